From an optimization exercise on the open Yosys and OpenROAD flow, aimed at small area, a short achievable clock period and few clock cycles per item; shortcuts taken in it are not production practice.
At most, simulation tests tie the RTL to the original design; equivalence was not proved.
Order is by start time. A run may have started before the one above it ended, and the first run may already hold edits.
Some runs may be left out. An edit can pass the tests and still lose a function that they never use.
For runs 3 to 13, 20 to 23 and 27, only the layout was checked, not whether the RTL still works.

File: config.mk
export PLATFORM = sky130hd
export DESIGN_NAME = filter
export DESIGN_NICKNAME = filter
export VERILOG_FILES = /design/flow/design.v
export SDC_FILE = /design/flow/constraint.sdc
export NUM_CORES = 4
export LEC_CHECK = 0
export CAP_MARGIN = 20
export CORE_MARGIN = 2
export CORE_UTILIZATION = 40
export SLEW_MARGIN = 20
export SYNTH_MEMORY_MAX_BITS = 16384
File: constraint.sdc
create_clock -name core_clock -period 10.0 [get_ports {clk}]
set_input_delay 2.0000 -clock core_clock [delete_from_list [all_inputs] [get_ports {clk}]]
set_output_delay 2.0000 -clock core_clock [all_outputs]
set_load 0.01 [all_outputs]
File: design.v
`timescale 1ns / 1ps
module filter
 #(parameter DWIDTH = 16,
   parameter DDWIDTH = 2*DWIDTH,
	parameter L = 160,
	parameter L_LOG = 8,
	parameter M = 147,
	parameter M_LOG = 8,
	parameter CWIDTH = 4*L,
	parameter J = 4,
	parameter J_LOG = 2)
  (input clk,
   input rst,
	output req_in,
	input ack_in,
	input signed [0:DWIDTH-1] data_in,
	output req_out,
	input ack_out,
	output signed [0:DWIDTH-1] data_out);
	reg req_out_buf;
	assign req_out = req_out_buf;
	reg req_in_buf;
	assign req_in = req_in_buf;
	reg signed [0:DWIDTH-1] sum;
	assign data_out = sum;
	reg signed [0:DWIDTH-1] input_buf [0:J - 1];
	reg signed [0:DDWIDTH-1] calc_buf;
	reg signed [0:DDWIDTH-1] last_calc;
	integer i;
	reg [0:J_LOG] count;
	reg signed [0:DWIDTH-1] h_in_reg [0:CWIDTH - 1];
	reg [0:L_LOG - 1] cur_mod;
	reg f;
	initial begin 
		$readmemh ("coef.hex", h_in_reg);
	end
	always @(posedge clk) begin
		if (rst) begin
			req_in_buf <= 1;
			req_out_buf <= 0;
			sum <= 0;
			count <= 0;
			cur_mod <= 0;
			f <= 0;
			for (i = 0; i < J; i = i + 1) begin
				input_buf[i] <= 0;
			end
		end
		else begin
			if (req_in && ack_in) begin
				req_in_buf <= 0;
				calc_buf <= 0;
				count <= 0;
				f <= 0;
				for(i = 0; i < J - 1; i = i + 1) begin
					input_buf[i + 1] <= input_buf[i]; 
				end
				input_buf[0] <= data_in;
			end
			if (req_out && ack_out) begin
				req_out_buf <= 0;
			end
			else if (!req_in && !req_out && !ack_in && !ack_out) begin		
				if (count == J + 1) begin
					req_in_buf <= cur_mod < M;
					calc_buf <= 0;
					count <= 0;
				end
				else if (count == J) begin
					sum <= calc_buf[1:DWIDTH];
					if (cur_mod >= L - M) begin
						cur_mod <= cur_mod - (L - M);
					end
					else begin
						cur_mod <= cur_mod + M;
					end
					req_out_buf <= 1;
					count <= count + 1;
				end
				else begin
					if(f) begin
						f <= 0;
						calc_buf <= last_calc + calc_buf;
						count <= count + 1;
					end
					else begin
						f <= 1;
						last_calc <= input_buf[count] * h_in_reg[count * L + cur_mod];
					end
				end
			end
		end
	end
endmodule
File: coef.hex
0000
0000
ffff
fffd
fffb
fff8
fff4
fff0
ffeb
ffe5
ffdf
ffd7
ffcf
ffc7
ffbd
ffb3
ffa8
ff9c
ff90
ff82
ff74
ff66
ff56
ff46
ff34
ff22
ff10
fefc
fee8
fed3
febd
fea7
fe8f
fe77
fe5f
fe45
fe2b
fe10
fdf4
fdd8
fdbb
fd9d
fd7f
fd60
fd40
fd20
fd00
fcde
fcbc
fc9a
fc77
fc53
fc30
fc0b
fbe6
fbc1
fb9c
fb76
fb4f
fb29
fb02
fadb
fab3
fa8c
fa64
fa3c
fa14
f9ec
f9c4
f99c
f974
f94c
f924
f8fd
f8d5
f8ae
f887
f860
f839
f813
f7ed
f7c8
f7a3
f77f
f75b
f738
f716
f6f4
f6d3
f6b3
f693
f675
f657
f63b
f61f
f604
f5eb
f5d2
f5bb
f5a5
f590
f57d
f56b
f55a
f54b
f53d
f531
f527
f51e
f516
f511
f50d
f50b
f50b
f50d
f511
f517
f51f
f528
f535
f543
f553
f566
f57b
f592
f5ac
f5c8
f5e6
f607
f62b
f651
f67a
f6a5
f6d3
f704
f737
f76d
f7a6
f7e2
f820
f862
f8a6
f8ee
f938
f985
f9d6
fa29
fa7f
fad9
fb35
fb95
fbf8
fc5e
fcc7
fd33
fda3
fe15
fe8b
ff04
ff81
0000
0083
0109
0192
021e
02ae
0341
03d7
0470
050d
05ad
064f
06f6
079f
084b
08fb
09ae
0a64
0b1c
0bd8
0c98
0d5a
0e1f
0ee7
0fb2
1080
1150
1224
12fa
13d4
14b0
158e
1670
1754
183a
1923
1a0f
1afd
1bed
1ce0
1dd5
1ecc
1fc6
20c1
21bf
22bf
23c0
24c4
25c9
26d1
27da
28e4
29f0
2afe
2c0d
2d1e
2e30
2f43
3057
316d
3283
339b
34b3
35cc
36e6
3800
391c
3a37
3b53
3c70
3d8c
3ea9
3fc6
40e3
4200
431c
4439
4555
4671
478c
48a7
49c1
4ada
4bf2
4d0a
4e21
4f36
504a
515d
526f
537f
548e
559b
56a7
57b0
58b8
59be
5ac2
5bc4
5cc4
5dc1
5ebc
5fb4
60ab
619e
628f
637d
6468
6550
6636
6718
67f7
68d3
69ab
6a81
6b52
6c21
6ceb
6db3
6e76
6f36
6ff1
70a9
715d
720d
72b9
7360
7404
74a3
753e
75d5
7667
76f4
777d
7802
7882
78fd
7974
79e6
7a53
7abb
7b1e
7b7d
7bd6
7c2b
7c7b
7cc5
7d0b
7d4c
7d87
7dbd
7def
7e1b
7e42
7e64
7e80
7e98
7eaa
7eb7
7ebf
7ec1
7ebf
7eb7
7eaa
7e98
7e80
7e64
7e42
7e1b
7def
7dbd
7d87
7d4c
7d0b
7cc5
7c7b
7c2b
7bd6
7b7d
7b1e
7abb
7a53
79e6
7974
78fd
7882
7802
777d
76f4
7667
75d5
753e
74a3
7404
7360
72b9
720d
715d
70a9
6ff1
6f36
6e76
6db3
6ceb
6c21
6b52
6a81
69ab
68d3
67f7
6718
6636
6550
6468
637d
628f
619e
60ab
5fb4
5ebc
5dc1
5cc4
5bc4
5ac2
59be
58b8
57b0
56a7
559b
548e
537f
526f
515d
504a
4f36
4e21
4d0a
4bf2
4ada
49c1
48a7
478c
4671
4555
4439
431c
4200
40e3
3fc6
3ea9
3d8c
3c70
3b53
3a37
391c
3800
36e6
35cc
34b3
339b
3283
316d
3057
2f43
2e30
2d1e
2c0d
2afe
29f0
28e4
27da
26d1
25c9
24c4
23c0
22bf
21bf
20c1
1fc6
1ecc
1dd5
1ce0
1bed
1afd
1a0f
1923
183a
1754
1670
158e
14b0
13d4
12fa
1224
1150
1080
0fb2
0ee7
0e1f
0d5a
0c98
0bd8
0b1c
0a64
09ae
08fb
084b
079f
06f6
064f
05ad
050d
0470
03d7
0341
02ae
021e
0192
0109
0083
0000
ff81
ff04
fe8b
fe15
fda3
fd33
fcc7
fc5e
fbf8
fb95
fb35
fad9
fa7f
fa29
f9d6
f985
f938
f8ee
f8a6
f862
f820
f7e2
f7a6
f76d
f737
f704
f6d3
f6a5
f67a
f651
f62b
f607
f5e6
f5c8
f5ac
f592
f57b
f566
f553
f543
f535
f528
f51f
f517
f511
f50d
f50b
f50b
f50d
f511
f516
f51e
f527
f531
f53d
f54b
f55a
f56b
f57d
f590
f5a5
f5bb
f5d2
f5eb
f604
f61f
f63b
f657
f675
f693
f6b3
f6d3
f6f4
f716
f738
f75b
f77f
f7a3
f7c8
f7ed
f813
f839
f860
f887
f8ae
f8d5
f8fd
f924
f94c
f974
f99c
f9c4
f9ec
fa14
fa3c
fa64
fa8c
fab3
fadb
fb02
fb29
fb4f
fb76
fb9c
fbc1
fbe6
fc0b
fc30
fc53
fc77
fc9a
fcbc
fcde
fd00
fd20
fd40
fd60
fd7f
fd9d
fdbb
fdd8
fdf4
fe10
fe2b
fe45
fe5f
fe77
fe8f
fea7
febd
fed3
fee8
fefc
ff10
ff22
ff34
ff46
ff56
ff66
ff74
ff82
ff90
ff9c
ffa8
ffb3
ffbd
ffc7
ffcf
ffd7
ffdf
ffe5
ffeb
fff0
fff4
fff8
fffb
fffd
ffff
0000
File: run.sh
#!/bin/bash
# synth_recipe.tcl (not shown) runs the flow's synth.tcl, then flattens the netlist and writes it again
# the make line also repeats each setting of config.mk as NAME=value (left out here)
make -C /OpenROAD-flow-scripts/flow DESIGN_CONFIG=/design/flow/config.mk WORK_HOME=/design/flow/orfs CLKGATE_MAP_FILE= SYNTH_SCRIPT=/design/flow/synth_recipe.tcl finish
==> results of run 1 <==
-- cell type report --
cell class | count | area, sq um
fillers | 6667 | 35500
multi-input cells | 2668 | 20100
inverters | 319 | 1200
clock buffers | 17 | 425
repair buffers | 393 | 3250
clock inverters | 15 | 188
well taps | 864 | 1080
flip-flops and latches | 156 | 3760
diodes | 5 | 12.5
-- flip-flops by register name, indices dropped and copies added, names as in the netlist --
| signal | cells |
|---|---|
| f | 1 |
| req_out_buf | 1 |
| sum | 16 |
| last_calc | 31 |
| req_in_buf | 1 |
| cur_mod | 8 |
| input_buf | 64 |
| calc_buf | 31 |
| count | 3 |
-- synth_stat cells (13+ instances only) --
cell type  number
nor2_1        273
buf_4          38
a2111oi_0      16
and2_1         29
nand3_1        68
a211oi_1       61
inv_1         313
xor2_1         35
buf_1          13
nor3_1         80
o31ai_1        14
o211ai_1       42
ha_1          141
a31oi_1        60
edfxtp_1       62
a221oi_1       19
nand2b_1       68
dfxtp_1        94
o21ai_0       209
o221ai_1       18
clkbuf_1      109
xnor2_1        46
nand2_1       453
nor2b_1        37
a21oi_1       299
a311oi_1       33
fa_1          258
and3_1         18
o311ai_0       31
mux2i_1        21
buf_2          96
a21o_1         37
a22oi_1        25
o22ai_1        23
-- critical path, delay by kind of cell, from the launching register on --
kind                       cells  cell delay (ns)
adders and majority gates      8             3.52
buffers and inverters          8             1.39
AOI/OAI and AO/OA              7             1.79
DFF                            1             0.35
and+or+nand+nor                8             1.97
xor gates and xnor gates       1             0.13
-- kinds of logic after synthesis --
group | count (synthesis) | synth area share
AOI/OAI and AO/OA | 1028 | 0.255
xor gates and xnor gates | 82 | 0.0276
adders and majority gates | 400 | 0.264
buffers and inverters | 588 | 0.0973
DFF | 156 | 0.142
muxes | 48 | 0.0238
and+or+nand+nor | 1110 | 0.190
-- routing by layer --
layer | track usage | wire [um] | vias up
met2 | 0.548 | 53500 | 2084
met5 | 0.00926 | 135 | -
li1 | - | - | 12200
met3 | 0.166 | 19400 | 440
met4 | 0.183 | 7120 | 8
met1 | 0.561 | 57800 | 14200
-- path summary, 6_finish.rpt --
check / slack, ns / cells past startpoint / startpoint / to
worst max-delay path: 0.54 / 32 / cur_mod[7]$_SDFFE_PP0P_ / last_calc[1]$_DFFE_PP_
worst min-delay path: 0.45 / 2 / sum[15]$_SDFFE_PP0P_ / sum[15]$_SDFFE_PP0P_
worst max register to register: 0.54 / 32 / cur_mod[7]$_SDFFE_PP0P_ / last_calc[1]$_DFFE_PP_
worst min register to register: 0.45 / 2 / sum[15]$_SDFFE_PP0P_ / sum[15]$_SDFFE_PP0P_
-- per-stage QoR --
step | hold slack, ns | setup slack [ns] | util | cells | cell area, sq um
2_1_floorplan | 0.436 | 1.32 | - | 3412 | 26300
3_3_place_gp | 0.443 | 0.746 | 0.448 | 4400 | 29400
3_5_place_dp | 0.447 | 0.780 | 0.448 | 4400 | 29400
4_1_cts | 0.457 | 0.736 | 0.458 | 4432 | 30000
5_1_grt | 0.474 | 0.154 | 0.458 | 4432 | 30000
6_report | 0.454 | 0.536 | 0.458 | 4437 | 30000
==> flow_summary.json, run 1 <==
{
  "grt_overflow": 0,
  "post-dp-hpwl_um": 106000,
  "area_delta_synth_final_pct": 14.0,
  "synth.cell_area_sq_um": 26300,
  "coreArea_sq_um": 65500,
  "synth_area_leaders": "fa_1 (20%), dfxtp_1 (7.1%), edfxtp_1 (7.1%)",
  "postCtsSetupBuffers": 0,
  "die_h_um": 261,
  "drt_pass1_iterations": 10,
  "rsz0062_at_grt": "false",
  "slowest_delay_ns": 0.62,
  "grt_antenna_before_repair": 8,
  "slowest_stage": "o311ai_2",
  "syn_nets": 3831,
  "criticalPathCategory": "reg -> reg",
  "fin_crit_sh": 0.946,
  "setup_viol": 0,
  "clock_sinks": 156,
  "synth-main-ff-cell": "dfxtp_1",
  "clockBufferDepth": 2,
  "synth_seq_cells": 156,
  "cts_max_level": 4,
  "path_common_cell": "fa_1",
  "final_common_cell": "nand2_1",
  "die_width_um": 261,
  "crit_required_ns": 10.24,
  "ant_nets": 0,
  "grt_pass1_wl_um": 199000,
  "status": "complete, no violations",
  "critPathCaptureType": "register",
  "clk_pin_slew_ns": 0.09,
  "fin_tns_setup_ns": 0,
  "totalWireLength_um": 138000,
  "initial_core_util": 0.402,
  "synthCells": 3412,
  "maxSlewViolCount": 0,
  "min_period_ns": 9.46,
  "synthArstFlopShare": 0,
  "relSlewSlack": 0.201,
  "cts_hold_buf": 0,
  "cp_max_fo": 47,
  "start_kind": "register",
  "max_cap_viol_count": 0,
  "synth_area_per_cell_sq_um": 7.72,
  "fmax_mhz": 106,
  "die_area_sq_um": 67900,
  "cts_buffers": 17,
  "core.rowCount": 94,
  "drc": 0,
  "synth_top_area_share": 0.196,
  "place_congestion": 1.09,
  "track_usage": 0.407,
  "finalHoldViolations": 0,
  "synth.distinct_cells": 103,
  "drive_above_1_share": 0.136,
  "post_drt_via_cell_ratio": 6.54,
  "first_iter_violations": 4709,
  "cts_resized": 0,
  "clock_skew_ns": 0.0193,
  "min_path_type": "reg -> reg",
  "ys_seq_area_frac": 0.142,
  "arrival_ns": 9.71,
  "synth_edf_count": 62,
  "cts_tree": "done",
  "first_global_vias": 27500,
  "clockRootBuffer": "clkbuf_16",
  "drt-wirelength-per-cell_um": 31.1,
  "worst_pin_slew_ns": 1.17,
  "vias": 29000,
  "port_buffers": 37,
  "clock_latency_ns": 0.49,
  "synth-warning-count": 2,
  "nNetsFinal": 3974,
  "ios": 38,
  "layout_common_cells": "nand2_1 (452), buf_4 (340), inv_1 (311)",
  "grt_max_degree": 130,
  "yosys.area.top_type": "fa_1"
}
Testbench counts, summed over its fixed seeds: cycles 61,016, items 5,120.
Power of run 1 is not shown: the default activity estimate is doubtful for this run.
--- run 2: outline of the changes from run 1 ---
design.v: 94 -> 962 lines; modules unchanged: 0
  filter: edited, 93 -> 961 lines, shown in part
==> module filter as of run 2, first 46 of 961 lines <==
module filter
 #(parameter DWIDTH = 16,
   parameter DDWIDTH = 2*DWIDTH,
	parameter L = 160,
	parameter L_LOG = 8,
	parameter M = 147,
	parameter M_LOG = 8,
	parameter CWIDTH = 4*L,
	parameter J = 4,
	parameter J_LOG = 2)
  (input clk,
   input rst,
	output req_in,
	input ack_in,
	input signed [0:DWIDTH-1] data_in,
	output req_out,
	input ack_out,
	output signed [0:DWIDTH-1] data_out);
  reg req_in_r, req_out_r;
  reg [15:0] dout;
  assign req_in = req_in_r;
  assign req_out = req_out_r;
  assign data_out = dout;
  wire [15:0] din = data_in;
  reg [15:0] xb, x0, x1, x2, x3;    
  reg xbv;                          
  reg v0, v1, v2, v3;               
  reg [7:0] p;                      
  reg [7:0] a;                      
  reg a_is_p;                       
  reg sh_done;                      
  reg run_a, a_conf, run_b;         
  reg sa0, sa1, sb2, sb3, fb_en;    
  reg pc_full;                      
  reg pend;                         
  reg [30:0] ps, pc;
  reg [28:0] rom;
  always @(*) begin
    case (a)
      8'd0: rom = {13'h0000, 16'h0000};
      8'd1: rom = {13'h0000, 16'h0083};
      8'd2: rom = {13'h1fff, 16'h0109};
      8'd3: rom = {13'h1ffd, 16'h0192};
      8'd4: rom = {13'h1ffb, 16'h021e};
      8'd5: rom = {13'h1ff8, 16'h02ae};
      8'd6: rom = {13'h1ff4, 16'h0341};
removed: coef.hex
==> flow_summary.json, run 2 <==
{
  "status": "complete, no violations",
  "crit_required_ns": 10.49,
  "fmax_mhz": 167,
  "worst_pin_slew_ns": 1.19,
  "critPathCaptureType": "register",
  "final_common_cell": "fa_1",
  "coreArea_sq_um": 60600,
  "core.rowCount": 90,
  "cp-startpoint": "p[0]$_SDFFE_PP0P_",
  "netlist_top_cells_count": "fa_1 (266), inv_1 (260), a22oi_1 (211)",
  "cp_cell_sequence": "ha_1 > o31ai_2 > o211ai_2 > o21ai_1 > nand3_1 > inv_2 > ha_1 > a21oi_1 > buf_4 > nor2_1 > a211oi_1 > a2111oi_0 > a211oi_1 > nand3_1",
  "start_kind": "register",
  "syn_nets": 3000,
  "clockRootBuffer": "clkbuf_16",
  "synth_top_area_share": 0.217,
  "grt_antenna_before_repair": 4,
  "relSlewSlack": 0.205,
  "synth_seq_cells": 263,
  "fin_tns_setup_ns": 0,
  "grt_max_degree": 105,
  "yosys.cell_count.top_type": "fa_1",
  "min_path_type": "reg -> reg",
  "slowest_delay_ns": 0.81,
  "finalHoldViolations": 0,
  "clk_pin_slew_ns": 0.06,
  "rsz0062_at_grt": "false",
  "clock_latency_ns": 0.59,
  "cts_buffers": 34,
  "cts_max_level": 2,
  "cp_max_fo": 16,
  "drc": 0,
  "cp.depth": 14,
  "drive_above_1_share": 0.0661,
  "synth_area_per_cell_sq_um": 9.26,
  "cts_tree": "done",
  "worst-path-buf-inv": 2,
  "grt_overflow": 0,
  "clock_skew_ns": 0.0309,
  "track_usage": 0.312,
  "fin_crit_sh": 0.599,
  "clock_sinks": 263,
  "maxSlewViolCount": 0,
  "die_width_um": 252,
  "postCtsSetupBuffers": 0,
  "setup_viol": 0,
  "layout_common_cells": "fa_1 (266), inv_1 (259), a22oi_1 (211)",
  "synth.distinct_cells": 88,
  "min_period_ns": 5.99,
  "synth.cell_area_sq_um": 24600,
  "yosys.area.top_type": "fa_1",
  "crit_end": "rom[1]$_DFF_P_",
  "synthArstFlopShare": 0,
  "criticalPathCategory": "reg -> reg",
  "cts_resized": 0,
  "synth_area_leaders": "fa_1 (22%), dfxtp_1 (14%), edfxtp_1 (12%)",
  "synthCells": 2653,
  "initial_core_util": 0.406,
  "area_delta_synth_final_pct": 8.40,
  "rrSetupSlack_ns": 4.01,
  "path_delay_family": "compound AO/OA/AOI/OAI gates",
  "ios": 38,
  "rr_worst_depth": 14,
  "synth-warning-count": 1,
  "place_congestion": 1.03,
  "die_h_um": 252,
  "synth_edf_count": 96,
  "totalWireLength_um": 99100,
  "first_global_vias": 21800,
  "die_area_sq_um": 63400,
  "grt_pass1_wl_um": 147000,
  "max_cap_viol_count": 0,
  "cts_hold_buf": 0,
  "first_iter_violations": 2859,
  "arrival_ns": 6.48,
  "ys_seq_area_frac": 0.253,
  "r2r_end": "rom[1]$_DFF_P_",
  "clockBufferDepth": 3,
  "port_buffers": 37,
  "rr_startpoint": "p[0]$_SDFFE_PP0P_",
  "nNetsFinal": 2892,
  "vias": 21600,
  "drt_pass1_iterations": 6,
  "post_drt_via_cell_ratio": 6.43,
  "drt-wirelength-per-cell_um": 29.6,
  "synth-main-ff-cell": "dfxtp_1",
  "ant_nets": 0,
  "diodes": 0,
  "post-dp-hpwl_um": 69800,
  "slowest_stage": "ha_1"
}
## run 2: area by class of cell
cell class,count,area (sq um)
clock buffers,42,911
clock inverters,20,250
well taps,782,978
fillers,5958,33900
flip-flops and latches,263,6230
inverters,267,1000
repair buffers,101,858
multi-input cells,1878,16400
## run 2: cells by family (layout without fill, tap and decap cells)
family                     Yosys count  count (layout)  share of synthesized area
AOI/OAI and AO/OA                  793             793                      0.226
adders and majority gates          327             327                      0.248
buffers and inverters              512             430                     0.0811
xor gates and xnor gates           270             270                     0.0962
and+or+nand+nor                    476             476                     0.0902
DFF                                263             263                      0.253
muxes                               12              12                    0.00555
## run 2: through the flow
stage | worst slack (ns) | cell area, sq um | hold slack, ns | util | std cells
final | 4.01 | 26600 | 0.364 | 0.440 | 3353
after global routing | 4.02 | 26600 | 0.372 | 0.440 | 3353
after CTS | 4.33 | 26600 | 0.367 | 0.440 | 3353
after global placement | 3.70 | 25500 | 0.353 | 0.420 | 3290
after floorplan | 2.86 | 24600 | 0.331 | - | 2653
after detailed placement | 3.77 | 25500 | 0.359 | 0.421 | 3291
## run 2: worst min-delay path by stage
stage,start,to,slack (ns),cells after the start
floorplan,rom[16]$_DFF_P_,on0[0]$_DFF_P_,0.33,0
global placement,rom[28]$_DFF_P_,ng0[6]$_DFF_P_,0.35,0
detailed placement,rom[28]$_DFF_P_,ng0[6]$_DFF_P_,0.36,0
CTS,rom[28]$_DFF_P_,ng0[6]$_DFF_P_,0.37,0
global route,rom[28]$_DFF_P_,ng0[6]$_DFF_P_,0.37,0
finish,rom[28]$_DFF_P_,ng0[6]$_DFF_P_,0.36,0
## run 2: layer usage
metal | vias up | routed length [um] | track usage
met5 | - | 23 | 0
met4 | 4 | 5250 | 0.148
met3 | 329 | 12000 | 0.102
met2 | 1485 | 41100 | 0.448
met1 | 10700 | 40700 | 0.424
li1 | 9035 | - | -
Testbench counts for the RTL of run 2, summed over its fixed seeds: cycles 10,272, items 5,120.
Power of run 2 is left out: the tool's default activity adds up to more than one toggle a clock period on the data nets, which glitch-free logic cannot reach.
==> run 3, diff against run 2 <==
--- a/design.v
+++ b/design.v
@@ -26,182 +26,682 @@
   reg [15:0] xb, x0, x1, x2, x3;    
   reg xbv;                          
   reg v0, v1, v2, v3;               
-  reg [7:0] p;                      
+  reg [7:0] p, q;                   
   reg [7:0] a;                      
   reg a_is_p;                       
   reg sh_done;                      
   reg run_a, a_conf, run_b;         
-  reg sa0, sa1, sb2, sb3, fb_en;    
+  reg fb_en;                        
   reg pc_full;                      
   reg pend;                         
+  reg [15:0] xm0, xm1;              
   reg [30:0] ps, pc;
-  reg [28:0] rom;
-  always @(*) begin
-    case (a)
-      8'd0: rom = {13'h0000, 16'h0000};
-      8'd1: rom = {13'h0000, 16'h0083};
-      8'd2: rom = {13'h1fff, 16'h0109};
-      8'd3: rom = {13'h1ffd, 16'h0192};
-      8'd4: rom = {13'h1ffb, 16'h021e};
-      8'd5: rom = {13'h1ff8, 16'h02ae};
-      8'd6: rom = {13'h1ff4, 16'h0341};
-      8'd7: rom = {13'h1ff0, 16'h03d7};
-      8'd8: rom = {13'h1feb, 16'h0470};
-      8'd9: rom = {13'h1fe5, 16'h050d};
-      8'd10: rom = {13'h1fdf, 16'h05ad};
-      8'd11: rom = {13'h1fd7, 16'h064f};
-      8'd12: rom = {13'h1fcf, 16'h06f6};
-      8'd13: rom = {13'h1fc7, 16'h079f};
-      8'd14: rom = {13'h1fbd, 16'h084b};
-      8'd15: rom = {13'h1fb3, 16'h08fb};
-      8'd16: rom = {13'h1fa8, 16'h09ae};
-      8'd17: rom = {13'h1f9c, 16'h0a64};
-      8'd18: rom = {13'h1f90, 16'h0b1c};
-      8'd19: rom = {13'h1f82, 16'h0bd8};
-      8'd20: rom = {13'h1f74, 16'h0c98};
-      8'd21: rom = {13'h1f66, 16'h0d5a};
-      8'd22: rom = {13'h1f56, 16'h0e1f};
-      8'd23: rom = {13'h1f46, 16'h0ee7};
-      8'd24: rom = {13'h1f34, 16'h0fb2};
-      8'd25: rom = {13'h1f22, 16'h1080};
-      8'd26: rom = {13'h1f10, 16'h1150};
-      8'd27: rom = {13'h1efc, 16'h1224};
-      8'd28: rom = {13'h1ee8, 16'h12fa};
-      8'd29: rom = {13'h1ed3, 16'h13d4};
-      8'd30: rom = {13'h1ebd, 16'h14b0};
-      8'd31: rom = {13'h1ea7, 16'h158e};
-      8'd32: rom = {13'h1e8f, 16'h1670};
-      8'd33: rom = {13'h1e77, 16'h1754};
-      8'd34: rom = {13'h1e5f, 16'h183a};
-      8'd35: rom = {13'h1e45, 16'h1923};
-      8'd36: rom = {13'h1e2b, 16'h1a0f};
-      8'd37: rom = {13'h1e10, 16'h1afd};
-      8'd38: rom = {13'h1df4, 16'h1bed};
-      8'd39: rom = {13'h1dd8, 16'h1ce0};
-      8'd40: rom = {13'h1dbb, 16'h1dd5};
-      8'd41: rom = {13'h1d9d, 16'h1ecc};
-      8'd42: rom = {13'h1d7f, 16'h1fc6};
-      8'd43: rom = {13'h1d60, 16'h20c1};
-      8'd44: rom = {13'h1d40, 16'h21bf};
-      8'd45: rom = {13'h1d20, 16'h22bf};
-      8'd46: rom = {13'h1d00, 16'h23c0};
-      8'd47: rom = {13'h1cde, 16'h24c4};
-      8'd48: rom = {13'h1cbc, 16'h25c9};
-      8'd49: rom = {13'h1c9a, 16'h26d1};
-      8'd50: rom = {13'h1c77, 16'h27da};
-      8'd51: rom = {13'h1c53, 16'h28e4};
-      8'd52: rom = {13'h1c30, 16'h29f0};
-      8'd53: rom = {13'h1c0b, 16'h2afe};
-      8'd54: rom = {13'h1be6, 16'h2c0d};
-      8'd55: rom = {13'h1bc1, 16'h2d1e};
-      8'd56: rom = {13'h1b9c, 16'h2e30};
-      8'd57: rom = {13'h1b76, 16'h2f43};
-      8'd58: rom = {13'h1b4f, 16'h3057};
-      8'd59: rom = {13'h1b29, 16'h316d};
-      8'd60: rom = {13'h1b02, 16'h3283};
-      8'd61: rom = {13'h1adb, 16'h339b};
-      8'd62: rom = {13'h1ab3, 16'h34b3};
-      8'd63: rom = {13'h1a8c, 16'h35cc};
-      8'd64: rom = {13'h1a64, 16'h36e6};
-      8'd65: rom = {13'h1a3c, 16'h3800};
-      8'd66: rom = {13'h1a14, 16'h391c};
-      8'd67: rom = {13'h19ec, 16'h3a37};
-      8'd68: rom = {13'h19c4, 16'h3b53};
-      8'd69: rom = {13'h199c, 16'h3c70};
-      8'd70: rom = {13'h1974, 16'h3d8c};
-      8'd71: rom = {13'h194c, 16'h3ea9};
-      8'd72: rom = {13'h1924, 16'h3fc6};
-      8'd73: rom = {13'h18fd, 16'h40e3};
-      8'd74: rom = {13'h18d5, 16'h4200};
-      8'd75: rom = {13'h18ae, 16'h431c};
-      8'd76: rom = {13'h1887, 16'h4439};
-      8'd77: rom = {13'h1860, 16'h4555};
-      8'd78: rom = {13'h1839, 16'h4671};
-      8'd79: rom = {13'h1813, 16'h478c};
-      8'd80: rom = {13'h17ed, 16'h48a7};
-      8'd81: rom = {13'h17c8, 16'h49c1};
-      8'd82: rom = {13'h17a3, 16'h4ada};
-      8'd83: rom = {13'h177f, 16'h4bf2};
-      8'd84: rom = {13'h175b, 16'h4d0a};
-      8'd85: rom = {13'h1738, 16'h4e21};
-      8'd86: rom = {13'h1716, 16'h4f36};
-      8'd87: rom = {13'h16f4, 16'h504a};
-      8'd88: rom = {13'h16d3, 16'h515d};
-      8'd89: rom = {13'h16b3, 16'h526f};
-      8'd90: rom = {13'h1693, 16'h537f};
-      8'd91: rom = {13'h1675, 16'h548e};
-      8'd92: rom = {13'h1657, 16'h559b};
-      8'd93: rom = {13'h163b, 16'h56a7};
-      8'd94: rom = {13'h161f, 16'h57b0};
-      8'd95: rom = {13'h1604, 16'h58b8};
-      8'd96: rom = {13'h15eb, 16'h59be};
-      8'd97: rom = {13'h15d2, 16'h5ac2};
-      8'd98: rom = {13'h15bb, 16'h5bc4};
-      8'd99: rom = {13'h15a5, 16'h5cc4};
-      8'd100: rom = {13'h1590, 16'h5dc1};
-      8'd101: rom = {13'h157d, 16'h5ebc};
-      8'd102: rom = {13'h156b, 16'h5fb4};
-      8'd103: rom = {13'h155a, 16'h60ab};
-      8'd104: rom = {13'h154b, 16'h619e};
-      8'd105: rom = {13'h153d, 16'h628f};
-      8'd106: rom = {13'h1531, 16'h637d};
-      8'd107: rom = {13'h1527, 16'h6468};
-      8'd108: rom = {13'h151e, 16'h6550};
-      8'd109: rom = {13'h1516, 16'h6636};
-      8'd110: rom = {13'h1511, 16'h6718};
-      8'd111: rom = {13'h150d, 16'h67f7};
-      8'd112: rom = {13'h150b, 16'h68d3};
-      8'd113: rom = {13'h150b, 16'h69ab};
-      8'd114: rom = {13'h150d, 16'h6a81};
-      8'd115: rom = {13'h1511, 16'h6b52};
-      8'd116: rom = {13'h1517, 16'h6c21};
-      8'd117: rom = {13'h151f, 16'h6ceb};
-      8'd118: rom = {13'h1528, 16'h6db3};
-      8'd119: rom = {13'h1535, 16'h6e76};
-      8'd120: rom = {13'h1543, 16'h6f36};
-      8'd121: rom = {13'h1553, 16'h6ff1};
-      8'd122: rom = {13'h1566, 16'h70a9};
-      8'd123: rom = {13'h157b, 16'h715d};
-      8'd124: rom = {13'h1592, 16'h720d};
-      8'd125: rom = {13'h15ac, 16'h72b9};
-      8'd126: rom = {13'h15c8, 16'h7360};
-      8'd127: rom = {13'h15e6, 16'h7404};
-      8'd128: rom = {13'h1607, 16'h74a3};
-      8'd129: rom = {13'h162b, 16'h753e};
-      8'd130: rom = {13'h1651, 16'h75d5};
-      8'd131: rom = {13'h167a, 16'h7667};
-      8'd132: rom = {13'h16a5, 16'h76f4};
-      8'd133: rom = {13'h16d3, 16'h777d};
-      8'd134: rom = {13'h1704, 16'h7802};
-      8'd135: rom = {13'h1737, 16'h7882};
-      8'd136: rom = {13'h176d, 16'h78fd};
-      8'd137: rom = {13'h17a6, 16'h7974};
-      8'd138: rom = {13'h17e2, 16'h79e6};
-      8'd139: rom = {13'h1820, 16'h7a53};
-      8'd140: rom = {13'h1862, 16'h7abb};
-      8'd141: rom = {13'h18a6, 16'h7b1e};
-      8'd142: rom = {13'h18ee, 16'h7b7d};
-      8'd143: rom = {13'h1938, 16'h7bd6};
-      8'd144: rom = {13'h1985, 16'h7c2b};
-      8'd145: rom = {13'h19d6, 16'h7c7b};
-      8'd146: rom = {13'h1a29, 16'h7cc5};
-      8'd147: rom = {13'h1a7f, 16'h7d0b};
-      8'd148: rom = {13'h1ad9, 16'h7d4c};
-      8'd149: rom = {13'h1b35, 16'h7d87};
-      8'd150: rom = {13'h1b95, 16'h7dbd};
-      8'd151: rom = {13'h1bf8, 16'h7def};
-      8'd152: rom = {13'h1c5e, 16'h7e1b};
-      8'd153: rom = {13'h1cc7, 16'h7e42};
-      8'd154: rom = {13'h1d33, 16'h7e64};
-      8'd155: rom = {13'h1da3, 16'h7e80};
-      8'd156: rom = {13'h1e15, 16'h7e98};
-      8'd157: rom = {13'h1e8b, 16'h7eaa};
-      8'd158: rom = {13'h1f04, 16'h7eb7};
-      8'd159: rom = {13'h1f81, 16'h7ebf};
-      8'd160: rom = {13'h0000, 16'h7ec1};
-      default: rom = 29'd0;
-    endcase
-  end
+  wire [28:0] rom;
+  wire rm0 = a[0] ? 1'b1 : 1'b0;
+  wire rm1 = a[0] ? 1'b0 : 1'b1;
+  wire rm2 = a[1] ? rm1 : rm0;
+  wire rm3 = a[1] ? 1'b1 : 1'b0;
+  wire rm4 = a[2] ? rm3 : rm2;
+  wire rm5 = a[1] ? 1'b1 : rm0;
+  wire rm6 = a[3] ? rm5 : rm4;
+  wire rm7 = a[2] ? rm3 : 1'b0;
+  wire rm8 = a[3] ? 1'b0 : rm7;
+  wire rm9 = a[4] ? rm8 : rm6;
+  wire rm10 = a[1] ? rm0 : 1'b0;
+  wire rm11 = a[1] ? rm1 : 1'b1;
+  wire rm12 = a[2] ? rm11 : rm10;
+  wire rm13 = a[1] ? rm0 : rm1;
+  wire rm14 = a[1] ? 1'b0 : 1'b1;
+  wire rm15 = a[2] ? rm14 : rm13;
+  wire rm16 = a[3] ? rm15 : rm12;
+  wire rm17 = a[1] ? rm1 : 1'b0;
+  wire rm18 = a[2] ? rm17 : rm14;
+  wire rm19 = a[2] ? rm11 : rm5;
+  wire rm20 = a[3] ? rm19 : rm18;
+  wire rm21 = a[4] ? rm20 : rm16;
+  wire rm22 = a[5] ? rm21 : rm9;
+  wire rm23 = a[2] ? rm13 : rm10;
+  wire rm24 = a[1] ? 1'b0 : rm0;
+  wire rm25 = a[2] ? rm11 : rm24;
+  wire rm26 = a[3] ? rm25 : rm23;
+  wire rm27 = a[2] ? rm24 : rm14;
+  wire rm28 = a[2] ? rm14 : rm11;
+  wire rm29 = a[3] ? rm28 : rm27;
+  wire rm30 = a[4] ? rm29 : rm26;
+  wire rm31 = a[2] ? rm13 : 1'b0;
+  wire rm32 = a[2] ? rm10 : rm2;
+  wire rm33 = a[3] ? rm32 : rm31;
+  wire rm34 = a[2] ? rm14 : rm5;
+  wire rm35 = a[3] ? rm34 : rm11;
+  wire rm36 = a[4] ? rm35 : rm33;
+  wire rm37 = a[5] ? rm36 : rm30;
+  wire rm38 = a[6] ? rm37 : rm22;
+  wire rm39 = a[1] ? 1'b1 : rm1;
+  wire rm40 = a[2] ? rm24 : rm39;
+  wire rm41 = a[2] ? rm1 : rm13;
+  wire rm42 = a[3] ? rm41 : rm40;
+  wire rm43 = a[2] ? rm5 : 1'b1;
+  wire rm44 = a[1] ? 1'b0 : rm1;
+  wire rm45 = a[2] ? rm3 : rm44;
+  wire rm46 = a[3] ? rm45 : rm43;
+  wire rm47 = a[4] ? rm46 : rm42;
+  wire rm48 = a[5] ? 1'b1 : rm47;
+  wire rm49 = a[7] ? rm48 : rm38;
+  assign rom[0] = rm49;
+  wire rm50 = a[1] ? rm0 : 1'b1;
+  wire rm51 = a[2] ? rm50 : rm0;
+  wire rm52 = a[2] ? 1'b1 : rm10;
+  wire rm53 = a[3] ? rm52 : rm51;
+  wire rm54 = a[2] ? rm5 : rm44;
+  wire rm55 = a[2] ? rm13 : rm44;
+  wire rm56 = a[3] ? rm55 : rm54;
+  wire rm57 = a[4] ? rm56 : rm53;
+  wire rm58 = a[2] ? rm44 : rm3;
+  wire rm59 = a[2] ? rm14 : rm17;
+  wire rm60 = a[3] ? rm59 : rm58;
+  wire rm61 = a[2] ? rm0 : rm17;
+  wire rm62 = a[2] ? rm11 : rm2;
+  wire rm63 = a[3] ? rm62 : rm61;
+  wire rm64 = a[4] ? rm63 : rm60;
+  wire rm65 = a[5] ? rm64 : rm57;
+  wire rm66 = a[2] ? rm44 : rm13;
+  wire rm67 = a[2] ? 1'b0 : rm14;
+  wire rm68 = a[3] ? rm67 : rm66;
+  wire rm69 = a[3] ? rm34 : rm39;
+  wire rm70 = a[4] ? rm69 : rm68;
+  wire rm71 = a[2] ? rm10 : rm14;
+  wire rm72 = a[2] ? rm0 : rm14;
+  wire rm73 = a[3] ? rm72 : rm71;
+  wire rm74 = a[2] ? rm5 : rm50;
+  wire rm75 = a[2] ? 1'b0 : rm44;
+  wire rm76 = a[3] ? rm75 : rm74;
+  wire rm77 = a[4] ? rm76 : rm73;
+  wire rm78 = a[5] ? rm77 : rm70;
+  wire rm79 = a[6] ? rm78 : rm65;
+  wire rm80 = a[2] ? rm3 : rm50;
+  wire rm81 = a[2] ? rm50 : rm3;
+  wire rm82 = a[3] ? rm81 : rm80;
+  wire rm83 = a[2] ? rm0 : rm50;
+  wire rm84 = a[2] ? rm5 : rm14;
+  wire rm85 = a[3] ? rm84 : rm83;
+  wire rm86 = a[4] ? rm85 : rm82;
+  wire rm87 = a[5] ? 1'b0 : rm86;
+  wire rm88 = a[7] ? rm87 : rm79;
+  assign rom[1] = rm88;
+  wire rm89 = a[2] ? rm50 : 1'b0;
+  wire rm90 = a[3] ? rm34 : rm89;
+  wire rm91 = a[2] ? rm3 : rm11;
+  wire rm92 = a[2] ? rm0 : rm10;
+  wire rm93 = a[3] ? rm92 : rm91;
+  wire rm94 = a[4] ? rm93 : rm90;
+  wire rm95 = a[2] ? rm50 : rm11;
+  wire rm96 = a[3] ? rm95 : rm25;
+  wire rm97 = a[2] ? rm5 : rm10;
+  wire rm98 = a[2] ? rm10 : rm3;
+  wire rm99 = a[3] ? rm98 : rm97;
+  wire rm100 = a[4] ? rm99 : rm96;
+  wire rm101 = a[5] ? rm100 : rm94;
+  wire rm102 = a[2] ? rm17 : rm39;
+  wire rm103 = a[2] ? rm0 : rm13;
+  wire rm104 = a[3] ? rm103 : rm102;
+  wire rm105 = a[2] ? rm17 : rm44;
+  wire rm106 = a[2] ? rm24 : 1'b1;
+  wire rm107 = a[3] ? rm106 : rm105;
+  wire rm108 = a[4] ? rm107 : rm104;
+  wire rm109 = a[2] ? rm2 : rm39;
+  wire rm110 = a[2] ? rm0 : rm11;
+  wire rm111 = a[3] ? rm110 : rm109;
+  wire rm112 = a[2] ? rm10 : 1'b0;
+  wire rm113 = a[3] ? rm13 : rm112;
+  wire rm114 = a[4] ? rm113 : rm111;
+  wire rm115 = a[5] ? rm114 : rm108;
+  wire rm116 = a[6] ? rm115 : rm101;
+  wire rm117 = a[2] ? rm5 : rm11;
+  wire rm118 = a[3] ? rm117 : rm34;
+  wire rm119 = a[2] ? 1'b1 : rm17;
+  wire rm120 = a[2] ? rm3 : rm17;
+  wire rm121 = a[3] ? rm120 : rm119;
+  wire rm122 = a[4] ? rm121 : rm118;
+  wire rm123 = a[5] ? 1'b0 : rm122;
+  wire rm124 = a[7] ? rm123 : rm116;
+  assign rom[2] = rm124;
+  wire rm125 = a[3] ? rm5 : rm59;
+  wire rm126 = a[2] ? rm11 : rm39;
+  wire rm127 = a[3] ? rm31 : rm126;
+  wire rm128 = a[4] ? rm127 : rm125;
+  wire rm129 = a[2] ? rm11 : rm17;
+  wire rm130 = a[2] ? rm14 : rm24;
+  wire rm131 = a[3] ? rm130 : rm129;
+  wire rm132 = a[2] ? rm5 : rm1;
+  wire rm133 = a[3] ? rm92 : rm132;
+  wire rm134 = a[4] ? rm133 : rm131;
+  wire rm135 = a[5] ? rm134 : rm128;
+  wire rm136 = a[3] ? rm23 : rm120;
+  wire rm137 = a[2] ? rm13 : rm17;
+  wire rm138 = a[2] ? rm13 : 1'b1;
+  wire rm139 = a[3] ? rm138 : rm137;
+  wire rm140 = a[4] ? rm139 : rm136;
+  wire rm141 = a[2] ? rm0 : rm44;
+  wire rm142 = a[2] ? rm17 : 1'b1;
+  wire rm143 = a[3] ? rm142 : rm141;
+  wire rm144 = a[2] ? rm14 : rm3;
+  wire rm145 = a[3] ? rm144 : rm24;
+  wire rm146 = a[4] ? rm145 : rm143;
+  wire rm147 = a[5] ? rm146 : rm140;
+  wire rm148 = a[6] ? rm147 : rm135;
+  wire rm149 = a[2] ? rm11 : rm44;
+  wire rm150 = a[3] ? rm149 : rm24;
+  wire rm151 = a[2] ? rm39 : rm50;
+  wire rm152 = a[2] ? rm50 : rm44;
+  wire rm153 = a[3] ? rm152 : rm151;
+  wire rm154 = a[4] ? rm153 : rm150;
+  wire rm155 = a[5] ? 1'b0 : rm154;
+  wire rm156 = a[7] ? rm155 : rm148;
+  assign rom[3] = rm156;
+  wire rm157 = a[3] ? rm152 : rm23;
+  wire rm158 = a[2] ? rm11 : rm3;
+  wire rm159 = a[2] ? rm11 : rm1;
+  wire rm160 = a[3] ? rm159 : rm158;
+  wire rm161 = a[4] ? rm160 : rm157;
+  wire rm162 = a[2] ? rm24 : rm11;
+  wire rm163 = a[2] ? rm14 : rm44;
+  wire rm164 = a[3] ? rm163 : rm162;
+  wire rm165 = a[2] ? rm50 : rm2;
+  wire rm166 = a[2] ? rm2 : rm1;
+  wire rm167 = a[3] ? rm166 : rm165;
+  wire rm168 = a[4] ? rm167 : rm164;
+  wire rm169 = a[5] ? rm168 : rm161;
+  wire rm170 = a[3] ? rm12 : rm144;
+  wire rm171 = a[2] ? rm17 : rm3;
+  wire rm172 = a[2] ? rm39 : rm1;
+  wire rm173 = a[3] ? rm172 : rm171;
+  wire rm174 = a[4] ? rm173 : rm170;
+  wire rm175 = a[2] ? rm2 : rm44;
+  wire rm176 = a[2] ? 1'b1 : rm1;
+  wire rm177 = a[3] ? rm176 : rm175;
+  wire rm178 = a[2] ? rm3 : rm13;
+  wire rm179 = a[2] ? rm24 : rm50;
+  wire rm180 = a[3] ? rm179 : rm178;
+  wire rm181 = a[4] ? rm180 : rm177;
+  wire rm182 = a[5] ? rm181 : rm174;
+  wire rm183 = a[6] ? rm182 : rm169;
+  wire rm184 = a[2] ? rm14 : rm2;
+  wire rm185 = a[2] ? 1'b1 : rm50;
+  wire rm186 = a[3] ? rm185 : rm184;
+  wire rm187 = a[2] ? rm17 : rm24;
+  wire rm188 = a[2] ? rm39 : rm44;
+  wire rm189 = a[3] ? rm188 : rm187;
+  wire rm190 = a[4] ? rm189 : rm186;
+  wire rm191 = a[5] ? 1'b0 : rm190;
+  wire rm192 = a[7] ? rm191 : rm183;
+  assign rom[4] = rm192;
+  wire rm193 = a[2] ? rm24 : 1'b0;
+  wire rm194 = a[2] ? rm13 : rm1;
+  wire rm195 = a[3] ? rm194 : rm193;
+  wire rm196 = a[3] ? rm41 : rm71;
+  wire rm197 = a[4] ? rm196 : rm195;
+  wire rm198 = a[2] ? rm5 : rm39;
+  wire rm199 = a[2] ? rm14 : 1'b0;
+  wire rm200 = a[3] ? rm199 : rm198;
+  wire rm201 = a[2] ? rm14 : rm10;
+  wire rm202 = a[2] ? rm17 : rm13;
+  wire rm203 = a[3] ? rm202 : rm201;
+  wire rm204 = a[4] ? rm203 : rm200;
+  wire rm205 = a[5] ? rm204 : rm197;
+  wire rm206 = a[2] ? rm1 : rm24;
+  wire rm207 = a[3] ? rm206 : rm103;
+  wire rm208 = a[2] ? rm2 : rm13;
+  wire rm209 = a[2] ? rm5 : rm2;
+  wire rm210 = a[3] ? rm209 : rm208;
+  wire rm211 = a[4] ? rm210 : rm207;
+  wire rm212 = a[2] ? rm0 : rm3;
+  wire rm213 = a[3] ? rm212 : rm54;
+  wire rm214 = a[2] ? 1'b1 : rm24;
+  wire rm215 = a[2] ? rm2 : rm11;
+  wire rm216 = a[3] ? rm215 : rm214;
+  wire rm217 = a[4] ? rm216 : rm213;
+  wire rm218 = a[5] ? rm217 : rm211;
+  wire rm219 = a[6] ? rm218 : rm205;
+  wire rm220 = a[2] ? rm14 : rm50;
+  wire rm221 = a[2] ? rm1 : rm11;
+  wire rm222 = a[3] ? rm221 : rm220;
+  wire rm223 = a[2] ? rm3 : rm14;
+  wire rm224 = a[2] ? rm5 : rm17;
+  wire rm225 = a[3] ? rm224 : rm223;
+  wire rm226 = a[4] ? rm225 : rm222;
+  wire rm227 = a[5] ? 1'b0 : rm226;
+  wire rm228 = a[7] ? rm227 : rm219;
+  assign rom[5] = rm228;
+  wire rm229 = a[2] ? rm39 : rm13;
+  wire rm230 = a[3] ? rm229 : rm7;
+  wire rm231 = a[3] ? rm59 : rm0;
+  wire rm232 = a[4] ? rm231 : rm230;
+  wire rm233 = a[2] ? rm3 : 1'b1;
+  wire rm234 = a[3] ? rm233 : rm84;
+  wire rm235 = a[2] ? rm14 : 1'b1;
+  wire rm236 = a[2] ? rm10 : rm5;
+  wire rm237 = a[3] ? rm236 : rm235;
+  wire rm238 = a[4] ? rm237 : rm234;
+  wire rm239 = a[5] ? rm238 : rm232;
+  wire rm240 = a[2] ? rm2 : rm14;
+  wire rm241 = a[3] ? rm240 : rm163;
+  wire rm242 = a[2] ? 1'b0 : rm11;
+  wire rm243 = a[3] ? rm242 : rm236;
+  wire rm244 = a[4] ? rm243 : rm241;
+  wire rm245 = a[2] ? rm44 : rm5;
+  wire rm246 = a[2] ? rm13 : rm3;
+  wire rm247 = a[3] ? rm246 : rm245;
+  wire rm248 = a[2] ? rm17 : rm0;
+  wire rm249 = a[3] ? rm248 : rm103;
+  wire rm250 = a[4] ? rm249 : rm247;
+  wire rm251 = a[5] ? rm250 : rm244;
+  wire rm252 = a[6] ? rm251 : rm239;
+  wire rm253 = a[3] ? rm233 : rm144;
+  wire rm254 = a[2] ? rm13 : rm2;
+  wire rm255 = a[2] ? 1'b0 : rm2;
+  wire rm256 = a[3] ? rm255 : rm254;
+  wire rm257 = a[4] ? rm256 : rm253;
+  wire rm258 = a[5] ? 1'b1 : rm257;
+  wire rm259 = a[7] ? rm258 : rm252;
+  assign rom[6] = rm259;
+  wire rm260 = a[2] ? rm50 : rm17;
+  wire rm261 = a[3] ? rm260 : rm0;
+  wire rm262 = a[2] ? 1'b1 : rm14;
+  wire rm263 = a[3] ? rm262 : rm13;
+  wire rm264 = a[4] ? rm263 : rm261;
+  wire rm265 = a[2] ? rm5 : 1'b0;
+  wire rm266 = a[3] ? 1'b1 : rm265;
+  wire rm267 = a[2] ? 1'b1 : 1'b0;
+  wire rm268 = a[3] ? rm267 : rm235;
+  wire rm269 = a[4] ? rm268 : rm266;
+  wire rm270 = a[5] ? rm269 : rm264;
+  wire rm271 = a[3] ? rm71 : rm45;
+  wire rm272 = a[2] ? 1'b0 : 1'b1;
+  wire rm273 = a[3] ? rm52 : rm272;
+  wire rm274 = a[4] ? rm273 : rm271;
+  wire rm275 = a[3] ? rm71 : 1'b1;
+  wire rm276 = a[2] ? rm24 : rm2;
+  wire rm277 = a[3] ? rm276 : rm215;
+  wire rm278 = a[4] ? rm277 : rm275;
+  wire rm279 = a[5] ? rm278 : rm274;
+  wire rm280 = a[6] ? rm279 : rm270;
+  wire rm281 = a[3] ? rm52 : rm224;
+  wire rm282 = a[4] ? rm281 : rm194;
+  wire rm283 = a[5] ? 1'b1 : rm282;
+  wire rm284 = a[7] ? rm283 : rm280;
+  assign rom[7] = rm284;
+  wire rm285 = a[3] ? rm276 : rm3;
+  wire rm286 = a[2] ? rm0 : rm1;
+  wire rm287 = a[3] ? rm286 : rm40;
+  wire rm288 = a[4] ? rm287 : rm285;
+  wire rm289 = a[3] ? rm1 : rm248;
+  wire rm290 = a[3] ? rm0 : rm194;
+  wire rm291 = a[4] ? rm290 : rm289;
+  wire rm292 = a[5] ? rm291 : rm288;
+  wire rm293 = a[2] ? rm1 : rm17;
+  wire rm294 = a[3] ? rm103 : rm293;
+  wire rm295 = a[2] ? rm1 : rm0;
+  wire rm296 = a[3] ? rm1 : rm295;
+  wire rm297 = a[4] ? rm296 : rm294;
+  wire rm298 = a[3] ? rm172 : rm1;
+  wire rm299 = a[2] ? rm17 : rm50;
+  wire rm300 = a[3] ? rm299 : rm248;
+  wire rm301 = a[4] ? rm300 : rm298;
+  wire rm302 = a[5] ? rm301 : rm297;
+  wire rm303 = a[6] ? rm302 : rm292;
+  wire rm304 = a[3] ? rm209 : rm276;
+  wire rm305 = a[3] ? 1'b0 : rm52;
+  wire rm306 = a[4] ? rm305 : rm304;
+  wire rm307 = a[5] ? 1'b0 : rm306;
+  wire rm308 = a[7] ? rm307 : rm303;
+  assign rom[8] = rm308;
+  wire rm309 = a[3] ? rm201 : rm267;
+  wire rm310 = a[2] ? rm3 : rm5;
+  wire rm311 = a[3] ? rm15 : rm310;
+  wire rm312 = a[4] ? rm311 : rm309;
+  wire rm313 = a[2] ? rm11 : rm14;
+  wire rm314 = a[3] ? rm2 : rm313;
+  wire rm315 = a[3] ? rm14 : rm276;
+  wire rm316 = a[4] ? rm315 : rm314;
+  wire rm317 = a[5] ? rm316 : rm312;
+  wire rm318 = a[2] ? rm3 : rm39;
+  wire rm319 = a[3] ? rm318 : rm13;
+  wire rm320 = a[2] ? rm2 : rm3;
+  wire rm321 = a[3] ? rm2 : rm320;
+  wire rm322 = a[4] ? rm321 : rm319;
+  wire rm323 = a[3] ? rm209 : rm2;
+  wire rm324 = a[3] ? rm313 : rm98;
+  wire rm325 = a[4] ? rm324 : rm323;
+  wire rm326 = a[5] ? rm325 : rm322;
+  wire rm327 = a[6] ? rm326 : rm317;
+  wire rm328 = a[3] ? rm52 : rm201;
+  wire rm329 = a[3] ? 1'b1 : 1'b0;
+  wire rm330 = a[4] ? rm329 : rm328;
+  wire rm331 = a[5] ? 1'b1 : rm330;
+  wire rm332 = a[7] ? rm331 : rm327;
+  assign rom[9] = rm332;
+  wire rm333 = a[3] ? rm235 : 1'b0;
+  wire rm334 = a[3] ? rm45 : rm267;
+  wire rm335 = a[4] ? rm334 : rm333;
+  wire rm336 = a[2] ? rm10 : rm11;
+  wire rm337 = a[3] ? rm336 : rm71;
+  wire rm338 = a[3] ? rm223 : rm91;
+  wire rm339 = a[4] ? rm338 : rm337;
+  wire rm340 = a[5] ? rm339 : rm335;
+  wire rm341 = a[2] ? 1'b1 : rm44;
+  wire rm342 = a[3] ? rm341 : rm54;
+  wire rm343 = a[2] ? rm11 : 1'b0;
+  wire rm344 = a[3] ? rm12 : rm343;
+  wire rm345 = a[4] ? rm344 : rm342;
+  wire rm346 = a[3] ? rm52 : rm12;
+  wire rm347 = a[3] ? rm71 : rm267;
+  wire rm348 = a[4] ? rm347 : rm346;
+  wire rm349 = a[5] ? rm348 : rm345;
+  wire rm350 = a[6] ? rm349 : rm340;
+  wire rm351 = a[3] ? 1'b0 : rm235;
+  wire rm352 = a[4] ? 1'b1 : rm351;
+  wire rm353 = a[5] ? 1'b1 : rm352;
+  wire rm354 = a[7] ? rm353 : rm350;
+  assign rom[10] = rm354;
+  wire rm355 = a[3] ? rm7 : 1'b0;
+  wire rm356 = a[3] ? rm75 : 1'b1;
+  wire rm357 = a[4] ? rm356 : rm355;
+  wire rm358 = a[2] ? 1'b1 : rm3;
+  wire rm359 = a[3] ? rm242 : rm358;
+  wire rm360 = a[3] ? rm67 : rm52;
+  wire rm361 = a[4] ? rm360 : rm359;
+  wire rm362 = a[5] ? rm361 : rm357;
+  wire rm363 = a[2] ? 1'b1 : rm5;
+  wire rm364 = a[3] ? rm75 : rm363;
+  wire rm365 = a[2] ? rm11 : 1'b1;
+  wire rm366 = a[3] ? rm112 : rm365;
+  wire rm367 = a[4] ? rm366 : rm364;
+  wire rm368 = a[3] ? 1'b0 : rm365;
+  wire rm369 = a[3] ? rm67 : 1'b1;
+  wire rm370 = a[4] ? rm369 : rm368;
+  wire rm371 = a[5] ? rm370 : rm367;
+  wire rm372 = a[6] ? rm371 : rm362;
+  wire rm373 = a[3] ? 1'b1 : rm7;
+  wire rm374 = a[4] ? 1'b1 : rm373;
+  wire rm375 = a[5] ? 1'b1 : rm374;
+  wire rm376 = a[7] ? rm375 : rm372;
+  assign rom[11] = rm376;
+  wire rm377 = a[3] ? rm363 : 1'b0;
+  wire rm378 = a[4] ? rm377 : 1'b0;
+  wire rm379 = a[3] ? rm242 : 1'b1;
+  wire rm380 = a[3] ? rm358 : 1'b0;
+  wire rm381 = a[4] ? rm380 : rm379;
+  wire rm382 = a[5] ? rm381 : rm378;
+  wire rm383 = a[3] ? 1'b1 : rm112;
+  wire rm384 = a[4] ? rm383 : rm356;
+  wire rm385 = a[4] ? rm380 : rm368;
+  wire rm386 = a[5] ? rm385 : rm384;
+  wire rm387 = a[6] ? rm386 : rm382;
+  wire rm388 = a[7] ? 1'b1 : rm387;
+  assign rom[12] = rm388;
+  wire rm389 = a[3] ? rm52 : 1'b0;
+  wire rm390 = a[4] ? 1'b1 : rm389;
+  wire rm391 = a[5] ? rm390 : 1'b0;
+  wire rm392 = a[4] ? 1'b0 : rm356;
+  wire rm393 = a[4] ? 1'b1 : rm383;
+  wire rm394 = a[5] ? rm393 : rm392;
+  wire rm395 = a[6] ? rm394 : rm391;
+  wire rm396 = a[7] ? 1'b1 : rm395;
+  assign rom[13] = rm396;
+  wire rm397 = a[4] ? 1'b1 : rm377;
+  wire rm398 = a[5] ? 1'b1 : rm397;
+  wire rm399 = a[6] ? rm398 : 1'b0;
+  wire rm400 = a[7] ? 1'b1 : rm399;
+  assign rom[14] = rm400;
+  assign rom[15] = 1'b0;
+  wire rm401 = a[3] ? 1'b1 : rm58;
+  wire rm402 = a[3] ? rm265 : 1'b0;
+  wire rm403 = a[4] ? rm402 : rm401;
+  wire rm404 = a[2] ? rm44 : 1'b1;
+  wire rm405 = a[3] ? rm242 : rm404;
+  wire rm406 = a[3] ? rm320 : rm212;
+  wire rm407 = a[4] ? rm406 : rm405;
+  wire rm408 = a[5] ? rm407 : rm403;
+  wire rm409 = a[2] ? rm39 : rm2;
+  wire rm410 = a[3] ? rm409 : 1'b0;
+  wire rm411 = a[2] ? rm44 : rm39;
+  wire rm412 = a[3] ? rm365 : rm411;
+  wire rm413 = a[4] ? rm412 : rm410;
+  wire rm414 = a[3] ? rm233 : rm109;
+  wire rm415 = a[2] ? rm50 : 1'b1;
+  wire rm416 = a[2] ? 1'b0 : rm50;
+  wire rm417 = a[3] ? rm416 : rm415;
+  wire rm418 = a[4] ? rm417 : rm414;
+  wire rm419 = a[5] ? rm418 : rm413;
+  wire rm420 = a[6] ? rm419 : rm408;
+  wire rm421 = a[3] ? rm75 : rm95;
+  wire rm422 = a[2] ? rm50 : rm5;
+  wire rm423 = a[3] ? rm422 : rm126;
+  wire rm424 = a[4] ? rm423 : rm421;
+  wire rm425 = a[5] ? 1'b0 : rm424;
+  wire rm426 = a[7] ? rm425 : rm420;
+  assign rom[16] = rm426;
+  wire rm427 = a[2] ? rm44 : rm17;
+  wire rm428 = a[2] ? rm50 : rm39;
+  wire rm429 = a[3] ? rm428 : rm427;
+  wire rm430 = a[2] ? rm0 : rm24;
+  wire rm431 = a[3] ? rm430 : rm97;
+  wire rm432 = a[4] ? rm431 : rm429;
+  wire rm433 = a[2] ? rm44 : rm11;
+  wire rm434 = a[2] ? rm10 : rm1;
+  wire rm435 = a[3] ? rm434 : rm433;
+  wire rm436 = a[2] ? rm2 : rm5;
+  wire rm437 = a[3] ? rm62 : rm436;
+  wire rm438 = a[4] ? rm437 : rm435;
+  wire rm439 = a[5] ? rm438 : rm432;
+  wire rm440 = a[3] ? rm23 : 1'b0;
+  wire rm441 = a[2] ? rm1 : rm3;
+  wire rm442 = a[3] ? rm11 : rm441;
+  wire rm443 = a[4] ? rm442 : rm440;
+  wire rm444 = a[3] ? rm15 : rm91;
+  wire rm445 = a[3] ? rm138 : rm14;
+  wire rm446 = a[4] ? rm445 : rm444;
+  wire rm447 = a[5] ? rm446 : rm443;
+  wire rm448 = a[6] ? rm447 : rm439;
+  wire rm449 = a[3] ? rm62 : rm83;
+  wire rm450 = a[2] ? 1'b0 : rm0;
+  wire rm451 = a[3] ? rm106 : rm450;
+  wire rm452 = a[4] ? rm451 : rm449;
+  wire rm453 = a[5] ? 1'b0 : rm452;
+  wire rm454 = a[7] ? rm453 : rm448;
+  assign rom[17] = rm454;
+  wire rm455 = a[3] ? rm19 : rm171;
+  wire rm456 = a[3] ? rm178 : rm214;
+  wire rm457 = a[4] ? rm456 : rm455;
+  wire rm458 = a[3] ? rm32 : rm142;
+  wire rm459 = a[2] ? rm17 : rm1;
+  wire rm460 = a[3] ? rm336 : rm459;
+  wire rm461 = a[4] ? rm460 : rm458;
+  wire rm462 = a[5] ? rm461 : rm457;
+  wire rm463 = a[3] ? rm404 : 1'b1;
+  wire rm464 = a[2] ? rm39 : rm10;
+  wire rm465 = a[3] ? rm464 : rm178;
+  wire rm466 = a[4] ? rm465 : rm463;
+  wire rm467 = a[2] ? rm24 : rm10;
+  wire rm468 = a[3] ? rm51 : rm467;
+  wire rm469 = a[3] ? rm61 : rm260;
+  wire rm470 = a[4] ? rm469 : rm468;
+  wire rm471 = a[5] ? rm470 : rm466;
+  wire rm472 = a[6] ? rm471 : rm462;
+  wire rm473 = a[3] ? rm240 : rm188;
+  wire rm474 = a[2] ? rm2 : rm50;
+  wire rm475 = a[2] ? rm1 : rm14;
+  wire rm476 = a[3] ? rm475 : rm474;
+  wire rm477 = a[4] ? rm476 : rm473;
+  wire rm478 = a[5] ? 1'b0 : rm477;
+  wire rm479 = a[7] ? rm478 : rm472;
+  assign rom[18] = rm479;
+  wire rm480 = a[3] ? rm1 : rm144;
+  wire rm481 = a[2] ? rm1 : rm10;
+  wire rm482 = a[3] ? rm481 : rm67;
+  wire rm483 = a[4] ? rm482 : rm480;
+  wire rm484 = a[3] ? rm336 : rm194;
+  wire rm485 = a[2] ? rm0 : rm39;
+  wire rm486 = a[3] ? rm485 : rm27;
+  wire rm487 = a[4] ? rm486 : rm484;
+  wire rm488 = a[5] ? rm487 : rm483;
+  wire rm489 = a[3] ? rm248 : rm0;
+  wire rm490 = a[2] ? rm2 : 1'b0;
+  wire rm491 = a[3] ? rm490 : rm220;
+  wire rm492 = a[4] ? rm491 : rm489;
+  wire rm493 = a[2] ? rm13 : rm14;
+  wire rm494 = a[3] ? rm493 : rm132;
+  wire rm495 = a[2] ? rm2 : rm10;
+  wire rm496 = a[3] ? rm495 : rm215;
+  wire rm497 = a[4] ? rm496 : rm494;
+  wire rm498 = a[5] ? rm497 : rm492;
+  wire rm499 = a[6] ? rm498 : rm488;
+  wire rm500 = a[3] ? rm45 : rm450;
+  wire rm501 = a[2] ? rm24 : rm44;
+  wire rm502 = a[3] ? rm501 : rm246;
+  wire rm503 = a[4] ? rm502 : rm500;
+  wire rm504 = a[5] ? 1'b0 : rm503;
+  wire rm505 = a[7] ? rm504 : rm499;
+  assign rom[19] = rm505;
+  wire rm506 = a[3] ? rm3 : rm358;
+  wire rm507 = a[2] ? rm1 : rm2;
+  wire rm508 = a[3] ? rm109 : rm507;
+  wire rm509 = a[4] ? rm508 : rm506;
+  wire rm510 = a[3] ? rm336 : rm209;
+  wire rm511 = a[3] ? rm240 : rm404;
+  wire rm512 = a[4] ? rm511 : rm510;
+  wire rm513 = a[5] ? rm512 : rm509;
+  wire rm514 = a[3] ? rm4 : rm2;
+  wire rm515 = a[3] ? rm365 : rm52;
+  wire rm516 = a[4] ? rm515 : rm514;
+  wire rm517 = a[3] ? rm62 : rm165;
+  wire rm518 = a[2] ? rm50 : rm10;
+  wire rm519 = a[2] ? rm44 : rm0;
+  wire rm520 = a[3] ? rm519 : rm518;
+  wire rm521 = a[4] ? rm520 : rm517;
+  wire rm522 = a[5] ? rm521 : rm516;
+  wire rm523 = a[6] ? rm522 : rm513;
+  wire rm524 = a[3] ? rm112 : rm212;
+  wire rm525 = a[2] ? 1'b1 : rm0;
+  wire rm526 = a[2] ? rm44 : rm1;
+  wire rm527 = a[3] ? rm526 : rm525;
+  wire rm528 = a[4] ? rm527 : rm524;
+  wire rm529 = a[5] ? 1'b0 : rm528;
+  wire rm530 = a[7] ? rm529 : rm523;
+  assign rom[20] = rm530;
+  wire rm531 = a[3] ? rm223 : rm358;
+  wire rm532 = a[3] ? rm151 : rm163;
+  wire rm533 = a[4] ? rm532 : rm531;
+  wire rm534 = a[3] ? rm40 : rm206;
+  wire rm535 = a[3] ? rm248 : rm1;
+  wire rm536 = a[4] ? rm535 : rm534;
+  wire rm537 = a[5] ? rm536 : rm533;
+  wire rm538 = a[3] ? rm474 : rm299;
+  wire rm539 = a[2] ? rm24 : rm0;
+  wire rm540 = a[3] ? rm539 : rm485;
+  wire rm541 = a[4] ? rm540 : rm538;
+  wire rm542 = a[2] ? 1'b0 : rm5;
+  wire rm543 = a[3] ? rm542 : rm109;
+  wire rm544 = a[3] ? rm212 : rm7;
+  wire rm545 = a[4] ? rm544 : rm543;
+  wire rm546 = a[5] ? rm545 : rm541;
+  wire rm547 = a[6] ? rm546 : rm537;
+  wire rm548 = a[2] ? rm13 : rm0;
+  wire rm549 = a[3] ? 1'b1 : rm548;
+  wire rm550 = a[2] ? 1'b0 : rm3;
+  wire rm551 = a[3] ? rm550 : rm212;
+  wire rm552 = a[4] ? rm551 : rm549;
+  wire rm553 = a[5] ? 1'b0 : rm552;
+  wire rm554 = a[7] ? rm553 : rm547;
+  assign rom[21] = rm554;
+  wire rm555 = a[3] ? rm235 : rm358;
+  wire rm556 = a[4] ? rm309 : rm555;
+  wire rm557 = a[3] ? rm246 : rm310;
+  wire rm558 = a[4] ? rm285 : rm557;
+  wire rm559 = a[5] ? rm558 : rm556;
+  wire rm560 = a[3] ? rm276 : rm229;
+  wire rm561 = a[2] ? rm13 : rm50;
+  wire rm562 = a[3] ? rm66 : rm561;
+  wire rm563 = a[4] ? rm562 : rm560;
+  wire rm564 = a[3] ? rm75 : rm84;
+  wire rm565 = a[3] ? rm233 : 1'b0;
+  wire rm566 = a[4] ? rm565 : rm564;
+  wire rm567 = a[5] ? rm566 : rm563;
+  wire rm568 = a[6] ? rm567 : rm559;
+  wire rm569 = a[2] ? rm24 : rm3;
+  wire rm570 = a[3] ? rm1 : rm569;
+  wire rm571 = a[3] ? rm67 : rm548;
+  wire rm572 = a[4] ? rm571 : rm570;
+  wire rm573 = a[5] ? 1'b0 : rm572;
+  wire rm574 = a[7] ? rm573 : rm568;
+  assign rom[22] = rm574;
+  wire rm575 = a[3] ? 1'b1 : rm358;
+  wire rm576 = a[4] ? rm273 : rm575;
+  wire rm577 = a[3] ? rm54 : rm223;
+  wire rm578 = a[4] ? rm577 : rm271;
+  wire rm579 = a[5] ? rm578 : rm576;
+  wire rm580 = a[3] ? rm245 : rm201;
+  wire rm581 = a[3] ? rm242 : rm336;
+  wire rm582 = a[4] ? rm581 : rm580;
+  wire rm583 = a[3] ? 1'b0 : rm404;
+  wire rm584 = a[3] ? rm267 : 1'b0;
+  wire rm585 = a[4] ? rm584 : rm583;
+  wire rm586 = a[5] ? rm585 : rm582;
+  wire rm587 = a[6] ? rm586 : rm579;
+  wire rm588 = a[3] ? rm2 : rm199;
+  wire rm589 = a[2] ? rm39 : rm14;
+  wire rm590 = a[3] ? rm0 : rm589;
+  wire rm591 = a[4] ? rm590 : rm588;
+  wire rm592 = a[5] ? 1'b0 : rm591;
+  wire rm593 = a[7] ? rm592 : rm587;
+  assign rom[23] = rm593;
+  wire rm594 = a[4] ? rm379 : rm575;
+  wire rm595 = a[3] ? rm365 : rm7;
+  wire rm596 = a[3] ? rm404 : rm7;
+  wire rm597 = a[4] ? rm596 : rm595;
+  wire rm598 = a[5] ? rm597 : rm594;
+  wire rm599 = a[3] ? rm75 : rm52;
+  wire rm600 = a[4] ? rm368 : rm599;
+  wire rm601 = a[5] ? 1'b1 : rm600;
+  wire rm602 = a[6] ? rm601 : rm598;
+  wire rm603 = a[3] ? rm336 : rm7;
+  wire rm604 = a[3] ? rm3 : rm84;
+  wire rm605 = a[4] ? rm604 : rm603;
+  wire rm606 = a[5] ? 1'b0 : rm605;
+  wire rm607 = a[7] ? rm606 : rm602;
+  assign rom[24] = rm607;
+  wire rm608 = a[4] ? 1'b1 : rm575;
+  wire rm609 = a[4] ? rm373 : rm351;
+  wire rm610 = a[5] ? rm609 : rm608;
+  wire rm611 = a[3] ? 1'b0 : rm242;
+  wire rm612 = a[4] ? 1'b1 : rm611;
+  wire rm613 = a[5] ? 1'b0 : rm612;
+  wire rm614 = a[6] ? rm613 : rm610;
+  wire rm615 = a[3] ? rm267 : rm358;
+  wire rm616 = a[4] ? rm615 : rm379;
+  wire rm617 = a[5] ? 1'b0 : rm616;
+  wire rm618 = a[7] ? rm617 : rm614;
+  assign rom[25] = rm618;
+  wire rm619 = a[4] ? rm351 : 1'b1;
+  wire rm620 = a[5] ? rm619 : rm608;
+  wire rm621 = a[4] ? 1'b1 : 1'b0;
+  wire rm622 = a[5] ? 1'b1 : rm621;
+  wire rm623 = a[6] ? rm622 : rm620;
+  wire rm624 = a[4] ? rm329 : rm379;
+  wire rm625 = a[5] ? 1'b0 : rm624;
+  wire rm626 = a[7] ? rm625 : rm623;
+  assign rom[26] = rm626;
+  wire rm627 = a[5] ? 1'b1 : rm608;
+  wire rm628 = a[4] ? 1'b0 : 1'b1;
+  wire rm629 = a[5] ? 1'b0 : rm628;
+  wire rm630 = a[6] ? rm629 : rm627;
+  wire rm631 = a[5] ? 1'b0 : rm390;
+  wire rm632 = a[7] ? rm631 : rm630;
+  assign rom[27] = rm632;
+  wire rm633 = a[6] ? 1'b1 : rm627;
+  wire rm634 = a[5] ? 1'b0 : 1'b1;
+  wire rm635 = a[7] ? rm634 : rm633;
+  assign rom[28] = rm635;
   wire [12:0] c0 = rom[28:16];
   wire [15:0] c1 = rom[15:0];
   wire [6:0] bo0, bt0, bn0;
@@ -257,8 +757,6 @@
     on0 <= bo0; tw0 <= bt0; ng0 <= bn0;
     on1 <= bo1; tw1 <= bt1; ng1 <= bn1;
   end
-  wire [15:0] xm0 = (x0 & {16{sa0}}) | (x3 & {16{sb3}});
-  wire [15:0] xm1 = (x1 & {16{sa1}}) | (x2 & {16{sb2}});
   wire [30:0] ts, tc;
   wire t1 = (ps[0] & fb_en) ^ (pc[0] & fb_en) ^ ng0[0];
   wire t2 = ((ps[0] & fb_en) & (pc[0] & fb_en)) | ((ps[0] & fb_en) & ng0[0]) | ((pc[0] & fb_en) & ng0[0]);
@@ -895,27 +1393,36 @@
   wire start = a_is_p & (!ns | sh_done | xbv);
   wire shift = start & ns & !sh_done;
   wire abort = run_a & !a_conf;
-  wire [7:0] pnext = (p < 8'd13) ? p + 8'd147 : p - 8'd13;
+  wire wrap = (p < 8'd13);
+  wire [7:0] pnext = wrap ? p + 8'd147 : p - 8'd13;
+  wire [7:0] qnext = wrap ? q - 8'd147 : q + 8'd13;
   wire pc_full_n = run_b | (pc_full & !load);
   wire ofree_n = req_out_r ? ack_out : !(load | pend);
   wire conf_n = start & !(pc_full_n & !ofree_n);
   wire v1_n = shift ? v0 : v1;
+  wire [15:0] xa0 = shift ? xb : x0;
+  wire [15:0] xa1 = (shift ? x0 : x1) & {16{v1_n}};
+  wire [15:0] xb3 = x3 & {16{a_conf & v3}};
+  wire [15:0] xb2 = x2 & {16{a_conf & v2}};
   always @(posedge clk) begin
     if (req_in_r) xb <= din;
     if (shift) begin
       x0 <= xb; x1 <= x0; x2 <= x1; x3 <= x2;
     end
     if (load) dout <= sum[30:15];
+    xm0 <= conf_n ? xa0 : xb3;
+    xm1 <= conf_n ? xa1 : xb2;
     if (rst) begin
       req_in_r <= 1'b1;
       xbv <= 1'b0;
       v0 <= 1'b0; v1 <= 1'b0; v2 <= 1'b0; v3 <= 1'b0;
       p <= 8'd0;
+      q <= 8'd160;
       a <= 8'd0;
       a_is_p <= 1'b1;
       sh_done <= 1'b0;
       run_a <= 1'b0; a_conf <= 1'b0; run_b <= 1'b0;
-      sa0 <= 1'b0; sa1 <= 1'b0; sb2 <= 1'b0; sb3 <= 1'b0; fb_en <= 1'b1;
+      fb_en <= 1'b1;
       pc_full <= 1'b0;
       pend <= 1'b0;
       req_out_r <= 1'b0;
@@ -931,11 +1438,12 @@
       a_conf <= conf_n;
       run_b <= a_conf;
       if (start) begin
-        a <= 8'd160 - p;
+        a <= q;
         a_is_p <= 1'b0;
         if (shift) sh_done <= 1'b1;
       end else if (a_conf) begin
         p <= pnext;
+        q <= qnext;
         a <= pnext;
         a_is_p <= 1'b1;
         sh_done <= 1'b0;
@@ -943,10 +1451,6 @@
         a <= p;
         a_is_p <= 1'b1;
       end
-      sa0 <= conf_n;
-      sa1 <= conf_n & v1_n;
-      sb2 <= a_conf & v2;
-      sb3 <= a_conf & v3;
       fb_en <= !conf_n;
       pc_full <= pc_full_n;
       if (req_out_r) begin
--- a/config.mk
+++ b/config.mk
@@ -5,8 +5,10 @@
 export SDC_FILE = /design/flow/constraint.sdc
 export NUM_CORES = 4
 export LEC_CHECK = 0
+export ABC_CLOCK_PERIOD_IN_PS = 3000
 export CAP_MARGIN = 20
 export CORE_MARGIN = 2
 export CORE_UTILIZATION = 40
+export SETUP_SLACK_MARGIN = 5
 export SLEW_MARGIN = 20
 export SYNTH_MEMORY_MAX_BITS = 16384
==> flow_summary.json, run 3 <==
{
  "arrival_ns": 5.28,
  "synth.cell_area_sq_um": 25600,
  "min_path_type": "reg -> reg",
  "ios": 38,
  "vias": 21000,
  "finalHoldViolations": 0,
  "coreArea_sq_um": 63200,
  "die_area_sq_um": 66100,
  "cp.depth": 12,
  "drt_pass1_iterations": 9,
  "netlist_top_cells_count": "fa_1 (268), inv_1 (256), a22oi_1 (210)",
  "ys_seq_area_frac": 0.238,
  "fmax_mhz": 209,
  "diodes": 0,
  "path_common_cell": "fa_1",
  "cp_max_fo": 13,
  "clock_skew_ns": 0.0481,
  "multi_input_area_sq_um": 17300,
  "postCtsSetupBuffers": 0,
  "synthArstFlopShare": 0,
  "clockBufferDepth": 3,
  "cp_cell_sequence": "clkinv_1 > xnor2_1 > fa_1 > fa_1 > fa_1 > fa_1 > inv_1 > fa_1 > inv_1 > fa_1 > inv_1 > ha_1",
  "setup_viol": 0,
  "final_util": 0.430,
  "nNetsFinal": 2971,
  "grt_max_degree": 86,
  "yosys.area.top_type": "fa_1",
  "rsz0062_at_grt": "false",
  "r2r_end": "pc[18]$_DFF_P_",
  "worst-path-buf-inv": 4,
  "die_width_um": 257,
  "crit_required_ns": 10.49,
  "clock_sinks": 272,
  "grt_antenna_before_repair": 0,
  "crit_end": "pc[18]$_DFF_P_",
  "port_buffers": 37,
  "layout_common_cells": "fa_1 (268), inv_1 (256), a22oi_1 (210)",
  "rrSetupSlack_ns": 5.21,
  "rr_startpoint": "ng0[3]$_DFF_P_",
  "post-dp-hpwl_um": 60300,
  "cts_tree": "done",
  "synth-warning-count": 1,
  "clock_latency_ns": 0.61,
  "syn_nets": 3109,
  "grt_pass1_wl_um": 131000,
  "synthCells": 2746,
  "fin_crit_sh": 0.479,
  "rr_worst_depth": 12,
  "synth_seq_cells": 272,
  "critPathCaptureType": "register",
  "clockRootBuffer": "clkbuf_16",
  "synth_area_per_cell_sq_um": 9.33,
  "slowest_delay_ns": 0.70,
  "ant_nets": 0,
  "status": "complete, no violations",
  "fin_tns_setup_ns": 0,
  "post_drt_via_cell_ratio": 6.04,
  "cts_max_level": 1,
  "synth-main-ff-cell": "dfxtp_1",
  "slowest_stage": "clkinv_1",
  "worst_pin_slew_ns": 1.10,
  "cts_resized": 0,
  "initial_core_util": 0.405,
  "path_delay_family": "adder cells",
  "seq_area_sq_um": 6100,
  "yosys.cell_count.top_type": "fa_1",
  "synth_top_area_share": 0.209,
  "cts_buffers": 29,
  "drt-wirelength-per-cell_um": 24.5,
  "synth.distinct_cells": 94,
  "first_global_vias": 21100,
  "core.rowCount": 92,
  "grt_overflow": 0,
  "place_congestion": 0.992,
  "cp-startpoint": "ng0[3]$_DFF_P_",
  "relSlewSlack": 0.262,
  "synth_area_leaders": "fa_1 (21%), dfxtp_1 (16%), edfxtp_1 (7.5%)",
  "criticalPathCategory": "reg -> reg",
  "die_h_um": 257,
  "area_delta_synth_final_pct": 6.20,
  "drive_above_1_share": 0.0696,
  "num-fill-cells": 6071,
  "totalWireLength_um": 85000,
  "clk_pin_slew_ns": 0.06,
  "max_cap_viol_count": 0,
  "cts_hold_buf": 0,
  "maxSlewViolCount": 0,
  "track_usage": 0.255,
  "final_common_cell": "fa_1",
  "drc": 0,
  "start_kind": "register",
  "synth_edf_count": 64,
  "min_period_ns": 4.79,
  "first_iter_violations": 2661
}
## run 3: cells by family (layout without fill, tap and decap cells)
kind of cell | count (synthesis) | in the layout | synth area share
AOI/OAI and AO/OA | 689 | 689 | 0.191
xor gates and xnor gates | 278 | 278 | 0.0951
DFF | 272 | 272 | 0.238
and+or+nand+nor | 576 | 576 | 0.109
adders and majority gates | 343 | 343 | 0.246
muxes | 69 | 69 | 0.0350
buffers and inverters | 519 | 403 | 0.0860
## run 3: how the worst min path moves through the flow
stage          slack, ns           start  depth (start not counted)          endpoint
2_1_floorplan       0.40   x1[0]$_DFF_P_                          0   x2[0]$_DFFE_PP_
3_3_place_gp        0.41  x1[15]$_DFF_P_                          0  x2[15]$_DFFE_PP_
3_5_place_dp        0.42  x1[10]$_DFF_P_                          0  x2[10]$_DFFE_PP_
4_1_cts             0.43  x1[11]$_DFF_P_                          0  x2[11]$_DFFE_PP_
5_1_grt             0.44  x1[12]$_DFF_P_                          0  x2[12]$_DFFE_PP_
6_report            0.43  x1[10]$_DFF_P_                          0  x2[10]$_DFFE_PP_
## run 3: area by class of cell
type                       count  share of cell area
multi-input combinational   1955               0.637
sequential                   272               0.224
tap                          846              0.0389
inverter                     264              0.0364
clock buffer                  41              0.0302
timing repair buffer          86              0.0271
clock inverter                12             0.00566
## run 3: through the flow
step | cells | area (sq um) | hold WS (ns) | setup WS [ns]
2_1_floorplan | 2746 | 25600 | 0.404 | 5.66
3_3_place_gp | 3423 | 26200 | 0.409 | 5.35
3_5_place_dp | 3423 | 26200 | 0.415 | 5.24
4_1_cts | 3476 | 27200 | 0.430 | 5.23
5_1_grt | 3476 | 27200 | 0.443 | 5.01
6_report | 3476 | 27200 | 0.428 | 5.21
## run 3: metal layers
metal / part of all wire / vias up / global-route usage
met4: 0.046 / 0 / 0.105
met2: 0.44 / 1256 / 0.391
met3: 0.095 / 260 / 0.0454
met1: 0.42 / 10300 / 0.354
li1: - / 9137 / -
met5: 0 / - / 0
Power of run 3 is left out for the same reason.
==> run 4, diff against run 3 <==
--- a/config.mk
+++ b/config.mk
@@ -5,7 +5,6 @@
 export SDC_FILE = /design/flow/constraint.sdc
 export NUM_CORES = 4
 export LEC_CHECK = 0
-export ABC_CLOCK_PERIOD_IN_PS = 3000
 export CAP_MARGIN = 20
 export CORE_MARGIN = 2
 export CORE_UTILIZATION = 40
==> flow_summary.json, run 4 <==
{
  "status": "complete, no violations",
  "first_global_vias": 21100,
  "relSlewSlack": 0.262,
  "clockBufferDepth": 3,
  "synth.distinct_cells": 94,
  "maxSlewViolCount": 0,
  "design_area_sq_um": 27200,
  "r2r_end": "pc[18]$_DFF_P_",
  "hold_start": "x1[10]$_DFF_P_",
  "synth.cell_area_sq_um": 25600,
  "die_width_um": 257,
  "core.rowCount": 92,
  "die_h_um": 257,
  "synth-warning-count": 1,
  "clockRootBuffer": "clkbuf_16",
  "initial_core_util": 0.405,
  "synthArstFlopShare": 0,
  "whs_path_depth": 0,
  "clock_skew_ns": 0.0481,
  "crit_required_ns": 10.49,
  "highest_layer": "met4",
  "rsz0062_at_grt": "false",
  "cts_hold_buf": 0,
  "ant_nets": 0,
  "grt_max_degree": 86,
  "cts_buffers": 29,
  "synth_top_area_share": 0.209,
  "fin_crit_sh": 0.479,
  "post-dp-hpwl_um": 60300,
  "synthCells": 2746,
  "synth_area_leaders": "fa_1 (21%), dfxtp_1 (16%), edfxtp_1 (7.5%)",
  "area_delta_synth_final_pct": 6.20,
  "ys_seq_area_frac": 0.238,
  "synth_area_per_cell_sq_um": 9.33,
  "min_path_type": "reg -> reg",
  "rrSetupSlack_ns": 5.21,
  "clk_pin_slew_ns": 0.06,
  "nNetsFinal": 2971,
  "netlist_top_cells_count": "fa_1 (268), inv_1 (256), a22oi_1 (210)",
  "placed_area_sq_um": 26200,
  "clock_latency_ns": 0.61,
  "num-fill-cells": 6071,
  "setup_viol": 0,
  "postCtsSetupBuffers": 0,
  "min_period_ns": 4.79,
  "rr_worst_depth": 12,
  "fmax_mhz": 209,
  "syn_nets": 3109,
  "drt-wirelength-per-cell_um": 24.5,
  "drc": 0,
  "grt_overflow": 0,
  "vias": 21000,
  "synth_seq_cells": 272,
  "synth_edf_count": 64,
  "cts_resized": 0,
  "yosys.area.top_type": "fa_1",
  "cp_max_fo": 13,
  "place_congestion": 0.992,
  "grt_pass1_wl_um": 131000,
  "track_usage": 0.255,
  "finalHoldViolations": 0,
  "arrival_ns": 5.28,
  "port_buffers": 37,
  "final_common_cell": "fa_1",
  "fin_tns_setup_ns": 0,
  "whs_endpoint": "x2[10]$_DFFE_PP_",
  "coreArea_sq_um": 63200,
  "max_cap_viol_count": 0,
  "critPathCaptureType": "register",
  "cts_max_level": 1,
  "wl_met3_um": 8100,
  "rr_startpoint": "ng0[3]$_DFF_P_",
  "worst_pin_slew_ns": 1.10,
  "yosys.cell_count.top_type": "fa_1",
  "clock_sinks": 272,
  "synth-main-ff-cell": "dfxtp_1",
  "diodes": 0,
  "start_kind": "register",
  "die_area_sq_um": 66100,
  "layout_common_cells": "fa_1 (268), inv_1 (256), a22oi_1 (210)",
  "dr_wl_met2_um": 37200,
  "grt_antenna_before_repair": 0,
  "ios": 38,
  "criticalPathCategory": "reg -> reg",
  "cts_tree": "done",
  "totalWireLength_um": 85000,
  "post_drt_via_cell_ratio": 6.04,
  "met1_length_um": 35800,
  "first_iter_violations": 2661,
  "drive_above_1_share": 0.0696,
  "drt_pass1_iterations": 9
}
==> run 4: layer usage <==
layer | up-vias | global-route usage
met5 | - | 0
met4 | 0 | 0.105
li1 | 9137 | -
met1 | 10300 | 0.354
met2 | 1256 | 0.391
met3 | 260 | 0.0454
==> run 4: worst max-delay path, stage by stage (launching register included) <==
cell      delay [ns]
dfxtp_1         0.50
clkinv_1        0.70
xnor2_1         0.48
fa_1            0.47
fa_1            0.43
fa_1            0.43
fa_1            0.38
inv_1           0.08
fa_1            0.40
inv_1           0.08
fa_1            0.42
inv_1           0.08
ha_1            0.22
==> run 4: how the worst max path moves through the flow <==
stage,start,to,slack [ns],cells past startpoint
after CTS,ng0[3]$_DFF_P_,pc[18]$_DFF_P_,5.23,12
after global placement,ng0[3]$_DFF_P_,pc[18]$_DFF_P_,5.35,12
final,ng0[3]$_DFF_P_,pc[18]$_DFF_P_,5.21,12
after detailed placement,ng0[3]$_DFF_P_,pc[18]$_DFF_P_,5.24,12
after global routing,ng0[3]$_DFF_P_,pc[18]$_DFF_P_,5.01,12
after floorplan,ng0[4]$_DFF_P_,pc[18]$_DFF_P_,5.66,13
==> run 4: metrics by stage <==
step	util	worst slack (ns)	hold slack (ns)	std cells
after global placement	0.415	5.35	0.409	3423
after global routing	0.430	5.01	0.443	3476
after CTS	0.430	5.23	0.430	3476
after floorplan	-	5.66	0.404	2746
after detailed placement	0.415	5.24	0.415	3423
final	0.430	5.21	0.428	3476
==> run 4: layout make-up <==
type                    instances  area [sq um]  area share
clock buffers                  41           821      0.0302
clock inverters                12           154     0.00566
inverters                     264           991      0.0364
multi-input cells            1955         17300       0.637
flip-flops and latches        272          6100       0.224
well taps                     846          1060      0.0389
repair buffers                 86           738      0.0271
==> run 4: kinds of logic after synthesis <==
| family | synth area share |
|---|---|
| compound gates | 0.191 |
| simple gates | 0.109 |
| buf+inv | 0.0860 |
| fa+ha+maj | 0.246 |
| xor+xnor | 0.0951 |
| flops | 0.238 |
| mux | 0.0350 |
Power of run 4 is left out for the same reason.
==> run 5, diff against run 4 <==
==> flow/run.sh (new file) <==
#!/bin/bash
# Standard layout, with timing repair aiming below the clock period.
set -euo pipefail
bash standard.sh SETUP_SLACK_MARGIN=6.5 finish > standard_make.log 2>&1
==> standard.sh (new file) <==
#!/bin/bash
# synth_recipe.tcl (not shown) runs the flow's synth.tcl, then flattens the netlist and writes it again
# the make line also repeats each setting of config.mk as NAME=value (left out here)
make -C /OpenROAD-flow-scripts/flow DESIGN_CONFIG=/design/flow/config.mk WORK_HOME=/design/flow/orfs CLKGATE_MAP_FILE= SYNTH_SCRIPT=/design/flow/synth_recipe.tcl "${@:-finish}"
--- a/config.mk
+++ b/config.mk
@@ -8,6 +8,5 @@
 export CAP_MARGIN = 20
 export CORE_MARGIN = 2
 export CORE_UTILIZATION = 40
-export SETUP_SLACK_MARGIN = 5
 export SLEW_MARGIN = 20
 export SYNTH_MEMORY_MAX_BITS = 16384
removed: run.sh
==> flow_summary.json, run 5 <==
{
  "min_period_ns": 4.11,
  "synth-main-ff-cell": "dfxtp_1",
  "clockRootBuffer": "clkbuf_16",
  "post-dp-hpwl_um": 60300,
  "placed_cells": 3414,
  "start_kind": "register",
  "relSlewSlack": 0.284,
  "criticalPathCategory": "reg -> reg",
  "synth.area.mux_share": 0.0350,
  "ant_nets": 0,
  "first_iter_violations": 2583,
  "crit_required_ns": 10.49,
  "min_path_type": "reg -> reg",
  "yosys.cell_count.top_type": "fa_1",
  "totalWireLength_um": 86300,
  "clock_sinks": 272,
  "cts_tree": "done",
  "ios": 38,
  "synth_area_per_cell_sq_um": 9.33,
  "max_cap_viol_count": 0,
  "clk_pin_slew_ns": 0.07,
  "nNetsFinal": 3015,
  "synthCells": 2746,
  "synth.cell_area_sq_um": 25600,
  "rr_worst_depth": 10,
  "status": "complete, no violations",
  "synth_seq_cells": 272,
  "worst_pin_slew_ns": 1.07,
  "setup_viol": 0,
  "coreArea_sq_um": 63200,
  "die_width_um": 257,
  "clock_skew_ns": 0.0481,
  "grt_antenna_before_repair": 0,
  "yosys.area.top_type": "fa_1",
  "track_usage": 0.257,
  "r2r_end": "pc[19]$_DFF_P_",
  "netlist_top_cells_count": "fa_1 (268), inv_1 (256), a22oi_1 (210)",
  "drive_above_1_share": 0.195,
  "vias": 21100,
  "place_congestion": 0.995,
  "first_global_vias": 21200,
  "synth-xor-area-share": 0.0951,
  "design_area_sq_um": 28900,
  "critPathCaptureType": "register",
  "synth-compound-area-share": 0.191,
  "synth_area_leaders": "fa_1 (21%), dfxtp_1 (16%), edfxtp_1 (7.5%)",
  "grt_pass1_wl_um": 132000,
  "synth_edf_count": 64,
  "crit_end": "pc[19]$_DFF_P_",
  "placed_area_sq_um": 26400,
  "synth-warning-count": 1,
  "cts_max_level": 1,
  "diodes": 0,
  "synth.distinct_cells": 94,
  "grt_max_degree": 84,
  "clockBufferDepth": 3,
  "post_drt_via_cell_ratio": 5.99,
  "cp-startpoint": "on1[7]$_DFF_P_",
  "cts_hold_buf": 0,
  "final_cells": 3520,
  "cp_max_fo": 17,
  "cts_buffers": 29,
  "arrival_ns": 4.59,
  "clock_latency_ns": 0.61,
  "core.rowCount": 92,
  "final_common_cell": "inv_1",
  "rr_startpoint": "on1[7]$_DFF_P_",
  "synth_fa_ha_area_frac": 0.246,
  "syn_nets": 3109,
  "die_area_sq_um": 66100,
  "drt_pass1_iterations": 7,
  "holdWs_ns": 0.424,
  "synth_top_area_share": 0.209,
  "die_h_um": 257,
  "rsz0062_at_grt": "true",
  "fin_tns_setup_ns": 0,
  "rrSetupSlack_ns": 5.89,
  "synth_top_family_by_area": "adder cells",
  "ys_seq_area_frac": 0.238,
  "drc": 0,
  "synthSimpleGateAreaFrac": 0.109,
  "port_buffers": 37,
  "fmax_mhz": 244,
  "maxSlewViolCount": 0,
  "area_delta_synth_final_pct": 12.8,
  "initial_core_util": 0.405,
  "synthArstFlopShare": 0,
  "grt_overflow": 0,
  "drt-wirelength-per-cell_um": 24.5,
  "fin_crit_sh": 0.411,
  "finalHoldViolations": 0,
  "layout_common_cells": "inv_1 (202), a22oi_1 (198), fa_1 (178)"
}
run 5: cell counts after synthesis:
Identical to the previous run, type by type.
run 5: kinds of logic after synthesis:
group,Yosys count
buf+inv,519
mux,69
simple gates,576
fa+ha+maj,343
xor+xnor,278
flops,272
compound gates,689
run 5: critical path, stage by stage (launching register included):
cell	delay, ns
dfxtp_1	0.86
a22oi_1	0.27
fa_1	0.54
inv_1	0.05
fa_1	0.36
inv_1	0.08
fa_1	0.41
inv_1	0.08
fa_1	0.42
fa_1	0.52
fa_1	0.42
run 5: how the worst min path moves through the flow:
stage / from / to / slack (ns) / cells past startpoint
floorplan: x1[0]$_DFF_P_ / x2[0]$_DFFE_PP_ / 0.40 / 0
global placement: x1[15]$_DFF_P_ / x2[15]$_DFFE_PP_ / 0.41 / 0
detailed placement: x1[4]$_DFF_P_ / x2[4]$_DFFE_PP_ / 0.41 / 0
CTS: x1[4]$_DFF_P_ / x2[4]$_DFFE_PP_ / 0.43 / 0
global route: x1[2]$_DFF_P_ / x2[2]$_DFFE_PP_ / 0.44 / 0
finish: x1[4]$_DFF_P_ / x2[4]$_DFFE_PP_ / 0.42 / 0
run 5: area by class of cell:
class,instances,area (sq um)
fill,5899,34300
multi-input combinational,1956,18100
sequential,272,6300
timing repair buffer,129,1400
tap,846,1060
inverter,264,1030
clock buffer,35,758
clock inverter,18,231
run 5: what timing repair did:
| action | CTS | global route |
|---|---|---|
| gates cloned | 6 | 1 |
| pin swaps | 35 | 35 |
| endpoints found under the setup margin | 97 | 78 |
| buffers inserted | 24 | 22 |
| resized for setup | 232 | 136 |
run 5: per-layer routing:
metal,track usage,part of all wire
met1,0.355,0.42
met2,0.406,0.44
met3,0.0463,0.094
met4,0.0888,0.043
met5,0,0
run 5: metrics by stage:
stage / util / setup WS (ns)
finish: 0.457 / 5.89
global route: 0.457 / 5.84
CTS: 0.448 / 5.95
detailed placement: 0.417 / 5.33
global placement: 0.417 / 5.46
floorplan: - / 6.03
Power of run 5 is left out for the same reason.
==> run 6, diff against run 5 <==
==> flow/run.sh (replaced) <==
#!/bin/bash
# Standard layout, with timing repair aiming below the clock period.
set -euo pipefail
bash standard.sh SETUP_SLACK_MARGIN=6.0 finish > standard_make.log 2>&1
==> flow_summary.json, run 6 <==
{
  "relSlewSlack": 0.246,
  "synthArstFlopShare": 0,
  "ys_seq_area_frac": 0.238,
  "clock_skew_ns": 0.0177,
  "yosys.cell_count.top_type": "fa_1",
  "cp_max_fo": 8,
  "synth_top_area_share": 0.209,
  "final_cells": 3503,
  "maxSlewViolCount": 0,
  "whs_path_depth": 0,
  "status": "complete, no violations",
  "cts_buffers": 30,
  "ios": 38,
  "track_usage": 0.253,
  "arrival_ns": 4.49,
  "synth_seq_cells": 272,
  "synth.distinct_cells": 94,
  "drt_pass1_iterations": 7,
  "post_drt_via_cell_ratio": 6.07,
  "die_h_um": 257,
  "layout_common_cells": "inv_1 (251), fa_1 (250), a22oi_1 (207)",
  "max_cap_viol_count": 0,
  "cts_tree": "done",
  "grt_antenna_before_repair": 1,
  "fin_tns_setup_ns": 0,
  "synth_edf_count": 64,
  "worst_pin_slew_ns": 1.13,
  "start_kind": "register",
  "criticalPathCategory": "reg -> reg",
  "setup_viol": 0,
  "netlist_top_cells_count": "fa_1 (268), inv_1 (256), a22oi_1 (210)",
  "clock_latency_ns": 0.59,
  "port_buffers": 37,
  "area_delta_synth_final_pct": 8.47,
  "drc": 0,
  "clk_pin_slew_ns": 0.06,
  "syn_nets": 3109,
  "clockRootBuffer": "clkbuf_16",
  "grt_overflow": 0,
  "totalWireLength_um": 85500,
  "synth.cell_area_sq_um": 25600,
  "nNetsFinal": 2996,
  "min_path_type": "reg -> reg",
  "finalHoldViolations": 0,
  "core.rowCount": 92,
  "die_width_um": 257,
  "diodes": 0,
  "critPathCaptureType": "register",
  "place_congestion": 0.976,
  "fmax_mhz": 249,
  "die_area_sq_um": 66100,
  "synth-main-ff-cell": "dfxtp_1",
  "synthCells": 2746,
  "drt-wirelength-per-cell_um": 24.4,
  "clock_sinks": 272,
  "vias": 21300,
  "final_common_cell": "inv_1",
  "num-fill-cells": 6032,
  "drive_above_1_share": 0.112,
  "coreArea_sq_um": 63200,
  "post-dp-hpwl_um": 59100,
  "cts_max_level": 1,
  "first_iter_violations": 2837,
  "grt_pass1_wl_um": 130000,
  "synth_area_per_cell_sq_um": 9.33,
  "synth-warning-count": 1,
  "rsz0062_at_grt": "true",
  "initial_core_util": 0.405,
  "crit_required_ns": 10.47,
  "fin_crit_sh": 0.401,
  "cts_hold_buf": 0,
  "synth_area_leaders": "fa_1 (21%), dfxtp_1 (16%), edfxtp_1 (7.5%)",
  "ant_nets": 0,
  "min_period_ns": 4.01,
  "first_global_vias": 21400,
  "placed_cells": 3429,
  "clockBufferDepth": 3,
  "rr_worst_depth": 12,
  "yosys.area.top_type": "fa_1",
  "grt_max_degree": 88
}
[run 6: cell types whose count changed in the layout (fill, tap and decap cells not counted), moves of 10 or more]
| cell | previous run | this run |
|---|---|---|
| dfxtp_4 | 54 | 42 |
| fa_2 | 90 | 18 |
| and2_1 | 28 | 38 |
| and2_4 | 11 | 1 |
| ha_1 | 59 | 70 |
| fa_1 | 178 | 250 |
| inv_2 | 53 | 7 |
| inv_1 | 202 | 251 |
| clkdlybuf4s50_1 | 27 | 37 |
| nand2_4 | 10 | 0 |
| dfxtp_1 | 144 | 155 |
| nand2_1 | 177 | 192 |
[run 6: per-layer routing]
| metal | GRT usage | vias up | wire (um) |
|---|---|---|---|
| met4 | 0.114 | 0 | 4290 |
| met3 | 0.0543 | 297 | 8950 |
| li1 | - | 9185 | - |
| met5 | 0 | - | 0 |
| met1 | 0.345 | 10400 | 34800 |
| met2 | 0.384 | 1355 | 37500 |
[run 6: final cells by class]
| type | count | area (sq um) | share of cell area |
|---|---|---|---|
| Clock buffer | 43 | 840 | 0.0302 |
| Clock inverter | 13 | 120 | 0.00432 |
| Inverter | 264 | 1010 | 0.0363 |
| Multi-Input combinational cell | 1955 | 17500 | 0.629 |
| Sequential cell | 272 | 6260 | 0.225 |
| Tap cell | 846 | 1060 | 0.0381 |
| Timing Repair Buffer | 110 | 1010 | 0.0364 |
[run 6: per-stage QoR]
step                setup WS, ns  hold slack (ns)   util  instance area (sq um)
finish                      5.99            0.423  0.440                  27800
global route                5.87            0.437  0.440                  27800
CTS                         5.95            0.424  0.435                  27500
detailed placement          5.21            0.413  0.416                  26300
global placement            5.34            0.408  0.416                  26300
floorplan                   5.95            0.404      -                  25700
[run 6: kinds of logic (layout without fill, tap and decap cells)]
group,count (synthesis),in the layout,share of synthesized area
fa+ha+maj,343,343,0.246
xor+xnor,278,278,0.0951
compound gates,689,689,0.191
flops,272,272,0.238
mux,69,69,0.0350
simple gates,576,576,0.109
buf+inv,519,430,0.0860
[run 6: worst paths after layout]
path | slack [ns] | end | from
hold / removal | 0.42 | x2[7]$_DFFE_PP_ | x1[7]$_DFF_P_
hold reg to reg | 0.42 | x2[7]$_DFFE_PP_ | x1[7]$_DFF_P_
setup / recovery | 5.99 | pc[21]$_DFF_P_ | fb_en$_SDFF_PP1_
setup reg to reg | 5.99 | pc[21]$_DFF_P_ | fb_en$_SDFF_PP1_
[run 6: worst max-delay path, stage by stage (launching register included)]
cell	delay (ns)
dfxtp_4	0.43
buf_8	0.16
nand2_2	0.07
fa_1	0.57
fa_1	0.43
fa_1	0.49
inv_1	0.05
fa_2	0.33
fa_1	0.49
inv_1	0.05
fa_1	0.35
inv_1	0.07
fa_1	0.39
[run 6: timing repair]
action / in CTS / in global routing
gates resized for setup: 76 / 75
setup buffers: 12 / 6
pin swaps: 1 / 9
endpoints found under the setup margin: 68 / 33
Power of run 6 is left out for the same reason.
--- run 7: outline of the changes from run 6 ---
design.v: 1466 -> 1551 lines; modules unchanged: 0
  filter: edited, 1465 -> 1550 lines, shown in part
==> module filter, changes in run 7, first 35 of 1580 lines <==
@@ -27,14 +27,16 @@
   reg v0, v1, v2, v3;               
   reg [7:0] p, q;                   
   reg [7:0] a;                      
-  reg a_is_p;                       
-  reg sh_done;                      
-  reg run_a, a_conf, run_b;         
+  reg opb;                          
+  reg a1, a2;                       
+  reg b1, b2;                       
   reg fb_en;                        
-  reg pc_full;                      
+  reg [1:0] nfl;                    
+  reg full;                         
+  reg spv;                          
   reg pend;                         
-  reg [15:0] xm0, xm1;              
-  reg [30:0] ps, pc;
+  reg [15:0] sp;
+  reg [30:0] acc;
   wire [28:0] rom;
   wire rm0 = a[0] ? 1'b1 : 1'b0;
   wire rm1 = a[0] ? 1'b0 : 1'b1;
@@ -701,716 +703,800 @@
   wire rm634 = a[5] ? 1'b0 : 1'b1;
   wire rm635 = a[7] ? rm634 : rm633;
   assign rom[28] = rm635;
-  wire [12:0] c0 = rom[28:16];
-  wire [15:0] c1 = rom[15:0];
-  wire [6:0] bo0, bt0, bn0;
+  reg [28:0] cr;
+  always @(posedge clk) cr <= rom;
+  wire [12:0] c0 = cr[28:16];
+  wire [15:0] c1 = cr[15:0];
+  wire ns = (p < 8'd147);                  
==> flow/run.sh (replaced) <==
#!/bin/bash
# Standard layout, with timing repair aiming below the clock period.
set -euo pipefail
bash standard.sh SETUP_SLACK_MARGIN=6.5 finish > standard_make.log 2>&1
==> flow_summary.json, run 7 <==
{
  "status": "complete, no violations",
  "yosys.cell_count.top_type": "inv_1",
  "synth.cell_area_sq_um": 27200,
  "finalHoldViolations": 0,
  "netlist_top_cells_count": "inv_1 (314), dfxtp_1 (293), xnor2_1 (251)",
  "regMostFlops": "r1",
  "drive_above_1_share": 0.113,
  "ios": 38,
  "path_delay_family": "adder cells",
  "core.rowCount": 95,
  "worst_pin_slew_ns": 0.946,
  "seq_area_sq_um": 8320,
  "grt_overflow": 0,
  "min_path_type": "reg -> reg",
  "synth_top_area_share": 0.216,
  "rr_startpoint": "r1[14]$_DFF_P_",
  "fmax_mhz": 253,
  "grt_antenna_before_repair": 0,
  "coreArea_sq_um": 67300,
  "synthArstFlopShare": 0,
  "ys_seq_area_frac": 0.304,
  "cts_buffers": 42,
  "slowest_stage": "or4_4",
  "final_common_cell": "inv_1",
  "initial_core_util": 0.404,
  "track_usage": 0.245,
  "fin_tns_setup_ns": 0,
  "whs_path_depth": 0,
  "r2r_end": "acc[27]$_DFF_P_",
  "critPathCaptureType": "register",
  "start_kind": "register",
  "slowest_delay_ns": 0.50,
  "min_period_ns": 3.95,
  "worst-path-buf-inv": 2,
  "num-fill-cells": 6416,
  "area_delta_synth_final_pct": 11.4,
  "grt_pass1_wl_um": 133000,
  "cts_hold_buf": 0,
  "diodes": 0,
  "synth.distinct_cells": 79,
  "hold_start": "x1[6]$_DFF_P_",
  "totalWireLength_um": 87300,
  "crit_required_ns": 10.46,
  "maxSlewViolCount": 0,
  "place_congestion": 0.988,
  "cp_cell_sequence": "inv_1 > fa_2 > fa_1 > inv_1 > fa_1 > ha_4 > nor3_1 > or4_4 > o21ai_4 > nor3b_4 > a2111oi_4 > o311ai_1 > a21oi_1 > xnor2_1",
  "yosys.area.top_type": "dfxtp_1",
  "criticalPathCategory": "reg -> reg",
  "first_global_vias": 21600,
  "first_iter_violations": 2271,
  "synthCells": 2893,
  "die_h_um": 265,
  "cts_tree": "done",
  "drt_pass1_iterations": 6,
  "synth_edf_count": 80,
  "largest_reg_flops": 114,
  "cp_max_fo": 3,
  "drc": 0,
  "synth-main-ff-cell": "dfxtp_1",
  "ant_nets": 0,
  "arrival_ns": 4.41,
  "setup_viol": 0,
  "synth_area_per_cell_sq_um": 9.40,
  "synth_seq_cells": 373,
  "cts_max_level": 2,
  "nNetsFinal": 3169,
  "layout_common_cells": "inv_1 (299), dfxtp_1 (263), xnor2_1 (251)",
  "vias": 21600,
  "rr_worst_depth": 14,
  "rsz0062_at_grt": "true",
  "clk_pin_slew_ns": 0.06,
  "die_width_um": 265,
  "multi_input_area_sq_um": 17200,
  "relSlewSlack": 0.368,
  "port_buffers": 37,
  "max_cap_viol_count": 0,
  "syn_nets": 3246,
  "synth-warning-count": 1,
  "clockBufferDepth": 3,
  "clockRootBuffer": "clkbuf_16",
  "rrSetupSlack_ns": 6.05,
  "post_drt_via_cell_ratio": 5.79,
  "grt_max_degree": 67,
  "drt-wirelength-per-cell_um": 23.5,
  "clock_latency_ns": 0.58,
  "post-dp-hpwl_um": 61700,
  "clock_sinks": 373,
  "clock_skew_ns": 0.0172,
  "synth_area_leaders": "dfxtp_1 (22%), fa_1 (17%), edfxtp_1 (8.8%)",
  "whs_endpoint": "x2[6]$_DFFE_PP_",
  "fin_crit_sh": 0.395,
  "die_area_sq_um": 70100
}
[run 7: logic make-up (layout without fill, tap and decap cells)]
family / count (synthesis) / in the layout / share of synthesized area
compound gates: 742 / 742 / 0.185
buf+inv: 555 / 509 / 0.0781
simple gates: 515 / 516 / 0.0859
flops: 373 / 373 / 0.304
fa+ha+maj: 333 / 333 / 0.218
xor+xnor: 304 / 304 / 0.0979
mux: 71 / 71 / 0.0308
[run 7: cell type report]
| cell class | instances | share of cell area |
|---|---|---|
| flip-flops and latches | 373 | 0.275 |
| clock inverters | 19 | 0.00793 |
| multi-input cells | 1966 | 0.568 |
| clock buffers | 57 | 0.0406 |
| inverters | 325 | 0.0409 |
| well taps | 873 | 0.0361 |
| repair buffers | 108 | 0.0323 |
[run 7: routing by layer]
layer,vias up,routed length (um),GRT usage
li1,9682,-,-
met1,10600,38400,0.339
met3,234,7270,0.0514
met4,0,3700,0.100
met5,-,0,0
met2,1070,37900,0.374
[run 7: per-stage QoR]
stage	util	setup slack [ns]	instances	area [sq um]	hold slack [ns]
2_1_floorplan	-	6.31	2893	27300	0.329
3_3_place_gp	0.418	5.29	3604	28100	0.407
3_5_place_dp	0.418	5.23	3604	28100	0.418
4_1_cts	0.445	6.04	3702	29900	0.433
5_1_grt	0.450	5.92	3721	30300	0.440
6_report	0.450	6.05	3721	30300	0.433
[run 7: timing repair]
| action | CTS | global route |
|---|---|---|
| setup endpoints to repair | 58 | 34 |
| gates resized for setup | 46 | 66 |
| cloned | 0 | 1 |
| pin swaps | 30 | 32 |
| setup buffers | 22 | 18 |
[run 7: worst max-delay path by stage]
stage                           startpoint         endpoint  depth (start not counted)
after floorplan             r1[80]$_DFF_P_  acc[28]$_DFF_P_                         16
after global placement    fb_en$_SDFF_PP1_  acc[27]$_DFF_P_                         14
after detailed placement  fb_en$_SDFF_PP1_  acc[27]$_DFF_P_                         14
after CTS                   r1[24]$_DFF_P_  acc[27]$_DFF_P_                         14
after global routing        r1[26]$_DFF_P_  acc[27]$_DFF_P_                         14
final                       r1[14]$_DFF_P_  acc[27]$_DFF_P_                         14
Power of run 7 is not shown: the default activity estimate is doubtful for this run.
==> run 8, diff against run 7 <==
==> flow/run.sh (replaced) <==
#!/bin/bash
# Standard layout, with timing repair aiming below the clock period.
set -euo pipefail
bash standard.sh SETUP_SLACK_MARGIN=7.0 finish > standard_make.log 2>&1
==> flow_summary.json, run 8 <==
{
  "synth.cell_area_sq_um": 27200,
  "fin_tns_setup_ns": 0,
  "synth_area_leaders": "dfxtp_1 (22%), fa_1 (17%), edfxtp_1 (8.8%)",
  "worst_pin_slew_ns": 0.892,
  "largest_reg_flops": 114,
  "maxSlewViolCount": 0,
  "syn_nets": 3246,
  "fin_crit_sh": 0.391,
  "track_usage": 0.245,
  "criticalPathCategory": "reg -> reg",
  "setup_slack_ns": 6.09,
  "initial_core_util": 0.404,
  "rsz0062_at_grt": "true",
  "first_iter_violations": 2369,
  "clock_sinks": 373,
  "ant_nets": 0,
  "post_drt_via_cell_ratio": 5.82,
  "drt_pass1_iterations": 5,
  "final_cells": 3767,
  "relSlewSlack": 0.403,
  "cts_buffers": 42,
  "first_global_vias": 22100,
  "synthArstFlopShare": 0,
  "synth_area_per_cell_sq_um": 9.40,
  "vias": 21900,
  "grt_overflow": 0,
  "final_common_cell": "inv_1",
  "clockRootBuffer": "clkbuf_16",
  "core.rowCount": 95,
  "synth_top_area_share": 0.216,
  "finalHoldViolations": 0,
  "setup_viol": 0,
  "die_h_um": 265,
  "ys_seq_area_frac": 0.304,
  "grt_max_degree": 82,
  "drive_above_1_share": 0.172,
  "post-dp-hpwl_um": 60700,
  "ios": 38,
  "synth.distinct_cells": 79,
  "grt_antenna_before_repair": 3,
  "drt-wirelength-per-cell_um": 23.1,
  "layout_common_cells": "inv_1 (293), xnor2_1 (246), fa_1 (219)",
  "synthCells": 2893,
  "cp_max_fo": 4,
  "min_period_ns": 3.91,
  "crit_required_ns": 10.45,
  "synth_seq_cells": 373,
  "totalWireLength_um": 86900,
  "holdWs_ns": 0.426,
  "synth_edf_count": 80,
  "min_path_type": "reg -> reg",
  "arrival_ns": 4.36,
  "synth-main-ff-cell": "dfxtp_1",
  "port_buffers": 37,
  "critPathCaptureType": "register",
  "status": "complete, no violations",
  "regMostFlops": "r1",
  "place_congestion": 0.979,
  "coreArea_sq_um": 67300,
  "drc": 0,
  "clockBufferDepth": 3,
  "synth-warning-count": 1,
  "place_ws_ns": 5.28,
  "nNetsFinal": 3212,
  "cts_max_level": 2,
  "max_cap_viol_count": 0,
  "start_kind": "register",
  "grt_pass1_wl_um": 133000,
  "die_area_sq_um": 70100,
  "fmax_mhz": 256,
  "die_width_um": 265,
  "yosys.area.top_type": "dfxtp_1",
  "cts_tree": "done",
  "yosys.cell_count.top_type": "inv_1",
  "clk_pin_slew_ns": 0.06,
  "netlist_top_cells_count": "inv_1 (314), dfxtp_1 (293), xnor2_1 (251)",
  "placed_cells": 3601,
  "cts_hold_buf": 0,
  "clock_skew_ns": 0.0155,
  "clock_latency_ns": 0.56,
  "area_delta_synth_final_pct": 15.6
}
[run 8: cell counts after synthesis]
Identical to the previous run, type by type.
[run 8: final cells by class]
cell class | instances | area (sq um)
Antenna cell | 1 | 2.50
Clock buffer | 63 | 1340
Clock inverter | 15 | 193
Fill cell | 6305 | 35800
Inverter | 325 | 1280
Multi-Input combinational cell | 1965 | 17600
Sequential cell | 373 | 8560
Tap cell | 873 | 1090
Timing Repair Buffer | 152 | 1360
[run 8: metrics by stage]
stage,utilization,instance area [sq um]
detailed placement,0.419,28200
global route,0.467,31400
CTS,0.457,30700
global placement,0.419,28200
finish,0.467,31400
floorplan,-,27500
[run 8: cell families after synthesis]
| kind of cell | Yosys count | synth area share |
|---|---|---|
| compound gates | 742 | 0.185 |
| buf+inv | 555 | 0.0781 |
| simple gates | 515 | 0.0859 |
| flops | 373 | 0.304 |
| fa+ha+maj | 333 | 0.218 |
| xor+xnor | 304 | 0.0979 |
| mux | 71 | 0.0308 |
[run 8: metal layers]
layer	share of wire	GRT usage	wire length [um]
met1	0.43	0.339	37300
met2	0.43	0.369	37600
met3	0.095	0.0526	8250
met4	0.044	0.104	3790
met5	0	0	0
[run 8: worst max-delay path, cell delays in order, from the launching register on]
cell	delay, ns
dfxtp_2	0.32
fa_2	0.39
inv_2	0.06
fa_1	0.42
fa_1	0.51
inv_2	0.05
ha_4	0.28
nand3_2	0.08
or4_4	0.54
o21ai_4	0.17
nor3b_4	0.31
a2111oi_4	0.13
o311ai_1	0.29
a21oi_1	0.12
xnor2_1	0.14
[run 8: path summary, 6_finish.rpt]
path / from / to / slack [ns] / cells after the start
worst max-delay path: r1[34]$_DFF_P_ / acc[27]$_DFF_P_ / 6.09 / 14
worst min-delay path: x1[6]$_DFF_P_ / x2[6]$_DFFE_PP_ / 0.43 / 0
worst max register to register: r1[34]$_DFF_P_ / acc[27]$_DFF_P_ / 6.09 / 14
worst min register to register: x1[6]$_DFF_P_ / x2[6]$_DFFE_PP_ / 0.43 / 0
[run 8: repair_timing]
item                                    CTS  global route
buffers inserted                         41            45
endpoints found under the hold margin     0             0
endpoints found under the setup margin  153            88
resized for setup                       309            98
cloned                                    0             1
pin swaps                                33            30
Power of run 8 is not shown: the default activity estimate is doubtful for this run.
==> run 9: too many edits to list; what changed since run 8 <==
design.v: 1551 -> 1575 lines; modules unchanged: 0
  filter: edited, 1550 -> 1574 lines, not shown
==> flow_summary.json, run 9 <==
{
  "ys_seq_area_frac": 0.303,
  "clockRootBuffer": "clkbuf_16",
  "crit_required_ns": 10.47,
  "worst_pin_slew_ns": 0.908,
  "criticalPathCategory": "reg -> reg",
  "rr_worst_depth": 15,
  "nNetsFinal": 3199,
  "clock_skew_ns": 0.0373,
  "track_usage": 0.247,
  "cts_hold_buf": 0,
  "synth.distinct_cells": 84,
  "diodes": 0,
  "syn_nets": 3281,
  "cts_tree": "done",
  "die_area_sq_um": 71000,
  "grt_pass1_wl_um": 135000,
  "clock_latency_ns": 0.59,
  "die_width_um": 267,
  "synthCells": 2908,
  "totalWireLength_um": 88200,
  "layout_common_cells": "inv_1 (309), nand2_1 (236), fa_1 (233)",
  "rsz0062_at_grt": "true",
  "rrSetupSlack_ns": 6.62,
  "first_iter_violations": 2092,
  "start_kind": "register",
  "regMostFlops": "r1",
  "ant_nets": 0,
  "cts_buffers": 43,
  "synth_area_per_cell_sq_um": 9.48,
  "coreArea_sq_um": 68500,
  "drc": 0,
  "synthArstFlopShare": 0,
  "cp_max_fo": 13,
  "whs_endpoint": "x2[14]$_DFFE_PP_",
  "initial_core_util": 0.403,
  "synth_area_leaders": "dfxtp_1 (22%), fa_1 (18%), edfxtp_1 (8.7%)",
  "synth_seq_cells": 377,
  "grt_antenna_before_repair": 2,
  "synth-main-ff-cell": "dfxtp_1",
  "ios": 38,
  "first_global_vias": 21800,
  "clk_pin_slew_ns": 0.06,
  "critPathCaptureType": "register",
  "die_h_um": 267,
  "synth_top_area_share": 0.216,
  "rr_startpoint": "fb_en$_SDFF_PP1_",
  "synth_edf_count": 80,
  "drive_above_1_share": 0.138,
  "yosys.area.top_type": "dfxtp_1",
  "status": "complete, no violations",
  "synth-warning-count": 1,
  "maxSlewViolCount": 0,
  "hold_start": "x1[14]$_DFF_P_",
  "relSlewSlack": 0.392,
  "synth.cell_area_sq_um": 27600,
  "grt_max_degree": 75,
  "fin_tns_setup_ns": 0,
  "netlist_top_cells_count": "inv_1 (322), dfxtp_1 (297), fa_1 (244)",
  "drt_pass1_iterations": 6,
  "cts_max_level": 2,
  "core.rowCount": 96,
  "grt_overflow": 0,
  "setup_viol": 0,
  "clock_sinks": 377,
  "final_common_cell": "inv_1",
  "min_path_type": "reg -> reg",
  "whs_path_depth": 0,
  "yosys.cell_count.top_type": "inv_1",
  "fmax_mhz": 296,
  "min_period_ns": 3.38,
  "fin_crit_sh": 0.338,
  "max_cap_viol_count": 0,
  "clockBufferDepth": 3,
  "area_delta_synth_final_pct": 11.1,
  "drt-wirelength-per-cell_um": 23.6,
  "r2r_end": "ac[3]$_DFF_P_",
  "vias": 21600,
  "post-dp-hpwl_um": 63100,
  "place_congestion": 1.00,
  "largest_reg_flops": 114,
  "arrival_ns": 3.85,
  "post_drt_via_cell_ratio": 5.77,
  "finalHoldViolations": 0,
  "port_buffers": 37
}
==> run 9: layout make-up <==
type / count / area, sq um
Clock buffer: 56 / 1190
Clock inverter: 23 / 190
Timing Repair Buffer: 109 / 933
Sequential cell: 377 / 8580
Tap cell: 882 / 1100
Inverter: 334 / 1270
Multi-Input combinational cell: 1960 / 17400
Fill cell: 6503 / 37800
Timing Repair inverter: 1 / 5.00
==> run 9: worst max-delay path by stage <==
stage	startpoint	to	slack, ns	depth (start not counted)
after global routing	fb_en$_SDFF_PP1_	ac[3]$_DFF_P_	6.47	15
after floorplan	fb_en$_SDFF_PP1_	ac[3]$_DFF_P_	6.60	16
final	fb_en$_SDFF_PP1_	ac[3]$_DFF_P_	6.62	15
after CTS	fb_en$_SDFF_PP1_	ac[2]$_DFF_P_	6.59	16
after detailed placement	fb_en$_SDFF_PP1_	ac[2]$_DFF_P_	6.32	16
after global placement	fb_en$_SDFF_PP1_	ac[2]$_DFF_P_	6.31	16
==> run 9: kinds of logic after synthesis <==
logic type	after synthesis	share of synthesized area
AOI/OAI and AO/OA	694	0.177
xor gates and xnor gates	305	0.0969
adders and majority gates	353	0.227
buffers and inverters	573	0.0799
DFF	377	0.303
muxes	59	0.0259
and+or+nand+nor	547	0.0913
==> run 9: timing repair <==
item,in CTS,in global routing
endpoints found under the setup margin,122,69
buffers inserted,23,15
pin swaps,17,16
cloned,4,0
resized for setup,177,99
==> run 9: layer usage <==
| layer | track usage | share of wire | up-vias |
|---|---|---|---|
| li1 | - | - | 9616 |
| met1 | 0.330 | 0.42 | 10600 |
| met2 | 0.385 | 0.45 | 1074 |
| met3 | 0.0538 | 0.092 | 256 |
| met4 | 0.109 | 0.045 | 0 |
| met5 | 0 | 0 | - |
==> run 9: critical path, cell delays in order, from the launching register on <==
cell and delay [ns]:
dfxtp_4 0.35, buf_12 0.14, and2_4 0.14, fa_1 0.50, inv_1 0.05, fa_1 0.46, fa_1 0.49, inv_1 0.04
ha_2 0.18, fa_2 0.36, a21oi_2 0.14, nor2_1 0.04, nor2_1 0.12, nor2b_1 0.07, o21ai_1 0.12, nand2b_1 0.06
==> run 9: metrics by stage <==
step,worst slack (ns),util,area [sq um],hold slack [ns],instances
global route,6.47,0.447,30600,0.438,3742
floorplan,6.60,-,27700,0.329,2908
CTS,6.59,0.441,30200,0.432,3727
finish,6.62,0.447,30600,0.433,3742
detailed placement,6.32,0.416,28400,0.415,3621
global placement,6.31,0.415,28400,0.408,3621
Power of run 9 is not shown: the default activity estimate is doubtful for this run.
==> run 10, diff against run 9 <==
--- a/config.mk
+++ b/config.mk
@@ -7,6 +7,6 @@
 export LEC_CHECK = 0
 export CAP_MARGIN = 20
 export CORE_MARGIN = 2
-export CORE_UTILIZATION = 40
+export CORE_UTILIZATION = 60
 export SLEW_MARGIN = 20
 export SYNTH_MEMORY_MAX_BITS = 16384
==> flow_summary.json, run 10 <==
{
  "status": "complete, no violations",
  "cts_max_level": 2,
  "core.rowCount": 78,
  "place_congestion": 1.01,
  "syn_nets": 3281,
  "met2_usage": 0.559,
  "die_area_sq_um": 47700,
  "port_buffers": 37,
  "regMostFlops": "r1",
  "post-dp-hpwl_um": 58900,
  "clockBufferDepth": 3,
  "synthCells": 2908,
  "worst_pin_slew_ns": 0.983,
  "met1_usage": 0.459,
  "synth_area_leaders": "dfxtp_1 (22%), fa_1 (18%), edfxtp_1 (8.7%)",
  "initial_core_util": 0.608,
  "criticalPathCategory": "reg -> reg",
  "die_h_um": 218,
  "drt_pass1_iterations": 8,
  "synth_top_area_share": 0.216,
  "ant_nets": 0,
  "min_period_ns": 3.49,
  "slowest_stage": "fa_1",
  "clock_latency_ns": 0.59,
  "area_delta_synth_final_pct": 11.8,
  "nNetsFinal": 3228,
  "rsz0062_at_grt": "true",
  "finalHoldViolations": 0,
  "clock_sinks": 377,
  "drc": 0,
  "slowest_delay_ns": 0.51,
  "synth_area_per_cell_sq_um": 9.48,
  "clk_pin_slew_ns": 0.06,
  "synth-warning-count": 1,
  "min_path_type": "reg -> reg",
  "synth-main-ff-cell": "dfxtp_1",
  "relSlewSlack": 0.342,
  "synth.distinct_cells": 84,
  "setup_slack_ns": 6.51,
  "ios": 38,
  "vias": 22300,
  "diodes": 0,
  "grt_max_degree": 87,
  "fmax_mhz": 287,
  "use_met3": 0.0743,
  "netlist_top_cells_count": "inv_1 (322), dfxtp_1 (297), fa_1 (244)",
  "synthArstFlopShare": 0,
  "start_kind": "register",
  "path_common_cell": "fa_1",
  "first_iter_violations": 2622,
  "coreArea_sq_um": 45400,
  "drive_above_1_share": 0.153,
  "fin_crit_sh": 0.349,
  "yosys.area.top_type": "dfxtp_1",
  "arrival_ns": 3.95,
  "grt_overflow": 0,
  "max_cap_viol_count": 0,
  "synth_seq_cells": 377,
  "track_usage": 0.355,
  "synth.cell_area_sq_um": 27600,
  "clockRootBuffer": "clkbuf_16",
  "num-fill-cells": 3403,
  "maxSlewViolCount": 0,
  "cp_cell_sequence": "buf_12 > and2_4 > fa_1 > inv_1 > fa_1 > fa_1 > inv_1 > ha_2 > fa_2 > a21oi_2 > nor2_1 > nor2_2 > nor2b_1 > o21ai_1 > nand2b_1",
  "yosys.cell_count.top_type": "inv_1",
  "crit_required_ns": 10.46,
  "grt_antenna_before_repair": 0,
  "final_common_cell": "inv_1",
  "die_width_um": 218,
  "cp_max_fo": 6,
  "synth_edf_count": 80,
  "setup_viol": 0,
  "fin_tns_setup_ns": 0,
  "clock_skew_ns": 0.0267,
  "grt_pass1_wl_um": 130000,
  "cts_tree": "done",
  "cts_buffers": 42,
  "drt-wirelength-per-cell_um": 24.6,
  "place_ws_ns": 6.30,
  "post_drt_via_cell_ratio": 6.39,
  "ys_seq_area_frac": 0.303,
  "layout_common_cells": "inv_1 (307), fa_1 (236), nand2_1 (234)",
  "busiest_layer": "met2",
  "largest_reg_flops": 114,
  "critPathCaptureType": "register",
  "first_global_vias": 22200,
  "totalWireLength_um": 85700
}
==> run 10: kinds of logic after synthesis <==
logic type | Yosys count | synth area share
compound gates | 694 | 0.177
buf+inv | 573 | 0.0799
simple gates | 547 | 0.0913
flops | 377 | 0.303
fa+ha+maj | 353 | 0.227
xor+xnor | 305 | 0.0969
mux | 59 | 0.0259
==> run 10: critical path, delay by kind of cell (launching register included) <==
kind / cells / cell delay (ns)
fa+ha+maj: 5 / 1.98
simple gates: 5 / 0.46
flops: 1 / 0.38
compound gates: 2 / 0.27
buf+inv: 3 / 0.24
==> run 10: final cells by class <==
cell class | instances | area, sq um | area share
clock buffers | 60 | 1220 | 0.0396
inverters | 334 | 1270 | 0.0413
multi-input cells | 1959 | 17500 | 0.567
clock inverters | 18 | 300 | 0.00974
well taps | 600 | 751 | 0.0244
repair buffers | 141 | 1220 | 0.0397
flip-flops and latches | 377 | 8580 | 0.278
==> run 10: timing repair <==
item                                    4_1_cts  5_1_grt
buffers inserted                             29       39
gates resized for setup                     188      130
cloned                                        1        2
endpoints found under the hold margin         0        0
hold buffers                                  0        0
pin swaps                                    14       35
endpoints found under the setup margin      128      106
==> run 10: final timing paths <==
| kind | from | to | slack (ns) | cells after the start |
|---|---|---|---|---|
| hold / removal | x1[5]$_DFF_P_ | x2[5]$_DFFE_PP_ | 0.42 | 0 |
| hold reg to reg | x1[5]$_DFF_P_ | x2[5]$_DFFE_PP_ | 0.42 | 0 |
| setup / recovery | fb_en$_SDFF_PP1_ | ac[3]$_DFF_P_ | 6.51 | 15 |
| setup reg to reg | fb_en$_SDFF_PP1_ | ac[3]$_DFF_P_ | 6.51 | 15 |
==> run 10: metrics by stage <==
stage / util / hold slack, ns / cells / instance area [sq um]
final: 0.679 / 0.421 / 3489 / 30800
after global placement: 0.619 / 0.407 / 3340 / 28100
after global routing: 0.679 / 0.443 / 3489 / 30800
after floorplan: - / 0.329 / 2908 / 27700
after detailed placement: 0.619 / 0.413 / 3340 / 28100
after CTS: 0.662 / 0.424 / 3448 / 30100
==> run 10: routing by layer <==
| metal | part of all wire | vias to the layer above |
|---|---|---|
| met5 | 0 | - |
| met1 | 0.38 | 10800 |
| met4 | 0.062 | 0 |
| met3 | 0.10 | 368 |
| met2 | 0.45 | 1466 |
| li1 | - | 9688 |
Power of run 10 is not shown: the default activity estimate is doubtful for this run.
--- run 11: outline of the changes from run 10 ---
design.v: 1575 -> 1571 lines; modules unchanged: 0
  filter: edited, 1574 -> 1570 lines, shown in part
==> module filter as of run 11, first 31 of 1570 lines <==
module filter
 #(parameter DWIDTH = 16,
   parameter DDWIDTH = 2*DWIDTH,
	parameter L = 160,
	parameter L_LOG = 8,
	parameter M = 147,
	parameter M_LOG = 8,
	parameter CWIDTH = 4*L,
	parameter J = 4,
	parameter J_LOG = 2)
  (input clk,
   input rst,
	output req_in,
	input ack_in,
	input signed [0:DWIDTH-1] data_in,
	output req_out,
	input ack_out,
	output signed [0:DWIDTH-1] data_out);
  reg req_in_r, req_out_r;
  reg [15:0] dout;
  assign req_in = req_in_r;
  assign req_out = req_out_r;
  assign data_out = dout;
  wire [15:0] din = data_in;
  reg [15:0] xb, x0, x1, x2, x3;    
  reg xbv;                          
  reg v0, v1, v2, v3;               
  reg [7:0] p;                      
  reg [7:0] a;                      
  reg opb;                          
  reg a1, a2;                       
==> flow/run.sh (replaced) <==
#!/bin/bash
# The standard layout (standard.sh), with these changes:
#  - synthesis skips the quick ABC pass inside Yosys's synth, so the adder
#    trees reach the full-adder extraction as written (same registers);
#  - timing repair aims below the clock period (larger setup margin).
set -euo pipefail
bash standard.sh SYNTH_ARGS=-noabc SETUP_SLACK_MARGIN=7.0 finish > standard_make.log 2>&1
--- a/config.mk
+++ b/config.mk
@@ -7,6 +7,6 @@
 export LEC_CHECK = 0
 export CAP_MARGIN = 20
 export CORE_MARGIN = 2
-export CORE_UTILIZATION = 60
+export CORE_UTILIZATION = 40
 export SLEW_MARGIN = 20
 export SYNTH_MEMORY_MAX_BITS = 16384
==> flow_summary.json, run 11 <==
{
  "status": "complete, no violations",
  "synth.cell_area_sq_um": 25900,
  "synth_area_per_cell_sq_um": 9.73,
  "nNetsFinal": 2899,
  "synthCells": 2659,
  "regMostFlops": "r1",
  "finalHoldViolations": 0,
  "clock_latency_ns": 0.58,
  "layout_common_cells": "dfxtp_1 (212), nand2_1 (211), fa_1 (211)",
  "r2r_end": "ac[3]$_DFF_P_",
  "drc": 0,
  "syn_nets": 2996,
  "maxSlewViolCount": 0,
  "clock_skew_ns": 0.0408,
  "rsz0062_at_grt": "true",
  "final_util": 0.452,
  "grt_overflow": 0,
  "clk_pin_slew_ns": 0.06,
  "ant_nets": 0,
  "cts_tree": "done",
  "post_drt_via_cell_ratio": 6.05,
  "drive_above_1_share": 0.147,
  "placed_area_sq_um": 26800,
  "rr_worst_depth": 12,
  "synth-warning-count": 1,
  "met1_length_um": 38400,
  "cts_max_level": 2,
  "die_area_sq_um": 66700,
  "synthSimpleGateAreaFrac": 0.0997,
  "fmax_mhz": 305,
  "synth_seq_cells": 366,
  "start_kind": "register",
  "first_iter_violations": 2320,
  "first_global_vias": 21300,
  "drt_pass1_iterations": 6,
  "rrSetupSlack_ns": 6.72,
  "critPathCaptureType": "register",
  "yosys.area.top_type": "dfxtp_1",
  "clockRootBuffer": "clkbuf_16",
  "ys_seq_area_frac": 0.314,
  "vias": 20900,
  "synth_edf_count": 80,
  "core.rowCount": 93,
  "area_delta_synth_final_pct": 12.2,
  "synth_top_family_by_area": "adder cells",
  "clock_sinks": 366,
  "cts_buffers": 42,
  "synth-compound-area-share": 0.192,
  "yosys.cell_count.top_type": "dfxtp_1",
  "synth.area.mux_share": 0.0200,
  "synth-main-ff-cell": "dfxtp_1",
  "crit_required_ns": 10.45,
  "synthArstFlopShare": 0,
  "whs_path_depth": 0,
  "highest_layer": "met4",
  "criticalPathCategory": "reg -> reg",
  "setup_viol": 0,
  "holdWs_ns": 0.404,
  "cp_max_fo": 2,
  "drt-wirelength-per-cell_um": 26.3,
  "clockBufferDepth": 3,
  "coreArea_sq_um": 64200,
  "cts_hold_buf": 0,
  "fin_tns_setup_ns": 0,
  "ios": 38,
  "whs_endpoint": "x2[14]$_DFFE_PP_",
  "largest_reg_flops": 111,
  "dr_wl_met2_um": 40200,
  "die_width_um": 258,
  "fin_crit_sh": 0.328,
  "grt_antenna_before_repair": 6,
  "initial_core_util": 0.403,
  "hold_start": "x1[14]$_DFF_P_",
  "max_cap_viol_count": 0,
  "design_area_sq_um": 29000,
  "totalWireLength_um": 90600,
  "worst_pin_slew_ns": 1.06,
  "track_usage": 0.269,
  "die_h_um": 258,
  "relSlewSlack": 0.291,
  "synth_area_leaders": "dfxtp_1 (22%), fa_1 (19%), edfxtp_1 (9.3%)",
  "netlist_top_cells_count": "dfxtp_1 (286), fa_1 (240), nand2_1 (213)",
  "grt_max_degree": 79,
  "arrival_ns": 3.73,
  "place_congestion": 0.954,
  "synth-xor-area-share": 0.101,
  "synth.distinct_cells": 78,
  "rr_startpoint": "r1[61]$_DFF_P_",
  "synth_top_area_share": 0.221,
  "synth_fa_ha_area_frac": 0.223,
  "wl_met3_um": 7980,
  "grt_pass1_wl_um": 137000,
  "port_buffers": 37,
  "min_path_type": "reg -> reg",
  "post-dp-hpwl_um": 63200,
  "num-fill-cells": 6099,
  "min_period_ns": 3.28,
  "final_common_cell": "dfxtp_1"
}
==> run 11: cell count changes in the layout (fill, tap and decap cells not counted), moves of 21 or more <==
| cell | previous run | this run |
|---|---|---|
| and2_1 | 17 | 38 |
| a21oi_1 | 124 | 150 |
| o21ai_0 | 69 | 135 |
| fa_2 | 8 | 29 |
| inv_1 | 307 | 63 |
| ha_1 | 90 | 65 |
| nand2_1 | 234 | 211 |
| buf_4 | 86 | 62 |
| fa_1 | 236 | 211 |
==> run 11: layout make-up <==
class,count,area (sq um),area share
well taps,855,1070,0.0368
clock buffers,63,1230,0.0424
diodes,4,10.0,0.000345
inverters,69,263,0.00905
multi-input cells,1963,16900,0.581
clock inverters,13,156,0.00539
repair buffers,120,1090,0.0375
flip-flops and latches,366,8340,0.287
==> run 11: worst max-delay path: stages (launching register included) <==
cell and delay [ns]:
dfxtp_1 0.32, fa_2 0.39, fa_2 0.34, fa_1 0.48, fa_2 0.50, ha_4 0.19
fa_2 0.37, a21oi_2 0.14, nor2_1 0.06, nor2_2 0.14, nor2b_1 0.06, o21ai_1 0.11
nand2b_1 0.07
==> run 11: metal layers <==
| layer | up-vias | track usage |
|---|---|---|
| li1 | 9109 | - |
| met2 | 1078 | 0.419 |
| met1 | 10500 | 0.360 |
| met4 | 0 | 0.117 |
| met3 | 229 | 0.0611 |
| met5 | - | 0 |
==> run 11: cells by family (layout without fill, tap and decap cells) <==
logic type / Yosys count / count (layout)
other cells: 0 / 4
flops: 366 / 366
buf+inv: 330 / 265
xor+xnor: 298 / 298
simple gates: 551 / 551
compound gates: 749 / 749
mux: 48 / 48
fa+ha+maj: 317 / 317
==> run 11: worst max-delay path by stage <==
stage / from / endpoint / slack [ns]
detailed placement: req_in_r$_SDFFE_PP1P_ / req_in / 6.37
global route: fb_en$_SDFF_PP1_ / ac[2]$_DFF_P_ / 6.57
floorplan: r1[37]$_DFF_P_ / ac[2]$_DFF_P_ / 6.84
CTS: fb_en$_SDFF_PP1_ / ac[2]$_DFF_P_ / 6.68
finish: r1[61]$_DFF_P_ / ac[3]$_DFF_P_ / 6.72
global placement: fb_en$_SDFF_PP1_ / ac[3]$_DFF_P_ / 6.39
==> run 11: through the flow <==
step / worst slack [ns] / instances
4_1_cts: 6.68 / 3436
3_3_place_gp: 6.39 / 3340
5_1_grt: 6.57 / 3453
2_1_floorplan: 6.84 / 2659
3_5_place_dp: 6.37 / 3340
6_report: 6.72 / 3453
==> run 11: what timing repair did <==
action                                  4_1_cts  5_1_grt
pin swaps                                    24       38
resized for setup                           189       98
buffers inserted                             18       13
cloned                                        2        0
endpoints found under the setup margin       95       69
Power of run 11 is not shown: the default activity estimate is doubtful for this run.
==> run 12, diff against run 11 <==
--- a/config.mk
+++ b/config.mk
@@ -8,5 +8,6 @@
 export CAP_MARGIN = 20
 export CORE_MARGIN = 2
 export CORE_UTILIZATION = 40
+export CTS_BUF_LIST = sky130_fd_sc_hd__clkbuf_8
 export SLEW_MARGIN = 20
 export SYNTH_MEMORY_MAX_BITS = 16384
==> flow_summary.json, run 12 <==
{
  "worst-path-buf-inv": 0,
  "grt_antenna_before_repair": 8,
  "cts_max_level": 3,
  "synth_seq_cells": 366,
  "place_congestion": 0.954,
  "hold_start": "x1[13]$_DFF_P_",
  "regMostFlops": "r1",
  "arrival_ns": 3.81,
  "crit_required_ns": 10.53,
  "critPathCaptureType": "register",
  "vias": 21000,
  "slowest_delay_ns": 0.54,
  "ios": 38,
  "relSlewSlack": 0.283,
  "drive_above_1_share": 0.160,
  "coreArea_sq_um": 64200,
  "synth-warning-count": 1,
  "status": "complete, no violations",
  "drc": 0,
  "final_common_cell": "dfxtp_1",
  "synth.cell_area_sq_um": 25900,
  "synth_area_leaders": "dfxtp_1 (22%), fa_1 (19%), edfxtp_1 (9.3%)",
  "die_area_sq_um": 66700,
  "clockBufferDepth": 3,
  "clock_skew_ns": 0.0325,
  "track_usage": 0.272,
  "setup_viol": 0,
  "core.rowCount": 93,
  "clk_pin_slew_ns": 0.06,
  "clockRootBuffer": "clkbuf_8",
  "whs_path_depth": 0,
  "synth_top_area_share": 0.221,
  "cp-startpoint": "r1[61]$_DFF_P_",
  "grt_pass1_wl_um": 137000,
  "clock_latency_ns": 0.64,
  "nNetsFinal": 2927,
  "criticalPathCategory": "reg -> reg",
  "yosys.area.top_type": "dfxtp_1",
  "fmax_mhz": 304,
  "post_drt_via_cell_ratio": 6.02,
  "ys_seq_area_frac": 0.314,
  "cts_buffers": 68,
  "yosys.cell_count.top_type": "dfxtp_1",
  "finalHoldViolations": 0,
  "die_h_um": 258,
  "ant_nets": 0,
  "rsz0062_at_grt": "true",
  "die_width_um": 258,
  "start_kind": "register",
  "synthArstFlopShare": 0,
  "fin_crit_sh": 0.329,
  "synth-main-ff-cell": "dfxtp_1",
  "synth_edf_count": 80,
  "post-dp-hpwl_um": 63200,
  "totalWireLength_um": 91100,
  "area_delta_synth_final_pct": 12.2,
  "cts_tree": "done",
  "whs_endpoint": "x2[13]$_DFFE_PP_",
  "path_delay_family": "adder cells",
  "first_global_vias": 21600,
  "final_util": 0.452,
  "drt-wirelength-per-cell_um": 26.1,
  "synth.distinct_cells": 78,
  "layout_common_cells": "dfxtp_1 (212), nand2_1 (211), fa_1 (208)",
  "maxSlewViolCount": 0,
  "slowest_stage": "fa_1",
  "max_cap_viol_count": 0,
  "initial_core_util": 0.403,
  "grt_overflow": 0,
  "min_period_ns": 3.29,
  "grt_max_degree": 79,
  "largest_reg_flops": 111,
  "min_path_type": "reg -> reg",
  "clock_sinks": 366,
  "num-fill-cells": 6125,
  "worst_pin_slew_ns": 1.08,
  "fin_tns_setup_ns": 0,
  "synthCells": 2659,
  "drt_pass1_iterations": 6,
  "cp_cell_sequence": "fa_2 > fa_2 > fa_1 > fa_2 > ha_4 > fa_2 > a21oi_2 > nor2_2 > nor2_2 > nor2b_1 > o21ai_1 > nand2b_1",
  "syn_nets": 2996,
  "synth_area_per_cell_sq_um": 9.73,
  "netlist_top_cells_count": "dfxtp_1 (286), fa_1 (240), nand2_1 (213)",
  "rrSetupSlack_ns": 6.71,
  "cp_max_fo": 2,
  "port_buffers": 37,
  "rr_worst_depth": 12,
  "first_iter_violations": 2199,
  "path_common_cell": "fa_2",
  "r2r_end": "ac[3]$_DFF_P_",
  "holdWs_ns": 0.413,
  "rr_startpoint": "r1[61]$_DFF_P_"
}
==> run 12: worst max path at each step <==
| stage | endpoint | slack [ns] | cells after the start |
|---|---|---|---|
| 6_report | ac[3]$_DFF_P_ | 6.71 | 12 |
| 5_1_grt | ac[3]$_DFF_P_ | 6.58 | 12 |
| 4_1_cts | ac[2]$_DFF_P_ | 6.70 | 12 |
| 3_5_place_dp | req_in | 6.37 | 1 |
| 3_3_place_gp | ac[3]$_DFF_P_ | 6.39 | 13 |
| 2_1_floorplan | ac[2]$_DFF_P_ | 6.84 | 12 |
==> run 12: kinds of logic after synthesis <==
| kind of cell | after synthesis | share of synthesized area |
|---|---|---|
| adders and majority gates | 317 | 0.223 |
| muxes | 48 | 0.0200 |
| AOI/OAI and AO/OA | 749 | 0.192 |
| and+or+nand+nor | 551 | 0.0997 |
| xor gates and xnor gates | 298 | 0.101 |
| buffers and inverters | 330 | 0.0500 |
| DFF | 366 | 0.314 |
==> run 12: through the flow <==
stage	cells	setup WS, ns	instance area (sq um)
after CTS	3480	6.70	28700
after global routing	3495	6.58	29000
after floorplan	2659	6.84	26000
after global placement	3340	6.39	26800
final	3495	6.71	29000
after detailed placement	3340	6.37	26800
==> run 12: area by class of cell <==
type                    instances  area, sq um  area share
diodes                          4         10.0    0.000345
clock buffers                  77         1060      0.0365
clock inverters                39          254     0.00875
inverters                      69          263     0.00905
multi-input cells            1963        16900       0.582
flip-flops and latches        366         8330       0.287
well taps                     855         1070      0.0368
repair buffers                122         1130      0.0390
==> run 12: metal layers <==
layer  share of wire  up-vias  track usage
li1                -     9164            -
met1            0.41    10500        0.355
met2            0.44     1146        0.422
met3           0.093      255       0.0709
met4           0.047        2        0.124
met5         0.00014        -            0
==> run 12: repair_timing <==
action                                  CTS  global route
pin swaps                                52            40
hold buffers                              0             0
setup buffers                            22            11
endpoints found under the setup margin   89            74
gates cloned                              2             0
gates resized for setup                 208            90
Power of run 12 is not shown: the default activity estimate is doubtful for this run.
--- run 13: outline of the changes from run 12 ---
design.v: 1571 -> 1577 lines; modules unchanged: 0
  filter: edited, 1570 -> 1576 lines, shown in part
==> module filter as of run 13, first 40 of 1576 lines <==
module filter
 #(parameter DWIDTH = 16,
   parameter DDWIDTH = 2*DWIDTH,
	parameter L = 160,
	parameter L_LOG = 8,
	parameter M = 147,
	parameter M_LOG = 8,
	parameter CWIDTH = 4*L,
	parameter J = 4,
	parameter J_LOG = 2)
  (input clk,
   input rst,
	output req_in,
	input ack_in,
	input signed [0:DWIDTH-1] data_in,
	output req_out,
	input ack_out,
	output signed [0:DWIDTH-1] data_out);
  reg req_in_r, req_out_r;
  reg [15:0] dout;
  assign req_in = req_in_r;
  assign req_out = req_out_r;
  assign data_out = dout;
  wire [15:0] din = data_in;
  reg [15:0] xb, x0, x1, x2, x3;    
  reg xbv;                          
  reg v0, v1, v2, v3;               
  reg [7:0] p;                      
  reg [7:0] a;                      
  reg opb;                          
  reg a1, a2;                       
  reg b1, b2;                       
  reg fb_en;                        
  reg [1:0] nfl;                    
  reg full;                         
  reg spv;                          
  reg pend;                         
  reg [15:0] sp;
  reg [30:0] acc;
  reg [4:0] ac;
--- a/config.mk
+++ b/config.mk
@@ -8,6 +8,5 @@
 export CAP_MARGIN = 20
 export CORE_MARGIN = 2
 export CORE_UTILIZATION = 40
-export CTS_BUF_LIST = sky130_fd_sc_hd__clkbuf_8
 export SLEW_MARGIN = 20
 export SYNTH_MEMORY_MAX_BITS = 16384
==> flow_summary.json, run 13 <==
{
  "synth_area_per_cell_sq_um": 10.1,
  "ios": 38,
  "ys_seq_area_frac": 0.316,
  "coreArea_sq_um": 64200,
  "place_ws_ns": 6.14,
  "slowest_delay_ns": 0.57,
  "vias": 20300,
  "slowest_stage": "fa_1",
  "first_iter_violations": 2330,
  "rrSetupSlack_ns": 6.88,
  "whs_endpoint": "r1[107]$_DFF_P_",
  "rr_startpoint": "r1[72]$_DFF_P_",
  "netlist_top_cells_count": "dfxtp_1 (289), fa_1 (240), xnor2_1 (221)",
  "grt_overflow": 0,
  "status": "complete, no violations",
  "multi_input_area_sq_um": 16600,
  "finalHoldViolations": 0,
  "synth.cell_area_sq_um": 25900,
  "rsz0062_at_grt": "true",
  "totalWireLength_um": 83000,
  "track_usage": 0.245,
  "maxSlewViolCount": 0,
  "die_width_um": 259,
  "synth_area_leaders": "dfxtp_1 (22%), fa_1 (19%), edfxtp_1 (9.3%)",
  "port_buffers": 37,
  "layout_common_cells": "fa_1 (230), dfxtp_1 (229), xnor2_1 (216)",
  "worst-path-buf-inv": 0,
  "yosys.area.top_type": "dfxtp_1",
  "fin_tns_setup_ns": 0,
  "worst_pin_slew_ns": 1.03,
  "hold_start": "ng0[7]$_DFF_P_",
  "min_path_type": "reg -> reg",
  "post_drt_via_cell_ratio": 6.04,
  "nNetsFinal": 2807,
  "critPathCaptureType": "register",
  "clk_pin_slew_ns": 0.06,
  "r2r_end": "ac[3]$_DFF_P_",
  "yosys.cell_count.top_type": "dfxtp_1",
  "synth_seq_cells": 369,
  "grt_pass1_wl_um": 127000,
  "drive_above_1_share": 0.141,
  "setup_slack_ns": 6.88,
  "clock_skew_ns": 0.0463,
  "synth-warning-count": 1,
  "path_delay_family": "adder cells",
  "syn_nets": 2906,
  "crit_required_ns": 10.45,
  "largest_reg_flops": 114,
  "relSlewSlack": 0.310,
  "die_h_um": 259,
  "drt-wirelength-per-cell_um": 24.7,
  "drc": 0,
  "initial_core_util": 0.404,
  "cp_max_fo": 2,
  "clockRootBuffer": "clkbuf_16",
  "core.rowCount": 93,
  "area_delta_synth_final_pct": 10.5,
  "die_area_sq_um": 66900,
  "ant_nets": 0,
  "place_congestion": 1.02,
  "seq_area_sq_um": 8360,
  "rr_worst_depth": 10,
  "cp_cell_sequence": "fa_1 > fa_1 > fa_1 > ha_2 > fa_2 > a21o_1 > a21oi_2 > nor2b_1 > o21ai_1 > nand2b_1",
  "fmax_mhz": 321,
  "cts_max_level": 2,
  "cp.depth": 10,
  "whs_path_depth": 0,
  "synth_edf_count": 80,
  "setup_viol": 0,
  "grt_max_degree": 74,
  "min_period_ns": 3.12,
  "synth-main-ff-cell": "dfxtp_1",
  "synthCells": 2569,
  "first_global_vias": 20600,
  "synthArstFlopShare": 0,
  "clock_sinks": 369,
  "path_common_cell": "fa_1",
  "drt_pass1_iterations": 8,
  "fin_crit_sh": 0.312,
  "final_cells": 3360,
  "regMostFlops": "r1",
  "criticalPathCategory": "reg -> reg",
  "clockBufferDepth": 3,
  "num-fill-cells": 6058,
  "clock_latency_ns": 0.59,
  "max_cap_viol_count": 0,
  "grt_antenna_before_repair": 3,
  "cts_buffers": 42,
  "placed_cells": 3242,
  "final_common_cell": "fa_1",
  "synth.distinct_cells": 83,
  "start_kind": "register",
  "cts_tree": "done",
  "arrival_ns": 3.57,
  "synth_top_area_share": 0.223,
  "post-dp-hpwl_um": 55500
}
==> run 13: cell count changes in the layout (fill, tap and decap cells not counted), sizes merged, moves of 14 or more <==
cell / change
nand2: -74
inv: -27
o21ai: -22
a22o: +18
a21oi: -17
clkbuf: -17
mux2: +15
mux2i: -15
xnor2: +14
==> run 13: routing by layer <==
metal | share of wire | track usage | wire length, um
met1 | 0.41 | 0.331 | 34200
met2 | 0.44 | 0.375 | 36500
met3 | 0.10 | 0.0516 | 8300
met4 | 0.048 | 0.113 | 4020
met5 | 0.00013 | 0 | 11
==> run 13: cell families after synthesis <==
family,after synthesis,share of synthesized area
flops,369,0.316
xor+xnor,303,0.102
buf+inv,317,0.0519
simple gates,468,0.0879
compound gates,747,0.198
mux,48,0.0217
fa+ha+maj,317,0.222
==> run 13: worst max path at each step <==
| stage | start | endpoint | slack, ns |
|---|---|---|---|
| after detailed placement | rst | a[3]$_SDFFE_PP0P_ | 6.14 |
| after global routing | fb_en$_SDFF_PP1_ | ac[3]$_DFF_P_ | 6.82 |
| after floorplan | ng1[1]$_DFF_P_ | r1[65]$_DFF_P_ | 6.98 |
| final | r1[72]$_DFF_P_ | ac[3]$_DFF_P_ | 6.88 |
| after global placement | fb_en$_SDFF_PP1_ | ac[2]$_DFF_P_ | 6.20 |
| after CTS | fb_en$_SDFF_PP1_ | ac[2]$_DFF_P_ | 6.86 |
==> run 13: stage by stage <==
| step | hold slack [ns] | area (sq um) | util |
|---|---|---|---|
| global route | 0.436 | 28700 | 0.446 |
| global placement | 0.408 | 26600 | 0.414 |
| detailed placement | 0.416 | 26600 | 0.414 |
| floorplan | 0.374 | 26000 | - |
| CTS | 0.431 | 28300 | 0.440 |
| finish | 0.431 | 28700 | 0.446 |
==> run 13: layout make-up <==
class | count | area share
flip-flops and latches | 369 | 0.291
well taps | 855 | 0.0373
inverters | 61 | 0.00877
diodes | 1 | 0.0000873
repair buffers | 113 | 0.0338
multi-input cells | 1883 | 0.581
clock inverters | 17 | 0.00563
clock buffers | 61 | 0.0421
==> run 13: repair_timing <==
item | 4_1_cts | 5_1_grt
buffers inserted | 24 | 15
pin swaps | 21 | 25
hold buffers | 0 | 0
setup endpoints to repair | 116 | 85
gates cloned | 0 | 0
resized for setup | 168 | 76
endpoints found under the hold margin | 0 | 0
Power of run 13 is not shown: the default activity estimate is doubtful for this run.
==> run 14, diff against run 13 <==
--- a/design.v
+++ b/design.v
@@ -38,7 +38,7 @@
   reg pend;                         
   reg [15:0] sp;
   reg [30:0] acc;
-  reg [4:0] ac;
+  reg [6:0] ac;
   wire [26:0] rom;
   wire rm0 = a[0] ? 1'b1 : 1'b0;
   wire rm1 = a[0] ? 1'b0 : 1'b1;
@@ -1225,295 +1225,302 @@
   wire t332 = (r1[10] & r1[11]) | (r1[10] & r1[12]) | (r1[11] & r1[12]);
   wire t333 = r1[14] ^ r1[15] ^ r1[16];
   wire t334 = (r1[14] & r1[15]) | (r1[14] & r1[16]) | (r1[15] & r1[16]);
-  wire t335 = r1[18] ^ r1[19] ^ r1[20];
-  wire t336 = (r1[18] & r1[19]) | (r1[18] & r1[20]) | (r1[19] & r1[20]);
-  wire t337 = r1[22] ^ r1[23] ^ r1[24];
-  wire t338 = (r1[22] & r1[23]) | (r1[22] & r1[24]) | (r1[23] & r1[24]);
-  wire t339 = r1[25] ^ (acc[6] & fb_en);
-  wire t340 = r1[25] & (acc[6] & fb_en);
-  wire t341 = r1[26] ^ r1[27] ^ r1[28];
-  wire t342 = (r1[26] & r1[27]) | (r1[26] & r1[28]) | (r1[27] & r1[28]);
-  wire t343 = r1[29] ^ (acc[7] & fb_en);
-  wire t344 = r1[29] & (acc[7] & fb_en);
-  wire t345 = r1[30] ^ r1[31] ^ r1[32];
-  wire t346 = (r1[30] & r1[31]) | (r1[30] & r1[32]) | (r1[31] & r1[32]);
-  wire t347 = r1[33] ^ (acc[8] & fb_en);
-  wire t348 = r1[33] & (acc[8] & fb_en);
-  wire t349 = r1[34] ^ r1[35] ^ r1[36];
-  wire t350 = (r1[34] & r1[35]) | (r1[34] & r1[36]) | (r1[35] & r1[36]);
-  wire t351 = r1[37] ^ (acc[9] & fb_en);
-  wire t352 = r1[37] & (acc[9] & fb_en);
-  wire t353 = r1[38] ^ r1[39] ^ r1[40];
-  wire t354 = (r1[38] & r1[39]) | (r1[38] & r1[40]) | (r1[39] & r1[40]);
-  wire t355 = r1[41] ^ (acc[10] & fb_en);
-  wire t356 = r1[41] & (acc[10] & fb_en);
-  wire t357 = r1[42] ^ r1[43] ^ r1[44];
-  wire t358 = (r1[42] & r1[43]) | (r1[42] & r1[44]) | (r1[43] & r1[44]);
-  wire t359 = r1[45] ^ (acc[11] & fb_en);
-  wire t360 = r1[45] & (acc[11] & fb_en);
-  wire t361 = r1[46] ^ r1[47] ^ r1[48];
-  wire t362 = (r1[46] & r1[47]) | (r1[46] & r1[48]) | (r1[47] & r1[48]);
-  wire t363 = r1[49] ^ (acc[12] & fb_en) ^ (ac[1] & fb_en);
-  wire t364 = (r1[49] & (acc[12] & fb_en)) | (r1[49] & (ac[1] & fb_en)) | ((acc[12] & fb_en) & (ac[1] & fb_en));
-  wire t365 = r1[50] ^ r1[51] ^ r1[52];
-  wire t366 = (r1[50] & r1[51]) | (r1[50] & r1[52]) | (r1[51] & r1[52]);
-  wire t367 = r1[53] ^ (acc[13] & fb_en);
-  wire t368 = r1[53] & (acc[13] & fb_en);
-  wire t369 = r1[54] ^ r1[55] ^ r1[56];
-  wire t370 = (r1[54] & r1[55]) | (r1[54] & r1[56]) | (r1[55] & r1[56]);
-  wire t371 = r1[57] ^ (acc[14] & fb_en);
-  wire t372 = r1[57] & (acc[14] & fb_en);
-  wire t373 = r1[58] ^ r1[59] ^ r1[60];
-  wire t374 = (r1[58] & r1[59]) | (r1[58] & r1[60]) | (r1[59] & r1[60]);
-  wire t375 = r1[61] ^ (acc[15] & fb_en);
-  wire t376 = r1[61] & (acc[15] & fb_en);
-  wire t377 = r1[62] ^ r1[63] ^ r1[64];
-  wire t378 = (r1[62] & r1[63]) | (r1[62] & r1[64]) | (r1[63] & r1[64]);
-  wire t379 = r1[65] ^ (acc[16] & fb_en);
-  wire t380 = r1[65] & (acc[16] & fb_en);
-  wire t381 = r1[66] ^ r1[67] ^ r1[68];
-  wire t382 = (r1[66] & r1[67]) | (r1[66] & r1[68]) | (r1[67] & r1[68]);
-  wire t383 = r1[69] ^ (acc[17] & fb_en);
-  wire t384 = r1[69] & (acc[17] & fb_en);
-  wire t385 = r1[70] ^ r1[71] ^ r1[72];
-  wire t386 = (r1[70] & r1[71]) | (r1[70] & r1[72]) | (r1[71] & r1[72]);
-  wire t387 = r1[73] ^ (acc[18] & fb_en) ^ (ac[2] & fb_en);
-  wire t388 = (r1[73] & (acc[18] & fb_en)) | (r1[73] & (ac[2] & fb_en)) | ((acc[18] & fb_en) & (ac[2] & fb_en));
-  wire t389 = r1[74] ^ r1[75] ^ r1[76];
-  wire t390 = (r1[74] & r1[75]) | (r1[74] & r1[76]) | (r1[75] & r1[76]);
-  wire t391 = r1[77] ^ (acc[19] & fb_en);
-  wire t392 = r1[77] & (acc[19] & fb_en);
-  wire t393 = r1[78] ^ r1[79] ^ r1[80];
-  wire t394 = (r1[78] & r1[79]) | (r1[78] & r1[80]) | (r1[79] & r1[80]);
-  wire t395 = r1[81] ^ (acc[20] & fb_en);
-  wire t396 = r1[81] & (acc[20] & fb_en);
-  wire t397 = r1[82] ^ r1[83] ^ r1[84];
-  wire t398 = (r1[82] & r1[83]) | (r1[82] & r1[84]) | (r1[83] & r1[84]);
-  wire t399 = r1[85] ^ (acc[21] & fb_en);
-  wire t400 = r1[85] & (acc[21] & fb_en);
-  wire t401 = r1[86] ^ r1[87] ^ r1[88];
-  wire t402 = (r1[86] & r1[87]) | (r1[86] & r1[88]) | (r1[87] & r1[88]);
-  wire t403 = r1[89] ^ (acc[22] & fb_en);
-  wire t404 = r1[89] & (acc[22] & fb_en);
-  wire t405 = r1[90] ^ r1[91] ^ r1[92];
-  wire t406 = (r1[90] & r1[91]) | (r1[90] & r1[92]) | (r1[91] & r1[92]);
-  wire t407 = r1[93] ^ (acc[23] & fb_en);
-  wire t408 = r1[93] & (acc[23] & fb_en);
-  wire t409 = r1[94] ^ r1[95] ^ r1[96];
-  wire t410 = (r1[94] & r1[95]) | (r1[94] & r1[96]) | (r1[95] & r1[96]);
-  wire t411 = r1[97] ^ (acc[24] & fb_en) ^ (ac[3] & fb_en);
-  wire t412 = (r1[97] & (acc[24] & fb_en)) | (r1[97] & (ac[3] & fb_en)) | ((acc[24] & fb_en) & (ac[3] & fb_en));
-  wire t413 = r1[98] ^ r1[99] ^ r1[100];
-  wire t414 = (r1[98] & r1[99]) | (r1[98] & r1[100]) | (r1[99] & r1[100]);
-  wire t415 = r1[101] ^ (acc[25] & fb_en);
-  wire t416 = r1[101] & (acc[25] & fb_en);
-  wire t417 = r1[102] ^ r1[103] ^ r1[104];
-  wire t418 = (r1[102] & r1[103]) | (r1[102] & r1[104]) | (r1[103] & r1[104]);
-  wire t419 = r1[105] ^ (acc[26] & fb_en);
-  wire t420 = r1[105] & (acc[26] & fb_en);
-  wire t421 = r1[106] ^ r1[107] ^ r1[108];
-  wire t422 = (r1[106] & r1[107]) | (r1[106] & r1[108]) | (r1[107] & r1[108]);
-  wire t423 = r1[109] ^ (acc[27] & fb_en);
-  wire t424 = r1[109] & (acc[27] & fb_en);
-  wire t425 = r1[110] ^ r1[111];
-  wire t426 = r1[110] & r1[111];
-  wire t427 = r1[2] ^ r1[3];
-  wire t428 = r1[2] & r1[3];
-  wire t429 = r1[4] ^ r1[5] ^ t328;
-  wire t430 = (r1[4] & r1[5]) | (r1[4] & t328) | (r1[5] & t328);
-  wire t431 = r1[8] ^ r1[9] ^ t329;
-  wire t432 = (r1[8] & r1[9]) | (r1[8] & t329) | (r1[9] & t329);
-  wire t433 = r1[13] ^ t330 ^ (acc[3] & fb_en);
-  wire t434 = (r1[13] & t330) | (r1[13] & (acc[3] & fb_en)) | (t330 & (acc[3] & fb_en));
-  wire t435 = r1[17] ^ (acc[4] & fb_en) ^ t332;
-  wire t436 = (r1[17] & (acc[4] & fb_en)) | (r1[17] & t332) | ((acc[4] & fb_en) & t332);
-  wire t437 = r1[21] ^ (acc[5] & fb_en) ^ t334;
-  wire t438 = (r1[21] & (acc[5] & fb_en)) | (r1[21] & t334) | ((acc[5] & fb_en) & t334);
-  wire t439 = (ac[0] & fb_en) ^ t336 ^ t337;
-  wire t440 = ((ac[0] & fb_en) & t336) | ((ac[0] & fb_en) & t337) | (t336 & t337);
-  wire t441 = t338 ^ t341 ^ t340;
-  wire t442 = (t338 & t341) | (t338 & t340) | (t341 & t340);
-  wire t443 = t342 ^ t345 ^ t344;
-  wire t444 = (t342 & t345) | (t342 & t344) | (t345 & t344);
-  wire t445 = t346 ^ t349 ^ t348;
-  wire t446 = (t346 & t349) | (t346 & t348) | (t349 & t348);
-  wire t447 = t350 ^ t353 ^ t352;
-  wire t448 = (t350 & t353) | (t350 & t352) | (t353 & t352);
-  wire t449 = t354 ^ t357 ^ t356;
-  wire t450 = (t354 & t357) | (t354 & t356) | (t357 & t356);
-  wire t451 = t358 ^ t361 ^ t360;
-  wire t452 = (t358 & t361) | (t358 & t360) | (t361 & t360);
-  wire t453 = t362 ^ t365 ^ t367;
-  wire t454 = (t362 & t365) | (t362 & t367) | (t365 & t367);
-  wire t455 = t366 ^ t369 ^ t368;
-  wire t456 = (t366 & t369) | (t366 & t368) | (t369 & t368);
-  wire t457 = t370 ^ t373 ^ t372;
-  wire t458 = (t370 & t373) | (t370 & t372) | (t373 & t372);
-  wire t459 = t374 ^ t377 ^ t376;
-  wire t460 = (t374 & t377) | (t374 & t376) | (t377 & t376);
-  wire t461 = t378 ^ t381 ^ t380;
-  wire t462 = (t378 & t381) | (t378 & t380) | (t381 & t380);
-  wire t463 = t382 ^ t385 ^ t384;
-  wire t464 = (t382 & t385) | (t382 & t384) | (t385 & t384);
-  wire t465 = t386 ^ t389 ^ t391;
-  wire t466 = (t386 & t389) | (t386 & t391) | (t389 & t391);
-  wire t467 = t390 ^ t393 ^ t392;
-  wire t468 = (t390 & t393) | (t390 & t392) | (t393 & t392);
-  wire t469 = t394 ^ t397 ^ t396;
-  wire t470 = (t394 & t397) | (t394 & t396) | (t397 & t396);
-  wire t471 = t398 ^ t401 ^ t400;
-  wire t472 = (t398 & t401) | (t398 & t400) | (t401 & t400);
-  wire t473 = t402 ^ t405 ^ t404;
-  wire t474 = (t402 & t405) | (t402 & t404) | (t405 & t404);
-  wire t475 = t406 ^ t409 ^ t408;
-  wire t476 = (t406 & t409) | (t406 & t408) | (t409 & t408);
-  wire t477 = t410 ^ t413 ^ t415;
-  wire t478 = (t410 & t413) | (t410 & t415) | (t413 & t415);
-  wire t479 = t414 ^ t417 ^ t416;
-  wire t480 = (t414 & t417) | (t414 & t416) | (t417 & t416);
-  wire t481 = t418 ^ t421 ^ t420;
-  wire t482 = (t418 & t421) | (t418 & t420) | (t421 & t420);
-  wire t483 = t425 ^ (acc[28] & fb_en) ^ t422;
-  wire t484 = (t425 & (acc[28] & fb_en)) | (t425 & t422) | ((acc[28] & fb_en) & t422);
-  wire t485 = r1[112] ^ r1[113] ^ t426;
-  wire t486 = (r1[112] & r1[113]) | (r1[112] & t426) | (r1[113] & t426);
-  wire t487 = r1[114] ^ (acc[30] & fb_en) ^ (ac[4] & fb_en);
-  wire t488 = t427 ^ t327;
-  wire t489 = t427 & t327;
-  wire t490 = t428 ^ (acc[1] & fb_en) ^ t429;
-  wire t491 = (t428 & (acc[1] & fb_en)) | (t428 & t429) | ((acc[1] & fb_en) & t429);
-  wire t492 = (acc[2] & fb_en) ^ t430 ^ t431;
-  wire t493 = ((acc[2] & fb_en) & t430) | ((acc[2] & fb_en) & t431) | (t430 & t431);
-  wire t494 = t331 ^ t432 ^ t433;
-  wire t495 = (t331 & t432) | (t331 & t433) | (t432 & t433);
-  wire t496 = t333 ^ t434 ^ t435;
-  wire t497 = (t333 & t434) | (t333 & t435) | (t434 & t435);
-  wire t498 = t335 ^ t436 ^ t437;
-  wire t499 = (t335 & t436) | (t335 & t437) | (t436 & t437);
-  wire t500 = t339 ^ t438 ^ t439;
-  wire t501 = (t339 & t438) | (t339 & t439) | (t438 & t439);
-  wire t502 = t343 ^ t440 ^ t441;
-  wire t503 = (t343 & t440) | (t343 & t441) | (t440 & t441);
-  wire t504 = t347 ^ t442 ^ t443;
-  wire t505 = (t347 & t442) | (t347 & t443) | (t442 & t443);
-  wire t506 = t351 ^ t444 ^ t445;
-  wire t507 = (t351 & t444) | (t351 & t445) | (t444 & t445);
-  wire t508 = t355 ^ t446 ^ t447;
-  wire t509 = (t355 & t446) | (t355 & t447) | (t446 & t447);
-  wire t510 = t359 ^ t448 ^ t449;
-  wire t511 = (t359 & t448) | (t359 & t449) | (t448 & t449);
-  wire t512 = t363 ^ t450 ^ t451;
-  wire t513 = (t363 & t450) | (t363 & t451) | (t450 & t451);
-  wire t514 = t364 ^ t452 ^ t453;
-  wire t515 = (t364 & t452) | (t364 & t453) | (t452 & t453);
-  wire t516 = t371 ^ t454 ^ t455;
-  wire t517 = (t371 & t454) | (t371 & t455) | (t454 & t455);
-  wire t518 = t375 ^ t456 ^ t457;
-  wire t519 = (t375 & t456) | (t375 & t457) | (t456 & t457);
-  wire t520 = t379 ^ t458 ^ t459;
-  wire t521 = (t379 & t458) | (t379 & t459) | (t458 & t459);
-  wire t522 = t383 ^ t460 ^ t461;
-  wire t523 = (t383 & t460) | (t383 & t461) | (t460 & t461);
-  wire t524 = t387 ^ t462 ^ t463;
-  wire t525 = (t387 & t462) | (t387 & t463) | (t462 & t463);
-  wire t526 = t388 ^ t464 ^ t465;
-  wire t527 = (t388 & t464) | (t388 & t465) | (t464 & t465);
-  wire t528 = t395 ^ t466 ^ t467;
-  wire t529 = (t395 & t466) | (t395 & t467) | (t466 & t467);
-  wire t530 = t399 ^ t468 ^ t469;
-  wire t531 = (t399 & t468) | (t399 & t469) | (t468 & t469);
-  wire t532 = t403 ^ t470 ^ t471;
-  wire t533 = (t403 & t470) | (t403 & t471) | (t470 & t471);
-  wire t534 = t407 ^ t472 ^ t473;
-  wire t535 = (t407 & t472) | (t407 & t473) | (t472 & t473);
-  wire t536 = t411 ^ t474 ^ t475;
-  wire t537 = (t411 & t474) | (t411 & t475) | (t474 & t475);
-  wire t538 = t412 ^ t476 ^ t477;
-  wire t539 = (t412 & t476) | (t412 & t477) | (t476 & t477);
-  wire t540 = t419 ^ t478 ^ t479;
-  wire t541 = (t419 & t478) | (t419 & t479) | (t478 & t479);
-  wire t542 = t423 ^ t480 ^ t481;
-  wire t543 = (t423 & t480) | (t423 & t481) | (t480 & t481);
-  wire t544 = t424 ^ t483 ^ t482;
-  wire t545 = (t424 & t483) | (t424 & t482) | (t483 & t482);
-  wire t546 = (acc[29] & fb_en) ^ t485 ^ t484;
-  wire t547 = ((acc[29] & fb_en) & t485) | ((acc[29] & fb_en) & t484) | (t485 & t484);
-  wire t548 = t486 ^ t487;
-  assign ts[0] = t488;
+  wire t335 = r1[17] ^ (acc[4] & fb_en);
+  wire t336 = r1[17] & (acc[4] & fb_en);
+  wire t337 = r1[18] ^ r1[19] ^ r1[20];
+  wire t338 = (r1[18] & r1[19]) | (r1[18] & r1[20]) | (r1[19] & r1[20]);
+  wire t339 = r1[21] ^ (acc[5] & fb_en);
+  wire t340 = r1[21] & (acc[5] & fb_en);
+  wire t341 = r1[22] ^ r1[23] ^ r1[24];
+  wire t342 = (r1[22] & r1[23]) | (r1[22] & r1[24]) | (r1[23] & r1[24]);
+  wire t343 = r1[25] ^ (acc[6] & fb_en);
+  wire t344 = r1[25] & (acc[6] & fb_en);
+  wire t345 = r1[26] ^ r1[27] ^ r1[28];
+  wire t346 = (r1[26] & r1[27]) | (r1[26] & r1[28]) | (r1[27] & r1[28]);
+  wire t347 = r1[29] ^ (acc[7] & fb_en);
+  wire t348 = r1[29] & (acc[7] & fb_en);
+  wire t349 = r1[30] ^ r1[31] ^ r1[32];
+  wire t350 = (r1[30] & r1[31]) | (r1[30] & r1[32]) | (r1[31] & r1[32]);
+  wire t351 = r1[33] ^ (acc[8] & fb_en) ^ (ac[1] & fb_en);
+  wire t352 = (r1[33] & (acc[8] & fb_en)) | (r1[33] & (ac[1] & fb_en)) | ((acc[8] & fb_en) & (ac[1] & fb_en));
+  wire t353 = r1[34] ^ r1[35] ^ r1[36];
+  wire t354 = (r1[34] & r1[35]) | (r1[34] & r1[36]) | (r1[35] & r1[36]);
+  wire t355 = r1[37] ^ (acc[9] & fb_en);
+  wire t356 = r1[37] & (acc[9] & fb_en);
+  wire t357 = r1[38] ^ r1[39] ^ r1[40];
+  wire t358 = (r1[38] & r1[39]) | (r1[38] & r1[40]) | (r1[39] & r1[40]);
+  wire t359 = r1[41] ^ (acc[10] & fb_en);
+  wire t360 = r1[41] & (acc[10] & fb_en);
+  wire t361 = r1[42] ^ r1[43] ^ r1[44];
+  wire t362 = (r1[42] & r1[43]) | (r1[42] & r1[44]) | (r1[43] & r1[44]);
+  wire t363 = r1[45] ^ (acc[11] & fb_en);
+  wire t364 = r1[45] & (acc[11] & fb_en);
+  wire t365 = r1[46] ^ r1[47] ^ r1[48];
+  wire t366 = (r1[46] & r1[47]) | (r1[46] & r1[48]) | (r1[47] & r1[48]);
+  wire t367 = r1[49] ^ (acc[12] & fb_en) ^ (ac[2] & fb_en);
+  wire t368 = (r1[49] & (acc[12] & fb_en)) | (r1[49] & (ac[2] & fb_en)) | ((acc[12] & fb_en) & (ac[2] & fb_en));
+  wire t369 = r1[50] ^ r1[51] ^ r1[52];
+  wire t370 = (r1[50] & r1[51]) | (r1[50] & r1[52]) | (r1[51] & r1[52]);
+  wire t371 = r1[53] ^ (acc[13] & fb_en);
+  wire t372 = r1[53] & (acc[13] & fb_en);
+  wire t373 = r1[54] ^ r1[55] ^ r1[56];
+  wire t374 = (r1[54] & r1[55]) | (r1[54] & r1[56]) | (r1[55] & r1[56]);
+  wire t375 = r1[57] ^ (acc[14] & fb_en);
+  wire t376 = r1[57] & (acc[14] & fb_en);
+  wire t377 = r1[58] ^ r1[59] ^ r1[60];
+  wire t378 = (r1[58] & r1[59]) | (r1[58] & r1[60]) | (r1[59] & r1[60]);
+  wire t379 = r1[61] ^ (acc[15] & fb_en);
+  wire t380 = r1[61] & (acc[15] & fb_en);
+  wire t381 = r1[62] ^ r1[63] ^ r1[64];
+  wire t382 = (r1[62] & r1[63]) | (r1[62] & r1[64]) | (r1[63] & r1[64]);
+  wire t383 = r1[65] ^ (acc[16] & fb_en) ^ (ac[3] & fb_en);
+  wire t384 = (r1[65] & (acc[16] & fb_en)) | (r1[65] & (ac[3] & fb_en)) | ((acc[16] & fb_en) & (ac[3] & fb_en));
+  wire t385 = r1[66] ^ r1[67] ^ r1[68];
+  wire t386 = (r1[66] & r1[67]) | (r1[66] & r1[68]) | (r1[67] & r1[68]);
+  wire t387 = r1[69] ^ (acc[17] & fb_en);
+  wire t388 = r1[69] & (acc[17] & fb_en);
+  wire t389 = r1[70] ^ r1[71] ^ r1[72];
+  wire t390 = (r1[70] & r1[71]) | (r1[70] & r1[72]) | (r1[71] & r1[72]);
+  wire t391 = r1[73] ^ (acc[18] & fb_en);
+  wire t392 = r1[73] & (acc[18] & fb_en);
+  wire t393 = r1[74] ^ r1[75] ^ r1[76];
+  wire t394 = (r1[74] & r1[75]) | (r1[74] & r1[76]) | (r1[75] & r1[76]);
+  wire t395 = r1[77] ^ (acc[19] & fb_en);
+  wire t396 = r1[77] & (acc[19] & fb_en);
+  wire t397 = r1[78] ^ r1[79] ^ r1[80];
+  wire t398 = (r1[78] & r1[79]) | (r1[78] & r1[80]) | (r1[79] & r1[80]);
+  wire t399 = r1[81] ^ (acc[20] & fb_en) ^ (ac[4] & fb_en);
+  wire t400 = (r1[81] & (acc[20] & fb_en)) | (r1[81] & (ac[4] & fb_en)) | ((acc[20] & fb_en) & (ac[4] & fb_en));
+  wire t401 = r1[82] ^ r1[83] ^ r1[84];
+  wire t402 = (r1[82] & r1[83]) | (r1[82] & r1[84]) | (r1[83] & r1[84]);
+  wire t403 = r1[85] ^ (acc[21] & fb_en);
+  wire t404 = r1[85] & (acc[21] & fb_en);
+  wire t405 = r1[86] ^ r1[87] ^ r1[88];
+  wire t406 = (r1[86] & r1[87]) | (r1[86] & r1[88]) | (r1[87] & r1[88]);
+  wire t407 = r1[89] ^ (acc[22] & fb_en);
+  wire t408 = r1[89] & (acc[22] & fb_en);
+  wire t409 = r1[90] ^ r1[91] ^ r1[92];
+  wire t410 = (r1[90] & r1[91]) | (r1[90] & r1[92]) | (r1[91] & r1[92]);
+  wire t411 = r1[93] ^ (acc[23] & fb_en);
+  wire t412 = r1[93] & (acc[23] & fb_en);
+  wire t413 = r1[94] ^ r1[95] ^ r1[96];
+  wire t414 = (r1[94] & r1[95]) | (r1[94] & r1[96]) | (r1[95] & r1[96]);
+  wire t415 = r1[97] ^ (acc[24] & fb_en) ^ (ac[5] & fb_en);
+  wire t416 = (r1[97] & (acc[24] & fb_en)) | (r1[97] & (ac[5] & fb_en)) | ((acc[24] & fb_en) & (ac[5] & fb_en));
+  wire t417 = r1[98] ^ r1[99] ^ r1[100];
+  wire t418 = (r1[98] & r1[99]) | (r1[98] & r1[100]) | (r1[99] & r1[100]);
+  wire t419 = r1[101] ^ (acc[25] & fb_en);
+  wire t420 = r1[101] & (acc[25] & fb_en);
+  wire t421 = r1[102] ^ r1[103] ^ r1[104];
+  wire t422 = (r1[102] & r1[103]) | (r1[102] & r1[104]) | (r1[103] & r1[104]);
+  wire t423 = r1[105] ^ (acc[26] & fb_en);
+  wire t424 = r1[105] & (acc[26] & fb_en);
+  wire t425 = r1[106] ^ r1[107] ^ r1[108];
+  wire t426 = (r1[106] & r1[107]) | (r1[106] & r1[108]) | (r1[107] & r1[108]);
+  wire t427 = r1[109] ^ (acc[27] & fb_en);
+  wire t428 = r1[109] & (acc[27] & fb_en);
+  wire t429 = r1[110] ^ r1[111] ^ (acc[28] & fb_en);
+  wire t430 = (r1[110] & r1[111]) | (r1[110] & (acc[28] & fb_en)) | (r1[111] & (acc[28] & fb_en));
+  wire t431 = r1[2] ^ r1[3];
+  wire t432 = r1[2] & r1[3];
+  wire t433 = r1[4] ^ r1[5] ^ t328;
+  wire t434 = (r1[4] & r1[5]) | (r1[4] & t328) | (r1[5] & t328);
+  wire t435 = r1[8] ^ r1[9] ^ t329;
+  wire t436 = (r1[8] & r1[9]) | (r1[8] & t329) | (r1[9] & t329);
+  wire t437 = r1[13] ^ t330 ^ (acc[3] & fb_en);
+  wire t438 = (r1[13] & t330) | (r1[13] & (acc[3] & fb_en)) | (t330 & (acc[3] & fb_en));
+  wire t439 = (ac[0] & fb_en) ^ t332 ^ t333;
+  wire t440 = ((ac[0] & fb_en) & t332) | ((ac[0] & fb_en) & t333) | (t332 & t333);
+  wire t441 = t334 ^ t337 ^ t336;
+  wire t442 = (t334 & t337) | (t334 & t336) | (t337 & t336);
+  wire t443 = t338 ^ t341 ^ t340;
+  wire t444 = (t338 & t341) | (t338 & t340) | (t341 & t340);
+  wire t445 = t342 ^ t345 ^ t344;
+  wire t446 = (t342 & t345) | (t342 & t344) | (t345 & t344);
+  wire t447 = t346 ^ t349 ^ t348;
+  wire t448 = (t346 & t349) | (t346 & t348) | (t349 & t348);
+  wire t449 = t350 ^ t353 ^ t355;
+  wire t450 = (t350 & t353) | (t350 & t355) | (t353 & t355);
+  wire t451 = t354 ^ t357 ^ t356;
+  wire t452 = (t354 & t357) | (t354 & t356) | (t357 & t356);
+  wire t453 = t358 ^ t361 ^ t360;
+  wire t454 = (t358 & t361) | (t358 & t360) | (t361 & t360);
+  wire t455 = t362 ^ t365 ^ t364;
+  wire t456 = (t362 & t365) | (t362 & t364) | (t365 & t364);
+  wire t457 = t366 ^ t369 ^ t371;
+  wire t458 = (t366 & t369) | (t366 & t371) | (t369 & t371);
+  wire t459 = t370 ^ t373 ^ t372;
+  wire t460 = (t370 & t373) | (t370 & t372) | (t373 & t372);
+  wire t461 = t374 ^ t377 ^ t376;
+  wire t462 = (t374 & t377) | (t374 & t376) | (t377 & t376);
+  wire t463 = t378 ^ t381 ^ t380;
+  wire t464 = (t378 & t381) | (t378 & t380) | (t381 & t380);
+  wire t465 = t382 ^ t385 ^ t387;
+  wire t466 = (t382 & t385) | (t382 & t387) | (t385 & t387);
+  wire t467 = t386 ^ t389 ^ t388;
+  wire t468 = (t386 & t389) | (t386 & t388) | (t389 & t388);
+  wire t469 = t390 ^ t393 ^ t392;
+  wire t470 = (t390 & t393) | (t390 & t392) | (t393 & t392);
+  wire t471 = t394 ^ t397 ^ t396;
+  wire t472 = (t394 & t397) | (t394 & t396) | (t397 & t396);
+  wire t473 = t398 ^ t401 ^ t403;
+  wire t474 = (t398 & t401) | (t398 & t403) | (t401 & t403);
+  wire t475 = t402 ^ t405 ^ t404;
+  wire t476 = (t402 & t405) | (t402 & t404) | (t405 & t404);
+  wire t477 = t406 ^ t409 ^ t408;
+  wire t478 = (t406 & t409) | (t406 & t408) | (t409 & t408);
+  wire t479 = t410 ^ t413 ^ t412;
+  wire t480 = (t410 & t413) | (t410 & t412) | (t413 & t412);
+  wire t481 = t414 ^ t417 ^ t419;
+  wire t482 = (t414 & t417) | (t414 & t419) | (t417 & t419);
+  wire t483 = t418 ^ t421 ^ t420;
+  wire t484 = (t418 & t421) | (t418 & t420) | (t421 & t420);
+  wire t485 = t422 ^ t425 ^ t424;
+  wire t486 = (t422 & t425) | (t422 & t424) | (t425 & t424);
+  wire t487 = (ac[6] & fb_en) ^ t426 ^ t428;
+  wire t488 = ((ac[6] & fb_en) & t426) | ((ac[6] & fb_en) & t428) | (t426 & t428);
+  wire t489 = r1[112] ^ r1[113] ^ (acc[29] & fb_en);
+  wire t490 = (r1[112] & r1[113]) | (r1[112] & (acc[29] & fb_en)) | (r1[113] & (acc[29] & fb_en));
+  wire t491 = t431 ^ t327;
+  wire t492 = t431 & t327;
+  wire t493 = t432 ^ (acc[1] & fb_en) ^ t433;
+  wire t494 = (t432 & (acc[1] & fb_en)) | (t432 & t433) | ((acc[1] & fb_en) & t433);
+  wire t495 = (acc[2] & fb_en) ^ t434 ^ t435;
+  wire t496 = ((acc[2] & fb_en) & t434) | ((acc[2] & fb_en) & t435) | (t434 & t435);
+  wire t497 = t331 ^ t436 ^ t437;
+  wire t498 = (t331 & t436) | (t331 & t437) | (t436 & t437);
+  wire t499 = t335 ^ t438 ^ t439;
+  wire t500 = (t335 & t438) | (t335 & t439) | (t438 & t439);
+  wire t501 = t339 ^ t440 ^ t441;
+  wire t502 = (t339 & t440) | (t339 & t441) | (t440 & t441);
+  wire t503 = t343 ^ t442 ^ t443;
+  wire t504 = (t343 & t442) | (t343 & t443) | (t442 & t443);
+  wire t505 = t347 ^ t444 ^ t445;
+  wire t506 = (t347 & t444) | (t347 & t445) | (t444 & t445);
+  wire t507 = t351 ^ t446 ^ t447;
+  wire t508 = (t351 & t446) | (t351 & t447) | (t446 & t447);
+  wire t509 = t352 ^ t448 ^ t449;
+  wire t510 = (t352 & t448) | (t352 & t449) | (t448 & t449);
+  wire t511 = t359 ^ t450 ^ t451;
+  wire t512 = (t359 & t450) | (t359 & t451) | (t450 & t451);
+  wire t513 = t363 ^ t452 ^ t453;
+  wire t514 = (t363 & t452) | (t363 & t453) | (t452 & t453);
+  wire t515 = t367 ^ t454 ^ t455;
+  wire t516 = (t367 & t454) | (t367 & t455) | (t454 & t455);
+  wire t517 = t368 ^ t456 ^ t457;
+  wire t518 = (t368 & t456) | (t368 & t457) | (t456 & t457);
+  wire t519 = t375 ^ t458 ^ t459;
+  wire t520 = (t375 & t458) | (t375 & t459) | (t458 & t459);
+  wire t521 = t379 ^ t460 ^ t461;
+  wire t522 = (t379 & t460) | (t379 & t461) | (t460 & t461);
+  wire t523 = t383 ^ t462 ^ t463;
+  wire t524 = (t383 & t462) | (t383 & t463) | (t462 & t463);
+  wire t525 = t384 ^ t464 ^ t465;
+  wire t526 = (t384 & t464) | (t384 & t465) | (t464 & t465);
+  wire t527 = t391 ^ t466 ^ t467;
+  wire t528 = (t391 & t466) | (t391 & t467) | (t466 & t467);
+  wire t529 = t395 ^ t468 ^ t469;
+  wire t530 = (t395 & t468) | (t395 & t469) | (t468 & t469);
+  wire t531 = t399 ^ t470 ^ t471;
+  wire t532 = (t399 & t470) | (t399 & t471) | (t470 & t471);
+  wire t533 = t400 ^ t472 ^ t473;
+  wire t534 = (t400 & t472) | (t400 & t473) | (t472 & t473);
+  wire t535 = t407 ^ t474 ^ t475;
+  wire t536 = (t407 & t474) | (t407 & t475) | (t474 & t475);
+  wire t537 = t411 ^ t476 ^ t477;
+  wire t538 = (t411 & t476) | (t411 & t477) | (t476 & t477);
+  wire t539 = t415 ^ t478 ^ t479;
+  wire t540 = (t415 & t478) | (t415 & t479) | (t478 & t479);
+  wire t541 = t416 ^ t480 ^ t481;
+  wire t542 = (t416 & t480) | (t416 & t481) | (t480 & t481);
+  wire t543 = t423 ^ t482 ^ t483;
+  wire t544 = (t423 & t482) | (t423 & t483) | (t482 & t483);
+  wire t545 = t427 ^ t484 ^ t485;
+  wire t546 = (t427 & t484) | (t427 & t485) | (t484 & t485);
+  wire t547 = t429 ^ t486 ^ t487;
+  wire t548 = (t429 & t486) | (t429 & t487) | (t486 & t487);
+  wire t549 = t430 ^ t489 ^ t488;
+  wire t550 = (t430 & t489) | (t430 & t488) | (t489 & t488);
+  wire t551 = r1[114] ^ (acc[30] & fb_en) ^ t490;
+  assign ts[0] = t491;
   assign tc[0] = (acc[0] & fb_en);
-  assign ts[1] = t489;
-  assign tc[1] = t490;
-  assign ts[2] = t491;
-  assign tc[2] = t492;
-  assign ts[3] = t493;
-  assign tc[3] = t494;
-  assign ts[4] = t495;
-  assign tc[4] = t496;
-  assign ts[5] = t497;
-  assign tc[5] = t498;
-  assign ts[6] = t499;
-  assign tc[6] = t500;
-  assign ts[7] = t501;
-  assign tc[7] = t502;
-  assign ts[8] = t503;
-  assign tc[8] = t504;
-  assign ts[9] = t505;
-  assign tc[9] = t506;
-  assign ts[10] = t507;
-  assign tc[10] = t508;
-  assign ts[11] = t509;
-  assign tc[11] = t510;
-  assign ts[12] = t511;
-  assign tc[12] = t512;
-  assign ts[13] = t513;
-  assign tc[13] = t514;
-  assign ts[14] = t515;
-  assign tc[14] = t516;
-  assign ts[15] = t517;
-  assign tc[15] = t518;
-  assign ts[16] = t519;
-  assign tc[16] = t520;
-  assign ts[17] = t521;
-  assign tc[17] = t522;
-  assign ts[18] = t523;
-  assign tc[18] = t524;
-  assign ts[19] = t525;
-  assign tc[19] = t526;
-  assign ts[20] = t527;
-  assign tc[20] = t528;
-  assign ts[21] = t529;
-  assign tc[21] = t530;
-  assign ts[22] = t531;
-  assign tc[22] = t532;
-  assign ts[23] = t533;
-  assign tc[23] = t534;
-  assign ts[24] = t535;
-  assign tc[24] = t536;
-  assign ts[25] = t537;
-  assign tc[25] = t538;
-  assign ts[26] = t539;
-  assign tc[26] = t540;
-  assign ts[27] = t541;
-  assign tc[27] = t542;
-  assign ts[28] = t543;
-  assign tc[28] = t544;
-  assign ts[29] = t545;
-  assign tc[29] = t546;
-  assign ts[30] = t547;
-  assign tc[30] = t548;
-  wire [6:0] cs0 = {1'b0, ts[5:0]} + {1'b0, tc[5:0]};
-  always @(posedge clk) begin acc[5:0] <= cs0[5:0]; ac[0] <= cs0[6]; end
-  wire [6:0] cs1 = {1'b0, ts[11:6]} + {1'b0, tc[11:6]};
-  always @(posedge clk) begin acc[11:6] <= cs1[5:0]; ac[1] <= cs1[6]; end
-  wire [6:0] cs2 = {1'b0, ts[17:12]} + {1'b0, tc[17:12]};
-  always @(posedge clk) begin acc[17:12] <= cs2[5:0]; ac[2] <= cs2[6]; end
-  wire [6:0] cs3 = {1'b0, ts[23:18]} + {1'b0, tc[23:18]};
-  always @(posedge clk) begin acc[23:18] <= cs3[5:0]; ac[3] <= cs3[6]; end
-  wire [6:0] cs4 = {1'b0, ts[29:24]} + {1'b0, tc[29:24]};
-  always @(posedge clk) begin acc[29:24] <= cs4[5:0]; ac[4] <= cs4[6]; end
-  wire [0:0] cs5 = ts[30:30] + tc[30:30];
-  always @(posedge clk) acc[30:30] <= cs5;
-  wire [30:0] acv = (31'd1 << 6) & {31{ac[0]}} | (31'd1 << 12) & {31{ac[1]}} | (31'd1 << 18) & {31{ac[2]}} | (31'd1 << 24) & {31{ac[3]}} | (31'd1 << 30) & {31{ac[4]}};
+  assign ts[1] = t492;
+  assign tc[1] = t493;
+  assign ts[2] = t494;
+  assign tc[2] = t495;
+  assign ts[3] = t496;
+  assign tc[3] = t497;
+  assign ts[4] = t498;
+  assign tc[4] = t499;
+  assign ts[5] = t500;
+  assign tc[5] = t501;
+  assign ts[6] = t502;
+  assign tc[6] = t503;
+  assign ts[7] = t504;
+  assign tc[7] = t505;
+  assign ts[8] = t506;
+  assign tc[8] = t507;
+  assign ts[9] = t508;
+  assign tc[9] = t509;
+  assign ts[10] = t510;
+  assign tc[10] = t511;
+  assign ts[11] = t512;
+  assign tc[11] = t513;
+  assign ts[12] = t514;
+  assign tc[12] = t515;
+  assign ts[13] = t516;
+  assign tc[13] = t517;
+  assign ts[14] = t518;
+  assign tc[14] = t519;
+  assign ts[15] = t520;
+  assign tc[15] = t521;
+  assign ts[16] = t522;
+  assign tc[16] = t523;
+  assign ts[17] = t524;
+  assign tc[17] = t525;
+  assign ts[18] = t526;
+  assign tc[18] = t527;
+  assign ts[19] = t528;
+  assign tc[19] = t529;
+  assign ts[20] = t530;
+  assign tc[20] = t531;
+  assign ts[21] = t532;
+  assign tc[21] = t533;
+  assign ts[22] = t534;
+  assign tc[22] = t535;
+  assign ts[23] = t536;
+  assign tc[23] = t537;
+  assign ts[24] = t538;
+  assign tc[24] = t539;
+  assign ts[25] = t540;
+  assign tc[25] = t541;
+  assign ts[26] = t542;
+  assign tc[26] = t543;
+  assign ts[27] = t544;
+  assign tc[27] = t545;
+  assign ts[28] = t546;
+  assign tc[28] = t547;
+  assign ts[29] = t548;
+  assign tc[29] = t549;
+  assign ts[30] = t550;
+  assign tc[30] = t551;
+  wire [4:0] cs0 = {1'b0, ts[3:0]} + {1'b0, tc[3:0]};
+  always @(posedge clk) begin acc[3:0] <= cs0[3:0]; ac[0] <= cs0[4]; end
+  wire [4:0] cs1 = {1'b0, ts[7:4]} + {1'b0, tc[7:4]};
+  always @(posedge clk) begin acc[7:4] <= cs1[3:0]; ac[1] <= cs1[4]; end
+  wire [4:0] cs2 = {1'b0, ts[11:8]} + {1'b0, tc[11:8]};
+  always @(posedge clk) begin acc[11:8] <= cs2[3:0]; ac[2] <= cs2[4]; end
+  wire [4:0] cs3 = {1'b0, ts[15:12]} + {1'b0, tc[15:12]};
+  always @(posedge clk) begin acc[15:12] <= cs3[3:0]; ac[3] <= cs3[4]; end
+  wire [4:0] cs4 = {1'b0, ts[19:16]} + {1'b0, tc[19:16]};
+  always @(posedge clk) begin acc[19:16] <= cs4[3:0]; ac[4] <= cs4[4]; end
+  wire [4:0] cs5 = {1'b0, ts[23:20]} + {1'b0, tc[23:20]};
+  always @(posedge clk) begin acc[23:20] <= cs5[3:0]; ac[5] <= cs5[4]; end
+  wire [4:0] cs6 = {1'b0, ts[27:24]} + {1'b0, tc[27:24]};
+  always @(posedge clk) begin acc[27:24] <= cs6[3:0]; ac[6] <= cs6[4]; end
+  wire [2:0] cs7 = ts[30:28] + tc[30:28];
+  always @(posedge clk) acc[30:28] <= cs7;
+  wire [30:0] acv = (31'd1 << 4) & {31{ac[0]}} | (31'd1 << 8) & {31{ac[1]}} | (31'd1 << 12) & {31{ac[2]}} | (31'd1 << 16) & {31{ac[3]}} | (31'd1 << 20) & {31{ac[4]}} | (31'd1 << 24) & {31{ac[5]}} | (31'd1 << 28) & {31{ac[6]}};
   wire [30:0] res = acc + acv;             
   wire dfree = !pend & !req_out_r;         
   wire take = req_out_r & ack_out;         
--- a/config.mk
+++ b/config.mk
@@ -8,5 +8,7 @@
 export CAP_MARGIN = 20
 export CORE_MARGIN = 2
 export CORE_UTILIZATION = 40
+export CTS_CLUSTER_DIAMETER = 100
+export CTS_CLUSTER_SIZE = 25
 export SLEW_MARGIN = 20
 export SYNTH_MEMORY_MAX_BITS = 16384
==> flow_summary.json, run 14 <==
{
  "max_cap_viol_count": 0,
  "die_area_sq_um": 67200,
  "maxSlewViolCount": 0,
  "netlist_top_cells_count": "dfxtp_1 (291), fa_1 (246), nand2_1 (227)",
  "fin_tns_setup_ns": 0,
  "grt_max_degree": 80,
  "synth-warning-count": 1,
  "relSlewSlack": 0.301,
  "worst_pin_slew_ns": 1.05,
  "synth.distinct_cells": 82,
  "ant_nets": 0,
  "synth_area_leaders": "dfxtp_1 (22%), fa_1 (19%), edfxtp_1 (9.2%)",
  "drt-wirelength-per-cell_um": 24.3,
  "critPathCaptureType": "primary output",
  "synthArstFlopShare": 0,
  "layout_common_cells": "fa_1 (231), dfxtp_1 (229), nand2_1 (225)",
  "ios": 38,
  "worst-path-buf-inv": 1,
  "synth_area_per_cell_sq_um": 9.90,
  "path_delay_family": "flip-flops",
  "diodes": 0,
  "slowest_delay_ns": 0.39,
  "synth_top_area_share": 0.224,
  "fin_crit_sh": 0.311,
  "largest_reg_flops": 114,
  "cts_max_level": 1,
  "place_congestion": 0.967,
  "totalWireLength_um": 82300,
  "rrSetupSlack_ns": 6.99,
  "grt_antenna_before_repair": 0,
  "clk_pin_slew_ns": 0.09,
  "slowest_stage": "edfxtp_1",
  "rr_worst_depth": 6,
  "regMostFlops": "r1",
  "coreArea_sq_um": 64500,
  "drc": 0,
  "crit_required_ns": 8.00,
  "arrival_ns": 1.11,
  "drt_pass1_iterations": 6,
  "cts_buffers": 23,
  "cts_hold_buf": 0,
  "cp_max_fo": 1,
  "status": "complete, no violations",
  "die_h_um": 259,
  "fmax_mhz": 321,
  "first_global_vias": 20600,
  "synth_edf_count": 80,
  "grt_pass1_wl_um": 126000,
  "design_area_sq_um": 28300,
  "vias": 20400,
  "clock_skew_ns": 0.0282,
  "area_delta_synth_final_pct": 8.62,
  "synth_seq_cells": 371,
  "core.rowCount": 93,
  "synth-main-ff-cell": "dfxtp_1",
  "syn_nets": 2973,
  "cts_tree": "done",
  "grt_overflow": 0,
  "finalHoldViolations": 0,
  "post-dp-hpwl_um": 57000,
  "yosys.cell_count.top_type": "dfxtp_1",
  "die_width_um": 259,
  "ys_seq_area_frac": 0.316,
  "port_buffers": 37,
  "initial_core_util": 0.404,
  "post_drt_via_cell_ratio": 6.02,
  "start_kind": "register",
  "min_path_type": "reg -> reg",
  "clock_latency_ns": 0.59,
  "criticalPathCategory": "reg -> out",
  "clock_sinks": 371,
  "cp.depth": 1,
  "final_common_cell": "fa_1",
  "cp_cell_sequence": "buf_2",
  "whs_path_depth": 0,
  "synthCells": 2629,
  "first_iter_violations": 2277,
  "yosys.area.top_type": "dfxtp_1",
  "nNetsFinal": 2857,
  "min_period_ns": 3.11,
  "synth.cell_area_sq_um": 26000,
  "drive_above_1_share": 0.126,
  "rsz0062_at_grt": "true",
  "placed_area_sq_um": 26700,
  "clockRootBuffer": "clkbuf_16",
  "setup_viol": 0,
  "clockBufferDepth": 3,
  "track_usage": 0.241
}
run 14: what timing repair did:
item | 4_1_cts | 5_1_grt
resized for setup | 162 | 82
pin swaps | 2 | 11
endpoints found under the setup margin | 154 | 66
cloned | 0 | 2
setup buffers | 17 | 26
run 14: worst paths after layout:
check                    end                from
max              data_out[0]  dout[15]$_DFFE_PP_
min          x2[1]$_DFFE_PP_       x1[1]$_DFF_P_
max reg2reg   r1[61]$_DFF_P_      tw0[6]$_DFF_P_
min reg2reg  x2[1]$_DFFE_PP_       x1[1]$_DFF_P_
run 14: layout make-up:
cell class                 instances  area (sq um)
timing repair buffer             118          1050
inverter                          54           225
tap                              855          1070
multi-input combinational       1945         16700
clock buffer                      31           616
clock inverter                    10           171
sequential                       371          8410
fill                            6082         36200
run 14: layer usage:
layer | global-route usage | share of wire
met2 | 0.371 | 0.44
met1 | 0.330 | 0.42
met4 | 0.109 | 0.048
met3 | 0.0436 | 0.087
met5 | 0 | 0
run 14: stage by stage:
| step | std cells | hold slack, ns | setup WS, ns | util |
|---|---|---|---|---|
| 5_1_grt | 3384 | 0.456 | 6.85 | 0.439 |
| 4_1_cts | 3356 | 0.442 | 6.87 | 0.431 |
| 3_5_place_dp | 3298 | 0.414 | 5.96 | 0.415 |
| 3_3_place_gp | 3298 | 0.410 | 6.14 | 0.415 |
| 6_report | 3384 | 0.440 | 6.89 | 0.439 |
| 2_1_floorplan | 2629 | 0.374 | 6.99 | - |
run 14: cell families (layout without fill, tap and decap cells):
family / after synthesis / in the layout / synth area share
simple gates: 550 / 551 / 0.0982
compound gates: 734 / 734 / 0.194
fa+ha+maj: 326 / 326 / 0.227
buf+inv: 314 / 213 / 0.0483
flops: 371 / 371 / 0.316
mux: 43 / 43 / 0.0180
xor+xnor: 291 / 291 / 0.0979
Testbench counts for the RTL of run 14, summed over its fixed seeds: cycles 10,280, items 5,120.
Power of run 14 is not shown: the default activity estimate is doubtful for this run.
==> run 15, diff against run 14 <==
==> flow/run.sh (replaced) <==
#!/bin/bash
# The standard layout (standard.sh), with these changes:
#  - synthesis skips the quick ABC pass inside Yosys's synth, so the adder
#    trees reach the full-adder extraction as written (same registers);
#  - timing repair aims below the clock period (larger setup margin).
set -euo pipefail
bash standard.sh SYNTH_ARGS=-noabc SETUP_SLACK_MARGIN=6.9 finish > standard_make.log 2>&1
==> flow_summary.json, run 15 <==
{
  "critPathCaptureType": "primary output",
  "synthCells": 2629,
  "fmax_mhz": 325,
  "synth_top_area_share": 0.224,
  "crit_required_ns": 8.00,
  "coreArea_sq_um": 64500,
  "diodes": 0,
  "rsz0062_at_grt": "true",
  "worst-path-buf-inv": 1,
  "synth.distinct_cells": 82,
  "die_area_sq_um": 67200,
  "first_global_vias": 20300,
  "regMostFlops": "r1",
  "min_period_ns": 3.08,
  "fin_crit_sh": 0.308,
  "die_width_um": 259,
  "clk_pin_slew_ns": 0.10,
  "synth_top_family_by_area": "adder cells",
  "slowest_delay_ns": 0.37,
  "clockRootBuffer": "clkbuf_16",
  "clockBufferDepth": 3,
  "post-dp-hpwl_um": 56700,
  "clock_skew_ns": 0.0247,
  "whs_path_depth": 0,
  "r2r_end": "cr[10]$_DFF_P_",
  "cp_cell_sequence": "buf_2",
  "totalWireLength_um": 81200,
  "start_kind": "register",
  "netlist_top_cells_count": "dfxtp_1 (291), fa_1 (246), nand2_1 (227)",
  "clock_latency_ns": 0.57,
  "area_delta_synth_final_pct": 6.17,
  "ys_seq_area_frac": 0.316,
  "port_buffers": 37,
  "drt-wirelength-per-cell_um": 24.3,
  "cts_buffers": 21,
  "synth.area.mux_share": 0.0180,
  "drc": 0,
  "min_path_type": "reg -> reg",
  "post_drt_via_cell_ratio": 6.03,
  "ios": 38,
  "initial_core_util": 0.404,
  "path_delay_family": "flip-flops",
  "rrSetupSlack_ns": 6.94,
  "cts_tree": "done",
  "core.rowCount": 93,
  "synth_edf_count": 80,
  "largest_reg_flops": 114,
  "arrival_ns": 1.08,
  "synth.cell_area_sq_um": 26000,
  "ant_nets": 0,
  "hold_start": "x1[5]$_DFF_P_",
  "drive_above_1_share": 0.0971,
  "synth-compound-area-share": 0.194,
  "criticalPathCategory": "reg -> out",
  "synth-warning-count": 1,
  "synthSimpleGateAreaFrac": 0.0982,
  "syn_nets": 2973,
  "drt_pass1_iterations": 6,
  "place_congestion": 0.976,
  "grt_antenna_before_repair": 0,
  "slowest_stage": "edfxtp_1",
  "first_iter_violations": 2384,
  "final_common_cell": "fa_1",
  "max_cap_viol_count": 0,
  "cp_max_fo": 1,
  "synth-xor-area-share": 0.0979,
  "synth-main-ff-cell": "dfxtp_1",
  "layout_common_cells": "fa_1 (246), dfxtp_1 (237), nand2_1 (226)",
  "rr_startpoint": "a[5]$_SDFFE_PP0P_",
  "synthArstFlopShare": 0,
  "grt_overflow": 0,
  "die_h_um": 259,
  "yosys.area.top_type": "dfxtp_1",
  "maxSlewViolCount": 0,
  "rr_worst_depth": 8,
  "grt_max_degree": 65,
  "track_usage": 0.239,
  "cts_max_level": 1,
  "grt_pass1_wl_um": 125000,
  "nNetsFinal": 2823,
  "relSlewSlack": 0.373,
  "worst_pin_slew_ns": 0.938,
  "whs_endpoint": "x2[5]$_DFFE_PP_",
  "synth_fa_ha_area_frac": 0.227,
  "synth_area_per_cell_sq_um": 9.90,
  "finalHoldViolations": 0,
  "synth_area_leaders": "dfxtp_1 (22%), fa_1 (19%), edfxtp_1 (9.2%)",
  "setup_viol": 0,
  "vias": 20200,
  "fin_tns_setup_ns": 0,
  "yosys.cell_count.top_type": "dfxtp_1",
  "clock_sinks": 371,
  "status": "complete, no violations",
  "synth_seq_cells": 371,
  "holdWs_ns": 0.435
}
run 15: cell counts after synthesis:
Identical to the previous run, type by type.
run 15: what timing repair did:
action,4_1_cts,5_1_grt
gates cloned,0,1
endpoints found under the setup margin,114,52
gates resized for setup,124,46
hold buffers,0,0
pin swaps,2,0
buffers inserted,9,1
run 15: kinds of logic (layout without fill, tap and decap cells):
| logic type | count (synthesis) | after routing |
|---|---|---|
| xor+xnor | 291 | 291 |
| simple gates | 550 | 551 |
| fa+ha+maj | 326 | 326 |
| flops | 371 | 371 |
| mux | 43 | 43 |
| compound gates | 734 | 734 |
| buf+inv | 314 | 176 |
run 15: worst max-delay path by stage:
stage                                     start           endpoint  slack, ns  cells after the start
after floorplan                         ack_out  nfl[1]$_SDFF_PP0_       6.94                      7
after global placement        p[0]$_SDFFE_PP0P_     tw1[4]$_DFF_P_       6.13                      9
after detailed placement      p[0]$_SDFFE_PP0P_     tw1[2]$_DFF_P_       6.00                      9
after CTS                 req_in_r$_SDFFE_PP1P_             req_in       6.77                      1
after global routing          a[2]$_SDFFE_PP0P_     cr[17]$_DFF_P_       6.83                      7
final                         dout[3]$_DFFE_PP_       data_out[12]       6.92                      1
run 15: layout make-up:
class | count | area (sq um)
clock buffer | 30 | 569
clock inverter | 6 | 103
fill | 6245 | 36800
inverter | 54 | 223
multi-input combinational | 1945 | 16600
sequential | 371 | 8350
tap | 855 | 1070
timing repair buffer | 86 | 704
run 15: layer usage:
layer | global-route usage | part of all wire | vias up
met5 | 0 | 0 | -
met2 | 0.368 | 0.44 | 1124
met3 | 0.0509 | 0.091 | 247
li1 | - | - | 8914
met4 | 0.101 | 0.047 | 0
met1 | 0.325 | 0.43 | 9889
run 15: through the flow:
| step | utilization | instance area, sq um | setup slack, ns | cells |
|---|---|---|---|---|
| floorplan | - | 26000 | 6.94 | 2629 |
| global placement | 0.415 | 26700 | 6.13 | 3300 |
| detailed placement | 0.415 | 26700 | 6.00 | 3300 |
| CTS | 0.427 | 27500 | 6.77 | 3345 |
| global route | 0.429 | 27600 | 6.83 | 3347 |
| finish | 0.429 | 27600 | 6.92 | 3347 |
Power of run 15 is not shown: the default activity estimate is doubtful for this run.
==> run 16, diff against run 15 <==
--- a/config.mk
+++ b/config.mk
@@ -5,6 +5,7 @@
 export SDC_FILE = /design/flow/constraint.sdc
 export NUM_CORES = 4
 export LEC_CHECK = 0
+export ABC_AREA = 1
 export CAP_MARGIN = 20
 export CORE_MARGIN = 2
 export CORE_UTILIZATION = 40
==> flow_summary.json, run 16 <==
{
  "largest_reg_flops": 114,
  "synth_area_per_cell_sq_um": 8.79,
  "min_period_ns": 3.17,
  "criticalPathCategory": "reg -> out",
  "synth_edf_count": 80,
  "cts_hold_buf": 0,
  "fmax_mhz": 315,
  "grt_overflow": 0,
  "die_area_sq_um": 66100,
  "die_h_um": 257,
  "rsz0062_at_grt": "true",
  "vias": 21600,
  "drive_above_1_share": 0.102,
  "clock_sinks": 371,
  "clockBufferDepth": 3,
  "syn_nets": 3259,
  "regMostFlops": "r1",
  "fin_tns_setup_ns": 0,
  "place_ws_ns": 6.08,
  "drt_pass1_iterations": 6,
  "drt-wirelength-per-cell_um": 24.7,
  "synthCells": 2915,
  "min_path_type": "reg -> reg",
  "cts_buffers": 20,
  "worst-path-buf-inv": 2,
  "place_congestion": 0.971,
  "synth-main-ff-cell": "dfxtp_1",
  "grt_antenna_before_repair": 4,
  "setup_viol": 0,
  "yosys.cell_count.top_type": "nand2_1",
  "arrival_ns": 1.17,
  "ys_seq_area_frac": 0.321,
  "cp_cell_sequence": "buf_12 > clkbuf_2",
  "initial_core_util": 0.405,
  "ant_nets": 0,
  "final_common_cell": "nand2_1",
  "design_area_sq_um": 28200,
  "netlist_top_cells_count": "nand2_1 (572), inv_1 (328), dfxtp_1 (291)",
  "max_cap_viol_count": 0,
  "grt_pass1_wl_um": 139000,
  "synth.distinct_cells": 59,
  "clock_skew_ns": 0.0258,
  "critPathCaptureType": "primary output",
  "finalHoldViolations": 0,
  "coreArea_sq_um": 63200,
  "cp_max_fo": 11,
  "port_buffers": 37,
  "totalWireLength_um": 94100,
  "status": "complete, no violations",
  "first_iter_violations": 2201,
  "nNetsFinal": 3292,
  "post_drt_via_cell_ratio": 5.66,
  "setup_slack_ns": 6.83,
  "first_global_vias": 21300,
  "clockRootBuffer": "clkbuf_16",
  "synth.cell_area_sq_um": 25600,
  "post-dp-hpwl_um": 70700,
  "start_kind": "register",
  "placed_area_sq_um": 26600,
  "die_width_um": 257,
  "maxSlewViolCount": 0,
  "area_delta_synth_final_pct": 10.1,
  "drc": 0,
  "synth-warning-count": 1,
  "track_usage": 0.278,
  "yosys.area.top_type": "dfxtp_1",
  "worst_pin_slew_ns": 1.07,
  "clock_latency_ns": 0.57,
  "grt_max_degree": 83,
  "crit_required_ns": 8.00,
  "relSlewSlack": 0.281,
  "fin_crit_sh": 0.317,
  "cts_max_level": 1,
  "final_cells": 3807,
  "layout_common_cells": "nand2_1 (570), inv_1 (295), xor2_1 (269)",
  "ios": 38,
  "synth_area_leaders": "dfxtp_1 (23%), fa_1 (19%), edfxtp_1 (9.4%)",
  "slowest_stage": "dfxtp_2",
  "synth_top_area_share": 0.227,
  "cts_tree": "done",
  "clk_pin_slew_ns": 0.10,
  "slowest_delay_ns": 0.36,
  "core.rowCount": 92,
  "path_delay_family": "flip-flops",
  "num-fill-cells": 6214,
  "placed_cells": 3676,
  "synthArstFlopShare": 0,
  "synth_seq_cells": 371
}
run 16: cell count changes in the layout (fill, tap and decap cells not counted), sizes merged, moves of 44 or more:
cell	delta
a21oi	-55
a22oi	-215
and2	-44
buf	+77
inv	+255
nand2	+349
nand3	+115
o22ai	+193
xnor2	-215
xor2	+198
run 16: path summary, 6_finish.rpt:
check | depth (start not counted) | to | slack [ns] | from
worst max-delay path | 2 | req_in | 6.83 | req_in_r$_SDFFE_PP1P_
worst min-delay path | 0 | x2[3]$_DFFE_PP_ | 0.44 | x1[3]$_DFF_P_
worst max register to register | 9 | cr[17]$_DFF_P_ | 6.94 | a[2]$_SDFFE_PP0P_
worst min register to register | 0 | x2[3]$_DFFE_PP_ | 0.44 | x1[3]$_DFF_P_
run 16: through the flow:
step                      hold slack, ns  utilization
after detailed placement           0.415        0.422
after global routing               0.449        0.446
final                              0.438        0.446
after global placement             0.411        0.422
after CTS                          0.440        0.436
after floorplan                    0.374            -
run 16: final cells by class:
| class | count | area [sq um] | share of cell area |
|---|---|---|---|
| Clock buffer | 30 | 559 | 0.0198 |
| Clock inverter | 4 | 61.3 | 0.00217 |
| Multi-Input combinational cell | 2050 | 15600 | 0.552 |
| Sequential cell | 371 | 8280 | 0.293 |
| Antenna cell | 1 | 2.50 | 0.0000887 |
| Timing Repair Buffer | 164 | 1280 | 0.0452 |
| Inverter | 340 | 1390 | 0.0494 |
| Tap cell | 846 | 1060 | 0.0375 |
| Timing Repair inverter | 1 | 5.00 | 0.000177 |
run 16: kinds of logic after synthesis:
logic type / after synthesis / share of synthesized area
xor+xnor: 274 / 0.0937
fa+ha+maj: 324 / 0.230
flops: 371 / 0.321
buf+inv: 494 / 0.0757
simple gates: 901 / 0.145
compound gates: 551 / 0.134
run 16: layer usage:
metal	track usage	wire [um]	vias up
li1	-	-	9635
met1	0.407	42300	10600
met2	0.406	39200	1125
met3	0.0763	9950	183
met4	0.0631	2560	4
met5	0	17	-
run 16: repair_timing:
action | in CTS | in global routing
pin swaps | 0 | 4
setup buffers | 32 | 62
setup endpoints to repair | 90 | 56
gates resized for setup | 104 | 60
cloned | 0 | 2
Power of run 16 is not shown: the default activity estimate is doubtful for this run.
==> run 17, diff against run 16 <==
==> flow/run.sh (replaced) <==
#!/bin/bash
# The standard layout (standard.sh), with these changes:
#  - synthesis skips the quick ABC pass inside Yosys's synth, so the adder
#    trees reach the full-adder extraction as written (same registers);
#  - timing repair aims below the clock period (larger setup margin).
set -euo pipefail
bash standard.sh SYNTH_ARGS=-noabc SETUP_SLACK_MARGIN=6.95 finish > standard_make.log 2>&1
--- a/config.mk
+++ b/config.mk
@@ -5,7 +5,6 @@
 export SDC_FILE = /design/flow/constraint.sdc
 export NUM_CORES = 4
 export LEC_CHECK = 0
-export ABC_AREA = 1
 export CAP_MARGIN = 20
 export CORE_MARGIN = 2
 export CORE_UTILIZATION = 40
==> flow_summary.json, run 17 <==
{
  "core.rowCount": 93,
  "vias": 20200,
  "clockBufferDepth": 3,
  "track_usage": 0.241,
  "first_global_vias": 20400,
  "slowest_stage": "edfxtp_1",
  "place_congestion": 0.989,
  "coreArea_sq_um": 64500,
  "ios": 38,
  "clockRootBuffer": "clkbuf_16",
  "grt_overflow": 0,
  "min_path_type": "reg -> reg",
  "final_common_cell": "fa_1",
  "die_width_um": 259,
  "drive_above_1_share": 0.0997,
  "cts_hold_buf": 0,
  "regMostFlops": "r1",
  "clock_latency_ns": 0.57,
  "worst_pin_slew_ns": 1.07,
  "yosys.area.top_type": "dfxtp_1",
  "maxSlewViolCount": 0,
  "cp_cell_sequence": "buf_2",
  "rr_startpoint": "cr[19]$_DFF_P_",
  "max_cap_viol_count": 0,
  "start_kind": "register",
  "whs_endpoint": "x2[6]$_DFFE_PP_",
  "synthArstFlopShare": 0,
  "die_area_sq_um": 67200,
  "path_delay_family": "flip-flops",
  "first_iter_violations": 2476,
  "synth_area_leaders": "dfxtp_1 (22%), fa_1 (19%), edfxtp_1 (9.2%)",
  "netlist_top_cells_count": "dfxtp_1 (291), fa_1 (246), nand2_1 (227)",
  "hold_start": "x1[6]$_DFF_P_",
  "synth_seq_cells": 371,
  "whs_path_depth": 0,
  "synth.distinct_cells": 82,
  "grt_pass1_wl_um": 126000,
  "rr_worst_depth": 6,
  "synth_top_area_share": 0.224,
  "synthCells": 2629,
  "drc": 0,
  "drt_pass1_iterations": 8,
  "cts_buffers": 22,
  "fin_crit_sh": 0.309,
  "syn_nets": 2973,
  "nNetsFinal": 2828,
  "post-dp-hpwl_um": 57200,
  "holdWs_ns": 0.437,
  "r2r_end": "r1[61]$_DFF_P_",
  "totalWireLength_um": 82400,
  "layout_common_cells": "fa_1 (246), dfxtp_1 (233), nand2_1 (225)",
  "clock_skew_ns": 0.0278,
  "largest_reg_flops": 114,
  "clock_sinks": 371,
  "synth-warning-count": 1,
  "min_period_ns": 3.09,
  "critPathCaptureType": "primary output",
  "cts_tree": "done",
  "port_buffers": 37,
  "synth_area_per_cell_sq_um": 9.90,
  "grt_antenna_before_repair": 2,
  "rrSetupSlack_ns": 6.92,
  "post_drt_via_cell_ratio": 6.04,
  "worst-path-buf-inv": 1,
  "slowest_delay_ns": 0.38,
  "criticalPathCategory": "reg -> out",
  "area_delta_synth_final_pct": 6.41,
  "setup_viol": 0,
  "yosys.cell_count.top_type": "dfxtp_1",
  "initial_core_util": 0.404,
  "relSlewSlack": 0.285,
  "cts_max_level": 1,
  "drt-wirelength-per-cell_um": 24.6,
  "rsz0062_at_grt": "true",
  "grt_max_degree": 82,
  "ys_seq_area_frac": 0.316,
  "synth_edf_count": 80,
  "status": "complete, no violations",
  "finalHoldViolations": 0,
  "crit_required_ns": 8.00,
  "synth.cell_area_sq_um": 26000,
  "die_h_um": 259,
  "final_util": 0.430,
  "clk_pin_slew_ns": 0.10,
  "fin_tns_setup_ns": 0,
  "cp_max_fo": 1,
  "arrival_ns": 1.09,
  "synth-main-ff-cell": "dfxtp_1",
  "diodes": 0,
  "ant_nets": 0,
  "fmax_mhz": 324
}
run 17: cells by family (layout without fill, tap and decap cells):
logic type,after synthesis,after routing,share of synthesized area
AOI/OAI and AO/OA,734,734,0.194
xor gates and xnor gates,291,291,0.0979
adders and majority gates,326,326,0.227
buffers and inverters,314,181,0.0483
DFF,371,371,0.316
muxes,43,43,0.0180
and+or+nand+nor,550,551,0.0982
run 17: cell type report:
class,count,area (sq um)
clock inverters,7,123
clock buffers,30,602
fillers,6235,36800
inverters,54,221
well taps,855,1070
repair buffers,90,744
flip-flops and latches,371,8340
multi-input cells,1945,16600
run 17: how the worst max path moves through the flow:
stage	start	to	slack, ns	cells after the start
detailed placement	p[0]$_SDFFE_PP0P_	tw1[3]$_DFF_P_	6.01	9
global route	dout[13]$_DFFE_PP_	data_out[2]	6.85	1
global placement	p[0]$_SDFFE_PP0P_	tw1[5]$_DFF_P_	6.18	9
CTS	req_in_r$_SDFFE_PP1P_	req_in	6.81	1
finish	dout[11]$_DFFE_PP_	data_out[4]	6.91	1
floorplan	cr[24]$_DFF_P_	r1[65]$_DFF_P_	6.95	8
run 17: timing repair:
item	CTS	global route
setup endpoints to repair	133	74
gates cloned	0	1
gates resized for setup	130	40
pin swaps	2	0
buffers inserted	11	4
run 17: routing by layer:
layer  GRT usage  part of all wire  vias up
met5           0                 0        -
met4       0.102             0.045        0
met3      0.0425             0.085      232
met2       0.372              0.44     1051
met1       0.333              0.43    10100
li1            -                 -     8904
run 17: metrics by stage:
step                setup slack, ns  cell area, sq um  std cells
finish                         6.91             27700       3352
global route                   6.85             27700       3352
CTS                            6.81             27600       3347
detailed placement             6.01             26700       3299
global placement               6.18             26700       3299
floorplan                      6.95             26100       2629
Power of run 17 is not shown: the default activity estimate is doubtful for this run.
==> run 18, diff against run 17 <==
==> flow/run.sh (replaced) <==
#!/bin/bash
# The standard layout (standard.sh), with these changes:
#  - synthesis skips the quick ABC pass inside Yosys's synth, so the adder
#    trees reach the full-adder extraction as written (same registers);
#  - timing repair aims below the clock period (larger setup margin).
set -euo pipefail
bash standard.sh SYNTH_ARGS=-noabc SETUP_SLACK_MARGIN=6.8 finish > standard_make.log 2>&1
==> flow_summary.json, run 18 <==
{
  "status": "complete, no violations",
  "synth-main-ff-cell": "dfxtp_1",
  "ys_seq_area_frac": 0.316,
  "start_kind": "register",
  "area_delta_synth_final_pct": 6.19,
  "vias": 20100,
  "synthArstFlopShare": 0,
  "die_h_um": 259,
  "worst-path-buf-inv": 0,
  "cp_cell_sequence": "a22oi_1 > xor2_1 > fa_1 > fa_1 > fa_1 > fa_1",
  "synth.cell_area_sq_um": 26000,
  "critPathCaptureType": "register",
  "synth_area_per_cell_sq_um": 9.90,
  "criticalPathCategory": "reg -> reg",
  "finalHoldViolations": 0,
  "synth.distinct_cells": 82,
  "min_path_type": "reg -> reg",
  "clockBufferDepth": 3,
  "post_drt_via_cell_ratio": 6.01,
  "slowest_stage": "dfxtp_1",
  "busiest_layer": "met2",
  "drt-wirelength-per-cell_um": 24.1,
  "synth_top_area_share": 0.224,
  "grt_pass1_wl_um": 124000,
  "synth-warning-count": 1,
  "cts_tree": "done",
  "totalWireLength_um": 80700,
  "first_global_vias": 20100,
  "arrival_ns": 3.64,
  "setup_viol": 0,
  "largest_reg_flops": 114,
  "clock_sinks": 371,
  "ant_nets": 0,
  "netlist_top_cells_count": "dfxtp_1 (291), fa_1 (246), nand2_1 (227)",
  "rsz0062_at_grt": "false",
  "grt_overflow": 0,
  "placed_cells": 3297,
  "yosys.area.top_type": "dfxtp_1",
  "syn_nets": 2973,
  "clock_latency_ns": 0.60,
  "fin_crit_sh": 0.321,
  "met2_usage": 0.365,
  "max_cap_viol_count": 0,
  "yosys.cell_count.top_type": "dfxtp_1",
  "initial_core_util": 0.404,
  "slowest_delay_ns": 0.70,
  "post-dp-hpwl_um": 56400,
  "num-fill-cells": 6136,
  "final_common_cell": "dfxtp_1",
  "drc": 0,
  "synth_edf_count": 80,
  "relSlewSlack": 0.309,
  "die_width_um": 259,
  "path_delay_family": "adder cells",
  "cts_buffers": 23,
  "port_buffers": 37,
  "cts_hold_buf": 0,
  "place_congestion": 0.993,
  "synth_area_leaders": "dfxtp_1 (22%), fa_1 (19%), edfxtp_1 (9.2%)",
  "drive_above_1_share": 0.0911,
  "met1_usage": 0.326,
  "die_area_sq_um": 67200,
  "grt_max_degree": 75,
  "core.rowCount": 93,
  "maxSlewViolCount": 0,
  "use_met3": 0.0441,
  "worst_pin_slew_ns": 1.04,
  "clock_skew_ns": 0.0385,
  "cts_max_level": 1,
  "crit_required_ns": 10.43,
  "drt_pass1_iterations": 9,
  "final_cells": 3348,
  "fmax_mhz": 311,
  "min_period_ns": 3.21,
  "cp_max_fo": 12,
  "synth_seq_cells": 371,
  "regMostFlops": "r1",
  "nNetsFinal": 2821,
  "grt_antenna_before_repair": 2,
  "path_common_cell": "fa_1",
  "track_usage": 0.238,
  "clk_pin_slew_ns": 0.10,
  "synthCells": 2629,
  "clockRootBuffer": "clkbuf_16",
  "ios": 38,
  "fin_tns_setup_ns": 0,
  "layout_common_cells": "dfxtp_1 (247), fa_1 (246), nand2_1 (227)",
  "coreArea_sq_um": 64500,
  "first_iter_violations": 2360
}
==> run 18: changes by cell type in the layout (fill, tap and decap cells not counted), moves of 3 or more <==
cell      change
buf_4         -5
clkbuf_2      +6
dfxtp_2       -9
buf_6         -4
clkbuf_1      -3
nand2b_1      +3
dfxtp_4       -5
buf_2         -5
dfxtp_1      +14
nand2b_2      -3
==> run 18: layout make-up <==
cell class	instances	area [sq um]	area share
inverters	54	214	0.00774
repair buffers	83	683	0.0247
diodes	1	2.50	0.0000905
clock buffers	28	616	0.0223
multi-input cells	1944	16600	0.600
well taps	855	1070	0.0387
flip-flops and latches	371	8310	0.300
clock inverters	12	174	0.00629
==> run 18: worst paths after layout <==
path	from	slack (ns)	end	cells after the start
worst min-delay path	x1[8]$_DFF_P_	0.43	x2[8]$_DFFE_PP_	0
worst max-delay path	tw0[6]$_DFF_P_	6.79	r1[61]$_DFF_P_	6
worst max register to register	tw0[6]$_DFF_P_	6.79	r1[61]$_DFF_P_	6
worst min register to register	x1[8]$_DFF_P_	0.43	x2[8]$_DFFE_PP_	0
==> run 18: kinds of logic after synthesis <==
kind of cell | count (synthesis) | synth area share
fa+ha+maj | 326 | 0.227
xor+xnor | 291 | 0.0979
buf+inv | 314 | 0.0483
compound gates | 734 | 0.194
simple gates | 550 | 0.0982
flops | 371 | 0.316
mux | 43 | 0.0180
==> run 18: layer usage <==
| layer | vias to the layer above | share of wire |
|---|---|---|
| met3 | 273 | 0.088 |
| met5 | - | 0 |
| met4 | 0 | 0.051 |
| met1 | 9851 | 0.42 |
| met2 | 1098 | 0.44 |
| li1 | 8910 | - |
==> run 18: what timing repair did <==
action / 4_1_cts / 5_1_grt
gates resized for setup: 95 / 37
setup endpoints to repair: 67 / 49
pin swaps: 0 / 2
buffers inserted: 8 / 2
==> run 18: metrics by stage <==
stage / setup slack (ns) / area (sq um) / hold slack (ns) / util
finish: 6.79 / 27700 / 0.435 / 0.429
global placement: 6.31 / 26700 / 0.410 / 0.414
detailed placement: 6.30 / 26700 / 0.412 / 0.414
global route: 6.80 / 27600 / 0.441 / 0.429
CTS: 6.74 / 27600 / 0.437 / 0.429
floorplan: 6.80 / 26000 / 0.374 / -
Power of run 18 is not shown: the default activity estimate is doubtful for this run.
==> run 19, diff against run 18 <==
==> flow/run.sh (replaced) <==
#!/bin/bash
# The standard layout (standard.sh), with these changes:
#  - synthesis skips the quick ABC pass inside Yosys's synth, so the adder
#    trees reach the full-adder extraction as written (same registers);
#  - timing repair aims below the clock period (larger setup margin).
set -euo pipefail
bash standard.sh SYNTH_ARGS=-noabc SETUP_SLACK_MARGIN=6.9 MATCH_CELL_FOOTPRINT=0 finish > standard_make.log 2>&1
==> flow_summary.json, run 19 <==
{
  "status": "complete, no violations",
  "clk_pin_slew_ns": 0.10,
  "synth_area_leaders": "dfxtp_1 (22%), fa_1 (19%), edfxtp_1 (9.2%)",
  "die_area_sq_um": 67200,
  "crit_required_ns": 10.46,
  "initial_core_util": 0.404,
  "slowest_stage": "o21ai_0",
  "yosys.cell_count.top_type": "dfxtp_1",
  "grt_antenna_before_repair": 2,
  "num-fill-cells": 6211,
  "synth-main-ff-cell": "dfxtp_1",
  "multi_input_area_sq_um": 16600,
  "ant_nets": 0,
  "met2_usage": 0.364,
  "fin_crit_sh": 0.312,
  "drc": 0,
  "met1_usage": 0.328,
  "finalHoldViolations": 0,
  "busiest_layer": "met2",
  "yosys.area.top_type": "dfxtp_1",
  "slowest_delay_ns": 0.61,
  "place_congestion": 0.997,
  "first_iter_violations": 2342,
  "core.rowCount": 93,
  "synth_edf_count": 80,
  "die_width_um": 259,
  "start_kind": "register",
  "coreArea_sq_um": 64500,
  "grt_max_degree": 70,
  "syn_nets": 2973,
  "area_delta_synth_final_pct": 6.32,
  "synthCells": 2629,
  "relSlewSlack": 0.300,
  "die_h_um": 259,
  "fmax_mhz": 321,
  "use_met3": 0.0438,
  "critPathCaptureType": "register",
  "synth.distinct_cells": 82,
  "arrival_ns": 3.58,
  "grt_pass1_wl_um": 125000,
  "synth_seq_cells": 371,
  "synth_top_area_share": 0.224,
  "max_cap_viol_count": 0,
  "design_area_sq_um": 27700,
  "clockBufferDepth": 3,
  "ys_seq_area_frac": 0.316,
  "setup_viol": 0,
  "synth_area_per_cell_sq_um": 9.90,
  "cp_cell_sequence": "buf_4 > buf_8 > nand3_1 > o21ai_0 > mux2_2 > o21ai_0 > a221o_1 > nand2_1",
  "largest_reg_flops": 114,
  "clock_latency_ns": 0.56,
  "drive_above_1_share": 0.0950,
  "fin_tns_setup_ns": 0,
  "seq_area_sq_um": 8320,
  "min_period_ns": 3.12,
  "port_buffers": 37,
  "nNetsFinal": 2826,
  "cp-startpoint": "a[0]$_SDFFE_PP0P_",
  "totalWireLength_um": 80600,
  "grt_overflow": 0,
  "min_path_type": "reg -> reg",
  "clockRootBuffer": "clkbuf_16",
  "synthArstFlopShare": 0,
  "worst-path-buf-inv": 2,
  "hold_start": "ng0[7]$_DFF_P_",
  "drt-wirelength-per-cell_um": 24.1,
  "track_usage": 0.238,
  "path_delay_family": "compound AO/OA/AOI/OAI gates",
  "netlist_top_cells_count": "dfxtp_1 (291), fa_1 (246), nand2_1 (227)",
  "layout_common_cells": "fa_1 (246), dfxtp_1 (242), nand2_1 (226)",
  "rsz0062_at_grt": "true",
  "cts_buffers": 22,
  "drt_pass1_iterations": 8,
  "cp_max_fo": 54,
  "maxSlewViolCount": 0,
  "post_drt_via_cell_ratio": 5.95,
  "final_common_cell": "fa_1",
  "placed_area_sq_um": 26700,
  "regMostFlops": "r1",
  "path_common_cell": "o21ai_0",
  "rrSetupSlack_ns": 6.88,
  "cts_max_level": 1,
  "vias": 19900,
  "worst_pin_slew_ns": 1.05,
  "ios": 38,
  "clock_skew_ns": 0.0234,
  "synth-warning-count": 1,
  "criticalPathCategory": "reg -> reg",
  "clock_sinks": 371,
  "synth.cell_area_sq_um": 26000,
  "rr_startpoint": "a[0]$_SDFFE_PP0P_",
  "post-dp-hpwl_um": 56400,
  "cts_tree": "done",
  "cts_hold_buf": 0,
  "first_global_vias": 20200
}
[run 19: changes by cell type in the layout (fill, tap and decap cells not counted), moves of 2 or more]
cell / delta
inv_12: -2
dfxtp_4: +4
clkbuf_2: +10
buf_2: -10
dfxtp_1: -5
buf_4: +6
clkinv_8: +2
clkbuf_1: +2
[run 19: area by class of cell]
class | instances | share of cell area
tap | 855 | 0.0386
timing repair buffer | 89 | 0.0269
antenna | 1 | 0.0000904
multi-input combinational | 1944 | 0.600
inverter | 54 | 0.00773
clock inverter | 9 | 0.00484
clock buffer | 29 | 0.0216
sequential | 371 | 0.301
[run 19: worst reg2reg max path, stage by stage, from the launching register on]
cell and delay (ns):
dfxtp_2 0.32, buf_4 0.47, buf_8 0.41, nand3_1 0.34
o21ai_0 0.19, mux2_2 0.35, o21ai_0 0.61, a221o_1 0.26
nand2_1 0.06
[run 19: what timing repair did]
action | in CTS | in global routing
setup endpoints to repair | 86 | 69
pin swaps | 1 | 0
resized for setup | 82 | 34
gates cloned | 0 | 0
setup buffers | 11 | 2
[run 19: kinds of logic after synthesis]
group           synth area share
xor+xnor                  0.0979
fa+ha+maj                  0.227
mux                       0.0180
compound gates             0.194
buf+inv                   0.0483
simple gates              0.0982
flops                      0.316
[run 19: metal layers]
metal | wire (um) | vias up
met5 | 9 | -
met4 | 3690 | 2
met3 | 6990 | 234
met2 | 35700 | 1038
met1 | 34300 | 9770
li1 | - | 8898
[run 19: final timing paths]
| path | endpoint | depth (start not counted) |
|---|---|---|
| hold reg to reg | r1[107]$_DFF_P_ | 0 |
| setup / recovery | cr[10]$_DFF_P_ | 8 |
| setup reg to reg | cr[10]$_DFF_P_ | 8 |
| hold / removal | r1[107]$_DFF_P_ | 0 |
[run 19: metrics by stage]
step	cells	setup WS [ns]	hold slack, ns	util
floorplan	2629	6.94	0.374	-
finish	3352	6.88	0.426	0.429
CTS	3348	6.88	0.434	0.427
global placement	3299	6.35	0.409	0.415
detailed placement	3299	6.28	0.414	0.415
global route	3351	6.77	0.443	0.429
Power of run 19 is not shown: the default activity estimate is doubtful for this run.
==> run 20, diff against run 19 <==
--- a/design.v
+++ b/design.v
@@ -1098,412 +1098,401 @@
   wire t324 = ((((on1[6] & m1[13]) | (tw1[6] & m1[12])) ^ ng1[6]) & (((on1[7] & m1[11]) | (tw1[7] & m1[10])) ^ ng1[7])) | ((((on1[6] & m1[13]) | (tw1[6] & m1[12])) ^ ng1[6]) & t232) | ((((on1[7] & m1[11]) | (tw1[7] & m1[10])) ^ ng1[7]) & t232);
   wire t325 = ~ng1[5] ^ (((tw0[7] & m0[11])) ^ ~ng0[7]) ^ (((on1[6] & m1[14]) | (tw1[6] & m1[13])) ^ ng1[6]);
   wire t326 = (~ng1[5] & (((tw0[7] & m0[11])) ^ ~ng0[7])) | (~ng1[5] & (((on1[6] & m1[14]) | (tw1[6] & m1[13])) ^ ng1[6])) | ((((tw0[7] & m0[11])) ^ ~ng0[7]) & (((on1[6] & m1[14]) | (tw1[6] & m1[13])) ^ ng1[6]));
-  reg [114:0] r1;
+  wire t327 = ng0[7] ^ (((tw1[6] & m1[14])) ^ ng1[6]) ^ (((on1[7] & m1[13]) | (tw1[7] & m1[12])) ^ ng1[7]);
+  wire t328 = (ng0[7] & (((tw1[6] & m1[14])) ^ ng1[6])) | (ng0[7] & (((on1[7] & m1[13]) | (tw1[7] & m1[12])) ^ ng1[7])) | ((((tw1[6] & m1[14])) ^ ng1[6]) & (((on1[7] & m1[13]) | (tw1[7] & m1[12])) ^ ng1[7]));
+  wire t329 = (((on1[7] & m1[12]) | (tw1[7] & m1[11])) ^ ng1[7]) ^ t322 ^ t325;
+  wire t330 = ((((on1[7] & m1[12]) | (tw1[7] & m1[11])) ^ ng1[7]) & t322) | ((((on1[7] & m1[12]) | (tw1[7] & m1[11])) ^ ng1[7]) & t325) | (t322 & t325);
+  wire t331 = t318 ^ t321 ^ t320;
+  wire t332 = (t318 & t321) | (t318 & t320) | (t321 & t320);
+  wire t333 = t317 ^ t314 ^ t319;
+  wire t334 = (t317 & t314) | (t317 & t319) | (t314 & t319);
+  wire t335 = t310 ^ t313 ^ t312;
+  wire t336 = (t310 & t313) | (t310 & t312) | (t313 & t312);
+  wire t337 = t306 ^ t309 ^ t308;
+  wire t338 = (t306 & t309) | (t306 & t308) | (t309 & t308);
+  wire t339 = t305 ^ t302 ^ t304;
+  wire t340 = (t305 & t302) | (t305 & t304) | (t302 & t304);
+  wire t341 = t298 ^ t301 ^ t303;
+  wire t342 = (t298 & t301) | (t298 & t303) | (t301 & t303);
+  wire t343 = ~ng0[0] ^ ng1[0] ^ (((on0[0] & m0[0])) ^ ~ng0[0]);
+  wire t344 = (~ng0[0] & ng1[0]) | (~ng0[0] & (((on0[0] & m0[0])) ^ ~ng0[0])) | (ng1[0] & (((on0[0] & m0[0])) ^ ~ng0[0]));
+  reg [105:0] r1;
   always @(posedge clk) begin
-    r1[0] <= ~ng0[0];
-    r1[1] <= ng1[0];
-    r1[2] <= (((on0[0] & m0[0])) ^ ~ng0[0]);
-    r1[3] <= (((on1[0] & m1[0])) ^ ng1[0]);
-    r1[4] <= (((on0[0] & m0[1]) | (tw0[0] & m0[0])) ^ ~ng0[0]);
-    r1[5] <= (((on1[0] & m1[1]) | (tw1[0] & m1[0])) ^ ng1[0]);
-    r1[6] <= t233;
-    r1[7] <= (((on0[1] & m0[0])) ^ ~ng0[1]);
-    r1[8] <= (((on1[0] & m1[2]) | (tw1[0] & m1[1])) ^ ng1[0]);
-    r1[9] <= (((on1[1] & m1[0])) ^ ng1[1]);
-    r1[10] <= t234;
+    r1[0] <= (((on1[0] & m1[0])) ^ ng1[0]);
+    r1[1] <= t343;
+    r1[2] <= (((on0[0] & m0[1]) | (tw0[0] & m0[0])) ^ ~ng0[0]);
+    r1[3] <= (((on1[0] & m1[1]) | (tw1[0] & m1[0])) ^ ng1[0]);
+    r1[4] <= t344;
+    r1[5] <= (((on0[1] & m0[0])) ^ ~ng0[1]);
+    r1[6] <= (((on1[0] & m1[2]) | (tw1[0] & m1[1])) ^ ng1[0]);
+    r1[7] <= (((on1[1] & m1[0])) ^ ng1[1]);
+    r1[8] <= t233;
+    r1[9] <= (((on1[0] & m1[3]) | (tw1[0] & m1[2])) ^ ng1[0]);
+    r1[10] <= (((on1[1] & m1[1]) | (tw1[1] & m1[0])) ^ ng1[1]);
     r1[11] <= t235;
-    r1[12] <= (((on1[0] & m1[3]) | (tw1[0] & m1[2])) ^ ng1[0]);
-    r1[13] <= (((on1[1] & m1[1]) | (tw1[1] & m1[0])) ^ ng1[1]);
-    r1[14] <= t236;
+    r1[12] <= t234;
+    r1[13] <= t236;
+    r1[14] <= t239;
     r1[15] <= t237;
-    r1[16] <= t239;
-    r1[17] <= t123;
+    r1[16] <= t123;
+    r1[17] <= t240;
     r1[18] <= t238;
-    r1[19] <= t240;
-    r1[20] <= t241;
-    r1[21] <= t243;
-    r1[22] <= t242;
+    r1[19] <= t241;
+    r1[20] <= t243;
+    r1[21] <= t242;
+    r1[22] <= t245;
     r1[23] <= t244;
-    r1[24] <= t245;
-    r1[25] <= t247;
-    r1[26] <= t246;
-    r1[27] <= t248;
-    r1[28] <= t249;
-    r1[29] <= t251;
-    r1[30] <= t250;
-    r1[31] <= t252;
-    r1[32] <= t253;
-    r1[33] <= t255;
-    r1[34] <= t254;
+    r1[24] <= t247;
+    r1[25] <= t246;
+    r1[26] <= t248;
+    r1[27] <= t249;
+    r1[28] <= t251;
+    r1[29] <= t250;
+    r1[30] <= t252;
+    r1[31] <= t253;
+    r1[32] <= t255;
+    r1[33] <= t254;
+    r1[34] <= t257;
     r1[35] <= t256;
-    r1[36] <= t257;
-    r1[37] <= t259;
-    r1[38] <= t258;
+    r1[36] <= t259;
+    r1[37] <= t258;
+    r1[38] <= t261;
     r1[39] <= t260;
-    r1[40] <= t261;
-    r1[41] <= t263;
-    r1[42] <= t262;
+    r1[40] <= t263;
+    r1[41] <= t262;
+    r1[42] <= t265;
     r1[43] <= t264;
-    r1[44] <= t265;
-    r1[45] <= t267;
-    r1[46] <= t266;
-    r1[47] <= t268;
-    r1[48] <= t269;
-    r1[49] <= t271;
-    r1[50] <= t270;
+    r1[44] <= t267;
+    r1[45] <= t266;
+    r1[46] <= t268;
+    r1[47] <= t269;
+    r1[48] <= t271;
+    r1[49] <= t270;
+    r1[50] <= t273;
     r1[51] <= t272;
-    r1[52] <= t273;
-    r1[53] <= t275;
-    r1[54] <= t274;
+    r1[52] <= t275;
+    r1[53] <= t274;
+    r1[54] <= t277;
     r1[55] <= t276;
-    r1[56] <= t277;
-    r1[57] <= t279;
-    r1[58] <= t278;
+    r1[56] <= t279;
+    r1[57] <= t278;
+    r1[58] <= t281;
     r1[59] <= t280;
-    r1[60] <= t281;
-    r1[61] <= t283;
-    r1[62] <= t282;
+    r1[60] <= t283;
+    r1[61] <= t282;
+    r1[62] <= t285;
     r1[63] <= t284;
-    r1[64] <= t285;
-    r1[65] <= t287;
+    r1[64] <= t287;
+    r1[65] <= t289;
     r1[66] <= t286;
     r1[67] <= t288;
-    r1[68] <= t289;
-    r1[69] <= t291;
-    r1[70] <= t290;
+    r1[68] <= t291;
+    r1[69] <= t290;
+    r1[70] <= t293;
     r1[71] <= t292;
-    r1[72] <= t293;
-    r1[73] <= t295;
-    r1[74] <= t294;
+    r1[72] <= t295;
+    r1[73] <= t294;
+    r1[74] <= t297;
     r1[75] <= t296;
-    r1[76] <= t297;
-    r1[77] <= t299;
-    r1[78] <= t298;
-    r1[79] <= t300;
-    r1[80] <= t301;
-    r1[81] <= t303;
-    r1[82] <= t302;
-    r1[83] <= t304;
-    r1[84] <= t305;
-    r1[85] <= t307;
-    r1[86] <= t306;
-    r1[87] <= t308;
-    r1[88] <= t309;
-    r1[89] <= t311;
-    r1[90] <= t310;
-    r1[91] <= t312;
-    r1[92] <= t313;
-    r1[93] <= t315;
-    r1[94] <= t314;
-    r1[95] <= t316;
-    r1[96] <= t317;
-    r1[97] <= t319;
-    r1[98] <= t318;
-    r1[99] <= t320;
-    r1[100] <= t321;
-    r1[101] <= t323;
-    r1[102] <= t322;
-    r1[103] <= t324;
-    r1[104] <= t325;
-    r1[105] <= (((on1[7] & m1[12]) | (tw1[7] & m1[11])) ^ ng1[7]);
-    r1[106] <= t326;
-    r1[107] <= ng0[7];
-    r1[108] <= (((tw1[6] & m1[14])) ^ ng1[6]);
-    r1[109] <= (((on1[7] & m1[13]) | (tw1[7] & m1[12])) ^ ng1[7]);
-    r1[110] <= ~ng1[6];
-    r1[111] <= (((on1[7] & m1[14]) | (tw1[7] & m1[13])) ^ ng1[7]);
-    r1[112] <= 1'b1;
-    r1[113] <= (((tw1[7] & m1[14])) ^ ng1[7]);
-    r1[114] <= ~ng1[7];
+    r1[76] <= t299;
+    r1[77] <= t300;
+    r1[78] <= t341;
+    r1[79] <= t307;
+    r1[80] <= t339;
+    r1[81] <= t342;
+    r1[82] <= t311;
+    r1[83] <= t337;
+    r1[84] <= t340;
+    r1[85] <= t315;
+    r1[86] <= t335;
+    r1[87] <= t338;
+    r1[88] <= t316;
+    r1[89] <= t333;
+    r1[90] <= t336;
+    r1[91] <= t323;
+    r1[92] <= t331;
+    r1[93] <= t334;
+    r1[94] <= t324;
+    r1[95] <= t329;
+    r1[96] <= t332;
+    r1[97] <= t326;
+    r1[98] <= t327;
+    r1[99] <= t330;
+    r1[100] <= ~ng1[6];
+    r1[101] <= (((on1[7] & m1[14]) | (tw1[7] & m1[13])) ^ ng1[7]);
+    r1[102] <= t328;
+    r1[103] <= 1'b1;
+    r1[104] <= (((tw1[7] & m1[14])) ^ ng1[7]);
+    r1[105] <= ~ng1[7];
   end
   wire [30:0] ts, tc;
-  wire t327 = r1[0] ^ r1[1];
-  wire t328 = r1[0] & r1[1];
-  wire t329 = r1[6] ^ r1[7];
-  wire t330 = r1[6] & r1[7];
-  wire t331 = r1[10] ^ r1[11] ^ r1[12];
-  wire t332 = (r1[10] & r1[11]) | (r1[10] & r1[12]) | (r1[11] & r1[12]);
-  wire t333 = r1[14] ^ r1[15] ^ r1[16];
-  wire t334 = (r1[14] & r1[15]) | (r1[14] & r1[16]) | (r1[15] & r1[16]);
-  wire t335 = r1[17] ^ (acc[4] & fb_en);
-  wire t336 = r1[17] & (acc[4] & fb_en);
-  wire t337 = r1[18] ^ r1[19] ^ r1[20];
-  wire t338 = (r1[18] & r1[19]) | (r1[18] & r1[20]) | (r1[19] & r1[20]);
-  wire t339 = r1[21] ^ (acc[5] & fb_en);
-  wire t340 = r1[21] & (acc[5] & fb_en);
-  wire t341 = r1[22] ^ r1[23] ^ r1[24];
-  wire t342 = (r1[22] & r1[23]) | (r1[22] & r1[24]) | (r1[23] & r1[24]);
-  wire t343 = r1[25] ^ (acc[6] & fb_en);
-  wire t344 = r1[25] & (acc[6] & fb_en);
-  wire t345 = r1[26] ^ r1[27] ^ r1[28];
-  wire t346 = (r1[26] & r1[27]) | (r1[26] & r1[28]) | (r1[27] & r1[28]);
-  wire t347 = r1[29] ^ (acc[7] & fb_en);
-  wire t348 = r1[29] & (acc[7] & fb_en);
-  wire t349 = r1[30] ^ r1[31] ^ r1[32];
-  wire t350 = (r1[30] & r1[31]) | (r1[30] & r1[32]) | (r1[31] & r1[32]);
-  wire t351 = r1[33] ^ (acc[8] & fb_en) ^ (ac[1] & fb_en);
-  wire t352 = (r1[33] & (acc[8] & fb_en)) | (r1[33] & (ac[1] & fb_en)) | ((acc[8] & fb_en) & (ac[1] & fb_en));
-  wire t353 = r1[34] ^ r1[35] ^ r1[36];
-  wire t354 = (r1[34] & r1[35]) | (r1[34] & r1[36]) | (r1[35] & r1[36]);
-  wire t355 = r1[37] ^ (acc[9] & fb_en);
-  wire t356 = r1[37] & (acc[9] & fb_en);
-  wire t357 = r1[38] ^ r1[39] ^ r1[40];
-  wire t358 = (r1[38] & r1[39]) | (r1[38] & r1[40]) | (r1[39] & r1[40]);
-  wire t359 = r1[41] ^ (acc[10] & fb_en);
-  wire t360 = r1[41] & (acc[10] & fb_en);
-  wire t361 = r1[42] ^ r1[43] ^ r1[44];
-  wire t362 = (r1[42] & r1[43]) | (r1[42] & r1[44]) | (r1[43] & r1[44]);
-  wire t363 = r1[45] ^ (acc[11] & fb_en);
-  wire t364 = r1[45] & (acc[11] & fb_en);
-  wire t365 = r1[46] ^ r1[47] ^ r1[48];
-  wire t366 = (r1[46] & r1[47]) | (r1[46] & r1[48]) | (r1[47] & r1[48]);
-  wire t367 = r1[49] ^ (acc[12] & fb_en) ^ (ac[2] & fb_en);
-  wire t368 = (r1[49] & (acc[12] & fb_en)) | (r1[49] & (ac[2] & fb_en)) | ((acc[12] & fb_en) & (ac[2] & fb_en));
-  wire t369 = r1[50] ^ r1[51] ^ r1[52];
-  wire t370 = (r1[50] & r1[51]) | (r1[50] & r1[52]) | (r1[51] & r1[52]);
-  wire t371 = r1[53] ^ (acc[13] & fb_en);
-  wire t372 = r1[53] & (acc[13] & fb_en);
-  wire t373 = r1[54] ^ r1[55] ^ r1[56];
-  wire t374 = (r1[54] & r1[55]) | (r1[54] & r1[56]) | (r1[55] & r1[56]);
-  wire t375 = r1[57] ^ (acc[14] & fb_en);
-  wire t376 = r1[57] & (acc[14] & fb_en);
-  wire t377 = r1[58] ^ r1[59] ^ r1[60];
-  wire t378 = (r1[58] & r1[59]) | (r1[58] & r1[60]) | (r1[59] & r1[60]);
-  wire t379 = r1[61] ^ (acc[15] & fb_en);
-  wire t380 = r1[61] & (acc[15] & fb_en);
-  wire t381 = r1[62] ^ r1[63] ^ r1[64];
-  wire t382 = (r1[62] & r1[63]) | (r1[62] & r1[64]) | (r1[63] & r1[64]);
-  wire t383 = r1[65] ^ (acc[16] & fb_en) ^ (ac[3] & fb_en);
-  wire t384 = (r1[65] & (acc[16] & fb_en)) | (r1[65] & (ac[3] & fb_en)) | ((acc[16] & fb_en) & (ac[3] & fb_en));
-  wire t385 = r1[66] ^ r1[67] ^ r1[68];
-  wire t386 = (r1[66] & r1[67]) | (r1[66] & r1[68]) | (r1[67] & r1[68]);
-  wire t387 = r1[69] ^ (acc[17] & fb_en);
-  wire t388 = r1[69] & (acc[17] & fb_en);
-  wire t389 = r1[70] ^ r1[71] ^ r1[72];
-  wire t390 = (r1[70] & r1[71]) | (r1[70] & r1[72]) | (r1[71] & r1[72]);
-  wire t391 = r1[73] ^ (acc[18] & fb_en);
-  wire t392 = r1[73] & (acc[18] & fb_en);
-  wire t393 = r1[74] ^ r1[75] ^ r1[76];
-  wire t394 = (r1[74] & r1[75]) | (r1[74] & r1[76]) | (r1[75] & r1[76]);
-  wire t395 = r1[77] ^ (acc[19] & fb_en);
-  wire t396 = r1[77] & (acc[19] & fb_en);
-  wire t397 = r1[78] ^ r1[79] ^ r1[80];
-  wire t398 = (r1[78] & r1[79]) | (r1[78] & r1[80]) | (r1[79] & r1[80]);
-  wire t399 = r1[81] ^ (acc[20] & fb_en) ^ (ac[4] & fb_en);
-  wire t400 = (r1[81] & (acc[20] & fb_en)) | (r1[81] & (ac[4] & fb_en)) | ((acc[20] & fb_en) & (ac[4] & fb_en));
-  wire t401 = r1[82] ^ r1[83] ^ r1[84];
-  wire t402 = (r1[82] & r1[83]) | (r1[82] & r1[84]) | (r1[83] & r1[84]);
-  wire t403 = r1[85] ^ (acc[21] & fb_en);
-  wire t404 = r1[85] & (acc[21] & fb_en);
-  wire t405 = r1[86] ^ r1[87] ^ r1[88];
-  wire t406 = (r1[86] & r1[87]) | (r1[86] & r1[88]) | (r1[87] & r1[88]);
-  wire t407 = r1[89] ^ (acc[22] & fb_en);
-  wire t408 = r1[89] & (acc[22] & fb_en);
-  wire t409 = r1[90] ^ r1[91] ^ r1[92];
-  wire t410 = (r1[90] & r1[91]) | (r1[90] & r1[92]) | (r1[91] & r1[92]);
-  wire t411 = r1[93] ^ (acc[23] & fb_en);
-  wire t412 = r1[93] & (acc[23] & fb_en);
-  wire t413 = r1[94] ^ r1[95] ^ r1[96];
-  wire t414 = (r1[94] & r1[95]) | (r1[94] & r1[96]) | (r1[95] & r1[96]);
-  wire t415 = r1[97] ^ (acc[24] & fb_en) ^ (ac[5] & fb_en);
-  wire t416 = (r1[97] & (acc[24] & fb_en)) | (r1[97] & (ac[5] & fb_en)) | ((acc[24] & fb_en) & (ac[5] & fb_en));
-  wire t417 = r1[98] ^ r1[99] ^ r1[100];
-  wire t418 = (r1[98] & r1[99]) | (r1[98] & r1[100]) | (r1[99] & r1[100]);
-  wire t419 = r1[101] ^ (acc[25] & fb_en);
-  wire t420 = r1[101] & (acc[25] & fb_en);
-  wire t421 = r1[102] ^ r1[103] ^ r1[104];
-  wire t422 = (r1[102] & r1[103]) | (r1[102] & r1[104]) | (r1[103] & r1[104]);
-  wire t423 = r1[105] ^ (acc[26] & fb_en);
-  wire t424 = r1[105] & (acc[26] & fb_en);
-  wire t425 = r1[106] ^ r1[107] ^ r1[108];
-  wire t426 = (r1[106] & r1[107]) | (r1[106] & r1[108]) | (r1[107] & r1[108]);
-  wire t427 = r1[109] ^ (acc[27] & fb_en);
-  wire t428 = r1[109] & (acc[27] & fb_en);
-  wire t429 = r1[110] ^ r1[111] ^ (acc[28] & fb_en);
-  wire t430 = (r1[110] & r1[111]) | (r1[110] & (acc[28] & fb_en)) | (r1[111] & (acc[28] & fb_en));
+  wire t345 = r1[5] ^ r1[6];
+  wire t346 = r1[5] & r1[6];
+  wire t347 = r1[9] ^ r1[10] ^ r1[11];
+  wire t348 = (r1[9] & r1[10]) | (r1[9] & r1[11]) | (r1[10] & r1[11]);
+  wire t349 = r1[13] ^ r1[14] ^ r1[15];
+  wire t350 = (r1[13] & r1[14]) | (r1[13] & r1[15]) | (r1[14] & r1[15]);
+  wire t351 = r1[16] ^ (acc[4] & fb_en);
+  wire t352 = r1[16] & (acc[4] & fb_en);
+  wire t353 = r1[17] ^ r1[18] ^ r1[19];
+  wire t354 = (r1[17] & r1[18]) | (r1[17] & r1[19]) | (r1[18] & r1[19]);
+  wire t355 = r1[20] ^ (acc[5] & fb_en);
+  wire t356 = r1[20] & (acc[5] & fb_en);
+  wire t357 = r1[21] ^ r1[22] ^ r1[23];
+  wire t358 = (r1[21] & r1[22]) | (r1[21] & r1[23]) | (r1[22] & r1[23]);
+  wire t359 = r1[24] ^ (acc[6] & fb_en);
+  wire t360 = r1[24] & (acc[6] & fb_en);
+  wire t361 = r1[25] ^ r1[26] ^ r1[27];
+  wire t362 = (r1[25] & r1[26]) | (r1[25] & r1[27]) | (r1[26] & r1[27]);
+  wire t363 = r1[28] ^ (acc[7] & fb_en);
+  wire t364 = r1[28] & (acc[7] & fb_en);
+  wire t365 = r1[29] ^ r1[30] ^ r1[31];
+  wire t366 = (r1[29] & r1[30]) | (r1[29] & r1[31]) | (r1[30] & r1[31]);
+  wire t367 = r1[32] ^ (acc[8] & fb_en) ^ (ac[1] & fb_en);
+  wire t368 = (r1[32] & (acc[8] & fb_en)) | (r1[32] & (ac[1] & fb_en)) | ((acc[8] & fb_en) & (ac[1] & fb_en));
+  wire t369 = r1[33] ^ r1[34] ^ r1[35];
+  wire t370 = (r1[33] & r1[34]) | (r1[33] & r1[35]) | (r1[34] & r1[35]);
+  wire t371 = r1[36] ^ (acc[9] & fb_en);
+  wire t372 = r1[36] & (acc[9] & fb_en);
+  wire t373 = r1[37] ^ r1[38] ^ r1[39];
+  wire t374 = (r1[37] & r1[38]) | (r1[37] & r1[39]) | (r1[38] & r1[39]);
+  wire t375 = r1[40] ^ (acc[10] & fb_en);
+  wire t376 = r1[40] & (acc[10] & fb_en);
+  wire t377 = r1[41] ^ r1[42] ^ r1[43];
+  wire t378 = (r1[41] & r1[42]) | (r1[41] & r1[43]) | (r1[42] & r1[43]);
+  wire t379 = r1[44] ^ (acc[11] & fb_en);
+  wire t380 = r1[44] & (acc[11] & fb_en);
+  wire t381 = r1[45] ^ r1[46] ^ r1[47];
+  wire t382 = (r1[45] & r1[46]) | (r1[45] & r1[47]) | (r1[46] & r1[47]);
+  wire t383 = r1[48] ^ (acc[12] & fb_en) ^ (ac[2] & fb_en);
+  wire t384 = (r1[48] & (acc[12] & fb_en)) | (r1[48] & (ac[2] & fb_en)) | ((acc[12] & fb_en) & (ac[2] & fb_en));
+  wire t385 = r1[49] ^ r1[50] ^ r1[51];
+  wire t386 = (r1[49] & r1[50]) | (r1[49] & r1[51]) | (r1[50] & r1[51]);
+  wire t387 = r1[52] ^ (acc[13] & fb_en);
+  wire t388 = r1[52] & (acc[13] & fb_en);
+  wire t389 = r1[53] ^ r1[54] ^ r1[55];
+  wire t390 = (r1[53] & r1[54]) | (r1[53] & r1[55]) | (r1[54] & r1[55]);
+  wire t391 = r1[56] ^ (acc[14] & fb_en);
+  wire t392 = r1[56] & (acc[14] & fb_en);
+  wire t393 = r1[57] ^ r1[58] ^ r1[59];
+  wire t394 = (r1[57] & r1[58]) | (r1[57] & r1[59]) | (r1[58] & r1[59]);
+  wire t395 = r1[60] ^ (acc[15] & fb_en);
+  wire t396 = r1[60] & (acc[15] & fb_en);
+  wire t397 = r1[61] ^ r1[62] ^ r1[63];
+  wire t398 = (r1[61] & r1[62]) | (r1[61] & r1[63]) | (r1[62] & r1[63]);
+  wire t399 = r1[64] ^ (acc[16] & fb_en) ^ (ac[3] & fb_en);
+  wire t400 = (r1[64] & (acc[16] & fb_en)) | (r1[64] & (ac[3] & fb_en)) | ((acc[16] & fb_en) & (ac[3] & fb_en));
+  wire t401 = r1[65] ^ r1[66] ^ r1[67];
+  wire t402 = (r1[65] & r1[66]) | (r1[65] & r1[67]) | (r1[66] & r1[67]);
+  wire t403 = r1[68] ^ (acc[17] & fb_en);
+  wire t404 = r1[68] & (acc[17] & fb_en);
+  wire t405 = r1[69] ^ r1[70] ^ r1[71];
+  wire t406 = (r1[69] & r1[70]) | (r1[69] & r1[71]) | (r1[70] & r1[71]);
+  wire t407 = r1[72] ^ (acc[18] & fb_en);
+  wire t408 = r1[72] & (acc[18] & fb_en);
+  wire t409 = r1[73] ^ r1[74] ^ r1[75];
+  wire t410 = (r1[73] & r1[74]) | (r1[73] & r1[75]) | (r1[74] & r1[75]);
+  wire t411 = r1[76] ^ (acc[19] & fb_en);
+  wire t412 = r1[76] & (acc[19] & fb_en);
+  wire t413 = r1[77] ^ r1[78] ^ (acc[20] & fb_en);
+  wire t414 = (r1[77] & r1[78]) | (r1[77] & (acc[20] & fb_en)) | (r1[78] & (acc[20] & fb_en));
+  wire t415 = r1[79] ^ r1[80];
+  wire t416 = r1[79] & r1[80];
+  wire t417 = r1[82] ^ r1[83];
+  wire t418 = r1[82] & r1[83];
+  wire t419 = r1[85] ^ r1[86];
+  wire t420 = r1[85] & r1[86];
+  wire t421 = r1[88] ^ r1[89] ^ r1[90];
+  wire t422 = (r1[88] & r1[89]) | (r1[88] & r1[90]) | (r1[89] & r1[90]);
+  wire t423 = r1[91] ^ r1[92];
+  wire t424 = r1[91] & r1[92];
+  wire t425 = r1[94] ^ r1[95];
+  wire t426 = r1[94] & r1[95];
+  wire t427 = r1[97] ^ r1[98];
+  wire t428 = r1[97] & r1[98];
+  wire t429 = r1[100] ^ r1[101] ^ r1[102];
+  wire t430 = (r1[100] & r1[101]) | (r1[100] & r1[102]) | (r1[101] & r1[102]);
   wire t431 = r1[2] ^ r1[3];
   wire t432 = r1[2] & r1[3];
-  wire t433 = r1[4] ^ r1[5] ^ t328;
-  wire t434 = (r1[4] & r1[5]) | (r1[4] & t328) | (r1[5] & t328);
-  wire t435 = r1[8] ^ r1[9] ^ t329;
-  wire t436 = (r1[8] & r1[9]) | (r1[8] & t329) | (r1[9] & t329);
-  wire t437 = r1[13] ^ t330 ^ (acc[3] & fb_en);
-  wire t438 = (r1[13] & t330) | (r1[13] & (acc[3] & fb_en)) | (t330 & (acc[3] & fb_en));
-  wire t439 = (ac[0] & fb_en) ^ t332 ^ t333;
-  wire t440 = ((ac[0] & fb_en) & t332) | ((ac[0] & fb_en) & t333) | (t332 & t333);
-  wire t441 = t334 ^ t337 ^ t336;
-  wire t442 = (t334 & t337) | (t334 & t336) | (t337 & t336);
-  wire t443 = t338 ^ t341 ^ t340;
-  wire t444 = (t338 & t341) | (t338 & t340) | (t341 & t340);
-  wire t445 = t342 ^ t345 ^ t344;
-  wire t446 = (t342 & t345) | (t342 & t344) | (t345 & t344);
-  wire t447 = t346 ^ t349 ^ t348;
-  wire t448 = (t346 & t349) | (t346 & t348) | (t349 & t348);
-  wire t449 = t350 ^ t353 ^ t355;
-  wire t450 = (t350 & t353) | (t350 & t355) | (t353 & t355);
-  wire t451 = t354 ^ t357 ^ t356;
-  wire t452 = (t354 & t357) | (t354 & t356) | (t357 & t356);
-  wire t453 = t358 ^ t361 ^ t360;
-  wire t454 = (t358 & t361) | (t358 & t360) | (t361 & t360);
-  wire t455 = t362 ^ t365 ^ t364;
-  wire t456 = (t362 & t365) | (t362 & t364) | (t365 & t364);
-  wire t457 = t366 ^ t369 ^ t371;
-  wire t458 = (t366 & t369) | (t366 & t371) | (t369 & t371);
-  wire t459 = t370 ^ t373 ^ t372;
-  wire t460 = (t370 & t373) | (t370 & t372) | (t373 & t372);
-  wire t461 = t374 ^ t377 ^ t376;
-  wire t462 = (t374 & t377) | (t374 & t376) | (t377 & t376);
-  wire t463 = t378 ^ t381 ^ t380;
-  wire t464 = (t378 & t381) | (t378 & t380) | (t381 & t380);
-  wire t465 = t382 ^ t385 ^ t387;
-  wire t466 = (t382 & t385) | (t382 & t387) | (t385 & t387);
-  wire t467 = t386 ^ t389 ^ t388;
-  wire t468 = (t386 & t389) | (t386 & t388) | (t389 & t388);
-  wire t469 = t390 ^ t393 ^ t392;
-  wire t470 = (t390 & t393) | (t390 & t392) | (t393 & t392);
-  wire t471 = t394 ^ t397 ^ t396;
-  wire t472 = (t394 & t397) | (t394 & t396) | (t397 & t396);
-  wire t473 = t398 ^ t401 ^ t403;
-  wire t474 = (t398 & t401) | (t398 & t403) | (t401 & t403);
-  wire t475 = t402 ^ t405 ^ t404;
-  wire t476 = (t402 & t405) | (t402 & t404) | (t405 & t404);
-  wire t477 = t406 ^ t409 ^ t408;
-  wire t478 = (t406 & t409) | (t406 & t408) | (t409 & t408);
-  wire t479 = t410 ^ t413 ^ t412;
-  wire t480 = (t410 & t413) | (t410 & t412) | (t413 & t412);
-  wire t481 = t414 ^ t417 ^ t419;
-  wire t482 = (t414 & t417) | (t414 & t419) | (t417 & t419);
-  wire t483 = t418 ^ t421 ^ t420;
-  wire t484 = (t418 & t421) | (t418 & t420) | (t421 & t420);
-  wire t485 = t422 ^ t425 ^ t424;
-  wire t486 = (t422 & t425) | (t422 & t424) | (t425 & t424);
-  wire t487 = (ac[6] & fb_en) ^ t426 ^ t428;
-  wire t488 = ((ac[6] & fb_en) & t426) | ((ac[6] & fb_en) & t428) | (t426 & t428);
-  wire t489 = r1[112] ^ r1[113] ^ (acc[29] & fb_en);
-  wire t490 = (r1[112] & r1[113]) | (r1[112] & (acc[29] & fb_en)) | (r1[113] & (acc[29] & fb_en));
-  wire t491 = t431 ^ t327;
-  wire t492 = t431 & t327;
-  wire t493 = t432 ^ (acc[1] & fb_en) ^ t433;
-  wire t494 = (t432 & (acc[1] & fb_en)) | (t432 & t433) | ((acc[1] & fb_en) & t433);
-  wire t495 = (acc[2] & fb_en) ^ t434 ^ t435;
-  wire t496 = ((acc[2] & fb_en) & t434) | ((acc[2] & fb_en) & t435) | (t434 & t435);
-  wire t497 = t331 ^ t436 ^ t437;
-  wire t498 = (t331 & t436) | (t331 & t437) | (t436 & t437);
-  wire t499 = t335 ^ t438 ^ t439;
-  wire t500 = (t335 & t438) | (t335 & t439) | (t438 & t439);
-  wire t501 = t339 ^ t440 ^ t441;
-  wire t502 = (t339 & t440) | (t339 & t441) | (t440 & t441);
-  wire t503 = t343 ^ t442 ^ t443;
-  wire t504 = (t343 & t442) | (t343 & t443) | (t442 & t443);
-  wire t505 = t347 ^ t444 ^ t445;
-  wire t506 = (t347 & t444) | (t347 & t445) | (t444 & t445);
-  wire t507 = t351 ^ t446 ^ t447;
-  wire t508 = (t351 & t446) | (t351 & t447) | (t446 & t447);
-  wire t509 = t352 ^ t448 ^ t449;
-  wire t510 = (t352 & t448) | (t352 & t449) | (t448 & t449);
-  wire t511 = t359 ^ t450 ^ t451;
-  wire t512 = (t359 & t450) | (t359 & t451) | (t450 & t451);
-  wire t513 = t363 ^ t452 ^ t453;
-  wire t514 = (t363 & t452) | (t363 & t453) | (t452 & t453);
-  wire t515 = t367 ^ t454 ^ t455;
-  wire t516 = (t367 & t454) | (t367 & t455) | (t454 & t455);
-  wire t517 = t368 ^ t456 ^ t457;
-  wire t518 = (t368 & t456) | (t368 & t457) | (t456 & t457);
-  wire t519 = t375 ^ t458 ^ t459;
-  wire t520 = (t375 & t458) | (t375 & t459) | (t458 & t459);
-  wire t521 = t379 ^ t460 ^ t461;
-  wire t522 = (t379 & t460) | (t379 & t461) | (t460 & t461);
-  wire t523 = t383 ^ t462 ^ t463;
-  wire t524 = (t383 & t462) | (t383 & t463) | (t462 & t463);
-  wire t525 = t384 ^ t464 ^ t465;
-  wire t526 = (t384 & t464) | (t384 & t465) | (t464 & t465);
-  wire t527 = t391 ^ t466 ^ t467;
-  wire t528 = (t391 & t466) | (t391 & t467) | (t466 & t467);
-  wire t529 = t395 ^ t468 ^ t469;
-  wire t530 = (t395 & t468) | (t395 & t469) | (t468 & t469);
-  wire t531 = t399 ^ t470 ^ t471;
-  wire t532 = (t399 & t470) | (t399 & t471) | (t470 & t471);
-  wire t533 = t400 ^ t472 ^ t473;
-  wire t534 = (t400 & t472) | (t400 & t473) | (t472 & t473);
-  wire t535 = t407 ^ t474 ^ t475;
-  wire t536 = (t407 & t474) | (t407 & t475) | (t474 & t475);
-  wire t537 = t411 ^ t476 ^ t477;
-  wire t538 = (t411 & t476) | (t411 & t477) | (t476 & t477);
-  wire t539 = t415 ^ t478 ^ t479;
-  wire t540 = (t415 & t478) | (t415 & t479) | (t478 & t479);
-  wire t541 = t416 ^ t480 ^ t481;
-  wire t542 = (t416 & t480) | (t416 & t481) | (t480 & t481);
-  wire t543 = t423 ^ t482 ^ t483;
-  wire t544 = (t423 & t482) | (t423 & t483) | (t482 & t483);
-  wire t545 = t427 ^ t484 ^ t485;
-  wire t546 = (t427 & t484) | (t427 & t485) | (t484 & t485);
-  wire t547 = t429 ^ t486 ^ t487;
-  wire t548 = (t429 & t486) | (t429 & t487) | (t486 & t487);
-  wire t549 = t430 ^ t489 ^ t488;
-  wire t550 = (t430 & t489) | (t430 & t488) | (t489 & t488);
-  wire t551 = r1[114] ^ (acc[30] & fb_en) ^ t490;
-  assign ts[0] = t491;
+  wire t433 = r1[7] ^ r1[8] ^ t345;
+  wire t434 = (r1[7] & r1[8]) | (r1[7] & t345) | (r1[8] & t345);
+  wire t435 = r1[12] ^ t346 ^ (acc[3] & fb_en);
+  wire t436 = (r1[12] & t346) | (r1[12] & (acc[3] & fb_en)) | (t346 & (acc[3] & fb_en));
+  wire t437 = (ac[0] & fb_en) ^ t348 ^ t349;
+  wire t438 = ((ac[0] & fb_en) & t348) | ((ac[0] & fb_en) & t349) | (t348 & t349);
+  wire t439 = t350 ^ t353 ^ t352;
+  wire t440 = (t350 & t353) | (t350 & t352) | (t353 & t352);
+  wire t441 = t354 ^ t357 ^ t356;
+  wire t442 = (t354 & t357) | (t354 & t356) | (t357 & t356);
+  wire t443 = t358 ^ t361 ^ t360;
+  wire t444 = (t358 & t361) | (t358 & t360) | (t361 & t360);
+  wire t445 = t362 ^ t365 ^ t364;
+  wire t446 = (t362 & t365) | (t362 & t364) | (t365 & t364);
+  wire t447 = t366 ^ t369 ^ t371;
+  wire t448 = (t366 & t369) | (t366 & t371) | (t369 & t371);
+  wire t449 = t370 ^ t373 ^ t372;
+  wire t450 = (t370 & t373) | (t370 & t372) | (t373 & t372);
+  wire t451 = t374 ^ t377 ^ t376;
+  wire t452 = (t374 & t377) | (t374 & t376) | (t377 & t376);
+  wire t453 = t378 ^ t381 ^ t380;
+  wire t454 = (t378 & t381) | (t378 & t380) | (t381 & t380);
+  wire t455 = t382 ^ t385 ^ t387;
+  wire t456 = (t382 & t385) | (t382 & t387) | (t385 & t387);
+  wire t457 = t386 ^ t389 ^ t388;
+  wire t458 = (t386 & t389) | (t386 & t388) | (t389 & t388);
+  wire t459 = t390 ^ t393 ^ t392;
+  wire t460 = (t390 & t393) | (t390 & t392) | (t393 & t392);
+  wire t461 = t394 ^ t397 ^ t396;
+  wire t462 = (t394 & t397) | (t394 & t396) | (t397 & t396);
+  wire t463 = t398 ^ t401 ^ t403;
+  wire t464 = (t398 & t401) | (t398 & t403) | (t401 & t403);
+  wire t465 = t402 ^ t405 ^ t404;
+  wire t466 = (t402 & t405) | (t402 & t404) | (t405 & t404);
+  wire t467 = t406 ^ t409 ^ t408;
+  wire t468 = (t406 & t409) | (t406 & t408) | (t409 & t408);
+  wire t469 = (ac[4] & fb_en) ^ t410 ^ t412;
+  wire t470 = ((ac[4] & fb_en) & t410) | ((ac[4] & fb_en) & t412) | (t410 & t412);
+  wire t471 = r1[81] ^ t415 ^ (acc[21] & fb_en);
+  wire t472 = (r1[81] & t415) | (r1[81] & (acc[21] & fb_en)) | (t415 & (acc[21] & fb_en));
+  wire t473 = r1[84] ^ t416 ^ t417;
+  wire t474 = (r1[84] & t416) | (r1[84] & t417) | (t416 & t417);
+  wire t475 = r1[87] ^ t418 ^ t419;
+  wire t476 = (r1[87] & t418) | (r1[87] & t419) | (t418 & t419);
+  wire t477 = t420 ^ (acc[24] & fb_en) ^ (ac[5] & fb_en);
+  wire t478 = (t420 & (acc[24] & fb_en)) | (t420 & (ac[5] & fb_en)) | ((acc[24] & fb_en) & (ac[5] & fb_en));
+  wire t479 = r1[93] ^ t423 ^ (acc[25] & fb_en);
+  wire t480 = (r1[93] & t423) | (r1[93] & (acc[25] & fb_en)) | (t423 & (acc[25] & fb_en));
+  wire t481 = r1[96] ^ t424 ^ t425;
+  wire t482 = (r1[96] & t424) | (r1[96] & t425) | (t424 & t425);
+  wire t483 = r1[99] ^ t426 ^ t427;
+  wire t484 = (r1[99] & t426) | (r1[99] & t427) | (t426 & t427);
+  wire t485 = t428 ^ (acc[28] & fb_en) ^ (ac[6] & fb_en);
+  wire t486 = (t428 & (acc[28] & fb_en)) | (t428 & (ac[6] & fb_en)) | ((acc[28] & fb_en) & (ac[6] & fb_en));
+  wire t487 = r1[103] ^ r1[104] ^ (acc[29] & fb_en);
+  wire t488 = (r1[103] & r1[104]) | (r1[103] & (acc[29] & fb_en)) | (r1[104] & (acc[29] & fb_en));
+  wire t489 = r1[0] ^ r1[1];
+  wire t490 = r1[0] & r1[1];
+  wire t491 = r1[4] ^ t431 ^ (acc[1] & fb_en);
+  wire t492 = (r1[4] & t431) | (r1[4] & (acc[1] & fb_en)) | (t431 & (acc[1] & fb_en));
+  wire t493 = t432 ^ (acc[2] & fb_en) ^ t433;
+  wire t494 = (t432 & (acc[2] & fb_en)) | (t432 & t433) | ((acc[2] & fb_en) & t433);
+  wire t495 = t347 ^ t434 ^ t435;
+  wire t496 = (t347 & t434) | (t347 & t435) | (t434 & t435);
+  wire t497 = t351 ^ t436 ^ t437;
+  wire t498 = (t351 & t436) | (t351 & t437) | (t436 & t437);
+  wire t499 = t355 ^ t438 ^ t439;
+  wire t500 = (t355 & t438) | (t355 & t439) | (t438 & t439);
+  wire t501 = t359 ^ t440 ^ t441;
+  wire t502 = (t359 & t440) | (t359 & t441) | (t440 & t441);
+  wire t503 = t363 ^ t442 ^ t443;
+  wire t504 = (t363 & t442) | (t363 & t443) | (t442 & t443);
+  wire t505 = t367 ^ t444 ^ t445;
+  wire t506 = (t367 & t444) | (t367 & t445) | (t444 & t445);
+  wire t507 = t368 ^ t446 ^ t447;
+  wire t508 = (t368 & t446) | (t368 & t447) | (t446 & t447);
+  wire t509 = t375 ^ t448 ^ t449;
+  wire t510 = (t375 & t448) | (t375 & t449) | (t448 & t449);
+  wire t511 = t379 ^ t450 ^ t451;
+  wire t512 = (t379 & t450) | (t379 & t451) | (t450 & t451);
+  wire t513 = t383 ^ t452 ^ t453;
+  wire t514 = (t383 & t452) | (t383 & t453) | (t452 & t453);
+  wire t515 = t384 ^ t454 ^ t455;
+  wire t516 = (t384 & t454) | (t384 & t455) | (t454 & t455);
+  wire t517 = t391 ^ t456 ^ t457;
+  wire t518 = (t391 & t456) | (t391 & t457) | (t456 & t457);
+  wire t519 = t395 ^ t458 ^ t459;
+  wire t520 = (t395 & t458) | (t395 & t459) | (t458 & t459);
+  wire t521 = t399 ^ t460 ^ t461;
+  wire t522 = (t399 & t460) | (t399 & t461) | (t460 & t461);
+  wire t523 = t400 ^ t462 ^ t463;
+  wire t524 = (t400 & t462) | (t400 & t463) | (t462 & t463);
+  wire t525 = t407 ^ t464 ^ t465;
+  wire t526 = (t407 & t464) | (t407 & t465) | (t464 & t465);
+  wire t527 = t411 ^ t466 ^ t467;
+  wire t528 = (t411 & t466) | (t411 & t467) | (t466 & t467);
+  wire t529 = t413 ^ t468 ^ t469;
+  wire t530 = (t413 & t468) | (t413 & t469) | (t468 & t469);
+  wire t531 = t414 ^ t471 ^ t470;
+  wire t532 = (t414 & t471) | (t414 & t470) | (t471 & t470);
+  wire t533 = (acc[22] & fb_en) ^ t473 ^ t472;
+  wire t534 = ((acc[22] & fb_en) & t473) | ((acc[22] & fb_en) & t472) | (t473 & t472);
+  wire t535 = (acc[23] & fb_en) ^ t474 ^ t475;
+  wire t536 = ((acc[23] & fb_en) & t474) | ((acc[23] & fb_en) & t475) | (t474 & t475);
+  wire t537 = t421 ^ t476 ^ t477;
+  wire t538 = (t421 & t476) | (t421 & t477) | (t476 & t477);
+  wire t539 = t422 ^ t478 ^ t479;
+  wire t540 = (t422 & t478) | (t422 & t479) | (t478 & t479);
+  wire t541 = (acc[26] & fb_en) ^ t481 ^ t480;
+  wire t542 = ((acc[26] & fb_en) & t481) | ((acc[26] & fb_en) & t480) | (t481 & t480);
+  wire t543 = (acc[27] & fb_en) ^ t482 ^ t483;
+  wire t544 = ((acc[27] & fb_en) & t482) | ((acc[27] & fb_en) & t483) | (t482 & t483);
+  wire t545 = t429 ^ t484 ^ t485;
+  wire t546 = (t429 & t484) | (t429 & t485) | (t484 & t485);
+  wire t547 = t430 ^ t486 ^ t487;
+  wire t548 = (t430 & t486) | (t430 & t487) | (t486 & t487);
+  wire t549 = r1[105] ^ (acc[30] & fb_en) ^ t488;
+  assign ts[0] = t489;
   assign tc[0] = (acc[0] & fb_en);
-  assign ts[1] = t492;
-  assign tc[1] = t493;
-  assign ts[2] = t494;
-  assign tc[2] = t495;
-  assign ts[3] = t496;
-  assign tc[3] = t497;
-  assign ts[4] = t498;
-  assign tc[4] = t499;
-  assign ts[5] = t500;
-  assign tc[5] = t501;
-  assign ts[6] = t502;
-  assign tc[6] = t503;
-  assign ts[7] = t504;
-  assign tc[7] = t505;
-  assign ts[8] = t506;
-  assign tc[8] = t507;
-  assign ts[9] = t508;
-  assign tc[9] = t509;
-  assign ts[10] = t510;
-  assign tc[10] = t511;
-  assign ts[11] = t512;
-  assign tc[11] = t513;
-  assign ts[12] = t514;
-  assign tc[12] = t515;
-  assign ts[13] = t516;
-  assign tc[13] = t517;
-  assign ts[14] = t518;
-  assign tc[14] = t519;
-  assign ts[15] = t520;
-  assign tc[15] = t521;
-  assign ts[16] = t522;
-  assign tc[16] = t523;
-  assign ts[17] = t524;
-  assign tc[17] = t525;
-  assign ts[18] = t526;
-  assign tc[18] = t527;
-  assign ts[19] = t528;
-  assign tc[19] = t529;
-  assign ts[20] = t530;
-  assign tc[20] = t531;
-  assign ts[21] = t532;
-  assign tc[21] = t533;
-  assign ts[22] = t534;
-  assign tc[22] = t535;
-  assign ts[23] = t536;
-  assign tc[23] = t537;
-  assign ts[24] = t538;
-  assign tc[24] = t539;
-  assign ts[25] = t540;
-  assign tc[25] = t541;
-  assign ts[26] = t542;
-  assign tc[26] = t543;
-  assign ts[27] = t544;
-  assign tc[27] = t545;
-  assign ts[28] = t546;
-  assign tc[28] = t547;
-  assign ts[29] = t548;
-  assign tc[29] = t549;
-  assign ts[30] = t550;
-  assign tc[30] = t551;
+  assign ts[1] = t490;
+  assign tc[1] = t491;
+  assign ts[2] = t492;
+  assign tc[2] = t493;
+  assign ts[3] = t494;
+  assign tc[3] = t495;
+  assign ts[4] = t496;
+  assign tc[4] = t497;
+  assign ts[5] = t498;
+  assign tc[5] = t499;
+  assign ts[6] = t500;
+  assign tc[6] = t501;
+  assign ts[7] = t502;
+  assign tc[7] = t503;
+  assign ts[8] = t504;
+  assign tc[8] = t505;
+  assign ts[9] = t506;
+  assign tc[9] = t507;
+  assign ts[10] = t508;
+  assign tc[10] = t509;
+  assign ts[11] = t510;
+  assign tc[11] = t511;
+  assign ts[12] = t512;
+  assign tc[12] = t513;
+  assign ts[13] = t514;
+  assign tc[13] = t515;
+  assign ts[14] = t516;
+  assign tc[14] = t517;
+  assign ts[15] = t518;
+  assign tc[15] = t519;
+  assign ts[16] = t520;
+  assign tc[16] = t521;
+  assign ts[17] = t522;
+  assign tc[17] = t523;
+  assign ts[18] = t524;
+  assign tc[18] = t525;
+  assign ts[19] = t526;
+  assign tc[19] = t527;
+  assign ts[20] = t528;
+  assign tc[20] = t529;
+  assign ts[21] = t530;
+  assign tc[21] = t531;
+  assign ts[22] = t532;
+  assign tc[22] = t533;
+  assign ts[23] = t534;
+  assign tc[23] = t535;
+  assign ts[24] = t536;
+  assign tc[24] = t537;
+  assign ts[25] = t538;
+  assign tc[25] = t539;
+  assign ts[26] = t540;
+  assign tc[26] = t541;
+  assign ts[27] = t542;
+  assign tc[27] = t543;
+  assign ts[28] = t544;
+  assign tc[28] = t545;
+  assign ts[29] = t546;
+  assign tc[29] = t547;
+  assign ts[30] = t548;
+  assign tc[30] = t549;
   wire [4:0] cs0 = {1'b0, ts[3:0]} + {1'b0, tc[3:0]};
   always @(posedge clk) begin acc[3:0] <= cs0[3:0]; ac[0] <= cs0[4]; end
   wire [4:0] cs1 = {1'b0, ts[7:4]} + {1'b0, tc[7:4]};
==> flow/run.sh (replaced) <==
#!/bin/bash
# The standard layout (standard.sh), with these changes:
#  - synthesis skips the quick ABC pass inside Yosys's synth, so the adder
#    trees reach the full-adder extraction as written (same registers);
#  - timing repair aims below the clock period (larger setup margin).
set -euo pipefail
bash standard.sh SYNTH_ARGS=-noabc SETUP_SLACK_MARGIN=6.9 finish > standard_make.log 2>&1
==> flow_summary.json, run 20 <==
{
  "first_global_vias": 20900,
  "synth_top_family_by_area": "adder cells",
  "synth_area_leaders": "dfxtp_1 (22%), fa_1 (19%), edfxtp_1 (9.3%)",
  "crit_end": "cr[18]$_DFF_P_",
  "totalWireLength_um": 87700,
  "cp-startpoint": "a[1]$_SDFFE_PP0P_",
  "port_buffers": 37,
  "final_util": 0.432,
  "drc": 0,
  "nNetsFinal": 2841,
  "status": "complete, no violations",
  "min_period_ns": 3.17,
  "start_kind": "register",
  "finalHoldViolations": 0,
  "synthArstFlopShare": 0,
  "rr_startpoint": "a[1]$_SDFFE_PP0P_",
  "initial_core_util": 0.403,
  "synth_top_area_share": 0.219,
  "yosys.cell_count.top_type": "dfxtp_1",
  "post_drt_via_cell_ratio": 6.05,
  "clock_latency_ns": 0.60,
  "highest_layer": "met4",
  "worst_pin_slew_ns": 1.20,
  "coreArea_sq_um": 64100,
  "place_congestion": 1.00,
  "ys_seq_area_frac": 0.312,
  "ant_nets": 0,
  "fin_crit_sh": 0.317,
  "criticalPathCategory": "reg -> reg",
  "synth-xor-area-share": 0.0981,
  "clock_skew_ns": 0.0500,
  "clock_sinks": 362,
  "syn_nets": 2964,
  "synth.distinct_cells": 79,
  "arrival_ns": 3.69,
  "max_cap_viol_count": 0,
  "largest_reg_flops": 105,
  "layout_common_cells": "fa_1 (246), nand2_1 (232), dfxtp_1 (225)",
  "fmax_mhz": 316,
  "grt_overflow": 0,
  "cts_max_level": 1,
  "synthCells": 2620,
  "final_common_cell": "fa_1",
  "drt_pass1_iterations": 7,
  "die_width_um": 258,
  "setup_slack_ns": 6.83,
  "core.rowCount": 93,
  "netlist_top_cells_count": "dfxtp_1 (282), fa_1 (246), nand2_1 (233)",
  "vias": 20400,
  "synth.area.mux_share": 0.0183,
  "min_path_type": "reg -> reg",
  "yosys.area.top_type": "dfxtp_1",
  "critPathCaptureType": "register",
  "synth-compound-area-share": 0.191,
  "drt-wirelength-per-cell_um": 26.0,
  "setup_viol": 0,
  "wl_met3_um": 7230,
  "cp_max_fo": 44,
  "synth.cell_area_sq_um": 25800,
  "crit_required_ns": 10.52,
  "rsz0062_at_grt": "true",
  "regMostFlops": "r1",
  "place_ws_ns": 6.32,
  "fin_tns_setup_ns": 0,
  "synthSimpleGateAreaFrac": 0.104,
  "first_iter_violations": 2241,
  "relSlewSlack": 0.196,
  "synth_seq_cells": 362,
  "die_area_sq_um": 66600,
  "grt_pass1_wl_um": 133000,
  "synth-warning-count": 1,
  "maxSlewViolCount": 0,
  "met1_length_um": 36900,
  "area_delta_synth_final_pct": 7.21,
  "grt_max_degree": 68,
  "diodes": 0,
  "synth-main-ff-cell": "dfxtp_1",
  "cts_tree": "done",
  "die_h_um": 258,
  "clockBufferDepth": 3,
  "rrSetupSlack_ns": 6.83,
  "r2r_end": "cr[18]$_DFF_P_",
  "synth_edf_count": 80,
  "synth_fa_ha_area_frac": 0.229,
  "rr_worst_depth": 7,
  "clockRootBuffer": "clkbuf_16",
  "track_usage": 0.262,
  "post-dp-hpwl_um": 62500,
  "drive_above_1_share": 0.100,
  "clk_pin_slew_ns": 0.10,
  "grt_antenna_before_repair": 0,
  "ios": 38,
  "cts_buffers": 23,
  "dr_wl_met2_um": 39600,
  "synth_area_per_cell_sq_um": 9.85
}
-- run 20: worst min path at each step --
stage	from	endpoint	slack, ns	cells past startpoint
floorplan	x1[0]$_DFF_P_	x2[0]$_DFFE_PP_	0.41	0
global placement	x1[6]$_DFF_P_	x2[6]$_DFFE_PP_	0.41	0
detailed placement	x1[6]$_DFF_P_	x2[6]$_DFFE_PP_	0.41	0
CTS	x1[4]$_DFF_P_	x2[4]$_DFFE_PP_	0.43	0
global route	x1[4]$_DFF_P_	x2[4]$_DFFE_PP_	0.44	0
finish	x1[4]$_DFF_P_	x2[4]$_DFFE_PP_	0.42	0
-- run 20: layout make-up --
class / count / area (sq um)
Fill cell: 6226 / 36400
Multi-Input combinational cell: 1943 / 16600
Sequential cell: 362 / 8170
Tap cell: 855 / 1070
Timing Repair Buffer: 98 / 791
Clock buffer: 30 / 616
Inverter: 69 / 270
Clock inverter: 9 / 171
-- run 20: per-stage QoR --
step,hold WS [ns],cells,instance area (sq um)
global route,0.438,3366,27700
CTS,0.432,3364,27500
detailed placement,0.415,3315,26700
floorplan,0.408,2620,25800
global placement,0.413,3315,26700
finish,0.424,3366,27700
-- run 20: worst max-delay path, cell delays in order, from the launching register on --
cell and delay (ns):
dfxtp_2 0.72, buf_6 0.40, nor2b_1 0.95, o21ai_0 0.20
o221ai_1 0.15, mux2i_2 0.19, a21oi_1 0.31, or3_1 0.16
-- run 20: kinds of logic after synthesis --
logic type | Yosys count
buffers and inverters | 316
adders and majority gates | 324
DFF | 362
and+or+nand+nor | 569
xor gates and xnor gates | 289
AOI/OAI and AO/OA | 715
muxes | 45
-- run 20: repair_timing --
action,CTS,global route
gates resized for setup,129,47
setup endpoints to repair,81,69
buffers inserted,10,1
cloned,0,1
hold buffers,0,0
pin swaps,0,1
-- run 20: per-layer routing --
layer | up-vias | GRT usage
li1 | 8911 | -
met1 | 10200 | 0.357
met2 | 1062 | 0.414
met3 | 215 | 0.0400
met4 | 0 | 0.111
met5 | - | 0
Power of run 20 is not shown: the default activity estimate is doubtful for this run.
==> run 21, diff against run 20 <==
--- a/design.v
+++ b/design.v
@@ -29,7 +29,7 @@
   reg [7:0] p;                      
   reg [7:0] a;                      
   reg opb;                          
-  reg a1, a2;                       
+  reg a1;                           
   reg b1, b2;                       
   reg fb_en;                        
   reg [1:0] nfl;                    
@@ -1520,16 +1520,16 @@
     if (shift) begin
       x0 <= xb; x1 <= x0; x2 <= x1; x3 <= x2;
     end
-    if (ld_d) dout <= spv ? sp : res[30:15];
     if (ld_s) sp <= res[30:15];
     if (rst) begin
+      dout <= 16'd0;
       req_in_r <= 1'b1;
       xbv <= 1'b0;
       v0 <= 1'b0; v1 <= 1'b0; v2 <= 1'b0; v3 <= 1'b0;
       p <= 8'd0;
       a <= 8'd0;
       opb <= 1'b0;
-      a1 <= 1'b0; a2 <= 1'b0; b1 <= 1'b0; b2 <= 1'b0;
+      a1 <= 1'b0; b1 <= 1'b0; b2 <= 1'b0;
       fb_en <= 1'b1;
       nfl <= 2'd0;
       full <= 1'b0;
@@ -1537,6 +1537,7 @@
       pend <= 1'b0;
       req_out_r <= 1'b0;
     end else begin
+      if (ld_d) dout <= spv ? sp : res[30:15];
       if (req_in_r & ack_in) req_in_r <= 1'b0;
       else if (!req_in_r & !ack_in & (!xbv | shift)) req_in_r <= 1'b1;
       if (req_in_r & ack_in) xbv <= 1'b1;
@@ -1554,7 +1555,6 @@
       end
       a1 <= start;
       b1 <= opb;
-      a2 <= a1;
       b2 <= b1;
       fb_en <= !a1;
       nfl <= nfl + {1'b0, start} - {1'b0, take};
==> flow/run.sh (replaced) <==
#!/bin/bash
# The standard layout (standard.sh), with these changes:
#  - synthesis skips the quick ABC pass inside Yosys's synth, so the adder
#    trees reach the full-adder extraction as written (same registers);
#  - timing repair aims below the clock period (larger setup margin).
set -euo pipefail
bash standard.sh SYNTH_ARGS=-noabc SETUP_SLACK_MARGIN=6.95 finish > standard_make.log 2>&1
==> flow_summary.json, run 21 <==
{
  "synth_top_area_share": 0.231,
  "clock_skew_ns": 0.0215,
  "post_drt_via_cell_ratio": 6.12,
  "arrival_ns": 1.13,
  "finalHoldViolations": 0,
  "grt_overflow": 0,
  "num-fill-cells": 6105,
  "drive_above_1_share": 0.107,
  "ant_nets": 0,
  "critPathCaptureType": "primary output",
  "first_global_vias": 20900,
  "cts_max_level": 1,
  "drc": 0,
  "cp_cell_sequence": "buf_12 > buf_6",
  "synth_edf_count": 64,
  "synth_area_per_cell_sq_um": 9.60,
  "layout_common_cells": "nand2_1 (258), fa_1 (242), xnor2_1 (227)",
  "synth.cell_area_sq_um": 25800,
  "worst-path-buf-inv": 2,
  "yosys.area.top_type": "dfxtp_1",
  "busiest_layer": "met2",
  "drt_pass1_iterations": 6,
  "nNetsFinal": 2910,
  "clockRootBuffer": "clkbuf_16",
  "first_iter_violations": 2340,
  "drt-wirelength-per-cell_um": 24.9,
  "regMostFlops": "r1",
  "largest_reg_flops": 105,
  "cts_hold_buf": 0,
  "cts_tree": "done",
  "worst_pin_slew_ns": 1.11,
  "netlist_top_cells_count": "dfxtp_1 (298), nand2_1 (259), fa_1 (246)",
  "path_delay_family": "flip-flops",
  "diodes": 0,
  "synthCells": 2685,
  "cp_max_fo": 2,
  "synth_top_family_by_area": "adder cells",
  "met2_usage": 0.381,
  "coreArea_sq_um": 64100,
  "clock_latency_ns": 0.56,
  "seq_area_sq_um": 8060,
  "synth_area_leaders": "dfxtp_1 (23%), fa_1 (19%), xnor2_1 (7.7%)",
  "design_area_sq_um": 28000,
  "cts_buffers": 20,
  "vias": 21000,
  "status": "complete, no violations",
  "core.rowCount": 93,
  "grt_max_degree": 75,
  "port_buffers": 37,
  "clockBufferDepth": 3,
  "relSlewSlack": 0.262,
  "crit_required_ns": 8.00,
  "clk_pin_slew_ns": 0.08,
  "synth.distinct_cells": 75,
  "synthArstFlopShare": 0,
  "initial_core_util": 0.402,
  "final_common_cell": "nand2_1",
  "criticalPathCategory": "reg -> out",
  "place_congestion": 0.990,
  "yosys.cell_count.top_type": "dfxtp_1",
  "ys_seq_area_frac": 0.306,
  "slowest_stage": "dfxtp_2",
  "die_width_um": 258,
  "synth-warning-count": 1,
  "post-dp-hpwl_um": 59200,
  "synth-compound-area-share": 0.204,
  "fmax_mhz": 320,
  "synth-xor-area-share": 0.0989,
  "start_kind": "register",
  "multi_input_area_sq_um": 16700,
  "max_cap_viol_count": 0,
  "placed_area_sq_um": 26600,
  "synth.area.mux_share": 0.0113,
  "synth-main-ff-cell": "dfxtp_1",
  "min_path_type": "reg -> reg",
  "rsz0062_at_grt": "true",
  "ios": 38,
  "place_ws_ns": 5.93,
  "min_period_ns": 3.13,
  "track_usage": 0.250,
  "setup_viol": 0,
  "maxSlewViolCount": 0,
  "met1_usage": 0.352,
  "fin_crit_sh": 0.313,
  "clock_sinks": 362,
  "grt_pass1_wl_um": 130000,
  "synth_fa_ha_area_frac": 0.229,
  "die_area_sq_um": 66500,
  "setup_slack_ns": 6.87,
  "synthSimpleGateAreaFrac": 0.100,
  "die_h_um": 258,
  "fin_tns_setup_ns": 0,
  "totalWireLength_um": 85600,
  "grt_antenna_before_repair": 2,
  "use_met3": 0.0547,
  "synth_seq_cells": 362,
  "area_delta_synth_final_pct": 8.44,
  "slowest_delay_ns": 0.34,
  "syn_nets": 3029
}
==> run 21: cell count changes after synthesis, sizes merged, moves of 8 or more <==
cell / change
a2111oi: +9
a21oi: +17
a22o: +16
clkbuf: +20
dfxtp: +16
edfxtp: -16
inv: +14
mux2: -10
nand2: +26
nand2b: -13
nor2: -14
o22ai: +8
==> run 21: worst register-to-register path: stages (launching register included) <==
cell	delay (ns)
dfxtp_4	0.64
buf_6	0.44
nand2b_1	0.17
buf_4	0.32
o21ai_0	0.14
o21ai_0	0.16
a31oi_1	0.23
a2111oi_1	0.61
o32ai_1	0.20
==> run 21: final timing paths <==
kind                         startpoint         endpoint  slack (ns)  cells after the start
setup / recovery  req_in_r$_SDFFE_PP1P_           req_in        6.87                      2
hold / removal            x1[6]$_DFF_P_  x2[6]$_DFFE_PP_        0.44                      0
setup reg to reg      a[2]$_SDFFE_PP0P_   cr[17]$_DFF_P_        6.92                      8
hold reg to reg           x1[6]$_DFF_P_  x2[6]$_DFFE_PP_        0.44                      0
==> run 21: area by class of cell <==
type,count,share of cell area
multi-input cells,1979,0.597
flip-flops and latches,362,0.288
repair buffers,122,0.0422
well taps,855,0.0383
clock buffers,29,0.0195
inverters,81,0.0116
clock inverters,6,0.00304
==> run 21: metrics by stage <==
step,hold slack [ns],cells,utilization
finish,0.438,3434,0.436
global route,0.455,3434,0.436
CTS,0.436,3414,0.429
detailed placement,0.415,3360,0.414
global placement,0.411,3360,0.414
floorplan,0.402,2685,-
==> run 21: kinds of logic (layout without fill, tap and decap cells) <==
logic type / after synthesis / count (layout)
AO/OA/AOI/OAI: 775 / 775
XOR/XNOR: 291 / 291
multiplexers: 28 / 28
buffers and inverters: 344 / 238
AND/OR/NAND/NOR: 561 / 561
adder cells (fa/ha/maj): 324 / 324
flip-flops: 362 / 362
==> run 21: timing repair <==
item,4_1_cts,5_1_grt
pin swaps,1,1
cloned,1,2
gates resized for setup,179,74
setup endpoints to repair,107,69
setup buffers,18,18
==> run 21: per-layer routing <==
layer  up-vias  share of wire
li1       9141              -
met1     10500           0.43
met2      1195           0.44
met3       210           0.10
met4         4          0.037
met5         -        0.00034
Power of run 21 is not shown: the default activity estimate is doubtful for this run.
==> run 22, diff against run 21 <==
--- a/design.v
+++ b/design.v
@@ -1516,7 +1516,7 @@
   wire ld_d = dfree & (spv | full);
   wire ld_s = full & (dfree ? spv : !spv);
   always @(posedge clk) begin
-    if (req_in_r) xb <= din;
+    if (!xbv) xb <= din;                   
     if (shift) begin
       x0 <= xb; x1 <= x0; x2 <= x1; x3 <= x2;
     end
==> flow_summary.json, run 22 <==
{
  "status": "complete, no violations",
  "yosys.area.top_type": "dfxtp_1",
  "synthArstFlopShare": 0,
  "hold_start": "x1[8]$_DFF_P_",
  "critPathCaptureType": "primary output",
  "worst-path-buf-inv": 1,
  "layout_common_cells": "fa_1 (246), nand2_1 (234), xnor2_1 (219), dfxtp_1 (219), a22oi_1 (211)",
  "clock_latency_ns": 0.56,
  "cts_max_level": 1,
  "clock_skew_ns": 0.0274,
  "initial_core_util": 0.405,
  "synth_edf_count": 64,
  "rsz0062_at_grt": "true",
  "path_delay_family": "flip-flops",
  "netlist_top_cells_count": "dfxtp_1 (298), fa_1 (246), nand2_1 (234)",
  "relSlewSlack": 0.228,
  "drt_pass1_iterations": 6,
  "grt_antenna_before_repair": 0,
  "first_global_vias": 21100,
  "synth.cell_area_sq_um": 26100,
  "synth_top_area_share": 0.228,
  "cts_hold_buf": 0,
  "die_width_um": 259,
  "start_kind": "register",
  "post-dp-hpwl_um": 58400,
  "fin_tns_setup_ns": 0,
  "first_iter_violations": 2311,
  "rrSetupSlack_ns": 6.93,
  "rr_worst_depth": 6,
  "clockRootBuffer": "clkbuf_16",
  "clk_pin_slew_ns": 0.10,
  "cts_buffers": 20,
  "slowest_delay_ns": 0.41,
  "ant_nets": 0,
  "setup_viol": 0,
  "die_area_sq_um": 67300,
  "finalHoldViolations": 0,
  "cts_tree": "done",
  "totalWireLength_um": 83900,
  "synth-main-ff-cell": "dfxtp_1",
  "whs_endpoint": "x2[8]$_DFFE_PP_",
  "track_usage": 0.244,
  "drt-wirelength-per-cell_um": 24.3,
  "crit_required_ns": 8.00,
  "clockBufferDepth": 3,
  "place_congestion": 0.970,
  "synth_area_per_cell_sq_um": 9.61,
  "diodes": 0,
  "nNetsFinal": 2922,
  "synth_area_leaders": "dfxtp_1 (23%), fa_1 (19%), xnor2_1 (7.4%)",
  "maxSlewViolCount": 0,
  "clock_sinks": 362,
  "grt_max_degree": 66,
  "grt_overflow": 0,
  "core.rowCount": 93,
  "r2r_end": "r1[78]$_DFF_P_",
  "cp_cell_sequence": "buf_6",
  "ys_seq_area_frac": 0.302,
  "max_cap_viol_count": 0,
  "die_h_um": 259,
  "ios": 38,
  "min_path_type": "reg -> reg",
  "criticalPathCategory": "reg -> out",
  "fmax_mhz": 324,
  "synth-warning-count": 1,
  "final_common_cell": "fa_1",
  "slowest_stage": "dfxtp_4",
  "area_delta_synth_final_pct": 7.26,
  "post_drt_via_cell_ratio": 6.08,
  "cp_max_fo": 3,
  "grt_pass1_wl_um": 128000,
  "port_buffers": 37,
  "syn_nets": 3060,
  "coreArea_sq_um": 64500,
  "arrival_ns": 1.08,
  "synthCells": 2716,
  "synth.distinct_cells": 74,
  "whs_path_depth": 0,
  "drc": 0,
  "synth_seq_cells": 362,
  "regMostFlops": "r1",
  "min_period_ns": 3.08,
  "worst_pin_slew_ns": 1.16,
  "drive_above_1_share": 0.0969,
  "rr_startpoint": "on1[5]$_DFF_P_",
  "yosys.cell_count.top_type": "dfxtp_1",
  "largest_reg_flops": 105,
  "num-fill-cells": 6235,
  "vias": 20900,
  "fin_crit_sh": 0.308
}
[run 22: changes by cell type in the layout (fill, tap and decap cells not counted), sizes merged, moves of 7 or more]
cell | before | now
o21ai | 139 | 147
nand2 | 259 | 234
and2 | 48 | 57
o31ai | 4 | 12
nand2b | 24 | 39
nor2 | 90 | 100
xnor2 | 227 | 220
a32o | 2 | 9
inv | 80 | 60
buf | 100 | 90
mux2i | 20 | 32
xor2 | 64 | 72
a22o | 18 | 11
nor2b | 21 | 32
[run 22: cell families after synthesis]
kind of cell    count (synthesis)  synth area share
compound gates                773             0.199
xor+xnor                      292            0.0980
fa+ha+maj                     325             0.226
buf+inv                       332            0.0498
flops                         362             0.302
mux                            42            0.0166
simple gates                  590             0.108
[run 22: worst register-to-register path, stage by stage, from the launching register on]
cell	delay (ns)
dfxtp_2	0.61
a22oi_1	0.20
xnor2_1	0.24
fa_1	0.47
fa_1	0.42
fa_1	0.58
fa_1	0.43
[run 22: metrics by stage]
stage                     area [sq um]  setup slack (ns)  utilization  cells  hold WS [ns]
after floorplan                  26100              6.93            -   2716         0.401
after global placement           26900              6.14        0.417   3386         0.415
after detailed placement         26900              6.09        0.417   3386         0.412
after CTS                        27800              6.90        0.431   3436         0.437
after global routing             28000              6.86        0.434   3446         0.450
final                            28000              6.92        0.434   3446         0.439
[run 22: what timing repair did]
action                     4_1_cts  5_1_grt
cloned                           1        0
buffers inserted                14       10
gates resized for setup        176       41
setup endpoints to repair      140       51
pin swaps                        0        0
[run 22: final cells by class]
type	count	area (sq um)	share of cell area
clock buffer	29	556	0.0198
clock inverter	6	103	0.00366
inverter	62	264	0.00943
multi-input combinational	2023	17000	0.606
sequential	362	8050	0.288
tap	855	1070	0.0382
timing repair buffer	109	977	0.0349
[run 22: worst max path at each step]
stage | from | end | slack, ns | depth (start not counted)
5_1_grt | cr[26]$_DFF_P_ | r1[78]$_DFF_P_ | 6.86 | 6
4_1_cts | req_in_r$_SDFFE_PP1P_ | req_in | 6.90 | 1
6_report | req_in_r$_SDFFE_PP1P_ | req_in | 6.92 | 1
3_3_place_gp | rst | dout[11]$_SDFFE_PP0P_ | 6.14 | 5
3_5_place_dp | rst | dout[11]$_SDFFE_PP0P_ | 6.09 | 5
2_1_floorplan | ng0[7]$_DFF_P_ | r1[78]$_DFF_P_ | 6.93 | 7
[run 22: metal layers]
layer,global-route usage,part of all wire,vias up
met1,0.331,0.42,10200
met3,0.0461,0.085,305
met4,0.111,0.053,0
li1,-,-,9229
met2,0.377,0.44,1173
met5,0,0,-
Power of run 22 is not shown: the default activity estimate is doubtful for this run.
==> run 23, diff against run 22 <==
==> flow/run.sh (replaced) <==
#!/bin/bash
# The standard layout (standard.sh), with these changes:
#  - synthesis skips the quick ABC pass inside Yosys's synth, so the adder
#    trees reach the full-adder extraction as written (same registers);
#  - timing repair aims below the clock period (larger setup margin).
set -euo pipefail
bash standard.sh SYNTH_ARGS=-noabc SETUP_SLACK_MARGIN=7.0 finish > standard_make.log 2>&1
==> flow_summary.json, run 23 <==
{
  "status": "complete, no violations",
  "fin_tns_setup_ns": 0,
  "clk_pin_slew_ns": 0.10,
  "min_period_ns": 3.06,
  "drc": 0,
  "post-dp-hpwl_um": 56700,
  "drive_above_1_share": 0.115,
  "totalWireLength_um": 84000,
  "ios": 38,
  "critPathCaptureType": "primary output",
  "arrival_ns": 1.06,
  "track_usage": 0.241,
  "port_buffers": 37,
  "clockRootBuffer": "clkbuf_16",
  "crit_required_ns": 8.00,
  "cp-startpoint": "req_in_r$_SDFFE_PP1P_",
  "slowest_delay_ns": 0.40,
  "synthCells": 2716,
  "synth_area_per_cell_sq_um": 9.61,
  "synth_top_area_share": 0.228,
  "final_common_cell": "fa_1",
  "drt-wirelength-per-cell_um": 24.3,
  "synth_edf_count": 64,
  "setup_slack_ns": 6.94,
  "rrSetupSlack_ns": 7.00,
  "post_drt_via_cell_ratio": 6.09,
  "fin_crit_sh": 0.306,
  "worst-path-buf-inv": 1,
  "synth-warning-count": 1,
  "synth-main-ff-cell": "dfxtp_1",
  "fmax_mhz": 327,
  "relSlewSlack": 0.185,
  "start_kind": "register",
  "grt_pass1_wl_um": 128000,
  "rr_startpoint": "a[3]$_SDFFE_PP0P_",
  "ys_seq_area_frac": 0.302,
  "final_util": 0.441,
  "synthArstFlopShare": 0,
  "die_width_um": 259,
  "setup_viol": 0,
  "place_congestion": 0.976,
  "cp_cell_sequence": "buf_6",
  "met1_usage": 0.325,
  "synth_seq_cells": 362,
  "layout_common_cells": "fa_1 (239), nand2_1 (233), xnor2_1 (217)",
  "cp_max_fo": 2,
  "criticalPathCategory": "reg -> out",
  "core.rowCount": 93,
  "max_cap_viol_count": 0,
  "yosys.cell_count.top_type": "dfxtp_1",
  "regMostFlops": "r1",
  "maxSlewViolCount": 0,
  "worst_pin_slew_ns": 1.22,
  "busiest_layer": "met2",
  "clock_sinks": 362,
  "clockBufferDepth": 3,
  "cts_buffers": 21,
  "yosys.area.top_type": "dfxtp_1",
  "clock_skew_ns": 0.0295,
  "largest_reg_flops": 105,
  "drt_pass1_iterations": 7,
  "met2_usage": 0.374,
  "nNetsFinal": 2940,
  "holdWs_ns": 0.437,
  "synth_area_leaders": "dfxtp_1 (23%), fa_1 (19%), xnor2_1 (7.4%)",
  "netlist_top_cells_count": "dfxtp_1 (298), fa_1 (246), nand2_1 (234)",
  "grt_max_degree": 75,
  "grt_overflow": 0,
  "slowest_stage": "dfxtp_4",
  "hold_start": "x1[8]$_DFF_P_",
  "place_ws_ns": 6.09,
  "die_h_um": 259,
  "area_delta_synth_final_pct": 8.77,
  "coreArea_sq_um": 64500,
  "clock_latency_ns": 0.55,
  "ant_nets": 0,
  "path_delay_family": "flip-flops",
  "vias": 21100,
  "first_global_vias": 21300,
  "diodes": 0,
  "min_path_type": "reg -> reg",
  "grt_antenna_before_repair": 1,
  "synth.cell_area_sq_um": 26100,
  "cts_tree": "done",
  "cts_max_level": 1,
  "use_met3": 0.0461,
  "syn_nets": 3060,
  "die_area_sq_um": 67300,
  "first_iter_violations": 2140,
  "rsz0062_at_grt": "true",
  "finalHoldViolations": 0,
  "initial_core_util": 0.405,
  "synth.distinct_cells": 74
}
run 23: cell counts after synthesis:
Identical to the previous run, type by type.
run 23: layer usage:
metal	up-vias	part of all wire
li1	9256	-
met1	10400	0.41
met2	1153	0.45
met3	290	0.090
met4	2	0.051
met5	-	0.00015
run 23: kinds of logic (layout without fill, tap and decap cells):
logic type	count (synthesis)	count (layout)	share of synthesized area
and+or+nand+nor	590	591	0.108
AOI/OAI and AO/OA	773	773	0.199
buffers and inverters	332	222	0.0498
muxes	42	42	0.0166
adders and majority gates	325	325	0.226
xor gates and xnor gates	292	292	0.0980
DFF	362	362	0.302
run 23: path summary, 6_finish.rpt:
| check | cells after the start | to |
|---|---|---|
| setup / recovery | 1 | req_in |
| hold / removal | 0 | x2[8]$_DFFE_PP_ |
| setup reg to reg | 7 | cr[22]$_DFF_P_ |
| hold reg to reg | 0 | x2[8]$_DFFE_PP_ |
run 23: what timing repair did:
item	in CTS	in global routing
hold buffers	0	0
hold endpoints to repair	0	0
buffers inserted	14	26
gates resized for setup	204	83
gates cloned	2	1
setup endpoints to repair	156	77
pin swaps	0	4
run 23: stage by stage:
| stage | cell area (sq um) | cells |
|---|---|---|
| after global routing | 28400 | 3462 |
| after global placement | 26800 | 3385 |
| after detailed placement | 26800 | 3385 |
| after CTS | 27900 | 3435 |
| after floorplan | 26100 | 2716 |
| final | 28400 | 3462 |
run 23: cell type report:
cell class / instances / area, sq um
Clock inverter: 7 / 128
Timing Repair inverter: 1 / 6.26
Sequential cell: 362 / 8110
Fill cell: 6193 / 36100
Timing Repair Buffer: 125 / 1180
Tap cell: 855 / 1070
Inverter: 62 / 259
Multi-Input combinational cell: 2023 / 17100
Clock buffer: 27 / 548
Power of run 23 is not shown: the default activity estimate is doubtful for this run.
==> run 24, diff against run 23 <==
--- a/design.v
+++ b/design.v
@@ -27,7 +27,7 @@
   reg xbv;                          
   reg v0, v1, v2, v3;               
   reg [7:0] p;                      
-  reg [7:0] a;                      
+  reg [3:0] o0, o1, o2, o3;         
   reg opb;                          
   reg a1;                           
   reg b1, b2;                       
@@ -40,666 +40,357 @@
   reg [30:0] acc;
   reg [6:0] ac;
   wire [26:0] rom;
-  wire rm0 = a[0] ? 1'b1 : 1'b0;
-  wire rm1 = a[0] ? 1'b0 : 1'b1;
-  wire rm2 = a[1] ? rm1 : rm0;
-  wire rm3 = a[1] ? 1'b1 : 1'b0;
-  wire rm4 = a[2] ? rm3 : rm2;
-  wire rm5 = a[1] ? 1'b1 : rm0;
-  wire rm6 = a[3] ? rm5 : rm4;
-  wire rm7 = a[2] ? rm3 : 1'b0;
-  wire rm8 = a[3] ? 1'b0 : rm7;
-  wire rm9 = a[4] ? rm8 : rm6;
-  wire rm10 = a[1] ? rm0 : 1'b0;
-  wire rm11 = a[1] ? rm1 : 1'b1;
-  wire rm12 = a[2] ? rm11 : rm10;
-  wire rm13 = a[1] ? rm0 : rm1;
-  wire rm14 = a[1] ? 1'b0 : 1'b1;
-  wire rm15 = a[2] ? rm14 : rm13;
-  wire rm16 = a[3] ? rm15 : rm12;
-  wire rm17 = a[1] ? rm1 : 1'b0;
-  wire rm18 = a[2] ? rm17 : rm14;
-  wire rm19 = a[2] ? rm11 : rm5;
-  wire rm20 = a[3] ? rm19 : rm18;
-  wire rm21 = a[4] ? rm20 : rm16;
-  wire rm22 = a[5] ? rm21 : rm9;
-  wire rm23 = a[2] ? rm13 : rm10;
-  wire rm24 = a[1] ? 1'b0 : rm0;
-  wire rm25 = a[2] ? rm11 : rm24;
-  wire rm26 = a[3] ? rm25 : rm23;
-  wire rm27 = a[2] ? rm24 : rm14;
-  wire rm28 = a[2] ? rm14 : rm11;
-  wire rm29 = a[3] ? rm28 : rm27;
-  wire rm30 = a[4] ? rm29 : rm26;
-  wire rm31 = a[2] ? rm13 : 1'b0;
-  wire rm32 = a[2] ? rm10 : rm2;
-  wire rm33 = a[3] ? rm32 : rm31;
-  wire rm34 = a[2] ? rm14 : rm5;
-  wire rm35 = a[3] ? rm34 : rm11;
-  wire rm36 = a[4] ? rm35 : rm33;
-  wire rm37 = a[5] ? rm36 : rm30;
-  wire rm38 = a[6] ? rm37 : rm22;
-  wire rm39 = a[1] ? 1'b1 : rm1;
-  wire rm40 = a[2] ? rm24 : rm39;
-  wire rm41 = a[2] ? rm1 : rm13;
-  wire rm42 = a[3] ? rm41 : rm40;
-  wire rm43 = a[2] ? rm5 : 1'b1;
-  wire rm44 = a[1] ? 1'b0 : rm1;
-  wire rm45 = a[2] ? rm3 : rm44;
-  wire rm46 = a[3] ? rm45 : rm43;
-  wire rm47 = a[4] ? rm46 : rm42;
-  wire rm48 = a[5] ? 1'b1 : rm47;
-  wire rm49 = a[7] ? rm48 : rm38;
-  assign rom[0] = rm49;
-  wire rm50 = a[1] ? rm0 : 1'b1;
-  wire rm51 = a[2] ? rm50 : rm0;
-  wire rm52 = a[2] ? 1'b1 : rm10;
-  wire rm53 = a[3] ? rm52 : rm51;
-  wire rm54 = a[2] ? rm5 : rm44;
-  wire rm55 = a[2] ? rm13 : rm44;
-  wire rm56 = a[3] ? rm55 : rm54;
-  wire rm57 = a[4] ? rm56 : rm53;
-  wire rm58 = a[2] ? rm44 : rm3;
-  wire rm59 = a[2] ? rm14 : rm17;
-  wire rm60 = a[3] ? rm59 : rm58;
-  wire rm61 = a[2] ? rm0 : rm17;
-  wire rm62 = a[2] ? rm11 : rm2;
-  wire rm63 = a[3] ? rm62 : rm61;
-  wire rm64 = a[4] ? rm63 : rm60;
-  wire rm65 = a[5] ? rm64 : rm57;
-  wire rm66 = a[2] ? rm44 : rm13;
-  wire rm67 = a[2] ? 1'b0 : rm14;
-  wire rm68 = a[3] ? rm67 : rm66;
-  wire rm69 = a[3] ? rm34 : rm39;
-  wire rm70 = a[4] ? rm69 : rm68;
-  wire rm71 = a[2] ? rm10 : rm14;
-  wire rm72 = a[2] ? rm0 : rm14;
-  wire rm73 = a[3] ? rm72 : rm71;
-  wire rm74 = a[2] ? rm5 : rm50;
-  wire rm75 = a[2] ? 1'b0 : rm44;
-  wire rm76 = a[3] ? rm75 : rm74;
-  wire rm77 = a[4] ? rm76 : rm73;
-  wire rm78 = a[5] ? rm77 : rm70;
-  wire rm79 = a[6] ? rm78 : rm65;
-  wire rm80 = a[2] ? rm3 : rm50;
-  wire rm81 = a[2] ? rm50 : rm3;
-  wire rm82 = a[3] ? rm81 : rm80;
-  wire rm83 = a[2] ? rm0 : rm50;
-  wire rm84 = a[2] ? rm5 : rm14;
-  wire rm85 = a[3] ? rm84 : rm83;
-  wire rm86 = a[4] ? rm85 : rm82;
-  wire rm87 = a[5] ? 1'b0 : rm86;
-  wire rm88 = a[7] ? rm87 : rm79;
-  assign rom[1] = rm88;
-  wire rm89 = a[2] ? rm50 : 1'b0;
-  wire rm90 = a[3] ? rm34 : rm89;
-  wire rm91 = a[2] ? rm3 : rm11;
-  wire rm92 = a[2] ? rm0 : rm10;
-  wire rm93 = a[3] ? rm92 : rm91;
-  wire rm94 = a[4] ? rm93 : rm90;
-  wire rm95 = a[2] ? rm50 : rm11;
-  wire rm96 = a[3] ? rm95 : rm25;
-  wire rm97 = a[2] ? rm5 : rm10;
-  wire rm98 = a[2] ? rm10 : rm3;
-  wire rm99 = a[3] ? rm98 : rm97;
-  wire rm100 = a[4] ? rm99 : rm96;
-  wire rm101 = a[5] ? rm100 : rm94;
-  wire rm102 = a[2] ? rm17 : rm39;
-  wire rm103 = a[2] ? rm0 : rm13;
-  wire rm104 = a[3] ? rm103 : rm102;
-  wire rm105 = a[2] ? rm17 : rm44;
-  wire rm106 = a[2] ? rm24 : 1'b1;
-  wire rm107 = a[3] ? rm106 : rm105;
-  wire rm108 = a[4] ? rm107 : rm104;
-  wire rm109 = a[2] ? rm2 : rm39;
-  wire rm110 = a[2] ? rm0 : rm11;
-  wire rm111 = a[3] ? rm110 : rm109;
-  wire rm112 = a[2] ? rm10 : 1'b0;
-  wire rm113 = a[3] ? rm13 : rm112;
-  wire rm114 = a[4] ? rm113 : rm111;
-  wire rm115 = a[5] ? rm114 : rm108;
-  wire rm116 = a[6] ? rm115 : rm101;
-  wire rm117 = a[2] ? rm5 : rm11;
-  wire rm118 = a[3] ? rm117 : rm34;
-  wire rm119 = a[2] ? 1'b1 : rm17;
-  wire rm120 = a[2] ? rm3 : rm17;
-  wire rm121 = a[3] ? rm120 : rm119;
-  wire rm122 = a[4] ? rm121 : rm118;
-  wire rm123 = a[5] ? 1'b0 : rm122;
-  wire rm124 = a[7] ? rm123 : rm116;
-  assign rom[2] = rm124;
-  wire rm125 = a[3] ? rm5 : rm59;
-  wire rm126 = a[2] ? rm11 : rm39;
-  wire rm127 = a[3] ? rm31 : rm126;
-  wire rm128 = a[4] ? rm127 : rm125;
-  wire rm129 = a[2] ? rm11 : rm17;
-  wire rm130 = a[2] ? rm14 : rm24;
-  wire rm131 = a[3] ? rm130 : rm129;
-  wire rm132 = a[2] ? rm5 : rm1;
-  wire rm133 = a[3] ? rm92 : rm132;
-  wire rm134 = a[4] ? rm133 : rm131;
-  wire rm135 = a[5] ? rm134 : rm128;
-  wire rm136 = a[3] ? rm23 : rm120;
-  wire rm137 = a[2] ? rm13 : rm17;
-  wire rm138 = a[2] ? rm13 : 1'b1;
-  wire rm139 = a[3] ? rm138 : rm137;
-  wire rm140 = a[4] ? rm139 : rm136;
-  wire rm141 = a[2] ? rm0 : rm44;
-  wire rm142 = a[2] ? rm17 : 1'b1;
-  wire rm143 = a[3] ? rm142 : rm141;
-  wire rm144 = a[2] ? rm14 : rm3;
-  wire rm145 = a[3] ? rm144 : rm24;
-  wire rm146 = a[4] ? rm145 : rm143;
-  wire rm147 = a[5] ? rm146 : rm140;
-  wire rm148 = a[6] ? rm147 : rm135;
-  wire rm149 = a[2] ? rm11 : rm44;
-  wire rm150 = a[3] ? rm149 : rm24;
-  wire rm151 = a[2] ? rm39 : rm50;
-  wire rm152 = a[2] ? rm50 : rm44;
-  wire rm153 = a[3] ? rm152 : rm151;
-  wire rm154 = a[4] ? rm153 : rm150;
-  wire rm155 = a[5] ? 1'b0 : rm154;
-  wire rm156 = a[7] ? rm155 : rm148;
-  assign rom[3] = rm156;
-  wire rm157 = a[3] ? rm152 : rm23;
-  wire rm158 = a[2] ? rm11 : rm3;
-  wire rm159 = a[2] ? rm11 : rm1;
-  wire rm160 = a[3] ? rm159 : rm158;
-  wire rm161 = a[4] ? rm160 : rm157;
-  wire rm162 = a[2] ? rm24 : rm11;
-  wire rm163 = a[2] ? rm14 : rm44;
-  wire rm164 = a[3] ? rm163 : rm162;
-  wire rm165 = a[2] ? rm50 : rm2;
-  wire rm166 = a[2] ? rm2 : rm1;
-  wire rm167 = a[3] ? rm166 : rm165;
-  wire rm168 = a[4] ? rm167 : rm164;
-  wire rm169 = a[5] ? rm168 : rm161;
-  wire rm170 = a[3] ? rm12 : rm144;
-  wire rm171 = a[2] ? rm17 : rm3;
-  wire rm172 = a[2] ? rm39 : rm1;
-  wire rm173 = a[3] ? rm172 : rm171;
-  wire rm174 = a[4] ? rm173 : rm170;
-  wire rm175 = a[2] ? rm2 : rm44;
-  wire rm176 = a[2] ? 1'b1 : rm1;
-  wire rm177 = a[3] ? rm176 : rm175;
-  wire rm178 = a[2] ? rm3 : rm13;
-  wire rm179 = a[2] ? rm24 : rm50;
-  wire rm180 = a[3] ? rm179 : rm178;
-  wire rm181 = a[4] ? rm180 : rm177;
-  wire rm182 = a[5] ? rm181 : rm174;
-  wire rm183 = a[6] ? rm182 : rm169;
-  wire rm184 = a[2] ? rm14 : rm2;
-  wire rm185 = a[2] ? 1'b1 : rm50;
-  wire rm186 = a[3] ? rm185 : rm184;
-  wire rm187 = a[2] ? rm17 : rm24;
-  wire rm188 = a[2] ? rm39 : rm44;
-  wire rm189 = a[3] ? rm188 : rm187;
-  wire rm190 = a[4] ? rm189 : rm186;
-  wire rm191 = a[5] ? 1'b0 : rm190;
-  wire rm192 = a[7] ? rm191 : rm183;
-  assign rom[4] = rm192;
-  wire rm193 = a[2] ? rm24 : 1'b0;
-  wire rm194 = a[2] ? rm13 : rm1;
-  wire rm195 = a[3] ? rm194 : rm193;
-  wire rm196 = a[3] ? rm41 : rm71;
-  wire rm197 = a[4] ? rm196 : rm195;
-  wire rm198 = a[2] ? rm5 : rm39;
-  wire rm199 = a[2] ? rm14 : 1'b0;
-  wire rm200 = a[3] ? rm199 : rm198;
-  wire rm201 = a[2] ? rm14 : rm10;
-  wire rm202 = a[2] ? rm17 : rm13;
-  wire rm203 = a[3] ? rm202 : rm201;
-  wire rm204 = a[4] ? rm203 : rm200;
-  wire rm205 = a[5] ? rm204 : rm197;
-  wire rm206 = a[2] ? rm1 : rm24;
-  wire rm207 = a[3] ? rm206 : rm103;
-  wire rm208 = a[2] ? rm2 : rm13;
-  wire rm209 = a[2] ? rm5 : rm2;
-  wire rm210 = a[3] ? rm209 : rm208;
-  wire rm211 = a[4] ? rm210 : rm207;
-  wire rm212 = a[2] ? rm0 : rm3;
-  wire rm213 = a[3] ? rm212 : rm54;
-  wire rm214 = a[2] ? 1'b1 : rm24;
-  wire rm215 = a[2] ? rm2 : rm11;
-  wire rm216 = a[3] ? rm215 : rm214;
-  wire rm217 = a[4] ? rm216 : rm213;
-  wire rm218 = a[5] ? rm217 : rm211;
-  wire rm219 = a[6] ? rm218 : rm205;
-  wire rm220 = a[2] ? rm14 : rm50;
-  wire rm221 = a[2] ? rm1 : rm11;
-  wire rm222 = a[3] ? rm221 : rm220;
-  wire rm223 = a[2] ? rm3 : rm14;
-  wire rm224 = a[2] ? rm5 : rm17;
-  wire rm225 = a[3] ? rm224 : rm223;
-  wire rm226 = a[4] ? rm225 : rm222;
-  wire rm227 = a[5] ? 1'b0 : rm226;
-  wire rm228 = a[7] ? rm227 : rm219;
-  assign rom[5] = rm228;
-  wire rm229 = a[2] ? rm39 : rm13;
-  wire rm230 = a[3] ? rm229 : rm7;
-  wire rm231 = a[3] ? rm59 : rm0;
-  wire rm232 = a[4] ? rm231 : rm230;
-  wire rm233 = a[2] ? rm3 : 1'b1;
-  wire rm234 = a[3] ? rm233 : rm84;
-  wire rm235 = a[2] ? rm14 : 1'b1;
-  wire rm236 = a[2] ? rm10 : rm5;
-  wire rm237 = a[3] ? rm236 : rm235;
-  wire rm238 = a[4] ? rm237 : rm234;
-  wire rm239 = a[5] ? rm238 : rm232;
-  wire rm240 = a[2] ? rm2 : rm14;
-  wire rm241 = a[3] ? rm240 : rm163;
-  wire rm242 = a[2] ? 1'b0 : rm11;
-  wire rm243 = a[3] ? rm242 : rm236;
-  wire rm244 = a[4] ? rm243 : rm241;
-  wire rm245 = a[2] ? rm44 : rm5;
-  wire rm246 = a[2] ? rm13 : rm3;
-  wire rm247 = a[3] ? rm246 : rm245;
-  wire rm248 = a[2] ? rm17 : rm0;
-  wire rm249 = a[3] ? rm248 : rm103;
-  wire rm250 = a[4] ? rm249 : rm247;
-  wire rm251 = a[5] ? rm250 : rm244;
-  wire rm252 = a[6] ? rm251 : rm239;
-  wire rm253 = a[3] ? rm233 : rm144;
-  wire rm254 = a[2] ? rm13 : rm2;
-  wire rm255 = a[2] ? 1'b0 : rm2;
-  wire rm256 = a[3] ? rm255 : rm254;
-  wire rm257 = a[4] ? rm256 : rm253;
-  wire rm258 = a[5] ? 1'b1 : rm257;
-  wire rm259 = a[7] ? rm258 : rm252;
-  assign rom[6] = rm259;
-  wire rm260 = a[2] ? rm50 : rm17;
-  wire rm261 = a[3] ? rm260 : rm0;
-  wire rm262 = a[2] ? 1'b1 : rm14;
-  wire rm263 = a[3] ? rm262 : rm13;
-  wire rm264 = a[4] ? rm263 : rm261;
-  wire rm265 = a[2] ? rm5 : 1'b0;
-  wire rm266 = a[3] ? 1'b1 : rm265;
-  wire rm267 = a[2] ? 1'b1 : 1'b0;
-  wire rm268 = a[3] ? rm267 : rm235;
-  wire rm269 = a[4] ? rm268 : rm266;
-  wire rm270 = a[5] ? rm269 : rm264;
-  wire rm271 = a[3] ? rm71 : rm45;
-  wire rm272 = a[2] ? 1'b0 : 1'b1;
-  wire rm273 = a[3] ? rm52 : rm272;
-  wire rm274 = a[4] ? rm273 : rm271;
-  wire rm275 = a[3] ? rm71 : 1'b1;
-  wire rm276 = a[2] ? rm24 : rm2;
-  wire rm277 = a[3] ? rm276 : rm215;
-  wire rm278 = a[4] ? rm277 : rm275;
-  wire rm279 = a[5] ? rm278 : rm274;
-  wire rm280 = a[6] ? rm279 : rm270;
-  wire rm281 = a[3] ? rm52 : rm224;
-  wire rm282 = a[4] ? rm281 : rm194;
-  wire rm283 = a[5] ? 1'b1 : rm282;
-  wire rm284 = a[7] ? rm283 : rm280;
-  assign rom[7] = rm284;
-  wire rm285 = a[3] ? rm276 : rm3;
-  wire rm286 = a[2] ? rm0 : rm1;
-  wire rm287 = a[3] ? rm286 : rm40;
-  wire rm288 = a[4] ? rm287 : rm285;
-  wire rm289 = a[3] ? rm1 : rm248;
-  wire rm290 = a[3] ? rm0 : rm194;
-  wire rm291 = a[4] ? rm290 : rm289;
-  wire rm292 = a[5] ? rm291 : rm288;
-  wire rm293 = a[2] ? rm1 : rm17;
-  wire rm294 = a[3] ? rm103 : rm293;
-  wire rm295 = a[2] ? rm1 : rm0;
-  wire rm296 = a[3] ? rm1 : rm295;
-  wire rm297 = a[4] ? rm296 : rm294;
-  wire rm298 = a[3] ? rm172 : rm1;
-  wire rm299 = a[2] ? rm17 : rm50;
-  wire rm300 = a[3] ? rm299 : rm248;
-  wire rm301 = a[4] ? rm300 : rm298;
-  wire rm302 = a[5] ? rm301 : rm297;
-  wire rm303 = a[6] ? rm302 : rm292;
-  wire rm304 = a[3] ? rm209 : rm276;
-  wire rm305 = a[3] ? 1'b0 : rm52;
-  wire rm306 = a[4] ? rm305 : rm304;
-  wire rm307 = a[5] ? 1'b0 : rm306;
-  wire rm308 = a[7] ? rm307 : rm303;
-  assign rom[8] = rm308;
-  wire rm309 = a[3] ? rm201 : rm267;
-  wire rm310 = a[2] ? rm3 : rm5;
-  wire rm311 = a[3] ? rm15 : rm310;
-  wire rm312 = a[4] ? rm311 : rm309;
-  wire rm313 = a[2] ? rm11 : rm14;
-  wire rm314 = a[3] ? rm2 : rm313;
-  wire rm315 = a[3] ? rm14 : rm276;
-  wire rm316 = a[4] ? rm315 : rm314;
-  wire rm317 = a[5] ? rm316 : rm312;
-  wire rm318 = a[2] ? rm3 : rm39;
-  wire rm319 = a[3] ? rm318 : rm13;
-  wire rm320 = a[2] ? rm2 : rm3;
-  wire rm321 = a[3] ? rm2 : rm320;
-  wire rm322 = a[4] ? rm321 : rm319;
-  wire rm323 = a[3] ? rm209 : rm2;
-  wire rm324 = a[3] ? rm313 : rm98;
-  wire rm325 = a[4] ? rm324 : rm323;
-  wire rm326 = a[5] ? rm325 : rm322;
-  wire rm327 = a[6] ? rm326 : rm317;
-  wire rm328 = a[3] ? rm52 : rm201;
-  wire rm329 = a[3] ? 1'b1 : 1'b0;
-  wire rm330 = a[4] ? rm329 : rm328;
-  wire rm331 = a[5] ? 1'b1 : rm330;
-  wire rm332 = a[7] ? rm331 : rm327;
-  assign rom[9] = rm332;
-  wire rm333 = a[3] ? rm235 : 1'b0;
-  wire rm334 = a[3] ? rm45 : rm267;
-  wire rm335 = a[4] ? rm334 : rm333;
-  wire rm336 = a[2] ? rm10 : rm11;
-  wire rm337 = a[3] ? rm336 : rm71;
-  wire rm338 = a[3] ? rm223 : rm91;
-  wire rm339 = a[4] ? rm338 : rm337;
-  wire rm340 = a[5] ? rm339 : rm335;
-  wire rm341 = a[2] ? 1'b1 : rm44;
-  wire rm342 = a[3] ? rm341 : rm54;
-  wire rm343 = a[2] ? rm11 : 1'b0;
-  wire rm344 = a[3] ? rm12 : rm343;
-  wire rm345 = a[4] ? rm344 : rm342;
-  wire rm346 = a[3] ? rm52 : rm12;
-  wire rm347 = a[3] ? rm71 : rm267;
-  wire rm348 = a[4] ? rm347 : rm346;
-  wire rm349 = a[5] ? rm348 : rm345;
-  wire rm350 = a[6] ? rm349 : rm340;
-  wire rm351 = a[3] ? 1'b0 : rm235;
-  wire rm352 = a[4] ? 1'b1 : rm351;
-  wire rm353 = a[5] ? 1'b1 : rm352;
-  wire rm354 = a[7] ? rm353 : rm350;
-  assign rom[10] = rm354;
-  wire rm355 = a[3] ? rm7 : 1'b0;
-  wire rm356 = a[3] ? rm75 : 1'b1;
-  wire rm357 = a[4] ? rm356 : rm355;
-  wire rm358 = a[2] ? 1'b1 : rm3;
-  wire rm359 = a[3] ? rm242 : rm358;
-  wire rm360 = a[3] ? rm67 : rm52;
-  wire rm361 = a[4] ? rm360 : rm359;
-  wire rm362 = a[5] ? rm361 : rm357;
-  wire rm363 = a[2] ? 1'b1 : rm5;
-  wire rm364 = a[3] ? rm75 : rm363;
-  wire rm365 = a[2] ? rm11 : 1'b1;
-  wire rm366 = a[3] ? rm112 : rm365;
-  wire rm367 = a[4] ? rm366 : rm364;
-  wire rm368 = a[3] ? 1'b0 : rm365;
-  wire rm369 = a[3] ? rm67 : 1'b1;
-  wire rm370 = a[4] ? rm369 : rm368;
-  wire rm371 = a[5] ? rm370 : rm367;
-  wire rm372 = a[6] ? rm371 : rm362;
-  wire rm373 = a[3] ? 1'b1 : rm7;
-  wire rm374 = a[4] ? 1'b1 : rm373;
-  wire rm375 = a[5] ? 1'b1 : rm374;
-  wire rm376 = a[7] ? rm375 : rm372;
-  assign rom[11] = rm376;
-  wire rm377 = a[3] ? rm363 : 1'b0;
-  wire rm378 = a[4] ? rm377 : 1'b0;
-  wire rm379 = a[3] ? rm242 : 1'b1;
-  wire rm380 = a[3] ? rm358 : 1'b0;
-  wire rm381 = a[4] ? rm380 : rm379;
-  wire rm382 = a[5] ? rm381 : rm378;
-  wire rm383 = a[3] ? 1'b1 : rm112;
-  wire rm384 = a[4] ? rm383 : rm356;
-  wire rm385 = a[4] ? rm380 : rm368;
-  wire rm386 = a[5] ? rm385 : rm384;
-  wire rm387 = a[6] ? rm386 : rm382;
-  wire rm388 = a[7] ? 1'b1 : rm387;
-  assign rom[12] = rm388;
-  wire rm389 = a[3] ? rm52 : 1'b0;
-  wire rm390 = a[4] ? 1'b1 : rm389;
-  wire rm391 = a[5] ? rm390 : 1'b0;
-  wire rm392 = a[4] ? 1'b0 : rm356;
-  wire rm393 = a[4] ? 1'b1 : rm383;
-  wire rm394 = a[5] ? rm393 : rm392;
-  wire rm395 = a[6] ? rm394 : rm391;
-  wire rm396 = a[7] ? 1'b1 : rm395;
-  assign rom[13] = rm396;
-  wire rm397 = a[4] ? 1'b1 : rm377;
-  wire rm398 = a[5] ? 1'b1 : rm397;
-  wire rm399 = a[6] ? rm398 : 1'b0;
-  wire rm400 = a[7] ? 1'b1 : rm399;
-  assign rom[14] = rm400;
-  wire rm401 = a[3] ? 1'b1 : rm58;
-  wire rm402 = a[3] ? rm265 : 1'b0;
-  wire rm403 = a[4] ? rm402 : rm401;
-  wire rm404 = a[2] ? rm44 : 1'b1;
-  wire rm405 = a[3] ? rm242 : rm404;
-  wire rm406 = a[3] ? rm320 : rm212;
-  wire rm407 = a[4] ? rm406 : rm405;
-  wire rm408 = a[5] ? rm407 : rm403;
-  wire rm409 = a[2] ? rm39 : rm2;
-  wire rm410 = a[3] ? rm409 : 1'b0;
-  wire rm411 = a[2] ? rm44 : rm39;
-  wire rm412 = a[3] ? rm365 : rm411;
-  wire rm413 = a[4] ? rm412 : rm410;
-  wire rm414 = a[3] ? rm233 : rm109;
-  wire rm415 = a[2] ? rm50 : 1'b1;
-  wire rm416 = a[2] ? 1'b0 : rm50;
-  wire rm417 = a[3] ? rm416 : rm415;
-  wire rm418 = a[4] ? rm417 : rm414;
-  wire rm419 = a[5] ? rm418 : rm413;
-  wire rm420 = a[6] ? rm419 : rm408;
-  wire rm421 = a[3] ? rm75 : rm95;
-  wire rm422 = a[2] ? rm50 : rm5;
-  wire rm423 = a[3] ? rm422 : rm126;
-  wire rm424 = a[4] ? rm423 : rm421;
-  wire rm425 = a[5] ? 1'b0 : rm424;
-  wire rm426 = a[7] ? rm425 : rm420;
-  assign rom[15] = rm426;
-  wire rm427 = a[2] ? 1'b0 : rm10;
-  wire rm428 = a[3] ? rm187 : rm427;
-  wire rm429 = a[3] ? rm187 : rm97;
-  wire rm430 = a[4] ? rm429 : rm428;
-  wire rm431 = a[2] ? rm10 : rm24;
-  wire rm432 = a[3] ? rm431 : rm427;
-  wire rm433 = a[2] ? rm3 : rm24;
-  wire rm434 = a[2] ? rm44 : rm0;
-  wire rm435 = a[3] ? rm434 : rm433;
-  wire rm436 = a[4] ? rm435 : rm432;
-  wire rm437 = a[5] ? rm436 : rm430;
-  wire rm438 = a[2] ? rm17 : rm5;
-  wire rm439 = a[3] ? rm438 : 1'b0;
-  wire rm440 = a[3] ? rm427 : rm105;
-  wire rm441 = a[4] ? rm440 : rm439;
-  wire rm442 = a[2] ? 1'b1 : rm2;
-  wire rm443 = a[3] ? rm442 : rm0;
-  wire rm444 = a[3] ? rm137 : rm98;
-  wire rm445 = a[4] ? rm444 : rm443;
-  wire rm446 = a[5] ? rm445 : rm441;
-  wire rm447 = a[6] ? rm446 : rm437;
-  wire rm448 = a[3] ? rm11 : rm58;
-  wire rm449 = a[3] ? rm55 : rm11;
-  wire rm450 = a[4] ? rm449 : rm448;
-  wire rm451 = a[5] ? 1'b0 : rm450;
-  wire rm452 = a[7] ? rm451 : rm447;
-  assign rom[16] = rm452;
-  wire rm453 = a[2] ? rm1 : 1'b0;
-  wire rm454 = a[2] ? rm10 : rm44;
-  wire rm455 = a[3] ? rm454 : rm453;
-  wire rm456 = a[3] ? rm179 : rm434;
-  wire rm457 = a[4] ? rm456 : rm455;
-  wire rm458 = a[3] ? rm75 : rm453;
-  wire rm459 = a[2] ? 1'b1 : rm13;
-  wire rm460 = a[3] ? rm459 : rm83;
-  wire rm461 = a[4] ? rm460 : rm458;
-  wire rm462 = a[5] ? rm461 : rm457;
-  wire rm463 = a[3] ? rm45 : 1'b1;
-  wire rm464 = a[3] ? rm110 : rm137;
-  wire rm465 = a[4] ? rm464 : rm463;
-  wire rm466 = a[2] ? rm17 : rm1;
-  wire rm467 = a[3] ? rm466 : rm91;
-  wire rm468 = a[3] ? rm220 : rm416;
-  wire rm469 = a[4] ? rm468 : rm467;
-  wire rm470 = a[5] ? rm469 : rm465;
-  wire rm471 = a[6] ? rm470 : rm462;
-  wire rm472 = a[2] ? rm2 : rm5;
-  wire rm473 = a[2] ? rm44 : rm17;
-  wire rm474 = a[3] ? rm473 : rm472;
-  wire rm475 = a[2] ? rm5 : rm3;
-  wire rm476 = a[3] ? rm475 : rm473;
-  wire rm477 = a[4] ? rm476 : rm474;
-  wire rm478 = a[5] ? 1'b0 : rm477;
-  wire rm479 = a[7] ? rm478 : rm471;
-  assign rom[17] = rm479;
-  wire rm480 = a[2] ? rm2 : 1'b0;
-  wire rm481 = a[3] ? rm0 : rm480;
-  wire rm482 = a[2] ? rm50 : rm14;
-  wire rm483 = a[3] ? rm482 : rm459;
-  wire rm484 = a[4] ? rm483 : rm481;
-  wire rm485 = a[2] ? rm3 : rm0;
-  wire rm486 = a[3] ? 1'b0 : rm485;
-  wire rm487 = a[3] ? rm206 : rm3;
-  wire rm488 = a[4] ? rm487 : rm486;
-  wire rm489 = a[5] ? rm488 : rm484;
-  wire rm490 = a[3] ? rm194 : rm1;
-  wire rm491 = a[3] ? rm138 : rm209;
-  wire rm492 = a[4] ? rm491 : rm490;
-  wire rm493 = a[2] ? 1'b0 : rm0;
-  wire rm494 = a[3] ? rm320 : rm493;
-  wire rm495 = a[2] ? rm39 : rm10;
-  wire rm496 = a[2] ? rm39 : rm11;
-  wire rm497 = a[3] ? rm496 : rm495;
-  wire rm498 = a[4] ? rm497 : rm494;
-  wire rm499 = a[5] ? rm498 : rm492;
-  wire rm500 = a[6] ? rm499 : rm489;
-  wire rm501 = a[3] ? rm165 : rm176;
-  wire rm502 = a[2] ? rm39 : rm5;
-  wire rm503 = a[3] ? rm502 : rm84;
-  wire rm504 = a[4] ? rm503 : rm501;
-  wire rm505 = a[5] ? 1'b0 : rm504;
-  wire rm506 = a[7] ? rm505 : rm500;
-  assign rom[18] = rm506;
-  wire rm507 = a[3] ? rm14 : rm112;
-  wire rm508 = a[2] ? rm0 : rm39;
-  wire rm509 = a[3] ? rm254 : rm508;
-  wire rm510 = a[4] ? rm509 : rm507;
-  wire rm511 = a[3] ? 1'b0 : rm15;
-  wire rm512 = a[3] ? rm246 : rm267;
-  wire rm513 = a[4] ? rm512 : rm511;
-  wire rm514 = a[5] ? rm513 : rm510;
-  wire rm515 = a[3] ? rm66 : rm13;
-  wire rm516 = a[3] ? rm112 : rm242;
-  wire rm517 = a[4] ? rm516 : rm515;
-  wire rm518 = a[2] ? rm10 : rm13;
-  wire rm519 = a[3] ? rm518 : rm41;
-  wire rm520 = a[2] ? rm17 : rm11;
-  wire rm521 = a[3] ? rm132 : rm520;
-  wire rm522 = a[4] ? rm521 : rm519;
-  wire rm523 = a[5] ? rm522 : rm517;
-  wire rm524 = a[6] ? rm523 : rm514;
-  wire rm525 = a[2] ? rm1 : rm14;
-  wire rm526 = a[3] ? rm11 : rm525;
-  wire rm527 = a[2] ? 1'b0 : rm1;
-  wire rm528 = a[2] ? rm5 : rm0;
-  wire rm529 = a[3] ? rm528 : rm527;
-  wire rm530 = a[4] ? rm529 : rm526;
-  wire rm531 = a[5] ? 1'b0 : rm530;
-  wire rm532 = a[7] ? rm531 : rm524;
-  assign rom[19] = rm532;
-  wire rm533 = a[3] ? rm144 : 1'b0;
-  wire rm534 = a[2] ? rm24 : rm17;
-  wire rm535 = a[3] ? rm534 : rm310;
-  wire rm536 = a[4] ? rm535 : rm533;
-  wire rm537 = a[3] ? rm0 : rm508;
-  wire rm538 = a[2] ? rm50 : rm1;
-  wire rm539 = a[3] ? rm538 : rm0;
-  wire rm540 = a[4] ? rm539 : rm537;
-  wire rm541 = a[5] ? rm540 : rm536;
-  wire rm542 = a[3] ? rm172 : rm206;
-  wire rm543 = a[4] ? rm542 : rm260;
-  wire rm544 = a[2] ? rm13 : rm24;
-  wire rm545 = a[3] ? rm341 : rm544;
-  wire rm546 = a[3] ? rm525 : rm235;
-  wire rm547 = a[4] ? rm546 : rm545;
-  wire rm548 = a[5] ? rm547 : rm543;
-  wire rm549 = a[6] ? rm548 : rm541;
-  wire rm550 = a[3] ? rm427 : rm166;
-  wire rm551 = a[3] ? rm262 : rm525;
-  wire rm552 = a[4] ? rm551 : rm550;
-  wire rm553 = a[5] ? 1'b0 : rm552;
-  wire rm554 = a[7] ? rm553 : rm549;
-  assign rom[20] = rm554;
-  wire rm555 = a[3] ? rm91 : rm272;
-  wire rm556 = a[4] ? rm555 : rm355;
-  wire rm557 = a[3] ? rm14 : rm163;
-  wire rm558 = a[3] ? rm229 : rm14;
-  wire rm559 = a[4] ? rm558 : rm557;
-  wire rm560 = a[5] ? rm559 : rm556;
-  wire rm561 = a[3] ? rm229 : rm276;
-  wire rm562 = a[2] ? rm2 : rm17;
-  wire rm563 = a[3] ? rm209 : rm562;
-  wire rm564 = a[4] ? rm563 : rm561;
-  wire rm565 = a[3] ? rm363 : rm58;
-  wire rm566 = a[3] ? rm199 : 1'b1;
-  wire rm567 = a[4] ? rm566 : rm565;
-  wire rm568 = a[5] ? rm567 : rm564;
-  wire rm569 = a[6] ? rm568 : rm560;
-  wire rm570 = a[2] ? rm39 : rm14;
-  wire rm571 = a[3] ? rm0 : rm570;
-  wire rm572 = a[3] ? rm358 : rm166;
-  wire rm573 = a[4] ? rm572 : rm571;
-  wire rm574 = a[5] ? 1'b0 : rm573;
-  wire rm575 = a[7] ? rm574 : rm569;
-  assign rom[21] = rm575;
-  wire rm576 = a[3] ? rm242 : rm267;
-  wire rm577 = a[4] ? rm576 : 1'b0;
-  wire rm578 = a[3] ? rm144 : rm34;
-  wire rm579 = a[3] ? rm245 : rm144;
-  wire rm580 = a[4] ? rm579 : rm578;
-  wire rm581 = a[5] ? rm580 : rm577;
-  wire rm582 = a[3] ? rm54 : rm91;
-  wire rm583 = a[4] ? rm346 : rm582;
-  wire rm584 = a[3] ? rm272 : 1'b1;
-  wire rm585 = a[4] ? rm584 : rm266;
-  wire rm586 = a[5] ? rm585 : rm583;
-  wire rm587 = a[6] ? rm586 : rm581;
-  wire rm588 = a[3] ? rm13 : rm233;
-  wire rm589 = a[2] ? rm24 : rm3;
-  wire rm590 = a[3] ? rm1 : rm589;
-  wire rm591 = a[4] ? rm590 : rm588;
-  wire rm592 = a[5] ? 1'b0 : rm591;
-  wire rm593 = a[7] ? rm592 : rm587;
-  assign rom[22] = rm593;
-  wire rm594 = a[4] ? rm389 : 1'b0;
-  wire rm595 = a[3] ? rm7 : rm235;
-  wire rm596 = a[3] ? rm265 : rm235;
-  wire rm597 = a[4] ? rm596 : rm595;
-  wire rm598 = a[5] ? rm597 : rm594;
-  wire rm599 = a[3] ? rm363 : rm242;
-  wire rm600 = a[4] ? rm383 : rm599;
-  wire rm601 = a[5] ? 1'b0 : rm600;
-  wire rm602 = a[6] ? rm601 : rm598;
-  wire rm603 = a[3] ? rm12 : rm235;
-  wire rm604 = a[3] ? rm14 : rm58;
-  wire rm605 = a[4] ? rm604 : rm603;
-  wire rm606 = a[5] ? 1'b0 : rm605;
-  wire rm607 = a[7] ? rm606 : rm602;
-  assign rom[23] = rm607;
-  wire rm608 = a[4] ? rm351 : rm373;
-  wire rm609 = a[5] ? rm608 : 1'b0;
-  wire rm610 = a[3] ? 1'b1 : rm52;
-  wire rm611 = a[4] ? 1'b0 : rm610;
-  wire rm612 = a[5] ? 1'b1 : rm611;
-  wire rm613 = a[6] ? rm612 : rm609;
-  wire rm614 = a[3] ? rm272 : rm67;
-  wire rm615 = a[4] ? rm614 : rm389;
-  wire rm616 = a[5] ? 1'b0 : rm615;
-  wire rm617 = a[7] ? rm616 : rm613;
-  assign rom[24] = rm617;
-  wire rm618 = a[4] ? rm373 : 1'b0;
-  wire rm619 = a[5] ? rm618 : 1'b0;
-  wire rm620 = a[4] ? 1'b0 : 1'b1;
-  wire rm621 = a[5] ? 1'b0 : rm620;
-  wire rm622 = a[6] ? rm621 : rm619;
-  wire rm623 = a[3] ? 1'b0 : 1'b1;
-  wire rm624 = a[4] ? rm623 : rm389;
-  wire rm625 = a[5] ? 1'b0 : rm624;
-  wire rm626 = a[7] ? rm625 : rm622;
-  assign rom[25] = rm626;
-  wire rm627 = a[4] ? 1'b1 : 1'b0;
-  wire rm628 = a[5] ? 1'b1 : rm627;
-  wire rm629 = a[6] ? rm628 : 1'b0;
-  wire rm630 = a[4] ? 1'b0 : rm379;
-  wire rm631 = a[5] ? 1'b0 : rm630;
-  wire rm632 = a[7] ? rm631 : rm629;
-  assign rom[26] = rm632;
+  wire rm0 = o0[1] | o0[2];
+  wire rm1 = o0[2] | o0[3];
+  wire rm2 = o0[1] | o0[2] | o0[3];
+  wire rm3 = (o1[0] & rm0) | (o1[1] & rm1) | (o1[2] & rm2) | (o1[3] & rm2);
+  wire rm4 = (o1[1] & rm1);
+  wire rm5 = o0[3];
+  wire rm6 = o0[0] | o0[1] | o0[2];
+  wire rm7 = o0[0] | o0[3];
+  wire rm8 = o0[0] | o0[1];
+  wire rm9 = (o1[0] & rm5) | (o1[1] & rm6) | (o1[2] & rm7) | (o1[3] & rm8);
+  wire rm10 = o0[2];
+  wire rm11 = (o1[0] & rm8) | (o1[1] & rm10) | (o1[2] & rm2) | (o1[3] & rm6);
+  wire rm12 = (o2[0] & rm3) | (o2[1] & rm4) | (o2[2] & rm9) | (o2[3] & rm11);
+  wire rm13 = o0[1];
+  wire rm14 = (o1[0] & rm5) | (o1[1] & rm7) | (o1[2] & rm13) | (o1[3] & rm6);
+  wire rm15 = (o1[0] & rm8) | (o1[1] & rm13) | (o1[2] & rm6) | (o1[3] & rm8);
+  wire rm16 = (o1[1] & rm7) | (o1[2] & rm0) | (o1[3] & rm5);
+  wire rm17 = (o1[0] & rm6) | (o1[1] & rm6) | (o1[2] & rm2) | (o1[3] & rm8);
+  wire rm18 = (o2[0] & rm14) | (o2[1] & rm15) | (o2[2] & rm16) | (o2[3] & rm17);
+  wire rm19 = o0[0] | o0[2] | o0[3];
+  wire rm20 = o0[0] | o0[2];
+  wire rm21 = (o1[0] & rm19) | (o1[1] & rm13) | (o1[2] & rm7) | (o1[3] & rm20);
+  wire rm22 = o0[0];
+  wire rm23 = o1[0] | (o1[1] & rm2) | (o1[2] & rm22) | (o1[3] & rm1);
+  wire rm24 = (o2[0] & rm21) | (o2[1] & rm23) | o2[2] | (o2[3] & rm21);
+  wire rm25 = (o3[0] & rm12) | (o3[1] & rm18) | (o3[2] & rm24) | (o3[3] & rm12);
+  assign rom[0] = rm25;
+  wire rm26 = o0[1] | o0[3];
+  wire rm27 = o0[0] | o0[1] | o0[3];
+  wire rm28 = (o1[0] & rm26) | (o1[1] & rm27) | (o1[2] & rm5) | o1[3];
+  wire rm29 = (o1[0] & rm22) | (o1[1] & rm2) | (o1[2] & rm22) | (o1[3] & rm7);
+  wire rm30 = (o1[0] & rm1) | (o1[1] & rm22) | (o1[2] & rm10) | (o1[3] & rm8);
+  wire rm31 = (o1[0] & rm10) | (o1[1] & rm26) | (o1[2] & rm0) | (o1[3] & rm6);
+  wire rm32 = (o2[0] & rm28) | (o2[1] & rm29) | (o2[2] & rm30) | (o2[3] & rm31);
+  wire rm33 = (o1[0] & rm7) | (o1[1] & rm22) | (o1[2] & rm8);
+  wire rm34 = (o1[0] & rm19) | (o1[1] & rm19) | (o1[2] & rm2) | (o1[3] & rm8);
+  wire rm35 = (o1[0] & rm8) | (o1[1] & rm5) | (o1[2] & rm8) | (o1[3] & rm26);
+  wire rm36 = (o1[0] & rm27) | (o1[1] & rm2) | (o1[2] & rm22);
+  wire rm37 = (o2[0] & rm33) | (o2[1] & rm34) | (o2[2] & rm35) | (o2[3] & rm36);
+  wire rm38 = (o1[0] & rm27) | (o1[1] & rm1) | (o1[2] & rm1) | (o1[3] & rm27);
+  wire rm39 = (o1[0] & rm27) | (o1[1] & rm26) | (o1[2] & rm8) | (o1[3] & rm2);
+  wire rm40 = (o2[0] & rm38) | (o2[1] & rm39) | (o2[3] & rm38);
+  wire rm41 = (o3[0] & rm32) | (o3[1] & rm37) | (o3[2] & rm40) | (o3[3] & rm32);
+  assign rom[1] = rm41;
+  wire rm42 = (o1[1] & rm27) | (o1[2] & rm2) | (o1[3] & rm8);
+  wire rm43 = (o1[0] & rm6) | (o1[1] & rm1) | (o1[2] & rm5) | (o1[3] & rm26);
+  wire rm44 = (o1[0] & rm13) | (o1[1] & rm6) | (o1[2] & rm6) | (o1[3] & rm27);
+  wire rm45 = (o1[0] & rm5) | (o1[1] & rm2) | (o1[2] & rm1) | (o1[3] & rm5);
+  wire rm46 = (o2[0] & rm42) | (o2[1] & rm43) | (o2[2] & rm44) | (o2[3] & rm45);
+  wire rm47 = (o1[0] & rm19) | (o1[1] & rm10) | (o1[2] & rm7) | (o1[3] & rm26);
+  wire rm48 = (o1[0] & rm22) | (o1[1] & rm10) | o1[2] | (o1[3] & rm13);
+  wire rm49 = (o1[0] & rm19) | (o1[1] & rm0) | (o1[2] & rm6) | (o1[3] & rm26);
+  wire rm50 = (o1[1] & rm5) | (o1[2] & rm7) | (o1[3] & rm7);
+  wire rm51 = (o2[0] & rm47) | (o2[1] & rm48) | (o2[2] & rm49) | (o2[3] & rm50);
+  wire rm52 = (o1[0] & rm2) | (o1[1] & rm8) | (o1[2] & rm6) | (o1[3] & rm2);
+  wire rm53 = (o1[0] & rm10) | o1[1] | (o1[2] & rm10) | (o1[3] & rm1);
+  wire rm54 = (o2[0] & rm52) | (o2[1] & rm53) | (o2[3] & rm52);
+  wire rm55 = (o3[0] & rm46) | (o3[1] & rm51) | (o3[2] & rm54) | (o3[3] & rm46);
+  assign rom[2] = rm55;
+  wire rm56 = (o1[0] & rm10) | (o1[1] & rm8) | (o1[2] & rm2) | (o1[3] & rm2);
+  wire rm57 = (o1[0] & rm19) | (o1[1] & rm6) | (o1[3] & rm7);
+  wire rm58 = (o1[0] & rm10) | (o1[1] & rm6) | (o1[2] & rm13) | (o1[3] & rm8);
+  wire rm59 = (o1[0] & rm20) | (o1[1] & rm2) | (o1[2] & rm5) | (o1[3] & rm26);
+  wire rm60 = (o2[0] & rm56) | (o2[1] & rm57) | (o2[2] & rm58) | (o2[3] & rm59);
+  wire rm61 = (o1[0] & rm10) | (o1[1] & rm1) | (o1[2] & rm5) | (o1[3] & rm7);
+  wire rm62 = (o1[0] & rm10) | (o1[1] & rm7) | o1[2] | (o1[3] & rm7);
+  wire rm63 = (o1[0] & rm22) | (o1[1] & rm26) | o1[2] | (o1[3] & rm10);
+  wire rm64 = (o1[0] & rm13) | (o1[1] & rm13) | (o1[2] & rm1) | (o1[3] & rm8);
+  wire rm65 = (o2[0] & rm61) | (o2[1] & rm62) | (o2[2] & rm63) | (o2[3] & rm64);
+  wire rm66 = (o1[0] & rm13) | (o1[1] & rm13) | (o1[2] & rm22) | (o1[3] & rm6);
+  wire rm67 = (o1[0] & rm27) | (o1[1] & rm19) | (o1[2] & rm22) | (o1[3] & rm27);
+  wire rm68 = (o2[0] & rm66) | (o2[1] & rm67) | (o2[3] & rm66);
+  wire rm69 = (o3[0] & rm60) | (o3[1] & rm65) | (o3[2] & rm68) | (o3[3] & rm60);
+  assign rom[3] = rm69;
+  wire rm70 = (o1[0] & rm5) | (o1[1] & rm7) | (o1[2] & rm22) | (o1[3] & rm27);
+  wire rm71 = (o1[0] & rm1) | (o1[1] & rm6) | (o1[2] & rm20) | (o1[3] & rm6);
+  wire rm72 = (o1[0] & rm6) | (o1[1] & rm13) | (o1[2] & rm22) | (o1[3] & rm8);
+  wire rm73 = (o1[0] & rm0) | (o1[1] & rm27) | (o1[2] & rm20) | (o1[3] & rm0);
+  wire rm74 = (o2[0] & rm70) | (o2[1] & rm71) | (o2[2] & rm72) | (o2[3] & rm73);
+  wire rm75 = (o1[0] & rm1) | (o1[1] & rm8) | (o1[2] & rm5) | (o1[3] & rm6);
+  wire rm76 = (o1[0] & rm1) | (o1[1] & rm10) | (o1[2] & rm20) | (o1[3] & rm19);
+  wire rm77 = (o1[0] & rm22) | (o1[1] & rm0) | (o1[2] & rm20) | o1[3];
+  wire rm78 = (o1[0] & rm7) | (o1[1] & rm1) | (o1[2] & rm27) | (o1[3] & rm13);
+  wire rm79 = (o2[0] & rm75) | (o2[1] & rm76) | (o2[2] & rm77) | (o2[3] & rm78);
+  wire rm80 = (o1[0] & rm0) | (o1[1] & rm8) | (o1[2] & rm27) | o1[3];
+  wire rm81 = (o1[0] & rm13) | (o1[1] & rm10) | (o1[2] & rm22) | (o1[3] & rm19);
+  wire rm82 = (o2[0] & rm80) | (o2[1] & rm81) | (o2[3] & rm80);
+  wire rm83 = (o3[0] & rm74) | (o3[1] & rm79) | (o3[2] & rm82) | (o3[3] & rm74);
+  assign rom[4] = rm83;
+  wire rm84 = (o1[1] & rm13) | (o1[2] & rm20) | (o1[3] & rm7);
+  wire rm85 = (o1[0] & rm8) | (o1[1] & rm5) | (o1[2] & rm7) | (o1[3] & rm20);
+  wire rm86 = (o1[0] & rm19) | (o1[1] & rm2) | (o1[3] & rm8);
+  wire rm87 = (o1[0] & rm5) | (o1[1] & rm8) | (o1[2] & rm7) | (o1[3] & rm10);
+  wire rm88 = (o2[0] & rm84) | (o2[1] & rm85) | (o2[2] & rm86) | (o2[3] & rm87);
+  wire rm89 = (o1[0] & rm7) | (o1[1] & rm26) | (o1[2] & rm13) | (o1[3] & rm20);
+  wire rm90 = (o1[0] & rm7) | (o1[1] & rm0) | (o1[2] & rm0) | (o1[3] & rm2);
+  wire rm91 = (o1[0] & rm22) | (o1[1] & rm2) | (o1[2] & rm1) | (o1[3] & rm26);
+  wire rm92 = (o1[0] & rm13) | o1[1] | (o1[2] & rm6) | (o1[3] & rm0);
+  wire rm93 = (o2[0] & rm89) | (o2[1] & rm90) | (o2[2] & rm91) | (o2[3] & rm92);
+  wire rm94 = (o1[0] & rm27) | (o1[1] & rm8) | (o1[2] & rm6) | (o1[3] & rm20);
+  wire rm95 = (o1[0] & rm8) | (o1[1] & rm1) | (o1[2] & rm10) | (o1[3] & rm2);
+  wire rm96 = (o2[0] & rm94) | (o2[1] & rm95) | (o2[3] & rm94);
+  wire rm97 = (o3[0] & rm88) | (o3[1] & rm93) | (o3[2] & rm96) | (o3[3] & rm88);
+  assign rom[5] = rm97;
+  wire rm98 = (o1[1] & rm1) | (o1[2] & rm7) | (o1[3] & rm19);
+  wire rm99 = (o1[0] & rm26) | (o1[1] & rm26) | (o1[2] & rm10) | (o1[3] & rm8);
+  wire rm100 = (o1[0] & rm8) | (o1[1] & rm2) | o1[2] | (o1[3] & rm1);
+  wire rm101 = o1[0] | (o1[1] & rm8) | (o1[2] & rm2) | (o1[3] & rm5);
+  wire rm102 = (o2[0] & rm98) | (o2[1] & rm99) | (o2[2] & rm100) | (o2[3] & rm101);
+  wire rm103 = (o1[0] & rm22) | (o1[1] & rm8) | (o1[2] & rm8) | (o1[3] & rm0);
+  wire rm104 = (o1[0] & rm2) | (o1[1] & rm5) | (o1[2] & rm6);
+  wire rm105 = (o1[0] & rm2) | (o1[1] & rm22) | (o1[2] & rm1) | (o1[3] & rm7);
+  wire rm106 = (o1[0] & rm7) | (o1[1] & rm26) | (o1[2] & rm26) | (o1[3] & rm10);
+  wire rm107 = (o2[0] & rm103) | (o2[1] & rm104) | (o2[2] & rm105) | (o2[3] & rm106);
+  wire rm108 = (o1[0] & rm1) | (o1[1] & rm8) | o1[2] | (o1[3] & rm1);
+  wire rm109 = (o1[0] & rm0) | (o1[1] & rm7) | (o1[2] & rm0);
+  wire rm110 = (o2[0] & rm108) | (o2[1] & rm109) | o2[2] | (o2[3] & rm108);
+  wire rm111 = (o3[0] & rm102) | (o3[1] & rm107) | (o3[2] & rm110) | (o3[3] & rm102);
+  assign rom[6] = rm111;
+  wire rm112 = (o1[0] & rm26) | (o1[1] & rm26) | (o1[2] & rm10) | (o1[3] & rm27);
+  wire rm113 = (o1[0] & rm7) | (o1[1] & rm7) | (o1[2] & rm8) | o1[3];
+  wire rm114 = (o1[1] & rm2) | o1[2] | o1[3];
+  wire rm115 = o1[0] | (o1[1] & rm8) | o1[3];
+  wire rm116 = (o2[0] & rm112) | (o2[1] & rm113) | (o2[2] & rm114) | (o2[3] & rm115);
+  wire rm117 = (o1[0] & rm22) | (o1[1] & rm1) | (o1[2] & rm8) | (o1[3] & rm5);
+  wire rm118 = o1[0] | (o1[2] & rm5) | o1[3];
+  wire rm119 = o1[0] | o1[1] | (o1[2] & rm8) | (o1[3] & rm5);
+  wire rm120 = (o1[0] & rm6) | (o1[1] & rm0) | (o1[2] & rm0) | (o1[3] & rm13);
+  wire rm121 = (o2[0] & rm117) | (o2[1] & rm118) | (o2[2] & rm119) | (o2[3] & rm120);
+  wire rm122 = (o1[0] & rm20) | (o1[1] & rm7) | (o1[2] & rm20) | (o1[3] & rm7);
+  wire rm123 = (o1[0] & rm10) | (o1[1] & rm2) | (o1[2] & rm5) | o1[3];
+  wire rm124 = (o2[0] & rm122) | (o2[1] & rm123) | o2[2] | (o2[3] & rm122);
+  wire rm125 = (o3[0] & rm116) | (o3[1] & rm121) | (o3[2] & rm124) | (o3[3] & rm116);
+  assign rom[7] = rm125;
+  wire rm126 = (o1[0] & rm1) | (o1[1] & rm1) | (o1[2] & rm0) | (o1[3] & rm13);
+  wire rm127 = (o1[0] & rm19) | (o1[1] & rm13) | (o1[2] & rm20) | (o1[3] & rm26);
+  wire rm128 = (o1[0] & rm26) | (o1[1] & rm10) | (o1[2] & rm20) | (o1[3] & rm20);
+  wire rm129 = (o1[0] & rm20) | (o1[1] & rm7) | (o1[2] & rm26) | (o1[3] & rm26);
+  wire rm130 = (o2[0] & rm126) | (o2[1] & rm127) | (o2[2] & rm128) | (o2[3] & rm129);
+  wire rm131 = (o1[0] & rm10) | (o1[1] & rm20) | (o1[2] & rm7) | (o1[3] & rm26);
+  wire rm132 = (o1[0] & rm26) | (o1[1] & rm20) | (o1[2] & rm20) | (o1[3] & rm20);
+  wire rm133 = (o1[0] & rm20) | (o1[1] & rm20) | (o1[2] & rm20) | (o1[3] & rm19);
+  wire rm134 = (o1[0] & rm26) | (o1[1] & rm10) | (o1[2] & rm27) | (o1[3] & rm10);
+  wire rm135 = (o2[0] & rm131) | (o2[1] & rm132) | (o2[2] & rm133) | (o2[3] & rm134);
+  wire rm136 = (o1[0] & rm0) | (o1[1] & rm13) | (o1[2] & rm0) | (o1[3] & rm2);
+  wire rm137 = (o1[0] & rm5) | o1[1];
+  wire rm138 = (o2[0] & rm136) | (o2[1] & rm137) | (o2[3] & rm136);
+  wire rm139 = (o3[0] & rm130) | (o3[1] & rm135) | (o3[2] & rm138) | (o3[3] & rm130);
+  assign rom[8] = rm139;
+  wire rm140 = o1[1] | (o1[2] & rm5) | (o1[3] & rm8);
+  wire rm141 = (o1[0] & rm2) | (o1[1] & rm1) | (o1[2] & rm7) | (o1[3] & rm8);
+  wire rm142 = (o1[0] & rm8) | (o1[1] & rm6) | (o1[2] & rm0) | (o1[3] & rm0);
+  wire rm143 = (o1[0] & rm0) | (o1[1] & rm13) | (o1[2] & rm8) | (o1[3] & rm8);
+  wire rm144 = (o2[0] & rm140) | (o2[1] & rm141) | (o2[2] & rm142) | (o2[3] & rm143);
+  wire rm145 = (o1[0] & rm7) | (o1[1] & rm7) | (o1[2] & rm19) | (o1[3] & rm1);
+  wire rm146 = (o1[0] & rm1) | (o1[1] & rm0) | (o1[2] & rm0) | (o1[3] & rm0);
+  wire rm147 = (o1[0] & rm0) | (o1[1] & rm0) | (o1[2] & rm0) | (o1[3] & rm2);
+  wire rm148 = (o1[0] & rm1) | (o1[1] & rm5) | (o1[2] & rm8) | (o1[3] & rm6);
+  wire rm149 = (o2[0] & rm145) | (o2[1] & rm146) | (o2[2] & rm147) | (o2[3] & rm148);
+  wire rm150 = (o1[0] & rm5) | (o1[1] & rm8) | (o1[2] & rm5) | o1[3];
+  wire rm151 = o1[2] | o1[3];
+  wire rm152 = (o2[0] & rm150) | (o2[1] & rm151) | o2[2] | (o2[3] & rm150);
+  wire rm153 = (o3[0] & rm144) | (o3[1] & rm149) | (o3[2] & rm152) | (o3[3] & rm144);
+  assign rom[9] = rm153;
+  wire rm154 = o1[2] | (o1[3] & rm8);
+  wire rm155 = o1[1] | (o1[2] & rm22) | (o1[3] & rm1);
+  wire rm156 = (o1[0] & rm8) | (o1[1] & rm5) | (o1[2] & rm6) | (o1[3] & rm5);
+  wire rm157 = (o1[0] & rm6) | (o1[1] & rm1) | (o1[2] & rm8) | (o1[3] & rm1);
+  wire rm158 = (o2[0] & rm154) | (o2[1] & rm155) | (o2[2] & rm156) | (o2[3] & rm157);
+  wire rm159 = (o1[0] & rm22) | (o1[1] & rm2) | (o1[2] & rm22) | o1[3];
+  wire rm160 = (o1[1] & rm6) | (o1[2] & rm5) | (o1[3] & rm6);
+  wire rm161 = (o1[0] & rm5) | (o1[1] & rm6) | (o1[2] & rm5) | o1[3];
+  wire rm162 = o1[1] | (o1[2] & rm8) | (o1[3] & rm5);
+  wire rm163 = (o2[0] & rm159) | (o2[1] & rm160) | (o2[2] & rm161) | (o2[3] & rm162);
+  wire rm164 = o1[0] | (o1[1] & rm8);
+  wire rm165 = (o2[0] & rm164) | o2[1] | o2[2] | (o2[3] & rm164);
+  wire rm166 = (o3[0] & rm158) | (o3[1] & rm163) | (o3[2] & rm165) | (o3[3] & rm158);
+  assign rom[10] = rm166;
+  wire rm167 = (o1[3] & rm1);
+  wire rm168 = o1[0] | o1[1] | (o1[2] & rm22);
+  wire rm169 = (o1[0] & rm1) | o1[1] | (o1[2] & rm6);
+  wire rm170 = (o1[0] & rm5) | o1[1] | (o1[2] & rm8);
+  wire rm171 = (o2[0] & rm167) | (o2[1] & rm168) | (o2[2] & rm169) | (o2[3] & rm170);
+  wire rm172 = (o1[0] & rm2) | o1[1] | (o1[2] & rm22);
+  wire rm173 = o1[0] | (o1[1] & rm6) | (o1[3] & rm5);
+  wire rm174 = o1[0] | (o1[1] & rm6);
+  wire rm175 = o1[0] | o1[1] | (o1[2] & rm8);
+  wire rm176 = (o2[0] & rm172) | (o2[1] & rm173) | (o2[2] & rm174) | (o2[3] & rm175);
+  wire rm177 = (o1[1] & rm1) | o1[2] | o1[3];
+  wire rm178 = (o2[0] & rm177) | o2[1] | o2[2] | (o2[3] & rm177);
+  wire rm179 = (o3[0] & rm171) | (o3[1] & rm176) | (o3[2] & rm178) | (o3[3] & rm171);
+  assign rom[11] = rm179;
+  wire rm180 = (o1[2] & rm2) | o1[3];
+  wire rm181 = o1[0] | o1[1] | (o1[2] & rm6);
+  wire rm182 = (o1[2] & rm1) | o1[3];
+  wire rm183 = (o2[1] & rm180) | (o2[2] & rm181) | (o2[3] & rm182);
+  wire rm184 = (o1[1] & rm5) | o1[2] | o1[3];
+  wire rm185 = (o2[0] & rm168) | (o2[1] & rm184) | (o2[2] & rm174) | (o2[3] & rm182);
+  wire rm186 = (o3[0] & rm183) | (o3[1] & rm185) | o3[2] | (o3[3] & rm183);
+  assign rom[12] = rm186;
+  wire rm187 = (o1[2] & rm5) | o1[3];
+  wire rm188 = (o2[2] & rm187) | o2[3];
+  wire rm189 = (o2[0] & rm168) | (o2[2] & rm184) | o2[3];
+  wire rm190 = (o3[0] & rm188) | (o3[1] & rm189) | o3[2] | (o3[3] & rm188);
+  assign rom[13] = rm190;
+  wire rm191 = (o2[0] & rm180) | o2[1] | o2[2] | o2[3];
+  wire rm192 = (o3[1] & rm191) | o3[2];
+  assign rom[14] = rm192;
+  wire rm193 = (o1[0] & rm1) | (o1[1] & rm22) | o1[2] | o1[3];
+  wire rm194 = (o1[3] & rm2);
+  wire rm195 = o1[0] | (o1[1] & rm22) | (o1[2] & rm6);
+  wire rm196 = (o1[0] & rm1) | (o1[1] & rm26) | (o1[2] & rm1) | (o1[3] & rm0);
+  wire rm197 = (o2[0] & rm193) | (o2[1] & rm194) | (o2[2] & rm195) | (o2[3] & rm196);
+  wire rm198 = (o1[2] & rm0) | (o1[3] & rm19);
+  wire rm199 = (o1[0] & rm19) | (o1[1] & rm22) | o1[2] | (o1[3] & rm6);
+  wire rm200 = (o1[0] & rm19) | (o1[1] & rm0) | o1[2] | (o1[3] & rm1);
+  wire rm201 = o1[0] | (o1[1] & rm27) | (o1[2] & rm27);
+  wire rm202 = (o2[0] & rm198) | (o2[1] & rm199) | (o2[2] & rm200) | (o2[3] & rm201);
+  wire rm203 = (o1[0] & rm6) | (o1[1] & rm27) | (o1[2] & rm22);
+  wire rm204 = (o1[0] & rm19) | (o1[1] & rm6) | (o1[2] & rm2) | (o1[3] & rm27);
+  wire rm205 = (o2[0] & rm203) | (o2[1] & rm204) | (o2[3] & rm203);
+  wire rm206 = (o3[0] & rm197) | (o3[1] & rm202) | (o3[2] & rm205) | (o3[3] & rm197);
+  assign rom[15] = rm206;
+  wire rm207 = (o1[0] & rm5) | (o1[2] & rm13) | (o1[3] & rm10);
+  wire rm208 = (o1[0] & rm5) | (o1[1] & rm2) | (o1[2] & rm13) | (o1[3] & rm10);
+  wire rm209 = (o1[0] & rm5) | (o1[2] & rm13) | (o1[3] & rm5);
+  wire rm210 = (o1[0] & rm13) | (o1[1] & rm1) | (o1[2] & rm26) | (o1[3] & rm22);
+  wire rm211 = (o2[0] & rm207) | (o2[1] & rm208) | (o2[2] & rm209) | (o2[3] & rm210);
+  wire rm212 = (o1[2] & rm2) | (o1[3] & rm10);
+  wire rm213 = (o1[0] & rm22) | (o1[1] & rm10) | (o1[2] & rm5);
+  wire rm214 = (o1[0] & rm26) | (o1[1] & rm26) | (o1[2] & rm0) | o1[3];
+  wire rm215 = (o1[0] & rm1) | (o1[1] & rm5) | (o1[2] & rm10) | (o1[3] & rm7);
+  wire rm216 = (o2[0] & rm212) | (o2[1] & rm213) | (o2[2] & rm214) | (o2[3] & rm215);
+  wire rm217 = (o1[0] & rm1) | (o1[1] & rm22) | (o1[2] & rm6) | (o1[3] & rm6);
+  wire rm218 = (o1[0] & rm6) | (o1[1] & rm6) | (o1[2] & rm22) | (o1[3] & rm7);
+  wire rm219 = (o2[0] & rm217) | (o2[1] & rm218) | (o2[3] & rm217);
+  wire rm220 = (o3[0] & rm211) | (o3[1] & rm216) | (o3[2] & rm219) | (o3[3] & rm211);
+  assign rom[16] = rm220;
+  wire rm221 = (o1[1] & rm20) | (o1[2] & rm22) | (o1[3] & rm5);
+  wire rm222 = (o1[0] & rm26) | (o1[1] & rm22) | (o1[2] & rm27) | (o1[3] & rm13);
+  wire rm223 = (o1[1] & rm20) | (o1[2] & rm22);
+  wire rm224 = (o1[0] & rm27) | (o1[1] & rm26) | (o1[2] & rm7) | o1[3];
+  wire rm225 = (o2[0] & rm221) | (o2[1] & rm222) | (o2[2] & rm223) | (o2[3] & rm224);
+  wire rm226 = o1[0] | o1[1] | (o1[2] & rm22) | (o1[3] & rm1);
+  wire rm227 = (o1[0] & rm10) | (o1[1] & rm7) | (o1[2] & rm6) | (o1[3] & rm26);
+  wire rm228 = (o1[0] & rm6) | (o1[1] & rm1) | (o1[2] & rm20) | (o1[3] & rm10);
+  wire rm229 = (o1[0] & rm27) | (o1[2] & rm27) | (o1[3] & rm8);
+  wire rm230 = (o2[0] & rm226) | (o2[1] & rm227) | (o2[2] & rm228) | (o2[3] & rm229);
+  wire rm231 = (o1[0] & rm2) | (o1[1] & rm0) | (o1[2] & rm10) | (o1[3] & rm22);
+  wire rm232 = (o1[0] & rm10) | (o1[1] & rm22) | (o1[2] & rm1) | (o1[3] & rm2);
+  wire rm233 = (o2[0] & rm231) | (o2[1] & rm232) | (o2[3] & rm231);
+  wire rm234 = (o3[0] & rm225) | (o3[1] & rm230) | (o3[2] & rm233) | (o3[3] & rm225);
+  assign rom[17] = rm234;
+  wire rm235 = (o1[1] & rm0) | (o1[2] & rm26) | (o1[3] & rm26);
+  wire rm236 = (o1[0] & rm7) | o1[1] | (o1[2] & rm8) | (o1[3] & rm27);
+  wire rm237 = (o1[0] & rm26) | (o1[1] & rm1);
+  wire rm238 = (o1[0] & rm1) | (o1[1] & rm1) | (o1[2] & rm13) | (o1[3] & rm20);
+  wire rm239 = (o2[0] & rm235) | (o2[1] & rm236) | (o2[2] & rm237) | (o2[3] & rm238);
+  wire rm240 = (o1[0] & rm20) | (o1[1] & rm20) | (o1[2] & rm20) | (o1[3] & rm7);
+  wire rm241 = (o1[0] & rm0) | (o1[1] & rm2) | o1[2] | (o1[3] & rm7);
+  wire rm242 = (o1[0] & rm26) | (o1[2] & rm1) | (o1[3] & rm0);
+  wire rm243 = (o1[0] & rm5) | (o1[1] & rm19) | (o1[2] & rm6) | (o1[3] & rm19);
+  wire rm244 = (o2[0] & rm240) | (o2[1] & rm241) | (o2[2] & rm242) | (o2[3] & rm243);
+  wire rm245 = (o1[0] & rm20) | o1[1] | (o1[2] & rm0) | (o1[3] & rm27);
+  wire rm246 = (o1[0] & rm8) | (o1[1] & rm2) | (o1[2] & rm2) | (o1[3] & rm19);
+  wire rm247 = (o2[0] & rm245) | (o2[1] & rm246) | (o2[3] & rm245);
+  wire rm248 = (o3[0] & rm239) | (o3[1] & rm244) | (o3[2] & rm247) | (o3[3] & rm239);
+  assign rom[18] = rm248;
+  wire rm249 = (o1[1] & rm5) | (o1[2] & rm8) | (o1[3] & rm8);
+  wire rm250 = (o1[0] & rm19) | (o1[1] & rm26) | (o1[2] & rm0) | (o1[3] & rm7);
+  wire rm251 = (o1[0] & rm7) | (o1[1] & rm8);
+  wire rm252 = o1[1] | (o1[2] & rm1) | (o1[3] & rm7);
+  wire rm253 = (o2[0] & rm249) | (o2[1] & rm250) | (o2[2] & rm251) | (o2[3] & rm252);
+  wire rm254 = (o1[0] & rm7) | (o1[1] & rm7) | (o1[2] & rm7) | (o1[3] & rm22);
+  wire rm255 = (o1[0] & rm6) | (o1[3] & rm5);
+  wire rm256 = (o1[0] & rm7) | (o1[1] & rm20) | (o1[2] & rm7) | (o1[3] & rm5);
+  wire rm257 = (o1[0] & rm6) | (o1[1] & rm10) | (o1[2] & rm20) | (o1[3] & rm2);
+  wire rm258 = (o2[0] & rm254) | (o2[1] & rm255) | (o2[2] & rm256) | (o2[3] & rm257);
+  wire rm259 = (o1[0] & rm8) | (o1[1] & rm20) | (o1[2] & rm6) | (o1[3] & rm6);
+  wire rm260 = (o1[0] & rm20) | (o1[2] & rm26) | (o1[3] & rm2);
+  wire rm261 = (o2[0] & rm259) | (o2[1] & rm260) | (o2[3] & rm259);
+  wire rm262 = (o3[0] & rm253) | (o3[1] & rm258) | (o3[2] & rm261) | (o3[3] & rm253);
+  assign rom[19] = rm262;
+  wire rm263 = (o1[2] & rm1) | (o1[3] & rm8);
+  wire rm264 = (o1[0] & rm2) | (o1[1] & rm1) | (o1[2] & rm10) | (o1[3] & rm13);
+  wire rm265 = (o1[0] & rm19) | (o1[1] & rm26) | (o1[2] & rm26) | (o1[3] & rm26);
+  wire rm266 = (o1[0] & rm26) | (o1[1] & rm26) | (o1[2] & rm20) | (o1[3] & rm27);
+  wire rm267 = (o2[0] & rm263) | (o2[1] & rm264) | (o2[2] & rm265) | (o2[3] & rm266);
+  wire rm268 = (o1[0] & rm10) | (o1[1] & rm27) | (o1[2] & rm10) | (o1[3] & rm27);
+  wire rm269 = (o1[0] & rm13) | (o1[1] & rm20) | (o1[2] & rm20) | (o1[3] & rm19);
+  wire rm270 = (o1[0] & rm13) | (o1[1] & rm7) | (o1[2] & rm22) | o1[3];
+  wire rm271 = o1[0] | (o1[1] & rm8) | (o1[2] & rm8) | (o1[3] & rm20);
+  wire rm272 = (o2[0] & rm268) | (o2[1] & rm269) | (o2[2] & rm270) | (o2[3] & rm271);
+  wire rm273 = (o1[0] & rm20) | (o1[1] & rm0) | (o1[2] & rm5);
+  wire rm274 = (o1[0] & rm8) | (o1[1] & rm20) | (o1[2] & rm8) | o1[3];
+  wire rm275 = (o2[0] & rm273) | (o2[1] & rm274) | (o2[3] & rm273);
+  wire rm276 = (o3[0] & rm267) | (o3[1] & rm272) | (o3[2] & rm275) | (o3[3] & rm267);
+  assign rom[20] = rm276;
+  wire rm277 = o1[0] | (o1[2] & rm6) | (o1[3] & rm1);
+  wire rm278 = (o1[0] & rm22) | (o1[1] & rm8) | (o1[2] & rm8) | (o1[3] & rm8);
+  wire rm279 = (o1[0] & rm8) | (o1[1] & rm8) | (o1[2] & rm7) | (o1[3] & rm19);
+  wire rm280 = (o2[0] & rm167) | (o2[1] & rm277) | (o2[2] & rm278) | (o2[3] & rm279);
+  wire rm281 = (o1[0] & rm0) | (o1[1] & rm13) | (o1[2] & rm7) | (o1[3] & rm19);
+  wire rm282 = (o1[0] & rm10) | (o1[1] & rm0) | (o1[2] & rm0) | (o1[3] & rm2);
+  wire rm283 = (o1[0] & rm1) | (o1[1] & rm22) | (o1[2] & rm2) | o1[3];
+  wire rm284 = o1[0] | o1[1] | (o1[3] & rm8);
+  wire rm285 = (o2[0] & rm281) | (o2[1] & rm282) | (o2[2] & rm283) | (o2[3] & rm284);
+  wire rm286 = (o1[0] & rm8) | (o1[1] & rm19) | (o1[2] & rm26) | (o1[3] & rm26);
+  wire rm287 = (o1[0] & rm20) | (o1[1] & rm0) | (o1[2] & rm1) | o1[3];
+  wire rm288 = (o2[0] & rm286) | (o2[1] & rm287) | (o2[3] & rm286);
+  wire rm289 = (o3[0] & rm280) | (o3[1] & rm285) | (o3[2] & rm288) | (o3[3] & rm280);
+  assign rom[21] = rm289;
+  wire rm290 = o1[1] | (o1[2] & rm6);
+  wire rm291 = (o1[0] & rm2) | (o1[1] & rm8) | (o1[2] & rm1) | (o1[3] & rm8);
+  wire rm292 = (o1[0] & rm1) | (o1[1] & rm8) | (o1[2] & rm2) | (o1[3] & rm22);
+  wire rm293 = (o2[1] & rm290) | (o2[2] & rm291) | (o2[3] & rm292);
+  wire rm294 = (o1[0] & rm6) | (o1[1] & rm1) | (o1[2] & rm22) | (o1[3] & rm2);
+  wire rm295 = o1[0] | o1[1] | o1[2];
+  wire rm296 = (o2[0] & rm294) | (o2[1] & rm161) | (o2[2] & rm114) | (o2[3] & rm295);
+  wire rm297 = o1[0] | (o1[1] & rm1) | (o1[2] & rm7) | (o1[3] & rm7);
+  wire rm298 = (o1[0] & rm1) | (o1[1] & rm13) | (o1[2] & rm20) | (o1[3] & rm20);
+  wire rm299 = (o2[0] & rm297) | (o2[1] & rm298) | (o2[3] & rm297);
+  wire rm300 = (o3[0] & rm293) | (o3[1] & rm296) | (o3[2] & rm299) | (o3[3] & rm293);
+  assign rom[22] = rm300;
+  wire rm301 = o1[0] | (o1[1] & rm8) | (o1[3] & rm1);
+  wire rm302 = o1[0] | (o1[1] & rm8) | (o1[3] & rm2);
+  wire rm303 = (o2[1] & rm187) | (o2[2] & rm301) | (o2[3] & rm302);
+  wire rm304 = (o1[0] & rm6) | (o1[2] & rm2) | o1[3];
+  wire rm305 = (o2[0] & rm304) | (o2[1] & rm184);
+  wire rm306 = o1[0] | (o1[1] & rm8) | (o1[2] & rm5) | (o1[3] & rm6);
+  wire rm307 = (o1[0] & rm1) | (o1[1] & rm22) | (o1[2] & rm8) | (o1[3] & rm8);
+  wire rm308 = (o2[0] & rm306) | (o2[1] & rm307) | (o2[3] & rm306);
+  wire rm309 = (o3[0] & rm303) | (o3[1] & rm305) | (o3[2] & rm308) | (o3[3] & rm303);
+  assign rom[23] = rm309;
+  wire rm310 = (o2[2] & rm177) | (o2[3] & rm164);
+  wire rm311 = (o1[0] & rm5) | o1[1] | o1[2] | o1[3];
+  wire rm312 = (o2[0] & rm311) | o2[2] | o2[3];
+  wire rm313 = (o1[0] & rm8) | o1[2];
+  wire rm314 = (o2[0] & rm187) | (o2[1] & rm313) | (o2[3] & rm187);
+  wire rm315 = (o3[0] & rm310) | (o3[1] & rm312) | (o3[2] & rm314) | (o3[3] & rm310);
+  assign rom[24] = rm315;
+  wire rm316 = (o2[3] & rm177);
+  wire rm317 = o2[0];
+  wire rm318 = o1[0] | o1[1];
+  wire rm319 = (o2[0] & rm187) | (o2[1] & rm318) | (o2[3] & rm187);
+  wire rm320 = (o3[0] & rm316) | (o3[1] & rm317) | (o3[2] & rm319) | (o3[3] & rm316);
+  assign rom[25] = rm320;
+  wire rm321 = o2[1] | o2[2] | o2[3];
+  wire rm322 = (o2[0] & rm181) | (o2[3] & rm181);
+  wire rm323 = (o3[1] & rm321) | (o3[2] & rm322);
+  assign rom[26] = rm323;
   reg [26:0] cr;
   always @(posedge clk) cr <= rom;
   wire [11:0] m0 = cr[26:15];              
@@ -709,6 +400,7 @@
   wire shift = start & ns;
   wire wrap = (p < 8'd13);
   wire [7:0] pnext = wrap ? p + 8'd147 : p - 8'd13;
+  wire [7:0] an = start ? 8'd160 - p : pnext;   
   wire v1_n = shift ? v0 : v1;
   wire [15:0] xa0 = shift ? xb : x0;
   wire [15:0] xa1 = (shift ? x0 : x1) & {16{v1_n}};
@@ -1527,7 +1219,7 @@
       xbv <= 1'b0;
       v0 <= 1'b0; v1 <= 1'b0; v2 <= 1'b0; v3 <= 1'b0;
       p <= 8'd0;
-      a <= 8'd0;
+      o0 <= 4'd1; o1 <= 4'd1; o2 <= 4'd1; o3 <= 4'd1;
       opb <= 1'b0;
       a1 <= 1'b0; b1 <= 1'b0; b2 <= 1'b0;
       fb_en <= 1'b1;
@@ -1545,11 +1237,15 @@
       if (shift) begin
         v0 <= 1'b1; v1 <= v0; v2 <= v1; v3 <= v2;
       end
+      if (start | opb) begin
+        o0 <= 4'd1 << an[1:0];
+        o1 <= 4'd1 << an[3:2];
+        o2 <= 4'd1 << an[5:4];
+        o3 <= 4'd1 << an[7:6];
+      end
       if (start) begin
-        a <= 8'd160 - p;
         opb <= 1'b1;
       end else if (opb) begin
-        a <= pnext;
         p <= pnext;
         opb <= 1'b0;
       end
==> flow_summary.json, run 24 <==
{
  "use_met3": 0.0355,
  "initial_core_util": 0.402,
  "first_global_vias": 20100,
  "cts_max_level": 1,
  "cts_tree": "done",
  "clock_latency_ns": 0.57,
  "track_usage": 0.256,
  "final_cells": 3324,
  "drt_pass1_iterations": 6,
  "arrival_ns": 1.04,
  "synth_seq_cells": 370,
  "vias": 19800,
  "start_kind": "register",
  "cts_buffers": 20,
  "ant_nets": 0,
  "clk_pin_slew_ns": 0.10,
  "clockBufferDepth": 3,
  "first_iter_violations": 2308,
  "rr_startpoint": "cr[2]$_DFF_P_",
  "min_path_type": "reg -> reg",
  "worst_pin_slew_ns": 1.10,
  "yosys.area.top_type": "dfxtp_1",
  "core.rowCount": 92,
  "met1_usage": 0.356,
  "synth-main-ff-cell": "dfxtp_1",
  "largest_reg_flops": 105,
  "synth.cell_area_sq_um": 25200,
  "clock_skew_ns": 0.0472,
  "design_area_sq_um": 27500,
  "fin_tns_setup_ns": 0,
  "whs_endpoint": "x2[1]$_DFFE_PP_",
  "yosys.cell_count.top_type": "dfxtp_1",
  "finalHoldViolations": 0,
  "slowest_delay_ns": 0.37,
  "synth_edf_count": 64,
  "grt_overflow": 0,
  "post-dp-hpwl_um": 59700,
  "clockRootBuffer": "clkbuf_16",
  "clock_sinks": 370,
  "synth.distinct_cells": 74,
  "critPathCaptureType": "primary output",
  "die_h_um": 255,
  "synth_top_area_share": 0.243,
  "regMostFlops": "r1",
  "drive_above_1_share": 0.113,
  "met2_usage": 0.398,
  "min_period_ns": 3.04,
  "synth_area_per_cell_sq_um": 9.88,
  "grt_antenna_before_repair": 3,
  "place_congestion": 0.979,
  "fmax_mhz": 329,
  "rr_worst_depth": 5,
  "synthSimpleGateAreaFrac": 0.112,
  "placed_area_sq_um": 26100,
  "max_cap_viol_count": 0,
  "relSlewSlack": 0.257,
  "r2r_end": "r1[68]$_DFF_P_",
  "netlist_top_cells_count": "dfxtp_1 (306), nand2_1 (264), fa_1 (246)",
  "placed_cells": 3254,
  "port_buffers": 37,
  "path_delay_family": "flip-flops",
  "final_util": 0.438,
  "setup_viol": 0,
  "criticalPathCategory": "reg -> out",
  "slowest_stage": "dfxtp_4",
  "syn_nets": 2898,
  "rrSetupSlack_ns": 7.00,
  "ys_seq_area_frac": 0.319,
  "whs_path_depth": 0,
  "final_common_cell": "nand2_1",
  "status": "complete, no violations",
  "maxSlewViolCount": 0,
  "area_delta_synth_final_pct": 8.90,
  "synth_fa_ha_area_frac": 0.234,
  "coreArea_sq_um": 62700,
  "post_drt_via_cell_ratio": 5.96,
  "worst-path-buf-inv": 1,
  "busiest_layer": "met2",
  "rsz0062_at_grt": "true",
  "drt-wirelength-per-cell_um": 25.1,
  "synth-xor-area-share": 0.101,
  "grt_pass1_wl_um": 126000,
  "synth-compound-area-share": 0.170,
  "fin_crit_sh": 0.304,
  "ios": 38,
  "diodes": 0,
  "layout_common_cells": "nand2_1 (260), fa_1 (240), xnor2_1 (226)",
  "grt_max_degree": 54,
  "die_area_sq_um": 65100,
  "drc": 0,
  "num-fill-cells": 6016,
  "synthArstFlopShare": 0,
  "synth_area_leaders": "dfxtp_1 (24%), fa_1 (20%), xnor2_1 (7.9%)",
  "cp_cell_sequence": "buf_6",
  "synthCells": 2554,
  "cts_hold_buf": 0,
  "hold_start": "x1[1]$_DFF_P_",
  "crit_required_ns": 8.00,
  "cp_max_fo": 3,
  "totalWireLength_um": 83500,
  "die_width_um": 255,
  "synth_top_family_by_area": "adder cells",
  "synth.area.mux_share": 0.0159,
  "nNetsFinal": 2809,
  "synth-warning-count": 1
}
run 24: cell count changes in the layout (fill, tap and decap cells not counted), moves of 15 or more:
cell	change
a21oi_1	-73
a221oi_1	-18
inv_1	+17
nand2_1	+27
nand3_1	+26
nand4_1	+16
nor2_1	-15
nor2b_1	-17
nor3_1	-16
o21ai_0	-28
o31ai_1	+15
run 24: cell families after synthesis:
logic type | count (synthesis)
AOI/OAI and AO/OA | 621
muxes | 38
buffers and inverters | 311
adders and majority gates | 324
xor gates and xnor gates | 291
and+or+nand+nor | 599
DFF | 370
run 24: per-stage QoR:
step / setup WS [ns] / hold slack (ns)
floorplan: 6.98 / 0.401
finish: 6.96 / 0.432
CTS: 6.88 / 0.437
detailed placement: 6.28 / 0.413
global placement: 6.34 / 0.409
global route: 6.93 / 0.442
run 24: worst max path at each step:
stage               depth (start not counted)  slack [ns]                 end                  start
floorplan                                   8        6.98      r1[78]$_DFF_P_         cr[10]$_DFF_P_
global placement                            5        6.34  o3[3]$_SDFFE_PP0P_                    rst
detailed placement                          5        6.28  o3[1]$_SDFFE_PP0P_                    rst
CTS                                         1        6.88             req_out   req_out_r$_SDFF_PP0_
global route                                1        6.93              req_in  req_in_r$_SDFFE_PP1P_
finish                                      1        6.96              req_in  req_in_r$_SDFFE_PP1P_
run 24: what timing repair did:
action | in CTS | in global routing
pin swaps | 0 | 11
gates cloned | 1 | 1
gates resized for setup | 202 | 66
setup buffers | 10 | 23
endpoints found under the setup margin | 107 | 84
run 24: area by class of cell:
cell class | instances | area (sq um) | share of cell area
Tap cell | 846 | 1060 | 0.0385
Timing Repair Buffer | 115 | 1070 | 0.0388
Inverter | 84 | 332 | 0.0121
Multi-Input combinational cell | 1873 | 16100 | 0.587
Clock buffer | 30 | 558 | 0.0203
Timing Repair inverter | 1 | 7.51 | 0.000273
Clock inverter | 5 | 80.1 | 0.00291
Sequential cell | 370 | 8250 | 0.300
run 24: layer usage:
metal,wire length (um),part of all wire
met5,23,0.00028
met4,3840,0.046
met2,37400,0.45
met3,6460,0.077
met1,35800,0.43
Testbench counts for the RTL of run 24, summed over its fixed seeds: cycles 10,280, items 5,120.
Power of run 24 is not shown: the default activity estimate is doubtful for this run.
==> run 25, diff against run 24 <==
==> flow/run.sh (replaced) <==
#!/bin/bash
# The standard layout (standard.sh), with these changes:
#  - synthesis skips the quick ABC pass inside Yosys's synth, so the adder
#    trees reach the full-adder extraction as written (same registers);
#  - timing repair aims below the clock period (larger setup margin).
set -euo pipefail
bash standard.sh SYNTH_ARGS=-noabc SETUP_SLACK_MARGIN=6.95 finish > standard_make.log 2>&1
==> flow_summary.json, run 25 <==
{
  "fmax_mhz": 328,
  "finalHoldViolations": 0,
  "core.rowCount": 92,
  "clockRootBuffer": "clkbuf_16",
  "grt_pass1_wl_um": 124000,
  "whs_endpoint": "x2[2]$_DFFE_PP_",
  "cp_max_fo": 6,
  "path_delay_family": "flip-flops",
  "cp_cell_sequence": "clkbuf_2",
  "ant_nets": 0,
  "synthCells": 2554,
  "critPathCaptureType": "primary output",
  "slowest_delay_ns": 0.38,
  "max_cap_viol_count": 0,
  "initial_core_util": 0.402,
  "grt_antenna_before_repair": 6,
  "cts_buffers": 19,
  "synth_area_per_cell_sq_um": 9.88,
  "grt_max_degree": 72,
  "drt_pass1_iterations": 7,
  "synth.cell_area_sq_um": 25200,
  "clock_skew_ns": 0.0316,
  "grt_overflow": 0,
  "syn_nets": 2898,
  "totalWireLength_um": 81900,
  "drive_above_1_share": 0.0945,
  "regMostFlops": "r1",
  "first_iter_violations": 2356,
  "worst_pin_slew_ns": 1.04,
  "rr_startpoint": "tw0[3]$_DFF_P_",
  "die_area_sq_um": 65100,
  "vias": 19700,
  "first_global_vias": 19700,
  "synthArstFlopShare": 0,
  "post_drt_via_cell_ratio": 5.95,
  "clock_sinks": 370,
  "clk_pin_slew_ns": 0.10,
  "worst-path-buf-inv": 1,
  "final_common_cell": "nand2_1",
  "drt-wirelength-per-cell_um": 24.8,
  "relSlewSlack": 0.298,
  "cts_tree": "done",
  "largest_reg_flops": 105,
  "rr_worst_depth": 6,
  "arrival_ns": 1.05,
  "clock_latency_ns": 0.55,
  "cts_hold_buf": 0,
  "ios": 38,
  "track_usage": 0.250,
  "yosys.area.top_type": "dfxtp_1",
  "synth_top_area_share": 0.243,
  "slowest_stage": "dfxtp_4",
  "coreArea_sq_um": 62700,
  "setup_viol": 0,
  "clockBufferDepth": 3,
  "fin_tns_setup_ns": 0,
  "die_width_um": 255,
  "synth_edf_count": 64,
  "crit_required_ns": 8.00,
  "synth_seq_cells": 370,
  "min_path_type": "reg -> reg",
  "synth-warning-count": 1,
  "layout_common_cells": "nand2_1 (263), fa_1 (246), dfxtp_1 (233)",
  "r2r_end": "r1[60]$_DFF_P_",
  "place_congestion": 0.969,
  "area_delta_synth_final_pct": 6.98,
  "synth_area_leaders": "dfxtp_1 (24%), fa_1 (20%), xnor2_1 (7.9%)",
  "yosys.cell_count.top_type": "dfxtp_1",
  "ys_seq_area_frac": 0.319,
  "whs_path_depth": 0,
  "synth.distinct_cells": 74,
  "cts_max_level": 1,
  "post-dp-hpwl_um": 58700,
  "hold_start": "x1[2]$_DFF_P_",
  "rsz0062_at_grt": "true",
  "maxSlewViolCount": 0,
  "netlist_top_cells_count": "dfxtp_1 (306), nand2_1 (264), fa_1 (246)",
  "start_kind": "register",
  "status": "complete, no violations",
  "die_h_um": 255,
  "port_buffers": 37,
  "nNetsFinal": 2788,
  "fin_crit_sh": 0.305,
  "synth-main-ff-cell": "dfxtp_1",
  "criticalPathCategory": "reg -> out",
  "min_period_ns": 3.05,
  "drc": 0,
  "rrSetupSlack_ns": 6.95,
  "num-fill-cells": 6013
}
==> run 25: worst max-delay path by stage <==
stage / from / to / cells after the start / slack, ns
after floorplan: ng1[6]$_DFF_P_ / r1[78]$_DFF_P_ / 7 / 6.91
after global placement: rst / o3[3]$_SDFFE_PP0P_ / 5 / 6.34
after detailed placement: rst / o3[3]$_SDFFE_PP0P_ / 5 / 6.31
after CTS: req_out_r$_SDFF_PP0_ / req_out / 1 / 6.80
after global routing: req_out_r$_SDFF_PP0_ / req_out / 1 / 6.90
final: req_out_r$_SDFF_PP0_ / req_out / 1 / 6.95
==> run 25: timing repair <==
action / CTS / global route
cloned: 0 / 0
pin swaps: 0 / 1
resized for setup: 156 / 41
endpoints found under the setup margin: 100 / 34
buffers inserted: 10 / 4
==> run 25: cells by family after synthesis <==
kind of cell	after synthesis	synth area share
buf+inv	311	0.0482
mux	38	0.0159
xor+xnor	291	0.101
simple gates	599	0.112
flops	370	0.319
fa+ha+maj	324	0.234
compound gates	621	0.170
==> run 25: metal layers <==
layer,global-route usage,vias to the layer above,part of all wire
met4,0.107,2,0.044
met3,0.0343,224,0.078
met1,0.346,9786,0.43
met2,0.394,1027,0.45
met5,0,-,0.00013
li1,-,8627,-
==> run 25: area by class of cell <==
class                   instances  area [sq um]  area share
clock inverters                 4          40.0     0.00148
repair buffers                 96           786      0.0291
well taps                     846          1060      0.0392
clock buffers                  27           526      0.0195
multi-input cells            1873         16000       0.595
diodes                          3          7.51    0.000278
flip-flops and latches        370          8190       0.304
inverters                      84           332      0.0123
==> run 25: stage by stage <==
step | hold slack, ns | cells | setup WS, ns | instance area, sq um | util
floorplan | 0.401 | 2554 | 6.91 | 25300 | -
global placement | 0.407 | 3255 | 6.34 | 26100 | 0.416
detailed placement | 0.409 | 3255 | 6.31 | 26100 | 0.416
CTS | 0.436 | 3296 | 6.80 | 26800 | 0.428
global route | 0.442 | 3302 | 6.90 | 27000 | 0.430
finish | 0.435 | 3303 | 6.95 | 27000 | 0.430
Power of run 25 is not shown: the default activity estimate is doubtful for this run.
==> run 26, diff against run 25 <==
--- a/config.mk
+++ b/config.mk
@@ -10,5 +10,6 @@
 export CORE_UTILIZATION = 40
 export CTS_CLUSTER_DIAMETER = 100
 export CTS_CLUSTER_SIZE = 25
+export PLACE_DENSITY = 0.7
 export SLEW_MARGIN = 20
 export SYNTH_MEMORY_MAX_BITS = 16384
==> flow_summary.json, run 26 <==
{
  "regMostFlops": "r1",
  "hold_start": "x1[10]$_DFF_P_",
  "clockRootBuffer": "clkbuf_16",
  "grt_max_degree": 56,
  "die_h_um": 255,
  "synthArstFlopShare": 0,
  "fin_tns_setup_ns": 0,
  "core.rowCount": 92,
  "yosys.cell_count.top_type": "dfxtp_1",
  "area_delta_synth_final_pct": 7.53,
  "min_path_type": "reg -> reg",
  "maxSlewViolCount": 0,
  "synth_top_area_share": 0.243,
  "place_congestion": 1.01,
  "largest_reg_flops": 105,
  "post-dp-hpwl_um": 60100,
  "arrival_ns": 3.48,
  "initial_core_util": 0.402,
  "first_iter_violations": 2578,
  "max_cap_viol_count": 0,
  "syn_nets": 2898,
  "finalHoldViolations": 0,
  "crit_required_ns": 10.39,
  "cp-startpoint": "o0[3]$_SDFFE_PP0P_",
  "status": "complete, no violations",
  "path_common_cell": "o21ai_0",
  "ios": 38,
  "cts_tree": "done",
  "critPathCaptureType": "register",
  "nNetsFinal": 2789,
  "clock_latency_ns": 0.55,
  "coreArea_sq_um": 62700,
  "cp_max_fo": 34,
  "totalWireLength_um": 85300,
  "track_usage": 0.258,
  "first_global_vias": 20000,
  "synth_seq_cells": 370,
  "clock_skew_ns": 0.0164,
  "synth.distinct_cells": 74,
  "layout_common_cells": "nand2_1 (264), fa_1 (244), xnor2_1 (225)",
  "synth.cell_area_sq_um": 25200,
  "start_kind": "register",
  "ys_seq_area_frac": 0.319,
  "setup_viol": 0,
  "grt_pass1_wl_um": 127000,
  "criticalPathCategory": "reg -> reg",
  "relSlewSlack": 0.254,
  "synthCells": 2554,
  "synth-main-ff-cell": "dfxtp_1",
  "port_buffers": 37,
  "synth_area_per_cell_sq_um": 9.88,
  "clock_sinks": 370,
  "die_width_um": 255,
  "ant_nets": 0,
  "slowest_delay_ns": 0.93,
  "vias": 20100,
  "fmax_mhz": 324,
  "final_common_cell": "nand2_1",
  "yosys.area.top_type": "dfxtp_1",
  "synth_area_leaders": "dfxtp_1 (24%), fa_1 (20%), xnor2_1 (7.9%)",
  "worst-path-buf-inv": 1,
  "rr_startpoint": "o0[3]$_SDFFE_PP0P_",
  "min_period_ns": 3.09,
  "cts_buffers": 20,
  "drive_above_1_share": 0.101,
  "synth-warning-count": 1,
  "grt_overflow": 0,
  "drt_pass1_iterations": 9,
  "cts_max_level": 1,
  "clockBufferDepth": 3,
  "rsz0062_at_grt": "true",
  "die_area_sq_um": 65100,
  "post_drt_via_cell_ratio": 6.08,
  "cp_cell_sequence": "buf_4 > o21ai_0 > nand2_1 > o21ai_0 > a31oi_1 > or4_1",
  "clk_pin_slew_ns": 0.11,
  "grt_antenna_before_repair": 3,
  "synth_edf_count": 64,
  "slowest_stage": "o21ai_0",
  "drc": 0,
  "path_delay_family": "compound AO/OA/AOI/OAI gates",
  "fin_crit_sh": 0.309,
  "netlist_top_cells_count": "dfxtp_1 (306), nand2_1 (264), fa_1 (246)",
  "drt-wirelength-per-cell_um": 25.8,
  "worst_pin_slew_ns": 1.11
}
## run 26: cell count changes in the layout (fill, tap and decap cells not counted), moves of 3 or more
cell and delta:
buf_4 +4, dfxtp_1 -15, dfxtp_4 +7, clkbuf_16 +3, buf_6 +4, dfxtp_2 +8
buf_2 -7
## run 26: timing repair
item | in CTS | in global routing
endpoints found under the setup margin | 124 | 41
hold buffers | 0 | 0
resized for setup | 183 | 39
setup buffers | 14 | 8
pin swaps | 0 | 1
cloned | 0 | 1
## run 26: routing by layer
metal / GRT usage / vias up / part of all wire
li1: - / 8648 / -
met1: 0.352 / 9995 / 0.42
met2: 0.399 / 1190 / 0.44
met3: 0.0542 / 257 / 0.099
met4: 0.101 / 2 / 0.043
met5: 0 / - / 0.00012
## run 26: path summary, 6_finish.rpt
check / end / slack, ns / cells after the start
setup reg to reg: cr[3]$_DFF_P_ / 6.91 / 6
setup / recovery: cr[3]$_DFF_P_ / 6.91 / 6
hold / removal: x2[10]$_DFFE_PP_ / 0.43 / 0
hold reg to reg: x2[10]$_DFFE_PP_ / 0.43 / 0
## run 26: cell type report
class                      instances  area (sq um)
timing repair buffer              96           836
inverter                          84           332
clock inverter                     5          61.3
clock buffer                      30           569
sequential                       370          8230
tap                              846          1060
antenna                            1          2.50
multi-input combinational       1873         16000
fill                            5905         35600
## run 26: worst register-to-register path, cell delays in order (launching register included)
cell and delay (ns):
dfxtp_2 0.32, buf_4 0.25, o21ai_0 0.97, nand2_1 0.28, o21ai_0 0.39, a31oi_1 0.17, or4_1 0.55
## run 26: cells by family after synthesis
family	share of synthesized area
adders and majority gates	0.234
AOI/OAI and AO/OA	0.170
xor gates and xnor gates	0.101
buffers and inverters	0.0482
and+or+nand+nor	0.112
muxes	0.0159
DFF	0.319
## run 26: metrics by stage
stage | setup WS, ns | cells | cell area, sq um | util | hold WS [ns]
after detailed placement | 6.01 | 3246 | 26000 | 0.415 | 0.412
after global placement | 6.30 | 3246 | 26000 | 0.415 | 0.410
after global routing | 6.88 | 3304 | 27100 | 0.432 | 0.453
after floorplan | 6.91 | 2554 | 25300 | - | 0.401
after CTS | 6.91 | 3295 | 26900 | 0.429 | 0.435
final | 6.91 | 3305 | 27100 | 0.432 | 0.429
Power of run 26 is not shown: the default activity estimate is doubtful for this run.
==> run 27, diff against run 26 <==
--- a/design.v
+++ b/design.v
@@ -38,7 +38,7 @@
   reg pend;                         
   reg [15:0] sp;
   reg [30:0] acc;
-  reg [6:0] ac;
+  reg [4:0] ac;
   wire [26:0] rom;
   wire rm0 = o0[1] | o0[2];
   wire rm1 = o0[2] | o0[3];
@@ -924,284 +924,277 @@
   wire t348 = (r1[9] & r1[10]) | (r1[9] & r1[11]) | (r1[10] & r1[11]);
   wire t349 = r1[13] ^ r1[14] ^ r1[15];
   wire t350 = (r1[13] & r1[14]) | (r1[13] & r1[15]) | (r1[14] & r1[15]);
-  wire t351 = r1[16] ^ (acc[4] & fb_en);
-  wire t352 = r1[16] & (acc[4] & fb_en);
-  wire t353 = r1[17] ^ r1[18] ^ r1[19];
-  wire t354 = (r1[17] & r1[18]) | (r1[17] & r1[19]) | (r1[18] & r1[19]);
-  wire t355 = r1[20] ^ (acc[5] & fb_en);
-  wire t356 = r1[20] & (acc[5] & fb_en);
-  wire t357 = r1[21] ^ r1[22] ^ r1[23];
-  wire t358 = (r1[21] & r1[22]) | (r1[21] & r1[23]) | (r1[22] & r1[23]);
-  wire t359 = r1[24] ^ (acc[6] & fb_en);
-  wire t360 = r1[24] & (acc[6] & fb_en);
-  wire t361 = r1[25] ^ r1[26] ^ r1[27];
-  wire t362 = (r1[25] & r1[26]) | (r1[25] & r1[27]) | (r1[26] & r1[27]);
-  wire t363 = r1[28] ^ (acc[7] & fb_en);
-  wire t364 = r1[28] & (acc[7] & fb_en);
-  wire t365 = r1[29] ^ r1[30] ^ r1[31];
-  wire t366 = (r1[29] & r1[30]) | (r1[29] & r1[31]) | (r1[30] & r1[31]);
-  wire t367 = r1[32] ^ (acc[8] & fb_en) ^ (ac[1] & fb_en);
-  wire t368 = (r1[32] & (acc[8] & fb_en)) | (r1[32] & (ac[1] & fb_en)) | ((acc[8] & fb_en) & (ac[1] & fb_en));
-  wire t369 = r1[33] ^ r1[34] ^ r1[35];
-  wire t370 = (r1[33] & r1[34]) | (r1[33] & r1[35]) | (r1[34] & r1[35]);
-  wire t371 = r1[36] ^ (acc[9] & fb_en);
-  wire t372 = r1[36] & (acc[9] & fb_en);
-  wire t373 = r1[37] ^ r1[38] ^ r1[39];
-  wire t374 = (r1[37] & r1[38]) | (r1[37] & r1[39]) | (r1[38] & r1[39]);
-  wire t375 = r1[40] ^ (acc[10] & fb_en);
-  wire t376 = r1[40] & (acc[10] & fb_en);
-  wire t377 = r1[41] ^ r1[42] ^ r1[43];
-  wire t378 = (r1[41] & r1[42]) | (r1[41] & r1[43]) | (r1[42] & r1[43]);
-  wire t379 = r1[44] ^ (acc[11] & fb_en);
-  wire t380 = r1[44] & (acc[11] & fb_en);
-  wire t381 = r1[45] ^ r1[46] ^ r1[47];
-  wire t382 = (r1[45] & r1[46]) | (r1[45] & r1[47]) | (r1[46] & r1[47]);
-  wire t383 = r1[48] ^ (acc[12] & fb_en) ^ (ac[2] & fb_en);
-  wire t384 = (r1[48] & (acc[12] & fb_en)) | (r1[48] & (ac[2] & fb_en)) | ((acc[12] & fb_en) & (ac[2] & fb_en));
-  wire t385 = r1[49] ^ r1[50] ^ r1[51];
-  wire t386 = (r1[49] & r1[50]) | (r1[49] & r1[51]) | (r1[50] & r1[51]);
-  wire t387 = r1[52] ^ (acc[13] & fb_en);
-  wire t388 = r1[52] & (acc[13] & fb_en);
-  wire t389 = r1[53] ^ r1[54] ^ r1[55];
-  wire t390 = (r1[53] & r1[54]) | (r1[53] & r1[55]) | (r1[54] & r1[55]);
-  wire t391 = r1[56] ^ (acc[14] & fb_en);
-  wire t392 = r1[56] & (acc[14] & fb_en);
-  wire t393 = r1[57] ^ r1[58] ^ r1[59];
-  wire t394 = (r1[57] & r1[58]) | (r1[57] & r1[59]) | (r1[58] & r1[59]);
-  wire t395 = r1[60] ^ (acc[15] & fb_en);
-  wire t396 = r1[60] & (acc[15] & fb_en);
-  wire t397 = r1[61] ^ r1[62] ^ r1[63];
-  wire t398 = (r1[61] & r1[62]) | (r1[61] & r1[63]) | (r1[62] & r1[63]);
-  wire t399 = r1[64] ^ (acc[16] & fb_en) ^ (ac[3] & fb_en);
-  wire t400 = (r1[64] & (acc[16] & fb_en)) | (r1[64] & (ac[3] & fb_en)) | ((acc[16] & fb_en) & (ac[3] & fb_en));
-  wire t401 = r1[65] ^ r1[66] ^ r1[67];
-  wire t402 = (r1[65] & r1[66]) | (r1[65] & r1[67]) | (r1[66] & r1[67]);
-  wire t403 = r1[68] ^ (acc[17] & fb_en);
-  wire t404 = r1[68] & (acc[17] & fb_en);
-  wire t405 = r1[69] ^ r1[70] ^ r1[71];
-  wire t406 = (r1[69] & r1[70]) | (r1[69] & r1[71]) | (r1[70] & r1[71]);
-  wire t407 = r1[72] ^ (acc[18] & fb_en);
-  wire t408 = r1[72] & (acc[18] & fb_en);
-  wire t409 = r1[73] ^ r1[74] ^ r1[75];
-  wire t410 = (r1[73] & r1[74]) | (r1[73] & r1[75]) | (r1[74] & r1[75]);
-  wire t411 = r1[76] ^ (acc[19] & fb_en);
-  wire t412 = r1[76] & (acc[19] & fb_en);
-  wire t413 = r1[77] ^ r1[78] ^ (acc[20] & fb_en);
-  wire t414 = (r1[77] & r1[78]) | (r1[77] & (acc[20] & fb_en)) | (r1[78] & (acc[20] & fb_en));
-  wire t415 = r1[79] ^ r1[80];
-  wire t416 = r1[79] & r1[80];
-  wire t417 = r1[82] ^ r1[83];
-  wire t418 = r1[82] & r1[83];
-  wire t419 = r1[85] ^ r1[86];
-  wire t420 = r1[85] & r1[86];
-  wire t421 = r1[88] ^ r1[89] ^ r1[90];
-  wire t422 = (r1[88] & r1[89]) | (r1[88] & r1[90]) | (r1[89] & r1[90]);
-  wire t423 = r1[91] ^ r1[92];
-  wire t424 = r1[91] & r1[92];
-  wire t425 = r1[94] ^ r1[95];
-  wire t426 = r1[94] & r1[95];
-  wire t427 = r1[97] ^ r1[98];
-  wire t428 = r1[97] & r1[98];
-  wire t429 = r1[100] ^ r1[101] ^ r1[102];
-  wire t430 = (r1[100] & r1[101]) | (r1[100] & r1[102]) | (r1[101] & r1[102]);
-  wire t431 = r1[2] ^ r1[3];
-  wire t432 = r1[2] & r1[3];
-  wire t433 = r1[7] ^ r1[8] ^ t345;
-  wire t434 = (r1[7] & r1[8]) | (r1[7] & t345) | (r1[8] & t345);
-  wire t435 = r1[12] ^ t346 ^ (acc[3] & fb_en);
-  wire t436 = (r1[12] & t346) | (r1[12] & (acc[3] & fb_en)) | (t346 & (acc[3] & fb_en));
-  wire t437 = (ac[0] & fb_en) ^ t348 ^ t349;
-  wire t438 = ((ac[0] & fb_en) & t348) | ((ac[0] & fb_en) & t349) | (t348 & t349);
-  wire t439 = t350 ^ t353 ^ t352;
-  wire t440 = (t350 & t353) | (t350 & t352) | (t353 & t352);
-  wire t441 = t354 ^ t357 ^ t356;
-  wire t442 = (t354 & t357) | (t354 & t356) | (t357 & t356);
-  wire t443 = t358 ^ t361 ^ t360;
-  wire t444 = (t358 & t361) | (t358 & t360) | (t361 & t360);
-  wire t445 = t362 ^ t365 ^ t364;
-  wire t446 = (t362 & t365) | (t362 & t364) | (t365 & t364);
-  wire t447 = t366 ^ t369 ^ t371;
-  wire t448 = (t366 & t369) | (t366 & t371) | (t369 & t371);
-  wire t449 = t370 ^ t373 ^ t372;
-  wire t450 = (t370 & t373) | (t370 & t372) | (t373 & t372);
-  wire t451 = t374 ^ t377 ^ t376;
-  wire t452 = (t374 & t377) | (t374 & t376) | (t377 & t376);
-  wire t453 = t378 ^ t381 ^ t380;
-  wire t454 = (t378 & t381) | (t378 & t380) | (t381 & t380);
-  wire t455 = t382 ^ t385 ^ t387;
-  wire t456 = (t382 & t385) | (t382 & t387) | (t385 & t387);
-  wire t457 = t386 ^ t389 ^ t388;
-  wire t458 = (t386 & t389) | (t386 & t388) | (t389 & t388);
-  wire t459 = t390 ^ t393 ^ t392;
-  wire t460 = (t390 & t393) | (t390 & t392) | (t393 & t392);
-  wire t461 = t394 ^ t397 ^ t396;
-  wire t462 = (t394 & t397) | (t394 & t396) | (t397 & t396);
-  wire t463 = t398 ^ t401 ^ t403;
-  wire t464 = (t398 & t401) | (t398 & t403) | (t401 & t403);
-  wire t465 = t402 ^ t405 ^ t404;
-  wire t466 = (t402 & t405) | (t402 & t404) | (t405 & t404);
-  wire t467 = t406 ^ t409 ^ t408;
-  wire t468 = (t406 & t409) | (t406 & t408) | (t409 & t408);
-  wire t469 = (ac[4] & fb_en) ^ t410 ^ t412;
-  wire t470 = ((ac[4] & fb_en) & t410) | ((ac[4] & fb_en) & t412) | (t410 & t412);
-  wire t471 = r1[81] ^ t415 ^ (acc[21] & fb_en);
-  wire t472 = (r1[81] & t415) | (r1[81] & (acc[21] & fb_en)) | (t415 & (acc[21] & fb_en));
-  wire t473 = r1[84] ^ t416 ^ t417;
-  wire t474 = (r1[84] & t416) | (r1[84] & t417) | (t416 & t417);
-  wire t475 = r1[87] ^ t418 ^ t419;
-  wire t476 = (r1[87] & t418) | (r1[87] & t419) | (t418 & t419);
-  wire t477 = t420 ^ (acc[24] & fb_en) ^ (ac[5] & fb_en);
-  wire t478 = (t420 & (acc[24] & fb_en)) | (t420 & (ac[5] & fb_en)) | ((acc[24] & fb_en) & (ac[5] & fb_en));
-  wire t479 = r1[93] ^ t423 ^ (acc[25] & fb_en);
-  wire t480 = (r1[93] & t423) | (r1[93] & (acc[25] & fb_en)) | (t423 & (acc[25] & fb_en));
-  wire t481 = r1[96] ^ t424 ^ t425;
-  wire t482 = (r1[96] & t424) | (r1[96] & t425) | (t424 & t425);
-  wire t483 = r1[99] ^ t426 ^ t427;
-  wire t484 = (r1[99] & t426) | (r1[99] & t427) | (t426 & t427);
-  wire t485 = t428 ^ (acc[28] & fb_en) ^ (ac[6] & fb_en);
-  wire t486 = (t428 & (acc[28] & fb_en)) | (t428 & (ac[6] & fb_en)) | ((acc[28] & fb_en) & (ac[6] & fb_en));
-  wire t487 = r1[103] ^ r1[104] ^ (acc[29] & fb_en);
-  wire t488 = (r1[103] & r1[104]) | (r1[103] & (acc[29] & fb_en)) | (r1[104] & (acc[29] & fb_en));
-  wire t489 = r1[0] ^ r1[1];
-  wire t490 = r1[0] & r1[1];
-  wire t491 = r1[4] ^ t431 ^ (acc[1] & fb_en);
-  wire t492 = (r1[4] & t431) | (r1[4] & (acc[1] & fb_en)) | (t431 & (acc[1] & fb_en));
-  wire t493 = t432 ^ (acc[2] & fb_en) ^ t433;
-  wire t494 = (t432 & (acc[2] & fb_en)) | (t432 & t433) | ((acc[2] & fb_en) & t433);
-  wire t495 = t347 ^ t434 ^ t435;
-  wire t496 = (t347 & t434) | (t347 & t435) | (t434 & t435);
-  wire t497 = t351 ^ t436 ^ t437;
-  wire t498 = (t351 & t436) | (t351 & t437) | (t436 & t437);
-  wire t499 = t355 ^ t438 ^ t439;
-  wire t500 = (t355 & t438) | (t355 & t439) | (t438 & t439);
-  wire t501 = t359 ^ t440 ^ t441;
-  wire t502 = (t359 & t440) | (t359 & t441) | (t440 & t441);
-  wire t503 = t363 ^ t442 ^ t443;
-  wire t504 = (t363 & t442) | (t363 & t443) | (t442 & t443);
-  wire t505 = t367 ^ t444 ^ t445;
-  wire t506 = (t367 & t444) | (t367 & t445) | (t444 & t445);
-  wire t507 = t368 ^ t446 ^ t447;
-  wire t508 = (t368 & t446) | (t368 & t447) | (t446 & t447);
-  wire t509 = t375 ^ t448 ^ t449;
-  wire t510 = (t375 & t448) | (t375 & t449) | (t448 & t449);
-  wire t511 = t379 ^ t450 ^ t451;
-  wire t512 = (t379 & t450) | (t379 & t451) | (t450 & t451);
-  wire t513 = t383 ^ t452 ^ t453;
-  wire t514 = (t383 & t452) | (t383 & t453) | (t452 & t453);
-  wire t515 = t384 ^ t454 ^ t455;
-  wire t516 = (t384 & t454) | (t384 & t455) | (t454 & t455);
-  wire t517 = t391 ^ t456 ^ t457;
-  wire t518 = (t391 & t456) | (t391 & t457) | (t456 & t457);
-  wire t519 = t395 ^ t458 ^ t459;
-  wire t520 = (t395 & t458) | (t395 & t459) | (t458 & t459);
-  wire t521 = t399 ^ t460 ^ t461;
-  wire t522 = (t399 & t460) | (t399 & t461) | (t460 & t461);
-  wire t523 = t400 ^ t462 ^ t463;
-  wire t524 = (t400 & t462) | (t400 & t463) | (t462 & t463);
-  wire t525 = t407 ^ t464 ^ t465;
-  wire t526 = (t407 & t464) | (t407 & t465) | (t464 & t465);
-  wire t527 = t411 ^ t466 ^ t467;
-  wire t528 = (t411 & t466) | (t411 & t467) | (t466 & t467);
-  wire t529 = t413 ^ t468 ^ t469;
-  wire t530 = (t413 & t468) | (t413 & t469) | (t468 & t469);
-  wire t531 = t414 ^ t471 ^ t470;
-  wire t532 = (t414 & t471) | (t414 & t470) | (t471 & t470);
-  wire t533 = (acc[22] & fb_en) ^ t473 ^ t472;
-  wire t534 = ((acc[22] & fb_en) & t473) | ((acc[22] & fb_en) & t472) | (t473 & t472);
-  wire t535 = (acc[23] & fb_en) ^ t474 ^ t475;
-  wire t536 = ((acc[23] & fb_en) & t474) | ((acc[23] & fb_en) & t475) | (t474 & t475);
-  wire t537 = t421 ^ t476 ^ t477;
-  wire t538 = (t421 & t476) | (t421 & t477) | (t476 & t477);
-  wire t539 = t422 ^ t478 ^ t479;
-  wire t540 = (t422 & t478) | (t422 & t479) | (t478 & t479);
-  wire t541 = (acc[26] & fb_en) ^ t481 ^ t480;
-  wire t542 = ((acc[26] & fb_en) & t481) | ((acc[26] & fb_en) & t480) | (t481 & t480);
-  wire t543 = (acc[27] & fb_en) ^ t482 ^ t483;
-  wire t544 = ((acc[27] & fb_en) & t482) | ((acc[27] & fb_en) & t483) | (t482 & t483);
-  wire t545 = t429 ^ t484 ^ t485;
-  wire t546 = (t429 & t484) | (t429 & t485) | (t484 & t485);
-  wire t547 = t430 ^ t486 ^ t487;
-  wire t548 = (t430 & t486) | (t430 & t487) | (t486 & t487);
-  wire t549 = r1[105] ^ (acc[30] & fb_en) ^ t488;
-  assign ts[0] = t489;
+  wire t351 = r1[17] ^ r1[18] ^ r1[19];
+  wire t352 = (r1[17] & r1[18]) | (r1[17] & r1[19]) | (r1[18] & r1[19]);
+  wire t353 = r1[21] ^ r1[22] ^ r1[23];
+  wire t354 = (r1[21] & r1[22]) | (r1[21] & r1[23]) | (r1[22] & r1[23]);
+  wire t355 = r1[24] ^ (acc[6] & fb_en);
+  wire t356 = r1[24] & (acc[6] & fb_en);
+  wire t357 = r1[25] ^ r1[26] ^ r1[27];
+  wire t358 = (r1[25] & r1[26]) | (r1[25] & r1[27]) | (r1[26] & r1[27]);
+  wire t359 = r1[28] ^ (acc[7] & fb_en);
+  wire t360 = r1[28] & (acc[7] & fb_en);
+  wire t361 = r1[29] ^ r1[30] ^ r1[31];
+  wire t362 = (r1[29] & r1[30]) | (r1[29] & r1[31]) | (r1[30] & r1[31]);
+  wire t363 = r1[32] ^ (acc[8] & fb_en);
+  wire t364 = r1[32] & (acc[8] & fb_en);
+  wire t365 = r1[33] ^ r1[34] ^ r1[35];
+  wire t366 = (r1[33] & r1[34]) | (r1[33] & r1[35]) | (r1[34] & r1[35]);
+  wire t367 = r1[36] ^ (acc[9] & fb_en);
+  wire t368 = r1[36] & (acc[9] & fb_en);
+  wire t369 = r1[37] ^ r1[38] ^ r1[39];
+  wire t370 = (r1[37] & r1[38]) | (r1[37] & r1[39]) | (r1[38] & r1[39]);
+  wire t371 = r1[40] ^ (acc[10] & fb_en);
+  wire t372 = r1[40] & (acc[10] & fb_en);
+  wire t373 = r1[41] ^ r1[42] ^ r1[43];
+  wire t374 = (r1[41] & r1[42]) | (r1[41] & r1[43]) | (r1[42] & r1[43]);
+  wire t375 = r1[44] ^ (acc[11] & fb_en);
+  wire t376 = r1[44] & (acc[11] & fb_en);
+  wire t377 = r1[45] ^ r1[46] ^ r1[47];
+  wire t378 = (r1[45] & r1[46]) | (r1[45] & r1[47]) | (r1[46] & r1[47]);
+  wire t379 = r1[48] ^ (acc[12] & fb_en) ^ (ac[1] & fb_en);
+  wire t380 = (r1[48] & (acc[12] & fb_en)) | (r1[48] & (ac[1] & fb_en)) | ((acc[12] & fb_en) & (ac[1] & fb_en));
+  wire t381 = r1[49] ^ r1[50] ^ r1[51];
+  wire t382 = (r1[49] & r1[50]) | (r1[49] & r1[51]) | (r1[50] & r1[51]);
+  wire t383 = r1[52] ^ (acc[13] & fb_en);
+  wire t384 = r1[52] & (acc[13] & fb_en);
+  wire t385 = r1[53] ^ r1[54] ^ r1[55];
+  wire t386 = (r1[53] & r1[54]) | (r1[53] & r1[55]) | (r1[54] & r1[55]);
+  wire t387 = r1[56] ^ (acc[14] & fb_en);
+  wire t388 = r1[56] & (acc[14] & fb_en);
+  wire t389 = r1[57] ^ r1[58] ^ r1[59];
+  wire t390 = (r1[57] & r1[58]) | (r1[57] & r1[59]) | (r1[58] & r1[59]);
+  wire t391 = r1[60] ^ (acc[15] & fb_en);
+  wire t392 = r1[60] & (acc[15] & fb_en);
+  wire t393 = r1[61] ^ r1[62] ^ r1[63];
+  wire t394 = (r1[61] & r1[62]) | (r1[61] & r1[63]) | (r1[62] & r1[63]);
+  wire t395 = r1[64] ^ (acc[16] & fb_en);
+  wire t396 = r1[64] & (acc[16] & fb_en);
+  wire t397 = r1[65] ^ r1[66] ^ r1[67];
+  wire t398 = (r1[65] & r1[66]) | (r1[65] & r1[67]) | (r1[66] & r1[67]);
+  wire t399 = r1[68] ^ (acc[17] & fb_en);
+  wire t400 = r1[68] & (acc[17] & fb_en);
+  wire t401 = r1[69] ^ r1[70] ^ r1[71];
+  wire t402 = (r1[69] & r1[70]) | (r1[69] & r1[71]) | (r1[70] & r1[71]);
+  wire t403 = r1[72] ^ (acc[18] & fb_en) ^ (ac[2] & fb_en);
+  wire t404 = (r1[72] & (acc[18] & fb_en)) | (r1[72] & (ac[2] & fb_en)) | ((acc[18] & fb_en) & (ac[2] & fb_en));
+  wire t405 = r1[73] ^ r1[74] ^ r1[75];
+  wire t406 = (r1[73] & r1[74]) | (r1[73] & r1[75]) | (r1[74] & r1[75]);
+  wire t407 = r1[76] ^ (acc[19] & fb_en);
+  wire t408 = r1[76] & (acc[19] & fb_en);
+  wire t409 = r1[77] ^ r1[78];
+  wire t410 = r1[77] & r1[78];
+  wire t411 = r1[79] ^ r1[80];
+  wire t412 = r1[79] & r1[80];
+  wire t413 = r1[82] ^ r1[83];
+  wire t414 = r1[82] & r1[83];
+  wire t415 = r1[85] ^ r1[86];
+  wire t416 = r1[85] & r1[86];
+  wire t417 = r1[88] ^ r1[89] ^ r1[90];
+  wire t418 = (r1[88] & r1[89]) | (r1[88] & r1[90]) | (r1[89] & r1[90]);
+  wire t419 = r1[91] ^ r1[92];
+  wire t420 = r1[91] & r1[92];
+  wire t421 = r1[94] ^ r1[95];
+  wire t422 = r1[94] & r1[95];
+  wire t423 = r1[97] ^ r1[98];
+  wire t424 = r1[97] & r1[98];
+  wire t425 = r1[100] ^ r1[101];
+  wire t426 = r1[100] & r1[101];
+  wire t427 = r1[2] ^ r1[3];
+  wire t428 = r1[2] & r1[3];
+  wire t429 = r1[7] ^ r1[8] ^ t345;
+  wire t430 = (r1[7] & r1[8]) | (r1[7] & t345) | (r1[8] & t345);
+  wire t431 = r1[12] ^ t346 ^ (acc[3] & fb_en);
+  wire t432 = (r1[12] & t346) | (r1[12] & (acc[3] & fb_en)) | (t346 & (acc[3] & fb_en));
+  wire t433 = r1[16] ^ (acc[4] & fb_en) ^ t348;
+  wire t434 = (r1[16] & (acc[4] & fb_en)) | (r1[16] & t348) | ((acc[4] & fb_en) & t348);
+  wire t435 = r1[20] ^ (acc[5] & fb_en) ^ t350;
+  wire t436 = (r1[20] & (acc[5] & fb_en)) | (r1[20] & t350) | ((acc[5] & fb_en) & t350);
+  wire t437 = (ac[0] & fb_en) ^ t352 ^ t353;
+  wire t438 = ((ac[0] & fb_en) & t352) | ((ac[0] & fb_en) & t353) | (t352 & t353);
+  wire t439 = t354 ^ t357 ^ t356;
+  wire t440 = (t354 & t357) | (t354 & t356) | (t357 & t356);
+  wire t441 = t358 ^ t361 ^ t360;
+  wire t442 = (t358 & t361) | (t358 & t360) | (t361 & t360);
+  wire t443 = t362 ^ t365 ^ t364;
+  wire t444 = (t362 & t365) | (t362 & t364) | (t365 & t364);
+  wire t445 = t366 ^ t369 ^ t368;
+  wire t446 = (t366 & t369) | (t366 & t368) | (t369 & t368);
+  wire t447 = t370 ^ t373 ^ t372;
+  wire t448 = (t370 & t373) | (t370 & t372) | (t373 & t372);
+  wire t449 = t374 ^ t377 ^ t376;
+  wire t450 = (t374 & t377) | (t374 & t376) | (t377 & t376);
+  wire t451 = t378 ^ t381 ^ t383;
+  wire t452 = (t378 & t381) | (t378 & t383) | (t381 & t383);
+  wire t453 = t382 ^ t385 ^ t384;
+  wire t454 = (t382 & t385) | (t382 & t384) | (t385 & t384);
+  wire t455 = t386 ^ t389 ^ t388;
+  wire t456 = (t386 & t389) | (t386 & t388) | (t389 & t388);
+  wire t457 = t390 ^ t393 ^ t392;
+  wire t458 = (t390 & t393) | (t390 & t392) | (t393 & t392);
+  wire t459 = t394 ^ t397 ^ t396;
+  wire t460 = (t394 & t397) | (t394 & t396) | (t397 & t396);
+  wire t461 = t398 ^ t401 ^ t400;
+  wire t462 = (t398 & t401) | (t398 & t400) | (t401 & t400);
+  wire t463 = t402 ^ t405 ^ t407;
+  wire t464 = (t402 & t405) | (t402 & t407) | (t405 & t407);
+  wire t465 = t409 ^ (acc[20] & fb_en) ^ t406;
+  wire t466 = (t409 & (acc[20] & fb_en)) | (t409 & t406) | ((acc[20] & fb_en) & t406);
+  wire t467 = r1[81] ^ t410 ^ t411;
+  wire t468 = (r1[81] & t410) | (r1[81] & t411) | (t410 & t411);
+  wire t469 = r1[84] ^ t412 ^ t413;
+  wire t470 = (r1[84] & t412) | (r1[84] & t413) | (t412 & t413);
+  wire t471 = r1[87] ^ t414 ^ t415;
+  wire t472 = (r1[87] & t414) | (r1[87] & t415) | (t414 & t415);
+  wire t473 = t416 ^ (acc[24] & fb_en) ^ (ac[3] & fb_en);
+  wire t474 = (t416 & (acc[24] & fb_en)) | (t416 & (ac[3] & fb_en)) | ((acc[24] & fb_en) & (ac[3] & fb_en));
+  wire t475 = r1[93] ^ t419 ^ (acc[25] & fb_en);
+  wire t476 = (r1[93] & t419) | (r1[93] & (acc[25] & fb_en)) | (t419 & (acc[25] & fb_en));
+  wire t477 = r1[96] ^ t420 ^ t421;
+  wire t478 = (r1[96] & t420) | (r1[96] & t421) | (t420 & t421);
+  wire t479 = r1[99] ^ t422 ^ t423;
+  wire t480 = (r1[99] & t422) | (r1[99] & t423) | (t422 & t423);
+  wire t481 = r1[102] ^ t424 ^ t425;
+  wire t482 = (r1[102] & t424) | (r1[102] & t425) | (t424 & t425);
+  wire t483 = r1[103] ^ r1[104] ^ t426;
+  wire t484 = (r1[103] & r1[104]) | (r1[103] & t426) | (r1[104] & t426);
+  wire t485 = r1[105] ^ (acc[30] & fb_en) ^ (ac[4] & fb_en);
+  wire t486 = r1[0] ^ r1[1];
+  wire t487 = r1[0] & r1[1];
+  wire t488 = r1[4] ^ t427 ^ (acc[1] & fb_en);
+  wire t489 = (r1[4] & t427) | (r1[4] & (acc[1] & fb_en)) | (t427 & (acc[1] & fb_en));
+  wire t490 = t428 ^ (acc[2] & fb_en) ^ t429;
+  wire t491 = (t428 & (acc[2] & fb_en)) | (t428 & t429) | ((acc[2] & fb_en) & t429);
+  wire t492 = t347 ^ t430 ^ t431;
+  wire t493 = (t347 & t430) | (t347 & t431) | (t430 & t431);
+  wire t494 = t349 ^ t432 ^ t433;
+  wire t495 = (t349 & t432) | (t349 & t433) | (t432 & t433);
+  wire t496 = t351 ^ t434 ^ t435;
+  wire t497 = (t351 & t434) | (t351 & t435) | (t434 & t435);
+  wire t498 = t355 ^ t436 ^ t437;
+  wire t499 = (t355 & t436) | (t355 & t437) | (t436 & t437);
+  wire t500 = t359 ^ t438 ^ t439;
+  wire t501 = (t359 & t438) | (t359 & t439) | (t438 & t439);
+  wire t502 = t363 ^ t440 ^ t441;
+  wire t503 = (t363 & t440) | (t363 & t441) | (t440 & t441);
+  wire t504 = t367 ^ t442 ^ t443;
+  wire t505 = (t367 & t442) | (t367 & t443) | (t442 & t443);
+  wire t506 = t371 ^ t444 ^ t445;
+  wire t507 = (t371 & t444) | (t371 & t445) | (t444 & t445);
+  wire t508 = t375 ^ t446 ^ t447;
+  wire t509 = (t375 & t446) | (t375 & t447) | (t446 & t447);
+  wire t510 = t379 ^ t448 ^ t449;
+  wire t511 = (t379 & t448) | (t379 & t449) | (t448 & t449);
+  wire t512 = t380 ^ t450 ^ t451;
+  wire t513 = (t380 & t450) | (t380 & t451) | (t450 & t451);
+  wire t514 = t387 ^ t452 ^ t453;
+  wire t515 = (t387 & t452) | (t387 & t453) | (t452 & t453);
+  wire t516 = t391 ^ t454 ^ t455;
+  wire t517 = (t391 & t454) | (t391 & t455) | (t454 & t455);
+  wire t518 = t395 ^ t456 ^ t457;
+  wire t519 = (t395 & t456) | (t395 & t457) | (t456 & t457);
+  wire t520 = t399 ^ t458 ^ t459;
+  wire t521 = (t399 & t458) | (t399 & t459) | (t458 & t459);
+  wire t522 = t403 ^ t460 ^ t461;
+  wire t523 = (t403 & t460) | (t403 & t461) | (t460 & t461);
+  wire t524 = t404 ^ t462 ^ t463;
+  wire t525 = (t404 & t462) | (t404 & t463) | (t462 & t463);
+  wire t526 = t408 ^ t465 ^ t464;
+  wire t527 = (t408 & t465) | (t408 & t464) | (t465 & t464);
+  wire t528 = (acc[21] & fb_en) ^ t467 ^ t466;
+  wire t529 = ((acc[21] & fb_en) & t467) | ((acc[21] & fb_en) & t466) | (t467 & t466);
+  wire t530 = (acc[22] & fb_en) ^ t468 ^ t469;
+  wire t531 = ((acc[22] & fb_en) & t468) | ((acc[22] & fb_en) & t469) | (t468 & t469);
+  wire t532 = (acc[23] & fb_en) ^ t470 ^ t471;
+  wire t533 = ((acc[23] & fb_en) & t470) | ((acc[23] & fb_en) & t471) | (t470 & t471);
+  wire t534 = t417 ^ t472 ^ t473;
+  wire t535 = (t417 & t472) | (t417 & t473) | (t472 & t473);
+  wire t536 = t418 ^ t474 ^ t475;
+  wire t537 = (t418 & t474) | (t418 & t475) | (t474 & t475);
+  wire t538 = (acc[26] & fb_en) ^ t477 ^ t476;
+  wire t539 = ((acc[26] & fb_en) & t477) | ((acc[26] & fb_en) & t476) | (t477 & t476);
+  wire t540 = (acc[27] & fb_en) ^ t478 ^ t479;
+  wire t541 = ((acc[27] & fb_en) & t478) | ((acc[27] & fb_en) & t479) | (t478 & t479);
+  wire t542 = (acc[28] & fb_en) ^ t480 ^ t481;
+  wire t543 = ((acc[28] & fb_en) & t480) | ((acc[28] & fb_en) & t481) | (t480 & t481);
+  wire t544 = (acc[29] & fb_en) ^ t482 ^ t483;
+  wire t545 = ((acc[29] & fb_en) & t482) | ((acc[29] & fb_en) & t483) | (t482 & t483);
+  wire t546 = t484 ^ t485;
+  assign ts[0] = t486;
   assign tc[0] = (acc[0] & fb_en);
-  assign ts[1] = t490;
-  assign tc[1] = t491;
-  assign ts[2] = t492;
-  assign tc[2] = t493;
-  assign ts[3] = t494;
-  assign tc[3] = t495;
-  assign ts[4] = t496;
-  assign tc[4] = t497;
-  assign ts[5] = t498;
-  assign tc[5] = t499;
-  assign ts[6] = t500;
-  assign tc[6] = t501;
-  assign ts[7] = t502;
-  assign tc[7] = t503;
-  assign ts[8] = t504;
-  assign tc[8] = t505;
-  assign ts[9] = t506;
-  assign tc[9] = t507;
-  assign ts[10] = t508;
-  assign tc[10] = t509;
-  assign ts[11] = t510;
-  assign tc[11] = t511;
-  assign ts[12] = t512;
-  assign tc[12] = t513;
-  assign ts[13] = t514;
-  assign tc[13] = t515;
-  assign ts[14] = t516;
-  assign tc[14] = t517;
-  assign ts[15] = t518;
-  assign tc[15] = t519;
-  assign ts[16] = t520;
-  assign tc[16] = t521;
-  assign ts[17] = t522;
-  assign tc[17] = t523;
-  assign ts[18] = t524;
-  assign tc[18] = t525;
-  assign ts[19] = t526;
-  assign tc[19] = t527;
-  assign ts[20] = t528;
-  assign tc[20] = t529;
-  assign ts[21] = t530;
-  assign tc[21] = t531;
-  assign ts[22] = t532;
-  assign tc[22] = t533;
-  assign ts[23] = t534;
-  assign tc[23] = t535;
-  assign ts[24] = t536;
-  assign tc[24] = t537;
-  assign ts[25] = t538;
-  assign tc[25] = t539;
-  assign ts[26] = t540;
-  assign tc[26] = t541;
-  assign ts[27] = t542;
-  assign tc[27] = t543;
-  assign ts[28] = t544;
-  assign tc[28] = t545;
-  assign ts[29] = t546;
-  assign tc[29] = t547;
-  assign ts[30] = t548;
-  assign tc[30] = t549;
-  wire [4:0] cs0 = {1'b0, ts[3:0]} + {1'b0, tc[3:0]};
-  always @(posedge clk) begin acc[3:0] <= cs0[3:0]; ac[0] <= cs0[4]; end
-  wire [4:0] cs1 = {1'b0, ts[7:4]} + {1'b0, tc[7:4]};
-  always @(posedge clk) begin acc[7:4] <= cs1[3:0]; ac[1] <= cs1[4]; end
-  wire [4:0] cs2 = {1'b0, ts[11:8]} + {1'b0, tc[11:8]};
-  always @(posedge clk) begin acc[11:8] <= cs2[3:0]; ac[2] <= cs2[4]; end
-  wire [4:0] cs3 = {1'b0, ts[15:12]} + {1'b0, tc[15:12]};
-  always @(posedge clk) begin acc[15:12] <= cs3[3:0]; ac[3] <= cs3[4]; end
-  wire [4:0] cs4 = {1'b0, ts[19:16]} + {1'b0, tc[19:16]};
-  always @(posedge clk) begin acc[19:16] <= cs4[3:0]; ac[4] <= cs4[4]; end
-  wire [4:0] cs5 = {1'b0, ts[23:20]} + {1'b0, tc[23:20]};
-  always @(posedge clk) begin acc[23:20] <= cs5[3:0]; ac[5] <= cs5[4]; end
-  wire [4:0] cs6 = {1'b0, ts[27:24]} + {1'b0, tc[27:24]};
-  always @(posedge clk) begin acc[27:24] <= cs6[3:0]; ac[6] <= cs6[4]; end
-  wire [2:0] cs7 = ts[30:28] + tc[30:28];
-  always @(posedge clk) acc[30:28] <= cs7;
-  wire [30:0] acv = (31'd1 << 4) & {31{ac[0]}} | (31'd1 << 8) & {31{ac[1]}} | (31'd1 << 12) & {31{ac[2]}} | (31'd1 << 16) & {31{ac[3]}} | (31'd1 << 20) & {31{ac[4]}} | (31'd1 << 24) & {31{ac[5]}} | (31'd1 << 28) & {31{ac[6]}};
+  assign ts[1] = t487;
+  assign tc[1] = t488;
+  assign ts[2] = t489;
+  assign tc[2] = t490;
+  assign ts[3] = t491;
+  assign tc[3] = t492;
+  assign ts[4] = t493;
+  assign tc[4] = t494;
+  assign ts[5] = t495;
+  assign tc[5] = t496;
+  assign ts[6] = t497;
+  assign tc[6] = t498;
+  assign ts[7] = t499;
+  assign tc[7] = t500;
+  assign ts[8] = t501;
+  assign tc[8] = t502;
+  assign ts[9] = t503;
+  assign tc[9] = t504;
+  assign ts[10] = t505;
+  assign tc[10] = t506;
+  assign ts[11] = t507;
+  assign tc[11] = t508;
+  assign ts[12] = t509;
+  assign tc[12] = t510;
+  assign ts[13] = t511;
+  assign tc[13] = t512;
+  assign ts[14] = t513;
+  assign tc[14] = t514;
+  assign ts[15] = t515;
+  assign tc[15] = t516;
+  assign ts[16] = t517;
+  assign tc[16] = t518;
+  assign ts[17] = t519;
+  assign tc[17] = t520;
+  assign ts[18] = t521;
+  assign tc[18] = t522;
+  assign ts[19] = t523;
+  assign tc[19] = t524;
+  assign ts[20] = t525;
+  assign tc[20] = t526;
+  assign ts[21] = t527;
+  assign tc[21] = t528;
+  assign ts[22] = t529;
+  assign tc[22] = t530;
+  assign ts[23] = t531;
+  assign tc[23] = t532;
+  assign ts[24] = t533;
+  assign tc[24] = t534;
+  assign ts[25] = t535;
+  assign tc[25] = t536;
+  assign ts[26] = t537;
+  assign tc[26] = t538;
+  assign ts[27] = t539;
+  assign tc[27] = t540;
+  assign ts[28] = t541;
+  assign tc[28] = t542;
+  assign ts[29] = t543;
+  assign tc[29] = t544;
+  assign ts[30] = t545;
+  assign tc[30] = t546;
+  wire [6:0] cs0 = {1'b0, ts[5:0]} + {1'b0, tc[5:0]};
+  always @(posedge clk) begin acc[5:0] <= cs0[5:0]; ac[0] <= cs0[6]; end
+  wire [6:0] cs1 = {1'b0, ts[11:6]} + {1'b0, tc[11:6]};
+  always @(posedge clk) begin acc[11:6] <= cs1[5:0]; ac[1] <= cs1[6]; end
+  wire [6:0] cs2 = {1'b0, ts[17:12]} + {1'b0, tc[17:12]};
+  always @(posedge clk) begin acc[17:12] <= cs2[5:0]; ac[2] <= cs2[6]; end
+  wire [6:0] cs3 = {1'b0, ts[23:18]} + {1'b0, tc[23:18]};
+  always @(posedge clk) begin acc[23:18] <= cs3[5:0]; ac[3] <= cs3[6]; end
+  wire [6:0] cs4 = {1'b0, ts[29:24]} + {1'b0, tc[29:24]};
+  always @(posedge clk) begin acc[29:24] <= cs4[5:0]; ac[4] <= cs4[6]; end
+  wire [0:0] cs5 = ts[30:30] + tc[30:30];
+  always @(posedge clk) acc[30:30] <= cs5;
+  wire [30:0] acv = (31'd1 << 6) & {31{ac[0]}} | (31'd1 << 12) & {31{ac[1]}} | (31'd1 << 18) & {31{ac[2]}} | (31'd1 << 24) & {31{ac[3]}} | (31'd1 << 30) & {31{ac[4]}};
   wire [30:0] res = acc + acv;             
   wire dfree = !pend & !req_out_r;         
   wire take = req_out_r & ack_out;         
--- a/config.mk
+++ b/config.mk
@@ -10,6 +10,5 @@
 export CORE_UTILIZATION = 40
 export CTS_CLUSTER_DIAMETER = 100
 export CTS_CLUSTER_SIZE = 25
-export PLACE_DENSITY = 0.7
 export SLEW_MARGIN = 20
 export SYNTH_MEMORY_MAX_BITS = 16384
==> flow_summary.json, run 27 <==
{
  "drt-wirelength-per-cell_um": 25.1,
  "drc": 0,
  "diodes": 0,
  "ios": 38,
  "maxSlewViolCount": 0,
  "relSlewSlack": 0.352,
  "track_usage": 0.258,
  "die_width_um": 254,
  "fin_crit_sh": 0.316,
  "totalWireLength_um": 83900,
  "arrival_ns": 3.58,
  "die_h_um": 254,
  "coreArea_sq_um": 61800,
  "clockRootBuffer": "clkbuf_16",
  "ys_seq_area_frac": 0.319,
  "start_kind": "register",
  "ant_nets": 0,
  "max_cap_viol_count": 0,
  "syn_nets": 2926,
  "crit_required_ns": 10.41,
  "hold_start": "x1[8]$_DFF_P_",
  "fmax_mhz": 316,
  "cts_tree": "done",
  "status": "complete, no violations",
  "cp_cell_sequence": "buf_4 > or2_2 > and2_1 > nor2_1 > o21ai_0 > a222oi_1 > o21ai_0 > a21o_1",
  "largest_reg_flops": 105,
  "post-dp-hpwl_um": 59500,
  "yosys.area.top_type": "dfxtp_1",
  "rrSetupSlack_ns": 6.84,
  "first_iter_violations": 2659,
  "netlist_top_cells_count": "dfxtp_1 (304), nand2_1 (295), fa_1 (240)",
  "clock_latency_ns": 0.55,
  "clockBufferDepth": 3,
  "clk_pin_slew_ns": 0.10,
  "worst-path-buf-inv": 1,
  "synth_top_area_share": 0.243,
  "slowest_delay_ns": 0.46,
  "num-fill-cells": 5910,
  "grt_overflow": 0,
  "regMostFlops": "r1",
  "post_drt_via_cell_ratio": 5.97,
  "final_common_cell": "nand2_1",
  "whs_endpoint": "x2[8]$_DFFE_PP_",
  "grt_pass1_wl_um": 127000,
  "port_buffers": 37,
  "setup_viol": 0,
  "final_cells": 3345,
  "synthArstFlopShare": 0,
  "synth_seq_cells": 368,
  "synth-main-ff-cell": "dfxtp_1",
  "r2r_end": "cr[1]$_DFF_P_",
  "criticalPathCategory": "reg -> reg",
  "cts_max_level": 1,
  "fin_tns_setup_ns": 0,
  "drt_pass1_iterations": 9,
  "rr_worst_depth": 8,
  "slowest_stage": "a222oi_1",
  "synth.cell_area_sq_um": 25100,
  "synth_area_per_cell_sq_um": 9.69,
  "yosys.cell_count.top_type": "dfxtp_1",
  "cp_max_fo": 25,
  "synth.distinct_cells": 72,
  "whs_path_depth": 0,
  "rr_startpoint": "o0[0]$_SDFFE_PP1P_",
  "min_period_ns": 3.16,
  "placed_cells": 3270,
  "synth_area_leaders": "dfxtp_1 (24%), fa_1 (19%), xnor2_1 (7.9%)",
  "area_delta_synth_final_pct": 8.33,
  "die_area_sq_um": 64800,
  "path_delay_family": "compound AO/OA/AOI/OAI gates",
  "cts_hold_buf": 0,
  "worst_pin_slew_ns": 0.972,
  "nNetsFinal": 2835,
  "grt_antenna_before_repair": 1,
  "finalHoldViolations": 0,
  "path_common_cell": "o21ai_0",
  "synth-warning-count": 1,
  "layout_common_cells": "nand2_1 (294), fa_1 (233), dfxtp_1 (222)",
  "critPathCaptureType": "register",
  "synthCells": 2589,
  "vias": 20000,
  "clock_sinks": 368,
  "place_congestion": 1.01,
  "first_global_vias": 20200,
  "synth_edf_count": 64,
  "grt_max_degree": 63,
  "initial_core_util": 0.406,
  "min_path_type": "reg -> reg",
  "drive_above_1_share": 0.112,
  "core.rowCount": 91,
  "rsz0062_at_grt": "true",
  "clock_skew_ns": 0.0333,
  "cts_buffers": 19
}
## run 27: how the worst max path moves through the flow
stage / startpoint / endpoint / slack (ns) / cells past startpoint
after floorplan: ng1[6]$_DFF_P_ / r1[78]$_DFF_P_ / 6.91 / 7
after global placement: fb_en$_SDFF_PP1_ / ac[2]$_DFF_P_ / 6.24 / 11
after detailed placement: fb_en$_SDFF_PP1_ / ac[2]$_DFF_P_ / 6.19 / 11
after CTS: fb_en$_SDFF_PP1_ / ac[2]$_DFF_P_ / 6.85 / 12
after global routing: r1[23]$_DFF_P_ / ac[1]$_DFF_P_ / 6.83 / 11
final: o0[0]$_SDFFE_PP1P_ / cr[1]$_DFF_P_ / 6.84 / 8
## run 27: what timing repair did
item	4_1_cts	5_1_grt
endpoints found under the hold margin	0	0
pin swaps	9	29
buffers inserted	15	28
gates cloned	0	1
endpoints found under the setup margin	99	53
gates resized for setup	169	79
## run 27: cells by family (layout without fill, tap and decap cells)
logic type | Yosys count | count (layout) | share of synthesized area
compound gates | 629 | 629 | 0.169
flops | 368 | 368 | 0.319
xor+xnor | 299 | 299 | 0.104
simple gates | 635 | 636 | 0.118
mux | 23 | 23 | 0.00957
buf+inv | 317 | 235 | 0.0489
fa+ha+maj | 318 | 318 | 0.230
## run 27: worst reg2reg max path: stages (launching register included)
cell and delay [ns]:
dfxtp_1 0.31, buf_4 0.24, or2_2 0.46, and2_1 0.37, nor2_1 0.40, o21ai_0 0.18
a222oi_1 0.46, o21ai_0 0.29, a21o_1 0.31
## run 27: layout make-up
cell class,instances,area (sq um),area share
Clock buffer,28,529,0.0195
Clock inverter,3,45.0,0.00166
Inverter,84,330,0.0122
Multi-Input combinational cell,1905,16100,0.591
Sequential cell,368,8200,0.302
Tap cell,837,1050,0.0385
Timing Repair Buffer,120,976,0.0359
## run 27: per-stage QoR
step / worst slack, ns / utilization / area, sq um / hold slack, ns
2_1_floorplan: 6.91 / - / 25100 / 0.404
3_3_place_gp: 6.24 / 0.419 / 25900 / 0.408
3_5_place_dp: 6.19 / 0.419 / 25900 / 0.412
4_1_cts: 6.85 / 0.432 / 26700 / 0.436
5_1_grt: 6.83 / 0.440 / 27200 / 0.447
6_report: 6.84 / 0.440 / 27200 / 0.435
## run 27: layer usage
layer | vias to the layer above | track usage | routed length, um
met1 | 9922 | 0.353 | 35600
met3 | 245 | 0.0403 | 6650
met5 | - | 0 | 13
met2 | 1055 | 0.405 | 37400
met4 | 2 | 0.113 | 4240
li1 | 8751 | - | -
Power of run 27 is not shown: the default activity estimate is doubtful for this run.
==> run 28, diff against run 27 <==
==> design.v: back to that of run 24 <==
==> flow/run.sh (replaced) <==
#!/bin/bash
# The standard layout (standard.sh), with these changes:
#  - synthesis skips the quick ABC pass inside Yosys's synth, so the adder
#    trees reach the full-adder extraction as written (same registers);
#  - timing repair aims below the clock period (larger setup margin).
set -euo pipefail
bash standard.sh SYNTH_ARGS=-noabc SETUP_SLACK_MARGIN=6.9 finish > standard_make.log 2>&1
==> flow_summary.json, run 28 <==
{
  "first_global_vias": 19800,
  "nNetsFinal": 2789,
  "arrival_ns": 3.50,
  "track_usage": 0.251,
  "ios": 38,
  "regMostFlops": "r1",
  "netlist_top_cells_count": "dfxtp_1 (306), nand2_1 (264), fa_1 (246)",
  "critPathCaptureType": "register",
  "die_area_sq_um": 65100,
  "synthArstFlopShare": 0,
  "maxSlewViolCount": 0,
  "criticalPathCategory": "reg -> reg",
  "clk_pin_slew_ns": 0.09,
  "fmax_mhz": 323,
  "drt_pass1_iterations": 9,
  "worst_pin_slew_ns": 1.01,
  "synth.distinct_cells": 74,
  "crit_required_ns": 10.41,
  "die_width_um": 255,
  "status": "complete, no violations",
  "cp_max_fo": 48,
  "syn_nets": 2898,
  "final_common_cell": "nand2_1",
  "min_path_type": "reg -> reg",
  "synth-main-ff-cell": "dfxtp_1",
  "core.rowCount": 92,
  "first_iter_violations": 2198,
  "yosys.cell_count.top_type": "dfxtp_1",
  "diodes": 0,
  "synth_seq_cells": 370,
  "grt_antenna_before_repair": 0,
  "grt_max_degree": 71,
  "drc": 0,
  "synth_top_area_share": 0.243,
  "port_buffers": 37,
  "max_cap_viol_count": 0,
  "setup_viol": 0,
  "min_period_ns": 3.09,
  "relSlewSlack": 0.322,
  "layout_common_cells": "nand2_1 (262), fa_1 (245), dfxtp_1 (235)",
  "synth.cell_area_sq_um": 25200,
  "ys_seq_area_frac": 0.319,
  "synth_area_leaders": "dfxtp_1 (24%), fa_1 (20%), xnor2_1 (7.9%)",
  "clock_latency_ns": 0.55,
  "start_kind": "register",
  "fin_crit_sh": 0.309,
  "synthCells": 2554,
  "ant_nets": 0,
  "clock_sinks": 370,
  "synth_edf_count": 64,
  "cts_tree": "done",
  "die_h_um": 255,
  "synth-warning-count": 1,
  "grt_overflow": 0,
  "cts_buffers": 19,
  "post-dp-hpwl_um": 59000,
  "initial_core_util": 0.402,
  "drive_above_1_share": 0.0934,
  "synth_area_per_cell_sq_um": 9.88,
  "clock_skew_ns": 0.0272,
  "totalWireLength_um": 82500,
  "rsz0062_at_grt": "true",
  "area_delta_synth_final_pct": 6.62,
  "yosys.area.top_type": "dfxtp_1",
  "vias": 19700,
  "place_congestion": 0.966,
  "post_drt_via_cell_ratio": 5.97,
  "num-fill-cells": 6103,
  "coreArea_sq_um": 62700,
  "drt-wirelength-per-cell_um": 25.0,
  "largest_reg_flops": 105,
  "clockBufferDepth": 3,
  "final_util": 0.429,
  "fin_tns_setup_ns": 0,
  "cts_hold_buf": 0,
  "cts_max_level": 1,
  "grt_pass1_wl_um": 125000,
  "finalHoldViolations": 0,
  "clockRootBuffer": "clkbuf_16"
}
run 28: metrics by stage:
step	cell area, sq um	hold WS [ns]	cells	setup slack, ns
2_1_floorplan	25200	0.401	2554	6.87
3_3_place_gp	26100	0.408	3256	6.36
3_5_place_dp	26100	0.413	3256	6.32
4_1_cts	26800	0.436	3293	6.81
5_1_grt	26900	0.442	3299	6.80
6_report	26900	0.436	3299	6.91
run 28: worst paths after layout:
kind / startpoint / endpoint / slack (ns) / cells after the start
max: o1[3]$_SDFFE_PP0P_ / cr[5]$_DFF_P_ / 6.91 / 7
min: x1[2]$_DFF_P_ / x2[2]$_DFFE_PP_ / 0.44 / 0
max reg2reg: o1[3]$_SDFFE_PP0P_ / cr[5]$_DFF_P_ / 6.91 / 7
min reg2reg: x1[2]$_DFF_P_ / x2[2]$_DFFE_PP_ / 0.44 / 0
run 28: cell families (layout without fill, tap and decap cells):
logic type | Yosys count | count (layout) | synth area share
multiplexers | 38 | 38 | 0.0159
buffers and inverters | 311 | 210 | 0.0482
flip-flops | 370 | 370 | 0.319
AND/OR/NAND/NOR | 599 | 599 | 0.112
adder cells (fa/ha/maj) | 324 | 324 | 0.234
XOR/XNOR | 291 | 291 | 0.101
AO/OA/AOI/OAI | 621 | 621 | 0.170
run 28: what timing repair did:
| action | 4_1_cts | 5_1_grt |
|---|---|---|
| gates cloned | 0 | 1 |
| gates resized for setup | 144 | 33 |
| endpoints found under the setup margin | 95 | 55 |
| setup buffers | 8 | 5 |
| pin swaps | 0 | 1 |
run 28: worst max-delay path, stage by stage, from the launching register on:
cell and delay, ns:
dfxtp_1 0.31, buf_4 0.28, or2_2 0.57, nor2_2 0.50, o21ai_0 0.18, a222oi_1 0.38, a21boi_0 0.15, or4_1 0.58
run 28: routing by layer:
metal / global-route usage / wire, um / vias up
met5: 0 / 0 / -
li1: - / - / 8642
met2: 0.392 / 37100 / 984
met4: 0.0982 / 3430 / 0
met3: 0.0384 / 6520 / 197
met1: 0.351 / 35500 / 9875
run 28: cell type report:
type	count	area, sq um	area share
Clock buffer	25	498	0.0185
Clock inverter	4	45.0	0.00167
Inverter	84	329	0.0122
Multi-Input combinational cell	1873	16000	0.596
Sequential cell	370	8160	0.304
Tap cell	846	1060	0.0394
Timing Repair Buffer	97	776	0.0288
Testbench counts for the RTL of run 28, summed over its fixed seeds: cycles 10,280, items 5,120.
Power of run 28 is not shown: the default activity estimate is doubtful for this run.
==> run 29, diff against run 28 <==
==> flow/run.sh (replaced) <==
#!/bin/bash
# The standard layout (standard.sh), with these changes:
#  - synthesis skips the quick ABC pass inside Yosys's synth, so the adder
#    trees reach the full-adder extraction as written (same registers);
#  - timing repair aims below the clock period (larger setup margin).
set -euo pipefail
bash standard.sh SYNTH_ARGS=-noabc SETUP_SLACK_MARGIN=6.95 finish > standard_make.log 2>&1
--- a/config.mk
+++ b/config.mk
@@ -8,7 +8,7 @@
 export CAP_MARGIN = 20
 export CORE_MARGIN = 2
 export CORE_UTILIZATION = 40
-export CTS_CLUSTER_DIAMETER = 100
-export CTS_CLUSTER_SIZE = 25
+export CTS_CLUSTER_DIAMETER = 80
+export CTS_CLUSTER_SIZE = 20
 export SLEW_MARGIN = 20
 export SYNTH_MEMORY_MAX_BITS = 16384
==> flow_summary.json, run 29 <==
{
  "status": "complete, no violations",
  "first_iter_violations": 2348,
  "fin_tns_setup_ns": 0,
  "cts_hold_buf": 0,
  "clk_pin_slew_ns": 0.08,
  "start_kind": "register",
  "path_common_cell": "fa_1",
  "fmax_mhz": 324,
  "synth.distinct_cells": 74,
  "place_congestion": 0.969,
  "cp_cell_sequence": "a22oi_1 > xnor2_2 > fa_1 > fa_1 > fa_1 > fa_1",
  "fin_crit_sh": 0.309,
  "clock_sinks": 370,
  "synth_area_leaders": "dfxtp_1 (24%), fa_1 (20%), xnor2_1 (7.9%)",
  "cp_max_fo": 12,
  "drive_above_1_share": 0.0969,
  "port_buffers": 37,
  "clockRootBuffer": "clkbuf_16",
  "grt_antenna_before_repair": 7,
  "synth.cell_area_sq_um": 25200,
  "slowest_delay_ns": 0.59,
  "setup_slack_ns": 6.91,
  "synth_area_per_cell_sq_um": 9.88,
  "synth_top_area_share": 0.243,
  "finalHoldViolations": 0,
  "syn_nets": 2898,
  "placed_area_sq_um": 26100,
  "area_delta_synth_final_pct": 7.85,
  "synth_seq_cells": 370,
  "core.rowCount": 92,
  "place_ws_ns": 6.31,
  "slowest_stage": "fa_1",
  "synthCells": 2554,
  "rr_worst_depth": 6,
  "yosys.cell_count.top_type": "dfxtp_1",
  "vias": 19600,
  "holdWs_ns": 0.427,
  "synth-main-ff-cell": "dfxtp_1",
  "ios": 38,
  "drt-wirelength-per-cell_um": 24.8,
  "ant_nets": 0,
  "synth_edf_count": 64,
  "cts_max_level": 1,
  "clock_skew_ns": 0.0418,
  "use_met3": 0.0364,
  "netlist_top_cells_count": "dfxtp_1 (306), nand2_1 (264), fa_1 (246)",
  "grt_max_degree": 72,
  "layout_common_cells": "nand2_1 (263), fa_1 (246), dfxtp_1 (234)",
  "arrival_ns": 3.54,
  "min_period_ns": 3.09,
  "criticalPathCategory": "reg -> reg",
  "drc": 0,
  "relSlewSlack": 0.272,
  "clockBufferDepth": 3,
  "grt_pass1_wl_um": 125000,
  "grt_overflow": 0,
  "final_common_cell": "nand2_1",
  "maxSlewViolCount": 0,
  "drt_pass1_iterations": 8,
  "die_h_um": 255,
  "crit_required_ns": 10.46,
  "yosys.area.top_type": "dfxtp_1",
  "cp.depth": 6,
  "min_path_type": "reg -> reg",
  "die_width_um": 255,
  "met1_usage": 0.347,
  "regMostFlops": "r1",
  "largest_reg_flops": 105,
  "worst_pin_slew_ns": 1.08,
  "worst-path-buf-inv": 0,
  "post-dp-hpwl_um": 58700,
  "rsz0062_at_grt": "true",
  "track_usage": 0.251,
  "met2_usage": 0.395,
  "first_global_vias": 19800,
  "critPathCaptureType": "register",
  "cts_buffers": 24,
  "nNetsFinal": 2796,
  "max_cap_viol_count": 0,
  "design_area_sq_um": 27200,
  "initial_core_util": 0.402,
  "synth-warning-count": 1,
  "path_delay_family": "adder cells",
  "ys_seq_area_frac": 0.319,
  "totalWireLength_um": 82100,
  "clock_latency_ns": 0.58,
  "setup_viol": 0,
  "whs_path_depth": 0,
  "die_area_sq_um": 65100,
  "cts_tree": "done",
  "busiest_layer": "met2",
  "post_drt_via_cell_ratio": 5.92,
  "coreArea_sq_um": 62700,
  "synthArstFlopShare": 0
}
## run 29: cell counts after synthesis
No cell type changed its count.
## run 29: routing by layer
layer | share of wire | routed length (um) | vias to the layer above
met5 | 0.00016 | 13 | -
met4 | 0.042 | 3490 | 2
met3 | 0.076 | 6260 | 217
met2 | 0.45 | 37100 | 1038
met1 | 0.43 | 35200 | 9714
li1 | - | - | 8656
## run 29: worst paths after layout
path / start / end / slack, ns
worst max-delay path: on0[3]$_DFF_P_ / r1[60]$_DFF_P_ / 6.91
worst min-delay path: x1[2]$_DFF_P_ / x2[2]$_DFFE_PP_ / 0.43
worst max register to register: on0[3]$_DFF_P_ / r1[60]$_DFF_P_ / 6.91
worst min register to register: x1[2]$_DFF_P_ / x2[2]$_DFFE_PP_ / 0.43
## run 29: final cells by class
type | count | area (sq um)
antenna | 4 | 10.0
clock inverter | 6 | 73.8
fill | 5993 | 35500
multi-input combinational | 1873 | 16000
inverter | 84 | 332
sequential | 370 | 8190
clock buffer | 34 | 658
tap | 846 | 1060
timing repair buffer | 99 | 857
## run 29: worst reg2reg max path: stages (launching register included)
cell     delay, ns
dfxtp_2       0.41
a22oi_1       0.41
xnor2_2       0.18
fa_1          0.46
fa_1          0.49
fa_1          0.59
fa_1          0.43
## run 29: cells by family after synthesis
group / synth area share
and+or+nand+nor: 0.112
AOI/OAI and AO/OA: 0.170
xor gates and xnor gates: 0.101
DFF: 0.319
adders and majority gates: 0.234
buffers and inverters: 0.0482
muxes: 0.0159
## run 29: through the flow
stage | instances | utilization
global placement | 3255 | 0.416
detailed placement | 3255 | 0.416
global route | 3314 | 0.434
CTS | 3308 | 0.431
finish | 3316 | 0.434
floorplan | 2554 | -
## run 29: what timing repair did
item	4_1_cts	5_1_grt
buffers inserted	13	4
resized for setup	159	38
setup endpoints to repair	99	40
Power of run 29 is not shown: the default activity estimate is doubtful for this run.

[what the ideal ports hide]
No port has a modelled driver above. Below, the same layouts with a new extraction and two added sets of constraints. Step 1: set_driving_cell puts a clkbuf_16 on clk and a buf_2 on each other input, an assumption about the parent block. Step 2 moves the port delays by t, midway between the first and last clock arrival at a register: inputs arrive t later, outputs are due t later. That takes back most of the time a late clock gives input paths. a / b / c = ideal ports / drivers / drivers and shift; a / b = the first two.
run | t, ns | setup WS [ns] | latest minus earliest clock arrival (ns) | worst slew at a driven data input, ns
run 1 | 0.536 | 0.536 / 0.536 / 0.536 | 0.019 / 0.020 | 0.04
run 2 | 0.635 | 4.013 / 4.013 / 3.448 | 0.031 / 0.031 | 0.05
run 3 | 0.641 | 5.210 / 5.210 / 5.210 | 0.050 / 0.049 | 0.05
run 4 | 0.641 | 5.210 / 5.210 / 5.210 | 0.050 / 0.049 | 0.05
run 5 | 0.643 | 5.894 / 5.894 / 5.894 | 0.048 / 0.048 | 0.05
run 6 | 0.638 | 5.986 / 5.986 / 5.680 | 0.018 / 0.018 | 0.05
run 7 | 0.630 | 6.051 / 6.051 / 6.051 | 0.018 / 0.018 | 0.05
run 8 | 0.617 | 6.086 / 6.086 / 6.086 | 0.015 / 0.016 | 0.05
run 9 | 0.629 | 6.622 / 6.622 / 6.622 | 0.038 / 0.037 | 0.05
run 10 | 0.633 | 6.514 / 6.514 / 6.514 | 0.027 / 0.027 | 0.05
run 11 | 0.619 | 6.720 / 6.720 / 6.495 | 0.043 / 0.044 | 0.14
run 12 | 0.685 | 6.712 / 6.712 / 6.458 | 0.041 / 0.041 | 0.15
run 13 | 0.623 | 6.884 / 6.863 / 6.554 | 0.046 / 0.047 | 0.04
run 14 | 0.641 | 6.889 / 6.824 / 6.480 | 0.031 / 0.031 | 0.05
run 15 | 0.615 | 6.925 / 6.863 / 6.421 | 0.025 / 0.025 | 0.05
run 16 | 0.610 | 6.826 / 6.768 / 6.397 | 0.026 / 0.026 | 0.04
run 17 | 0.619 | 6.910 / 6.848 / 6.440 | 0.031 / 0.031 | 0.04
run 18 | 0.639 | 6.789 / 6.789 / 6.401 | 0.039 / 0.039 | 0.05
run 19 | 0.621 | 6.881 / 6.836 / 6.407 | 0.029 / 0.029 | 0.05
run 20 | 0.643 | 6.831 / 6.823 / 6.558 | 0.051 / 0.051 | 0.08
run 21 | 0.605 | 6.871 / 6.816 / 6.419 | 0.022 / 0.022 | 0.04
run 22 | 0.607 | 6.917 / 6.855 / 6.406 | 0.031 / 0.031 | 0.04
run 23 | 0.599 | 6.939 / 6.879 / 6.506 | 0.033 / 0.034 | 0.07
run 24 | 0.605 | 6.962 / 6.903 / 6.478 | 0.053 / 0.053 | 0.04
run 25 | 0.596 | 6.947 / 6.890 / 6.487 | 0.032 / 0.032 | 0.05
run 26 | 0.600 | 6.914 / 6.882 / 6.450 | 0.016 / 0.016 | 0.05
run 27 | 0.597 | 6.838 / 6.838 / 6.571 | 0.035 / 0.035 | 0.06
run 28 | 0.599 | 6.908 / 6.899 / 6.444 | 0.028 / 0.027 | 0.04
run 29 | 0.617 | 6.913 / 6.913 / 6.439 | 0.042 / 0.042 | 0.05
After both steps setup and hold are still met in every run listed. For run 2, which loses most, drivers alone change the setup slack by 0.000 ns; drivers and shift together by -0.565 ns.
